Context: an optimization exercise on an open-source flow, tuned for small area, a short achievable clock period and few clock cycles per item. The choices shown serve that exercise and are no tape-out recipe.
Where RTL was checked, it was by simulation tests only, not by an equivalence proof against the original.
The runs stand in the order in which they began. Some may have run side by side, so a run need not build on the results above it, and the first need not be the original design.
Some runs may be left out. An edit can pass the tests and still lose a function that they never use.
Only the layout flow was run in runs 2, 3, 5 to 8, 10, 11, 23 to 26, 28, 29, 31 and 32; the RTL was not checked for function there.
The clock cells of runs 34 to 36 come from the design's own scripts or RTL, not from TritonCTS.
No driver is modelled on the clock port, so clock power and skew are understated where the tree is cut down; a real chip needs a root buffer or a tree.

--- flow/run.sh ---
#!/bin/bash
# synth_recipe.tcl (not shown) runs the flow's synth.tcl, then flattens the netlist and writes it again
# the make line also repeats each setting of config.mk as NAME=value (left out here)
make -C /OpenROAD-flow-scripts/flow DESIGN_CONFIG=/design/flow/config.mk WORK_HOME=/design/flow/orfs CLKGATE_MAP_FILE= SYNTH_SCRIPT=/design/flow/synth_recipe.tcl finish
--- flow/config.mk ---
export PLATFORM = sky130hd
export DESIGN_NAME = ntt_bfly
export DESIGN_NICKNAME = ntt_bfly
export VERILOG_FILES = /design/flow/design.v
export SDC_FILE = /design/flow/constraint.sdc
export NUM_CORES = 4
export LEC_CHECK = 0
export CAP_MARGIN = 20
export CORE_MARGIN = 2
export CORE_UTILIZATION = 40
export SLEW_MARGIN = 20
--- flow/constraint.sdc ---
create_clock -name core_clock -period 42.0 [get_ports {clk}]
set_input_delay 8.4000 -clock core_clock [delete_from_list [all_inputs] [get_ports {clk}]]
set_output_delay 8.4000 -clock core_clock [all_outputs]
set_load 0.01 [all_outputs]
--- flow/design.v ---
`timescale 1ns / 1ps
module full_adder(
    input a,
    input b,
    input cin,
    output s,
    output cout
    );
    assign s = a ^ b ^ cin;
    assign cout = (a & b) | (a & cin) | (b & cin);
endmodule
`timescale 1ns / 1ps
module adder #(parameter N = 2) (
    input [N-1:0] a,
    input [N-1:0] b,
    input cin,
    output [N-1:0] s,
    output cout
    );
    wire cwire[N-2:0];
    genvar i;
    generate
    for (i = 0; i < N; i = i + 1) begin
        if (i == 0)
            full_adder fa(.a(a[i]), .b(b[i]), .cin(cin), .s(s[i]), .cout(cwire[i]));
        else if (i == N - 1)
            full_adder fa(.a(a[i]), .b(b[i]), .cin(cwire[i - 1]), .s(s[i]), .cout(cout));
        else
            full_adder fa(.a(a[i]), .b(b[i]), .cin(cwire[i - 1]), .s(s[i]), .cout(cwire[i]));
    end
    endgenerate
endmodule
`timescale 1ps/1ps
module multiplier_signed #(parameter N = 17) (
    input signed [N-1:0] a,
    input signed [N-1:0] b,
    output [2*N-1:0] p
    );
    genvar i;
    wire [2*N-1:0] adder_out [N-1:0];
    generate
    for (i = 0; i < N; i = i + 1) begin
        if (i == 0)
            adder #(.N(2*N)) add(
                .a({(2*N){1'B0}}), 
                .b({{N{1'B0}}, b} & {(2*N){a[i]}}), 
                .cin(1'B0), 
                .s(adder_out[i])
            );
        else if (i == N-1)
            adder #(.N(2*N)) add(
                .a(adder_out[i-1]), 
                .b(~{{{{N{1'B0}}, b} << i} & {(2*N){a[i]}}}), 
                .cin(1'B1), 
                .s(adder_out[i])
            );
        else
            adder #(.N(2*N)) add(
                .a(adder_out[i-1]), 
                .b({{{N{1'B0}}, b} << i} & {(2*N){a[i]}}), 
                .cin(1'B0), 
                .s(adder_out[i])
            );
    end
    endgenerate
    assign p = adder_out[N-1];
endmodule
`timescale 1ns / 1ps
module mux_2x1 #(parameter N = 1)(
    input [N-1:0] a,
    input [N-1:0] b,
    input sel,
    output reg [N-1:0] s
    );
    always @(sel or a or b) begin
        case (sel)
            1'B0: s <= a;
            1'B1: s <= b;
        endcase
    end
endmodule
`timescale 1ns / 1ps
module modred_v2 #(parameter LOGQ = 17) (
    input [2*LOGQ-1:0] a,
    output [LOGQ-1:0] s
    );
    parameter [2*LOGQ-1:0] Q = (1 << (LOGQ-1)) + 1;
    parameter K = LOGQ - 1;
    wire [LOGQ:0] t, s_temp, m0_out;
    wire gte;
    wire pos;
    assign pos = ~t[LOGQ];
    assign gte = t[LOGQ-1] & |t[LOGQ-2:0] & pos;
    adder #(.N(LOGQ+1)) a0(
        .a({2'B0, a[K-1:0]}), 
        .b(~a[2*LOGQ-1:K]), 
        .cin(1'B1), 
        .s(t)
    );
    adder #(.N(LOGQ+1)) a1(
        .a(t), 
        .b({(LOGQ+1){pos}}^(Q[LOGQ:0]&{(LOGQ+1){gte|(~gte&~pos)}})), 
        .cin(pos), 
        .s(s_temp)
    );
    assign s = s_temp;
endmodule
`timescale 1ps/1ps
module ntt_intt_pe_cell_v2 #(parameter N = 17, NINV = 61441) (
    input inv,
    input sub,
    input [N-1:0] tf,
    input [N-1:0] a,
    input [N-1:0] b,
    output [N-1:0] p
    );
    wire [N-1:0] m0_out, m2_out, m3_out, m5_out;
    wire [N-1:0] add0_out;
    wire [N:0] m1_out;
    wire [2*N-1:0] add1_out, m4_out;
    wire add0_cout;
    wire [2*N+1:0] mul0_out;
    mux_2x1 #(.N(N)) m0(.a(b), .b(a), .sel(sub), .s(m0_out));
    wire [N:0] add0_ext = (~sub & add0_cout) ? {(N+1){1'B1}} << 1 : {sub&~add0_cout, add0_out};
    mux_2x1 #(.N(N+1)) m1(.a({1'B0, m0_out}), .b(add0_ext), .sel(inv), .s(m1_out));
    mux_2x1 #(.N(N)) m2(.a(m5_out), .b(tf), .sel(~inv|(inv&sub)), .s(m2_out));
    mux_2x1 #(.N(N)) m3(.a(a), .b(b), .sel(sub), .s(m3_out));
    mux_2x1 #(.N(2*N)) m4(.a({{N{1'B0}}, m3_out}), .b({(2*N){1'B0}}), .sel(inv), .s(m4_out));
    mux_2x1 #(.N(N)) m5(.a(17'D1), .b(32769), .sel(~sub&inv), .s(m5_out));
    adder #(.N(N)) add0(.a(b), .b({N{sub}}^a), .cin(sub), .s(add0_out), .cout(add0_cout));
    adder #(.N(2*N)) add1(.a({(2*N){~inv}} & {{N{1'B0}}, m3_out}), .b({(2*N){(~inv&sub)}} ^ mul0_out[2*N-1:0]), .cin(~inv&sub), .s(add1_out), .cout());
    multiplier_signed #(.N(N+1)) mul0(.a(m1_out), .b({1'B0, m2_out}), .p(mul0_out));
    modred_v2 #(.LOGQ(N)) mr0(.a(add1_out), .s(p));
endmodule
`timescale 1ns / 1ps
module ntt_bfly (
    input clk,
    input rst,
    input in_valid,
    input inv,
    input sub,
    input [16:0] a,
    input [16:0] b,
    input [16:0] tf,
    output out_valid,
    output [16:0] p
    );
    reg v0, v1;
    reg inv_q, sub_q;
    reg [16:0] a_q, b_q, tf_q, p_q;
    wire [16:0] pe_p;
    always @(posedge clk) begin
        if (rst) begin
            v0 <= 1'B0;
            v1 <= 1'B0;
        end else begin
            v0 <= in_valid;
            v1 <= v0;
        end
        inv_q <= inv;
        sub_q <= sub;
        a_q <= a;
        b_q <= b;
        tf_q <= tf;
        p_q <= pe_p;
    end
    ntt_intt_pe_cell_v2 #(.N(17), .NINV(61441)) pe(
        .inv(inv_q),
        .sub(sub_q),
        .tf(tf_q),
        .a(a_q),
        .b(b_q),
        .p(pe_p)
    );
    assign out_valid = v1;
    assign p = p_q;
endmodule
==> results.toml, run 1 <==
[status]
status = "complete, no violations"

[place]
globalplace.congestion = 0.862
dp_hpwl_um = 21700
port_buffers = 73
place_inst = 1551

[timing]
fin_skew_ns = 0.00687
finalCritPeriodShare_pct = 92.0
grt_setup_unrepaired = "false"
tns_ns = 0
final_max_slew_viol_count = 0
worst_pin_slew_ns = 1.03
setup_viol = 0
relSlewSlack_pct = 31.6
fin_crit_ns = 38.65
hold_viol = 0
fmax_ghz = 0.0259

[worst_setup_path]
crit_family = "adder cells"
worstSetupPathType = "register to register"
crit_fanout = 36
worstPathArrival_ns = 38.89
cp-end-kind = "register"
cp_common_cell = "fa_1"
startpoint_type = "register"
crit_slowest_cell = "dfxtp_2"
critPathBufInv = 10
required_ns = 42.24
cp_slowest_stage_delay_ns = 0.84

[layout]
syn2layout_area_growth_pct = 10.8
drive_gt1_share_pct = 4.59
antenna_cells = 0
fin_cells = 1567
multi_input_area_um2 = 9710
n_fill_cell = 2868
finalNetCount = 1597
seqCellArea_um2 = 1440
final_common_cell = "fa_1"
final_cell_mix = "fa_1 (332), nor2_1 (266), inv_1 (129)"

[synth]
ys.flop_type = "dfxtp_1"
synth-simple-area-share_pct = 13.3
synth.area.mux_share_pct = 1.52
synth_top_family_by_area = "adder cells"
synth_warnings = 10
ys_ff_latch = 72
ys_seq_area_share_pct = 12.1
syn_avg_cell_area_um2 = 10.5
synth_edf_count = 0
synthXorXnorAreaFrac_pct = 4.24
yosysUniqueCellTypes = 38
syn_area_um2 = 11900
synthArstFlopShare_pct = 0
synth_compound_area_share_pct = 2.61
synthCells = 1139
synth_adder_area_share_pct = 59.6

[route]
vias = 7672
drt_iter0_drc = 297
drc = 0
post_drt_wl_per_cell_um = 16.0
ant_nets = 0
routed_wirelength_um = 25100
dr.pass1.iters = 5
vias_per_cell = 4.90

[global_routing]
antenna_found_initial = 0
grt_pass1_wl_um = 43200
grt_start_max_net_pins = 59
grt_pass1_vias = 8687
grtUsageTotal_pct = 17.8
overflow = 0

[clocking]
cts_tree = "yes"
cts_buffers = 9
clock_latency_ns = 0.34
cts-resized-gates = 0
cts.path.max_buffers = 2
cts_setup_buffers = 0
cts.sinks = 72
clock-root-buffer = "clkbuf_16"
path_clk_slew_ns = 0.06
cts_hold_buffers = 0
htreeDepth = 3

[floorplanning]
row_count = 63
die_x_um = 177
fp.dieH_um = 177
io_pins = 74
core-area_um2 = 29500
dieArea_um2 = 31200
start_util_pct = 40.4

[hold_path]
holdCritPathClass = "register to register"

[job]
drv_cap = 0
==> cells by family (layout without fill, tap and decap cells) <==
group	after synthesis	count (layout)
xor+xnor	56	56
simple gates	389	389
flops	72	72
mux	18	18
compound gates	44	44
fa+ha+maj	369	369
buf+inv	191	229
==> cell type report <==
class	instances	area share (%)
multi-input cells	876	73.5
repair buffers	83	6.10
inverters	130	3.70
clock inverters	6	0.341
clock buffers	10	1.73
flip-flops and latches	72	10.9
well taps	390	3.70
==> through the flow <==
stage	util, %	hold WS, ns	area, µm²	setup WS [ns]
3_5_place_dp	43.9	0.456	12900	3.15
3_3_place_gp	43.9	0.441	12900	3.78
4_1_cts	44.8	0.464	13200	3.14
5_1_grt	44.8	0.471	13200	1.74
6_report	44.8	0.457	13200	3.35
2_1_floorplan	-	0.414	11900	5.17
==> metal layers <==
layer | vias to the layer above | GRT usage, % | wire [µm]
met5 | - | 0 | 0
met4 | 0 | 4.48 | 522
met3 | 34 | 2.06 | 766
met2 | 138 | 32.8 | 13400
met1 | 4022 | 22.1 | 10500
li1 | 3478 | - | -
==> synthesized netlist by cell type, types with 7 or more instances <==
library cell	n	area, µm²
nor2_1	266	998
dfxtp_1	72	1440
inv_1	129	484
fa_1	332	6650
clkbuf_1	18	67.6
o21ai_2	9	78.8
xnor2_1	47	412
o21ai_0	17	85.1
ha_1	37	463
nand3_1	48	240
mux2i_1	17	170
nand2_1	50	188
xor2_1	7	61.3
buf_2	39	195
==> worst reg2reg max path, delay by kind of cell (launching register included) <==
kind | cells | cell delay, ns
fa+ha+maj | 82 | 34.53
simple gates | 3 | 0.49
compound gates | 3 | 1.16
flops | 1 | 0.84
buf+inv | 10 | 0.93
xor+xnor | 4 | 0.65
==> sequential cells by signal, summed over array words and instances, names as in the netlist <==
name and flops:
a_q 17, v0 1, inv_q 1, p_q 17, v1 1, sub_q 1, b_q 17, tf_q 17
==> path summary, 6_finish.rpt <==
kind                            start       to  slack, ns  cells past startpoint
worst max-delay path            sub_q  p_q[15]       3.35                    102
worst min-delay path               v0       v1       0.46                      1
worst max register to register  sub_q  p_q[15]       3.35                    102
worst min register to register     v0       v1       0.46                      1
Testbench counts, summed over its fixed seeds: cycles 24,008, items 24,000.
Power of run 1 is left out: the tool's default activity adds up to more than one toggle a clock period on the data nets, which glitch-free logic cannot reach.
==> run 2: changes to the inputs <==
==> flow/design.v (replaced) <==
`timescale 1ns / 1ps
module ntt_bfly (
    input clk,
    input rst,
    input in_valid,
    input inv,
    input sub,
    input [16:0] a,
    input [16:0] b,
    input [16:0] tf,
    output out_valid,
    output [16:0] p
    );
    reg v0, v1;
    reg inv_q, sub_q;
    reg [16:0] a_q, b_q, tf_q, p_q;
    always @(posedge clk) begin
        if (rst) begin
            v0 <= 1'b0;
            v1 <= 1'b0;
        end else begin
            v0 <= in_valid;
            v1 <= v0;
        end
        inv_q <= inv;
        sub_q <= sub;
        a_q <= a;
        b_q <= b;
        tf_q <= tf;
        p_q <= p_d;
    end
    wire use_b = inv_q | ~sub_q;
    wire use_a = inv_q | sub_q;
    wire [18:0] bx = use_b ? {2'b00, b_q} : 19'd0;
    wire [18:0] ax = use_a ? {2'b00, a_q} : 19'd0;
    wire signed [18:0] x = bx + (ax ^ {19{sub_q}}) + sub_q;
    wire [16:0] y = (inv_q & ~sub_q) ? 17'd32769 : tf_q;
    wire [16:0] c = inv_q ? 17'd0 : (sub_q ? b_q : a_q);
    wire signed [36:0] t = $signed({20'd0, c}) + x * $signed({1'b0, y});
    wire signed [18:0] r = $signed({3'b000, t[15:0]}) - $signed({3'b000, t[31:16]})
                         + $signed(t[34:32]);
    wire [18:0] rq = r + 19'd65537;
    wire [16:0] p_d = r[18] ? rq[16:0] : (r == 19'd65537 ? 17'd0 : r[16:0]);
    assign out_valid = v1;
    assign p = p_q;
endmodule
==> run 2 against run 1 <==
Still clean on timing, DRC and antenna. Final area grew 50%. Core utilization shrank 0.93 points. Final cell count grew 74%. Flip-flop and latch count is the same. Non-clock buffer count grew 8. Clock-buffer cell count shrank 1. Sequential share of layout area shrank 3.7 points. Critical path depth shrank 58. Global-route usage grew 4.7 points. Area after synthesis grew 53%. Critical path type unchanged. Largest cell class unchanged.
==> results.toml, run 2 <==
[worst_setup_path]
cp_slowest_stage_delay_ns = 0.95
r2r_slack_ns = 28.34
required_ns = 42.30
r2r-start = "sub_q"
critPathBufInv = 4
worstSetupPathType = "register to register"
crit_family = "compound AO/OA/AOI/OAI gates"
r2r-end = "p_q[15]"
cp-end-kind = "register"
worstPathArrival_ns = 13.96
cp_common_cell = "fa_1"
startpoint_type = "register"
ff2ff_path_depth = 44
crit_slowest_cell = "dfxtp_2"
crit_fanout = 43

[clocking]
cts_hold_buffers = 0
clock-root-buffer = "clkbuf_16"
clock_latency_ns = 0.39
cts.path.max_buffers = 2
cts-resized-gates = 0
path_clk_slew_ns = 0.07
cts_tree = "yes"
cts_buffers = 9
cts_setup_buffers = 0
htreeDepth = 3
cts.sinks = 72

[hold_path]
hold_path_end = "v1"
hold_start = "v0"
holdPathStages = 1
holdCritPathClass = "register to register"

[status]
status = "complete, no violations"

[synth]
synthCells = 2110
synth_top_area_share_pct = 36.4
ys.flop_type = "dfxtp_1"
synth_area_leaders = "fa_1 (36%), ha_1 (11%), inv_1 (9.1%)"
yosysUniqueCellTypes = 75
ys_seq_area_share_pct = 7.91
syn_avg_cell_area_um2 = 8.64
ys_ff_latch = 72
netlist_top_cells_count = "inv_1 (443), fa_1 (331), nor2_1 (182), ha_1 (158), nand2_1 (142)"
synthArstFlopShare_pct = 0
synth_edf_count = 0
yosysMostFrequentCell = "inv_1"
synth_warnings = 1
yosysTopAreaCell = "fa_1"
syn_area_um2 = 18200

[layout]
antenna_cells = 0
final_util_pct = 43.9
n_fill_cell = 4399
syn2layout_area_growth_pct = 8.78
finalNetCount = 2671
drive_gt1_share_pct = 5.07
final_cell_mix = "inv_1 (443), fa_1 (331), nor2_1 (182)"
final_common_cell = "inv_1"

[route]
ant_nets = 0
dr.pass1.iters = 8
vias = 14500
vias_per_cell = 5.31
drc = 0
routed_wirelength_um = 50100
post_drt_wl_per_cell_um = 18.3
drt_iter0_drc = 994

[job]
drv_cap = 0

[timing]
grt_setup_unrepaired = "false"
tns_ns = 0
fin_crit_ns = 13.66
fmax_ghz = 0.0732
fin_skew_ns = 0.0163
hold_viol = 0
final_max_slew_viol_count = 0
whs_ns = 0.454
setup_viol = 0
finalCritPeriodShare_pct = 32.5
relSlewSlack_pct = 20.9
worst_pin_slew_ns = 1.18

[floorplanning]
die_x_um = 217
start_util_pct = 40.3
fp.dieH_um = 217
core-area_um2 = 45200
row_count = 78
dieArea_um2 = 47300
io_pins = 74

[global_routing]
grtUsageTotal_pct = 22.5
grt_pass1_wl_um = 81700
antenna_found_initial = 0
grt_start_max_net_pins = 50
grt_pass1_vias = 15100
overflow = 0

[place]
dp_hpwl_um = 42000
globalplace.congestion = 0.950
port_buffers = 73
run 2: how the worst max path moves through the flow:
stage                    to  startpoint  cells after the start
floorplan           p_q[16]       sub_q                     51
global placement     p_q[8]       inv_q                     44
detailed placement   p_q[9]       inv_q                     44
CTS                 p_q[15]       inv_q                     44
global route        p_q[15]       sub_q                     44
finish              p_q[15]       sub_q                     44
run 2: final cells by class:
class	count	area [µm²]	area share, %
clock buffers	9	225	1.14
inverters	443	1660	8.39
flip-flops and latches	72	1440	7.28
repair buffers	91	866	4.37
well taps	600	751	3.79
multi-input cells	1509	14800	74.7
clock inverters	7	60.1	0.303
run 2: logic make-up (layout without fill, tap and decap cells):
kind of cell,after synthesis,after routing,share of synthesized area (%)
adder cells (fa/ha/maj),489,489,47.2
buffers and inverters,529,550,11.0
multiplexers,39,39,2.27
flip-flops,72,72,7.91
AND/OR/NAND/NOR,622,622,16.5
AO/OA/AOI/OAI,272,272,11.0
XOR/XNOR,87,87,4.18
run 2: through the flow:
step | cell area [µm²] | std cells | worst slack, ns
2_1_floorplan | 18200 | 2110 | 30.29
3_3_place_gp | 19500 | 2715 | 28.59
3_5_place_dp | 19500 | 2715 | 28.19
4_1_cts | 19800 | 2731 | 28.10
5_1_grt | 19800 | 2731 | 27.13
6_report | 19800 | 2731 | 28.34
run 2: worst register-to-register path, delay by kind of cell (launching register included):
family                     cells  cell delay, ns
xor gates and xnor gates       2            0.32
AOI/OAI and AO/OA             21            5.45
buffers and inverters          4            0.20
adders and majority gates     10            4.52
DFF                            1            0.95
and+or+nand+nor                7            2.17
run 2: layer usage:
layer,GRT usage (%),vias to the layer above,wire [µm]
li1,-,6732,-
met1,29.9,7287,21700
met2,37.2,418,23700
met3,3.44,74,3110
met4,7.76,0,1530
met5,0,-,0
Power of run 2 is left out for the same reason.
==> run 3: changes to the inputs <==
==> flow/design.v (replaced) <==
`timescale 1ns / 1ps
module ntt_bfly (
    input clk,
    input rst,
    input in_valid,
    input inv,
    input sub,
    input [16:0] a,
    input [16:0] b,
    input [16:0] tf,
    output out_valid,
    output [16:0] p
    );
    reg v0, v1;
    reg inv_q, sub_q;
    reg [16:0] a_q, b_q, tf_q, p_q;
    wire [16:0] p_d;
    always @(posedge clk) begin
        if (rst) begin
            v0 <= 1'b0;
            v1 <= 1'b0;
        end else begin
            v0 <= in_valid;
            v1 <= v0;
        end
        inv_q <= inv;
        sub_q <= sub;
        a_q <= a;
        b_q <= b;
        tf_q <= tf;
        p_q <= p_d;
    end
    wire m00 = ~inv_q & ~sub_q;
    wire m01 = ~inv_q & sub_q;
    wire m10 = inv_q & ~sub_q;
    wire m11 = inv_q & sub_q;
    wire [17:0] bt = b_q[16] ? 18'h3ffff : {2'b00, b_q[15:0]};
    wire [17:0] at = a_q[16] ? 18'h3ffff : {2'b00, a_q[15:0]};
    wire [17:0] bs = ~m01 ? bt : 18'd0;
    wire [17:0] as = ~m00 ? at : 18'd0;
    wire [17:0] y = bs + (as ^ {18{m11}}) + {17'd0, m11};
    wire tf16 = tf_q[16] & ~m10;
    wire [15:0] M = m10 ? 16'd32769 : (tf_q[15:0] | {15'd0, tf16});
    wire NG = m01 ^ tf16;
    wire [15:0] cl = ({16{m00}} & a_q[15:0]) | ({16{m01}} & b_q[15:0]);
    wire c16 = (m00 & a_q[16]) | (m01 & b_q[16]);
    wire [18:0] ye = {y, 1'b0};
    wire one0 = ye[1] ^ ye[0];
    wire two0 = (ye[2] & ~ye[1] & ~ye[0]) | (~ye[2] & ye[1] & ye[0]);
    wire neg0 = ye[2] ^ NG;
    wire one1 = ye[3] ^ ye[2];
    wire two1 = (ye[4] & ~ye[3] & ~ye[2]) | (~ye[4] & ye[3] & ye[2]);
    wire neg1 = ye[4] ^ NG;
    wire one2 = ye[5] ^ ye[4];
    wire two2 = (ye[6] & ~ye[5] & ~ye[4]) | (~ye[6] & ye[5] & ye[4]);
    wire neg2 = ye[6] ^ NG;
    wire one3 = ye[7] ^ ye[6];
    wire two3 = (ye[8] & ~ye[7] & ~ye[6]) | (~ye[8] & ye[7] & ye[6]);
    wire neg3 = ye[8] ^ NG;
    wire one4 = ye[9] ^ ye[8];
    wire two4 = (ye[10] & ~ye[9] & ~ye[8]) | (~ye[10] & ye[9] & ye[8]);
    wire neg4 = ye[10] ^ NG;
    wire one5 = ye[11] ^ ye[10];
    wire two5 = (ye[12] & ~ye[11] & ~ye[10]) | (~ye[12] & ye[11] & ye[10]);
    wire neg5 = ye[12] ^ NG;
    wire one6 = ye[13] ^ ye[12];
    wire two6 = (ye[14] & ~ye[13] & ~ye[12]) | (~ye[14] & ye[13] & ye[12]);
    wire neg6 = ye[14] ^ NG;
    wire one7 = ye[15] ^ ye[14];
    wire two7 = (ye[16] & ~ye[15] & ~ye[14]) | (~ye[16] & ye[15] & ye[14]);
    wire neg7 = ye[16] ^ NG;
    wire one8 = ye[17] ^ ye[16];
    wire two8 = (ye[18] & ~ye[17] & ~ye[16]) | (~ye[18] & ye[17] & ye[16]);
    wire neg8 = ye[18] ^ NG ^ 1'b1;
    wire pp1 = ((one0 & M[0]) | (two0 & ~M[15])) ^ neg0;
    wire pp2 = ((one0 & M[1]) | (two0 & M[0])) ^ neg0;
    wire pp3 = ((one0 & M[2]) | (two0 & M[1])) ^ neg0;
    wire pp4 = ((one0 & M[3]) | (two0 & M[2])) ^ neg0;
    wire pp5 = ((one0 & M[4]) | (two0 & M[3])) ^ neg0;
    wire pp6 = ((one0 & M[5]) | (two0 & M[4])) ^ neg0;
    wire pp7 = ((one0 & M[6]) | (two0 & M[5])) ^ neg0;
    wire pp8 = ((one0 & M[7]) | (two0 & M[6])) ^ neg0;
    wire pp9 = ((one0 & M[8]) | (two0 & M[7])) ^ neg0;
    wire pp10 = ((one0 & M[9]) | (two0 & M[8])) ^ neg0;
    wire pp11 = ((one0 & M[10]) | (two0 & M[9])) ^ neg0;
    wire pp12 = ((one0 & M[11]) | (two0 & M[10])) ^ neg0;
    wire pp13 = ((one0 & M[12]) | (two0 & M[11])) ^ neg0;
    wire pp14 = ((one0 & M[13]) | (two0 & M[12])) ^ neg0;
    wire pp15 = ((one0 & M[14]) | (two0 & M[13])) ^ neg0;
    wire pp16 = ((one0 & M[15]) | (two0 & M[14])) ^ neg0;
    wire pp17 = ~((one1 & M[14]) | (two1 & M[13])) ^ neg1;
    wire pp18 = ~((one1 & M[15]) | (two1 & M[14])) ^ neg1;
    wire pp19 = ((one1 & M[0]) | (two1 & ~M[15])) ^ neg1;
    wire pp20 = ((one1 & M[1]) | (two1 & M[0])) ^ neg1;
    wire pp21 = ((one1 & M[2]) | (two1 & M[1])) ^ neg1;
    wire pp22 = ((one1 & M[3]) | (two1 & M[2])) ^ neg1;
    wire pp23 = ((one1 & M[4]) | (two1 & M[3])) ^ neg1;
    wire pp24 = ((one1 & M[5]) | (two1 & M[4])) ^ neg1;
    wire pp25 = ((one1 & M[6]) | (two1 & M[5])) ^ neg1;
    wire pp26 = ((one1 & M[7]) | (two1 & M[6])) ^ neg1;
    wire pp27 = ((one1 & M[8]) | (two1 & M[7])) ^ neg1;
    wire pp28 = ((one1 & M[9]) | (two1 & M[8])) ^ neg1;
    wire pp29 = ((one1 & M[10]) | (two1 & M[9])) ^ neg1;
    wire pp30 = ((one1 & M[11]) | (two1 & M[10])) ^ neg1;
    wire pp31 = ((one1 & M[12]) | (two1 & M[11])) ^ neg1;
    wire pp32 = ((one1 & M[13]) | (two1 & M[12])) ^ neg1;
    wire pp33 = ~((one2 & M[12]) | (two2 & M[11])) ^ neg2;
    wire pp34 = ~((one2 & M[13]) | (two2 & M[12])) ^ neg2;
    wire pp35 = ~((one2 & M[14]) | (two2 & M[13])) ^ neg2;
    wire pp36 = ~((one2 & M[15]) | (two2 & M[14])) ^ neg2;
    wire pp37 = ((one2 & M[0]) | (two2 & ~M[15])) ^ neg2;
    wire pp38 = ((one2 & M[1]) | (two2 & M[0])) ^ neg2;
    wire pp39 = ((one2 & M[2]) | (two2 & M[1])) ^ neg2;
    wire pp40 = ((one2 & M[3]) | (two2 & M[2])) ^ neg2;
    wire pp41 = ((one2 & M[4]) | (two2 & M[3])) ^ neg2;
    wire pp42 = ((one2 & M[5]) | (two2 & M[4])) ^ neg2;
    wire pp43 = ((one2 & M[6]) | (two2 & M[5])) ^ neg2;
    wire pp44 = ((one2 & M[7]) | (two2 & M[6])) ^ neg2;
    wire pp45 = ((one2 & M[8]) | (two2 & M[7])) ^ neg2;
    wire pp46 = ((one2 & M[9]) | (two2 & M[8])) ^ neg2;
    wire pp47 = ((one2 & M[10]) | (two2 & M[9])) ^ neg2;
    wire pp48 = ((one2 & M[11]) | (two2 & M[10])) ^ neg2;
    wire pp49 = ~((one3 & M[10]) | (two3 & M[9])) ^ neg3;
    wire pp50 = ~((one3 & M[11]) | (two3 & M[10])) ^ neg3;
    wire pp51 = ~((one3 & M[12]) | (two3 & M[11])) ^ neg3;
    wire pp52 = ~((one3 & M[13]) | (two3 & M[12])) ^ neg3;
    wire pp53 = ~((one3 & M[14]) | (two3 & M[13])) ^ neg3;
    wire pp54 = ~((one3 & M[15]) | (two3 & M[14])) ^ neg3;
    wire pp55 = ((one3 & M[0]) | (two3 & ~M[15])) ^ neg3;
    wire pp56 = ((one3 & M[1]) | (two3 & M[0])) ^ neg3;
    wire pp57 = ((one3 & M[2]) | (two3 & M[1])) ^ neg3;
    wire pp58 = ((one3 & M[3]) | (two3 & M[2])) ^ neg3;
    wire pp59 = ((one3 & M[4]) | (two3 & M[3])) ^ neg3;
    wire pp60 = ((one3 & M[5]) | (two3 & M[4])) ^ neg3;
    wire pp61 = ((one3 & M[6]) | (two3 & M[5])) ^ neg3;
    wire pp62 = ((one3 & M[7]) | (two3 & M[6])) ^ neg3;
    wire pp63 = ((one3 & M[8]) | (two3 & M[7])) ^ neg3;
    wire pp64 = ((one3 & M[9]) | (two3 & M[8])) ^ neg3;
    wire pp65 = ~((one4 & M[8]) | (two4 & M[7])) ^ neg4;
    wire pp66 = ~((one4 & M[9]) | (two4 & M[8])) ^ neg4;
    wire pp67 = ~((one4 & M[10]) | (two4 & M[9])) ^ neg4;
    wire pp68 = ~((one4 & M[11]) | (two4 & M[10])) ^ neg4;
    wire pp69 = ~((one4 & M[12]) | (two4 & M[11])) ^ neg4;
    wire pp70 = ~((one4 & M[13]) | (two4 & M[12])) ^ neg4;
    wire pp71 = ~((one4 & M[14]) | (two4 & M[13])) ^ neg4;
    wire pp72 = ~((one4 & M[15]) | (two4 & M[14])) ^ neg4;
    wire pp73 = ((one4 & M[0]) | (two4 & ~M[15])) ^ neg4;
    wire pp74 = ((one4 & M[1]) | (two4 & M[0])) ^ neg4;
    wire pp75 = ((one4 & M[2]) | (two4 & M[1])) ^ neg4;
    wire pp76 = ((one4 & M[3]) | (two4 & M[2])) ^ neg4;
    wire pp77 = ((one4 & M[4]) | (two4 & M[3])) ^ neg4;
    wire pp78 = ((one4 & M[5]) | (two4 & M[4])) ^ neg4;
    wire pp79 = ((one4 & M[6]) | (two4 & M[5])) ^ neg4;
    wire pp80 = ((one4 & M[7]) | (two4 & M[6])) ^ neg4;
    wire pp81 = ~((one5 & M[6]) | (two5 & M[5])) ^ neg5;
    wire pp82 = ~((one5 & M[7]) | (two5 & M[6])) ^ neg5;
    wire pp83 = ~((one5 & M[8]) | (two5 & M[7])) ^ neg5;
    wire pp84 = ~((one5 & M[9]) | (two5 & M[8])) ^ neg5;
    wire pp85 = ~((one5 & M[10]) | (two5 & M[9])) ^ neg5;
    wire pp86 = ~((one5 & M[11]) | (two5 & M[10])) ^ neg5;
    wire pp87 = ~((one5 & M[12]) | (two5 & M[11])) ^ neg5;
    wire pp88 = ~((one5 & M[13]) | (two5 & M[12])) ^ neg5;
    wire pp89 = ~((one5 & M[14]) | (two5 & M[13])) ^ neg5;
    wire pp90 = ~((one5 & M[15]) | (two5 & M[14])) ^ neg5;
    wire pp91 = ((one5 & M[0]) | (two5 & ~M[15])) ^ neg5;
    wire pp92 = ((one5 & M[1]) | (two5 & M[0])) ^ neg5;
    wire pp93 = ((one5 & M[2]) | (two5 & M[1])) ^ neg5;
    wire pp94 = ((one5 & M[3]) | (two5 & M[2])) ^ neg5;
    wire pp95 = ((one5 & M[4]) | (two5 & M[3])) ^ neg5;
    wire pp96 = ((one5 & M[5]) | (two5 & M[4])) ^ neg5;
    wire pp97 = ~((one6 & M[4]) | (two6 & M[3])) ^ neg6;
    wire pp98 = ~((one6 & M[5]) | (two6 & M[4])) ^ neg6;
    wire pp99 = ~((one6 & M[6]) | (two6 & M[5])) ^ neg6;
    wire pp100 = ~((one6 & M[7]) | (two6 & M[6])) ^ neg6;
    wire pp101 = ~((one6 & M[8]) | (two6 & M[7])) ^ neg6;
    wire pp102 = ~((one6 & M[9]) | (two6 & M[8])) ^ neg6;
    wire pp103 = ~((one6 & M[10]) | (two6 & M[9])) ^ neg6;
    wire pp104 = ~((one6 & M[11]) | (two6 & M[10])) ^ neg6;
    wire pp105 = ~((one6 & M[12]) | (two6 & M[11])) ^ neg6;
    wire pp106 = ~((one6 & M[13]) | (two6 & M[12])) ^ neg6;
    wire pp107 = ~((one6 & M[14]) | (two6 & M[13])) ^ neg6;
    wire pp108 = ~((one6 & M[15]) | (two6 & M[14])) ^ neg6;
    wire pp109 = ((one6 & M[0]) | (two6 & ~M[15])) ^ neg6;
    wire pp110 = ((one6 & M[1]) | (two6 & M[0])) ^ neg6;
    wire pp111 = ((one6 & M[2]) | (two6 & M[1])) ^ neg6;
    wire pp112 = ((one6 & M[3]) | (two6 & M[2])) ^ neg6;
    wire pp113 = ~((one7 & M[2]) | (two7 & M[1])) ^ neg7;
    wire pp114 = ~((one7 & M[3]) | (two7 & M[2])) ^ neg7;
    wire pp115 = ~((one7 & M[4]) | (two7 & M[3])) ^ neg7;
    wire pp116 = ~((one7 & M[5]) | (two7 & M[4])) ^ neg7;
    wire pp117 = ~((one7 & M[6]) | (two7 & M[5])) ^ neg7;
    wire pp118 = ~((one7 & M[7]) | (two7 & M[6])) ^ neg7;
    wire pp119 = ~((one7 & M[8]) | (two7 & M[7])) ^ neg7;
    wire pp120 = ~((one7 & M[9]) | (two7 & M[8])) ^ neg7;
    wire pp121 = ~((one7 & M[10]) | (two7 & M[9])) ^ neg7;
    wire pp122 = ~((one7 & M[11]) | (two7 & M[10])) ^ neg7;
    wire pp123 = ~((one7 & M[12]) | (two7 & M[11])) ^ neg7;
    wire pp124 = ~((one7 & M[13]) | (two7 & M[12])) ^ neg7;
    wire pp125 = ~((one7 & M[14]) | (two7 & M[13])) ^ neg7;
    wire pp126 = ~((one7 & M[15]) | (two7 & M[14])) ^ neg7;
    wire pp127 = ((one7 & M[0]) | (two7 & ~M[15])) ^ neg7;
    wire pp128 = ((one7 & M[1]) | (two7 & M[0])) ^ neg7;
    wire pp129 = ((one8 & M[0]) | (two8 & ~M[15])) ^ neg8;
    wire pp130 = ((one8 & M[1]) | (two8 & M[0])) ^ neg8;
    wire pp131 = ((one8 & M[2]) | (two8 & M[1])) ^ neg8;
    wire pp132 = ((one8 & M[3]) | (two8 & M[2])) ^ neg8;
    wire pp133 = ((one8 & M[4]) | (two8 & M[3])) ^ neg8;
    wire pp134 = ((one8 & M[5]) | (two8 & M[4])) ^ neg8;
    wire pp135 = ((one8 & M[6]) | (two8 & M[5])) ^ neg8;
    wire pp136 = ((one8 & M[7]) | (two8 & M[6])) ^ neg8;
    wire pp137 = ((one8 & M[8]) | (two8 & M[7])) ^ neg8;
    wire pp138 = ((one8 & M[9]) | (two8 & M[8])) ^ neg8;
    wire pp139 = ((one8 & M[10]) | (two8 & M[9])) ^ neg8;
    wire pp140 = ((one8 & M[11]) | (two8 & M[10])) ^ neg8;
    wire pp141 = ((one8 & M[12]) | (two8 & M[11])) ^ neg8;
    wire pp142 = ((one8 & M[13]) | (two8 & M[12])) ^ neg8;
    wire pp143 = ((one8 & M[14]) | (two8 & M[13])) ^ neg8;
    wire pp144 = ((one8 & M[15]) | (two8 & M[14])) ^ neg8;
    wire s145 = (cl[0] | c16) ^ c16 ^ ~two0;
    wire c146 = ((cl[0] | c16) & c16) | ((cl[0] | c16) & ~two0) | (c16 & ~two0);
    wire s147 = 1'b1 ^ (cl[1] | c16) ^ (neg0 & ~two0);
    wire c148 = (1'b1 & (cl[1] | c16)) | (1'b1 & (neg0 & ~two0)) | ((cl[1] | c16) & (neg0 & ~two0));
    wire s149 = (cl[2] | c16) ^ (neg0 & two0) ^ ~two1;
    wire c150 = ((cl[2] | c16) & (neg0 & two0)) | ((cl[2] | c16) & ~two1) | ((neg0 & two0) & ~two1);
    wire s151 = 1'b1 ^ (cl[4] | c16) ^ (neg1 & two1);
    wire c152 = (1'b1 & (cl[4] | c16)) | (1'b1 & (neg1 & two1)) | ((cl[4] | c16) & (neg1 & two1));
    wire s153 = 1'b1 ^ (cl[6] | c16) ^ (neg2 & two2);
    wire c154 = (1'b1 & (cl[6] | c16)) | (1'b1 & (neg2 & two2)) | ((cl[6] | c16) & (neg2 & two2));
    wire s155 = 1'b1 ^ (cl[8] | c16) ^ (neg3 & two3);
    wire c156 = (1'b1 & (cl[8] | c16)) | (1'b1 & (neg3 & two3)) | ((cl[8] | c16) & (neg3 & two3));
    wire s157 = 1'b1 ^ (cl[10] | c16) ^ (neg4 & two4);
    wire c158 = (1'b1 & (cl[10] | c16)) | (1'b1 & (neg4 & two4)) | ((cl[10] | c16) & (neg4 & two4));
    wire s159 = 1'b1 ^ (cl[12] | c16) ^ (neg5 & two5);
    wire c160 = (1'b1 & (cl[12] | c16)) | (1'b1 & (neg5 & two5)) | ((cl[12] | c16) & (neg5 & two5));
    wire s161 = 1'b1 ^ (cl[14] | c16) ^ (neg6 & two6);
    wire c162 = (1'b1 & (cl[14] | c16)) | (1'b1 & (neg6 & two6)) | ((cl[14] | c16) & (neg6 & two6));
    wire s163 = (cl[3] | c16) ^ (neg1 & ~two1) ^ c150;
    wire c164 = ((cl[3] | c16) & (neg1 & ~two1)) | ((cl[3] | c16) & c150) | ((neg1 & ~two1) & c150);
    wire s165 = (cl[5] | c16) ^ (neg2 & ~two2) ^ c152;
    wire c166 = ((cl[5] | c16) & (neg2 & ~two2)) | ((cl[5] | c16) & c152) | ((neg2 & ~two2) & c152);
    wire s167 = (cl[7] | c16) ^ (neg3 & ~two3) ^ c154;
    wire c168 = ((cl[7] | c16) & (neg3 & ~two3)) | ((cl[7] | c16) & c154) | ((neg3 & ~two3) & c154);
    wire s169 = (cl[9] | c16) ^ (neg4 & ~two4) ^ c156;
    wire c170 = ((cl[9] | c16) & (neg4 & ~two4)) | ((cl[9] | c16) & c156) | ((neg4 & ~two4) & c156);
    wire s171 = (cl[11] | c16) ^ (neg5 & ~two5) ^ c158;
    wire c172 = ((cl[11] | c16) & (neg5 & ~two5)) | ((cl[11] | c16) & c158) | ((neg5 & ~two5) & c158);
    wire s173 = (cl[13] | c16) ^ (neg6 & ~two6) ^ c160;
    wire c174 = ((cl[13] | c16) & (neg6 & ~two6)) | ((cl[13] | c16) & c160) | ((neg6 & ~two6) & c160);
    wire s175 = (cl[15] | c16) ^ (neg7 & ~two7) ^ c162;
    wire c176 = ((cl[15] | c16) & (neg7 & ~two7)) | ((cl[15] | c16) & c162) | ((neg7 & ~two7) & c162);
    wire s177 = ~(neg7 & two7) ^ ~two8 ^ s145;
    wire c178 = (~(neg7 & two7) & ~two8) | (~(neg7 & two7) & s145) | (~two8 & s145);
    wire s179 = (neg8 & ~two8) ^ c146 ^ s147;
    wire c180 = ((neg8 & ~two8) & c146) | ((neg8 & ~two8) & s147) | (c146 & s147);
    wire s181 = (neg8 & two8) ^ c148 ^ s149;
    wire c182 = ((neg8 & two8) & c148) | ((neg8 & two8) & s149) | (c148 & s149);
    wire s183 = pp1 ^ pp17 ^ pp33;
    wire c184 = (pp1 & pp17) | (pp1 & pp33) | (pp17 & pp33);
    wire s185 = pp49 ^ pp65 ^ pp81;
    wire c186 = (pp49 & pp65) | (pp49 & pp81) | (pp65 & pp81);
    wire s187 = pp97 ^ pp113 ^ pp129;
    wire c188 = (pp97 & pp113) | (pp97 & pp129) | (pp113 & pp129);
    wire s189 = pp2 ^ pp18 ^ pp34;
    wire c190 = (pp2 & pp18) | (pp2 & pp34) | (pp18 & pp34);
    wire s191 = pp50 ^ pp66 ^ pp82;
    wire c192 = (pp50 & pp66) | (pp50 & pp82) | (pp66 & pp82);
    wire s193 = pp98 ^ pp114 ^ pp130;
    wire c194 = (pp98 & pp114) | (pp98 & pp130) | (pp114 & pp130);
    wire s195 = pp3 ^ pp19 ^ pp35;
    wire c196 = (pp3 & pp19) | (pp3 & pp35) | (pp19 & pp35);
    wire s197 = pp51 ^ pp67 ^ pp83;
    wire c198 = (pp51 & pp67) | (pp51 & pp83) | (pp67 & pp83);
    wire s199 = pp99 ^ pp115 ^ pp131;
    wire c200 = (pp99 & pp115) | (pp99 & pp131) | (pp115 & pp131);
    wire s201 = pp4 ^ pp20 ^ pp36;
    wire c202 = (pp4 & pp20) | (pp4 & pp36) | (pp20 & pp36);
    wire s203 = pp52 ^ pp68 ^ pp84;
    wire c204 = (pp52 & pp68) | (pp52 & pp84) | (pp68 & pp84);
    wire s205 = pp100 ^ pp116 ^ pp132;
    wire c206 = (pp100 & pp116) | (pp100 & pp132) | (pp116 & pp132);
    wire s207 = ~two2 ^ s151 ^ pp5;
    wire c208 = (~two2 & s151) | (~two2 & pp5) | (s151 & pp5);
    wire s209 = pp21 ^ pp37 ^ pp53;
    wire c210 = (pp21 & pp37) | (pp21 & pp53) | (pp37 & pp53);
    wire s211 = pp69 ^ pp85 ^ pp101;
    wire c212 = (pp69 & pp85) | (pp69 & pp101) | (pp85 & pp101);
    wire s213 = pp6 ^ pp22 ^ pp38;
    wire c214 = (pp6 & pp22) | (pp6 & pp38) | (pp22 & pp38);
    wire s215 = pp54 ^ pp70 ^ pp86;
    wire c216 = (pp54 & pp70) | (pp54 & pp86) | (pp70 & pp86);
    wire s217 = pp102 ^ pp118 ^ pp134;
    wire c218 = (pp102 & pp118) | (pp102 & pp134) | (pp118 & pp134);
    wire s219 = ~two3 ^ s153 ^ pp7;
    wire c220 = (~two3 & s153) | (~two3 & pp7) | (s153 & pp7);
    wire s221 = pp23 ^ pp39 ^ pp55;
    wire c222 = (pp23 & pp39) | (pp23 & pp55) | (pp39 & pp55);
    wire s223 = pp71 ^ pp87 ^ pp103;
    wire c224 = (pp71 & pp87) | (pp71 & pp103) | (pp87 & pp103);
    wire s225 = pp8 ^ pp24 ^ pp40;
    wire c226 = (pp8 & pp24) | (pp8 & pp40) | (pp24 & pp40);
    wire s227 = pp56 ^ pp72 ^ pp88;
    wire c228 = (pp56 & pp72) | (pp56 & pp88) | (pp72 & pp88);
    wire s229 = pp104 ^ pp120 ^ pp136;
    wire c230 = (pp104 & pp120) | (pp104 & pp136) | (pp120 & pp136);
    wire s231 = ~two4 ^ s155 ^ pp9;
    wire c232 = (~two4 & s155) | (~two4 & pp9) | (s155 & pp9);
    wire s233 = pp25 ^ pp41 ^ pp57;
    wire c234 = (pp25 & pp41) | (pp25 & pp57) | (pp41 & pp57);
    wire s235 = pp73 ^ pp89 ^ pp105;
    wire c236 = (pp73 & pp89) | (pp73 & pp105) | (pp89 & pp105);
    wire s237 = pp10 ^ pp26 ^ pp42;
    wire c238 = (pp10 & pp26) | (pp10 & pp42) | (pp26 & pp42);
    wire s239 = pp58 ^ pp74 ^ pp90;
    wire c240 = (pp58 & pp74) | (pp58 & pp90) | (pp74 & pp90);
    wire s241 = pp106 ^ pp122 ^ pp138;
    wire c242 = (pp106 & pp122) | (pp106 & pp138) | (pp122 & pp138);
    wire s243 = ~two5 ^ s157 ^ pp11;
    wire c244 = (~two5 & s157) | (~two5 & pp11) | (s157 & pp11);
    wire s245 = pp27 ^ pp43 ^ pp59;
    wire c246 = (pp27 & pp43) | (pp27 & pp59) | (pp43 & pp59);
    wire s247 = pp75 ^ pp91 ^ pp107;
    wire c248 = (pp75 & pp91) | (pp75 & pp107) | (pp91 & pp107);
    wire s249 = pp12 ^ pp28 ^ pp44;
    wire c250 = (pp12 & pp28) | (pp12 & pp44) | (pp28 & pp44);
    wire s251 = pp60 ^ pp76 ^ pp92;
    wire c252 = (pp60 & pp76) | (pp60 & pp92) | (pp76 & pp92);
    wire s253 = pp108 ^ pp124 ^ pp140;
    wire c254 = (pp108 & pp124) | (pp108 & pp140) | (pp124 & pp140);
    wire s255 = ~two6 ^ s159 ^ pp13;
    wire c256 = (~two6 & s159) | (~two6 & pp13) | (s159 & pp13);
    wire s257 = pp29 ^ pp45 ^ pp61;
    wire c258 = (pp29 & pp45) | (pp29 & pp61) | (pp45 & pp61);
    wire s259 = pp77 ^ pp93 ^ pp109;
    wire c260 = (pp77 & pp93) | (pp77 & pp109) | (pp93 & pp109);
    wire s261 = pp14 ^ pp30 ^ pp46;
    wire c262 = (pp14 & pp30) | (pp14 & pp46) | (pp30 & pp46);
    wire s263 = pp62 ^ pp78 ^ pp94;
    wire c264 = (pp62 & pp78) | (pp62 & pp94) | (pp78 & pp94);
    wire s265 = pp110 ^ pp126 ^ pp142;
    wire c266 = (pp110 & pp126) | (pp110 & pp142) | (pp126 & pp142);
    wire s267 = ~two7 ^ s161 ^ pp15;
    wire c268 = (~two7 & s161) | (~two7 & pp15) | (s161 & pp15);
    wire s269 = pp31 ^ pp47 ^ pp63;
    wire c270 = (pp31 & pp47) | (pp31 & pp63) | (pp47 & pp63);
    wire s271 = pp79 ^ pp95 ^ pp111;
    wire c272 = (pp79 & pp95) | (pp79 & pp111) | (pp95 & pp111);
    wire s273 = pp16 ^ pp32 ^ pp48;
    wire c274 = (pp16 & pp32) | (pp16 & pp48) | (pp32 & pp48);
    wire s275 = pp64 ^ pp80 ^ pp96;
    wire c276 = (pp64 & pp80) | (pp64 & pp96) | (pp80 & pp96);
    wire s277 = pp112 ^ pp128 ^ pp144;
    wire c278 = (pp112 & pp128) | (pp112 & pp144) | (pp128 & pp144);
    wire s279 = pp117 ^ pp133 ^ c164;
    wire c280 = (pp117 & pp133) | (pp117 & c164) | (pp133 & c164);
    wire s281 = pp119 ^ pp135 ^ c166;
    wire c282 = (pp119 & pp135) | (pp119 & c166) | (pp135 & c166);
    wire s283 = pp121 ^ pp137 ^ c168;
    wire c284 = (pp121 & pp137) | (pp121 & c168) | (pp137 & c168);
    wire s285 = pp123 ^ pp139 ^ c170;
    wire c286 = (pp123 & pp139) | (pp123 & c170) | (pp139 & c170);
    wire s287 = pp125 ^ pp141 ^ c172;
    wire c288 = (pp125 & pp141) | (pp125 & c172) | (pp141 & c172);
    wire s289 = pp127 ^ pp143 ^ c174;
    wire c290 = (pp127 & pp143) | (pp127 & c174) | (pp143 & c174);
    wire s291 = ~c176 ^ s177 ^ ~c274;
    wire c292 = (~c176 & s177) | (~c176 & ~c274) | (s177 & ~c274);
    wire s293 = c178 ^ s179 ^ c184;
    wire c294 = (c178 & s179) | (c178 & c184) | (s179 & c184);
    wire s295 = c180 ^ s181 ^ c190;
    wire c296 = (c180 & s181) | (c180 & c190) | (s181 & c190);
    wire s297 = s163 ^ c182 ^ c196;
    wire c298 = (s163 & c182) | (s163 & c196) | (c182 & c196);
    wire s299 = c202 ^ c204 ^ c206;
    wire c300 = (c202 & c204) | (c202 & c206) | (c204 & c206);
    wire s301 = s165 ^ c208 ^ c210;
    wire c302 = (s165 & c208) | (s165 & c210) | (c208 & c210);
    wire s303 = c214 ^ c216 ^ c218;
    wire c304 = (c214 & c216) | (c214 & c218) | (c216 & c218);
    wire s305 = s167 ^ c220 ^ c222;
    wire c306 = (s167 & c220) | (s167 & c222) | (c220 & c222);
    wire s307 = c226 ^ c228 ^ c230;
    wire c308 = (c226 & c228) | (c226 & c230) | (c228 & c230);
    wire s309 = s169 ^ c232 ^ c234;
    wire c310 = (s169 & c232) | (s169 & c234) | (c232 & c234);
    wire s311 = c238 ^ c240 ^ c242;
    wire c312 = (c238 & c240) | (c238 & c242) | (c240 & c242);
    wire s313 = s171 ^ c244 ^ c246;
    wire c314 = (s171 & c244) | (s171 & c246) | (c244 & c246);
    wire s315 = c250 ^ c252 ^ c254;
    wire c316 = (c250 & c252) | (c250 & c254) | (c252 & c254);
    wire s317 = s173 ^ c256 ^ c258;
    wire c318 = (s173 & c256) | (s173 & c258) | (c256 & c258);
    wire s319 = c262 ^ c264 ^ c266;
    wire c320 = (c262 & c264) | (c262 & c266) | (c264 & c266);
    wire s321 = s175 ^ c268 ^ c270;
    wire c322 = (s175 & c268) | (s175 & c270) | (c268 & c270);
    wire s323 = ~c276 ^ ~c278 ^ s183;
    wire c324 = (~c276 & ~c278) | (~c276 & s183) | (~c278 & s183);
    wire s325 = c186 ^ c188 ^ s189;
    wire c326 = (c186 & c188) | (c186 & s189) | (c188 & s189);
    wire s327 = c192 ^ c194 ^ s195;
    wire c328 = (c192 & c194) | (c192 & s195) | (c194 & s195);
    wire s329 = c198 ^ c200 ^ s201;
    wire c330 = (c198 & c200) | (c198 & s201) | (c200 & s201);
    wire s331 = s207 ^ s209 ^ s211;
    wire c332 = (s207 & s209) | (s207 & s211) | (s209 & s211);
    wire s333 = c212 ^ s213 ^ s215;
    wire c334 = (c212 & s213) | (c212 & s215) | (s213 & s215);
    wire s335 = s219 ^ s221 ^ s223;
    wire c336 = (s219 & s221) | (s219 & s223) | (s221 & s223);
    wire s337 = c224 ^ s225 ^ s227;
    wire c338 = (c224 & s225) | (c224 & s227) | (s225 & s227);
    wire s339 = s231 ^ s233 ^ s235;
    wire c340 = (s231 & s233) | (s231 & s235) | (s233 & s235);
    wire s341 = c236 ^ s237 ^ s239;
    wire c342 = (c236 & s237) | (c236 & s239) | (s237 & s239);
    wire s343 = s243 ^ s245 ^ s247;
    wire c344 = (s243 & s245) | (s243 & s247) | (s245 & s247);
    wire s345 = c248 ^ s249 ^ s251;
    wire c346 = (c248 & s249) | (c248 & s251) | (s249 & s251);
    wire s347 = s255 ^ s257 ^ s259;
    wire c348 = (s255 & s257) | (s255 & s259) | (s257 & s259);
    wire s349 = c260 ^ s261 ^ s263;
    wire c350 = (c260 & s261) | (c260 & s263) | (s261 & s263);
    wire s351 = s267 ^ s269 ^ s271;
    wire c352 = (s267 & s269) | (s267 & s271) | (s269 & s271);
    wire s353 = c272 ^ s273 ^ s275;
    wire c354 = (c272 & s273) | (c272 & s275) | (s273 & s275);
    wire s355 = s185 ^ s187 ^ ~c322;
    wire c356 = (s185 & s187) | (s185 & ~c322) | (s187 & ~c322);
    wire s357 = s191 ^ s193 ^ c292;
    wire c358 = (s191 & s193) | (s191 & c292) | (s193 & c292);
    wire s359 = s197 ^ s199 ^ c294;
    wire c360 = (s197 & s199) | (s197 & c294) | (s199 & c294);
    wire s361 = s203 ^ s205 ^ c296;
    wire c362 = (s203 & s205) | (s203 & c296) | (s205 & c296);
    wire s363 = s217 ^ c280 ^ c300;
    wire c364 = (s217 & c280) | (s217 & c300) | (c280 & c300);
    wire s365 = s229 ^ c282 ^ c304;
    wire c366 = (s229 & c282) | (s229 & c304) | (c282 & c304);
    wire s367 = s241 ^ c284 ^ c308;
    wire c368 = (s241 & c284) | (s241 & c308) | (c284 & c308);
    wire s369 = s253 ^ c286 ^ c312;
    wire c370 = (s253 & c286) | (s253 & c312) | (c286 & c312);
    wire s371 = s265 ^ c288 ^ c316;
    wire c372 = (s265 & c288) | (s265 & c316) | (c288 & c316);
    wire s373 = s277 ^ c290 ^ c320;
    wire c374 = (s277 & c290) | (s277 & c320) | (c290 & c320);
    wire s375 = s279 ^ c298 ^ s299;
    wire c376 = (s279 & c298) | (s279 & s299) | (c298 & s299);
    wire s377 = s281 ^ c302 ^ s303;
    wire c378 = (s281 & c302) | (s281 & s303) | (c302 & s303);
    wire s379 = s283 ^ c306 ^ s307;
    wire c380 = (s283 & c306) | (s283 & s307) | (c306 & s307);
    wire s381 = s285 ^ c310 ^ s311;
    wire c382 = (s285 & c310) | (s285 & s311) | (c310 & s311);
    wire s383 = s287 ^ c314 ^ s315;
    wire c384 = (s287 & c314) | (s287 & s315) | (c314 & s315);
    wire s385 = s289 ^ c318 ^ s319;
    wire c386 = (s289 & c318) | (s289 & s319) | (c318 & s319);
    wire s387 = s291 ^ ~c354 ^ s323;
    wire c388 = (s291 & ~c354) | (s291 & s323) | (~c354 & s323);
    wire s389 = s293 ^ c324 ^ s325;
    wire c390 = (s293 & c324) | (s293 & s325) | (c324 & s325);
    wire s391 = s295 ^ c326 ^ s327;
    wire c392 = (s295 & c326) | (s295 & s327) | (c326 & s327);
    wire s393 = s297 ^ c328 ^ s329;
    wire c394 = (s297 & c328) | (s297 & s329) | (c328 & s329);
    wire s395 = s301 ^ c332 ^ s333;
    wire c396 = (s301 & c332) | (s301 & s333) | (c332 & s333);
    wire s397 = s305 ^ c336 ^ s337;
    wire c398 = (s305 & c336) | (s305 & s337) | (c336 & s337);
    wire s399 = s309 ^ c340 ^ s341;
    wire c400 = (s309 & c340) | (s309 & s341) | (c340 & s341);
    wire s401 = s313 ^ c344 ^ s345;
    wire c402 = (s313 & c344) | (s313 & s345) | (c344 & s345);
    wire s403 = s317 ^ c348 ^ s349;
    wire c404 = (s317 & c348) | (s317 & s349) | (c348 & s349);
    wire s405 = s321 ^ c352 ^ s353;
    wire c406 = (s321 & c352) | (s321 & s353) | (c352 & s353);
    wire s407 = c330 ^ s331 ^ c362;
    wire c408 = (c330 & s331) | (c330 & c362) | (s331 & c362);
    wire s409 = c334 ^ s335 ^ c364;
    wire c410 = (c334 & s335) | (c334 & c364) | (s335 & c364);
    wire s411 = c338 ^ s339 ^ c366;
    wire c412 = (c338 & s339) | (c338 & c366) | (s339 & c366);
    wire s413 = c342 ^ s343 ^ c368;
    wire c414 = (c342 & s343) | (c342 & c368) | (s343 & c368);
    wire s415 = c346 ^ s347 ^ c370;
    wire c416 = (c346 & s347) | (c346 & c370) | (s347 & c370);
    wire s417 = c350 ^ s351 ^ c372;
    wire c418 = (c350 & s351) | (c350 & c372) | (s351 & c372);
    wire s419 = ~c374 ^ s355 ^ ~c406;
    wire c420 = (~c374 & s355) | (~c374 & ~c406) | (s355 & ~c406);
    wire s421 = c356 ^ s357 ^ c388;
    wire c422 = (c356 & s357) | (c356 & c388) | (s357 & c388);
    wire s423 = c358 ^ s359 ^ c390;
    wire c424 = (c358 & s359) | (c358 & c390) | (s359 & c390);
    wire s425 = c360 ^ s361 ^ c392;
    wire c426 = (c360 & s361) | (c360 & c392) | (s361 & c392);
    wire s427 = s363 ^ c376 ^ s395;
    wire c428 = (s363 & c376) | (s363 & s395) | (c376 & s395);
    wire s429 = s365 ^ c378 ^ s397;
    wire c430 = (s365 & c378) | (s365 & s397) | (c378 & s397);
    wire s431 = s367 ^ c380 ^ s399;
    wire c432 = (s367 & c380) | (s367 & s399) | (c380 & s399);
    wire s433 = s369 ^ c382 ^ s401;
    wire c434 = (s369 & c382) | (s369 & s401) | (c382 & s401);
    wire s435 = s371 ^ c384 ^ s403;
    wire c436 = (s371 & c384) | (s371 & s403) | (c384 & s403);
    wire s437 = s373 ^ c386 ^ s405;
    wire c438 = (s373 & c386) | (s373 & s405) | (c386 & s405);
    wire s439 = s375 ^ c394 ^ s407;
    wire c440 = (s375 & c394) | (s375 & s407) | (c394 & s407);
    wire s441 = s377 ^ c396 ^ s409;
    wire c442 = (s377 & c396) | (s377 & s409) | (c396 & s409);
    wire s443 = s379 ^ c398 ^ s411;
    wire c444 = (s379 & c398) | (s379 & s411) | (c398 & s411);
    wire s445 = s381 ^ c400 ^ s413;
    wire c446 = (s381 & c400) | (s381 & s413) | (c400 & s413);
    wire s447 = s383 ^ c402 ^ s415;
    wire c448 = (s383 & c402) | (s383 & s415) | (c402 & s415);
    wire s449 = s385 ^ c404 ^ s417;
    wire c450 = (s385 & c404) | (s385 & s417) | (c404 & s417);
    wire s451 = s387 ^ s419 ^ ~c438;
    wire c452 = (s387 & s419) | (s387 & ~c438) | (s419 & ~c438);
    wire s453 = s389 ^ c420 ^ s421;
    wire c454 = (s389 & c420) | (s389 & s421) | (c420 & s421);
    wire s455 = s391 ^ c422 ^ s423;
    wire c456 = (s391 & c422) | (s391 & s423) | (c422 & s423);
    wire s457 = s393 ^ c424 ^ s425;
    wire c458 = (s393 & c424) | (s393 & s425) | (c424 & s425);
    wire s459 = c408 ^ s427 ^ c440;
    wire c460 = (c408 & s427) | (c408 & c440) | (s427 & c440);
    wire s461 = c410 ^ s429 ^ c442;
    wire c462 = (c410 & s429) | (c410 & c442) | (s429 & c442);
    wire s463 = c412 ^ s431 ^ c444;
    wire c464 = (c412 & s431) | (c412 & c444) | (s431 & c444);
    wire s465 = c414 ^ s433 ^ c446;
    wire c466 = (c414 & s433) | (c414 & c446) | (s433 & c446);
    wire s467 = c416 ^ s435 ^ c448;
    wire c468 = (c416 & s435) | (c416 & c448) | (s435 & c448);
    wire s469 = c418 ^ s437 ^ c450;
    wire c470 = (c418 & s437) | (c418 & c450) | (s437 & c450);
    wire s471 = c426 ^ s439 ^ c458;
    wire c472 = (c426 & s439) | (c426 & c458) | (s439 & c458);
    wire s473 = c428 ^ s441 ^ c460;
    wire c474 = (c428 & s441) | (c428 & c460) | (s441 & c460);
    wire s475 = c430 ^ s443 ^ c462;
    wire c476 = (c430 & s443) | (c430 & c462) | (s443 & c462);
    wire s477 = c432 ^ s445 ^ c464;
    wire c478 = (c432 & s445) | (c432 & c464) | (s445 & c464);
    wire s479 = c434 ^ s447 ^ c466;
    wire c480 = (c434 & s447) | (c434 & c466) | (s447 & c466);
    wire s481 = c436 ^ s449 ^ c468;
    wire c482 = (c436 & s449) | (c436 & c468) | (s449 & c468);
    wire [15:0] S = {s469, s481, s467, s479, s465, s477, s463, s475, s461, s473, s459, s471, c456, c454, c452, s451};
    wire [15:0] C = {c482, 1'b0, c480, 1'b0, c478, 1'b0, c476, 1'b0, c474, 1'b0, c472, 1'b0, s457, s455, s453, ~c470};
    wire [16:0] u0 = {1'b0, S} + {1'b0, C};
    wire [16:0] u1 = {1'b0, S} + {1'b0, C} + 17'd1;
    assign p_d = u0[16] ? {1'b0, u0[15:0]} : u1;
    assign out_valid = v1;
    assign p = p_q;
endmodule
==> run 3 against run 2 <==
Critical path depth decreased by 10. Maximum frequency grew 23%. Worst hold slack gained 0.0029 ns. Register-to-register slack improved by 2.5 ns. Global-route usage increased by 4.6 points. Flip-flop and latch count unchanged. Sequential share of layout area increased by 2.7 points. Core utilization increased by 0.51 points. Worst setup slack improved by 2.5 ns. Critical endpoint unchanged. Via count is 17% lower.
==> results.toml, run 3 <==
[synth]
syn_area_um2 = 13200
synth_warnings = 1
syn_avg_cell_area_um2 = 8.22
netlist_top_cells_count = "inv_1 (164), fa_1 (162), xnor2_1 (143), nor2_1 (122), a21oi_1 (110)"
synthArstFlopShare_pct = 0
ys_seq_area_share_pct = 10.9
synth_top_area_share_pct = 24.6
synth_edf_count = 0
yosysMostFrequentCell = "inv_1"
yosysUniqueCellTypes = 83
synthCells = 1604
yosysTopAreaCell = "fa_1"
ys_ff_latch = 72
synth_area_leaders = "fa_1 (25%), dfxtp_1 (11%), xnor2_1 (9.5%)"
ys.flop_type = "dfxtp_1"

[clocking]
htreeDepth = 3
cts_hold_buffers = 0
cts_setup_buffers = 0
cts-resized-gates = 0
cts.path.max_buffers = 2
path_clk_slew_ns = 0.06
clock-root-buffer = "clkbuf_16"
cts_buffers = 9
cts.sinks = 72
cts_tree = "yes"
clock_latency_ns = 0.35

[layout]
final_common_cell = "inv_1"
finalNetCount = 1832
n_fill_cell = 3262
drive_gt1_share_pct = 6.13
antenna_cells = 0
final_cell_mix = "inv_1 (164), fa_1 (162), xnor2_1 (138)"
stdcell_area_um2 = 14400
syn2layout_area_growth_pct = 9.27

[timing]
fin_crit_ns = 11.14
grt_setup_unrepaired = "false"
tns_ns = 0
fin_skew_ns = 0.00976
hold_viol = 0
finalCritPeriodShare_pct = 26.5
relSlewSlack_pct = 22.6
final_max_slew_viol_count = 0
worst_pin_slew_ns = 1.16
setup_slack_ns = 30.86
setup_viol = 0
fmax_ghz = 0.0897

[floorplanning]
die_x_um = 186
io_pins = 74
core-area_um2 = 32500
row_count = 66
fp.dieH_um = 186
start_util_pct = 40.6
dieArea_um2 = 34400

[global_routing]
antenna_found_initial = 0
grt_pass1_wl_um = 70000
grtUsageTotal_pct = 27.1
overflow = 0
grt_start_max_net_pins = 50
grt_pass1_vias = 11800

[worst_setup_path]
r2r-start = "sub_q"
ff2ff_path_depth = 34
startpoint_type = "register"
cp_common_cell = "fa_1"
worstPathArrival_ns = 11.42
cp_slowest_stage_delay_ns = 0.73
r2r_slack_ns = 30.86
cp-end-kind = "register"
r2r-end = "p_q[15]"
worstSetupPathType = "register to register"
crit_fanout = 38
required_ns = 42.27
crit_slowest_cell = "nand2b_1"

[place]
place_ws_ns = 30.88
globalplace.congestion = 0.945
dp_hpwl_um = 34100
placed_area_um2 = 14100
port_buffers = 73

[hold_path]
hold_start = "v0"
holdPathStages = 1
hold_path_end = "v1"
holdCritPathClass = "register to register"

[route]
vias = 12000
ant_nets = 0
post_drt_wl_per_cell_um = 22.3
drt_iter0_drc = 1407
routed_wirelength_um = 45200
vias_per_cell = 5.92
drc = 0
dr.pass1.iters = 9

[job]
drv_cap = 0

[status]
status = "complete, no violations"
## run 3: cell count changes after synthesis, sizes merged, moves of 24 or more
cell    change
a21oi      +59
a221oi     +27
a22oi      +56
buf        +37
fa        -169
ha        -123
inv       -279
nand2      -64
nor2       -58
nor3       -24
o21ai      +41
o22ai      +49
xnor2      +93
## run 3: kinds of logic (layout without fill, tap and decap cells)
group	after synthesis	in the layout	share of synthesized area (%)
AOI/OAI and AO/OA	450	450	23.0
and+or+nand+nor	374	374	13.8
buffers and inverters	303	282	9.46
xor gates and xnor gates	201	201	14.3
adders and majority gates	199	199	28.1
DFF	72	72	10.9
muxes	5	5	0.389
## run 3: worst max-delay path by stage
stage,from,endpoint,slack (ns),cells past startpoint
3_3_place_gp,sub_q,p_q[15],31.15,31
3_5_place_dp,sub_q,p_q[15],30.88,31
5_1_grt,sub_q,p_q[15],30.11,34
2_1_floorplan,sub_q,p_q[9],32.72,39
6_report,sub_q,p_q[15],30.86,34
4_1_cts,sub_q,p_q[15],30.87,31
## run 3: worst max-delay path: cells and delay by family (launching register included)
kind / cells / cell delay [ns]
compound gates: 8 / 1.94
xor+xnor: 2 / 0.37
fa+ha+maj: 8 / 3.57
buf+inv: 5 / 0.78
flops: 1 / 0.30
simple gates: 11 / 4.09
## run 3: stage by stage
| stage | util [%] | instances | hold WS [ns] |
|---|---|---|---|
| floorplan | - | 1604 | 0.414 |
| global placement | 43.5 | 2010 | 0.447 |
| detailed placement | 43.5 | 2010 | 0.459 |
| CTS | 44.3 | 2025 | 0.467 |
| global route | 44.4 | 2025 | 0.479 |
| finish | 44.4 | 2025 | 0.457 |
## run 3: final cells by class
type	count	area (µm²)	share of cell area [%]
clock buffers	9	225	1.56
clock inverters	6	45.0	0.313
inverters	164	616	4.27
multi-input cells	1229	10600	73.4
flip-flops and latches	72	1440	10.0
well taps	442	553	3.84
repair buffers	103	956	6.64
## run 3: metal layers
layer,vias to the layer above,GRT usage [%],wire [µm]
li1,5425,-,-
met1,5789,37.1,18900
met2,651,40.9,19100
met3,127,5.77,4700
met4,0,12.3,2430
met5,-,0,0
Power of run 3 is left out for the same reason.
==> run 4: changes to the inputs <==
==> flow/design.v (replaced) <==
`timescale 1ns / 1ps
module full_adder(
    input a,
    input b,
    input cin,
    output s,
    output cout
    );
    assign s = a ^ b ^ cin;
    assign cout = (a & b) | (a & cin) | (b & cin);
endmodule
`timescale 1ns / 1ps
module ntt_bfly (
    input clk,
    input rst,
    input in_valid,
    input inv,
    input sub,
    input [16:0] a,
    input [16:0] b,
    input [16:0] tf,
    output out_valid,
    output [16:0] p
    );
    reg v0, v1;
    reg inv_q, sub_q;
    reg [16:0] a_q, b_q, tf_q, p_q;
    wire [16:0] p_d;
    always @(posedge clk) begin
        if (rst) begin
            v0 <= 1'b0;
            v1 <= 1'b0;
        end else begin
            v0 <= in_valid;
            v1 <= v0;
        end
        inv_q <= inv;
        sub_q <= sub;
        a_q <= a;
        b_q <= b;
        tf_q <= tf;
        p_q <= p_d;
    end
    wire m00 = ~inv_q & ~sub_q;
    wire m01 = ~inv_q & sub_q;
    wire m10 = inv_q & ~sub_q;
    wire m11 = inv_q & sub_q;
    wire [17:0] bt = b_q[16] ? 18'h3ffff : {2'b00, b_q[15:0]};
    wire [17:0] at = a_q[16] ? 18'h3ffff : {2'b00, a_q[15:0]};
    wire [17:0] bs = ~m01 ? bt : 18'd0;
    wire [17:0] ax = (~m00 ? at : 18'd0) ^ {18{m11}};
    wire [17:0] y;
    wire flip = ~m10 & (tf_q[16] | (tf_q[15:0] == 16'h8000));
    wire [15:0] M = m10 ? 16'h8001 : (tf_q[15:0] | {15'd0, flip});
    wire [14:0] Mdec = M[14:0] - 15'd1;
    wire [15:0] D = M[15] ? {Mdec, 1'b1} : {M[14:0], 1'b0};
    wire NG = m01 ^ flip;
    wire [15:0] cl = ({16{m00}} & a_q[15:0]) | ({16{m01}} & b_q[15:0]);
    wire c16 = (m00 & a_q[16]) | (m01 & b_q[16]);
    wire [15:0] cx = cl | {16{c16}};
    wire [18:0] ye = {y, 1'b0};
    assign y[0] = yp0_1 ^ m11;
    assign y[1] = yp0_2 ^ yag1;
    assign y[2] = yp0_3 ^ yag10;
    assign y[3] = yp0_4 ^ yag11;
    assign y[4] = yp0_5 ^ yag19;
    assign y[5] = yp0_6 ^ yag20;
    assign y[6] = yp0_7 ^ yag21;
    assign y[7] = yp0_8 ^ yag22;
    assign y[8] = yp0_9 ^ yag27;
    assign y[9] = yp0_10 ^ yag28;
    assign y[10] = yp0_11 ^ yag29;
    assign y[11] = yp0_12 ^ yag30;
    assign y[12] = yp0_13 ^ yag31;
    assign y[13] = yp0_14 ^ yag32;
    assign y[14] = yp0_15 ^ yag33;
    assign y[15] = yp0_16 ^ yag34;
    assign y[16] = yp0_17 ^ yag35;
    assign y[17] = yp0_18 ^ yag36;
    wire one0 = ye[1] ^ ye[0];
    wire two0 = ye[2] ? (~ye[1] & ~ye[0]) : (ye[1] & ye[0]);
    wire neg0 = ye[2] ^ NG;
    wire one1 = ye[3] ^ ye[2];
    wire two1 = ye[4] ? (~ye[3] & ~ye[2]) : (ye[3] & ye[2]);
    wire neg1 = ye[4] ^ NG;
    wire one2 = ye[5] ^ ye[4];
    wire two2 = ye[6] ? (~ye[5] & ~ye[4]) : (ye[5] & ye[4]);
    wire neg2 = ye[6] ^ NG;
    wire one3 = ye[7] ^ ye[6];
    wire two3 = ye[8] ? (~ye[7] & ~ye[6]) : (ye[7] & ye[6]);
    wire neg3 = ye[8] ^ NG;
    wire one4 = ye[9] ^ ye[8];
    wire two4 = ye[10] ? (~ye[9] & ~ye[8]) : (ye[9] & ye[8]);
    wire neg4 = ye[10] ^ NG;
    wire one5 = ye[11] ^ ye[10];
    wire two5 = ye[12] ? (~ye[11] & ~ye[10]) : (ye[11] & ye[10]);
    wire neg5 = ye[12] ^ NG;
    wire one6 = ye[13] ^ ye[12];
    wire two6 = ye[14] ? (~ye[13] & ~ye[12]) : (ye[13] & ye[12]);
    wire neg6 = ye[14] ^ NG;
    wire one7 = ye[15] ^ ye[14];
    wire two7 = ye[16] ? (~ye[15] & ~ye[14]) : (ye[15] & ye[14]);
    wire neg7 = ye[16] ^ NG;
    wire one8 = ye[17] ^ ye[16];
    wire two8 = ye[18] ? (~ye[17] & ~ye[16]) : (ye[17] & ye[16]);
    wire neg8 = ye[18] ^ NG ^ 1'b1;
    wire yg0_1 = bs[0] & ax[0];
    wire yg0_2 = bs[1] & ax[1];
    wire yg0_3 = bs[2] & ax[2];
    wire yg0_4 = bs[3] & ax[3];
    wire yg0_5 = bs[4] & ax[4];
    wire yg0_6 = bs[5] & ax[5];
    wire yg0_7 = bs[6] & ax[6];
    wire yg0_8 = bs[7] & ax[7];
    wire yg0_9 = bs[8] & ax[8];
    wire yg0_10 = bs[9] & ax[9];
    wire yg0_11 = bs[10] & ax[10];
    wire yg0_12 = bs[11] & ax[11];
    wire yg0_13 = bs[12] & ax[12];
    wire yg0_14 = bs[13] & ax[13];
    wire yg0_15 = bs[14] & ax[14];
    wire yg0_16 = bs[15] & ax[15];
    wire yg0_17 = bs[16] & ax[16];
    wire yg0_18 = bs[17] & ax[17];
    wire yp0_1 = bs[0] ^ ax[0];
    wire yp0_2 = bs[1] ^ ax[1];
    wire yp0_3 = bs[2] ^ ax[2];
    wire yp0_4 = bs[3] ^ ax[3];
    wire yp0_5 = bs[4] ^ ax[4];
    wire yp0_6 = bs[5] ^ ax[5];
    wire yp0_7 = bs[6] ^ ax[6];
    wire yp0_8 = bs[7] ^ ax[7];
    wire yp0_9 = bs[8] ^ ax[8];
    wire yp0_10 = bs[9] ^ ax[9];
    wire yp0_11 = bs[10] ^ ax[10];
    wire yp0_12 = bs[11] ^ ax[11];
    wire yp0_13 = bs[12] ^ ax[12];
    wire yp0_14 = bs[13] ^ ax[13];
    wire yp0_15 = bs[14] ^ ax[14];
    wire yp0_16 = bs[15] ^ ax[15];
    wire yp0_17 = bs[16] ^ ax[16];
    wire yp0_18 = bs[17] ^ ax[17];
    wire yag1 = yg0_1 | (yp0_1 & m11);
    wire yag2 = yg0_3 | (yp0_3 & yg0_2);
    wire yap1 = yp0_3 & yp0_2;
    wire yag3 = yg0_5 | (yp0_5 & yg0_4);
    wire yap2 = yp0_5 & yp0_4;
    wire yag4 = yg0_7 | (yp0_7 & yg0_6);
    wire yap3 = yp0_7 & yp0_6;
    wire yag5 = yg0_9 | (yp0_9 & yg0_8);
    wire yap4 = yp0_9 & yp0_8;
    wire yag6 = yg0_11 | (yp0_11 & yg0_10);
    wire yap5 = yp0_11 & yp0_10;
    wire yag7 = yg0_13 | (yp0_13 & yg0_12);
    wire yap6 = yp0_13 & yp0_12;
    wire yag8 = yg0_15 | (yp0_15 & yg0_14);
    wire yap7 = yp0_15 & yp0_14;
    wire yag9 = yg0_17 | (yp0_17 & yg0_16);
    wire yap8 = yp0_17 & yp0_16;
    wire yag10 = yg0_2 | (yp0_2 & yag1);
    wire yag11 = yag2 | (yap1 & yag1);
    wire yag12 = yg0_6 | (yp0_6 & yag3);
    wire yap9 = yp0_6 & yap2;
    wire yag13 = yag4 | (yap3 & yag3);
    wire yap10 = yap3 & yap2;
    wire yag14 = yg0_10 | (yp0_10 & yag5);
    wire yap11 = yp0_10 & yap4;
    wire yag15 = yag6 | (yap5 & yag5);
    wire yap12 = yap5 & yap4;
    wire yag16 = yg0_14 | (yp0_14 & yag7);
    wire yap13 = yp0_14 & yap6;
    wire yag17 = yag8 | (yap7 & yag7);
    wire yap14 = yap7 & yap6;
    wire yag18 = yg0_18 | (yp0_18 & yag9);
    wire yap15 = yp0_18 & yap8;
    wire yag19 = yg0_4 | (yp0_4 & yag11);
    wire yag20 = yag3 | (yap2 & yag11);
    wire yag21 = yag12 | (yap9 & yag11);
    wire yag22 = yag13 | (yap10 & yag11);
    wire yag23 = yg0_12 | (yp0_12 & yag15);
    wire yap16 = yp0_12 & yap12;
    wire yag24 = yag7 | (yap6 & yag15);
    wire yap17 = yap6 & yap12;
    wire yag25 = yag16 | (yap13 & yag15);
    wire yap18 = yap13 & yap12;
    wire yag26 = yag17 | (yap14 & yag15);
    wire yap19 = yap14 & yap12;
    wire yag27 = yg0_8 | (yp0_8 & yag22);
    wire yag28 = yag5 | (yap4 & yag22);
    wire yag29 = yag14 | (yap11 & yag22);
    wire yag30 = yag15 | (yap12 & yag22);
    wire yag31 = yag23 | (yap16 & yag22);
    wire yag32 = yag24 | (yap17 & yag22);
    wire yag33 = yag25 | (yap18 & yag22);
    wire yag34 = yag26 | (yap19 & yag22);
    wire yag35 = yg0_16 | (yp0_16 & yag34);
    wire yag36 = yag9 | (yap8 & yag34);
    wire yag37 = yag18 | (yap15 & yag34);
    wire pp1;
    bsel sel_pp1(.one(one0), .two(two0), .neg(neg0), .m(M[0]), .d(D[0]), .pp(pp1));
    wire pp2;
    bsel sel_pp2(.one(one0), .two(two0), .neg(neg0), .m(M[1]), .d(D[1]), .pp(pp2));
    wire pp3;
    bsel sel_pp3(.one(one0), .two(two0), .neg(neg0), .m(M[2]), .d(D[2]), .pp(pp3));
    wire pp4;
    bsel sel_pp4(.one(one0), .two(two0), .neg(neg0), .m(M[3]), .d(D[3]), .pp(pp4));
    wire pp5;
    bsel sel_pp5(.one(one0), .two(two0), .neg(neg0), .m(M[4]), .d(D[4]), .pp(pp5));
    wire pp6;
    bsel sel_pp6(.one(one0), .two(two0), .neg(neg0), .m(M[5]), .d(D[5]), .pp(pp6));
    wire pp7;
    bsel sel_pp7(.one(one0), .two(two0), .neg(neg0), .m(M[6]), .d(D[6]), .pp(pp7));
    wire pp8;
    bsel sel_pp8(.one(one0), .two(two0), .neg(neg0), .m(M[7]), .d(D[7]), .pp(pp8));
    wire pp9;
    bsel sel_pp9(.one(one0), .two(two0), .neg(neg0), .m(M[8]), .d(D[8]), .pp(pp9));
    wire pp10;
    bsel sel_pp10(.one(one0), .two(two0), .neg(neg0), .m(M[9]), .d(D[9]), .pp(pp10));
    wire pp11;
    bsel sel_pp11(.one(one0), .two(two0), .neg(neg0), .m(M[10]), .d(D[10]), .pp(pp11));
    wire pp12;
    bsel sel_pp12(.one(one0), .two(two0), .neg(neg0), .m(M[11]), .d(D[11]), .pp(pp12));
    wire pp13;
    bsel sel_pp13(.one(one0), .two(two0), .neg(neg0), .m(M[12]), .d(D[12]), .pp(pp13));
    wire pp14;
    bsel sel_pp14(.one(one0), .two(two0), .neg(neg0), .m(M[13]), .d(D[13]), .pp(pp14));
    wire pp15;
    bsel sel_pp15(.one(one0), .two(two0), .neg(neg0), .m(M[14]), .d(D[14]), .pp(pp15));
    wire pp16;
    bsel sel_pp16(.one(one0), .two(two0), .neg(neg0), .m(M[15]), .d(D[15]), .pp(pp16));
    wire pp17;
    bseln sel_pp17(.one(one1), .two(two1), .neg(neg1), .m(M[14]), .d(D[14]), .pp(pp17));
    wire pp18;
    bseln sel_pp18(.one(one1), .two(two1), .neg(neg1), .m(M[15]), .d(D[15]), .pp(pp18));
    wire pp19;
    bsel sel_pp19(.one(one1), .two(two1), .neg(neg1), .m(M[0]), .d(D[0]), .pp(pp19));
    wire pp20;
    bsel sel_pp20(.one(one1), .two(two1), .neg(neg1), .m(M[1]), .d(D[1]), .pp(pp20));
    wire pp21;
    bsel sel_pp21(.one(one1), .two(two1), .neg(neg1), .m(M[2]), .d(D[2]), .pp(pp21));
    wire pp22;
    bsel sel_pp22(.one(one1), .two(two1), .neg(neg1), .m(M[3]), .d(D[3]), .pp(pp22));
    wire pp23;
    bsel sel_pp23(.one(one1), .two(two1), .neg(neg1), .m(M[4]), .d(D[4]), .pp(pp23));
    wire pp24;
    bsel sel_pp24(.one(one1), .two(two1), .neg(neg1), .m(M[5]), .d(D[5]), .pp(pp24));
    wire pp25;
    bsel sel_pp25(.one(one1), .two(two1), .neg(neg1), .m(M[6]), .d(D[6]), .pp(pp25));
    wire pp26;
    bsel sel_pp26(.one(one1), .two(two1), .neg(neg1), .m(M[7]), .d(D[7]), .pp(pp26));
    wire pp27;
    bsel sel_pp27(.one(one1), .two(two1), .neg(neg1), .m(M[8]), .d(D[8]), .pp(pp27));
    wire pp28;
    bsel sel_pp28(.one(one1), .two(two1), .neg(neg1), .m(M[9]), .d(D[9]), .pp(pp28));
    wire pp29;
    bsel sel_pp29(.one(one1), .two(two1), .neg(neg1), .m(M[10]), .d(D[10]), .pp(pp29));
    wire pp30;
    bsel sel_pp30(.one(one1), .two(two1), .neg(neg1), .m(M[11]), .d(D[11]), .pp(pp30));
    wire pp31;
    bsel sel_pp31(.one(one1), .two(two1), .neg(neg1), .m(M[12]), .d(D[12]), .pp(pp31));
    wire pp32;
    bsel sel_pp32(.one(one1), .two(two1), .neg(neg1), .m(M[13]), .d(D[13]), .pp(pp32));
    wire pp33;
    bseln sel_pp33(.one(one2), .two(two2), .neg(neg2), .m(M[12]), .d(D[12]), .pp(pp33));
    wire pp34;
    bseln sel_pp34(.one(one2), .two(two2), .neg(neg2), .m(M[13]), .d(D[13]), .pp(pp34));
    wire pp35;
    bseln sel_pp35(.one(one2), .two(two2), .neg(neg2), .m(M[14]), .d(D[14]), .pp(pp35));
    wire pp36;
    bseln sel_pp36(.one(one2), .two(two2), .neg(neg2), .m(M[15]), .d(D[15]), .pp(pp36));
    wire pp37;
    bsel sel_pp37(.one(one2), .two(two2), .neg(neg2), .m(M[0]), .d(D[0]), .pp(pp37));
    wire pp38;
    bsel sel_pp38(.one(one2), .two(two2), .neg(neg2), .m(M[1]), .d(D[1]), .pp(pp38));
    wire pp39;
    bsel sel_pp39(.one(one2), .two(two2), .neg(neg2), .m(M[2]), .d(D[2]), .pp(pp39));
    wire pp40;
    bsel sel_pp40(.one(one2), .two(two2), .neg(neg2), .m(M[3]), .d(D[3]), .pp(pp40));
    wire pp41;
    bsel sel_pp41(.one(one2), .two(two2), .neg(neg2), .m(M[4]), .d(D[4]), .pp(pp41));
    wire pp42;
    bsel sel_pp42(.one(one2), .two(two2), .neg(neg2), .m(M[5]), .d(D[5]), .pp(pp42));
    wire pp43;
    bsel sel_pp43(.one(one2), .two(two2), .neg(neg2), .m(M[6]), .d(D[6]), .pp(pp43));
    wire pp44;
    bsel sel_pp44(.one(one2), .two(two2), .neg(neg2), .m(M[7]), .d(D[7]), .pp(pp44));
    wire pp45;
    bsel sel_pp45(.one(one2), .two(two2), .neg(neg2), .m(M[8]), .d(D[8]), .pp(pp45));
    wire pp46;
    bsel sel_pp46(.one(one2), .two(two2), .neg(neg2), .m(M[9]), .d(D[9]), .pp(pp46));
    wire pp47;
    bsel sel_pp47(.one(one2), .two(two2), .neg(neg2), .m(M[10]), .d(D[10]), .pp(pp47));
    wire pp48;
    bsel sel_pp48(.one(one2), .two(two2), .neg(neg2), .m(M[11]), .d(D[11]), .pp(pp48));
    wire pp49;
    bseln sel_pp49(.one(one3), .two(two3), .neg(neg3), .m(M[10]), .d(D[10]), .pp(pp49));
    wire pp50;
    bseln sel_pp50(.one(one3), .two(two3), .neg(neg3), .m(M[11]), .d(D[11]), .pp(pp50));
    wire pp51;
    bseln sel_pp51(.one(one3), .two(two3), .neg(neg3), .m(M[12]), .d(D[12]), .pp(pp51));
    wire pp52;
    bseln sel_pp52(.one(one3), .two(two3), .neg(neg3), .m(M[13]), .d(D[13]), .pp(pp52));
    wire pp53;
    bseln sel_pp53(.one(one3), .two(two3), .neg(neg3), .m(M[14]), .d(D[14]), .pp(pp53));
    wire pp54;
    bseln sel_pp54(.one(one3), .two(two3), .neg(neg3), .m(M[15]), .d(D[15]), .pp(pp54));
    wire pp55;
    bsel sel_pp55(.one(one3), .two(two3), .neg(neg3), .m(M[0]), .d(D[0]), .pp(pp55));
    wire pp56;
    bsel sel_pp56(.one(one3), .two(two3), .neg(neg3), .m(M[1]), .d(D[1]), .pp(pp56));
    wire pp57;
    bsel sel_pp57(.one(one3), .two(two3), .neg(neg3), .m(M[2]), .d(D[2]), .pp(pp57));
    wire pp58;
    bsel sel_pp58(.one(one3), .two(two3), .neg(neg3), .m(M[3]), .d(D[3]), .pp(pp58));
    wire pp59;
    bsel sel_pp59(.one(one3), .two(two3), .neg(neg3), .m(M[4]), .d(D[4]), .pp(pp59));
    wire pp60;
    bsel sel_pp60(.one(one3), .two(two3), .neg(neg3), .m(M[5]), .d(D[5]), .pp(pp60));
    wire pp61;
    bsel sel_pp61(.one(one3), .two(two3), .neg(neg3), .m(M[6]), .d(D[6]), .pp(pp61));
    wire pp62;
    bsel sel_pp62(.one(one3), .two(two3), .neg(neg3), .m(M[7]), .d(D[7]), .pp(pp62));
    wire pp63;
    bsel sel_pp63(.one(one3), .two(two3), .neg(neg3), .m(M[8]), .d(D[8]), .pp(pp63));
    wire pp64;
    bsel sel_pp64(.one(one3), .two(two3), .neg(neg3), .m(M[9]), .d(D[9]), .pp(pp64));
    wire pp65;
    bseln sel_pp65(.one(one4), .two(two4), .neg(neg4), .m(M[8]), .d(D[8]), .pp(pp65));
    wire pp66;
    bseln sel_pp66(.one(one4), .two(two4), .neg(neg4), .m(M[9]), .d(D[9]), .pp(pp66));
    wire pp67;
    bseln sel_pp67(.one(one4), .two(two4), .neg(neg4), .m(M[10]), .d(D[10]), .pp(pp67));
    wire pp68;
    bseln sel_pp68(.one(one4), .two(two4), .neg(neg4), .m(M[11]), .d(D[11]), .pp(pp68));
    wire pp69;
    bseln sel_pp69(.one(one4), .two(two4), .neg(neg4), .m(M[12]), .d(D[12]), .pp(pp69));
    wire pp70;
    bseln sel_pp70(.one(one4), .two(two4), .neg(neg4), .m(M[13]), .d(D[13]), .pp(pp70));
    wire pp71;
    bseln sel_pp71(.one(one4), .two(two4), .neg(neg4), .m(M[14]), .d(D[14]), .pp(pp71));
    wire pp72;
    bseln sel_pp72(.one(one4), .two(two4), .neg(neg4), .m(M[15]), .d(D[15]), .pp(pp72));
    wire pp73;
    bsel sel_pp73(.one(one4), .two(two4), .neg(neg4), .m(M[0]), .d(D[0]), .pp(pp73));
    wire pp74;
    bsel sel_pp74(.one(one4), .two(two4), .neg(neg4), .m(M[1]), .d(D[1]), .pp(pp74));
    wire pp75;
    bsel sel_pp75(.one(one4), .two(two4), .neg(neg4), .m(M[2]), .d(D[2]), .pp(pp75));
    wire pp76;
    bsel sel_pp76(.one(one4), .two(two4), .neg(neg4), .m(M[3]), .d(D[3]), .pp(pp76));
    wire pp77;
    bsel sel_pp77(.one(one4), .two(two4), .neg(neg4), .m(M[4]), .d(D[4]), .pp(pp77));
    wire pp78;
    bsel sel_pp78(.one(one4), .two(two4), .neg(neg4), .m(M[5]), .d(D[5]), .pp(pp78));
    wire pp79;
    bsel sel_pp79(.one(one4), .two(two4), .neg(neg4), .m(M[6]), .d(D[6]), .pp(pp79));
    wire pp80;
    bsel sel_pp80(.one(one4), .two(two4), .neg(neg4), .m(M[7]), .d(D[7]), .pp(pp80));
    wire pp81;
    bseln sel_pp81(.one(one5), .two(two5), .neg(neg5), .m(M[6]), .d(D[6]), .pp(pp81));
    wire pp82;
    bseln sel_pp82(.one(one5), .two(two5), .neg(neg5), .m(M[7]), .d(D[7]), .pp(pp82));
    wire pp83;
    bseln sel_pp83(.one(one5), .two(two5), .neg(neg5), .m(M[8]), .d(D[8]), .pp(pp83));
    wire pp84;
    bseln sel_pp84(.one(one5), .two(two5), .neg(neg5), .m(M[9]), .d(D[9]), .pp(pp84));
    wire pp85;
    bseln sel_pp85(.one(one5), .two(two5), .neg(neg5), .m(M[10]), .d(D[10]), .pp(pp85));
    wire pp86;
    bseln sel_pp86(.one(one5), .two(two5), .neg(neg5), .m(M[11]), .d(D[11]), .pp(pp86));
    wire pp87;
    bseln sel_pp87(.one(one5), .two(two5), .neg(neg5), .m(M[12]), .d(D[12]), .pp(pp87));
    wire pp88;
    bseln sel_pp88(.one(one5), .two(two5), .neg(neg5), .m(M[13]), .d(D[13]), .pp(pp88));
    wire pp89;
    bseln sel_pp89(.one(one5), .two(two5), .neg(neg5), .m(M[14]), .d(D[14]), .pp(pp89));
    wire pp90;
    bseln sel_pp90(.one(one5), .two(two5), .neg(neg5), .m(M[15]), .d(D[15]), .pp(pp90));
    wire pp91;
    bsel sel_pp91(.one(one5), .two(two5), .neg(neg5), .m(M[0]), .d(D[0]), .pp(pp91));
    wire pp92;
    bsel sel_pp92(.one(one5), .two(two5), .neg(neg5), .m(M[1]), .d(D[1]), .pp(pp92));
    wire pp93;
    bsel sel_pp93(.one(one5), .two(two5), .neg(neg5), .m(M[2]), .d(D[2]), .pp(pp93));
    wire pp94;
    bsel sel_pp94(.one(one5), .two(two5), .neg(neg5), .m(M[3]), .d(D[3]), .pp(pp94));
    wire pp95;
    bsel sel_pp95(.one(one5), .two(two5), .neg(neg5), .m(M[4]), .d(D[4]), .pp(pp95));
    wire pp96;
    bsel sel_pp96(.one(one5), .two(two5), .neg(neg5), .m(M[5]), .d(D[5]), .pp(pp96));
    wire pp97;
    bseln sel_pp97(.one(one6), .two(two6), .neg(neg6), .m(M[4]), .d(D[4]), .pp(pp97));
    wire pp98;
    bseln sel_pp98(.one(one6), .two(two6), .neg(neg6), .m(M[5]), .d(D[5]), .pp(pp98));
    wire pp99;
    bseln sel_pp99(.one(one6), .two(two6), .neg(neg6), .m(M[6]), .d(D[6]), .pp(pp99));
    wire pp100;
    bseln sel_pp100(.one(one6), .two(two6), .neg(neg6), .m(M[7]), .d(D[7]), .pp(pp100));
    wire pp101;
    bseln sel_pp101(.one(one6), .two(two6), .neg(neg6), .m(M[8]), .d(D[8]), .pp(pp101));
    wire pp102;
    bseln sel_pp102(.one(one6), .two(two6), .neg(neg6), .m(M[9]), .d(D[9]), .pp(pp102));
    wire pp103;
    bseln sel_pp103(.one(one6), .two(two6), .neg(neg6), .m(M[10]), .d(D[10]), .pp(pp103));
    wire pp104;
    bseln sel_pp104(.one(one6), .two(two6), .neg(neg6), .m(M[11]), .d(D[11]), .pp(pp104));
    wire pp105;
    bseln sel_pp105(.one(one6), .two(two6), .neg(neg6), .m(M[12]), .d(D[12]), .pp(pp105));
    wire pp106;
    bseln sel_pp106(.one(one6), .two(two6), .neg(neg6), .m(M[13]), .d(D[13]), .pp(pp106));
    wire pp107;
    bseln sel_pp107(.one(one6), .two(two6), .neg(neg6), .m(M[14]), .d(D[14]), .pp(pp107));
    wire pp108;
    bseln sel_pp108(.one(one6), .two(two6), .neg(neg6), .m(M[15]), .d(D[15]), .pp(pp108));
    wire pp109;
    bsel sel_pp109(.one(one6), .two(two6), .neg(neg6), .m(M[0]), .d(D[0]), .pp(pp109));
    wire pp110;
    bsel sel_pp110(.one(one6), .two(two6), .neg(neg6), .m(M[1]), .d(D[1]), .pp(pp110));
    wire pp111;
    bsel sel_pp111(.one(one6), .two(two6), .neg(neg6), .m(M[2]), .d(D[2]), .pp(pp111));
    wire pp112;
    bsel sel_pp112(.one(one6), .two(two6), .neg(neg6), .m(M[3]), .d(D[3]), .pp(pp112));
    wire pp113;
    bseln sel_pp113(.one(one7), .two(two7), .neg(neg7), .m(M[2]), .d(D[2]), .pp(pp113));
    wire pp114;
    bseln sel_pp114(.one(one7), .two(two7), .neg(neg7), .m(M[3]), .d(D[3]), .pp(pp114));
    wire pp115;
    bseln sel_pp115(.one(one7), .two(two7), .neg(neg7), .m(M[4]), .d(D[4]), .pp(pp115));
    wire pp116;
    bseln sel_pp116(.one(one7), .two(two7), .neg(neg7), .m(M[5]), .d(D[5]), .pp(pp116));
    wire pp117;
    bseln sel_pp117(.one(one7), .two(two7), .neg(neg7), .m(M[6]), .d(D[6]), .pp(pp117));
    wire pp118;
    bseln sel_pp118(.one(one7), .two(two7), .neg(neg7), .m(M[7]), .d(D[7]), .pp(pp118));
    wire pp119;
    bseln sel_pp119(.one(one7), .two(two7), .neg(neg7), .m(M[8]), .d(D[8]), .pp(pp119));
    wire pp120;
    bseln sel_pp120(.one(one7), .two(two7), .neg(neg7), .m(M[9]), .d(D[9]), .pp(pp120));
    wire pp121;
    bseln sel_pp121(.one(one7), .two(two7), .neg(neg7), .m(M[10]), .d(D[10]), .pp(pp121));
    wire pp122;
    bseln sel_pp122(.one(one7), .two(two7), .neg(neg7), .m(M[11]), .d(D[11]), .pp(pp122));
    wire pp123;
    bseln sel_pp123(.one(one7), .two(two7), .neg(neg7), .m(M[12]), .d(D[12]), .pp(pp123));
    wire pp124;
    bseln sel_pp124(.one(one7), .two(two7), .neg(neg7), .m(M[13]), .d(D[13]), .pp(pp124));
    wire pp125;
    bseln sel_pp125(.one(one7), .two(two7), .neg(neg7), .m(M[14]), .d(D[14]), .pp(pp125));
    wire pp126;
    bseln sel_pp126(.one(one7), .two(two7), .neg(neg7), .m(M[15]), .d(D[15]), .pp(pp126));
    wire pp127;
    bsel sel_pp127(.one(one7), .two(two7), .neg(neg7), .m(M[0]), .d(D[0]), .pp(pp127));
    wire pp128;
    bsel sel_pp128(.one(one7), .two(two7), .neg(neg7), .m(M[1]), .d(D[1]), .pp(pp128));
    wire pp129;
    bsel sel_pp129(.one(one8), .two(two8), .neg(neg8), .m(M[0]), .d(D[0]), .pp(pp129));
    wire pp130;
    bsel sel_pp130(.one(one8), .two(two8), .neg(neg8), .m(M[1]), .d(D[1]), .pp(pp130));
    wire pp131;
    bsel sel_pp131(.one(one8), .two(two8), .neg(neg8), .m(M[2]), .d(D[2]), .pp(pp131));
    wire pp132;
    bsel sel_pp132(.one(one8), .two(two8), .neg(neg8), .m(M[3]), .d(D[3]), .pp(pp132));
    wire pp133;
    bsel sel_pp133(.one(one8), .two(two8), .neg(neg8), .m(M[4]), .d(D[4]), .pp(pp133));
    wire pp134;
    bsel sel_pp134(.one(one8), .two(two8), .neg(neg8), .m(M[5]), .d(D[5]), .pp(pp134));
    wire pp135;
    bsel sel_pp135(.one(one8), .two(two8), .neg(neg8), .m(M[6]), .d(D[6]), .pp(pp135));
    wire pp136;
    bsel sel_pp136(.one(one8), .two(two8), .neg(neg8), .m(M[7]), .d(D[7]), .pp(pp136));
    wire pp137;
    bsel sel_pp137(.one(one8), .two(two8), .neg(neg8), .m(M[8]), .d(D[8]), .pp(pp137));
    wire pp138;
    bsel sel_pp138(.one(one8), .two(two8), .neg(neg8), .m(M[9]), .d(D[9]), .pp(pp138));
    wire pp139;
    bsel sel_pp139(.one(one8), .two(two8), .neg(neg8), .m(M[10]), .d(D[10]), .pp(pp139));
    wire pp140;
    bsel sel_pp140(.one(one8), .two(two8), .neg(neg8), .m(M[11]), .d(D[11]), .pp(pp140));
    wire pp141;
    bsel sel_pp141(.one(one8), .two(two8), .neg(neg8), .m(M[12]), .d(D[12]), .pp(pp141));
    wire pp142;
    bsel sel_pp142(.one(one8), .two(two8), .neg(neg8), .m(M[13]), .d(D[13]), .pp(pp142));
    wire pp143;
    bsel sel_pp143(.one(one8), .two(two8), .neg(neg8), .m(M[14]), .d(D[14]), .pp(pp143));
    wire pp144;
    bsel sel_pp144(.one(one8), .two(two8), .neg(neg8), .m(M[15]), .d(D[15]), .pp(pp144));
    wire ts1 = ~(cx[0] ^ c16);
    wire tc1 = cx[0] | c16;
    wire ts2, tc2;
    full_adder fa_ts2(.a(cx[1]), .b(tc1), .cin(neg0), .s(ts2), .cout(tc2));
    wire ts3 = ~(cx[3] ^ neg1);
    wire tc3 = cx[3] | neg1;
    wire ts4 = ~(cx[5] ^ neg2);
    wire tc4 = cx[5] | neg2;
    wire ts5 = ~(cx[7] ^ neg3);
    wire tc5 = cx[7] | neg3;
    wire ts6 = ~(cx[9] ^ neg4);
    wire tc6 = cx[9] | neg4;
    wire ts7 = ~(cx[11] ^ neg5);
    wire tc7 = cx[11] | neg5;
    wire ts8 = ~(cx[13] ^ neg6);
    wire tc8 = cx[13] | neg6;
    wire ts9 = ~(cx[15] ^ neg7);
    wire tc9 = cx[15] | neg7;
    wire ts10, tc10;
    full_adder fa_ts10(.a(ts1), .b(pp1), .cin(pp17), .s(ts10), .cout(tc10));
    wire ts11, tc11;
    full_adder fa_ts11(.a(pp33), .b(pp49), .cin(pp65), .s(ts11), .cout(tc11));
    wire ts12, tc12;
    full_adder fa_ts12(.a(pp81), .b(pp97), .cin(pp113), .s(ts12), .cout(tc12));
    wire ts13, tc13;
    full_adder fa_ts13(.a(neg8), .b(pp2), .cin(pp18), .s(ts13), .cout(tc13));
    wire ts14, tc14;
    full_adder fa_ts14(.a(pp34), .b(pp50), .cin(pp66), .s(ts14), .cout(tc14));
    wire ts15, tc15;
    full_adder fa_ts15(.a(pp82), .b(pp98), .cin(pp114), .s(ts15), .cout(tc15));
    wire ts16, tc16;
    full_adder fa_ts16(.a(cx[2]), .b(pp3), .cin(pp19), .s(ts16), .cout(tc16));
    wire ts17, tc17;
    full_adder fa_ts17(.a(pp35), .b(pp51), .cin(pp67), .s(ts17), .cout(tc17));
    wire ts18, tc18;
    full_adder fa_ts18(.a(pp83), .b(pp99), .cin(pp115), .s(ts18), .cout(tc18));
    wire ts19, tc19;
    full_adder fa_ts19(.a(pp4), .b(pp20), .cin(pp36), .s(ts19), .cout(tc19));
    wire ts20, tc20;
    full_adder fa_ts20(.a(pp52), .b(pp68), .cin(pp84), .s(ts20), .cout(tc20));
    wire ts21, tc21;
    full_adder fa_ts21(.a(pp100), .b(pp116), .cin(pp132), .s(ts21), .cout(tc21));
    wire ts22, tc22;
    full_adder fa_ts22(.a(cx[4]), .b(pp5), .cin(pp21), .s(ts22), .cout(tc22));
    wire ts23, tc23;
    full_adder fa_ts23(.a(pp37), .b(pp53), .cin(pp69), .s(ts23), .cout(tc23));
    wire ts24, tc24;
    full_adder fa_ts24(.a(pp85), .b(pp101), .cin(pp117), .s(ts24), .cout(tc24));
    wire ts25, tc25;
    full_adder fa_ts25(.a(pp6), .b(pp22), .cin(pp38), .s(ts25), .cout(tc25));
    wire ts26, tc26;
    full_adder fa_ts26(.a(pp54), .b(pp70), .cin(pp86), .s(ts26), .cout(tc26));
    wire ts27, tc27;
    full_adder fa_ts27(.a(pp102), .b(pp118), .cin(pp134), .s(ts27), .cout(tc27));
    wire ts28, tc28;
    full_adder fa_ts28(.a(cx[6]), .b(pp7), .cin(pp23), .s(ts28), .cout(tc28));
    wire ts29, tc29;
    full_adder fa_ts29(.a(pp39), .b(pp55), .cin(pp71), .s(ts29), .cout(tc29));
    wire ts30, tc30;
    full_adder fa_ts30(.a(pp87), .b(pp103), .cin(pp119), .s(ts30), .cout(tc30));
    wire ts31, tc31;
    full_adder fa_ts31(.a(pp8), .b(pp24), .cin(pp40), .s(ts31), .cout(tc31));
    wire ts32, tc32;
    full_adder fa_ts32(.a(pp56), .b(pp72), .cin(pp88), .s(ts32), .cout(tc32));
    wire ts33, tc33;
    full_adder fa_ts33(.a(pp104), .b(pp120), .cin(pp136), .s(ts33), .cout(tc33));
    wire ts34, tc34;
    full_adder fa_ts34(.a(cx[8]), .b(pp9), .cin(pp25), .s(ts34), .cout(tc34));
    wire ts35, tc35;
    full_adder fa_ts35(.a(pp41), .b(pp57), .cin(pp73), .s(ts35), .cout(tc35));
    wire ts36, tc36;
    full_adder fa_ts36(.a(pp89), .b(pp105), .cin(pp121), .s(ts36), .cout(tc36));
    wire ts37, tc37;
    full_adder fa_ts37(.a(pp10), .b(pp26), .cin(pp42), .s(ts37), .cout(tc37));
    wire ts38, tc38;
    full_adder fa_ts38(.a(pp58), .b(pp74), .cin(pp90), .s(ts38), .cout(tc38));
    wire ts39, tc39;
    full_adder fa_ts39(.a(pp106), .b(pp122), .cin(pp138), .s(ts39), .cout(tc39));
    wire ts40, tc40;
    full_adder fa_ts40(.a(cx[10]), .b(pp11), .cin(pp27), .s(ts40), .cout(tc40));
    wire ts41, tc41;
    full_adder fa_ts41(.a(pp43), .b(pp59), .cin(pp75), .s(ts41), .cout(tc41));
    wire ts42, tc42;
    full_adder fa_ts42(.a(pp91), .b(pp107), .cin(pp123), .s(ts42), .cout(tc42));
    wire ts43, tc43;
    full_adder fa_ts43(.a(pp12), .b(pp28), .cin(pp44), .s(ts43), .cout(tc43));
    wire ts44, tc44;
    full_adder fa_ts44(.a(pp60), .b(pp76), .cin(pp92), .s(ts44), .cout(tc44));
    wire ts45, tc45;
    full_adder fa_ts45(.a(pp108), .b(pp124), .cin(pp140), .s(ts45), .cout(tc45));
    wire ts46, tc46;
    full_adder fa_ts46(.a(cx[12]), .b(pp13), .cin(pp29), .s(ts46), .cout(tc46));
    wire ts47, tc47;
    full_adder fa_ts47(.a(pp45), .b(pp61), .cin(pp77), .s(ts47), .cout(tc47));
    wire ts48, tc48;
    full_adder fa_ts48(.a(pp93), .b(pp109), .cin(pp125), .s(ts48), .cout(tc48));
    wire ts49, tc49;
    full_adder fa_ts49(.a(pp14), .b(pp30), .cin(pp46), .s(ts49), .cout(tc49));
    wire ts50, tc50;
    full_adder fa_ts50(.a(pp62), .b(pp78), .cin(pp94), .s(ts50), .cout(tc50));
    wire ts51, tc51;
    full_adder fa_ts51(.a(pp110), .b(pp126), .cin(pp142), .s(ts51), .cout(tc51));
    wire ts52, tc52;
    full_adder fa_ts52(.a(cx[14]), .b(pp15), .cin(pp31), .s(ts52), .cout(tc52));
    wire ts53, tc53;
    full_adder fa_ts53(.a(pp47), .b(pp63), .cin(pp79), .s(ts53), .cout(tc53));
    wire ts54, tc54;
    full_adder fa_ts54(.a(pp95), .b(pp111), .cin(pp127), .s(ts54), .cout(tc54));
    wire ts55, tc55;
    full_adder fa_ts55(.a(pp16), .b(pp32), .cin(pp48), .s(ts55), .cout(tc55));
    wire ts56, tc56;
    full_adder fa_ts56(.a(pp64), .b(pp80), .cin(pp96), .s(ts56), .cout(tc56));
    wire ts57, tc57;
    full_adder fa_ts57(.a(pp112), .b(pp128), .cin(pp144), .s(ts57), .cout(tc57));
    wire ts58, tc58;
    full_adder fa_ts58(.a(pp129), .b(~tc9), .cin(~tc55), .s(ts58), .cout(tc58));
    wire ts59, tc59;
    full_adder fa_ts59(.a(pp130), .b(ts2), .cin(tc10), .s(ts59), .cout(tc59));
    wire ts60, tc60;
    full_adder fa_ts60(.a(pp131), .b(tc2), .cin(tc13), .s(ts60), .cout(tc60));
    wire ts61, tc61;
    full_adder fa_ts61(.a(ts3), .b(tc16), .cin(tc17), .s(ts61), .cout(tc61));
    wire ts62, tc62;
    full_adder fa_ts62(.a(pp133), .b(tc3), .cin(tc19), .s(ts62), .cout(tc62));
    wire ts63, tc63;
    full_adder fa_ts63(.a(ts4), .b(tc22), .cin(tc23), .s(ts63), .cout(tc63));
    wire ts64, tc64;
    full_adder fa_ts64(.a(pp135), .b(tc4), .cin(tc25), .s(ts64), .cout(tc64));
    wire ts65, tc65;
    full_adder fa_ts65(.a(ts5), .b(tc28), .cin(tc29), .s(ts65), .cout(tc65));
    wire ts66, tc66;
    full_adder fa_ts66(.a(pp137), .b(tc5), .cin(tc31), .s(ts66), .cout(tc66));
    wire ts67, tc67;
    full_adder fa_ts67(.a(ts6), .b(tc34), .cin(tc35), .s(ts67), .cout(tc67));
    wire ts68, tc68;
    full_adder fa_ts68(.a(pp139), .b(tc6), .cin(tc37), .s(ts68), .cout(tc68));
    wire ts69, tc69;
    full_adder fa_ts69(.a(ts7), .b(tc40), .cin(tc41), .s(ts69), .cout(tc69));
    wire ts70, tc70;
    full_adder fa_ts70(.a(pp141), .b(tc7), .cin(tc43), .s(ts70), .cout(tc70));
    wire ts71, tc71;
    full_adder fa_ts71(.a(ts8), .b(tc46), .cin(tc47), .s(ts71), .cout(tc71));
    wire ts72, tc72;
    full_adder fa_ts72(.a(pp143), .b(tc8), .cin(tc49), .s(ts72), .cout(tc72));
    wire ts73, tc73;
    full_adder fa_ts73(.a(ts9), .b(tc52), .cin(tc53), .s(ts73), .cout(tc73));
    wire ts74, tc74;
    full_adder fa_ts74(.a(~tc56), .b(~tc57), .cin(ts10), .s(ts74), .cout(tc74));
    wire ts75, tc75;
    full_adder fa_ts75(.a(tc11), .b(tc12), .cin(ts13), .s(ts75), .cout(tc75));
    wire ts76, tc76;
    full_adder fa_ts76(.a(tc14), .b(tc15), .cin(ts16), .s(ts76), .cout(tc76));
    wire ts77, tc77;
    full_adder fa_ts77(.a(tc18), .b(ts19), .cin(ts20), .s(ts77), .cout(tc77));
    wire ts78, tc78;
    full_adder fa_ts78(.a(tc20), .b(tc21), .cin(ts22), .s(ts78), .cout(tc78));
    wire ts79, tc79;
    full_adder fa_ts79(.a(tc24), .b(ts25), .cin(ts26), .s(ts79), .cout(tc79));
    wire ts80, tc80;
    full_adder fa_ts80(.a(tc26), .b(tc27), .cin(ts28), .s(ts80), .cout(tc80));
    wire ts81, tc81;
    full_adder fa_ts81(.a(tc30), .b(ts31), .cin(ts32), .s(ts81), .cout(tc81));
    wire ts82, tc82;
    full_adder fa_ts82(.a(tc32), .b(tc33), .cin(ts34), .s(ts82), .cout(tc82));
    wire ts83, tc83;
    full_adder fa_ts83(.a(tc36), .b(ts37), .cin(ts38), .s(ts83), .cout(tc83));
    wire ts84, tc84;
    full_adder fa_ts84(.a(tc38), .b(tc39), .cin(ts40), .s(ts84), .cout(tc84));
    wire ts85, tc85;
    full_adder fa_ts85(.a(tc42), .b(ts43), .cin(ts44), .s(ts85), .cout(tc85));
    wire ts86, tc86;
    full_adder fa_ts86(.a(tc44), .b(tc45), .cin(ts46), .s(ts86), .cout(tc86));
    wire ts87, tc87;
    full_adder fa_ts87(.a(tc48), .b(ts49), .cin(ts50), .s(ts87), .cout(tc87));
    wire ts88, tc88;
    full_adder fa_ts88(.a(tc50), .b(tc51), .cin(ts52), .s(ts88), .cout(tc88));
    wire ts89, tc89;
    full_adder fa_ts89(.a(tc54), .b(ts55), .cin(ts56), .s(ts89), .cout(tc89));
    wire ts90, tc90;
    full_adder fa_ts90(.a(ts11), .b(ts12), .cin(~tc73), .s(ts90), .cout(tc90));
    wire ts91, tc91;
    full_adder fa_ts91(.a(ts14), .b(ts15), .cin(tc58), .s(ts91), .cout(tc91));
    wire ts92, tc92;
    full_adder fa_ts92(.a(ts17), .b(ts18), .cin(tc59), .s(ts92), .cout(tc92));
    wire ts93, tc93;
    full_adder fa_ts93(.a(ts23), .b(ts24), .cin(tc61), .s(ts93), .cout(tc93));
    wire ts94, tc94;
    full_adder fa_ts94(.a(ts29), .b(ts30), .cin(tc63), .s(ts94), .cout(tc94));
    wire ts95, tc95;
    full_adder fa_ts95(.a(ts35), .b(ts36), .cin(tc65), .s(ts95), .cout(tc95));
    wire ts96, tc96;
    full_adder fa_ts96(.a(ts41), .b(ts42), .cin(tc67), .s(ts96), .cout(tc96));
    wire ts97, tc97;
    full_adder fa_ts97(.a(ts47), .b(ts48), .cin(tc69), .s(ts97), .cout(tc97));
    wire ts98, tc98;
    full_adder fa_ts98(.a(ts53), .b(ts54), .cin(tc71), .s(ts98), .cout(tc98));
    wire ts99, tc99;
    full_adder fa_ts99(.a(ts21), .b(tc60), .cin(ts61), .s(ts99), .cout(tc99));
    wire ts100, tc100;
    full_adder fa_ts100(.a(ts27), .b(tc62), .cin(ts63), .s(ts100), .cout(tc100));
    wire ts101, tc101;
    full_adder fa_ts101(.a(ts33), .b(tc64), .cin(ts65), .s(ts101), .cout(tc101));
    wire ts102, tc102;
    full_adder fa_ts102(.a(ts39), .b(tc66), .cin(ts67), .s(ts102), .cout(tc102));
    wire ts103, tc103;
    full_adder fa_ts103(.a(ts45), .b(tc68), .cin(ts69), .s(ts103), .cout(tc103));
    wire ts104, tc104;
    full_adder fa_ts104(.a(ts51), .b(tc70), .cin(ts71), .s(ts104), .cout(tc104));
    wire ts105, tc105;
    full_adder fa_ts105(.a(ts57), .b(tc72), .cin(ts73), .s(ts105), .cout(tc105));
    wire ts106, tc106;
    full_adder fa_ts106(.a(ts58), .b(~tc89), .cin(ts74), .s(ts106), .cout(tc106));
    wire ts107, tc107;
    full_adder fa_ts107(.a(ts59), .b(tc74), .cin(ts75), .s(ts107), .cout(tc107));
    wire ts108, tc108;
    full_adder fa_ts108(.a(ts60), .b(tc75), .cin(ts76), .s(ts108), .cout(tc108));
    wire ts109, tc109;
    full_adder fa_ts109(.a(ts62), .b(tc77), .cin(ts78), .s(ts109), .cout(tc109));
    wire ts110, tc110;
    full_adder fa_ts110(.a(ts64), .b(tc79), .cin(ts80), .s(ts110), .cout(tc110));
    wire ts111, tc111;
    full_adder fa_ts111(.a(ts66), .b(tc81), .cin(ts82), .s(ts111), .cout(tc111));
    wire ts112, tc112;
    full_adder fa_ts112(.a(ts68), .b(tc83), .cin(ts84), .s(ts112), .cout(tc112));
    wire ts113, tc113;
    full_adder fa_ts113(.a(ts70), .b(tc85), .cin(ts86), .s(ts113), .cout(tc113));
    wire ts114, tc114;
    full_adder fa_ts114(.a(ts72), .b(tc87), .cin(ts88), .s(ts114), .cout(tc114));
    wire ts115, tc115;
    full_adder fa_ts115(.a(tc76), .b(ts77), .cin(tc92), .s(ts115), .cout(tc115));
    wire ts116, tc116;
    full_adder fa_ts116(.a(tc78), .b(ts79), .cin(tc93), .s(ts116), .cout(tc116));
    wire ts117, tc117;
    full_adder fa_ts117(.a(tc80), .b(ts81), .cin(tc94), .s(ts117), .cout(tc117));
    wire ts118, tc118;
    full_adder fa_ts118(.a(tc82), .b(ts83), .cin(tc95), .s(ts118), .cout(tc118));
    wire ts119, tc119;
    full_adder fa_ts119(.a(tc84), .b(ts85), .cin(tc96), .s(ts119), .cout(tc119));
    wire ts120, tc120;
    full_adder fa_ts120(.a(tc86), .b(ts87), .cin(tc97), .s(ts120), .cout(tc120));
    wire ts121, tc121;
    full_adder fa_ts121(.a(tc88), .b(ts89), .cin(tc98), .s(ts121), .cout(tc121));
    wire ts122, tc122;
    full_adder fa_ts122(.a(tc90), .b(ts91), .cin(tc106), .s(ts122), .cout(tc122));
    wire ts123, tc123;
    full_adder fa_ts123(.a(tc91), .b(ts92), .cin(tc107), .s(ts123), .cout(tc123));
    wire ts124, tc124;
    full_adder fa_ts124(.a(ts90), .b(~tc105), .cin(ts106), .s(ts124), .cout(tc124));
    wire ts125, tc125;
    full_adder fa_ts125(.a(ts93), .b(tc99), .cin(ts109), .s(ts125), .cout(tc125));
    wire ts126, tc126;
    full_adder fa_ts126(.a(ts94), .b(tc100), .cin(ts110), .s(ts126), .cout(tc126));
    wire ts127, tc127;
    full_adder fa_ts127(.a(ts95), .b(tc101), .cin(ts111), .s(ts127), .cout(tc127));
    wire ts128, tc128;
    full_adder fa_ts128(.a(ts96), .b(tc102), .cin(ts112), .s(ts128), .cout(tc128));
    wire ts129, tc129;
    full_adder fa_ts129(.a(ts97), .b(tc103), .cin(ts113), .s(ts129), .cout(tc129));
    wire ts130, tc130;
    full_adder fa_ts130(.a(ts98), .b(tc104), .cin(ts114), .s(ts130), .cout(tc130));
    wire ts131, tc131;
    full_adder fa_ts131(.a(ts99), .b(tc108), .cin(ts115), .s(ts131), .cout(tc131));
    wire ts132, tc132;
    full_adder fa_ts132(.a(ts100), .b(tc109), .cin(ts116), .s(ts132), .cout(tc132));
    wire ts133, tc133;
    full_adder fa_ts133(.a(ts101), .b(tc110), .cin(ts117), .s(ts133), .cout(tc133));
    wire ts134, tc134;
    full_adder fa_ts134(.a(ts102), .b(tc111), .cin(ts118), .s(ts134), .cout(tc134));
    wire ts135, tc135;
    full_adder fa_ts135(.a(ts103), .b(tc112), .cin(ts119), .s(ts135), .cout(tc135));
    wire ts136, tc136;
    full_adder fa_ts136(.a(ts104), .b(tc113), .cin(ts120), .s(ts136), .cout(tc136));
    wire ts137, tc137;
    full_adder fa_ts137(.a(ts105), .b(tc114), .cin(ts121), .s(ts137), .cout(tc137));
    wire ts138, tc138;
    full_adder fa_ts138(.a(ts107), .b(ts122), .cin(tc124), .s(ts138), .cout(tc138));
    wire ts139, tc139;
    full_adder fa_ts139(.a(ts108), .b(tc122), .cin(ts123), .s(ts139), .cout(tc139));
    wire ts140, tc140;
    full_adder fa_ts140(.a(~tc121), .b(ts124), .cin(~tc137), .s(ts140), .cout(tc140));
    wire ts141, tc141;
    full_adder fa_ts141(.a(tc115), .b(ts125), .cin(tc131), .s(ts141), .cout(tc141));
    wire ts142, tc142;
    full_adder fa_ts142(.a(tc116), .b(ts126), .cin(tc132), .s(ts142), .cout(tc142));
    wire ts143, tc143;
    full_adder fa_ts143(.a(tc117), .b(ts127), .cin(tc133), .s(ts143), .cout(tc143));
    wire ts144, tc144;
    full_adder fa_ts144(.a(tc118), .b(ts128), .cin(tc134), .s(ts144), .cout(tc144));
    wire ts145, tc145;
    full_adder fa_ts145(.a(tc119), .b(ts129), .cin(tc135), .s(ts145), .cout(tc145));
    wire ts146, tc146;
    full_adder fa_ts146(.a(tc120), .b(ts130), .cin(tc136), .s(ts146), .cout(tc146));
    wire ts147, tc147;
    full_adder fa_ts147(.a(tc123), .b(ts131), .cin(tc139), .s(ts147), .cout(tc147));
    wire ts148, tc148;
    full_adder fa_ts148(.a(tc125), .b(ts132), .cin(tc141), .s(ts148), .cout(tc148));
    wire ts149, tc149;
    full_adder fa_ts149(.a(tc126), .b(ts133), .cin(tc142), .s(ts149), .cout(tc149));
    wire ts150, tc150;
    full_adder fa_ts150(.a(tc127), .b(ts134), .cin(tc143), .s(ts150), .cout(tc150));
    wire ts151, tc151;
    full_adder fa_ts151(.a(tc128), .b(ts135), .cin(tc144), .s(ts151), .cout(tc151));
    wire ts152, tc152;
    full_adder fa_ts152(.a(tc129), .b(ts136), .cin(tc145), .s(ts152), .cout(tc152));
    wire ts153, tc153;
    full_adder fa_ts153(.a(tc130), .b(ts137), .cin(tc146), .s(ts153), .cout(tc153));
    wire fg0_1 = ts140 & ~tc153;
    wire fg0_2 = ts138 & tc140;
    wire fg0_3 = tc138 & ts139;
    wire fg0_4 = ts147 & 1'b0;
    wire fg0_5 = ts141 & tc147;
    wire fg0_6 = ts148 & 1'b0;
    wire fg0_7 = ts142 & tc148;
    wire fg0_8 = ts149 & 1'b0;
    wire fg0_9 = ts143 & tc149;
    wire fg0_10 = ts150 & 1'b0;
    wire fg0_11 = ts144 & tc150;
    wire fg0_12 = ts151 & 1'b0;
    wire fg0_13 = ts145 & tc151;
    wire fg0_14 = ts152 & 1'b0;
    wire fg0_15 = ts146 & tc152;
    wire fg0_16 = ts153 & 1'b0;
    wire fp0_1 = ts140 ^ ~tc153;
    wire fp0_2 = ts138 ^ tc140;
    wire fp0_3 = tc138 ^ ts139;
    wire fp0_4 = ts147 ^ 1'b0;
    wire fp0_5 = ts141 ^ tc147;
    wire fp0_6 = ts148 ^ 1'b0;
    wire fp0_7 = ts142 ^ tc148;
    wire fp0_8 = ts149 ^ 1'b0;
    wire fp0_9 = ts143 ^ tc149;
    wire fp0_10 = ts150 ^ 1'b0;
    wire fp0_11 = ts144 ^ tc150;
    wire fp0_12 = ts151 ^ 1'b0;
    wire fp0_13 = ts145 ^ tc151;
    wire fp0_14 = ts152 ^ 1'b0;
    wire fp0_15 = ts146 ^ tc152;
    wire fp0_16 = ts153 ^ 1'b0;
    wire fag1 = fg0_2 | (fp0_2 & fg0_1);
    wire fap1 = fp0_2 & fp0_1;
    wire fag2 = fg0_4 | (fp0_4 & fg0_3);
    wire fap2 = fp0_4 & fp0_3;
    wire fag3 = fg0_6 | (fp0_6 & fg0_5);
    wire fap3 = fp0_6 & fp0_5;
    wire fag4 = fg0_8 | (fp0_8 & fg0_7);
    wire fap4 = fp0_8 & fp0_7;
    wire fag5 = fg0_10 | (fp0_10 & fg0_9);
    wire fap5 = fp0_10 & fp0_9;
    wire fag6 = fg0_12 | (fp0_12 & fg0_11);
    wire fap6 = fp0_12 & fp0_11;
    wire fag7 = fg0_14 | (fp0_14 & fg0_13);
    wire fap7 = fp0_14 & fp0_13;
    wire fag8 = fg0_16 | (fp0_16 & fg0_15);
    wire fap8 = fp0_16 & fp0_15;
    wire fag9 = fg0_3 | (fp0_3 & fag1);
    wire fap9 = fp0_3 & fap1;
    wire fag10 = fag2 | (fap2 & fag1);
    wire fap10 = fap2 & fap1;
    wire fag11 = fg0_7 | (fp0_7 & fag3);
    wire fap11 = fp0_7 & fap3;
    wire fag12 = fag4 | (fap4 & fag3);
    wire fap12 = fap4 & fap3;
    wire fag13 = fg0_11 | (fp0_11 & fag5);
    wire fap13 = fp0_11 & fap5;
    wire fag14 = fag6 | (fap6 & fag5);
    wire fap14 = fap6 & fap5;
    wire fag15 = fg0_15 | (fp0_15 & fag7);
    wire fap15 = fp0_15 & fap7;
    wire fag16 = fag8 | (fap8 & fag7);
    wire fap16 = fap8 & fap7;
    wire fag17 = fg0_5 | (fp0_5 & fag10);
    wire fap17 = fp0_5 & fap10;
    wire fag18 = fag3 | (fap3 & fag10);
    wire fap18 = fap3 & fap10;
    wire fag19 = fag11 | (fap11 & fag10);
    wire fap19 = fap11 & fap10;
    wire fag20 = fag12 | (fap12 & fag10);
    wire fap20 = fap12 & fap10;
    wire fag21 = fg0_13 | (fp0_13 & fag14);
    wire fap21 = fp0_13 & fap14;
    wire fag22 = fag7 | (fap7 & fag14);
    wire fap22 = fap7 & fap14;
    wire fag23 = fag15 | (fap15 & fag14);
    wire fap23 = fap15 & fap14;
    wire fag24 = fag16 | (fap16 & fag14);
    wire fap24 = fap16 & fap14;
    wire fag25 = fg0_9 | (fp0_9 & fag20);
    wire fap25 = fp0_9 & fap20;
    wire fag26 = fag5 | (fap5 & fag20);
    wire fap26 = fap5 & fap20;
    wire fag27 = fag13 | (fap13 & fag20);
    wire fap27 = fap13 & fap20;
    wire fag28 = fag14 | (fap14 & fag20);
    wire fap28 = fap14 & fap20;
    wire fag29 = fag21 | (fap21 & fag20);
    wire fap29 = fap21 & fap20;
    wire fag30 = fag22 | (fap22 & fag20);
    wire fap30 = fap22 & fap20;
    wire fag31 = fag23 | (fap23 & fag20);
    wire fap31 = fap23 & fap20;
    wire fag32 = fag24 | (fap24 & fag20);
    wire fap32 = fap24 & fap20;
    wire ncout = ~fag32;
    assign p_d[0] = fp0_1 ^ ncout;
    assign p_d[1] = fp0_2 ^ (fg0_1 | (fp0_1 & ncout));
    assign p_d[2] = fp0_3 ^ (fag1 | (fap1 & ncout));
    assign p_d[3] = fp0_4 ^ (fag9 | (fap9 & ncout));
    assign p_d[4] = fp0_5 ^ (fag10 | (fap10 & ncout));
    assign p_d[5] = fp0_6 ^ (fag17 | (fap17 & ncout));
    assign p_d[6] = fp0_7 ^ (fag18 | (fap18 & ncout));
    assign p_d[7] = fp0_8 ^ (fag19 | (fap19 & ncout));
    assign p_d[8] = fp0_9 ^ (fag20 | (fap20 & ncout));
    assign p_d[9] = fp0_10 ^ (fag25 | (fap25 & ncout));
    assign p_d[10] = fp0_11 ^ (fag26 | (fap26 & ncout));
    assign p_d[11] = fp0_12 ^ (fag27 | (fap27 & ncout));
    assign p_d[12] = fp0_13 ^ (fag28 | (fap28 & ncout));
    assign p_d[13] = fp0_14 ^ (fag29 | (fap29 & ncout));
    assign p_d[14] = fp0_15 ^ (fag30 | (fap30 & ncout));
    assign p_d[15] = fp0_16 ^ (fag31 | (fap31 & ncout));
    assign p_d[16] = ncout & fap32;
    wire [15:0] S = {ts153, ts146, ts152, ts145, ts151, ts144, ts150, ts143, ts149, ts142, ts148, ts141, ts147, tc138, ts138, ts140};
    wire [15:0] C = {1'b0, tc152, 1'b0, tc151, 1'b0, tc150, 1'b0, tc149, 1'b0, tc148, 1'b0, tc147, 1'b0, ts139, tc140, ~tc153};
    assign out_valid = v1;
    assign p = p_q;
endmodule
module bsel(input one, input two, input neg, input m, input d, output pp);
    assign pp = ((one & m) | (two & d)) ^ neg;
endmodule
module bseln(input one, input two, input neg, input m, input d, output pp);
    assign pp = ~((one & m) | (two & d)) ^ neg;
endmodule
--- a/flow/config.mk
+++ b/flow/config.mk
@@ -10,2 +10,3 @@
 export CORE_UTILIZATION = 40
 export SLEW_MARGIN = 20
+export SYNTH_HIERARCHICAL = 1
==> run 4 against run 3 <==
Core utilization up 1.8 points. Still clean. Via count down 31%. Flip-flop and latch count unchanged. Critical path type unchanged. Die area down 18%. Final cell count down 29%. Register-to-register slack better by 0.71 ns. Worst hold slack worse by 0.024 ns. Worst setup slack better by 0.71 ns. Critical endpoint is now p_q[14]. Clock skew up 0.0016 ns. Sequential share of layout area up 1.7 points. Clock-buffer cell count up 1.
==> results.toml, run 4 <==
[status]
status = "complete, no violations"

[synth]
ys_seq_area_share_pct = 13.4
synthArstFlopShare_pct = 0
synth_edf_count = 0
synth_top_area_share_pct = 27.9
synthCells = 1017
ys_ff_latch = 72
yosysTopAreaCell = "fa_1"
ys.flop_type = "dfxtp_1"
synth_warnings = 7
netlist_top_cells_count = "fa_1 (150), a22oi_2 (144), xnor2_1 (115), dfxtp_1 (72), nor2_1 (72)"
syn_area_um2 = 10800
synth_area_leaders = "fa_1 (28%), a22oi_2 (17%), dfxtp_1 (13%)"
yosysMostFrequentCell = "fa_1"
yosysUniqueCellTypes = 55
syn_avg_cell_area_um2 = 10.6

[clocking]
cts.path.max_buffers = 2
path_clk_slew_ns = 0.07
cts_tree = "yes"
htreeDepth = 3
clock-root-buffer = "clkbuf_16"
cts_hold_buffers = 0
cts_buffers = 9
cts_setup_buffers = 0
cts.sinks = 72
cts-resized-gates = 0
clock_latency_ns = 0.36

[layout]
antenna_cells = 0
drive_gt1_share_pct = 19.8
syn2layout_area_growth_pct = 14.5
final_cell_mix = "fa_1 (150), a22oi_2 (144), xnor2_1 (109)"
final_util_pct = 46.2
finalNetCount = 1355
n_fill_cell = 2545
final_common_cell = "fa_1"

[global_routing]
grtUsageTotal_pct = 23.3
antenna_found_initial = 0
grt_pass1_vias = 8215
grt_pass1_wl_um = 49900
grt_start_max_net_pins = 57
overflow = 0

[worst_setup_path]
required_ns = 42.23
worstSetupPathType = "register to register"
ff2ff_path_depth = 31
cp-end-kind = "register"
crit_fanout = 56
critPathBufInv = 2
crit_family = "adder cells"
r2r_slack_ns = 31.56
r2r-start = "sub_q"
cp_slowest_stage_delay_ns = 0.95
crit_slowest_cell = "dfxtp_2"
startpoint_type = "register"
worstPathArrival_ns = 10.67
r2r-end = "p_q[14]"
cp_common_cell = "fa_1"

[route]
routed_wirelength_um = 32500
drt_iter0_drc = 696
ant_nets = 0
vias = 8271
vias_per_cell = 5.72
dr.pass1.iters = 5
post_drt_wl_per_cell_um = 22.5
drc = 0

[floorplanning]
io_pins = 74
start_util_pct = 40.4
core-area_um2 = 26700
fp.dieH_um = 168
row_count = 60
dieArea_um2 = 28200
die_x_um = 168

[timing]
final_max_slew_viol_count = 0
tns_ns = 0
grt_setup_unrepaired = "false"
finalCritPeriodShare_pct = 24.8
hold_viol = 0
fin_skew_ns = 0.0114
fin_crit_ns = 10.44
worst_pin_slew_ns = 1.05
relSlewSlack_pct = 30.1
fmax_ghz = 0.0958
setup_viol = 0

[place]
port_buffers = 73
dp_hpwl_um = 24900
globalplace.congestion = 0.970

[job]
drv_cap = 0

[hold_path]
hold_path_end = "v1"
hold_start = "v0"
holdPathStages = 1
holdCritPathClass = "register to register"
-- run 4: changes by cell type after synthesis, moves of 23 or more --
cell / change
a221oi_1: -30
nor3_1: -38
buf_2: -33
nand2_1: -54
a21oi_1: -89
xnor2_1: -28
a22oi_2: +144
o21ai_0: -28
nor2_1: -50
o22ai_1: -48
inv_1: -103
a22oi_1: -57
clkbuf_1: -69
xor2_1: +23
-- run 4: final cells by class --
type | count | area, µm² | share of cell area [%]
sequential | 72 | 1440 | 11.7
tap | 341 | 427 | 3.47
inverter | 63 | 236 | 1.92
clock inverter | 6 | 50.0 | 0.407
multi-input combinational | 856 | 9020 | 73.2
timing repair buffer | 97 | 911 | 7.40
clock buffer | 10 | 229 | 1.86
-- run 4: worst max path at each step --
stage	cells after the start	slack [ns]	end	start
5_1_grt	31	30.97	p_q[14]	sub_q
6_report	31	31.56	p_q[14]	sub_q
3_5_place_dp	31	31.34	p_q[14]	sub_q
3_3_place_gp	31	31.67	p_q[14]	sub_q
4_1_cts	31	31.30	p_q[14]	sub_q
2_1_floorplan	33	32.56	p_q[14]	sub_q
-- run 4: per-stage QoR --
| stage | hold WS, ns | cell area (µm²) | std cells | setup slack (ns) |
|---|---|---|---|---|
| after floorplan | 0.414 | 10800 | 1017 | 32.56 |
| after global placement | 0.424 | 12000 | 1429 | 31.67 |
| after detailed placement | 0.442 | 12000 | 1429 | 31.34 |
| after CTS | 0.433 | 12300 | 1445 | 31.30 |
| after global routing | 0.448 | 12300 | 1445 | 30.97 |
| final | 0.433 | 12300 | 1445 | 31.56 |
-- run 4: cells by family (layout without fill, tap and decap cells) --
group / Yosys count / in the layout / synth area share, %
AO/OA/AOI/OAI: 257 / 257 / 23.2
XOR/XNOR: 189 / 189 / 15.7
adder cells (fa/ha/maj): 200 / 200 / 33.7
buffers and inverters: 89 / 176 / 3.26
flip-flops: 72 / 72 / 13.4
multiplexers: 18 / 18 / 1.78
AND/OR/NAND/NOR: 192 / 192 / 8.86
-- run 4: modules after synthesis (local to each module, per instance) --
module      cell area [µm²]  flip-flops and latches  cells inside  times used
bsel                   21.3                       0             2          88
bseln                  21.3                       0             2          56
full_adder             20.0                       0             1         145
ntt_bfly               4790                      72           584           1
-- run 4: per-layer routing --
metal  vias up  global-route usage, %  routed length (µm)  share of wire, %
met1      4120                   32.8               14500                45
met4         0                   6.62                 906               2.8
li1       3722                      -                   -                 -
met3        63                   4.07                2380               7.3
met5         -                      0                   0                 0
met2       366                   37.1               14700                45
Testbench counts for the RTL of run 4, summed over its fixed seeds: cycles 24,008, items 24,000.
Power of run 4 is left out for the same reason.
--- run 5: outline of the changes from run 4 ---
flow/design.v: 917 -> 981 lines; modules unchanged: 1
  ntt_bfly: edited, 899 -> 957 lines, shown in part
  c_inv: new, 1 line
  c_buf: new, 1 line
  c_nand2: new, 1 line
  c_nor2: new, 1 line
  c_and2: new, 1 line
  c_or2: new, 1 line
  c_xor2: new, 1 line
  c_xnor2: new, 1 line
  c_a21o: new, 1 line
  c_o22ai: new, 1 line
  c_a22o: new, 1 line
  c_ha: new, 1 line
  removed: bsel, bseln
==> module ntt_bfly as of run 5, first 31 of 957 lines <==
module ntt_bfly (
    input clk,
    input rst,
    input in_valid,
    input inv,
    input sub,
    input [16:0] a,
    input [16:0] b,
    input [16:0] tf,
    output out_valid,
    output [16:0] p
    );
    reg v0, v1;
    reg inv_q, sub_q;
    reg [16:0] a_q, b_q, tf_q, p_q;
    wire [16:0] p_d;
    always @(posedge clk) begin
        if (rst) begin
            v0 <= 1'b0;
            v1 <= 1'b0;
        end else begin
            v0 <= in_valid;
            v1 <= v0;
        end
        inv_q <= inv;
        sub_q <= sub;
        a_q <= a;
        b_q <= b;
        tf_q <= tf;
        p_q <= p_d;
    end
==> module c_inv as of run 5 <==
module c_inv(input a, output y); assign y = ~a; endmodule
==> module c_buf as of run 5 <==
module c_buf(input a, output y); assign y = a; endmodule
==> module c_nand2 as of run 5 <==
module c_nand2(input a, input b, output y); assign y = ~(a & b); endmodule
==> module c_nor2 as of run 5 <==
module c_nor2(input a, input b, output y); assign y = ~(a | b); endmodule
==> module c_and2 as of run 5 <==
module c_and2(input a, input b, output y); assign y = a & b; endmodule
==> module c_or2 as of run 5 <==
module c_or2(input a, input b, output y); assign y = a | b; endmodule
==> module c_xor2 as of run 5 <==
module c_xor2(input a, input b, output y); assign y = a ^ b; endmodule
==> module c_xnor2 as of run 5 <==
module c_xnor2(input a, input b, output y); assign y = ~(a ^ b); endmodule
==> module c_a21o as of run 5 <==
module c_a21o(input a1, input a2, input b1, output y); assign y = (a1 & a2) | b1; endmodule
==> module c_o22ai as of run 5 <==
module c_o22ai(input a1, input a2, input b1, input b2, output y); assign y = ~((a1 | a2) & (b1 | b2)); endmodule
==> module c_a22o as of run 5 <==
module c_a22o(input a1, input a2, input b1, input b2, output y); assign y = (a1 & a2) | (b1 & b2); endmodule
==> module c_ha as of run 5 <==
module c_ha(input a, input b, output s, output co); assign s = a ^ b; assign co = a & b; endmodule
==> run 5 against run 4 <==
Flip-flop and latch count did not move. Sequential share of layout area is 1.1 points higher. Final cell count shrank 4.6%. Worst hold slack better by 0.017 ns. Maximum frequency increased by 7.1%. Via count shrank 6.2%. Wire length decreased by 6.8%. Largest cell class unchanged. Still clean on timing, DRC and antenna. Global-route usage rose by 0.56 points. Clock-buffer cell count is 1 lower. Area after synthesis is 9.9% lower. Register-to-register slack better by 0.69 ns. Core utilization is 1.3 points higher.
==> results.toml, run 5 <==
[place]
globalplace.congestion = 0.981
port_buffers = 73
dp_hpwl_um = 22800
place_ws_ns = 32.06

[synth]
ys_ff_latch = 72
yosysUniqueCellTypes = 16
yosysTopAreaCell = "fa_1"
netlist_top_cells_count = "xor2_1 (172), o22ai_1 (160), fa_1 (145), nor2_1 (83), a21o_1 (82)"
ys_seq_area_share_pct = 14.9
synthCells = 977
synth_edf_count = 0
synthArstFlopShare_pct = 0
syn_area_um2 = 9700
ys.flop_type = "dfxtp_1"
syn_avg_cell_area_um2 = 9.92
synth_top_area_share_pct = 29.9
synth_warnings = 7
yosysMostFrequentCell = "xor2_1"
synth_area_leaders = "fa_1 (30%), xor2_1 (16%), dfxtp_1 (15%)"

[timing]
relSlewSlack_pct = 18.8
grt_setup_unrepaired = "false"
hold_viol = 0
fin_skew_ns = 0.0128
fin_crit_ns = 9.74
worst_pin_slew_ns = 1.21
tns_ns = 0
finalCritPeriodShare_pct = 23.2
setup_viol = 0
fmax_ghz = 0.103
setup_slack_ns = 32.26
final_max_slew_viol_count = 0

[worst_setup_path]
crit_fanout = 19
r2r_slack_ns = 32.26
required_ns = 42.23
r2r-end = "p_q[2]"
cp_slowest_stage_delay_ns = 0.91
cp-startpoint = "inv_q"
ff2ff_path_depth = 28
cp_common_cell = "a21o_1"
worstPathArrival_ns = 9.97
crit_end = "p_q[2]"
startpoint_type = "register"
crit_slowest_cell = "xnor2_2"
r2r-start = "inv_q"
worstSetupPathType = "register to register"
cp-end-kind = "register"

[clocking]
cts.path.max_buffers = 2
cts-resized-gates = 0
cts_tree = "yes"
cts_hold_buffers = 0
cts_buffers = 9
htreeDepth = 3
clock-root-buffer = "clkbuf_16"
clock_latency_ns = 0.35
cts_setup_buffers = 0
path_clk_slew_ns = 0.07
cts.sinks = 72

[floorplanning]
dieArea_um2 = 25500
start_util_pct = 41.1
io_pins = 74
die_x_um = 160
core-area_um2 = 23600
row_count = 56
fp.dieH_um = 160

[route]
vias_per_cell = 5.63
drc = 0
dr.pass1.iters = 6
post_drt_wl_per_cell_um = 22.0
ant_nets = 0
vias = 7758
drt_iter0_drc = 836
routed_wirelength_um = 30300

[hold_path]
holdCritPathClass = "register to register"

[global_routing]
use_met3_pct = 6.91
grt-busiest-layer = "met2"
grt_start_max_net_pins = 20
grtUsageTotal_pct = 23.9
grt_util_met2_pct = 37.9
use_met1_pct = 31.8
grt_pass1_vias = 7908
overflow = 0
grt_pass1_wl_um = 47000
antenna_found_initial = 0

[job]
drv_cap = 0

[layout]
final_common_cell = "xor2_1"
multi_input_area_um2 = 8100
drive_gt1_share_pct = 5.47
finalNetCount = 1283
final_cell_mix = "xor2_1 (162), o22ai_1 (160), fa_1 (145)"
n_fill_cell = 2270
seqCellArea_um2 = 1440
final_util_pct = 47.5
syn2layout_area_growth_pct = 15.7
antenna_cells = 0

[status]
status = "complete, no violations"
[run 5: cell count changes after synthesis, moves of 20 or more]
cell	before	now
clkbuf_1	20	0
xor2_1	69	172
a22oi_2	144	0
inv_1	61	19
buf_4	0	34
ha_1	50	27
and2_1	12	66
o22ai_1	1	160
nand3_1	20	0
a21o_1	5	82
o21ai_0	47	0
a21oi_1	21	0
xnor2_1	115	73
[run 5: worst min-delay path by stage]
stage / startpoint / end / slack [ns] / cells past startpoint
floorplan: v0 / v1 / 0.41 / 1
global placement: v0 / v1 / 0.42 / 1
detailed placement: v0 / v1 / 0.44 / 1
CTS: v0 / v1 / 0.46 / 1
global route: v0 / v1 / 0.48 / 1
finish: v0 / v1 / 0.45 / 1
[run 5: routing by layer]
metal  up-vias  part of all wire (%)
met5         -                     0
met2       443                    45
li1       3474                     -
met4         0                   3.1
met3        85                    11
met1      3756                    41
[run 5: Yosys stat by module (local to each module, per instance), a selection]
module	copies in the design	flip-flops and latches
c_nand2	30	0
c_xnor2	73	0
c_a22o	1	0
c_o22ai	160	0
c_xor2	172	0
c_buf	34	0
c_or2	10	0
ntt_bfly	1	72
c_inv	19	0
c_nor2	83	0
c_ha	27	0
full_adder	145	0
c_and2	66	0
[run 5: layout make-up]
| class | count | share of cell area [%] |
|---|---|---|
| Multi-Input combinational cell | 858 | 72.2 |
| Clock inverter | 7 | 0.736 |
| Tap cell | 319 | 3.56 |
| Sequential cell | 72 | 12.9 |
| Clock buffer | 9 | 2.01 |
| Inverter | 19 | 0.636 |
| Timing Repair Buffer | 95 | 8.02 |
[run 5: cells by family after synthesis]
logic type      share of synthesized area [%]
flops                                    14.9
xor+xnor                                 22.1
simple gates                             9.41
other cells                            0.0387
compound gates                           16.8
fa+ha+maj                                33.4
buf+inv                                  3.37
[run 5: through the flow]
| stage | hold slack, ns | std cells | area, µm² |
|---|---|---|---|
| after floorplan | 0.414 | 983 | 9720 |
| after global placement | 0.421 | 1362 | 10900 |
| after detailed placement | 0.437 | 1363 | 10900 |
| after CTS | 0.457 | 1379 | 11200 |
| after global routing | 0.483 | 1379 | 11200 |
| final | 0.450 | 1379 | 11200 |
[run 5: worst max-delay path, delay by kind of cell (launching register included)]
kind / cells / cell delay (ns)
and+or+nand+nor: 3 / 1.42
AOI/OAI and AO/OA: 10 / 2.49
adders and majority gates: 8 / 3.26
xor gates and xnor gates: 5 / 1.68
buffers and inverters: 2 / 0.34
DFF: 1 / 0.41
Power of run 5 is left out for the same reason.
==> run 6: too many edits to list; what changed since run 5 <==
flow/design.v: 981 -> 1013 lines; modules unchanged: 13
  ntt_bfly: edited, 957 -> 989 lines, shown in part
==> module ntt_bfly as of run 6, first 31 of 989 lines <==
module ntt_bfly (
    input clk,
    input rst,
    input in_valid,
    input inv,
    input sub,
    input [16:0] a,
    input [16:0] b,
    input [16:0] tf,
    output out_valid,
    output [16:0] p
    );
    reg v0, v1;
    reg inv_q, sub_q;
    reg [16:0] a_q, b_q, tf_q, p_q;
    wire [16:0] p_d;
    always @(posedge clk) begin
        if (rst) begin
            v0 <= 1'b0;
            v1 <= 1'b0;
        end else begin
            v0 <= in_valid;
            v1 <= v0;
        end
        inv_q <= inv;
        sub_q <= sub;
        a_q <= a;
        b_q <= b;
        tf_q <= tf;
        p_q <= p_d;
    end
==> run 6 against run 5 <==
Maximum frequency shrank 2.2%. Via count grew 1.3%. Highest routed layer unchanged. Flip-flop and latch count stayed put. Synthesized cell count up 3.3%. First-iteration DRC count up 4.2%. Die area increased by 1.7%. Final cell count rose by 2.4%. Critical path depth down 1. Critical endpoint is now p_q[12]. Area after synthesis rose by 1.7%. Register-to-register slack got worse by 0.22 ns. Critical path type unchanged. Worst hold slack got worse by 0.0078 ns.
==> results.toml, run 6 <==
[clocking]
cts-resized-gates = 0
cts_tree = "yes"
cts_setup_buffers = 0
path_clk_slew_ns = 0.07
cts_buffers = 9
clock_latency_ns = 0.35
clock-root-buffer = "clkbuf_16"
htreeDepth = 3
cts.sinks = 72
cts.path.max_buffers = 2
cts_hold_buffers = 0

[synth]
synth_edf_count = 0
synth_top_area_share_pct = 29.4
yosysTopAreaCell = "fa_1"
synthCells = 1009
netlist_top_cells_count = "xor2_1 (172), o22ai_1 (160), fa_1 (145), and2_1 (85), nor2_1 (83)"
syn_avg_cell_area_um2 = 9.78
ys_ff_latch = 72
synthArstFlopShare_pct = 0
yosysUniqueCellTypes = 16
synth_warnings = 7
syn_area_um2 = 9860
synth_area_leaders = "fa_1 (29%), xor2_1 (15%), dfxtp_1 (15%)"
yosysMostFrequentCell = "xor2_1"
ys_seq_area_share_pct = 14.6
ys.flop_type = "dfxtp_1"

[place]
dp_hpwl_um = 22900
globalplace.congestion = 0.974
port_buffers = 73

[timing]
fin_crit_ns = 9.96
fin_skew_ns = 0.0135
finalCritPeriodShare_pct = 23.7
final_max_slew_viol_count = 0
fmax_ghz = 0.100
setup_viol = 0
hold_viol = 0
tns_ns = 0
worst_pin_slew_ns = 1.19
relSlewSlack_pct = 20.4
grt_setup_unrepaired = "false"

[worst_setup_path]
cp-end-kind = "register"
cp_common_cell = "a21o_1"
crit_fanout = 19
worstPathArrival_ns = 10.24
r2r-start = "sub_q"
r2r_slack_ns = 32.04
required_ns = 42.27
crit_slowest_cell = "xnor2_2"
ff2ff_path_depth = 27
worstSetupPathType = "register to register"
r2r-end = "p_q[12]"
startpoint_type = "register"
cp_slowest_stage_delay_ns = 0.91

[layout]
seqCellArea_um2 = 1440
syn2layout_area_growth_pct = 15.0
final_cell_mix = "xor2_1 (163), o22ai_1 (160), fa_1 (145)"
drive_gt1_share_pct = 4.60
final_common_cell = "xor2_1"
n_fill_cell = 2337
finalNetCount = 1311
multi_input_area_um2 = 8200
antenna_cells = 0

[route]
vias = 7857
routed_wirelength_um = 30100
dr.pass1.iters = 6
vias_per_cell = 5.56
drc = 0
drt_iter0_drc = 871
post_drt_wl_per_cell_um = 21.3
ant_nets = 0

[status]
status = "complete, no violations"

[global_routing]
overflow = 0
grt_pass1_wl_um = 46600
antenna_found_initial = 0
grt_pass1_vias = 8052
grtUsageTotal_pct = 23.6
grt_start_max_net_pins = 20

[floorplanning]
start_util_pct = 40.7
dieArea_um2 = 25900
die_x_um = 161
core-area_um2 = 24200
io_pins = 74
row_count = 57
fp.dieH_um = 161

[hold_path]
holdCritPathClass = "register to register"
hold_path_end = "v1"
holdPathStages = 1
hold_start = "v0"

[job]
drv_cap = 0
-- run 6: critical path: cells and delay by family (launching register included) --
family,cells,cell delay [ns]
buffers and inverters,1,0.37
AOI/OAI and AO/OA,8,2.01
xor gates and xnor gates,5,1.62
and+or+nand+nor,5,1.99
adders and majority gates,8,3.47
DFF,1,0.41
-- run 6: per-stage QoR --
stage               hold WS [ns]  setup WS [ns]  instance area, µm²  instances  util (%)
global route               0.463          31.63               11300       1412      46.8
CTS                        0.448          32.20               11300       1412      46.8
finish                     0.442          32.04               11300       1412      46.8
floorplan                  0.414          33.27                9890       1015         -
global placement           0.421          32.23               11000       1396      45.5
detailed placement         0.430          32.24               11000       1396      45.5
-- run 6: final cells by class --
class | instances | area share [%]
Timing Repair Buffer | 91 | 7.63
Sequential cell | 72 | 12.7
Multi-Input combinational cell | 877 | 72.3
Clock buffer | 9 | 1.99
Inverter | 32 | 1.06
Tap cell | 324 | 3.57
Clock inverter | 7 | 0.750
-- run 6: logic make-up (layout without fill, tap and decap cells) --
family | after synthesis | in the layout | share of synthesized area, %
AO/OA/AOI/OAI | 243 | 243 | 16.5
XOR/XNOR | 245 | 245 | 21.8
adder cells (fa/ha/maj) | 172 | 172 | 32.9
buffers and inverters | 66 | 139 | 3.81
flip-flops | 72 | 72 | 14.6
other | 1 | 7 | 0.0380
AND/OR/NAND/NOR | 210 | 210 | 10.5
-- run 6: worst max-delay path by stage --
stage           endpoint  cells after the start  slack, ns  start
6_report         p_q[12]                     27      32.04  sub_q
5_1_grt          p_q[12]                     27      31.63  inv_q
4_1_cts          p_q[12]                     27      32.20  inv_q
3_5_place_dp     p_q[12]                     27      32.24  inv_q
3_3_place_gp     p_q[13]                     27      32.23  inv_q
2_1_floorplan  out_valid                      0      33.27     v1
-- run 6: routing by layer --
layer | vias to the layer above | wire (µm) | track usage [%]
li1 | 3546 | - | -
met1 | 3714 | 12300 | 30.7
met2 | 487 | 13400 | 37.6
met3 | 110 | 3190 | 6.39
met4 | 0 | 1230 | 9.46
met5 | - | 0 | 0
-- run 6: Yosys stat by module (local to each module, per instance), excerpt --
module	flops+latches	cell area (µm²)	cells inside	copies in the design
c_xnor2	0	8.76	1	73
c_xor2	0	8.76	1	172
c_buf	0	7.51	1	34
c_and2	0	6.26	1	85
full_adder	0	20.0	1	145
c_or2	0	6.26	1	10
ntt_bfly	72	1460	75	1
c_nor2	0	3.75	1	83
c_o22ai	0	6.26	1	160
c_inv	0	3.75	1	32
Power of run 6 is left out for the same reason.
==> run 7: too many edits to list; what changed since run 6 <==
flow/design.v: 1013 -> 975 lines; modules unchanged: 13
  ntt_bfly: edited, 989 -> 951 lines, shown in part
==> module ntt_bfly as of run 7, first 31 of 951 lines <==
module ntt_bfly (
    input clk,
    input rst,
    input in_valid,
    input inv,
    input sub,
    input [16:0] a,
    input [16:0] b,
    input [16:0] tf,
    output out_valid,
    output [16:0] p
    );
    reg v0, v1;
    reg inv_q, sub_q;
    reg [16:0] a_q, b_q, tf_q, p_q;
    wire [16:0] p_d;
    always @(posedge clk) begin
        if (rst) begin
            v0 <= 1'b0;
            v1 <= 1'b0;
        end else begin
            v0 <= in_valid;
            v1 <= v0;
        end
        inv_q <= inv;
        sub_q <= sub;
        a_q <= a;
        b_q <= b;
        tf_q <= tf;
        p_q <= p_d;
    end
--- a/flow/config.mk
+++ b/flow/config.mk
@@ -9,4 +9,6 @@
 export CORE_MARGIN = 2
 export CORE_UTILIZATION = 40
+export CTS_BUF_LIST = sky130_fd_sc_hd__clkbuf_4 sky130_fd_sc_hd__clkbuf_8
+export GPL_TIMING_DRIVEN = 0
 export SLEW_MARGIN = 20
 export SYNTH_HIERARCHICAL = 1
==> run 7 against run 6 <==
Critical endpoint is now p[1]. Clock-buffer cell count grew 1. Final area decreased by 2.4%. Final cell count shrank 1.7%. Maximum frequency is 3.4% higher. Synthesized cell count decreased by 3.6%. Area after synthesis decreased by 2.5%. Global-route usage fell by 1.2 points. Non-clock buffer count increased by 17. Clock skew up 0.012 ns. Core utilization grew 0.24 points.
==> results.toml, run 7 <==
[status]
status = "complete, no violations"

[timing]
finalCritPeriodShare_pct = 23.0
final_max_slew_viol_count = 0
grt_setup_unrepaired = "false"
worst_pin_slew_ns = 1.33
setup_viol = 0
whs_ns = 0.458
fin_crit_ns = 9.64
fin_skew_ns = 0.0254
relSlewSlack_pct = 11.1
tns_ns = 0
hold_viol = 0
fmax_ghz = 0.104

[synth]
synthCells = 973
syn_avg_cell_area_um2 = 9.89
yosysUniqueCellTypes = 16
syn_area_um2 = 9620
ys_seq_area_share_pct = 15.0
synth_edf_count = 0
netlist_top_cells_count = "xor2_1 (172), o22ai_1 (160), fa_1 (145), nor2_1 (96), xnor2_1 (73)"
synth_area_leaders = "fa_1 (30%), xor2_1 (16%), dfxtp_1 (15%)"
ys.flop_type = "dfxtp_1"
synth_top_area_share_pct = 30.2
synthArstFlopShare_pct = 0
yosysMostFrequentCell = "xor2_1"
yosysTopAreaCell = "fa_1"
ys_ff_latch = 72
synth_warnings = 7

[global_routing]
grt_pass1_wl_um = 44100
grt_start_max_net_pins = 20
grtUsageTotal_pct = 22.4
overflow = 0
antenna_found_initial = 0
grt_pass1_vias = 7558

[floorplanning]
fp.dieH_um = 159
die_x_um = 159
core-area_um2 = 23500
dieArea_um2 = 25300
io_pins = 74
row_count = 56
start_util_pct = 40.9

[clocking]
cts_buffers = 9
cts_hold_buffers = 0
htreeDepth = 3
cts_tree = "yes"
path_clk_slew_ns = 0.11
cts.path.max_buffers = 2
cts-resized-gates = 0
clock_latency_ns = 0.39
clock-root-buffer = "clkbuf_8"
cts_setup_buffers = 0
cts.sinks = 72

[route]
drc = 0
vias = 7710
dr.pass1.iters = 5
routed_wirelength_um = 28400
vias_per_cell = 5.55
ant_nets = 0
post_drt_wl_per_cell_um = 20.4
drt_iter0_drc = 802

[layout]
final_util_pct = 47.0
antenna_cells = 0
seqCellArea_um2 = 1440
final_cell_mix = "xor2_1 (167), o22ai_1 (160), fa_1 (145)"
fin_cells = 1388
multi_input_area_um2 = 7920
final_common_cell = "xor2_1"
drive_gt1_share_pct = 5.33
syn2layout_area_growth_pct = 15.1
finalNetCount = 1292
n_fill_cell = 2366

[worst_setup_path]
path_cells = "clkdlybuf4s50_1"
crit_fanout = 1
cp_slowest_stage_delay_ns = 0.52
worstPathArrival_ns = 1.24
ff2ff_path_depth = 30
r2r-start = "tf_q[13]"
worstSetupPathType = "register to output port"
r2r-end = "p_q[15]"
crit_slowest_cell = "clkdlybuf4s50_1"
cp-end-kind = "output port"
crit_family = "buffers and inverters"
r2r_slack_ns = 32.93
critPathBufInv = 1
startpoint_type = "register"
required_ns = 33.60

[place]
dp_hpwl_um = 20900
globalplace.congestion = 0.920
place_inst = 1372
port_buffers = 73

[job]
drv_cap = 0

[hold_path]
hold_path_end = "v1"
hold_start = "v0"
holdPathStages = 1
holdCritPathClass = "register to register"
-- run 7: cell types whose count changed in the layout (fill, tap and decap cells not counted), sizes merged, moves of 2 or more --
| cell | change |
|---|---|
| buf | +17 |
| or2 | +19 |
| a21o | -12 |
| bufinv | +2 |
| and2 | -44 |
| nor2 | +13 |
| inv | -15 |
-- run 7: layer usage --
metal	track usage [%]	vias to the layer above	wire length, µm
li1	-	3480	-
met1	31.0	3718	12400
met2	34.3	451	12400
met3	5.42	61	2770
met4	8.10	0	795
met5	0	-	0
-- run 7: how the worst max path moves through the flow --
stage                      start        end  slack [ns]  cells after the start
after global routing      p_q[3]       p[3]       32.30                      1
after detailed placement  p_q[4]       p[4]       32.77                      1
after CTS                 p_q[1]       p[1]       32.33                      1
after floorplan               v1  out_valid       33.27                      0
final                     p_q[1]       p[1]       32.36                      1
after global placement    p_q[6]       p[6]       32.78                      1
-- run 7: cell type report --
class	instances	share of cell area, %
inverters	19	0.644
well taps	319	3.61
plain buffers	34	2.31
clock inverters	6	1.04
clock buffers	10	1.19
repair buffers	74	6.70
multi-input cells	854	71.5
flip-flops and latches	72	13.0
-- run 7: per-stage QoR --
step	worst slack (ns)	instance area [µm²]
final	32.36	11100
after global routing	32.30	11100
after CTS	32.33	11000
after detailed placement	32.77	10800
after global placement	32.78	10800
after floorplan	33.27	9640
-- run 7: per-module statistics from Yosys, one instance, submodules excluded, excerpt --
module   area [µm²]  flops+latches  times used
c_inv          3.75              0          19
c_o22ai        6.26              0         160
c_nor2         3.75              0          96
c_or2          6.26              0          29
c_ha           12.5              0          27
c_a21o         7.51              0          70
c_xnor2        8.76              0          73
c_nand2        3.75              0          31
-- run 7: cells by family (layout without fill, tap and decap cells) --
logic type	count (synthesis)	count (layout)	synth area share (%)
adders and majority gates	172	172	33.7
xor gates and xnor gates	245	245	22.3
other	1	7	0.0390
buffers and inverters	53	143	3.39
DFF	72	72	15.0
and+or+nand+nor	199	199	9.64
AOI/OAI and AO/OA	231	231	16.0
Power of run 7 is left out for the same reason.
==> run 8: changes to the inputs <==
--- a/flow/config.mk
+++ b/flow/config.mk
@@ -9,5 +9,4 @@
 export CORE_MARGIN = 2
 export CORE_UTILIZATION = 40
-export CTS_BUF_LIST = sky130_fd_sc_hd__clkbuf_4 sky130_fd_sc_hd__clkbuf_8
 export GPL_TIMING_DRIVEN = 0
 export SLEW_MARGIN = 20
==> run 8 against run 7 <==
Still clean on timing, DRC and antenna. Non-clock buffer count up 1. Core utilization is 0.45 points higher. Clock-buffer cell count unchanged. Critical path depth unchanged. Global-route usage rose by 0.085 points. Synthesized cell count unchanged. Highest routed layer unchanged.
==> results.toml, run 8 <==
[status]
status = "complete, no violations"

[timing]
fin_crit_ns = 9.59
worst_pin_slew_ns = 1.26
relSlewSlack_pct = 15.6
grt_setup_unrepaired = "false"
fmax_ghz = 0.104
fin_skew_ns = 0.0158
setup_viol = 0
tns_ns = 0
hold_viol = 0
final_max_slew_viol_count = 0
finalCritPeriodShare_pct = 22.8

[floorplanning]
dieArea_um2 = 25300
fp.dieH_um = 159
core-area_um2 = 23500
io_pins = 74
die_x_um = 159
row_count = 56
start_util_pct = 40.9

[layout]
drive_gt1_share_pct = 5.33
final_common_cell = "xor2_1"
n_fill_cell = 2345
multi_input_area_um2 = 7920
finalNetCount = 1293
syn2layout_area_growth_pct = 16.2
antenna_cells = 0
final_cell_mix = "xor2_1 (167), o22ai_1 (160), fa_1 (145)"
seqCellArea_um2 = 1440

[synth]
yosysUniqueCellTypes = 16
syn_avg_cell_area_um2 = 9.89
ys_ff_latch = 72
synthCells = 973
synth_top_area_share_pct = 30.2
ys_seq_area_share_pct = 15.0
synthArstFlopShare_pct = 0
synth_warnings = 7
synth_area_leaders = "fa_1 (30%), xor2_1 (16%), dfxtp_1 (15%)"
yosysMostFrequentCell = "xor2_1"
syn_area_um2 = 9620
synth_edf_count = 0
yosysTopAreaCell = "fa_1"
ys.flop_type = "dfxtp_1"
netlist_top_cells_count = "xor2_1 (172), o22ai_1 (160), fa_1 (145), nor2_1 (96), xnor2_1 (73)"

[place]
globalplace.congestion = 0.920
dp_hpwl_um = 20900
port_buffers = 73

[clocking]
path_clk_slew_ns = 0.07
clock-root-buffer = "clkbuf_16"
cts_tree = "yes"
cts_hold_buffers = 0
clock_latency_ns = 0.35
cts-resized-gates = 0
htreeDepth = 3
cts_buffers = 9
cts.path.max_buffers = 2
cts.sinks = 72
cts_setup_buffers = 0

[global_routing]
antenna_found_initial = 0
grt_pass1_vias = 7606
grt_start_max_net_pins = 20
grtUsageTotal_pct = 22.5
overflow = 0
grt_pass1_wl_um = 44200

[worst_setup_path]
r2r_slack_ns = 32.97
required_ns = 33.60
cp-end-kind = "output port"
critPathBufInv = 1
crit_fanout = 1
startpoint_type = "register"
worstPathArrival_ns = 1.19
ff2ff_path_depth = 30
crit_slowest_cell = "clkdlybuf4s50_1"
cp_slowest_stage_delay_ns = 0.52
cp_num_cells = 1
worstSetupPathType = "register to output port"
path_cells = "clkdlybuf4s50_1"
crit_family = "buffers and inverters"

[route]
ant_nets = 0
drc = 0
vias = 7703
routed_wirelength_um = 28400
post_drt_wl_per_cell_um = 20.5
vias_per_cell = 5.55
dr.pass1.iters = 5
drt_iter0_drc = 819

[hold_path]
holdCritPathClass = "register to register"
holdPathStages = 1

[job]
drv_cap = 0
[run 8: cell types whose count changed in the layout (fill, tap and decap cells not counted)]
cell	change
clkbuf_4	-1
clkbuf_1	+1
clkbuf_8	-9
buf_4	+1
clkbuf_16	+9
[run 8: cell families (layout without fill, tap and decap cells)]
family                     count (synthesis)  count (layout)  synth area share, %
DFF                                       72              72                 15.0
adders and majority gates                172             172                 33.7
and+or+nand+nor                          199             199                 9.64
buffers and inverters                     53             144                 3.39
xor gates and xnor gates                 245             245                 22.3
AOI/OAI and AO/OA                        231             231                 16.0
other                                      1               7               0.0390
[run 8: layer usage]
metal / vias to the layer above / part of all wire [%] / track usage (%)
met5: - / 0 / 0
met3: 59 / 11 / 5.99
met1: 3720 / 42 / 30.7
li1: 3476 / - / -
met2: 448 / 44 / 34.4
met4: 0 / 2.8 / 8.31
[run 8: final cells by class]
class	count	area share, %
Buffer	34	2.28
Clock buffer	10	2.05
Clock inverter	6	1.03
Inverter	19	0.638
Multi-Input combinational cell	854	70.8
Sequential cell	72	12.9
Tap cell	319	3.57
Timing Repair Buffer	75	6.71
[run 8: worst paths after layout]
check | from | endpoint
min reg2reg | v0 | v1
max | p_q[1] | p[1]
max reg2reg | tf_q[11] | p_q[15]
min | v0 | v1
[run 8: Yosys stat by module, one instance, submodules excluded]
module,cells inside,flip-flops and latches
ntt_bfly,75,72
full_adder,1,0
c_ha,1,0
c_a22o,1,0
c_xnor2,1,0
c_xor2,1,0
c_a21o,1,0
c_buf,1,0
c_and2,1,0
c_o22ai,1,0
c_or2,1,0
c_inv,1,0
c_nand2,1,0
c_nor2,1,0
[run 8: metrics by stage]
stage / util, % / instance area, µm² / setup slack [ns] / hold slack [ns] / std cells
finish: 47.5 / 11200 / 32.41 / 0.450 / 1389
detailed placement: 45.8 / 10800 / 32.77 / 0.434 / 1372
global placement: 45.8 / 10800 / 32.78 / 0.419 / 1371
CTS: 47.3 / 11100 / 32.39 / 0.459 / 1388
global route: 47.5 / 11200 / 32.35 / 0.469 / 1389
floorplan: - / 9640 / 33.27 / 0.414 / 979
Power of run 8 is left out for the same reason.
## Run 9: large edit since run 8, in outline
flow/design.v: 975 -> 980 lines; modules unchanged: 13
  ntt_bfly: edited, 951 -> 956 lines, shown in part
==> module ntt_bfly as of run 9, first 31 of 956 lines <==
module ntt_bfly (
    input clk,
    input rst,
    input in_valid,
    input inv,
    input sub,
    input [16:0] a,
    input [16:0] b,
    input [16:0] tf,
    output out_valid,
    output [16:0] p
    );
    reg v0, v1;
    reg inv_q, sub_q;
    reg [16:0] a_q, b_q, tf_q, p_q;
    wire [16:0] p_d;
    always @(posedge clk) begin
        if (rst) begin
            v0 <= 1'b0;
            v1 <= 1'b0;
        end else begin
            v0 <= in_valid;
            v1 <= v0;
        end
        inv_q <= inv;
        sub_q <= sub;
        a_q <= a;
        b_q <= b;
        tf_q <= tf;
        p_q <= p_d;
    end
==> run 9 against run 8 <==
Final area about the same. Wire length fell by 1.8%. Register-to-register slack gained 0.93 ns. Flip-flop and latch count did not move. Core utilization about the same. Clock-buffer cell count unchanged. Critical endpoint is now p[4]. Largest cell class unchanged.
==> results.toml, run 9 <==
[global_routing]
grt_start_max_net_pins = 20
grt_pass1_vias = 7662
grt_pass1_wl_um = 43800
grtUsageTotal_pct = 22.3
overflow = 0
antenna_found_initial = 0

[timing]
worst_pin_slew_ns = 1.22
hold_viol = 0
finalCritPeriodShare_pct = 22.9
tns_ns = 0
fmax_ghz = 0.104
fin_crit_ns = 9.60
relSlewSlack_pct = 18.3
fin_skew_ns = 0.0125
final_max_slew_viol_count = 0
grt_setup_unrepaired = "false"
setup_viol = 0

[hold_path]
holdPathStages = 1
hold_start = "v0"
hold_path_end = "v1"
holdCritPathClass = "register to register"

[floorplanning]
start_util_pct = 40.9
dieArea_um2 = 25400
fp.dieH_um = 159
io_pins = 74
die_x_um = 159
row_count = 56
core-area_um2 = 23500

[worst_setup_path]
critPathBufInv = 1
r2r-end = "p_q[15]"
crit_fanout = 1
crit_slowest_cell = "clkdlybuf4s50_1"
worstPathArrival_ns = 1.20
startpoint_type = "register"
cp_slowest_stage_delay_ns = 0.53
worstSetupPathType = "register to output port"
ff2ff_path_depth = 28
r2r_slack_ns = 33.90
r2r-start = "a_q[16]"
crit_family = "buffers and inverters"
path_cells = "clkdlybuf4s50_1"
cp-end-kind = "output port"
required_ns = 33.60

[status]
status = "complete, no violations"

[route]
routed_wirelength_um = 27900
drt_iter0_drc = 731
post_drt_wl_per_cell_um = 20.0
vias_per_cell = 5.51
ant_nets = 0
drc = 0
dr.pass1.iters = 7
vias = 7678

[synth]
synth_warnings = 7
synthCells = 978
syn_area_um2 = 9640
synth_edf_count = 0
ys_ff_latch = 72
ys_seq_area_share_pct = 15.0
yosysUniqueCellTypes = 16
yosysMostFrequentCell = "xor2_1"
ys.flop_type = "dfxtp_1"
netlist_top_cells_count = "xor2_1 (172), o22ai_1 (160), fa_1 (145), nor2_1 (98), xnor2_1 (73)"
synth_area_leaders = "fa_1 (30%), xor2_1 (16%), dfxtp_1 (15%)"
synth_top_area_share_pct = 30.1
yosysTopAreaCell = "fa_1"
synthArstFlopShare_pct = 0
syn_avg_cell_area_um2 = 9.86

[clocking]
cts-resized-gates = 0
cts_setup_buffers = 0
cts_hold_buffers = 0
clock-root-buffer = "clkbuf_16"
cts.sinks = 72
htreeDepth = 3
cts.path.max_buffers = 2
cts_tree = "yes"
cts_buffers = 9
path_clk_slew_ns = 0.07
clock_latency_ns = 0.35

[place]
dp_hpwl_um = 20900
port_buffers = 73
globalplace.congestion = 0.922

[layout]
n_fill_cell = 2325
antenna_cells = 0
syn2layout_area_growth_pct = 15.9
final_common_cell = "xor2_1"
drive_gt1_share_pct = 5.40
final_cell_mix = "xor2_1 (166), o22ai_1 (160), fa_1 (145)"
finalNetCount = 1297

[job]
drv_cap = 0
run 9: worst max-delay path by stage:
stage | from | end | slack [ns] | cells past startpoint
2_1_floorplan | v1 | out_valid | 33.27 | 0
3_3_place_gp | p_q[15] | p[15] | 32.77 | 1
3_5_place_dp | p_q[4] | p[4] | 32.76 | 1
4_1_cts | v1 | out_valid | 32.38 | 1
5_1_grt | p_q[15] | p[15] | 32.36 | 1
6_report | p_q[4] | p[4] | 32.40 | 1
run 9: cell families after synthesis:
family	share of synthesized area [%]
xor+xnor	22.3
compound gates	15.9
other cells	0.0389
buf+inv	3.58
simple gates	9.63
flops	15.0
fa+ha+maj	33.6
run 9: cell type report:
cell class / count / area, µm² / area share [%]
multi-input combinational: 855 / 7920 / 70.9
sequential: 72 / 1440 / 12.9
timing repair buffer: 74 / 746 / 6.67
tap: 319 / 399 / 3.57
buffer: 35 / 263 / 2.35
clock buffer: 10 / 229 / 2.05
clock inverter: 6 / 92.6 / 0.828
inverter: 22 / 82.6 / 0.739
run 9: modules after synthesis, one instance, submodules excluded, a selection:
module | cells inside | cell area (µm²) | flip-flops and latches | copies in the design
c_a21o | 1 | 7.51 | 0 | 70
c_ha | 1 | 12.5 | 0 | 27
c_a22o | 1 | 8.76 | 0 | 1
c_buf | 1 | 7.51 | 0 | 35
full_adder | 1 | 20.0 | 0 | 145
c_xnor2 | 1 | 8.76 | 0 | 73
c_nand2 | 1 | 3.75 | 0 | 31
c_and2 | 1 | 6.26 | 0 | 40
ntt_bfly | 75 | 1460 | 72 | 1
c_nor2 | 1 | 3.75 | 0 | 98
c_o22ai | 1 | 6.26 | 0 | 160
c_inv | 1 | 3.75 | 0 | 22
c_or2 | 1 | 6.26 | 0 | 29
run 9: stage by stage:
stage               instance area [µm²]  instances  hold slack [ns]  setup slack (ns)  utilization (%)
global route                      11200       1393            0.481             32.36             47.5
floorplan                          9660        984            0.414             33.27                -
CTS                               11200       1393            0.467             32.38             47.4
detailed placement                10800       1377            0.454             32.76             46.0
global placement                  10800       1376            0.419             32.77             45.8
finish                            11200       1393            0.458             32.40             47.5
run 9: routing by layer:
metal  vias up  GRT usage, %  routed length [µm]
met1      3685          29.6               11800
li1       3484             -                   -
met2       413          35.1               12400
met3        96          5.21                2630
met4         0          9.01                1080
met5         -             0                   0
Testbench counts for the RTL of run 9, summed over its fixed seeds: cycles 24,008, items 24,000.
Power of run 9 is left out for the same reason.
--- run 10: outline of the changes from run 9 ---
flow/design.v: 980 -> 953 lines; modules unchanged: 13
  ntt_bfly: edited, 956 -> 929 lines, shown in part
==> module ntt_bfly as of run 10, first 31 of 929 lines <==
module ntt_bfly (
    input clk,
    input rst,
    input in_valid,
    input inv,
    input sub,
    input [16:0] a,
    input [16:0] b,
    input [16:0] tf,
    output out_valid,
    output [16:0] p
    );
    reg v0, v1;
    reg inv_q, sub_q;
    reg [16:0] a_q, b_q, tf_q, p_q;
    wire [16:0] p_d;
    always @(posedge clk) begin
        if (rst) begin
            v0 <= 1'b0;
            v1 <= 1'b0;
        end else begin
            v0 <= in_valid;
            v1 <= v0;
        end
        inv_q <= inv;
        sub_q <= sub;
        a_q <= a;
        b_q <= b;
        tf_q <= tf;
        p_q <= p_d;
    end
removed: flow/run.sh
==> flow/flow/run.sh (new file) <==
#!/bin/bash
# Own flow: the standard layout (standard.sh: the standard synthesis and
# steps), except the cells that buffer_ports puts on the ports: buf_2 on each
# output (hook before global placement), buf_1 on each input.  Every port
# still gets a buffer of its own.
set -euo pipefail
here=$(pwd)
printf 'buffer_ports -outputs -buffer_cell sky130_fd_sc_hd__buf_2\n' > "$here/buffer_outputs.tcl"
export PRE_GLOBAL_PLACE_TCL="$here/buffer_outputs.tcl"
export BUFFER_PORTS_ARGS="-inputs -buffer_cell sky130_fd_sc_hd__buf_1"
bash standard.sh finish > standard_make.log 2>&1
==> flow/standard.sh (new file) <==
#!/bin/bash
# synth_recipe.tcl (not shown) runs the flow's synth.tcl, then flattens the netlist and writes it again
# the make line also repeats each setting of config.mk as NAME=value (left out here)
make -C /OpenROAD-flow-scripts/flow DESIGN_CONFIG=/design/flow/config.mk WORK_HOME=/design/flow/orfs CLKGATE_MAP_FILE= SYNTH_SCRIPT=/design/flow/synth_recipe.tcl "${@:-finish}"
--- a/flow/config.mk
+++ b/flow/config.mk
@@ -8,5 +8,5 @@
 export CAP_MARGIN = 20
 export CORE_MARGIN = 2
-export CORE_UTILIZATION = 40
+export CORE_UTILIZATION = 60
 export GPL_TIMING_DRIVEN = 0
 export SLEW_MARGIN = 20
==> run 10 against run 9 <==
Still clean on timing, DRC and antenna. Global-route usage up 12 points. Synthesized cell count down 2.8%. Clock-buffer cell count down 1. Sequential share of layout area up 0.50 points. Final area down 3.7%. Die area down 34%. First-iteration DRC count up 17%. Via count up 1.9%.
==> results.toml, run 10 <==
[status]
status = "complete, no violations"

[global_routing]
grt_pass1_vias = 7955
grtUsageTotal_pct = 34.3
use_met1_pct = 44.9
grt-busiest-layer = "met2"
grt_start_max_net_pins = 20
overflow = 0
grt_pass1_wl_um = 43400
antenna_found_initial = 0
grt_util_met2_pct = 54.2
use_met3_pct = 7.64

[synth]
ys.flop_type = "dfxtp_1"
yosysMostFrequentCell = "xor2_1"
ys_seq_area_share_pct = 15.3
syn_avg_cell_area_um2 = 9.92
yosysTopAreaCell = "fa_1"
synthArstFlopShare_pct = 0
synth_top_area_share_pct = 30.8
synth_area_leaders = "fa_1 (31%), xor2_1 (16%), dfxtp_1 (15%)"
syn_area_um2 = 9440
synth_edf_count = 0
yosysUniqueCellTypes = 16
netlist_top_cells_count = "xor2_1 (172), o22ai_1 (160), fa_1 (145), nor2_1 (98), xnor2_1 (73)"
synthCells = 951
ys_ff_latch = 72
synth_warnings = 7

[worst_setup_path]
r2r-end = "p_q[15]"
cp-end-kind = "register"
cp_slowest_stage_delay_ns = 0.80
crit_fanout = 18
r2r-start = "a_q[16]"
crit_slowest_cell = "xnor2_2"
required_ns = 42.24
r2r_slack_ns = 32.76
worstPathArrival_ns = 9.47
ff2ff_path_depth = 30
startpoint_type = "register"
worstSetupPathType = "register to register"

[place]
port_buffers = 73
globalplace.congestion = 0.998
dp_hpwl_um = 20300

[timing]
finalCritPeriodShare_pct = 22.0
fin_skew_ns = 0.0107
relSlewSlack_pct = 18.6
hold_viol = 0
worst_pin_slew_ns = 1.22
fin_crit_ns = 9.24
whs_ns = 0.449
setup_viol = 0
final_max_slew_viol_count = 0
grt_setup_unrepaired = "false"
tns_ns = 0
fmax_ghz = 0.108

[clocking]
path_clk_slew_ns = 0.06
cts-resized-gates = 0
cts_setup_buffers = 0
cts_buffers = 9
clock-root-buffer = "clkbuf_16"
cts_hold_buffers = 0
cts.path.max_buffers = 2
htreeDepth = 3
cts.sinks = 72
clock_latency_ns = 0.35
cts_tree = "yes"

[floorplanning]
core-area_um2 = 15300
dieArea_um2 = 16700
start_util_pct = 61.9
io_pins = 74
die_x_um = 129
row_count = 45
fp.dieH_um = 129

[hold_path]
hold_start = "v0"
holdCritPathClass = "register to register"
holdPathStages = 1
hold_path_end = "v1"

[route]
ant_nets = 0
drc = 0
vias = 7821
vias_per_cell = 6.15
drt_iter0_drc = 852
post_drt_wl_per_cell_um = 21.3
routed_wirelength_um = 27100
dr.pass1.iters = 5

[layout]
final_cell_mix = "xor2_1 (160), o22ai_1 (160), fa_1 (145)"
seqCellArea_um2 = 1440
drive_gt1_share_pct = 7.36
antenna_cells = 0
syn2layout_area_growth_pct = 14.0
multi_input_area_um2 = 8120
n_fill_cell = 1241
finalNetCount = 1283

[job]
drv_cap = 0
-- run 10: cell count changes after synthesis, sizes merged --
| cell | change |
|---|---|
| buf | -27 |
-- run 10: kinds of logic (layout without fill, tap and decap cells) --
family	count (synthesis)	count (layout)	share of synthesized area, %
buf+inv	30	133	1.51
fa+ha+maj	172	172	34.3
compound gates	231	231	16.3
flops	72	72	15.3
other cells	1	7	0.0397
simple gates	200	200	9.84
xor+xnor	245	245	22.7
-- run 10: how the worst max path moves through the flow --
| stage | cells after the start | slack, ns | start | to |
|---|---|---|---|---|
| after floorplan | 0 | 33.27 | v1 | out_valid |
| after global placement | 29 | 32.04 | a_q[16] | p_q[15] |
| after detailed placement | 30 | 32.98 | a_q[16] | p_q[15] |
| after CTS | 1 | 32.82 | p_q[2] | p[2] |
| after global routing | 30 | 32.31 | a_q[16] | p_q[15] |
| final | 30 | 32.76 | a_q[16] | p_q[15] |
-- run 10: modules after synthesis, one instance, submodules excluded, a selection --
module	flops+latches	times used	area (µm²)	cells inside
c_inv	0	22	3.75	1
c_a22o	0	1	8.76	1
c_a21o	0	70	7.51	1
c_or2	0	29	6.26	1
c_ha	0	27	12.5	1
c_nor2	0	98	3.75	1
c_buf	0	8	7.51	1
-- run 10: stage by stage --
step / util (%) / area (µm²) / setup slack [ns] / std cells
detailed placement: 68.4 / 10400 / 32.98 / 1255
CTS: 70.4 / 10700 / 32.82 / 1271
global placement: 65.7 / 10000 / 32.04 / 1241
finish: 70.5 / 10800 / 32.76 / 1271
global route: 70.5 / 10800 / 32.31 / 1271
floorplan: - / 9460 / 33.27 / 957
-- run 10: critical path: cells and delay by family (launching register included) --
| family | cells | cell delay (ns) |
|---|---|---|
| and+or+nand+nor | 9 | 2.01 |
| adders and majority gates | 8 | 3.00 |
| DFF | 1 | 0.72 |
| AOI/OAI and AO/OA | 7 | 1.65 |
| buffers and inverters | 1 | 0.12 |
| xor gates and xnor gates | 5 | 1.59 |
-- run 10: area by class of cell --
type / count / share of cell area (%)
Buffer: 8 / 0.558
Clock buffer: 9 / 2.09
Clock inverter: 7 / 0.721
Inverter: 22 / 0.767
Multi-Input combinational cell: 855 / 75.4
Sequential cell: 72 / 13.4
Tap cell: 211 / 2.45
Timing Repair Buffer: 87 / 4.59
-- run 10: metal layers --
layer / wire length, µm / up-vias
li1: - / 3465
met1: 10500 / 3655
met2: 12200 / 554
met3: 2960 / 147
met4: 1460 / 0
met5: 0 / -
Power of run 10 is left out for the same reason.
==> run 11: changes to the inputs <==
--- a/flow/config.mk
+++ b/flow/config.mk
@@ -8,5 +8,5 @@
 export CAP_MARGIN = 20
 export CORE_MARGIN = 2
-export CORE_UTILIZATION = 60
+export CORE_UTILIZATION = 40
 export GPL_TIMING_DRIVEN = 0
 export SLEW_MARGIN = 20
==> run 11 against run 10 <==
Via count fell by 0.97%. Final area rose by 2.2%. Worst hold slack lost 0.0034 ns. Register-to-register slack better by 0.47 ns. Critical path depth shrank 29. Critical path type is now register to output port. Core utilization down 23 points. Area after synthesis unchanged. Wire length up 3.9%.
==> results.toml, run 11 <==
[status]
status = "complete, no violations"

[job]
drv_cap = 0

[clocking]
cts_hold_buffers = 0
clock-root-buffer = "clkbuf_16"
cts-resized-gates = 0
cts_buffers = 9
htreeDepth = 3
path_clk_slew_ns = 0.07
cts_tree = "yes"
cts_setup_buffers = 0
cts.sinks = 72
clock_latency_ns = 0.35
cts.path.max_buffers = 2

[synth]
ys_seq_area_share_pct = 15.3
syn_avg_cell_area_um2 = 9.92
yosysTopAreaCell = "fa_1"
yosysMostFrequentCell = "xor2_1"
ys.flop_type = "dfxtp_1"
ys_ff_latch = 72
synth_top_area_share_pct = 30.8
synth_area_leaders = "fa_1 (31%), xor2_1 (16%), dfxtp_1 (15%)"
netlist_top_cells_count = "xor2_1 (172), o22ai_1 (160), fa_1 (145), nor2_1 (98), xnor2_1 (73)"
synthArstFlopShare_pct = 0
yosysUniqueCellTypes = 16
synth_warnings = 7
synthCells = 951
synth_edf_count = 0
syn_area_um2 = 9440

[hold_path]
holdCritPathClass = "register to register"

[timing]
whs_ns = 0.445
relSlewSlack_pct = 14.3
hold_viol = 0
setup_slack_ns = 32.82
finalCritPeriodShare_pct = 21.9
fin_skew_ns = 0.0184
final_max_slew_viol_count = 0
tns_ns = 0
fmax_ghz = 0.109
worst_pin_slew_ns = 1.28
fin_crit_ns = 9.18
setup_viol = 0
grt_setup_unrepaired = "false"

[route]
drc = 0
dr.pass1.iters = 5
drt_iter0_drc = 727
post_drt_wl_per_cell_um = 20.4
ant_nets = 0
routed_wirelength_um = 28200
vias = 7745
vias_per_cell = 5.60

[place]
globalplace.congestion = 0.951
port_buffers = 73
dp_hpwl_um = 21800
place_ws_ns = 33.19

[global_routing]
grt_start_max_net_pins = 20
grt_pass1_vias = 7663
antenna_found_initial = 0
overflow = 0
grtUsageTotal_pct = 23.2
grt_pass1_wl_um = 43300

[worst_setup_path]
path_cells = "buf_2"
crit_fanout = 1
cp-end-kind = "output port"
required_ns = 33.60
worstPathArrival_ns = 0.78
crit_family = "flip-flops"
crit_slowest_cell = "dfxtp_1"
cp_slowest_stage_delay_ns = 0.31
critPathBufInv = 1
startpoint_type = "register"
worstSetupPathType = "register to output port"

[floorplanning]
core-area_um2 = 23300
die_x_um = 158
row_count = 56
start_util_pct = 40.4
io_pins = 74
fp.dieH_um = 158
dieArea_um2 = 24800

[layout]
final_cell_mix = "xor2_1 (161), o22ai_1 (160), fa_1 (145)"
multi_input_area_um2 = 8130
final_common_cell = "xor2_1"
n_fill_cell = 2242
antenna_cells = 0
syn2layout_area_growth_pct = 16.5
drive_gt1_share_pct = 7.71
seqCellArea_um2 = 1440
finalNetCount = 1287
run 11: cell types whose count changed in the layout (fill, tap and decap cells not counted), sizes merged:
| cell | change |
|---|---|
| buf | +4 |
| clkbuf | +1 |
| bufinv | -1 |
| inv | -1 |
| clkinvlp | +1 |
run 11: per-layer routing:
metal / share of wire, % / GRT usage [%]
met5: 0 / 0
met4: 3.9 / 9.83
met3: 10 / 5.72
met2: 45 / 36.6
met1: 40 / 30.5
run 11: final timing paths:
check / depth (start not counted) / startpoint / slack, ns / end
min reg2reg: 1 / v0 / 0.45 / v1
min: 1 / v0 / 0.45 / v1
max: 1 / v1 / 32.82 / out_valid
max reg2reg: 30 / a_q[16] / 33.23 / p_q[15]
run 11: per-module statistics from Yosys, one instance, submodules excluded:
module	area (µm²)	copies in the design
c_a22o	8.76	1
c_buf	7.51	8
c_inv	3.75	22
c_or2	6.26	29
c_xor2	8.76	172
ntt_bfly	1460	1
c_and2	6.26	40
c_o22ai	6.26	160
c_xnor2	8.76	73
full_adder	20.0	145
c_nor2	3.75	98
c_nand2	3.75	31
c_ha	12.5	27
c_a21o	7.51	70
run 11: final cells by class:
| cell class | count | share of cell area, % |
|---|---|---|
| Clock inverter | 6 | 0.455 |
| Tap cell | 319 | 3.63 |
| Multi-Input combinational cell | 855 | 74.0 |
| Buffer | 8 | 0.546 |
| Sequential cell | 72 | 13.1 |
| Inverter | 22 | 0.751 |
| Clock buffer | 10 | 2.17 |
| Timing Repair Buffer | 91 | 5.38 |
run 11: kinds of logic after synthesis:
logic type,count (synthesis),synth area share (%)
compound gates,231,16.3
xor+xnor,245,22.7
fa+ha+maj,172,34.3
buf+inv,30,1.51
flops,72,15.3
other cells,1,0.0397
simple gates,200,9.84
run 11: metrics by stage:
step	cell area, µm²	cells	utilization (%)
CTS	11000	1382	46.9
finish	11000	1383	47.1
global route	11000	1383	47.1
global placement	10200	1349	43.5
detailed placement	10700	1366	45.7
floorplan	9460	957	-
Power of run 11 is left out for the same reason.
==> run 12: changes to the inputs <==
==> flow/design.v: back to that of run 9 <==
==> flow/flow/run.sh (replaced) <==
#!/bin/bash
# Own flow: the standard layout (standard.sh, unchanged synthesis and
# steps), except that the ports get buf_2 buffers instead of the cell that
# buffer_ports picks by default.  Every port still gets its own buffer.
set -euo pipefail
export BUFFER_PORTS_ARGS="-buffer_cell sky130_fd_sc_hd__buf_2"
bash standard.sh finish > standard_make.log 2>&1
==> run 12 against run 11 <==
Clock-buffer cell count unchanged. Synthesized cell count grew 2.8%. Area after synthesis grew 2.1%. Final area is 1.8% lower. Critical path depth did not move. Core utilization decreased by 1.3 points. Flip-flop and latch count unchanged. Final cell count grew 0.72%. Global-route usage down 1.2 points. Worst hold slack better by 0.0055 ns. First-iteration DRC count is 16% higher. Wire length is 1.7% lower. Critical path type unchanged. Highest routed layer unchanged.
==> results.toml, run 12 <==
[layout]
finalNetCount = 1297
seqCellArea_um2 = 1440
n_fill_cell = 2308
antenna_cells = 0
syn2layout_area_growth_pct = 12.0
drive_gt1_share_pct = 11.8
multi_input_area_um2 = 7890
final_cell_mix = "xor2_1 (171), o22ai_1 (160), fa_1 (145)"
final_common_cell = "xor2_1"

[global_routing]
grtUsageTotal_pct = 22.0
grt_pass1_vias = 7695
grt_start_max_net_pins = 20
overflow = 0
antenna_found_initial = 0
grt_pass1_wl_um = 43600

[worst_setup_path]
crit_fanout = 1
critPathBufInv = 1
ff2ff_path_depth = 25
cp-end-kind = "output port"
path_cells = "buf_2"
crit_family = "flip-flops"
crit_slowest_cell = "dfxtp_1"
worstSetupPathType = "register to output port"
worstPathArrival_ns = 0.76
cp_slowest_stage_delay_ns = 0.31
r2r_slack_ns = 33.86
cp_num_cells = 1
r2r-start = "tf_q[1]"
required_ns = 33.60
r2r-end = "p_q[15]"
startpoint_type = "register"

[clocking]
clock-root-buffer = "clkbuf_16"
cts.sinks = 72
cts_setup_buffers = 0
cts-resized-gates = 0
cts_hold_buffers = 0
cts_buffers = 9
path_clk_slew_ns = 0.07
cts.path.max_buffers = 2
cts_tree = "yes"
htreeDepth = 3
clock_latency_ns = 0.35

[route]
routed_wirelength_um = 27700
dr.pass1.iters = 5
drc = 0
post_drt_wl_per_cell_um = 19.9
vias_per_cell = 5.56
drt_iter0_drc = 841
vias = 7747
ant_nets = 0

[floorplanning]
core-area_um2 = 23500
die_x_um = 159
fp.dieH_um = 159
row_count = 56
start_util_pct = 40.9
dieArea_um2 = 25400
io_pins = 74

[place]
globalplace.congestion = 0.946
dp_hpwl_um = 20500
port_buffers = 73

[synth]
synth_edf_count = 0
yosysMostFrequentCell = "xor2_1"
synth_area_leaders = "fa_1 (30%), xor2_1 (16%), dfxtp_1 (15%)"
ys_ff_latch = 72
synth_top_area_share_pct = 30.1
yosysUniqueCellTypes = 16
ys.flop_type = "dfxtp_1"
synthCells = 978
syn_avg_cell_area_um2 = 9.86
yosysTopAreaCell = "fa_1"
syn_area_um2 = 9640
netlist_top_cells_count = "xor2_1 (172), o22ai_1 (160), fa_1 (145), nor2_1 (98), xnor2_1 (73)"
synth_warnings = 7
ys_seq_area_share_pct = 15.0
synthArstFlopShare_pct = 0

[hold_path]
holdPathStages = 1
hold_path_end = "v1"
holdCritPathClass = "register to register"
hold_start = "v0"

[timing]
fmax_ghz = 0.109
tns_ns = 0
final_max_slew_viol_count = 0
finalCritPeriodShare_pct = 21.8
hold_viol = 0
worst_pin_slew_ns = 1.23
fin_crit_ns = 9.16
relSlewSlack_pct = 17.8
setup_viol = 0
fin_skew_ns = 0.0181
grt_setup_unrepaired = "false"

[status]
status = "complete, no violations"

[job]
drv_cap = 0
-- run 12: changes by cell type after synthesis, sizes merged --
| cell | before | now |
|---|---|---|
| buf | 8 | 35 |
-- run 12: kinds of logic after synthesis --
family                     synth area share [%]
xor gates and xnor gates                   22.3
AOI/OAI and AO/OA                          15.9
DFF                                        15.0
and+or+nand+nor                            9.63
buffers and inverters                      3.58
other                                    0.0389
adders and majority gates                  33.6
-- run 12: metrics by stage --
step	hold WS (ns)	cell area (µm²)	util (%)	cells	setup slack, ns
floorplan	0.414	9660	-	984	33.27
global placement	0.419	10400	44.3	1376	33.19
detailed placement	0.434	10400	44.4	1377	33.20
CTS	0.454	10800	45.8	1393	32.82
global route	0.463	10800	45.9	1393	32.77
finish	0.451	10800	45.9	1393	32.84
-- run 12: modules after synthesis, one instance, submodules excluded, a selection --
module,copies in the design,cells inside,flops+latches,area (µm²)
full_adder,145,1,0,20.0
c_and2,40,1,0,6.26
ntt_bfly,1,75,72,1460
c_nor2,98,1,0,3.75
c_inv,22,1,0,3.75
c_or2,29,1,0,6.26
c_a22o,1,1,0,8.76
c_ha,27,1,0,12.5
c_xnor2,73,1,0,8.76
-- run 12: worst max path at each step --
stage                     slack [ns]  startpoint   endpoint
after detailed placement       33.20     p_q[15]      p[15]
after floorplan                33.27          v1  out_valid
after CTS                      32.82     p_q[15]      p[15]
after global placement         33.19     p_q[15]      p[15]
after global routing           32.77     p_q[15]      p[15]
final                          32.84     p_q[13]      p[13]
-- run 12: routing by layer --
layer / share of wire, % / wire, µm / global-route usage [%]
met1: 41 / 11300 / 29.7
met2: 44 / 12100 / 34.1
met3: 12 / 3330 / 5.57
met4: 3.4 / 945 / 8.43
met5: 0 / 0 / 0
-- run 12: area by class of cell --
type | count | area share [%]
Multi-Input combinational cell | 855 | 73.1
Sequential cell | 72 | 13.3
Tap cell | 319 | 3.70
Timing Repair Buffer | 74 | 3.52
Buffer | 35 | 2.43
Clock buffer | 10 | 2.12
Clock inverter | 6 | 1.07
Inverter | 22 | 0.765
Testbench counts for the RTL of run 12, summed over its fixed seeds: cycles 24,008, items 24,000.
Power of run 12 is left out for the same reason.
==> run 13: changes to the inputs <==
==> flow/flow/run.sh (replaced) <==
#!/bin/bash
# Own flow: the standard layout (standard.sh: the standard synthesis and
# steps), except the cells that buffer_ports puts on the ports: buf_2 on each
# output (hook before global placement), buf_1 on each input.  Every port
# still gets a buffer of its own.
set -euo pipefail
here=$(pwd)
printf 'buffer_ports -outputs -buffer_cell sky130_fd_sc_hd__buf_2\n' > "$here/buffer_outputs.tcl"
export PRE_GLOBAL_PLACE_TCL="$here/buffer_outputs.tcl"
export BUFFER_PORTS_ARGS="-inputs -buffer_cell sky130_fd_sc_hd__buf_1"
bash standard.sh finish > standard_make.log 2>&1
==> run 13 against run 12 <==
Maximum frequency is essentially flat. Critical path depth stayed put. Non-clock buffer count did not move. Global-route usage grew 0.37 points. Worst setup slack got worse by 0.0080 ns. Highest routed layer unchanged.
==> results.toml, run 13 <==
[route]
drt_iter0_drc = 985
vias = 7665
drc = 0
vias_per_cell = 5.50
post_drt_wl_per_cell_um = 20.0
dr.pass1.iters = 8
ant_nets = 0
routed_wirelength_um = 27800

[synth]
synthCells = 978
netlist_top_cells_count = "xor2_1 (172), o22ai_1 (160), fa_1 (145), nor2_1 (98), xnor2_1 (73)"
synth_warnings = 7
yosysTopAreaCell = "fa_1"
syn_avg_cell_area_um2 = 9.86
ys.flop_type = "dfxtp_1"
synthArstFlopShare_pct = 0
ys_ff_latch = 72
syn_area_um2 = 9640
yosysMostFrequentCell = "xor2_1"
synth_top_area_share_pct = 30.1
ys_seq_area_share_pct = 15.0
yosysUniqueCellTypes = 16
synth_area_leaders = "fa_1 (30%), xor2_1 (16%), dfxtp_1 (15%)"
synth_edf_count = 0

[worst_setup_path]
cp_num_cells = 1
crit_family = "flip-flops"
cp_slowest_stage_delay_ns = 0.29
cp-startpoint = "p_q[5]"
startpoint_type = "register"
required_ns = 33.60
critPathBufInv = 1
r2r_slack_ns = 33.94
worstPathArrival_ns = 0.77
ff2ff_path_depth = 26
crit_fanout = 1
r2r-end = "p_q[15]"
crit_end = "p[5]"
worstSetupPathType = "register to output port"
crit_slowest_cell = "dfxtp_1"
r2r-start = "a_q[16]"
path_cells = "buf_2"
cp-end-kind = "output port"

[clocking]
cts_setup_buffers = 0
cts.path.max_buffers = 2
clock-root-buffer = "clkbuf_16"
cts_tree = "yes"
cts_hold_buffers = 0
clock_latency_ns = 0.36
path_clk_slew_ns = 0.06
htreeDepth = 3
cts_buffers = 9
cts.sinks = 72
cts-resized-gates = 0

[place]
dp_hpwl_um = 20500
port_buffers = 73
placed_area_um2 = 10400
globalplace.congestion = 0.946
place_ws_ns = 33.20

[layout]
drive_gt1_share_pct = 7.17
stdcell_area_um2 = 10700
multi_input_area_um2 = 7920
seqCellArea_um2 = 1440
antenna_cells = 0
finalNetCount = 1297
final_cell_mix = "xor2_1 (167), o22ai_1 (160), fa_1 (145)"
n_fill_cell = 2319
final_common_cell = "xor2_1"
syn2layout_area_growth_pct = 11.2

[timing]
finalCritPeriodShare_pct = 21.8
hold_viol = 0
setup_slack_ns = 32.83
fin_skew_ns = 0.0166
worst_pin_slew_ns = 1.20
final_max_slew_viol_count = 0
tns_ns = 0
fmax_ghz = 0.109
setup_viol = 0
fin_crit_ns = 9.17
grt_setup_unrepaired = "false"
relSlewSlack_pct = 19.5

[floorplanning]
row_count = 56
io_pins = 74
core-area_um2 = 23500
fp.dieH_um = 159
dieArea_um2 = 25400
start_util_pct = 40.9
die_x_um = 159

[job]
drv_cap = 0

[hold_path]
holdCritPathClass = "register to register"
holdPathStages = 1

[global_routing]
grt_start_max_net_pins = 20
grt_pass1_vias = 7905
grtUsageTotal_pct = 22.4
antenna_found_initial = 0
grt_pass1_wl_um = 44300
overflow = 0

[status]
status = "complete, no violations"
-- run 13: cell counts after synthesis --
No cell type changed its count.
-- run 13: per-layer routing --
metal	global-route usage [%]	share of wire (%)	wire [µm]	up-vias
li1	-	-	-	3494
met1	30.1	41	11400	3611
met2	34.5	44	12400	472
met3	4.95	11	3060	88
met4	10.2	3.6	998	0
met5	0	0	0	-
-- run 13: cell families after synthesis --
| logic type | after synthesis | synth area share, % |
|---|---|---|
| other | 1 | 0.0389 |
| xor gates and xnor gates | 245 | 22.3 |
| buffers and inverters | 57 | 3.58 |
| and+or+nand+nor | 200 | 9.63 |
| DFF | 72 | 15.0 |
| AOI/OAI and AO/OA | 231 | 15.9 |
| adders and majority gates | 172 | 33.6 |
-- run 13: cell type report --
class	instances	area share [%]
Clock buffer	10	2.23
Inverter	22	0.770
Buffer	35	2.45
Timing Repair Buffer	74	2.87
Tap cell	319	3.72
Clock inverter	6	0.619
Multi-Input combinational cell	855	73.9
Sequential cell	72	13.4
-- run 13: per-module statistics from Yosys, one instance, submodules excluded, excerpt --
module,area [µm²],flip-flops and latches
c_a22o,8.76,0
c_nor2,3.75,0
c_o22ai,6.26,0
ntt_bfly,1460,72
c_ha,12.5,0
c_buf,7.51,0
c_xnor2,8.76,0
c_inv,3.75,0
c_a21o,7.51,0
c_nand2,3.75,0
c_xor2,8.76,0
c_and2,6.26,0
-- run 13: how the worst min path moves through the flow --
stage,startpoint,endpoint
after floorplan,v0,v1
after global placement,v0,v1
after detailed placement,v0,v1
after CTS,v0,v1
after global routing,v0,v1
final,v0,v1
-- run 13: metrics by stage --
step           hold slack (ns)  utilization (%)  std cells
2_1_floorplan            0.414                -        984
3_3_place_gp             0.419             44.0       1376
3_5_place_dp             0.427             44.1       1377
4_1_cts                  0.448             45.4       1393
5_1_grt                  0.491             45.5       1393
6_report                 0.444             45.5       1393
Power of run 13 is left out for the same reason.
==> run 14: changes to the inputs <==
--- a/flow/config.mk
+++ b/flow/config.mk
@@ -9,4 +9,5 @@
 export CORE_MARGIN = 2
 export CORE_UTILIZATION = 40
+export CTS_BUF_LIST = sky130_fd_sc_hd__clkbuf_4 sky130_fd_sc_hd__clkbuf_8
 export GPL_TIMING_DRIVEN = 0
 export SLEW_MARGIN = 20
==> run 14 against run 13 <==
Critical path depth is the same. Via count grew 1.6%. Register-to-register slack lost 0.03 ns. Area after synthesis is the same. Core utilization shrank 0.46 points. Flip-flop and latch count is the same. Clock-buffer cell count is the same. Worst hold slack gained 0.0057 ns. First-iteration DRC count shrank 4.4%. Die area is the same. Clock skew grew 0.0087 ns. Final area shrank 1.0%.
==> results.toml, run 14 <==
[status]
status = "complete, no violations"

[timing]
final_max_slew_viol_count = 0
tns_ns = 0
relSlewSlack_pct = 18.5
setup_slack_ns = 32.80
hold_viol = 0
fmax_ghz = 0.109
grt_setup_unrepaired = "false"
whs_ns = 0.450
worst_pin_slew_ns = 1.22
fin_crit_ns = 9.20
fin_skew_ns = 0.0253
finalCritPeriodShare_pct = 21.9
setup_viol = 0

[floorplanning]
die_x_um = 159
row_count = 56
fp.dieH_um = 159
dieArea_um2 = 25400
core-area_um2 = 23500
start_util_pct = 40.9
io_pins = 74

[worst_setup_path]
cp-end-kind = "output port"
ff2ff_path_depth = 26
worstPathArrival_ns = 0.80
crit_family = "flip-flops"
startpoint_type = "register"
crit_fanout = 1
cp_num_cells = 1
crit_slowest_cell = "dfxtp_1"
critPathBufInv = 1
worstSetupPathType = "register to output port"
path_cells = "buf_2"
required_ns = 33.60
cp_slowest_stage_delay_ns = 0.30

[synth]
yosysMostFrequentCell = "xor2_1"
yosysUniqueCellTypes = 16
synth_warnings = 7
synthArstFlopShare_pct = 0
yosysTopAreaCell = "fa_1"
synth_area_leaders = "fa_1 (30%), xor2_1 (16%), dfxtp_1 (15%)"
syn_area_um2 = 9640
synth_top_area_share_pct = 30.1
synthCells = 978
syn_avg_cell_area_um2 = 9.86
synth_edf_count = 0
netlist_top_cells_count = "xor2_1 (172), o22ai_1 (160), fa_1 (145), nor2_1 (98), xnor2_1 (73)"
ys_seq_area_share_pct = 15.0
ys_ff_latch = 72
ys.flop_type = "dfxtp_1"

[route]
vias_per_cell = 5.59
vias = 7787
drt_iter0_drc = 942
wl_met2_um = 12500
wl_met3_um = 3140
highest-signal-layer = "met4"
drc = 0
routed_wirelength_um = 27900
dr.pass1.iters = 5
post_drt_wl_per_cell_um = 20.0
ant_nets = 0
wl_met1_um = 11300

[layout]
final_cell_mix = "xor2_1 (168), o22ai_1 (160), fa_1 (145)"
fin_cells = 1393
drive_gt1_share_pct = 7.08
finalNetCount = 1297
antenna_cells = 0
syn2layout_area_growth_pct = 10.0
final_common_cell = "xor2_1"

[clocking]
cts.path.max_buffers = 2
cts_buffers = 9
cts_tree = "yes"
clock_latency_ns = 0.39
cts_hold_buffers = 0
cts_setup_buffers = 0
clock-root-buffer = "clkbuf_8"
htreeDepth = 3
cts.sinks = 72
path_clk_slew_ns = 0.09
cts-resized-gates = 0

[place]
place_inst = 1377
dp_hpwl_um = 20500
port_buffers = 73
globalplace.congestion = 0.946
place_ws_ns = 33.20

[global_routing]
grt_pass1_wl_um = 44200
grt_start_max_net_pins = 20
overflow = 0
antenna_found_initial = 0
grt_pass1_vias = 7907
grtUsageTotal_pct = 22.3

[hold_path]
holdCritPathClass = "register to register"
holdPathStages = 1

[job]
drv_cap = 0
run 14: cells by family after synthesis:
logic type,share of synthesized area (%)
other,0.0389
and+or+nand+nor,9.63
AOI/OAI and AO/OA,15.9
DFF,15.0
xor gates and xnor gates,22.3
buffers and inverters,3.58
adders and majority gates,33.6
run 14: layout make-up:
cell class,instances,area (µm²)
Timing Repair Buffer,74,308
Fill cell,2329,12900
Inverter,22,82.6
Multi-Input combinational cell,855,7910
Tap cell,319,399
Buffer,35,263
Clock inverter,6,66.3
Sequential cell,72,1440
Clock buffer,10,138
run 14: routing by layer:
layer,track usage (%),vias up
li1,-,3484
met1,29.7,3700
met2,34.9,510
met3,4.95,93
met4,9.59,0
met5,0,-
run 14: worst paths after layout:
path	startpoint	to	slack, ns
max	p_q[5]	p[5]	32.80
min reg2reg	v0	v1	0.45
max reg2reg	a_q[16]	p_q[15]	33.91
min	v0	v1	0.45
run 14: modules after synthesis, one instance, submodules excluded, a selection:
module	flops+latches	cell area, µm²
c_and2	0	6.26
c_buf	0	7.51
c_nand2	0	3.75
c_nor2	0	3.75
c_o22ai	0	6.26
c_or2	0	6.26
c_xor2	0	8.76
run 14: metrics by stage:
stage | util (%) | cell area, µm²
after floorplan | - | 9660
after global placement | 44.0 | 10400
after detailed placement | 44.1 | 10400
after CTS | 45.0 | 10600
after global routing | 45.1 | 10600
final | 45.1 | 10600
Power of run 14 is left out for the same reason.
==> run 15: changes to the inputs <==
==> flow/flow/run.sh (replaced) <==
#!/bin/bash
# Own flow: the standard layout (standard.sh: the standard synthesis and
# steps), except:
#  - the cells that buffer_ports puts on the ports: buf_2 on each output
#    (hook before global placement), buf_1 on each input.  Every port still
#    gets a buffer of its own.
#  - clock tree synthesis without dummy load cells.
set -euo pipefail
here=$(pwd)
printf 'buffer_ports -outputs -buffer_cell sky130_fd_sc_hd__buf_2\n' > "$here/buffer_outputs.tcl"
export PRE_GLOBAL_PLACE_TCL="$here/buffer_outputs.tcl"
export BUFFER_PORTS_ARGS="-inputs -buffer_cell sky130_fd_sc_hd__buf_1"
export CTS_ARGS="-sink_clustering_enable -repair_clock_nets -dont_use_dummy_load"
bash standard.sh finish > standard_make.log 2>&1
--- a/flow/config.mk
+++ b/flow/config.mk
@@ -9,5 +9,4 @@
 export CORE_MARGIN = 2
 export CORE_UTILIZATION = 40
-export CTS_BUF_LIST = sky130_fd_sc_hd__clkbuf_4 sky130_fd_sc_hd__clkbuf_8
 export GPL_TIMING_DRIVEN = 0
 export SLEW_MARGIN = 20
==> run 15 against run 14 <==
Synthesized cell count unchanged. Via count is 2.2% lower. Wire length is 1.1% lower. Maximum frequency rose by 0.51%. First-iteration DRC count is 5.7% lower. Non-clock buffer count stayed put. Global-route usage is 0.075 points lower. Sequential share of layout area about the same. Die area is the same. Final cell count is 0.50% lower. Critical path type unchanged. Critical endpoint is now out_valid. Largest cell class unchanged.
==> results.toml, run 15 <==
[route]
drc = 0
drt_iter0_drc = 888
dr.pass1.iters = 5
vias = 7619
vias_per_cell = 5.50
routed_wirelength_um = 27600
post_drt_wl_per_cell_um = 19.9
ant_nets = 0

[floorplanning]
start_util_pct = 40.9
die_x_um = 159
core-area_um2 = 23500
io_pins = 74
fp.dieH_um = 159
row_count = 56
dieArea_um2 = 25400

[clocking]
clock_latency_ns = 0.35
cts.path.max_buffers = 2
cts_hold_buffers = 0
cts.sinks = 72
clock-root-buffer = "clkbuf_16"
cts_tree = "yes"
htreeDepth = 3
cts-resized-gates = 0
cts_buffers = 9
cts_setup_buffers = 0
path_clk_slew_ns = 0.06

[timing]
hold_viol = 0
tns_ns = 0
setup_viol = 0
finalCritPeriodShare_pct = 21.8
worst_pin_slew_ns = 1.22
fmax_ghz = 0.109
final_max_slew_viol_count = 0
fin_skew_ns = 0.0127
grt_setup_unrepaired = "false"
relSlewSlack_pct = 18.1
fin_crit_ns = 9.16

[layout]
final_common_cell = "xor2_1"
finalNetCount = 1297
syn2layout_area_growth_pct = 10.2
n_fill_cell = 2328
antenna_cells = 0
final_cell_mix = "xor2_1 (169), o22ai_1 (160), fa_1 (145)"
drive_gt1_share_pct = 6.37

[synth]
ys_seq_area_share_pct = 15.0
syn_avg_cell_area_um2 = 9.86
synthCells = 978
syn_area_um2 = 9640
ys_ff_latch = 72
netlist_top_cells_count = "xor2_1 (172), o22ai_1 (160), fa_1 (145), nor2_1 (98), xnor2_1 (73)"
ys.flop_type = "dfxtp_1"
synth_top_area_share_pct = 30.1
yosysUniqueCellTypes = 16
yosysMostFrequentCell = "xor2_1"
synthArstFlopShare_pct = 0
synth_warnings = 7
synth_area_leaders = "fa_1 (30%), xor2_1 (16%), dfxtp_1 (15%)"
yosysTopAreaCell = "fa_1"
synth_edf_count = 0

[worst_setup_path]
crit_fanout = 1
critPathBufInv = 1
crit_slowest_cell = "dfxtp_1"
required_ns = 33.60
startpoint_type = "register"
crit_family = "flip-flops"
cp-end-kind = "output port"
worstSetupPathType = "register to output port"
path_cells = "buf_2"
worstPathArrival_ns = 0.76
cp_slowest_stage_delay_ns = 0.29

[global_routing]
grtUsageTotal_pct = 22.2
grt_start_max_net_pins = 20
antenna_found_initial = 0
grt_pass1_vias = 7867
grt_pass1_wl_um = 43900
overflow = 0

[status]
status = "complete, no violations"

[place]
port_buffers = 73
dp_hpwl_um = 20500
globalplace.congestion = 0.946

[job]
drv_cap = 0

[hold_path]
holdCritPathClass = "register to register"
## run 15: cell types whose count changed in the layout (fill, tap and decap cells not counted)
cell	change
bufinv_16	-1
clkbuf_16	+9
clkbuf_8	-10
clkinv_2	-1
clkinvlp_4	-3
inv_6	-1
xor2_1	+1
xor2_2	-1
## run 15: per-module statistics from Yosys (local to each module, per instance), excerpt
module | cells | times used
ntt_bfly | 75 | 1
c_xor2 | 1 | 172
c_a22o | 1 | 1
c_and2 | 1 | 40
c_ha | 1 | 27
c_a21o | 1 | 70
c_or2 | 1 | 29
c_inv | 1 | 22
c_nor2 | 1 | 98
c_xnor2 | 1 | 73
c_o22ai | 1 | 160
c_nand2 | 1 | 31
c_buf | 1 | 35
## run 15: area by class of cell
cell class,instances,area (µm²),area share (%)
buffer,35,263,2.47
clock buffer,9,225,2.12
inverter,22,82.6,0.777
multi-input combinational,855,7900,74.4
sequential,72,1440,13.6
tap,319,399,3.76
timing repair buffer,74,308,2.90
## run 15: routing by layer
layer	share of wire [%]	global-route usage [%]
met3	10	4.69
met1	42	30.0
met4	3.9	10.3
met5	0	0
met2	44	34.1
## run 15: path summary, 6_finish.rpt
path                start         to  slack [ns]  cells after the start
setup / recovery       v1  out_valid       32.84                      1
hold / removal         v0         v1        0.45                      1
setup reg to reg  a_q[16]    p_q[15]       33.94                     25
hold reg to reg        v0         v1        0.45                      1
## run 15: kinds of logic (layout without fill, tap and decap cells)
logic type | count (synthesis) | after routing | synth area share (%)
buffers and inverters | 57 | 140 | 3.58
AOI/OAI and AO/OA | 231 | 231 | 15.9
xor gates and xnor gates | 245 | 245 | 22.3
and+or+nand+nor | 200 | 200 | 9.63
DFF | 72 | 72 | 15.0
adders and majority gates | 172 | 172 | 33.6
other | 1 | 7 | 0.0389
## run 15: stage by stage
step                      setup WS [ns]  hold slack (ns)  utilization, %  instances  cell area (µm²)
final                             32.84            0.449            45.1       1386            10600
after global placement            33.19            0.419            44.0       1376            10400
after detailed placement          33.20            0.427            44.1       1377            10400
after CTS                         32.83            0.449            45.0       1386            10600
after floorplan                   33.27            0.414               -        984             9660
after global routing              32.79            0.493            45.1       1386            10600
Power of run 15 is left out for the same reason.
==> run 16: changes to the inputs <==
--- a/flow/flow/run.sh
+++ b/flow/flow/run.sh
@@ -11,4 +11,4 @@
 export PRE_GLOBAL_PLACE_TCL="$here/buffer_outputs.tcl"
 export BUFFER_PORTS_ARGS="-inputs -buffer_cell sky130_fd_sc_hd__buf_1"
-export CTS_ARGS="-sink_clustering_enable -repair_clock_nets -dont_use_dummy_load"
+export CTS_ARGS="-sink_clustering_enable -repair_clock_nets -dont_use_dummy_load -buf_list sky130_fd_sc_hd__clkbuf_8 -sink_clustering_size 24 -sink_clustering_max_diameter 200"
 bash standard.sh finish > standard_make.log 2>&1
==> run 16 against run 15 <==
Wire length is 0.51% higher. Register-to-register slack about the same. Synthesized cell count stayed put. Via count up 0.97%. Die area stayed put.
==> results.toml, run 16 <==
[global_routing]
antenna_found_initial = 1
grt_start_max_net_pins = 20
overflow = 0
grt_pass1_vias = 7877
grtUsageTotal_pct = 22.2
grt_pass1_wl_um = 44000

[clocking]
cts_setup_buffers = 0
cts_hold_buffers = 0
cts_tree = "yes"
cts_buffers = 9
path_clk_slew_ns = 0.08
cts-resized-gates = 0
clock_latency_ns = 0.38
cts.sinks = 72
clock-root-buffer = "clkbuf_8"
htreeDepth = 3
cts.path.max_buffers = 2

[hold_path]
holdPathStages = 1
hold_start = "v0"
hold_path_end = "v1"
holdCritPathClass = "register to register"

[floorplanning]
row_count = 56
start_util_pct = 40.9
die_x_um = 159
fp.dieH_um = 159
dieArea_um2 = 25400
core-area_um2 = 23500
io_pins = 74

[timing]
final_max_slew_viol_count = 0
setup_slack_ns = 32.81
fin_crit_ns = 9.19
fin_skew_ns = 0.0237
relSlewSlack_pct = 16.1
setup_viol = 0
grt_setup_unrepaired = "false"
tns_ns = 0
worst_pin_slew_ns = 1.25
finalCritPeriodShare_pct = 21.9
hold_viol = 0
fmax_ghz = 0.109

[synth]
syn_area_um2 = 9640
ys_ff_latch = 72
yosysMostFrequentCell = "xor2_1"
synth_warnings = 7
ys_seq_area_share_pct = 15.0
yosysUniqueCellTypes = 16
synthCells = 978
synth_area_leaders = "fa_1 (30%), xor2_1 (16%), dfxtp_1 (15%)"
synthArstFlopShare_pct = 0
netlist_top_cells_count = "xor2_1 (172), o22ai_1 (160), fa_1 (145), nor2_1 (98), xnor2_1 (73)"
synth_edf_count = 0
syn_avg_cell_area_um2 = 9.86
yosysTopAreaCell = "fa_1"
synth_top_area_share_pct = 30.1
ys.flop_type = "dfxtp_1"

[place]
globalplace.congestion = 0.946
place_ws_ns = 33.20
dp_hpwl_um = 20500
port_buffers = 73
place_inst = 1377

[status]
status = "complete, no violations"

[route]
ant_nets = 0
drt_iter0_drc = 921
wl_met1_um = 11300
post_drt_wl_per_cell_um = 20.0
drc = 0
wl_met3_um = 3090
vias_per_cell = 5.55
routed_wirelength_um = 27700
highest-signal-layer = "met4"
vias = 7693
dr.pass1.iters = 8
wl_met2_um = 12300

[worst_setup_path]
ff2ff_path_depth = 25
cp-end-kind = "output port"
critPathBufInv = 1
startpoint_type = "register"
cp_slowest_stage_delay_ns = 0.30
crit_slowest_cell = "dfxtp_1"
r2r-end = "p_q[15]"
required_ns = 33.60
r2r_slack_ns = 33.93
crit_family = "flip-flops"
worstSetupPathType = "register to output port"
path_cells = "buf_2"
worstPathArrival_ns = 0.79
cp-startpoint = "v1"
r2r-start = "a_q[16]"
crit_fanout = 1

[layout]
n_fill_cell = 2333
finalNetCount = 1297
final_cell_mix = "xor2_1 (169), o22ai_1 (160), fa_1 (145)"
fin_cells = 1387
syn2layout_area_growth_pct = 9.16
final_common_cell = "xor2_1"
drive_gt1_share_pct = 6.37
final_util_pct = 44.7

[job]
drv_cap = 0
run 16: Yosys stat by module, one instance, submodules excluded, a selection:
module,flip-flops and latches,times used
c_xor2,0,172
c_or2,0,29
ntt_bfly,72,1
c_and2,0,40
c_nand2,0,31
c_inv,0,22
c_buf,0,35
c_o22ai,0,160
c_nor2,0,98
c_a22o,0,1
c_ha,0,27
full_adder,0,145
run 16: per-stage QoR:
step / area [µm²] / hold slack [ns]
after detailed placement: 10400 / 0.427
after floorplan: 9660 / 0.414
after CTS: 10500 / 0.459
after global placement: 10400 / 0.419
final: 10500 / 0.450
after global routing: 10500 / 0.506
run 16: cell type report:
class                      count  area, µm²  share of cell area (%)
antenna                        1       2.50                  0.0238
multi-input combinational    855       7900                    75.1
clock buffer                   9        124                    1.18
timing repair buffer          74        308                    2.92
tap                          319        399                    3.79
buffer                        35        263                    2.50
sequential                    72       1440                    13.7
inverter                      22       82.6                   0.785
run 16: cell families (layout without fill, tap and decap cells):
family / Yosys count / count (layout) / share of synthesized area [%]
compound gates: 231 / 231 / 15.9
xor+xnor: 245 / 245 / 22.3
fa+ha+maj: 172 / 172 / 33.6
buf+inv: 57 / 140 / 3.58
flops: 72 / 72 / 15.0
other cells: 1 / 8 / 0.0389
simple gates: 200 / 200 / 9.63
run 16: routing by layer:
layer	global-route usage (%)	up-vias
met1	29.7	3627
met5	0	-
met3	5.21	100
met4	9.88	0
li1	-	3479
met2	34.2	487
run 16: how the worst max path moves through the flow:
stage | cells past startpoint | end
final | 1 | out_valid
after global routing | 1 | p[15]
after CTS | 1 | out_valid
after detailed placement | 1 | p[15]
after global placement | 1 | p[15]
after floorplan | 0 | out_valid
run 16: worst register-to-register path: stages (launching register included):
cell and delay [ns]:
dfxtp_1 0.74, nor2_1 0.16, xor2_1 0.17, nor2_1 0.11
ha_1 0.26, a21o_1 0.23, xor2_1 0.33, xor2_1 0.11
buf_4 0.26, fa_1 0.44, fa_1 0.59, fa_1 0.46
fa_1 0.53, fa_1 0.55, fa_1 0.45, fa_1 0.44
fa_1 0.38, ha_1 0.33, and2_1 0.18, and2_1 0.15
a21o_1 0.24, a21o_1 0.21, a21o_1 0.17, a21o_1 0.15
a21o_1 0.15, xor2_1 0.15
Power of run 16 is left out for the same reason.
==> run 17: too many edits to list; what changed since run 16 <==
flow/design.v: 980 -> 954 lines; modules unchanged: 13
  ntt_bfly: edited, 956 -> 929 lines, shown in part
  c_nand2b: new, 1 line
==> module ntt_bfly as of run 17, first 31 of 929 lines <==
module ntt_bfly (
    input clk,
    input rst,
    input in_valid,
    input inv,
    input sub,
    input [16:0] a,
    input [16:0] b,
    input [16:0] tf,
    output out_valid,
    output [16:0] p
    );
    reg v0, v1;
    reg inv_q, sub_q;
    reg [16:0] a_q, b_q, tf_q, p_q;
    wire [16:0] p_d;
    always @(posedge clk) begin
        if (rst) begin
            v0 <= 1'b0;
            v1 <= 1'b0;
        end else begin
            v0 <= in_valid;
            v1 <= v0;
        end
        inv_q <= inv;
        sub_q <= sub;
        a_q <= a;
        b_q <= b;
        tf_q <= tf;
        p_q <= p_d;
    end
==> module c_nand2b as of run 17 <==
module c_nand2b(input a_n, input b, output y); assign y = ~(~a_n & b); endmodule
--- a/flow/flow/run.sh
+++ b/flow/flow/run.sh
@@ -11,4 +11,4 @@
 export PRE_GLOBAL_PLACE_TCL="$here/buffer_outputs.tcl"
 export BUFFER_PORTS_ARGS="-inputs -buffer_cell sky130_fd_sc_hd__buf_1"
-export CTS_ARGS="-sink_clustering_enable -repair_clock_nets -dont_use_dummy_load -buf_list sky130_fd_sc_hd__clkbuf_8 -sink_clustering_size 24 -sink_clustering_max_diameter 200"
+export CTS_ARGS="-sink_clustering_enable -repair_clock_nets -dont_use_dummy_load -buf_list sky130_fd_sc_hd__clkbuf_16 -sink_clustering_size 72 -sink_clustering_max_diameter 500"
 bash standard.sh finish > standard_make.log 2>&1
==> run 17 against run 16 <==
Global-route usage is 1.5 points higher. Register-to-register slack better by 0.32 ns. Maximum frequency is 0.22% higher. Worst hold slack worse by 0.014 ns. Final cell count is 2.5% lower. Still clean on timing, DRC and antenna. Critical path type unchanged. Clock skew is 0.0024 ns lower.
==> results.toml, run 17 <==
[place]
globalplace.congestion = 0.964
place_inst = 1344
dp_hpwl_um = 20500
port_buffers = 73

[synth]
synthArstFlopShare_pct = 0
synth_area_leaders = "fa_1 (31%), dfxtp_1 (15%), xor2_1 (14%)"
synth-simple-area-share_pct = 10.4
synth_compound_area_share_pct = 13.5
syn_area_um2 = 9430
ys.flop_type = "dfxtp_1"
synth.area.mux_share_pct = 0
ys_ff_latch = 72
synth_top_family_by_area = "adder cells"
syn_avg_cell_area_um2 = 9.92
netlist_top_cells_count = "o22ai_1 (160), xor2_1 (155), fa_1 (145), nor2_1 (106), xnor2_1 (81)"
synthXorXnorAreaFrac_pct = 21.9
synth_adder_area_share_pct = 35.3
synth_edf_count = 0
yosysTopAreaCell = "fa_1"
yosysMostFrequentCell = "o22ai_1"
synth_top_area_share_pct = 30.8
yosysUniqueCellTypes = 16
synth_warnings = 7
synthCells = 951
ys_seq_area_share_pct = 15.3

[timing]
tns_ns = 0
fmax_ghz = 0.109
worst_pin_slew_ns = 1.20
grt_setup_unrepaired = "false"
fin_crit_ns = 9.17
relSlewSlack_pct = 19.7
fin_skew_ns = 0.0213
hold_viol = 0
setup_viol = 0
final_max_slew_viol_count = 0
finalCritPeriodShare_pct = 21.8

[worst_setup_path]
path_cells = "buf_2"
startpoint_type = "register"
r2r-start = "tf_q[1]"
worstSetupPathType = "register to output port"
critPathBufInv = 1
crit_slowest_cell = "dfxtp_1"
required_ns = 33.60
crit_family = "flip-flops"
cp_slowest_stage_delay_ns = 0.30
cp-end-kind = "output port"
worstPathArrival_ns = 0.77
cp-startpoint = "v1"
crit_fanout = 1

[layout]
antenna_cells = 0
final_cell_mix = "o22ai_1 (160), xor2_1 (153), fa_1 (145)"
syn2layout_area_growth_pct = 10.1
fin_cells = 1353
drive_gt1_share_pct = 6.48
finalNetCount = 1271
final_common_cell = "o22ai_1"

[route]
drc = 0
ant_nets = 0
vias = 7454
post_drt_wl_per_cell_um = 20.7
drt_iter0_drc = 764
routed_wirelength_um = 28000
dr.pass1.iters = 5
vias_per_cell = 5.51

[status]
status = "complete, no violations"

[global_routing]
grtUsageTotal_pct = 23.6
grt_pass1_wl_um = 43700
overflow = 0
grt_start_max_net_pins = 20
antenna_found_initial = 0
grt_pass1_vias = 7663

[clocking]
cts_buffers = 9
cts_tree = "yes"
htreeDepth = 3
cts.sinks = 72
cts-resized-gates = 0
cts.path.max_buffers = 2
cts_hold_buffers = 0
clock_latency_ns = 0.35
clock-root-buffer = "clkbuf_16"
path_clk_slew_ns = 0.07
cts_setup_buffers = 0

[floorplanning]
die_x_um = 158
io_pins = 74
core-area_um2 = 23300
fp.dieH_um = 158
row_count = 56
dieArea_um2 = 24800
start_util_pct = 40.4

[hold_path]
hold_start = "v0"
holdCritPathClass = "register to register"

[job]
drv_cap = 0
-- run 17: cell count changes after synthesis, sizes merged --
cell,previous run,this run
xnor2,73,81
and2,40,35
xor2,172,155
a21o,70,35
nand2b,0,8
conb,1,0
nor2,98,106
ha,27,34
-- run 17: stage by stage --
stage | hold slack, ns | worst slack, ns | instance area, µm² | utilization (%)
5_1_grt | 0.471 | 32.79 | 10400 | 44.5
4_1_cts | 0.439 | 32.81 | 10400 | 44.5
3_3_place_gp | 0.429 | 33.18 | 10100 | 43.4
6_report | 0.435 | 32.83 | 10400 | 44.5
3_5_place_dp | 0.422 | 33.19 | 10200 | 43.5
2_1_floorplan | 0.414 | 33.27 | 9430 | -
-- run 17: cell type report --
cell class                 instances  area (µm²)
buffer                            35         263
sequential                        72        1440
clock buffer                       9         225
timing repair buffer              74         308
multi-input combinational        822        7660
inverter                          22        82.6
tap                              319         399
fill                            2345       12900
-- run 17: modules after synthesis, one instance, submodules excluded, excerpt --
module	times used	area, µm²
c_ha	34	12.5
c_o22ai	160	6.26
c_a22o	1	8.76
c_inv	22	3.75
c_nand2b	8	6.26
c_xor2	155	8.76
c_and2	35	6.26
c_nand2	31	3.75
c_buf	35	7.51
-- run 17: routing by layer --
| metal | global-route usage (%) | vias to the layer above | wire, µm |
|---|---|---|---|
| li1 | - | 3373 | - |
| met1 | 30.8 | 3506 | 11300 |
| met2 | 36.5 | 477 | 12200 |
| met3 | 6.83 | 98 | 3380 |
| met4 | 10.3 | 0 | 1100 |
| met5 | 0 | - | 0 |
-- run 17: path summary, 6_finish.rpt --
| check | endpoint | slack (ns) | cells past startpoint |
|---|---|---|---|
| worst max-delay path | out_valid | 32.83 | 1 |
| worst min-delay path | v1 | 0.44 | 1 |
| worst max register to register | p_q[15] | 34.25 | 24 |
| worst min register to register | v1 | 0.44 | 1 |
-- run 17: cells by family after synthesis --
family,after synthesis
buffers and inverters,57
adders and majority gates,179
and+or+nand+nor,211
DFF,72
AOI/OAI and AO/OA,196
xor gates and xnor gates,236
Testbench counts for the RTL of run 17, summed over its fixed seeds: cycles 24,008, items 24,000.
Power of run 17 is left out for the same reason.
==> run 18: changes to the inputs <==
--- a/flow/flow/run.sh
+++ b/flow/flow/run.sh
@@ -11,4 +11,4 @@
 export PRE_GLOBAL_PLACE_TCL="$here/buffer_outputs.tcl"
 export BUFFER_PORTS_ARGS="-inputs -buffer_cell sky130_fd_sc_hd__buf_1"
-export CTS_ARGS="-sink_clustering_enable -repair_clock_nets -dont_use_dummy_load -buf_list sky130_fd_sc_hd__clkbuf_16 -sink_clustering_size 72 -sink_clustering_max_diameter 500"
+export CTS_ARGS="-sink_clustering_enable -repair_clock_nets -dont_use_dummy_load -buf_list sky130_fd_sc_hd__clkbuf_8 -sink_clustering_size 24 -sink_clustering_max_diameter 200"
 bash standard.sh finish > standard_make.log 2>&1
==> run 18 against run 17 <==
Worst hold slack better by 0.0051 ns. Worst setup slack worse by 0.031 ns. Global-route usage about the same. Flip-flop and latch count unchanged. Critical path type unchanged.
==> results.toml, run 18 <==
[synth]
synth_area_leaders = "fa_1 (31%), dfxtp_1 (15%), xor2_1 (14%)"
ys_ff_latch = 72
yosysUniqueCellTypes = 16
synth_top_area_share_pct = 30.8
synth_edf_count = 0
ys_seq_area_share_pct = 15.3
synthCells = 951
synth_warnings = 7
syn_area_um2 = 9430
yosysMostFrequentCell = "o22ai_1"
ys.flop_type = "dfxtp_1"
netlist_top_cells_count = "o22ai_1 (160), xor2_1 (155), fa_1 (145), nor2_1 (106), xnor2_1 (81)"
yosysTopAreaCell = "fa_1"
synthArstFlopShare_pct = 0
syn_avg_cell_area_um2 = 9.92

[layout]
syn2layout_area_growth_pct = 9.02
final_common_cell = "o22ai_1"
drive_gt1_share_pct = 6.48
antenna_cells = 0
final_cell_mix = "o22ai_1 (160), xor2_1 (153), fa_1 (145)"
finalNetCount = 1271

[place]
globalplace.congestion = 0.964
port_buffers = 73
dp_hpwl_um = 20500

[timing]
fin_skew_ns = 0.0273
fin_crit_ns = 9.20
hold_viol = 0
relSlewSlack_pct = 18.1
grt_setup_unrepaired = "false"
final_max_slew_viol_count = 0
worst_pin_slew_ns = 1.22
setup_viol = 0
fmax_ghz = 0.109
tns_ns = 0
finalCritPeriodShare_pct = 21.9

[worst_setup_path]
path_cells = "buf_2"
startpoint_type = "register"
crit_slowest_cell = "dfxtp_1"
required_ns = 33.60
critPathBufInv = 1
cp-end-kind = "output port"
worstSetupPathType = "register to output port"
worstPathArrival_ns = 0.80
cp_num_cells = 1
cp_slowest_stage_delay_ns = 0.31
crit_family = "flip-flops"
ff2ff_path_depth = 24
crit_fanout = 1

[route]
vias = 7467
post_drt_wl_per_cell_um = 20.7
ant_nets = 0
routed_wirelength_um = 27900
drt_iter0_drc = 835
vias_per_cell = 5.52
drc = 0
dr.pass1.iters = 5

[clocking]
cts-resized-gates = 0
cts_buffers = 9
path_clk_slew_ns = 0.09
clock-root-buffer = "clkbuf_8"
clock_latency_ns = 0.37
cts.sinks = 72
htreeDepth = 3
cts_tree = "yes"
cts.path.max_buffers = 2
cts_hold_buffers = 0
cts_setup_buffers = 0

[floorplanning]
io_pins = 74
die_x_um = 158
row_count = 56
start_util_pct = 40.4
core-area_um2 = 23300
dieArea_um2 = 24800
fp.dieH_um = 158

[global_routing]
grtUsageTotal_pct = 23.6
overflow = 0
grt_pass1_vias = 7643
antenna_found_initial = 0
grt_start_max_net_pins = 20
grt_pass1_wl_um = 43700

[hold_path]
holdPathStages = 1
holdCritPathClass = "register to register"

[status]
status = "complete, no violations"

[job]
drv_cap = 0
## run 18: changes by cell type in the layout (fill, tap and decap cells not counted)
cell	before	now
clkbuf_16	9	0
clkbuf_8	0	9
## run 18: kinds of logic after synthesis
kind of cell / synth area share (%)
xor+xnor: 21.9
simple gates: 10.4
compound gates: 13.5
fa+ha+maj: 35.3
flops: 15.3
buf+inv: 3.66
## run 18: path summary, 6_finish.rpt
| path | start | endpoint | slack, ns |
|---|---|---|---|
| max | v1 | out_valid | 32.80 |
| max reg2reg | tf_q[1] | p_q[15] | 34.23 |
| min | v0 | v1 | 0.44 |
| min reg2reg | v0 | v1 | 0.44 |
## run 18: Yosys stat by module (local to each module, per instance), excerpt
| module | copies in the design | flip-flops and latches | area [µm²] |
|---|---|---|---|
| c_inv | 22 | 0 | 3.75 |
| c_a21o | 35 | 0 | 7.51 |
| c_ha | 34 | 0 | 12.5 |
| ntt_bfly | 1 | 72 | 1450 |
| c_buf | 35 | 0 | 7.51 |
| c_xor2 | 155 | 0 | 8.76 |
| c_nand2 | 31 | 0 | 3.75 |
| full_adder | 145 | 0 | 20.0 |
| c_nand2b | 8 | 0 | 6.26 |
| c_xnor2 | 81 | 0 | 8.76 |
| c_nor2 | 106 | 0 | 3.75 |
| c_o22ai | 160 | 0 | 6.26 |
| c_and2 | 35 | 0 | 6.26 |
## run 18: metrics by stage
stage	hold slack (ns)	cell area (µm²)	setup slack [ns]	util, %	instances
floorplan	0.414	9430	33.27	-	951
global placement	0.429	10100	33.18	43.4	1343
detailed placement	0.422	10200	33.19	43.5	1344
CTS	0.445	10300	32.76	44.0	1353
global route	0.475	10300	32.74	44.1	1353
finish	0.441	10300	32.80	44.1	1353
## run 18: layout make-up
class | count | area, µm²
Buffer | 35 | 263
Clock buffer | 9 | 124
Fill cell | 2351 | 13100
Inverter | 22 | 82.6
Multi-Input combinational cell | 822 | 7660
Sequential cell | 72 | 1440
Tap cell | 319 | 399
Timing Repair Buffer | 74 | 308
## run 18: routing by layer
metal	wire (µm)	track usage (%)	vias to the layer above
met5	0	0	-
met1	11300	31.0	3530
met4	1050	10.4	0
met3	3360	6.42	85
li1	-	-	3376
met2	12300	36.5	476
Power of run 18 is left out for the same reason.
==> run 19: changes to the inputs <==
--- a/flow/flow/run.sh
+++ b/flow/flow/run.sh
@@ -11,4 +11,4 @@
 export PRE_GLOBAL_PLACE_TCL="$here/buffer_outputs.tcl"
 export BUFFER_PORTS_ARGS="-inputs -buffer_cell sky130_fd_sc_hd__buf_1"
-export CTS_ARGS="-sink_clustering_enable -repair_clock_nets -dont_use_dummy_load -buf_list sky130_fd_sc_hd__clkbuf_8 -sink_clustering_size 24 -sink_clustering_max_diameter 200"
+export CTS_ARGS="-sink_clustering_enable -repair_clock_nets -dont_use_dummy_load -buf_list sky130_fd_sc_hd__clkbuf_4 -sink_clustering_size 24 -sink_clustering_max_diameter 200"
 bash standard.sh finish > standard_make.log 2>&1
--- a/flow/config.mk
+++ b/flow/config.mk
@@ -8,5 +8,5 @@
 export CAP_MARGIN = 20
 export CORE_MARGIN = 2
-export CORE_UTILIZATION = 40
+export CORE_UTILIZATION = 55
 export GPL_TIMING_DRIVEN = 0
 export SLEW_MARGIN = 20
==> run 19 against run 18 <==
Clock skew down 0.0017 ns. Wire length down 2.5%. Worst setup slack worse by 0.11 ns. Global-route usage up 7.3 points. Still clean on timing, DRC and antenna. Worst hold slack worse by 0.016 ns. Critical path type unchanged. Non-clock buffer count up 1.
==> results.toml, run 19 <==
[status]
status = "complete, no violations"

[timing]
grt_setup_unrepaired = "false"
fmax_ghz = 0.107
final_max_slew_viol_count = 0
setup_viol = 0
worst_pin_slew_ns = 1.25
finalCritPeriodShare_pct = 22.2
tns_ns = 0
relSlewSlack_pct = 16.5
whs_ns = 0.425
hold_viol = 0
fin_crit_ns = 9.30
fin_skew_ns = 0.0255

[worst_setup_path]
worstSetupPathType = "register to output port"
required_ns = 33.60
crit_fanout = 1
cp_slowest_stage_delay_ns = 0.34
crit_slowest_cell = "dfxtp_1"
r2r-start = "tf_q[1]"
path_cells = "buf_2"
cp-startpoint = "p_q[13]"
cp-end-kind = "output port"
worstPathArrival_ns = 0.90
startpoint_type = "register"
crit_family = "flip-flops"
critPathBufInv = 1

[synth]
synth_area_leaders = "fa_1 (31%), dfxtp_1 (15%), xor2_1 (14%)"
synth_top_area_share_pct = 30.8
netlist_top_cells_count = "o22ai_1 (160), xor2_1 (155), fa_1 (145), nor2_1 (106), xnor2_1 (81)"
ys.flop_type = "dfxtp_1"
yosysTopAreaCell = "fa_1"
synthArstFlopShare_pct = 0
syn_avg_cell_area_um2 = 9.92
synth_edf_count = 0
syn_area_um2 = 9430
synth_warnings = 7
yosysMostFrequentCell = "o22ai_1"
synthCells = 951
yosysUniqueCellTypes = 16
ys_seq_area_share_pct = 15.3
ys_ff_latch = 72

[floorplanning]
fp.dieH_um = 135
io_pins = 74
core-area_um2 = 16700
start_util_pct = 56.5
dieArea_um2 = 18200
die_x_um = 135
row_count = 47

[job]
drv_cap = 0

[layout]
syn2layout_area_growth_pct = 7.12
seqCellArea_um2 = 1440
final_cell_mix = "o22ai_1 (160), xor2_1 (155), fa_1 (145)"
n_fill_cell = 1536
multi_input_area_um2 = 7650
drive_gt1_share_pct = 6.38
finalNetCount = 1272
fin_cells = 1257
stdcell_area_um2 = 10100
final_common_cell = "o22ai_1"

[global_routing]
grt_pass1_vias = 7389
antenna_found_initial = 1
grt_pass1_wl_um = 42200
overflow = 0
grt_start_max_net_pins = 20
grtUsageTotal_pct = 30.9

[route]
vias = 7448
vias_per_cell = 5.93
routed_wirelength_um = 27300
post_drt_wl_per_cell_um = 21.7
drt_iter0_drc = 895
drc = 0
ant_nets = 0
dr.pass1.iters = 7

[clocking]
htreeDepth = 3
cts_hold_buffers = 0
path_clk_slew_ns = 0.12
cts.sinks = 72
cts_setup_buffers = 0
clock_latency_ns = 0.44
clock-root-buffer = "clkbuf_4"
cts-resized-gates = 0
cts_tree = "yes"
cts_buffers = 9
cts.path.max_buffers = 2

[hold_path]
hold_start = "v0"
holdCritPathClass = "register to register"

[place]
globalplace.congestion = 0.952
placed_area_um2 = 10000
port_buffers = 73
dp_hpwl_um = 20300
place_inst = 1245
-- run 19: changes by cell type in the layout (fill, tap and decap cells not counted), sizes merged --
cell,before,now
clkbuf,9,10
diode,0,2
-- run 19: per-layer routing --
metal / wire length [µm] / vias up / global-route usage (%)
met2: 12200 / 495 / 48.8
li1: - / 3368 / -
met4: 992 / 0 / 10.7
met5: 0 / - / 0
met3: 3420 / 88 / 7.39
met1: 10600 / 3497 / 41.7
-- run 19: worst paths after layout --
kind             end  slack, ns  cells past startpoint
max            p[13]      32.70                      1
min               v1       0.42                      1
max reg2reg  p_q[15]      34.16                     24
min reg2reg       v1       0.42                      1
-- run 19: cells by family after synthesis --
kind of cell	Yosys count	synth area share (%)
buffers and inverters	57	3.66
XOR/XNOR	236	21.9
adder cells (fa/ha/maj)	179	35.3
AO/OA/AOI/OAI	196	13.5
flip-flops	72	15.3
AND/OR/NAND/NOR	211	10.4
-- run 19: final cells by class --
class | instances | area share [%]
Timing Repair Buffer | 75 | 3.16
Clock buffer | 9 | 0.669
Inverter | 22 | 0.817
Tap cell | 220 | 2.72
Antenna cell | 2 | 0.0495
Buffer | 35 | 2.60
Sequential cell | 72 | 14.3
Multi-Input combinational cell | 822 | 75.7
-- run 19: metrics by stage --
stage / setup slack [ns] / util (%)
after global placement: 33.20 / 59.9
after CTS: 32.64 / 60.4
after detailed placement: 33.17 / 60.0
after global routing: 32.63 / 60.5
final: 32.70 / 60.5
after floorplan: 33.27 / -
-- run 19: modules after synthesis (local to each module, per instance), excerpt --
| module | area (µm²) | cells inside | flops+latches |
|---|---|---|---|
| c_nor2 | 3.75 | 1 | 0 |
| c_or2 | 6.26 | 1 | 0 |
| c_nand2b | 6.26 | 1 | 0 |
| c_ha | 12.5 | 1 | 0 |
| ntt_bfly | 1450 | 74 | 72 |
| c_a22o | 8.76 | 1 | 0 |
| c_xnor2 | 8.76 | 1 | 0 |
| c_xor2 | 8.76 | 1 | 0 |
| c_a21o | 7.51 | 1 | 0 |
| c_and2 | 6.26 | 1 | 0 |
| c_inv | 3.75 | 1 | 0 |
| c_buf | 7.51 | 1 | 0 |
Power of run 19 is left out for the same reason.
==> run 20: changes to the inputs <==
--- a/flow/flow/run.sh
+++ b/flow/flow/run.sh
@@ -11,4 +11,4 @@
 export PRE_GLOBAL_PLACE_TCL="$here/buffer_outputs.tcl"
 export BUFFER_PORTS_ARGS="-inputs -buffer_cell sky130_fd_sc_hd__buf_1"
-export CTS_ARGS="-sink_clustering_enable -repair_clock_nets -dont_use_dummy_load -buf_list sky130_fd_sc_hd__clkbuf_4 -sink_clustering_size 24 -sink_clustering_max_diameter 200"
+export CTS_ARGS="-sink_clustering_enable -repair_clock_nets -dont_use_dummy_load -buf_list sky130_fd_sc_hd__clkbuf_8 -sink_clustering_size 24 -sink_clustering_max_diameter 200"
 bash standard.sh finish > standard_make.log 2>&1
==> run 20 against run 19 <==
Area after synthesis did not move. Sequential share of layout area fell by 0.072 points. Final cell count fell by 0.16%. Worst setup slack improved by 0.093 ns. Flip-flop and latch count did not move. Final area rose by 0.51%. Wire length rose by 0.17%. First-iteration DRC count fell by 8.5%. Largest cell class unchanged.
==> results.toml, run 20 <==
[status]
status = "complete, no violations"

[timing]
finalCritPeriodShare_pct = 21.9
final_max_slew_viol_count = 0
relSlewSlack_pct = 18.8
hold_viol = 0
fin_skew_ns = 0.0233
whs_ns = 0.420
fin_crit_ns = 9.21
grt_setup_unrepaired = "false"
tns_ns = 0
worst_pin_slew_ns = 1.21
setup_viol = 0
fmax_ghz = 0.109

[synth]
synthArstFlopShare_pct = 0
synth_edf_count = 0
synth_warnings = 7
syn_avg_cell_area_um2 = 9.92
ys.flop_type = "dfxtp_1"
yosysTopAreaCell = "fa_1"
yosysMostFrequentCell = "o22ai_1"
syn_area_um2 = 9430
yosysUniqueCellTypes = 16
synth_top_area_share_pct = 30.8
synthCells = 951
ys_ff_latch = 72
ys_seq_area_share_pct = 15.3
synth_area_leaders = "fa_1 (31%), dfxtp_1 (15%), xor2_1 (14%)"
netlist_top_cells_count = "o22ai_1 (160), xor2_1 (155), fa_1 (145), nor2_1 (106), xnor2_1 (81)"

[global_routing]
grt_util_met2_pct = 49.0
use_met1_pct = 41.1
use_met3_pct = 8.30
grt_start_max_net_pins = 20
grt_pass1_wl_um = 42300
grt-busiest-layer = "met2"
grtUsageTotal_pct = 31.0
antenna_found_initial = 1
grt_pass1_vias = 7407
overflow = 0

[worst_setup_path]
critPathBufInv = 1
cp_slowest_stage_delay_ns = 0.33
crit_family = "flip-flops"
path_cells = "buf_2"
crit_slowest_cell = "dfxtp_1"
required_ns = 33.60
worstPathArrival_ns = 0.81
cp-end-kind = "output port"
crit_fanout = 1
worstSetupPathType = "register to output port"
startpoint_type = "register"

[route]
post_drt_wl_per_cell_um = 21.7
vias_per_cell = 5.92
drt_iter0_drc = 819
vias = 7425
drc = 0
ant_nets = 0
routed_wirelength_um = 27300
dr.pass1.iters = 8

[job]
drv_cap = 0

[clocking]
cts.path.max_buffers = 2
path_clk_slew_ns = 0.09
clock_latency_ns = 0.37
htreeDepth = 3
cts_tree = "yes"
cts_buffers = 9
cts.sinks = 72
clock-root-buffer = "clkbuf_8"
cts-resized-gates = 0
cts_setup_buffers = 0
cts_hold_buffers = 0

[floorplanning]
io_pins = 74
row_count = 47
start_util_pct = 56.5
die_x_um = 135
dieArea_um2 = 18200
core-area_um2 = 16700
fp.dieH_um = 135

[layout]
antenna_cells = 0
syn2layout_area_growth_pct = 7.67
finalNetCount = 1272
fin_cells = 1255
stdcell_area_um2 = 10200
n_fill_cell = 1525
final_common_cell = "o22ai_1"
drive_gt1_share_pct = 6.38
final_cell_mix = "o22ai_1 (160), xor2_1 (155), fa_1 (145)"

[hold_path]
holdCritPathClass = "register to register"

[place]
placed_area_um2 = 10000
globalplace.congestion = 0.952
dp_hpwl_um = 20300
place_inst = 1245
port_buffers = 73
run 20: modules after synthesis (local to each module, per instance), excerpt:
module,cells,flops+latches
ntt_bfly,74,72
c_nand2,1,0
c_nor2,1,0
c_or2,1,0
c_buf,1,0
c_xnor2,1,0
full_adder,1,0
c_o22ai,1,0
c_and2,1,0
run 20: per-layer routing:
metal	up-vias	share of wire (%)
li1	3369	-
met1	3481	40
met2	479	44
met3	94	12
met4	2	3.9
met5	-	0.026
run 20: worst register-to-register path, cell delays in order (launching register included):
cell	delay, ns
dfxtp_1	0.36
or2_1	0.26
or2_1	0.27
or2_1	0.28
or2_1	0.25
or2_1	0.22
nor2_1	0.13
xor2_1	0.91
o22ai_1	0.24
xnor2_1	0.21
fa_1	0.44
fa_1	0.63
fa_1	0.46
fa_1	0.47
fa_1	0.43
fa_1	0.39
ha_1	0.34
and2_1	0.17
and2_1	0.16
a21o_1	0.26
a21o_1	0.23
a21o_1	0.18
a21o_1	0.16
a21o_1	0.16
xor2_1	0.15
run 20: path summary, 6_finish.rpt:
check	startpoint	to	slack, ns	depth (start not counted)
worst min register to register	v0	v1	0.42	1
worst max-delay path	p_q[13]	p[13]	32.79	1
worst max register to register	tf_q[1]	p_q[15]	34.14	24
worst min-delay path	v0	v1	0.42	1
run 20: cell type report:
cell class                      count  area [µm²]  area share, %
Multi-Input combinational cell    822        7650           75.3
Sequential cell                    72        1440           14.2
Timing Repair Buffer               75         319           3.14
Tap cell                          220         275           2.71
Buffer                             35         263           2.59
Clock buffer                        9         124           1.22
Inverter                           22        82.6          0.813
run 20: cell families after synthesis:
family,synth area share [%]
AO/OA/AOI/OAI,13.5
XOR/XNOR,21.9
adder cells (fa/ha/maj),35.3
buffers and inverters,3.66
flip-flops,15.3
AND/OR/NAND/NOR,10.4
run 20: metrics by stage:
stage / setup slack [ns] / utilization [%]
floorplan: 33.27 / -
global placement: 33.20 / 59.9
detailed placement: 33.17 / 60.0
CTS: 32.75 / 60.7
global route: 32.74 / 60.8
finish: 32.79 / 60.8
Power of run 20 is left out for the same reason.
==> run 21: changes to the inputs <==
--- a/flow/design.v
+++ b/flow/design.v
@@ -42,5 +42,5 @@
         p_q <= p_d;
     end
-    wire n1, n2, n3, n4, n5, n6, n7, n8, n9, n10, n11, n12, n13, n14, n15, n16, n17, n18, n19, n20, n21, n22, n23, n24, n25, n26, n27, n28, n29, n30, n31, n32, n33, n34, n35, n36, n37, n38, n39, n40, n41, n42, n43, n44, n45, n46, n47, n48, n49, n50, n51, n52, n53, n54, n55, n56, n57, n58, n59, n60, n61, n62, n63, n64, n65, n66, n67, n68, n69, n70, n71, n72, n73, n74, n75, n76, n77, n78, n79, n80, n81, n82, n83, n84, n85, n86, n87, n88, n89, n90, n91, n92, n93, n94, n95, n96, n97, n98, n99, n100, n101, n102, n103, n104, n105, n106, n107, n108, n109, n110, n111, n112, n113, n114, n115, n116, n117, n118, n119, n120, n121, n122, n123, n124, n125, n126, n127, n128, n129, n130, n131, n132, n133, n134, n135, n136, n137, n138, n139, n140, n141, n142, n143, n144, n145, n146, n147, n148, n149, n150, n151, n152, n153, n154, n155, n156, n157, n158, n159, n160, n161, n162, n163, n164, n165, n166, n167, n168, n169, n170, n171, n172, n173, n174, n175, n176, n177, n178, n179, n180, n181, n182, n183, n184, n185, n186, n187, n188, n189, n190, n191, n192, n193, n194, n195, n196, n197, n198, n199, n200, n201, n202, n203, n204, n205, n206, n207, n208, n209, n210, n211, n212, n213, n214, n215, n216, n217, n218, n219, n220, n221, n222, n223, n224, n225, n226, n227, n228, n229, n230, n231, n232, n233, n234, n235, n236, n237, n238, n239, n240, n241, n242, n243, n244, n245, n246, n247, n248, n249, n250, n251, n252, n253, n254, n255, n256, n257, n258, n259, n260, n261, n262, n263, n264, n265, n266, n267, n268, n269, n270, n271, n272, n273, n274, n275, n276, n277, n278, n279, n280, n281, n282, n283, n284, n285, n286, n287, n288, n289, n290, n291, n292, n293, n294, n295, n296, n297, n298, n299, n300, n301, n302, n303, n304, n305, n306, n307, n308, n309, n310, n311, n312, n313, n314, n315, n316, n317, n318, n319, n320, n321, n322, n323, n324, n325, n326, n327, n328, n329, n330, n331, n332, n333, n334, n335, n336, n337, n338, n339, n340, n341, n342, n343, n344, n345, n346, n347, n348, n349, n350, n351, n352, n353, n354, n355, n356, n357, n358, n359, n360, n361, n362, n363, n364, n365, n366, n367, n368, n369, n370, n371, n372, n373, n374, n375, n376, n377, n378, n379, n380, n381, n382, n383, n384, n385, n386, n387, n388, n389, n390, n391, n392, n393, n394, n395, n396, n397, n398, n399, n400, n401, n402, n403, n404, n405, n406, n407, n408, n409, n410, n411, n412, n413, n414, n415, n416, n417, n418, n419, n420, n421, n422, n423, n424, n425, n426, n427, n428, n429, n430, n431, n432, n433, n434, n435, n436, n437, n438, n439, n440, n441, n442, n443, n444, n445, n446, n447, n448, n449, n450, n451, n452, n453, n454, n455, n456, n457, n458, n459, n460, n461, n462, n463, n464, n465, n466, n467, n468, n469, n470, n471, n472, n473, n474, n475, n476, n477, n478, n479, n480, n481, n482, n483, n484, n485, n486, n487, n488, n489, n490, n491, n492, n493, n494, n495, n496, n497, n498, n499, n500, n501, n502, n503, n504, n505, n506, n507, n508, n509, n510, n511, n512, n513, n514, n515, n516, n517, n518, n519, n520, n521, n522, n523, n524, n525, n526, n527, n528, n529, n530, n531, n532, n533, n534, n535, n536, n537, n538, n539, n540, n541, n542, n543, n544, n545, n546, n547, n548, n549, n550, n551, n552, n553, n554, n555, n556, n557, n558, n559, n560, n561, n562, n563, n564, n565, n566, n567, n568, n569, n570, n571, n572, n573, n574, n575, n576, n577, n578, n579, n580, n581, n582, n583, n584, n585, n586, n587, n588, n589, n590, n591, n592, n593, n594, n595, n596, n597, n598, n599, n600, n601, n602, n603, n604, n605, n606, n607, n608, n609, n610, n611, n612, n613, n614, n615, n616, n617, n618, n619, n620, n621, n622, n623, n624, n625, n626, n627, n628, n629, n630, n631, n632, n633, n634, n635, n636, n637, n638, n639, n640, n641, n642, n643, n644, n645, n646, n647, n648, n649, n650, n651, n652, n653, n654, n655, n656, n657, n658, n659, n660, n661, n662, n663, n664, n665, n666, n667, n668, n669, n670, n671, n672, n673, n674, n675, n676, n677, n678, n679, n680, n681, n682, n683, n684, n685, n686, n687, n688, n689, n690, n691, n692, n693, n694, n695, n696, n697, n698, n699, n700, n701, n702, n703, n704, n705, n706, n707, n708, n709, n710, n711, n712, n713, n714, n715, n716, n717, n718, n719, n720, n721, n722, n723, n724, n725, n726, n727, n728, n729, n730, n731, n732, n733, n734, n735, n736, n737, n738, n739, n740, n741, n742, n743, n744, n745, n746, n747, n748, n749, n750, n751, n752, n753, n754, n755, n756, n757, n758, n759, n760, n761, n762, n763, n764, n765, n766, n767, n768, n769, n770, n771, n772, n773, n774, n775, n776, n777, n778, n779, n780, n781, n782, n783, n784, n785, n786, n787, n788, n789, n790, n791, n792, n793, n794, n795, n796, n797, n798, n799, n800, n801, n802, n803, n804, n805, n806, n807, n808, n809, n810, n811, n812, n813, n814, n815, n816, n817, n818, n819, n820, n821, n822, n823, n824, n825, n826, n827, n828, n829, n830, n831, n832, n833, n834, n835, n836, n837, n838, n839, n840, n841, n842, n843, n844, n845, n846, n847, n848, n849, n850, n851, n852, n853, n854, n855, n856, n857, n858, n859, n860, n861, n862, n863, n864, n865, n866, n867, n868, n869, n870, n871, n872, n873, n874, n875, n876, n877, n878, n879, n880, n881, n882, n883, n884, n885, n886, n887, n888, n889, n890, n891, n892, n893, n894, n895, n896, n897, n898, n899, n900, n901, n902, n903, n904, n905, n906, n907, n908, n909, n910, n911, n912, n913, n914, n915, n916, n917, n918, n919, n920, n921, n922, n923, n924, n925, n926, n927, n928, n929, n930, n931, n932, n933, n934, n935, n936, n937, n938, n939, n940, n941, n942, n943, n944, n945, n946, n947, n948, n949, n950, n951, n952, n953, n954, n955, n956, n957, n958, n959, n960, n961, n962, n963, n964, n965, n966, n967, n968, n969, n970, n971, n972, n973, n974, n975, n976, n977, n978, n979, n980, n981, n982, n983, n984, n985, n986, n987, n988, n989, n990, n991, n992, n993, n994, n995, n996, n997, n998, n999, n1000, n1001, n1002, n1003, n1004, n1005, n1006, n1007, n1008, n1009, n1010, n1011, n1012, n1013, n1014, n1015, n1016, n1017, n1018, n1019, n1020, n1021, n1022, n1023, n1024, n1025, n1026, n1027, n1028, n1029, n1030, n1031, n1032, n1033, n1034, n1035, n1036, n1037, n1038, n1039, n1040, n1041, n1042, n1043, n1044, n1045, n1046, n1047, n1048, n1049, n1050, n1051, n1052, n1053, n1054, n1055, n1056;
+    wire n1, n2, n3, n4, n5, n6, n7, n8, n9, n10, n11, n12, n13, n14, n15, n16, n17, n18, n19, n20, n21, n22, n23, n24, n25, n26, n27, n28, n29, n30, n31, n32, n33, n34, n35, n36, n37, n38, n39, n40, n41, n42, n43, n44, n45, n46, n47, n48, n49, n50, n51, n52, n53, n54, n55, n56, n57, n58, n59, n60, n61, n62, n63, n64, n65, n66, n67, n68, n69, n70, n71, n72, n73, n74, n75, n76, n77, n78, n79, n80, n81, n82, n83, n84, n85, n86, n87, n88, n89, n90, n91, n92, n93, n94, n95, n96, n97, n98, n99, n100, n101, n102, n103, n104, n105, n106, n107, n108, n109, n110, n111, n112, n113, n114, n115, n116, n117, n118, n119, n120, n121, n122, n123, n124, n125, n126, n127, n128, n129, n130, n131, n132, n133, n134, n135, n136, n137, n138, n139, n140, n141, n142, n143, n144, n145, n146, n147, n148, n149, n150, n151, n152, n153, n154, n155, n156, n157, n158, n159, n160, n161, n162, n163, n164, n165, n166, n167, n168, n169, n170, n171, n172, n173, n174, n175, n176, n177, n178, n179, n180, n181, n182, n183, n184, n185, n186, n187, n188, n189, n190, n191, n192, n193, n194, n195, n196, n197, n198, n199, n200, n201, n202, n203, n204, n205, n206, n207, n208, n209, n210, n211, n212, n213, n214, n215, n216, n217, n218, n219, n220, n221, n222, n223, n224, n225, n226, n227, n228, n229, n230, n231, n232, n233, n234, n235, n236, n237, n238, n239, n240, n241, n242, n243, n244, n245, n246, n247, n248, n249, n250, n251, n252, n253, n254, n255, n256, n257, n258, n259, n260, n261, n262, n263, n264, n265, n266, n267, n268, n269, n270, n271, n272, n273, n274, n275, n276, n277, n278, n279, n280, n281, n282, n283, n284, n285, n286, n287, n288, n289, n290, n291, n292, n293, n294, n295, n296, n297, n298, n299, n300, n301, n302, n303, n304, n305, n306, n307, n308, n309, n310, n311, n312, n313, n314, n315, n316, n317, n318, n319, n320, n321, n322, n323, n324, n325, n326, n327, n328, n329, n330, n331, n332, n333, n334, n335, n336, n337, n338, n339, n340, n341, n342, n343, n344, n345, n346, n347, n348, n349, n350, n351, n352, n353, n354, n355, n356, n357, n358, n359, n360, n361, n362, n363, n364, n365, n366, n367, n368, n369, n370, n371, n372, n373, n374, n375, n376, n377, n378, n379, n380, n381, n382, n383, n384, n385, n386, n387, n388, n389, n390, n391, n392, n393, n394, n395, n396, n397, n398, n399, n400, n401, n402, n403, n404, n405, n406, n407, n408, n409, n410, n411, n412, n413, n414, n415, n416, n417, n418, n419, n420, n421, n422, n423, n424, n425, n426, n427, n428, n429, n430, n431, n432, n433, n434, n435, n436, n437, n438, n439, n440, n441, n442, n443, n444, n445, n446, n447, n448, n449, n450, n451, n452, n453, n454, n455, n456, n457, n458, n459, n460, n461, n462, n463, n464, n465, n466, n467, n468, n469, n470, n471, n472, n473, n474, n475, n476, n477, n478, n479, n480, n481, n482, n483, n484, n485, n486, n487, n488, n489, n490, n491, n492, n493, n494, n495, n496, n497, n498, n499, n500, n501, n502, n503, n504, n505, n506, n507, n508, n509, n510, n511, n512, n513, n514, n515, n516, n517, n518, n519, n520, n521, n522, n523, n524, n525, n526, n527, n528, n529, n530, n531, n532, n533, n534, n535, n536, n537, n538, n539, n540, n541, n542, n543, n544, n545, n546, n547, n548, n549, n550, n551, n552, n553, n554, n555, n556, n557, n558, n559, n560, n561, n562, n563, n564, n565, n566, n567, n568, n569, n570, n571, n572, n573, n574, n575, n576, n577, n578, n579, n580, n581, n582, n583, n584, n585, n586, n587, n588, n589, n590, n591, n592, n593, n594, n595, n596, n597, n598, n599, n600, n601, n602, n603, n604, n605, n606, n607, n608, n609, n610, n611, n612, n613, n614, n615, n616, n617, n618, n619, n620, n621, n622, n623, n624, n625, n626, n627, n628, n629, n630, n631, n632, n633, n634, n635, n636, n637, n638, n639, n640, n641, n642, n643, n644, n645, n646, n647, n648, n649, n650, n651, n652, n653, n654, n655, n656, n657, n658, n659, n660, n661, n662, n663, n664, n665, n666, n667, n668, n669, n670, n671, n672, n673, n674, n675, n676, n677, n678, n679, n680, n681, n682, n683, n684, n685, n686, n687, n688, n689, n690, n691, n692, n693, n694, n695, n696, n697, n698, n699, n700, n701, n702, n703, n704, n705, n706, n707, n708, n709, n710, n711, n712, n713, n714, n715, n716, n717, n718, n719, n720, n721, n722, n723, n724, n725, n726, n727, n728, n729, n730, n731, n732, n733, n734, n735, n736, n737, n738, n739, n740, n741, n742, n743, n744, n745, n746, n747, n748, n749, n750, n751, n752, n753, n754, n755, n756, n757, n758, n759, n760, n761, n762, n763, n764, n765, n766, n767, n768, n769, n770, n771, n772, n773, n774, n775, n776, n777, n778, n779, n780, n781, n782, n783, n784, n785, n786, n787, n788, n789, n790, n791, n792, n793, n794, n795, n796, n797, n798, n799, n800, n801, n802, n803, n804, n805, n806, n807, n808, n809, n810, n811, n812, n813, n814, n815, n816, n817, n818, n819, n820, n821, n822, n823, n824, n825, n826, n827, n828, n829, n830, n831, n832, n833, n834, n835, n836, n837, n838, n839, n840, n841, n842, n843, n844, n845, n846, n847, n848, n849, n850, n851, n852, n853, n854, n855, n856, n857, n858, n859, n860, n861, n862, n863, n864, n865, n866, n867, n868, n869, n870, n871, n872, n873, n874, n875, n876, n877, n878, n879, n880, n881, n882, n883, n884, n885, n886, n887, n888, n889, n890, n891, n892, n893, n894, n895, n896, n897, n898, n899, n900, n901, n902, n903, n904, n905, n906, n907, n908, n909, n910, n911, n912, n913, n914, n915, n916, n917, n918, n919, n920, n921, n922, n923, n924, n925, n926, n927, n928, n929, n930, n931, n932, n933, n934, n935, n936, n937, n938, n939, n940, n941, n942, n943, n944, n945, n946, n947, n948, n949, n950, n951, n952, n953, n954, n955, n956, n957, n958, n959, n960, n961, n962, n963, n964, n965, n966, n967, n968, n969, n970, n971, n972, n973, n974, n975, n976, n977, n978, n979, n980, n981, n982, n983, n984, n985, n986, n987, n988, n989, n990, n991, n992, n993, n994, n995, n996, n997, n998, n999, n1000, n1001, n1002, n1003, n1004, n1005, n1006, n1007, n1008, n1009, n1010, n1011, n1012, n1013, n1014, n1015, n1016, n1017, n1018, n1019, n1020, n1021, n1022, n1023, n1024, n1025, n1026, n1027, n1028, n1029, n1030, n1031, n1032, n1033, n1034;
     c_inv u1(.a(inv_q), .y(n1));
     c_inv u2(.a(sub_q), .y(n2));
@@ -836,105 +836,83 @@
     c_a21o u971(.a1(n955), .a2(n954), .b1(n956), .y(n971));
     c_and2 u972(.a(n955), .b(n953), .y(n972));
-    c_and2 u973(.a(n938), .b(n958), .y(n973));
-    c_and2 u974(.a(n938), .b(n957), .y(n974));
-    c_and2 u975(.a(n940), .b(n960), .y(n975));
-    c_and2 u976(.a(n940), .b(n959), .y(n976));
-    c_and2 u977(.a(n942), .b(n962), .y(n977));
-    c_and2 u978(.a(n942), .b(n961), .y(n978));
-    c_and2 u979(.a(n944), .b(n964), .y(n979));
-    c_and2 u980(.a(n944), .b(n963), .y(n980));
-    c_and2 u981(.a(n946), .b(n966), .y(n981));
-    c_and2 u982(.a(n946), .b(n965), .y(n982));
-    c_and2 u983(.a(n948), .b(n968), .y(n983));
-    c_and2 u984(.a(n948), .b(n967), .y(n984));
-    c_and2 u985(.a(n950), .b(n970), .y(n985));
-    c_and2 u986(.a(n950), .b(n969), .y(n986));
-    c_a21o u987(.a1(n974), .a2(n971), .b1(n973), .y(n987));
-    c_and2 u988(.a(n974), .b(n972), .y(n988));
-    c_a21o u989(.a1(n978), .a2(n975), .b1(n977), .y(n989));
-    c_and2 u990(.a(n978), .b(n976), .y(n990));
-    c_a21o u991(.a1(n982), .a2(n979), .b1(n981), .y(n991));
-    c_and2 u992(.a(n982), .b(n980), .y(n992));
-    c_a21o u993(.a1(n986), .a2(n983), .b1(n985), .y(n993));
-    c_and2 u994(.a(n986), .b(n984), .y(n994));
-    c_a21o u995(.a1(n990), .a2(n987), .b1(n989), .y(n995));
-    c_and2 u996(.a(n990), .b(n988), .y(n996));
-    c_a21o u997(.a1(n994), .a2(n991), .b1(n993), .y(n997));
-    c_and2 u998(.a(n994), .b(n992), .y(n998));
-    c_a21o u999(.a1(n998), .a2(n995), .b1(n997), .y(n999));
-    c_and2 u1000(.a(n998), .b(n996), .y(n1000));
-    c_a21o u1001(.a1(n992), .a2(n995), .b1(n991), .y(n1001));
-    c_and2 u1002(.a(n992), .b(n996), .y(n1002));
-    c_a21o u1003(.a1(n976), .a2(n987), .b1(n975), .y(n1003));
-    c_and2 u1004(.a(n976), .b(n988), .y(n1004));
-    c_a21o u1005(.a1(n980), .a2(n995), .b1(n979), .y(n1005));
-    c_and2 u1006(.a(n980), .b(n996), .y(n1006));
-    c_a21o u1007(.a1(n984), .a2(n1001), .b1(n983), .y(n1007));
-    c_and2 u1008(.a(n984), .b(n1002), .y(n1008));
-    c_a21o u1009(.a1(n957), .a2(n971), .b1(n958), .y(n1009));
-    c_and2 u1010(.a(n957), .b(n972), .y(n1010));
-    c_a21o u1011(.a1(n959), .a2(n987), .b1(n960), .y(n1011));
-    c_and2 u1012(.a(n959), .b(n988), .y(n1012));
-    c_a21o u1013(.a1(n961), .a2(n1003), .b1(n962), .y(n1013));
-    c_and2 u1014(.a(n961), .b(n1004), .y(n1014));
-    c_a21o u1015(.a1(n963), .a2(n995), .b1(n964), .y(n1015));
-    c_and2 u1016(.a(n963), .b(n996), .y(n1016));
-    c_a21o u1017(.a1(n965), .a2(n1005), .b1(n966), .y(n1017));
-    c_and2 u1018(.a(n965), .b(n1006), .y(n1018));
-    c_a21o u1019(.a1(n967), .a2(n1001), .b1(n968), .y(n1019));
-    c_and2 u1020(.a(n967), .b(n1002), .y(n1020));
-    c_a21o u1021(.a1(n969), .a2(n1007), .b1(n970), .y(n1021));
-    c_and2 u1022(.a(n969), .b(n1008), .y(n1022));
-    c_inv u1023(.a(n999), .y(n1023));
-    c_buf u1024(.a(n1023), .y(n1024));
-    c_xor2 u1025(.a(n953), .b(n1024), .y(n1025));
-    c_a21o u1026(.a1(n953), .a2(n1024), .b1(n954), .y(n1026));
-    c_xor2 u1027(.a(n955), .b(n1026), .y(n1027));
-    c_a21o u1028(.a1(n972), .a2(n1024), .b1(n971), .y(n1028));
-    c_xor2 u1029(.a(n957), .b(n1028), .y(n1029));
-    c_a21o u1030(.a1(n1010), .a2(n1024), .b1(n1009), .y(n1030));
-    c_xor2 u1031(.a(n938), .b(n1030), .y(n1031));
-    c_a21o u1032(.a1(n988), .a2(n1024), .b1(n987), .y(n1032));
-    c_xor2 u1033(.a(n959), .b(n1032), .y(n1033));
-    c_a21o u1034(.a1(n1012), .a2(n1024), .b1(n1011), .y(n1034));
-    c_xor2 u1035(.a(n940), .b(n1034), .y(n1035));
-    c_a21o u1036(.a1(n1004), .a2(n1024), .b1(n1003), .y(n1036));
-    c_xor2 u1037(.a(n961), .b(n1036), .y(n1037));
-    c_a21o u1038(.a1(n1014), .a2(n1024), .b1(n1013), .y(n1038));
-    c_xor2 u1039(.a(n942), .b(n1038), .y(n1039));
-    c_a21o u1040(.a1(n996), .a2(n1024), .b1(n995), .y(n1040));
-    c_xor2 u1041(.a(n963), .b(n1040), .y(n1041));
-    c_a21o u1042(.a1(n1016), .a2(n1024), .b1(n1015), .y(n1042));
-    c_xor2 u1043(.a(n944), .b(n1042), .y(n1043));
-    c_a21o u1044(.a1(n1006), .a2(n1024), .b1(n1005), .y(n1044));
-    c_xor2 u1045(.a(n965), .b(n1044), .y(n1045));
-    c_a21o u1046(.a1(n1018), .a2(n1024), .b1(n1017), .y(n1046));
-    c_xor2 u1047(.a(n946), .b(n1046), .y(n1047));
-    c_a21o u1048(.a1(n1002), .a2(n1024), .b1(n1001), .y(n1048));
-    c_xor2 u1049(.a(n967), .b(n1048), .y(n1049));
-    c_a21o u1050(.a1(n1020), .a2(n1024), .b1(n1019), .y(n1050));
-    c_xor2 u1051(.a(n948), .b(n1050), .y(n1051));
-    c_a21o u1052(.a1(n1008), .a2(n1024), .b1(n1007), .y(n1052));
-    c_xor2 u1053(.a(n969), .b(n1052), .y(n1053));
-    c_a21o u1054(.a1(n1022), .a2(n1024), .b1(n1021), .y(n1054));
-    c_xor2 u1055(.a(n950), .b(n1054), .y(n1055));
-    c_and2 u1056(.a(n1023), .b(n1000), .y(n1056));
-    assign p_d[0] = n1025;
-    assign p_d[1] = n1027;
-    assign p_d[2] = n1029;
-    assign p_d[3] = n1031;
-    assign p_d[4] = n1033;
-    assign p_d[5] = n1035;
-    assign p_d[6] = n1037;
-    assign p_d[7] = n1039;
-    assign p_d[8] = n1041;
-    assign p_d[9] = n1043;
-    assign p_d[10] = n1045;
-    assign p_d[11] = n1047;
-    assign p_d[12] = n1049;
-    assign p_d[13] = n1051;
-    assign p_d[14] = n1053;
-    assign p_d[15] = n1055;
-    assign p_d[16] = n1056;
+    c_a21o u973(.a1(n957), .a2(n971), .b1(n958), .y(n973));
+    c_and2 u974(.a(n957), .b(n972), .y(n974));
+    c_and2 u975(.a(n938), .b(n973), .y(n975));
+    c_and2 u976(.a(n938), .b(n974), .y(n976));
+    c_a21o u977(.a1(n959), .a2(n975), .b1(n960), .y(n977));
+    c_and2 u978(.a(n959), .b(n976), .y(n978));
+    c_and2 u979(.a(n940), .b(n977), .y(n979));
+    c_and2 u980(.a(n940), .b(n978), .y(n980));
+    c_a21o u981(.a1(n961), .a2(n979), .b1(n962), .y(n981));
+    c_and2 u982(.a(n961), .b(n980), .y(n982));
+    c_and2 u983(.a(n942), .b(n981), .y(n983));
+    c_and2 u984(.a(n942), .b(n982), .y(n984));
+    c_a21o u985(.a1(n963), .a2(n983), .b1(n964), .y(n985));
+    c_and2 u986(.a(n963), .b(n984), .y(n986));
+    c_and2 u987(.a(n944), .b(n985), .y(n987));
+    c_and2 u988(.a(n944), .b(n986), .y(n988));
+    c_a21o u989(.a1(n965), .a2(n987), .b1(n966), .y(n989));
+    c_and2 u990(.a(n965), .b(n988), .y(n990));
+    c_and2 u991(.a(n946), .b(n989), .y(n991));
+    c_and2 u992(.a(n946), .b(n990), .y(n992));
+    c_a21o u993(.a1(n967), .a2(n991), .b1(n968), .y(n993));
+    c_and2 u994(.a(n967), .b(n992), .y(n994));
+    c_and2 u995(.a(n948), .b(n993), .y(n995));
+    c_and2 u996(.a(n948), .b(n994), .y(n996));
+    c_a21o u997(.a1(n969), .a2(n995), .b1(n970), .y(n997));
+    c_and2 u998(.a(n969), .b(n996), .y(n998));
+    c_and2 u999(.a(n950), .b(n997), .y(n999));
+    c_and2 u1000(.a(n950), .b(n998), .y(n1000));
+    c_inv u1001(.a(n999), .y(n1001));
+    c_buf u1002(.a(n1001), .y(n1002));
+    c_xor2 u1003(.a(n953), .b(n1002), .y(n1003));
+    c_a21o u1004(.a1(n953), .a2(n1002), .b1(n954), .y(n1004));
+    c_xor2 u1005(.a(n955), .b(n1004), .y(n1005));
+    c_a21o u1006(.a1(n972), .a2(n1002), .b1(n971), .y(n1006));
+    c_xor2 u1007(.a(n957), .b(n1006), .y(n1007));
+    c_a21o u1008(.a1(n974), .a2(n1002), .b1(n973), .y(n1008));
+    c_xor2 u1009(.a(n938), .b(n1008), .y(n1009));
+    c_a21o u1010(.a1(n976), .a2(n1002), .b1(n975), .y(n1010));
+    c_xor2 u1011(.a(n959), .b(n1010), .y(n1011));
+    c_a21o u1012(.a1(n978), .a2(n1002), .b1(n977), .y(n1012));
+    c_xor2 u1013(.a(n940), .b(n1012), .y(n1013));
+    c_a21o u1014(.a1(n980), .a2(n1002), .b1(n979), .y(n1014));
+    c_xor2 u1015(.a(n961), .b(n1014), .y(n1015));
+    c_a21o u1016(.a1(n982), .a2(n1002), .b1(n981), .y(n1016));
+    c_xor2 u1017(.a(n942), .b(n1016), .y(n1017));
+    c_a21o u1018(.a1(n984), .a2(n1002), .b1(n983), .y(n1018));
+    c_xor2 u1019(.a(n963), .b(n1018), .y(n1019));
+    c_a21o u1020(.a1(n986), .a2(n1002), .b1(n985), .y(n1020));
+    c_xor2 u1021(.a(n944), .b(n1020), .y(n1021));
+    c_a21o u1022(.a1(n988), .a2(n1002), .b1(n987), .y(n1022));
+    c_xor2 u1023(.a(n965), .b(n1022), .y(n1023));
+    c_a21o u1024(.a1(n990), .a2(n1002), .b1(n989), .y(n1024));
+    c_xor2 u1025(.a(n946), .b(n1024), .y(n1025));
+    c_a21o u1026(.a1(n992), .a2(n1002), .b1(n991), .y(n1026));
+    c_xor2 u1027(.a(n967), .b(n1026), .y(n1027));
+    c_a21o u1028(.a1(n994), .a2(n1002), .b1(n993), .y(n1028));
+    c_xor2 u1029(.a(n948), .b(n1028), .y(n1029));
+    c_a21o u1030(.a1(n996), .a2(n1002), .b1(n995), .y(n1030));
+    c_xor2 u1031(.a(n969), .b(n1030), .y(n1031));
+    c_a21o u1032(.a1(n998), .a2(n1002), .b1(n997), .y(n1032));
+    c_xor2 u1033(.a(n950), .b(n1032), .y(n1033));
+    c_and2 u1034(.a(n1001), .b(n1000), .y(n1034));
+    assign p_d[0] = n1003;
+    assign p_d[1] = n1005;
+    assign p_d[2] = n1007;
+    assign p_d[3] = n1009;
+    assign p_d[4] = n1011;
+    assign p_d[5] = n1013;
+    assign p_d[6] = n1015;
+    assign p_d[7] = n1017;
+    assign p_d[8] = n1019;
+    assign p_d[9] = n1021;
+    assign p_d[10] = n1023;
+    assign p_d[11] = n1025;
+    assign p_d[12] = n1027;
+    assign p_d[13] = n1029;
+    assign p_d[14] = n1031;
+    assign p_d[15] = n1033;
+    assign p_d[16] = n1034;
     assign out_valid = v1;
     assign p = p_q;
--- a/flow/config.mk
+++ b/flow/config.mk
@@ -8,5 +8,5 @@
 export CAP_MARGIN = 20
 export CORE_MARGIN = 2
-export CORE_UTILIZATION = 55
+export CORE_UTILIZATION = 40
 export GPL_TIMING_DRIVEN = 0
 export SLEW_MARGIN = 20
==> run 21 against run 20 <==
Sequential share of layout area rose by 0.10 points. Synthesized cell count down 2.3%. Wire length rose by 0.62%. Flip-flop and latch count unchanged. Clock-buffer cell count did not move. Maximum frequency about the same. First-iteration DRC count increased by 3.7%. Via count decreased by 1.8%. Clock skew is 0.0043 ns higher. Highest routed layer is now met4. Core utilization decreased by 16 points. Critical path type unchanged. Die area rose by 34%.
==> results.toml, run 21 <==
[route]
drt_iter0_drc = 849
vias_per_cell = 5.62
vias = 7293
routed_wirelength_um = 27500
dr.pass1.iters = 8
ant_nets = 0
post_drt_wl_per_cell_um = 21.2
drc = 0

[global_routing]
grt_pass1_vias = 7337
grt_pass1_wl_um = 42600
overflow = 0
grt_util_met2_pct = 36.3
use_met3_pct = 5.23
use_met1_pct = 31.9
antenna_found_initial = 0
grtUsageTotal_pct = 23.2
grt_start_max_net_pins = 20
grt-busiest-layer = "met2"

[synth]
synth_top_area_share_pct = 31.3
yosysMostFrequentCell = "o22ai_1"
syn_avg_cell_area_um2 = 9.99
yosysTopAreaCell = "fa_1"
synthArstFlopShare_pct = 0
synthCells = 929
synth_area_leaders = "fa_1 (31%), dfxtp_1 (16%), xor2_1 (15%)"
synth_edf_count = 0
yosysUniqueCellTypes = 16
synth_warnings = 7
ys_ff_latch = 72
ys_seq_area_share_pct = 15.5
netlist_top_cells_count = "o22ai_1 (160), xor2_1 (155), fa_1 (145), nor2_1 (106), xnor2_1 (81)"
syn_area_um2 = 9280
ys.flop_type = "dfxtp_1"

[hold_path]
holdPathStages = 1
holdCritPathClass = "register to register"
hold_start = "v0"

[worst_setup_path]
crit_fanout = 1
crit_family = "flip-flops"
r2r-start = "tf_q[1]"
cp-startpoint = "v1"
ff2ff_path_depth = 36
worstSetupPathType = "register to output port"
path_cells = "buf_2"
worstPathArrival_ns = 0.81
cp_num_cells = 1
critPathBufInv = 1
cp-end-kind = "output port"
required_ns = 33.60
startpoint_type = "register"
crit_slowest_cell = "dfxtp_1"
cp_slowest_stage_delay_ns = 0.31

[place]
place_inst = 1288
dp_hpwl_um = 20500
place_ws_ns = 33.05
globalplace.congestion = 1.01
placed_area_um2 = 9950
port_buffers = 73

[floorplanning]
row_count = 55
fp.dieH_um = 156
core-area_um2 = 22700
die_x_um = 156
dieArea_um2 = 24400
io_pins = 74
start_util_pct = 40.9

[timing]
finalCritPeriodShare_pct = 21.9
worst_pin_slew_ns = 1.29
tns_ns = 0
grt_setup_unrepaired = "false"
relSlewSlack_pct = 13.7
setup_viol = 0
fmax_ghz = 0.109
fin_skew_ns = 0.0276
fin_crit_ns = 9.21
hold_viol = 0
final_max_slew_viol_count = 0
setup_slack_ns = 32.79

[clocking]
cts-resized-gates = 0
cts.path.max_buffers = 2
path_clk_slew_ns = 0.09
clock-root-buffer = "clkbuf_8"
cts_tree = "yes"
cts_hold_buffers = 0
clock_latency_ns = 0.37
cts_buffers = 9
htreeDepth = 3
cts_setup_buffers = 0
cts.sinks = 72

[layout]
n_fill_cell = 2240
drive_gt1_share_pct = 6.52
syn2layout_area_growth_pct = 8.63
final_cell_mix = "o22ai_1 (160), xor2_1 (154), fa_1 (145)"
fin_cells = 1297
finalNetCount = 1249
final_common_cell = "o22ai_1"
antenna_cells = 0
stdcell_area_um2 = 10100

[status]
status = "complete, no violations"

[job]
drv_cap = 0
-- run 21: cell count changes after synthesis, sizes merged --
| cell | before | now |
|---|---|---|
| a21o | 35 | 24 |
| and2 | 35 | 24 |
-- run 21: metal layers --
metal / wire length [µm] / up-vias / share of wire, %
met5: 0 / - / 0
met4: 831 / 0 / 3.0
met3: 3160 / 68 / 12
met2: 12000 / 465 / 44
met1: 11400 / 3465 / 42
li1: - / 3295 / -
-- run 21: logic make-up (layout without fill, tap and decap cells) --
family	count (synthesis)	after routing	synth area share, %
fa+ha+maj	179	179	35.9
buf+inv	57	140	3.72
compound gates	185	185	12.8
flops	72	72	15.5
simple gates	200	200	9.79
xor+xnor	236	236	22.3
-- run 21: path summary, 6_finish.rpt --
| check | endpoint | slack, ns |
|---|---|---|
| worst max-delay path | out_valid | 32.79 |
| worst min-delay path | v1 | 0.45 |
| worst max register to register | p_q[9] | 32.97 |
| worst min register to register | v1 | 0.45 |
-- run 21: stage by stage --
| stage | utilization, % | hold WS [ns] |
|---|---|---|
| CTS | 44.4 | 0.458 |
| floorplan | - | 0.414 |
| finish | 44.4 | 0.455 |
| global placement | 43.7 | 0.447 |
| global route | 44.4 | 0.475 |
| detailed placement | 43.8 | 0.442 |
-- run 21: layout make-up --
cell class | count | area (µm²) | area share, %
plain buffers | 35 | 263 | 2.61
clock buffers | 9 | 124 | 1.23
inverters | 22 | 82.6 | 0.819
multi-input cells | 800 | 7510 | 74.5
flip-flops and latches | 72 | 1440 | 14.3
well taps | 285 | 357 | 3.54
repair buffers | 74 | 308 | 3.05
-- run 21: modules after synthesis (local to each module, per instance), excerpt --
module      copies in the design  area (µm²)  cells inside
c_a21o                        24        7.51             1
c_a22o                         1        8.76             1
c_and2                        24        6.26             1
c_buf                         35        7.51             1
c_nand2b                       8        6.26             1
c_nor2                       106        3.75             1
c_o22ai                      160        6.26             1
c_or2                         29        6.26             1
c_xnor2                       81        8.76             1
c_xor2                       155        8.76             1
full_adder                   145        20.0             1
ntt_bfly                       1        1450            74
Testbench counts for the RTL of run 21, summed over its fixed seeds: cycles 24,008, items 24,000.
Power of run 21 is left out for the same reason.
==> run 22: changes to the inputs <==
--- a/flow/flow/run.sh
+++ b/flow/flow/run.sh
@@ -11,4 +11,4 @@
 export PRE_GLOBAL_PLACE_TCL="$here/buffer_outputs.tcl"
 export BUFFER_PORTS_ARGS="-inputs -buffer_cell sky130_fd_sc_hd__buf_1"
-export CTS_ARGS="-sink_clustering_enable -repair_clock_nets -dont_use_dummy_load -buf_list sky130_fd_sc_hd__clkbuf_8 -sink_clustering_size 24 -sink_clustering_max_diameter 200"
+export CTS_ARGS="-sink_clustering_enable -repair_clock_nets -dont_use_dummy_load -root_buf sky130_fd_sc_hd__clkbuf_16 -buf_list sky130_fd_sc_hd__clkbuf_8 -sink_clustering_size 24 -sink_clustering_max_diameter 200"
 bash standard.sh finish > standard_make.log 2>&1
==> run 22 against run 21 <==
Register-to-register slack gained 0.06 ns. Global-route usage is essentially flat. Core utilization grew 0.45 points. Largest cell class unchanged.
==> results.toml, run 22 <==
[status]
status = "complete, no violations"

[synth]
yosysMostFrequentCell = "o22ai_1"
ys_seq_area_share_pct = 15.5
yosysTopAreaCell = "fa_1"
synth_top_area_share_pct = 31.3
synth_area_leaders = "fa_1 (31%), dfxtp_1 (16%), xor2_1 (15%)"
synthCells = 929
syn_avg_cell_area_um2 = 9.99
synth_edf_count = 0
ys_ff_latch = 72
ys.flop_type = "dfxtp_1"
yosysUniqueCellTypes = 16
syn_area_um2 = 9280
synthArstFlopShare_pct = 0
netlist_top_cells_count = "o22ai_1 (160), xor2_1 (155), fa_1 (145), nor2_1 (106), xnor2_1 (81)"
synth_warnings = 7

[timing]
setup_viol = 0
grt_setup_unrepaired = "false"
final_max_slew_viol_count = 0
relSlewSlack_pct = 18.5
tns_ns = 0
finalCritPeriodShare_pct = 21.8
worst_pin_slew_ns = 1.22
fmax_ghz = 0.109
fin_crit_ns = 9.17
fin_skew_ns = 0.0193
hold_viol = 0

[floorplanning]
io_pins = 74
fp.dieH_um = 156
start_util_pct = 40.9
dieArea_um2 = 24400
core-area_um2 = 22700
die_x_um = 156
row_count = 55

[place]
port_buffers = 73
globalplace.congestion = 1.01
dp_hpwl_um = 20500

[route]
wl_met1_um = 11300
vias_per_cell = 5.58
highest-signal-layer = "met4"
dr.pass1.iters = 6
routed_wirelength_um = 27300
wl_met3_um = 3130
post_drt_wl_per_cell_um = 21.1
drc = 0
drt_iter0_drc = 762
wl_met2_um = 12200
ant_nets = 0
vias = 7243

[layout]
antenna_cells = 0
drive_gt1_share_pct = 6.52
syn2layout_area_growth_pct = 9.72
finalNetCount = 1249
final_common_cell = "o22ai_1"
final_cell_mix = "o22ai_1 (160), xor2_1 (154), fa_1 (145)"

[clocking]
cts.sinks = 72
cts_tree = "yes"
path_clk_slew_ns = 0.06
cts-resized-gates = 0
htreeDepth = 3
cts_hold_buffers = 0
clock-root-buffer = "clkbuf_16"
clock_latency_ns = 0.35
cts_buffers = 9
cts.path.max_buffers = 2
cts_setup_buffers = 0

[worst_setup_path]
startpoint_type = "register"
cp_slowest_stage_delay_ns = 0.30
critPathBufInv = 1
path_cells = "buf_2"
crit_slowest_cell = "dfxtp_1"
crit_fanout = 1
worstPathArrival_ns = 0.77
crit_family = "flip-flops"
worstSetupPathType = "register to output port"
cp-end-kind = "output port"
required_ns = 33.60

[global_routing]
overflow = 0
grt_pass1_wl_um = 42600
antenna_found_initial = 0
grt_pass1_vias = 7370
grt_start_max_net_pins = 20
grtUsageTotal_pct = 23.2

[hold_path]
holdCritPathClass = "register to register"

[job]
drv_cap = 0
-- run 22: cell types whose count changed in the layout (fill, tap and decap cells not counted) --
| cell | before | now |
|---|---|---|
| clkbuf_8 | 9 | 0 |
| clkbuf_16 | 0 | 9 |
-- run 22: final cells by class --
cell class,count,area (µm²)
Inverter,22,82.6
Tap cell,285,357
Sequential cell,72,1440
Timing Repair Buffer,74,308
Buffer,35,263
Multi-Input combinational cell,800,7510
Clock buffer,9,225
Fill cell,2235,12500
-- run 22: through the flow --
stage	hold WS, ns	area [µm²]	std cells	util [%]	setup slack, ns
2_1_floorplan	0.414	9280	929	-	33.27
3_3_place_gp	0.447	9930	1287	43.7	32.70
3_5_place_dp	0.442	9950	1288	43.8	33.05
4_1_cts	0.454	10200	1297	44.8	32.81
5_1_grt	0.471	10200	1297	44.8	32.53
6_report	0.449	10200	1297	44.8	32.83
-- run 22: cells by family (layout without fill, tap and decap cells) --
logic type / count (synthesis) / count (layout) / synth area share (%)
adders and majority gates: 179 / 179 / 35.9
buffers and inverters: 57 / 140 / 3.72
DFF: 72 / 72 / 15.5
AOI/OAI and AO/OA: 185 / 185 / 12.8
xor gates and xnor gates: 236 / 236 / 22.3
and+or+nand+nor: 200 / 200 / 9.79
-- run 22: layer usage --
layer | up-vias | global-route usage (%)
met5 | - | 0
met2 | 445 | 36.3
met1 | 3451 | 31.8
met4 | 0 | 7.25
li1 | 3289 | -
met3 | 58 | 5.46
-- run 22: worst paths after layout --
path	startpoint	endpoint	slack [ns]	depth (start not counted)
worst max-delay path	v1	out_valid	32.83	1
worst min-delay path	v0	v1	0.45	1
worst max register to register	tf_q[1]	p_q[9]	33.03	36
worst min register to register	v0	v1	0.45	1
-- run 22: modules after synthesis, one instance, submodules excluded --
module      flops+latches  cells  cell area, µm²  times used
full_adder              0      1            20.0         145
c_nand2b                0      1            6.26           8
c_a22o                  0      1            8.76           1
c_inv                   0      1            3.75          22
c_nand2                 0      1            3.75          31
c_a21o                  0      1            7.51          24
c_buf                   0      1            7.51          35
c_or2                   0      1            6.26          29
c_xor2                  0      1            8.76         155
ntt_bfly               72     74            1450           1
c_o22ai                 0      1            6.26         160
c_and2                  0      1            6.26          24
c_xnor2                 0      1            8.76          81
c_nor2                  0      1            3.75         106
c_ha                    0      1            12.5          34
Power of run 22 is left out for the same reason.
## Run 23: large edit since run 22, in outline
flow/design.v: 932 -> 919 lines; modules unchanged: 14
  ntt_bfly: edited, 907 -> 894 lines, shown in part
==> module ntt_bfly as of run 23, first 31 of 894 lines <==
module ntt_bfly (
    input clk,
    input rst,
    input in_valid,
    input inv,
    input sub,
    input [16:0] a,
    input [16:0] b,
    input [16:0] tf,
    output out_valid,
    output [16:0] p
    );
    reg v0, v1;
    reg inv_q, sub_q;
    reg [16:0] a_q, b_q, tf_q, p_q;
    wire [16:0] p_d;
    always @(posedge clk) begin
        if (rst) begin
            v0 <= 1'b0;
            v1 <= 1'b0;
        end else begin
            v0 <= in_valid;
            v1 <= v0;
        end
        inv_q <= inv;
        sub_q <= sub;
        a_q <= a;
        b_q <= b;
        tf_q <= tf;
        p_q <= p_d;
    end
--- a/flow/flow/run.sh
+++ b/flow/flow/run.sh
@@ -11,4 +11,4 @@
 export PRE_GLOBAL_PLACE_TCL="$here/buffer_outputs.tcl"
 export BUFFER_PORTS_ARGS="-inputs -buffer_cell sky130_fd_sc_hd__buf_1"
-export CTS_ARGS="-sink_clustering_enable -repair_clock_nets -dont_use_dummy_load -root_buf sky130_fd_sc_hd__clkbuf_16 -buf_list sky130_fd_sc_hd__clkbuf_8 -sink_clustering_size 24 -sink_clustering_max_diameter 200"
+export CTS_ARGS="-sink_clustering_enable -repair_clock_nets -dont_use_dummy_load -buf_list sky130_fd_sc_hd__clkbuf_8 -sink_clustering_size 24 -sink_clustering_max_diameter 200"
 bash standard.sh finish > standard_make.log 2>&1
==> run 23 against run 22 <==
Flip-flop and latch count is the same. Final cell count shrank 1.0%. Worst hold slack gained 0.0042 ns. Critical endpoint unchanged. Worst setup slack lost 0.036 ns. Die area shrank 1.0%. Clock skew grew 0.011 ns. Still clean. Area after synthesis shrank 1.1%. Via count grew 0.95%. Critical path depth is the same. Sequential share of layout area grew 0.28 points. Final area shrank 1.9%. Register-to-register slack lost 0.21 ns.
==> results.toml, run 23 <==
[worst_setup_path]
critPathBufInv = 1
ff2ff_path_depth = 36
r2r_slack_ns = 32.82
crit_slowest_cell = "dfxtp_1"
cp_slowest_stage_delay_ns = 0.32
required_ns = 33.60
worstPathArrival_ns = 0.81
cp-end-kind = "output port"
crit_family = "flip-flops"
worstSetupPathType = "register to output port"
crit_fanout = 1
r2r-end = "p_q[13]"
r2r-start = "tf_q[1]"
path_cells = "buf_2"
startpoint_type = "register"

[floorplanning]
fp.dieH_um = 156
start_util_pct = 40.7
core-area_um2 = 22600
dieArea_um2 = 24200
io_pins = 74
die_x_um = 156
row_count = 55

[place]
dp_hpwl_um = 20400
globalplace.congestion = 0.969
port_buffers = 73
place_ws_ns = 32.87

[route]
drc = 0
vias = 7312
routed_wirelength_um = 27900
vias_per_cell = 5.69
dr.pass1.iters = 5
drt_iter0_drc = 843
ant_nets = 0
post_drt_wl_per_cell_um = 21.8

[clocking]
path_clk_slew_ns = 0.10
cts.path.max_buffers = 2
cts.sinks = 72
cts_hold_buffers = 0
clock-root-buffer = "clkbuf_8"
cts_buffers = 9
htreeDepth = 3
clock_latency_ns = 0.37
cts_setup_buffers = 0
cts_tree = "yes"
cts-resized-gates = 0

[synth]
ys_seq_area_share_pct = 15.7
yosysMostFrequentCell = "o22ai_1"
synth_warnings = 7
synth_edf_count = 0
synthCells = 916
synth_adder_area_share_pct = 36.2
ys.flop_type = "dfxtp_1"
synth-simple-area-share_pct = 9.89
synth.area.mux_share_pct = 0
netlist_top_cells_count = "o22ai_1 (160), xor2_1 (155), fa_1 (145), nor2_1 (106), xnor2_1 (81)"
syn_area_um2 = 9180
yosysUniqueCellTypes = 16
syn_avg_cell_area_um2 = 10.0
yosysTopAreaCell = "fa_1"
synth_compound_area_share_pct = 13.0
synthXorXnorAreaFrac_pct = 22.5
synth_top_family_by_area = "adder cells"
synth_top_area_share_pct = 31.6
ys_ff_latch = 72
synthArstFlopShare_pct = 0
synth_area_leaders = "fa_1 (32%), dfxtp_1 (16%), xor2_1 (15%)"

[timing]
setup_slack_ns = 32.79
setup_viol = 0
hold_viol = 0
grt_setup_unrepaired = "false"
fin_crit_ns = 9.21
fin_skew_ns = 0.0303
relSlewSlack_pct = 17.5
fmax_ghz = 0.109
worst_pin_slew_ns = 1.23
finalCritPeriodShare_pct = 21.9
final_max_slew_viol_count = 0
tns_ns = 0

[job]
drv_cap = 0

[layout]
syn2layout_area_growth_pct = 8.73
drive_gt1_share_pct = 5.21
antenna_cells = 0
finalNetCount = 1236
final_common_cell = "o22ai_1"
final_cell_mix = "o22ai_1 (160), xor2_1 (154), fa_1 (145)"

[hold_path]
hold_start = "v0"
holdPathStages = 1
holdCritPathClass = "register to register"
hold_path_end = "v1"

[status]
status = "complete, no violations"

[global_routing]
grt_start_max_net_pins = 20
grt_pass1_wl_um = 43000
grtUsageTotal_pct = 23.5
overflow = 0
antenna_found_initial = 0
grt_pass1_vias = 7277
-- run 23: how the worst max path moves through the flow --
| stage | cells past startpoint | start | slack (ns) | end |
|---|---|---|---|---|
| 4_1_cts | 1 | v1 | 32.76 | out_valid |
| 6_report | 1 | v1 | 32.79 | out_valid |
| 3_3_place_gp | 32 | inv_q | 32.69 | p_q[13] |
| 3_5_place_dp | 36 | a_q[16] | 32.87 | p_q[13] |
| 5_1_grt | 39 | a_q[16] | 32.24 | p_q[2] |
| 2_1_floorplan | 0 | v1 | 33.27 | out_valid |
-- run 23: cells by family after synthesis --
logic type	count (synthesis)
xor+xnor	236
simple gates	200
compound gates	185
fa+ha+maj	179
flops	72
buf+inv	44
-- run 23: cell type report --
type | count | area (µm²)
Clock buffer | 9 | 124
Multi-Input combinational cell | 800 | 7500
Buffer | 22 | 165
Fill cell | 2221 | 12600
Sequential cell | 72 | 1440
Timing Repair Buffer | 74 | 312
Inverter | 22 | 82.6
Tap cell | 285 | 357
-- run 23: modules after synthesis, one instance, submodules excluded, excerpt --
module	cell area (µm²)	flops+latches
c_a21o	7.51	0
c_o22ai	6.26	0
c_buf	7.51	0
c_nand2	3.75	0
c_a22o	8.76	0
c_xnor2	8.76	0
ntt_bfly	1450	72
c_nand2b	6.26	0
c_ha	12.5	0
c_xor2	8.76	0
c_or2	6.26	0
full_adder	20.0	0
-- run 23: metrics by stage --
step | util, % | area, µm² | std cells | hold WS [ns]
6_report | 44.2 | 9980 | 1284 | 0.454
5_1_grt | 44.2 | 9980 | 1284 | 0.466
4_1_cts | 44.2 | 9980 | 1284 | 0.458
3_5_place_dp | 43.7 | 9860 | 1275 | 0.439
3_3_place_gp | 43.6 | 9840 | 1274 | 0.448
2_1_floorplan | - | 9180 | 916 | 0.414
-- run 23: metal layers --
metal	routed length [µm]	GRT usage, %
met5	0	0
met4	715	6.12
met3	3210	6.35
met2	12200	36.9
met1	11800	32.3
Power of run 23 is left out for the same reason.
==> run 24: too many edits to list; what changed since run 23 <==
flow/design.v: 919 -> 920 lines; modules unchanged: 14
  ntt_bfly: edited, 894 -> 895 lines, shown in part
==> module ntt_bfly as of run 24, first 31 of 895 lines <==
module ntt_bfly (
    input clk,
    input rst,
    input in_valid,
    input inv,
    input sub,
    input [16:0] a,
    input [16:0] b,
    input [16:0] tf,
    output out_valid,
    output [16:0] p
    );
    reg v0, v1;
    reg inv_q, sub_q;
    reg [16:0] a_q, b_q, tf_q, p_q;
    wire [16:0] p_d;
    always @(posedge clk) begin
        if (rst) begin
            v0 <= 1'b0;
            v1 <= 1'b0;
        end else begin
            v0 <= in_valid;
            v1 <= v0;
        end
        inv_q <= inv;
        sub_q <= sub;
        a_q <= a;
        b_q <= b;
        tf_q <= tf;
        p_q <= p_d;
    end
==> run 24 against run 23 <==
Synthesized cell count rose by 0.11%. Highest routed layer unchanged. Core utilization is essentially flat. Global-route usage is 0.80 points lower. Flip-flop and latch count unchanged. Clock-buffer cell count did not move. Largest cell class unchanged. Via count shrank 2.1%.
==> results.toml, run 24 <==
[timing]
fmax_ghz = 0.109
finalCritPeriodShare_pct = 21.9
fin_crit_ns = 9.21
worst_pin_slew_ns = 1.10
relSlewSlack_pct = 26.5
hold_viol = 0
setup_viol = 0
tns_ns = 0
grt_setup_unrepaired = "false"
fin_skew_ns = 0.0191
final_max_slew_viol_count = 0

[synth]
synthArstFlopShare_pct = 0
yosysMostFrequentCell = "o22ai_1"
ys_seq_area_share_pct = 15.7
ys_ff_latch = 72
yosysTopAreaCell = "fa_1"
netlist_top_cells_count = "o22ai_1 (160), xor2_1 (155), fa_1 (145), nor2_1 (106), xnor2_1 (81)"
synth_edf_count = 0
yosysUniqueCellTypes = 16
syn_area_um2 = 9190
synth_area_leaders = "fa_1 (32%), dfxtp_1 (16%), xor2_1 (15%)"
synthCells = 917
synth_warnings = 7
ys.flop_type = "dfxtp_1"
synth_top_area_share_pct = 31.6
syn_avg_cell_area_um2 = 10.0

[clocking]
path_clk_slew_ns = 0.08
cts_setup_buffers = 0
htreeDepth = 3
cts-resized-gates = 0
cts.path.max_buffers = 2
cts_buffers = 9
cts_hold_buffers = 0
clock-root-buffer = "clkbuf_8"
cts_tree = "yes"
cts.sinks = 72
clock_latency_ns = 0.37

[place]
globalplace.congestion = 0.997
dp_hpwl_um = 20200
port_buffers = 73

[worst_setup_path]
crit_fanout = 18
cp_slowest_stage_delay_ns = 0.73
r2r-end = "p_q[11]"
startpoint_type = "register"
r2r-start = "a_q[16]"
cp_common_cell = "a21o_1"
crit_slowest_cell = "dfxtp_1"
ff2ff_path_depth = 36
cp-end-kind = "register"
worstSetupPathType = "register to register"
worstPathArrival_ns = 9.50
required_ns = 42.29
r2r_slack_ns = 32.79

[floorplanning]
start_util_pct = 40.7
die_x_um = 156
row_count = 55
dieArea_um2 = 24200
io_pins = 74
fp.dieH_um = 156
core-area_um2 = 22600

[global_routing]
grtUsageTotal_pct = 22.7
grt_pass1_wl_um = 41700
antenna_found_initial = 0
grt_pass1_vias = 7222
grt_start_max_net_pins = 20
overflow = 0

[route]
routed_wirelength_um = 26900
drt_iter0_drc = 728
ant_nets = 0
dr.pass1.iters = 5
vias = 7162
drc = 0
vias_per_cell = 5.57
post_drt_wl_per_cell_um = 20.9

[layout]
antenna_cells = 0
final_common_cell = "o22ai_1"
finalNetCount = 1237
drive_gt1_share_pct = 5.40
syn2layout_area_growth_pct = 8.75
final_cell_mix = "o22ai_1 (160), xor2_1 (154), fa_1 (145)"

[hold_path]
holdCritPathClass = "register to register"
hold_start = "v0"
hold_path_end = "v1"
holdPathStages = 1

[job]
drv_cap = 0

[status]
status = "complete, no violations"
run 24: modules after synthesis, one instance, submodules excluded:
module	flip-flops and latches	times used	cell area, µm²	cells inside
c_a21o	0	24	7.51	1
c_a22o	0	1	8.76	1
c_and2	0	24	6.26	1
c_buf	0	23	7.51	1
c_ha	0	34	12.5	1
c_inv	0	22	3.75	1
c_nand2	0	31	3.75	1
c_nand2b	0	8	6.26	1
c_nor2	0	106	3.75	1
c_o22ai	0	160	6.26	1
c_or2	0	29	6.26	1
c_xnor2	0	81	8.76	1
c_xor2	0	155	8.76	1
full_adder	0	145	20.0	1
ntt_bfly	72	1	1450	74
run 24: logic make-up (layout without fill, tap and decap cells):
group | Yosys count | after routing | synth area share, %
AND/OR/NAND/NOR | 200 | 200 | 9.88
flip-flops | 72 | 72 | 15.7
XOR/XNOR | 236 | 236 | 22.5
adder cells (fa/ha/maj) | 179 | 179 | 36.2
AO/OA/AOI/OAI | 185 | 185 | 12.9
buffers and inverters | 45 | 128 | 2.78
run 24: layout make-up:
cell class	count	area [µm²]
inverters	22	82.6
multi-input cells	800	7510
fillers	2265	12600
flip-flops and latches	72	1440
clock buffers	9	124
plain buffers	23	173
well taps	285	357
repair buffers	74	312
run 24: worst max-delay path: cells and delay by family, from the launching register on:
| family | cells | cell delay, ns |
|---|---|---|
| buffers and inverters | 2 | 0.27 |
| and+or+nand+nor | 11 | 1.98 |
| adders and majority gates | 8 | 3.31 |
| AOI/OAI and AO/OA | 10 | 1.91 |
| xor gates and xnor gates | 5 | 0.91 |
| DFF | 1 | 0.73 |
run 24: how the worst max path moves through the flow:
stage,depth (start not counted),from,end
3_5_place_dp,36,a_q[16],p_q[11]
6_report,36,a_q[16],p_q[11]
3_3_place_gp,31,sub_q,p_q[11]
5_1_grt,39,a_q[16],p_q[11]
2_1_floorplan,0,v1,out_valid
4_1_cts,1,v1,out_valid
run 24: per-stage QoR:
step | area, µm² | hold slack [ns] | setup WS (ns) | std cells | util, %
after floorplan | 9190 | 0.414 | 33.27 | 917 | -
after global placement | 9840 | 0.423 | 32.79 | 1275 | 43.6
after detailed placement | 9860 | 0.425 | 32.87 | 1276 | 43.7
after CTS | 9980 | 0.448 | 32.78 | 1285 | 44.2
after global routing | 9990 | 0.475 | 32.12 | 1285 | 44.3
final | 9990 | 0.443 | 32.79 | 1285 | 44.3
run 24: per-layer routing:
layer  track usage [%]  routed length, µm
met1              28.7              10700
met2              35.8              12000
met3              9.69               3590
met4              6.12                542
met5                 0                  0
Power of run 24 is left out for the same reason.
==> run 25: too many edits to list; what changed since run 24 <==
flow/design.v: 920 -> 922 lines; modules unchanged: 14
  ntt_bfly: edited, 895 -> 897 lines, shown in part
==> module ntt_bfly as of run 25, first 31 of 897 lines <==
module ntt_bfly (
    input clk,
    input rst,
    input in_valid,
    input inv,
    input sub,
    input [16:0] a,
    input [16:0] b,
    input [16:0] tf,
    output out_valid,
    output [16:0] p
    );
    reg v0, v1;
    reg inv_q, sub_q;
    reg [16:0] a_q, b_q, tf_q, p_q;
    wire [16:0] p_d;
    always @(posedge clk) begin
        if (rst) begin
            v0 <= 1'b0;
            v1 <= 1'b0;
        end else begin
            v0 <= in_valid;
            v1 <= v0;
        end
        inv_q <= inv;
        sub_q <= sub;
        a_q <= a;
        b_q <= b;
        tf_q <= tf;
        p_q <= p_d;
    end
==> run 25 against run 24 <==
Critical path type is now register to output port. Area after synthesis increased by 0.16%. Via count is 1.9% higher. Sequential share of layout area is 0.059 points lower. Register-to-register slack improved by 0.08 ns.
==> results.toml, run 25 <==
[status]
status = "complete, no violations"

[clocking]
cts-resized-gates = 0
clock-root-buffer = "clkbuf_8"
cts_buffers = 9
cts.sinks = 72
cts.path.max_buffers = 2
path_clk_slew_ns = 0.08
cts_hold_buffers = 0
cts_setup_buffers = 0
htreeDepth = 3
clock_latency_ns = 0.38
cts_tree = "yes"

[timing]
worst_pin_slew_ns = 1.14
grt_setup_unrepaired = "false"
fin_skew_ns = 0.0405
setup_viol = 0
relSlewSlack_pct = 23.6
fin_crit_ns = 9.20
fmax_ghz = 0.109
hold_viol = 0
finalCritPeriodShare_pct = 21.9
tns_ns = 0
final_max_slew_viol_count = 0
whs_ns = 0.442

[worst_setup_path]
worstSetupPathType = "register to output port"
crit_fanout = 1
required_ns = 33.60
cp_slowest_stage_delay_ns = 0.31
crit_family = "flip-flops"
startpoint_type = "register"
path_cells = "buf_2"
critPathBufInv = 1
worstPathArrival_ns = 0.80
crit_slowest_cell = "dfxtp_1"
cp-end-kind = "output port"

[global_routing]
grtUsageTotal_pct = 24.2
overflow = 0
antenna_found_initial = 0
grt_pass1_vias = 7498
grt_start_max_net_pins = 20
grt_pass1_wl_um = 43800

[synth]
yosysUniqueCellTypes = 16
ys.flop_type = "dfxtp_1"
ys_seq_area_share_pct = 15.7
synthArstFlopShare_pct = 0
synth_top_area_share_pct = 31.5
yosysTopAreaCell = "fa_1"
synth_edf_count = 0
yosysMostFrequentCell = "o22ai_1"
synthCells = 919
ys_ff_latch = 72
synth_area_leaders = "fa_1 (32%), dfxtp_1 (16%), xor2_1 (15%)"
syn_area_um2 = 9210
syn_avg_cell_area_um2 = 10.0
synth_warnings = 7
netlist_top_cells_count = "o22ai_1 (160), xor2_1 (155), fa_1 (145), nor2_1 (106), xnor2_1 (81)"

[route]
dr.pass1.iters = 5
vias_per_cell = 5.67
post_drt_wl_per_cell_um = 21.9
drc = 0
ant_nets = 0
routed_wirelength_um = 28200
vias = 7300
drt_iter0_drc = 784

[layout]
finalNetCount = 1240
n_fill_cell = 2236
final_cell_mix = "o22ai_1 (160), xor2_1 (151), fa_1 (145)"
final_util_pct = 44.3
syn2layout_area_growth_pct = 9.03
drive_gt1_share_pct = 5.98
final_common_cell = "o22ai_1"
antenna_cells = 0

[job]
drv_cap = 0

[place]
port_buffers = 73
globalplace.congestion = 0.966
dp_hpwl_um = 20500

[floorplanning]
io_pins = 74
fp.dieH_um = 156
row_count = 55
core-area_um2 = 22600
start_util_pct = 40.7
die_x_um = 156
dieArea_um2 = 24200

[hold_path]
holdCritPathClass = "register to register"
[run 25: cell count changes after synthesis]
| cell | delta |
|---|---|
| buf_4 | +2 |
[run 25: cell type report]
type / instances / area, µm² / share of cell area [%]
clock buffers: 9 / 124 / 1.23
plain buffers: 25 / 188 / 1.87
flip-flops and latches: 72 / 1440 / 14.4
well taps: 285 / 357 / 3.55
multi-input cells: 800 / 7530 / 75.0
repair buffers: 75 / 315 / 3.14
inverters: 22 / 82.6 / 0.823
[run 25: path summary, 6_finish.rpt]
path	end	slack [ns]	cells past startpoint	startpoint
setup reg to reg	p_q[2]	32.87	37	inv_q
hold / removal	v1	0.44	1	v0
setup / recovery	out_valid	32.80	1	v1
hold reg to reg	v1	0.44	1	v0
[run 25: per-module statistics from Yosys (local to each module, per instance)]
module | cell area [µm²] | cells | flip-flops and latches | times used
c_and2 | 6.26 | 1 | 0 | 24
ntt_bfly | 1450 | 74 | 72 | 1
c_or2 | 6.26 | 1 | 0 | 29
c_ha | 12.5 | 1 | 0 | 34
c_nand2 | 3.75 | 1 | 0 | 31
full_adder | 20.0 | 1 | 0 | 145
c_nor2 | 3.75 | 1 | 0 | 106
c_xnor2 | 8.76 | 1 | 0 | 81
c_o22ai | 6.26 | 1 | 0 | 160
c_inv | 3.75 | 1 | 0 | 22
c_nand2b | 6.26 | 1 | 0 | 8
c_buf | 7.51 | 1 | 0 | 25
c_a22o | 8.76 | 1 | 0 | 1
c_a21o | 7.51 | 1 | 0 | 24
c_xor2 | 8.76 | 1 | 0 | 155
[run 25: through the flow]
stage | std cells | setup WS (ns) | area, µm²
2_1_floorplan | 919 | 33.27 | 9210
3_3_place_gp | 1277 | 32.66 | 9860
3_5_place_dp | 1279 | 32.92 | 9900
4_1_cts | 1288 | 32.76 | 10000
5_1_grt | 1288 | 32.29 | 10000
6_report | 1288 | 32.80 | 10000
[run 25: metal layers]
| metal | wire [µm] | GRT usage, % | vias up | share of wire, % |
|---|---|---|---|---|
| li1 | - | - | 3268 | - |
| met1 | 11600 | 32.1 | 3509 | 41 |
| met2 | 12300 | 37.3 | 446 | 44 |
| met3 | 3260 | 7.22 | 77 | 12 |
| met4 | 978 | 9.17 | 0 | 3.5 |
| met5 | 0 | 0 | - | 0 |
[run 25: logic make-up (layout without fill, tap and decap cells)]
| kind of cell | count (synthesis) | after routing | synth area share, % |
|---|---|---|---|
| xor+xnor | 236 | 236 | 22.5 |
| simple gates | 200 | 200 | 9.87 |
| compound gates | 185 | 185 | 12.9 |
| fa+ha+maj | 179 | 179 | 36.2 |
| flops | 72 | 72 | 15.7 |
| buf+inv | 47 | 131 | 2.94 |
Power of run 25 is left out for the same reason.
--- run 26: outline of the changes from run 25 ---
flow/design.v: 922 -> 925 lines; modules unchanged: 14
  ntt_bfly: edited, 897 -> 900 lines, shown in part
==> module ntt_bfly as of run 26, first 31 of 900 lines <==
module ntt_bfly (
    input clk,
    input rst,
    input in_valid,
    input inv,
    input sub,
    input [16:0] a,
    input [16:0] b,
    input [16:0] tf,
    output out_valid,
    output [16:0] p
    );
    reg v0, v1;
    reg inv_q, sub_q;
    reg [16:0] a_q, b_q, tf_q, p_q;
    wire [16:0] p_d;
    always @(posedge clk) begin
        if (rst) begin
            v0 <= 1'b0;
            v1 <= 1'b0;
        end else begin
            v0 <= in_valid;
            v1 <= v0;
        end
        inv_q <= inv;
        sub_q <= sub;
        a_q <= a;
        b_q <= b;
        tf_q <= tf;
        p_q <= p_d;
    end
==> run 26 against run 25 <==
Core utilization hardly changed. Highest routed layer unchanged. Still clean on timing, DRC and antenna. Critical path type unchanged. Flip-flop and latch count stayed put. Final cell count is 0.23% higher. Largest cell class unchanged.
==> results.toml, run 26 <==
[layout]
final_cell_mix = "o22ai_1 (160), xor2_1 (154), fa_1 (145)"
seqCellArea_um2 = 1440
antenna_cells = 0
finalNetCount = 1243
drive_gt1_share_pct = 5.96
multi_input_area_um2 = 7510
n_fill_cell = 2264
syn2layout_area_growth_pct = 8.80
final_common_cell = "o22ai_1"

[worst_setup_path]
cp_slowest_stage_delay_ns = 0.30
r2r_slack_ns = 32.88
startpoint_type = "register"
required_ns = 33.60
critPathBufInv = 1
crit_slowest_cell = "dfxtp_1"
path_cells = "buf_2"
worstPathArrival_ns = 0.80
cp-end-kind = "output port"
crit_fanout = 1
worstSetupPathType = "register to output port"
crit_family = "flip-flops"

[status]
status = "complete, no violations"

[synth]
synthArstFlopShare_pct = 0
synth_top_area_share_pct = 31.5
ys_seq_area_share_pct = 15.6
synth_edf_count = 0
synth_compound_area_share_pct = 12.9
synth_warnings = 7
synthXorXnorAreaFrac_pct = 22.4
yosysTopAreaCell = "fa_1"
yosysUniqueCellTypes = 16
synthCells = 922
synth_adder_area_share_pct = 36.1
synth_top_family_by_area = "adder cells"
ys_ff_latch = 72
syn_avg_cell_area_um2 = 10.0
netlist_top_cells_count = "o22ai_1 (160), xor2_1 (155), fa_1 (145), nor2_1 (106), xnor2_1 (81)"
ys.flop_type = "dfxtp_1"
synth_area_leaders = "fa_1 (31%), dfxtp_1 (16%), xor2_1 (15%)"
synth-simple-area-share_pct = 9.84
yosysMostFrequentCell = "o22ai_1"
syn_area_um2 = 9230
synth.area.mux_share_pct = 0

[route]
drc = 0
post_drt_wl_per_cell_um = 21.5
ant_nets = 0
drt_iter0_drc = 802
vias = 7265
vias_per_cell = 5.63
routed_wirelength_um = 27800
dr.pass1.iters = 5

[global_routing]
grt_pass1_vias = 7536
antenna_found_initial = 1
grt_pass1_wl_um = 43000
grtUsageTotal_pct = 23.6
overflow = 0
grt_start_max_net_pins = 20

[place]
port_buffers = 73
globalplace.congestion = 1.02
dp_hpwl_um = 20400

[clocking]
cts_hold_buffers = 0
cts_setup_buffers = 0
cts_tree = "yes"
htreeDepth = 3
cts-resized-gates = 0
clock_latency_ns = 0.38
clock-root-buffer = "clkbuf_8"
path_clk_slew_ns = 0.08
cts_buffers = 9
cts.path.max_buffers = 2
cts.sinks = 72

[timing]
finalCritPeriodShare_pct = 21.9
relSlewSlack_pct = 19.2
tns_ns = 0
setup_viol = 0
final_max_slew_viol_count = 0
worst_pin_slew_ns = 1.21
grt_setup_unrepaired = "false"
hold_viol = 0
fmax_ghz = 0.109
fin_crit_ns = 9.20
fin_skew_ns = 0.0278

[floorplanning]
core-area_um2 = 22600
start_util_pct = 40.8
dieArea_um2 = 24300
fp.dieH_um = 156
row_count = 55
die_x_um = 156
io_pins = 74

[hold_path]
holdCritPathClass = "register to register"

[job]
drv_cap = 0
run 26: cell types whose count changed in the layout (fill, tap and decap cells not counted):
cell    delta
buf_6      -1
xor2_1     +3
buf_4      +3
buf_8      +1
xor2_2     -3
run 26: Yosys stat by module, one instance, submodules excluded:
module / copies in the design / flip-flops and latches / cell area (µm²) / cells inside
c_nor2: 106 / 0 / 3.75 / 1
c_nand2b: 8 / 0 / 6.26 / 1
c_o22ai: 160 / 0 / 6.26 / 1
c_and2: 24 / 0 / 6.26 / 1
full_adder: 145 / 0 / 20.0 / 1
c_inv: 22 / 0 / 3.75 / 1
c_xnor2: 81 / 0 / 8.76 / 1
c_or2: 29 / 0 / 6.26 / 1
c_ha: 34 / 0 / 12.5 / 1
c_a21o: 24 / 0 / 7.51 / 1
c_buf: 28 / 0 / 7.51 / 1
ntt_bfly: 1 / 72 / 1450 / 74
c_nand2: 31 / 0 / 3.75 / 1
c_a22o: 1 / 0 / 8.76 / 1
c_xor2: 155 / 0 / 8.76 / 1
run 26: cells by family (layout without fill, tap and decap cells):
logic type	Yosys count	in the layout
flops	72	72
compound gates	185	185
simple gates	200	200
xor+xnor	236	236
buf+inv	50	134
fa+ha+maj	179	179
run 26: final timing paths:
path	cells past startpoint	end	startpoint
worst max-delay path	1	out_valid	v1
worst min-delay path	1	v1	v0
worst max register to register	37	p_q[4]	inv_q
worst min register to register	1	v1	v0
run 26: layout make-up:
type                            instances  area share [%]
Buffer                                 28            2.09
Clock buffer                            9            1.23
Inverter                               22           0.823
Multi-Input combinational cell        800            74.8
Sequential cell                        72            14.4
Tap cell                              285            3.55
Timing Repair Buffer                   75            3.18
run 26: per-stage QoR:
stage,std cells,cell area [µm²],worst slack (ns),util [%],hold WS [ns]
after floorplan,922,9230,33.27,-,0.414
after global placement,1280,9880,32.80,43.6,0.420
after detailed placement,1281,9900,32.95,43.7,0.431
after CTS,1290,10000,32.77,44.3,0.428
after global routing,1291,10000,32.37,44.3,0.451
final,1291,10000,32.80,44.3,0.421
run 26: layer usage:
metal,GRT usage [%],routed length (µm),up-vias
met1,30.3,11300,3460
met3,8.14,3310,88
met4,9.00,1030,0
met5,0,0,-
met2,37.0,12200,435
li1,-,-,3282
Power of run 26 is left out for the same reason.
==> run 27: changes to the inputs <==
==> flow/design.v: back to that of run 21 <==
--- a/flow/flow/run.sh
+++ b/flow/flow/run.sh
@@ -11,4 +11,4 @@
 export PRE_GLOBAL_PLACE_TCL="$here/buffer_outputs.tcl"
 export BUFFER_PORTS_ARGS="-inputs -buffer_cell sky130_fd_sc_hd__buf_1"
-export CTS_ARGS="-sink_clustering_enable -repair_clock_nets -dont_use_dummy_load -buf_list sky130_fd_sc_hd__clkbuf_8 -sink_clustering_size 24 -sink_clustering_max_diameter 200"
+export CTS_ARGS="-sink_clustering_enable -repair_clock_nets -dont_use_dummy_load -buf_list sky130_fd_sc_hd__clkbuf_8 -sink_clustering_size 36 -sink_clustering_max_diameter 400 -sink_clustering_levels 1"
 bash standard.sh finish > standard_make.log 2>&1
==> run 27 against run 26 <==
Wire length fell by 1.1%. Synthesized cell count rose by 0.76%. Area after synthesis up 0.57%. Still clean on timing, DRC and antenna. Via count grew 0.39%. Critical path type unchanged.
==> results.toml, run 27 <==
[status]
status = "complete, no violations"

[timing]
relSlewSlack_pct = 13.7
worst_pin_slew_ns = 1.29
tns_ns = 0
hold_viol = 0
fin_skew_ns = 0.0276
fmax_ghz = 0.109
finalCritPeriodShare_pct = 21.9
setup_slack_ns = 32.79
grt_setup_unrepaired = "false"
whs_ns = 0.455
final_max_slew_viol_count = 0
fin_crit_ns = 9.21
setup_viol = 0

[global_routing]
antenna_found_initial = 0
grtUsageTotal_pct = 23.2
grt_start_max_net_pins = 20
grt_pass1_wl_um = 42600
grt_util_met2_pct = 36.3
use_met1_pct = 31.9
overflow = 0
use_met3_pct = 5.23
grt-busiest-layer = "met2"
grt_pass1_vias = 7337

[synth]
yosysMostFrequentCell = "o22ai_1"
synth_edf_count = 0
yosysUniqueCellTypes = 16
synthArstFlopShare_pct = 0
syn_area_um2 = 9280
ys_ff_latch = 72
ys.flop_type = "dfxtp_1"
synth_warnings = 7
synth_area_leaders = "fa_1 (31%), dfxtp_1 (16%), xor2_1 (15%)"
netlist_top_cells_count = "o22ai_1 (160), xor2_1 (155), fa_1 (145), nor2_1 (106), xnor2_1 (81)"
synthCells = 929
ys_seq_area_share_pct = 15.5
synth_top_area_share_pct = 31.3
syn_avg_cell_area_um2 = 9.99
yosysTopAreaCell = "fa_1"

[layout]
final_cell_mix = "o22ai_1 (160), xor2_1 (154), fa_1 (145)"
finalNetCount = 1249
syn2layout_area_growth_pct = 8.63
drive_gt1_share_pct = 6.52
final_common_cell = "o22ai_1"
antenna_cells = 0

[worst_setup_path]
startpoint_type = "register"
required_ns = 33.60
worstSetupPathType = "register to output port"
crit_fanout = 1
worstPathArrival_ns = 0.81
crit_slowest_cell = "dfxtp_1"
critPathBufInv = 1
cp_slowest_stage_delay_ns = 0.31
crit_family = "flip-flops"
cp-end-kind = "output port"
path_cells = "buf_2"

[floorplanning]
core-area_um2 = 22700
start_util_pct = 40.9
row_count = 55
dieArea_um2 = 24400
io_pins = 74
fp.dieH_um = 156
die_x_um = 156

[clocking]
clock_latency_ns = 0.37
clock-root-buffer = "clkbuf_8"
cts_buffers = 9
cts.sinks = 72
cts-resized-gates = 0
cts_setup_buffers = 0
htreeDepth = 3
cts.path.max_buffers = 2
cts_hold_buffers = 0
path_clk_slew_ns = 0.09
cts_tree = "yes"

[route]
drc = 0
post_drt_wl_per_cell_um = 21.2
drt_iter0_drc = 849
dr.pass1.iters = 8
vias = 7293
routed_wirelength_um = 27500
ant_nets = 0
vias_per_cell = 5.62

[place]
dp_hpwl_um = 20500
port_buffers = 73
place_ws_ns = 33.05
globalplace.congestion = 1.01

[job]
drv_cap = 0

[hold_path]
holdCritPathClass = "register to register"
==> run 27: cells by family after synthesis <==
kind of cell             count (synthesis)  synth area share, %
AO/OA/AOI/OAI                          185                 12.8
buffers and inverters                   57                 3.72
AND/OR/NAND/NOR                        200                 9.79
XOR/XNOR                               236                 22.3
adder cells (fa/ha/maj)                179                 35.9
flip-flops                              72                 15.5
==> run 27: modules after synthesis, one instance, submodules excluded, excerpt <==
module	cells	copies in the design	area, µm²
c_a21o	1	24	7.51
c_inv	1	22	3.75
full_adder	1	145	20.0
c_nand2	1	31	3.75
c_buf	1	35	7.51
c_or2	1	29	6.26
c_nand2b	1	8	6.26
c_nor2	1	106	3.75
==> run 27: layout make-up <==
cell class	instances	area [µm²]
fill	2240	12600
multi-input combinational	800	7510
sequential	72	1440
tap	285	357
timing repair buffer	74	308
buffer	35	263
clock buffer	9	124
inverter	22	82.6
==> run 27: final timing paths <==
| path | startpoint | slack (ns) | depth (start not counted) | to |
|---|---|---|---|---|
| worst min-delay path | v0 | 0.45 | 1 | v1 |
| worst max-delay path | v1 | 32.79 | 1 | out_valid |
| worst max register to register | tf_q[1] | 32.97 | 36 | p_q[9] |
| worst min register to register | v0 | 0.45 | 1 | v1 |
==> run 27: routing by layer <==
| layer | wire, µm | up-vias | part of all wire [%] |
|---|---|---|---|
| li1 | - | 3295 | - |
| met1 | 11400 | 3465 | 42 |
| met2 | 12000 | 465 | 44 |
| met3 | 3160 | 68 | 12 |
| met4 | 831 | 0 | 3.0 |
| met5 | 0 | - | 0 |
==> run 27: per-stage QoR <==
step,instance area [µm²],std cells,utilization (%)
6_report,10100,1297,44.4
5_1_grt,10100,1297,44.4
4_1_cts,10100,1297,44.4
3_5_place_dp,9950,1288,43.8
3_3_place_gp,9930,1287,43.7
2_1_floorplan,9280,929,-
Testbench counts for the RTL of run 27, summed over its fixed seeds: cycles 24,008, items 24,000.
Power of run 27 is left out for the same reason.
==> run 28: changes to the inputs <==
==> flow/design.v: back to that of run 25 <==
--- a/flow/flow/run.sh
+++ b/flow/flow/run.sh
@@ -11,4 +11,4 @@
 export PRE_GLOBAL_PLACE_TCL="$here/buffer_outputs.tcl"
 export BUFFER_PORTS_ARGS="-inputs -buffer_cell sky130_fd_sc_hd__buf_1"
-export CTS_ARGS="-sink_clustering_enable -repair_clock_nets -dont_use_dummy_load -buf_list sky130_fd_sc_hd__clkbuf_8 -sink_clustering_size 36 -sink_clustering_max_diameter 400 -sink_clustering_levels 1"
+export CTS_ARGS="-sink_clustering_enable -repair_clock_nets -dont_use_dummy_load -buf_list sky130_fd_sc_hd__clkbuf_8 -sink_clustering_size 24 -sink_clustering_max_diameter 200"
 bash standard.sh finish > standard_make.log 2>&1
--- a/flow/config.mk
+++ b/flow/config.mk
@@ -10,4 +10,5 @@
 export CORE_UTILIZATION = 40
 export GPL_TIMING_DRIVEN = 0
+export PLACE_DENSITY = 0.8
 export SLEW_MARGIN = 20
 export SYNTH_HIERARCHICAL = 1
==> run 28 against run 27 <==
Final area decreased by 0.58%. Final cell count is 0.77% lower. Via count is 3.4% higher. Critical path depth unchanged. Area after synthesis down 0.81%. First-iteration DRC count up 6.6%. Highest routed layer unchanged.
==> results.toml, run 28 <==
[global_routing]
overflow = 0
grt_pass1_vias = 7728
grtUsageTotal_pct = 23.4
antenna_found_initial = 0
grt_start_max_net_pins = 20
grt_pass1_wl_um = 42900

[worst_setup_path]
crit_slowest_cell = "dfxtp_1"
crit_family = "flip-flops"
critPathBufInv = 1
r2r-end = "p_q[8]"
worstSetupPathType = "register to output port"
worstPathArrival_ns = 0.80
startpoint_type = "register"
crit_fanout = 1
required_ns = 33.60
ff2ff_path_depth = 40
cp_slowest_stage_delay_ns = 0.31
cp-end-kind = "output port"
path_cells = "buf_2"
r2r_slack_ns = 32.87
r2r-start = "sub_q"

[place]
globalplace.congestion = 1.04
dp_hpwl_um = 20000
port_buffers = 73

[clocking]
clock-root-buffer = "clkbuf_8"
cts_tree = "yes"
clock_latency_ns = 0.37
path_clk_slew_ns = 0.07
cts_hold_buffers = 0
cts.sinks = 72
cts.path.max_buffers = 2
cts-resized-gates = 0
htreeDepth = 3
cts_buffers = 9
cts_setup_buffers = 0

[synth]
yosysTopAreaCell = "fa_1"
synthCells = 919
syn_avg_cell_area_um2 = 10.0
syn_area_um2 = 9210
synth_edf_count = 0
yosysMostFrequentCell = "o22ai_1"
synthArstFlopShare_pct = 0
netlist_top_cells_count = "o22ai_1 (160), xor2_1 (155), fa_1 (145), nor2_1 (106), xnor2_1 (81)"
synth_warnings = 7
ys_ff_latch = 72
synth_area_leaders = "fa_1 (32%), dfxtp_1 (16%), xor2_1 (15%)"
ys.flop_type = "dfxtp_1"
ys_seq_area_share_pct = 15.7
yosysUniqueCellTypes = 16
synth_top_area_share_pct = 31.5

[timing]
fin_skew_ns = 0.0279
finalCritPeriodShare_pct = 21.9
fmax_ghz = 0.109
hold_viol = 0
grt_setup_unrepaired = "false"
fin_crit_ns = 9.20
tns_ns = 0
relSlewSlack_pct = 16.4
worst_pin_slew_ns = 1.25
final_max_slew_viol_count = 0
setup_viol = 0

[floorplanning]
core-area_um2 = 22600
start_util_pct = 40.7
dieArea_um2 = 24200
fp.dieH_um = 156
die_x_um = 156
io_pins = 74
row_count = 55

[layout]
syn2layout_area_growth_pct = 8.88
drive_gt1_share_pct = 5.69
finalNetCount = 1239
antenna_cells = 0
final_cell_mix = "o22ai_1 (160), xor2_1 (152), fa_1 (145)"
final_common_cell = "o22ai_1"

[route]
highest-signal-layer = "met4"
vias_per_cell = 5.86
drc = 0
dr.pass1.iters = 5
ant_nets = 0
post_drt_wl_per_cell_um = 21.8
vias = 7544
routed_wirelength_um = 28100
drt_iter0_drc = 905
wl_met1_um = 10800
wl_met3_um = 3690
wl_met2_um = 12400

[hold_path]
holdCritPathClass = "register to register"
hold_start = "v0"
hold_path_end = "v1"
holdPathStages = 1

[status]
status = "complete, no violations"

[job]
drv_cap = 0
## run 28: metal layers
layer | vias to the layer above | global-route usage (%)
met5 | - | 0
met4 | 0 | 9.48
met3 | 117 | 8.67
met2 | 494 | 36.9
met1 | 3666 | 29.1
li1 | 3267 | -
## run 28: how the worst max path moves through the flow
stage,from,end,slack (ns),depth (start not counted)
3_5_place_dp,sub_q,p_q[8],33.01,40
6_report,p_q[13],p[13],32.80,1
5_1_grt,sub_q,p_q[8],32.36,40
4_1_cts,p_q[15],p[15],32.78,1
2_1_floorplan,v1,out_valid,33.27,0
3_3_place_gp,sub_q,p_q[14],33.01,31
## run 28: kinds of logic (layout without fill, tap and decap cells)
family                     after synthesis  after routing  share of synthesized area [%]
AOI/OAI and AO/OA                      185            185                           12.9
DFF                                     72             72                           15.7
adders and majority gates              179            179                           36.2
and+or+nand+nor                        200            200                           9.87
buffers and inverters                   47            130                           2.94
xor gates and xnor gates               236            236                           22.5
## run 28: per-stage QoR
| step | utilization (%) | setup slack [ns] | hold slack, ns | std cells | cell area, µm² |
|---|---|---|---|---|---|
| 5_1_grt | 44.3 | 32.36 | 0.504 | 1287 | 10000 |
| 2_1_floorplan | - | 33.27 | 0.414 | 919 | 9210 |
| 4_1_cts | 44.2 | 32.78 | 0.461 | 1287 | 10000 |
| 3_5_place_dp | 43.6 | 33.01 | 0.439 | 1278 | 9880 |
| 6_report | 44.3 | 32.80 | 0.453 | 1287 | 10000 |
| 3_3_place_gp | 43.5 | 33.01 | 0.419 | 1277 | 9860 |
## run 28: layout make-up
| class | count | area (µm²) |
|---|---|---|
| repair buffers | 74 | 312 |
| fillers | 2183 | 12600 |
| multi-input cells | 800 | 7520 |
| flip-flops and latches | 72 | 1440 |
| clock buffers | 9 | 124 |
| plain buffers | 25 | 188 |
| inverters | 22 | 82.6 |
| well taps | 285 | 357 |
## run 28: modules after synthesis (local to each module, per instance), a selection
module | flip-flops and latches | times used | cells
c_inv | 0 | 22 | 1
ntt_bfly | 72 | 1 | 74
c_a22o | 0 | 1 | 1
c_o22ai | 0 | 160 | 1
c_nor2 | 0 | 106 | 1
full_adder | 0 | 145 | 1
Power of run 28 is left out for the same reason.
==> run 29: changes to the inputs <==
--- a/flow/config.mk
+++ b/flow/config.mk
@@ -8,7 +8,7 @@
 export CAP_MARGIN = 20
 export CORE_MARGIN = 2
-export CORE_UTILIZATION = 40
+export CORE_UTILIZATION = 65
 export GPL_TIMING_DRIVEN = 0
-export PLACE_DENSITY = 0.8
+export PLACE_DENSITY = 0.75
 export SLEW_MARGIN = 20
 export SYNTH_HIERARCHICAL = 1
==> run 29 against run 28 <==
Wire length is 8.8% lower. Register-to-register slack worse by 0.02 ns. Area after synthesis stayed put.
==> results.toml, run 29 <==
[hold_path]
holdCritPathClass = "register to register"
hold_path_end = "v1"
hold_start = "v0"
holdPathStages = 1

[clocking]
cts-resized-gates = 0
cts_tree = "yes"
htreeDepth = 3
cts_setup_buffers = 0
clock-root-buffer = "clkbuf_8"
cts.sinks = 72
cts_buffers = 9
cts.path.max_buffers = 2
clock_latency_ns = 0.37
path_clk_slew_ns = 0.08
cts_hold_buffers = 0

[worst_setup_path]
crit_fanout = 1
startpoint_type = "register"
r2r-end = "p_q[14]"
crit_family = "flip-flops"
ff2ff_path_depth = 39
path_cells = "buf_2"
cp-startpoint = "p_q[3]"
worstSetupPathType = "register to output port"
r2r-start = "sub_q"
cp_slowest_stage_delay_ns = 0.32
worstPathArrival_ns = 0.81
critPathBufInv = 1
cp-end-kind = "output port"
required_ns = 33.60
r2r_slack_ns = 32.85
crit_slowest_cell = "dfxtp_1"

[place]
dp_hpwl_um = 18800
port_buffers = 73
globalplace.congestion = 1.01

[route]
post_drt_wl_per_cell_um = 21.7
vias_per_cell = 6.33
drt_iter0_drc = 873
routed_wirelength_um = 25600
drc = 0
ant_nets = 0
dr.pass1.iters = 6
vias = 7481

[floorplanning]
die_x_um = 123
io_pins = 74
core-area_um2 = 13900
row_count = 43
start_util_pct = 66.3
fp.dieH_um = 123
dieArea_um2 = 15100

[global_routing]
grtUsageTotal_pct = 35.6
antenna_found_initial = 0
grt_pass1_wl_um = 39700
overflow = 0
grt_pass1_vias = 7332
grt_start_max_net_pins = 20

[synth]
yosysMostFrequentCell = "o22ai_1"
synth_area_leaders = "fa_1 (32%), dfxtp_1 (16%), xor2_1 (15%)"
yosysTopAreaCell = "fa_1"
syn_area_um2 = 9210
ys_ff_latch = 72
syn_avg_cell_area_um2 = 10.0
ys.flop_type = "dfxtp_1"
synth_top_area_share_pct = 31.5
ys_seq_area_share_pct = 15.7
synth_edf_count = 0
yosysUniqueCellTypes = 16
synth_warnings = 7
netlist_top_cells_count = "o22ai_1 (160), xor2_1 (155), fa_1 (145), nor2_1 (106), xnor2_1 (81)"
synthArstFlopShare_pct = 0
synthCells = 919

[timing]
whs_ns = 0.448
fin_crit_ns = 9.21
hold_viol = 0
tns_ns = 0
final_max_slew_viol_count = 0
fmax_ghz = 0.109
worst_pin_slew_ns = 1.16
setup_viol = 0
finalCritPeriodShare_pct = 21.9
fin_skew_ns = 0.0193
grt_setup_unrepaired = "false"
relSlewSlack_pct = 22.5

[layout]
finalNetCount = 1239
multi_input_area_um2 = 7500
final_common_cell = "o22ai_1"
seqCellArea_um2 = 1440
drive_gt1_share_pct = 5.49
syn2layout_area_growth_pct = 7.29
antenna_cells = 0
final_cell_mix = "o22ai_1 (160), xor2_1 (154), fa_1 (145)"
n_fill_cell = 1149

[job]
drv_cap = 0

[status]
status = "complete, no violations"
==> run 29: kinds of logic after synthesis <==
kind of cell    count (synthesis)  synth area share (%)
compound gates                185                  12.9
xor+xnor                      236                  22.5
buf+inv                        47                  2.94
flops                          72                  15.7
simple gates                  200                  9.87
fa+ha+maj                     179                  36.2
==> run 29: worst max path at each step <==
stage / slack [ns] / cells past startpoint / to
floorplan: 33.27 / 0 / out_valid
global placement: 32.95 / 31 / p_q[6]
detailed placement: 32.96 / 37 / p_q[3]
CTS: 32.77 / 1 / out_valid
global route: 32.34 / 37 / p_q[13]
finish: 32.79 / 1 / p[3]
==> run 29: worst reg2reg max path: cells and delay by family (launching register included) <==
kind | cells | cell delay, ns
adder cells (fa/ha/maj) | 9 | 3.35
buffers and inverters | 4 | 0.63
flip-flops | 1 | 0.40
XOR/XNOR | 5 | 0.82
AND/OR/NAND/NOR | 11 | 1.92
AO/OA/AOI/OAI | 10 | 1.93
==> run 29: per-layer routing <==
metal  vias up  part of all wire [%]  global-route usage, %
met4         0                   5.3                   16.2
li1       3277                     -                      -
met5         -                     0                      0
met2       575                    44                   55.8
met1      3482                    37                   44.1
met3       147                    14                   12.9
==> run 29: modules after synthesis, one instance, submodules excluded, excerpt <==
module	flip-flops and latches	area (µm²)
full_adder	0	20.0
c_buf	0	7.51
ntt_bfly	72	1450
c_inv	0	3.75
c_or2	0	6.26
c_a21o	0	7.51
c_and2	0	6.26
c_a22o	0	8.76
c_xnor2	0	8.76
c_o22ai	0	6.26
c_xor2	0	8.76
c_ha	0	12.5
==> run 29: final cells by class <==
| class | count | area share (%) |
|---|---|---|
| Clock buffer | 9 | 1.25 |
| Timing Repair Buffer | 74 | 3.15 |
| Sequential cell | 72 | 14.6 |
| Inverter | 22 | 0.836 |
| Tap cell | 180 | 2.28 |
| Buffer | 25 | 1.90 |
| Multi-Input combinational cell | 800 | 76.0 |
==> run 29: stage by stage <==
| stage | std cells | cell area (µm²) | setup WS [ns] | utilization, % |
|---|---|---|---|---|
| after floorplan | 919 | 9210 | 33.27 | - |
| after global placement | 1172 | 9730 | 32.95 | 70.1 |
| after detailed placement | 1173 | 9740 | 32.96 | 70.2 |
| after CTS | 1182 | 9870 | 32.77 | 71.1 |
| after global routing | 1182 | 9880 | 32.34 | 71.1 |
| final | 1182 | 9880 | 32.79 | 71.1 |
Power of run 29 is left out for the same reason.
==> run 30: too many edits to list; what changed since run 29 <==
flow/design.v: 922 -> 942 lines; modules unchanged: 14
  ntt_bfly: edited, 897 -> 917 lines, shown in part
==> module ntt_bfly as of run 30, first 31 of 917 lines <==
module ntt_bfly (
    input clk,
    input rst,
    input in_valid,
    input inv,
    input sub,
    input [16:0] a,
    input [16:0] b,
    input [16:0] tf,
    output out_valid,
    output [16:0] p
    );
    reg v0, v1;
    reg inv_q, sub_q;
    reg [16:0] a_q, b_q, tf_q, p_q;
    wire [16:0] p_d;
    always @(posedge clk) begin
        if (rst) begin
            v0 <= 1'b0;
            v1 <= 1'b0;
        end else begin
            v0 <= in_valid;
            v1 <= v0;
        end
        inv_q <= inv;
        sub_q <= sub;
        a_q <= a;
        b_q <= b;
        tf_q <= tf;
        p_q <= p_d;
    end
--- a/flow/config.mk
+++ b/flow/config.mk
@@ -8,7 +8,6 @@
 export CAP_MARGIN = 20
 export CORE_MARGIN = 2
-export CORE_UTILIZATION = 65
+export CORE_UTILIZATION = 40
 export GPL_TIMING_DRIVEN = 0
-export PLACE_DENSITY = 0.75
 export SLEW_MARGIN = 20
 export SYNTH_HIERARCHICAL = 1
==> run 30 against run 29 <==
Still clean on timing, DRC and antenna. Area after synthesis increased by 0.82%. Clock skew increased by 0.011 ns. Final cell count increased by 11%. Clock-buffer cell count unchanged. Sequential share of layout area decreased by 0.31 points. Non-clock buffer count increased by 10. Global-route usage decreased by 12 points. First-iteration DRC count decreased by 18%. Die area increased by 62%.
==> results.toml, run 30 <==
[timing]
whs_ns = 0.454
fin_crit_ns = 9.20
grt_setup_unrepaired = "false"
fin_skew_ns = 0.0306
worst_pin_slew_ns = 1.19
finalCritPeriodShare_pct = 21.9
final_max_slew_viol_count = 0
relSlewSlack_pct = 20.2
hold_viol = 0
fmax_ghz = 0.109
setup_viol = 0
tns_ns = 0

[status]
status = "complete, no violations"

[clocking]
cts.sinks = 72
path_clk_slew_ns = 0.08
clock_latency_ns = 0.37
cts_tree = "yes"
cts_setup_buffers = 0
clock-root-buffer = "clkbuf_8"
htreeDepth = 3
cts.path.max_buffers = 2
cts_hold_buffers = 0
cts-resized-gates = 0
cts_buffers = 9

[synth]
ys_ff_latch = 72
synthArstFlopShare_pct = 0
ys.flop_type = "dfxtp_1"
netlist_top_cells_count = "o22ai_1 (160), xor2_1 (155), fa_1 (145), nor2_1 (112), xnor2_1 (81)"
ys_seq_area_share_pct = 15.5
synth_top_area_share_pct = 31.3
synth_area_leaders = "fa_1 (31%), dfxtp_1 (16%), xor2_1 (15%)"
synth_warnings = 7
yosysTopAreaCell = "fa_1"
synthCells = 939
yosysUniqueCellTypes = 16
yosysMostFrequentCell = "o22ai_1"
syn_avg_cell_area_um2 = 9.88
synth_edf_count = 0
syn_area_um2 = 9280

[floorplanning]
fp.dieH_um = 156
die_x_um = 156
io_pins = 74
core-area_um2 = 22700
dieArea_um2 = 24400
row_count = 55
start_util_pct = 40.9

[layout]
syn2layout_area_growth_pct = 8.71
finalNetCount = 1259
fin_cells = 1307
antenna_cells = 0
n_fill_cell = 2240
final_common_cell = "o22ai_1"
final_cell_mix = "o22ai_1 (160), xor2_1 (153), fa_1 (145)"
drive_gt1_share_pct = 6.56

[route]
drc = 0
routed_wirelength_um = 27800
ant_nets = 0
drt_iter0_drc = 718
vias_per_cell = 5.57
dr.pass1.iters = 6
vias = 7285
post_drt_wl_per_cell_um = 21.3

[hold_path]
hold_path_end = "v1"
holdCritPathClass = "register to register"
hold_start = "v0"
holdPathStages = 1

[worst_setup_path]
cp-end-kind = "output port"
r2r-start = "inv_q"
crit_family = "flip-flops"
r2r-end = "p_q[2]"
ff2ff_path_depth = 35
worstPathArrival_ns = 0.80
crit_slowest_cell = "dfxtp_1"
critPathBufInv = 1
crit_fanout = 1
r2r_slack_ns = 33.19
startpoint_type = "register"
worstSetupPathType = "register to output port"
required_ns = 33.60
cp_slowest_stage_delay_ns = 0.31
path_cells = "buf_2"

[place]
port_buffers = 73
dp_hpwl_um = 20500
place_inst = 1298
globalplace.congestion = 0.965

[global_routing]
antenna_found_initial = 0
grt_pass1_wl_um = 43400
overflow = 0
grt_pass1_vias = 7393
grtUsageTotal_pct = 23.8
grt_start_max_net_pins = 20

[job]
drv_cap = 0
-- run 30: cell types whose count changed in the layout (fill, tap and decap cells not counted), moves of 4 or more --
cell	delta
nor2_1	+5
nand2_1	+12
inv_1	+7
or2_1	-19
buf_4	+10
and2_1	+4
-- run 30: layout make-up --
type                    instances  area, µm²  area share, %
well taps                     285        357           3.53
clock buffers                   9        124           1.23
repair buffers                 74        308           3.05
inverters                      29        109           1.08
flip-flops and latches         72       1440           14.3
plain buffers                  35        263           2.60
multi-input cells             803       7490           74.2
-- run 30: layer usage --
layer  vias to the layer above  global-route usage (%)  wire (µm)
met4                         0                    8.56        858
met3                        68                    6.26       3020
met5                         -                       0          0
met1                      3472                    32.4      11800
met2                       434                    36.5      12200
li1                       3311                       -          -
-- run 30: Yosys stat by module, one instance, submodules excluded, excerpt --
module      times used  cells inside  flops+latches  cell area [µm²]
c_xor2             155             1              0             8.76
full_adder         145             1              0             20.0
c_or2               10             1              0             6.26
c_ha                34             1              0             12.5
c_o22ai            160             1              0             6.26
c_a21o              24             1              0             7.51
c_buf               35             1              0             7.51
c_nor2             112             1              0             3.75
c_nand2b             8             1              0             6.26
c_inv               29             1              0             3.75
ntt_bfly             1            74             72             1450
-- run 30: stage by stage --
stage | util, % | setup WS [ns] | cell area, µm²
global route | 44.4 | 32.59 | 10100
floorplan | - | 33.27 | 9280
detailed placement | 43.8 | 33.12 | 9950
CTS | 44.4 | 32.77 | 10100
global placement | 43.7 | 33.00 | 9930
finish | 44.4 | 32.80 | 10100
-- run 30: how the worst max path moves through the flow --
stage	startpoint	to	slack [ns]	cells past startpoint
after floorplan	v1	out_valid	33.27	0
after global placement	sub_q	p_q[12]	33.00	31
after detailed placement	tf_q[13]	p_q[3]	33.12	36
after CTS	v1	out_valid	32.77	1
after global routing	a_q[16]	p_q[6]	32.59	40
final	v1	out_valid	32.80	1
-- run 30: cells by family (layout without fill, tap and decap cells) --
kind of cell / Yosys count / after routing / synth area share [%]
adder cells (fa/ha/maj): 179 / 179 / 35.9
buffers and inverters: 64 / 147 / 4.00
XOR/XNOR: 236 / 236 / 22.3
AND/OR/NAND/NOR: 203 / 203 / 9.51
flip-flops: 72 / 72 / 15.5
AO/OA/AOI/OAI: 185 / 185 / 12.8
Testbench counts for the RTL of run 30, summed over its fixed seeds: cycles 24,008, items 24,000.
Power of run 30 is left out for the same reason.
--- run 31: outline of the changes from run 30 ---
flow/design.v: 942 -> 930 lines; modules unchanged: 14
  ntt_bfly: edited, 917 -> 905 lines, shown in part
==> module ntt_bfly as of run 31, first 31 of 905 lines <==
module ntt_bfly (
    input clk,
    input rst,
    input in_valid,
    input inv,
    input sub,
    input [16:0] a,
    input [16:0] b,
    input [16:0] tf,
    output out_valid,
    output [16:0] p
    );
    reg v0, v1;
    reg inv_q, sub_q;
    reg [16:0] a_q, b_q, tf_q, p_q;
    wire [16:0] p_d;
    always @(posedge clk) begin
        if (rst) begin
            v0 <= 1'b0;
            v1 <= 1'b0;
        end else begin
            v0 <= in_valid;
            v1 <= v0;
        end
        inv_q <= inv;
        sub_q <= sub;
        a_q <= a;
        b_q <= b;
        tf_q <= tf;
        p_q <= p_d;
    end
==> run 31 against run 30 <==
Still clean on timing, DRC and antenna. Core utilization fell by 0.14 points. Area after synthesis fell by 0.97%. Global-route usage fell by 0.39 points. Final area fell by 0.92%.
==> results.toml, run 31 <==
[synth]
ys_seq_area_share_pct = 15.7
synthArstFlopShare_pct = 0
synth_edf_count = 0
yosysTopAreaCell = "fa_1"
ys.flop_type = "dfxtp_1"
synth_area_leaders = "fa_1 (32%), dfxtp_1 (16%), xor2_1 (15%)"
synth_warnings = 7
synth_top_area_share_pct = 31.6
netlist_top_cells_count = "o22ai_1 (160), xor2_1 (155), fa_1 (145), nor2_1 (112), xnor2_1 (81)"
yosysMostFrequentCell = "o22ai_1"
syn_avg_cell_area_um2 = 9.91
ys_ff_latch = 72
synthCells = 927
yosysUniqueCellTypes = 16
syn_area_um2 = 9190

[clocking]
cts.sinks = 72
clock_latency_ns = 0.37
cts_setup_buffers = 0
clock-root-buffer = "clkbuf_8"
cts-resized-gates = 0
cts_hold_buffers = 0
cts_buffers = 9
htreeDepth = 3
cts.path.max_buffers = 2
cts_tree = "yes"
path_clk_slew_ns = 0.08

[worst_setup_path]
crit_fanout = 1
worstPathArrival_ns = 0.80
crit_slowest_cell = "dfxtp_1"
required_ns = 33.60
startpoint_type = "register"
critPathBufInv = 1
cp-end-kind = "output port"
cp_slowest_stage_delay_ns = 0.32
path_cells = "buf_2"
worstSetupPathType = "register to output port"
crit_family = "flip-flops"

[route]
routed_wirelength_um = 27400
ant_nets = 0
drc = 0
dr.pass1.iters = 5
vias_per_cell = 5.63
post_drt_wl_per_cell_um = 21.1
drt_iter0_drc = 870
vias = 7285

[floorplanning]
row_count = 55
io_pins = 74
fp.dieH_um = 156
dieArea_um2 = 24200
start_util_pct = 40.7
die_x_um = 156
core-area_um2 = 22600

[timing]
tns_ns = 0
grt_setup_unrepaired = "false"
setup_viol = 0
hold_viol = 0
fmax_ghz = 0.109
finalCritPeriodShare_pct = 21.9
fin_crit_ns = 9.20
final_max_slew_viol_count = 0
relSlewSlack_pct = 18.8
worst_pin_slew_ns = 1.21
setup_slack_ns = 32.80
fin_skew_ns = 0.0265

[global_routing]
grt_pass1_wl_um = 42500
grt_pass1_vias = 7288
grtUsageTotal_pct = 23.4
overflow = 0
antenna_found_initial = 0
grt_start_max_net_pins = 20

[job]
drv_cap = 0

[layout]
final_cell_mix = "o22ai_1 (160), xor2_1 (153), fa_1 (145)"
final_common_cell = "o22ai_1"
final_util_pct = 44.3
antenna_cells = 0
drive_gt1_share_pct = 5.35
syn2layout_area_growth_pct = 8.77
finalNetCount = 1247

[place]
globalplace.congestion = 0.983
place_ws_ns = 33.03
dp_hpwl_um = 20300
port_buffers = 73

[status]
status = "complete, no violations"

[hold_path]
holdCritPathClass = "register to register"
==> run 31: changes by cell type after synthesis <==
cell and change:
buf_4 -12
==> run 31: per-layer routing <==
metal  vias up  GRT usage [%]  part of all wire, %  routed length [µm]
met3        56           6.33                   12                3310
met1      3523           32.6                   42               11400
met2       410           35.7                   44               12000
li1       3296              -                    -                   -
met4         0           7.08                  2.5                 697
met5         -              0                    0                   0
==> run 31: final timing paths <==
kind         startpoint  endpoint  slack [ns]  cells after the start
max             p_q[15]     p[15]       32.80                      1
min                  v0        v1        0.45                      1
max reg2reg     a_q[16]    p_q[5]       32.95                     39
min reg2reg          v0        v1        0.45                      1
==> run 31: Yosys stat by module, one instance, submodules excluded, excerpt <==
module	cells inside	copies in the design	area, µm²
c_or2	1	10	6.26
c_a22o	1	1	8.76
c_nand2b	1	8	6.26
c_ha	1	34	12.5
c_nor2	1	112	3.75
c_xor2	1	155	8.76
c_xnor2	1	81	8.76
ntt_bfly	74	1	1450
c_buf	1	23	7.51
c_and2	1	28	6.26
full_adder	1	145	20.0
==> run 31: final cells by class <==
| class | count | area [µm²] |
|---|---|---|
| sequential | 72 | 1440 |
| timing repair buffer | 74 | 308 |
| multi-input combinational | 803 | 7480 |
| fill | 2248 | 12600 |
| buffer | 23 | 173 |
| tap | 285 | 357 |
| inverter | 29 | 109 |
| clock buffer | 9 | 124 |
==> run 31: through the flow <==
| stage | std cells | hold WS (ns) | instance area [µm²] |
|---|---|---|---|
| final | 1295 | 0.448 | 10000 |
| after floorplan | 927 | 0.414 | 9190 |
| after CTS | 1295 | 0.452 | 9980 |
| after detailed placement | 1286 | 0.431 | 9860 |
| after global routing | 1295 | 0.484 | 10000 |
| after global placement | 1285 | 0.420 | 9840 |
==> run 31: kinds of logic after synthesis <==
family                   count (synthesis)  synth area share [%]
XOR/XNOR                               236                  22.5
flip-flops                              72                  15.7
adder cells (fa/ha/maj)                179                  36.2
AO/OA/AOI/OAI                          185                  12.9
AND/OR/NAND/NOR                        203                  9.60
buffers and inverters                   52                  3.06
Power of run 31 is left out for the same reason.
==> run 32: too many edits to list; what changed since run 31 <==
flow/design.v: 930 -> 931 lines; modules unchanged: 14
  ntt_bfly: edited, 905 -> 906 lines, shown in part
==> module ntt_bfly as of run 32, first 31 of 906 lines <==
module ntt_bfly (
    input clk,
    input rst,
    input in_valid,
    input inv,
    input sub,
    input [16:0] a,
    input [16:0] b,
    input [16:0] tf,
    output out_valid,
    output [16:0] p
    );
    reg v0, v1;
    reg inv_q, sub_q;
    reg [16:0] a_q, b_q, tf_q, p_q;
    wire [16:0] p_d;
    always @(posedge clk) begin
        if (rst) begin
            v0 <= 1'b0;
            v1 <= 1'b0;
        end else begin
            v0 <= in_valid;
            v1 <= v0;
        end
        inv_q <= inv;
        sub_q <= sub;
        a_q <= a;
        b_q <= b;
        tf_q <= tf;
        p_q <= p_d;
    end
==> run 32 against run 31 <==
Synthesized cell count increased by 0.11%. Clock skew increased by 0.0072 ns. Final area increased by 0.21%. Highest routed layer unchanged. Sequential share of layout area about the same.
==> results.toml, run 32 <==
[layout]
multi_input_area_um2 = 7490
drive_gt1_share_pct = 5.64
syn2layout_area_growth_pct = 8.91
final_common_cell = "o22ai_1"
finalNetCount = 1248
antenna_cells = 0
seqCellArea_um2 = 1440
n_fill_cell = 2270
final_cell_mix = "o22ai_1 (160), xor2_1 (152), fa_1 (145)"

[worst_setup_path]
worstSetupPathType = "register to output port"
startpoint_type = "register"
worstPathArrival_ns = 0.83
cp_slowest_stage_delay_ns = 0.33
crit_end = "p[0]"
required_ns = 33.60
crit_family = "flip-flops"
r2r-end = "p_q[2]"
crit_fanout = 1
r2r-start = "sub_q"
crit_slowest_cell = "dfxtp_1"
cp-startpoint = "p_q[0]"
critPathBufInv = 1
ff2ff_path_depth = 37
cp_num_cells = 1
path_cells = "buf_2"
r2r_slack_ns = 32.87
cp-end-kind = "output port"

[clocking]
cts.sinks = 72
cts.path.max_buffers = 2
path_clk_slew_ns = 0.10
clock_latency_ns = 0.39
cts_tree = "yes"
cts_setup_buffers = 0
cts_hold_buffers = 0
clock-root-buffer = "clkbuf_8"
cts-resized-gates = 0
htreeDepth = 3
cts_buffers = 9

[place]
globalplace.congestion = 0.959
dp_hpwl_um = 20700
port_buffers = 73
place_ws_ns = 32.97

[route]
vias = 7330
wl_met3_um = 3450
drc = 0
vias_per_cell = 5.66
wl_met2_um = 12100
drt_iter0_drc = 753
post_drt_wl_per_cell_um = 21.6
highest-signal-layer = "met4"
dr.pass1.iters = 6
ant_nets = 0
routed_wirelength_um = 28100
wl_met1_um = 11300

[timing]
worst_pin_slew_ns = 1.28
setup_slack_ns = 32.77
hold_viol = 0
relSlewSlack_pct = 14.3
final_max_slew_viol_count = 0
fin_crit_ns = 9.23
finalCritPeriodShare_pct = 22.0
tns_ns = 0
grt_setup_unrepaired = "false"
fin_skew_ns = 0.0337
fmax_ghz = 0.108
setup_viol = 0

[synth]
netlist_top_cells_count = "o22ai_1 (160), xor2_1 (155), fa_1 (145), nor2_1 (112), xnor2_1 (81)"
synth_area_leaders = "fa_1 (32%), dfxtp_1 (16%), xor2_1 (15%)"
yosysUniqueCellTypes = 16
ys.flop_type = "dfxtp_1"
synth_warnings = 7
yosysTopAreaCell = "fa_1"
ys_seq_area_share_pct = 15.7
synth_top_area_share_pct = 31.6
syn_avg_cell_area_um2 = 9.91
syn_area_um2 = 9200
yosysMostFrequentCell = "o22ai_1"
synth_edf_count = 0
synthCells = 928
ys_ff_latch = 72
synthArstFlopShare_pct = 0

[status]
status = "complete, no violations"

[global_routing]
grtUsageTotal_pct = 23.9
overflow = 0
antenna_found_initial = 0
grt_pass1_wl_um = 43000
grt_pass1_vias = 7368
grt_start_max_net_pins = 20

[hold_path]
holdCritPathClass = "register to register"
holdPathStages = 1

[floorplanning]
io_pins = 74
die_x_um = 156
fp.dieH_um = 156
core-area_um2 = 22600
dieArea_um2 = 24200
start_util_pct = 40.7
row_count = 55

[job]
drv_cap = 0
run 32: cell types whose count changed after synthesis:
cell and change:
buf_4 +1
run 32: final cells by class:
| class | instances | share of cell area [%] |
|---|---|---|
| plain buffers | 24 | 1.80 |
| clock buffers | 9 | 1.24 |
| inverters | 29 | 1.09 |
| multi-input cells | 803 | 74.8 |
| flip-flops and latches | 72 | 14.4 |
| well taps | 285 | 3.56 |
| repair buffers | 74 | 3.11 |
run 32: how the worst min path moves through the flow:
stage | from | end
after global placement | v0 | v1
after floorplan | v0 | v1
after CTS | v0 | v1
after detailed placement | v0 | v1
final | v0 | v1
after global routing | v0 | v1
run 32: logic make-up after synthesis:
logic type / share of synthesized area, %
XOR/XNOR: 22.5
AND/OR/NAND/NOR: 9.59
AO/OA/AOI/OAI: 12.9
adder cells (fa/ha/maj): 36.2
flip-flops: 15.7
buffers and inverters: 3.14
run 32: layer usage:
metal | global-route usage (%) | up-vias
met5 | 0 | -
met4 | 9.26 | 0
met3 | 7.42 | 101
met2 | 37.4 | 485
met1 | 31.1 | 3446
li1 | - | 3298
run 32: per-stage QoR:
stage                     utilization (%)  cells  hold WS (ns)  instance area, µm²
final                                44.4   1296         0.454               10000
after global routing                 44.4   1296         0.475               10000
after CTS                            44.3   1296         0.459               10000
after detailed placement             43.8   1287         0.445                9880
after global placement               43.6   1286         0.449                9850
after floorplan                         -    928         0.414                9200
run 32: Yosys stat by module, one instance, submodules excluded, a selection:
module	times used	flops+latches
ntt_bfly	1	72
c_o22ai	160	0
c_ha	34	0
c_xnor2	81	0
c_or2	10	0
c_a21o	24	0
Power of run 32 is left out for the same reason.
--- run 33: outline of the changes from run 32 ---
flow/design.v: 931 -> 932 lines; modules unchanged: 14
  ntt_bfly: edited, 906 -> 907 lines, shown in part
==> module ntt_bfly as of run 33, first 31 of 907 lines <==
module ntt_bfly (
    input clk,
    input rst,
    input in_valid,
    input inv,
    input sub,
    input [16:0] a,
    input [16:0] b,
    input [16:0] tf,
    output out_valid,
    output [16:0] p
    );
    reg v0, v1;
    reg inv_q, sub_q;
    reg [16:0] a_q, b_q, tf_q, p_q;
    wire [16:0] p_d;
    always @(posedge clk) begin
        if (rst) begin
            v0 <= 1'b0;
            v1 <= 1'b0;
        end else begin
            v0 <= in_valid;
            v1 <= v0;
        end
        inv_q <= inv;
        sub_q <= sub;
        a_q <= a;
        b_q <= b;
        tf_q <= tf;
        p_q <= p_d;
    end
==> run 33 against run 32 <==
Non-clock buffer count grew 2. Wire length shrank 0.38%. Synthesized cell count is 0.11% higher. Maximum frequency up 0.33%. Worst hold slack worse by 0.0042 ns. Die area about the same. Still clean on timing, DRC and antenna. Register-to-register slack gained 0.07 ns.
==> results.toml, run 33 <==
[status]
status = "complete, no violations"

[layout]
final_common_cell = "o22ai_1"
drive_gt1_share_pct = 5.53
finalNetCount = 1250
final_cell_mix = "o22ai_1 (160), xor2_1 (154), fa_1 (145)"
syn2layout_area_growth_pct = 8.75
antenna_cells = 0

[place]
globalplace.congestion = 0.972
dp_hpwl_um = 20300
port_buffers = 73

[clocking]
path_clk_slew_ns = 0.08
cts-resized-gates = 0
cts.sinks = 72
cts_tree = "yes"
htreeDepth = 3
cts.path.max_buffers = 2
cts_hold_buffers = 0
cts_buffers = 9
clock_latency_ns = 0.38
clock-root-buffer = "clkbuf_8"
cts_setup_buffers = 0

[timing]
relSlewSlack_pct = 20.1
grt_setup_unrepaired = "false"
setup_viol = 0
tns_ns = 0
final_max_slew_viol_count = 0
worst_pin_slew_ns = 1.19
fin_crit_ns = 9.20
finalCritPeriodShare_pct = 21.9
fmax_ghz = 0.109
fin_skew_ns = 0.0359
hold_viol = 0

[route]
post_drt_wl_per_cell_um = 21.5
vias = 7247
drc = 0
drt_iter0_drc = 768
dr.pass1.iters = 5
routed_wirelength_um = 27900
ant_nets = 0
vias_per_cell = 5.58

[worst_setup_path]
crit_slowest_cell = "dfxtp_1"
worstSetupPathType = "register to output port"
critPathBufInv = 1
cp_slowest_stage_delay_ns = 0.31
crit_fanout = 1
cp-end-kind = "output port"
path_cells = "buf_2"
startpoint_type = "register"
crit_family = "flip-flops"
worstPathArrival_ns = 0.80
required_ns = 33.60

[synth]
ys_ff_latch = 72
yosysTopAreaCell = "fa_1"
synthArstFlopShare_pct = 0
syn_avg_cell_area_um2 = 9.91
synth_warnings = 7
netlist_top_cells_count = "o22ai_1 (160), xor2_1 (155), fa_1 (145), nor2_1 (112), xnor2_1 (81)"
synth_edf_count = 0
synthCells = 929
yosysMostFrequentCell = "o22ai_1"
ys.flop_type = "dfxtp_1"
yosysUniqueCellTypes = 16
synth_top_area_share_pct = 31.5
ys_seq_area_share_pct = 15.7
syn_area_um2 = 9210
synth_area_leaders = "fa_1 (32%), dfxtp_1 (16%), xor2_1 (15%)"

[floorplanning]
fp.dieH_um = 156
core-area_um2 = 22600
row_count = 55
io_pins = 74
start_util_pct = 40.7
dieArea_um2 = 24200
die_x_um = 156

[global_routing]
grtUsageTotal_pct = 23.9
grt_start_max_net_pins = 20
overflow = 0
antenna_found_initial = 0
grt_pass1_wl_um = 43300
grt_pass1_vias = 7365

[hold_path]
holdCritPathClass = "register to register"

[job]
drv_cap = 0
[run 33: final timing paths]
check	startpoint	to	slack, ns	depth (start not counted)
max reg2reg	sub_q	p_q[7]	32.94	37
min	v0	v1	0.45	1
max	v1	out_valid	32.80	1
min reg2reg	v0	v1	0.45	1
[run 33: kinds of logic after synthesis]
kind of cell / Yosys count / share of synthesized area, %
AND/OR/NAND/NOR: 203 / 9.58
XOR/XNOR: 236 / 22.5
buffers and inverters: 54 / 3.22
flip-flops: 72 / 15.7
adder cells (fa/ha/maj): 179 / 36.2
AO/OA/AOI/OAI: 185 / 12.9
[run 33: stage by stage]
stage | worst slack (ns) | utilization, % | cell area [µm²] | std cells | hold slack, ns
4_1_cts | 32.76 | 44.2 | 10000 | 1297 | 0.456
5_1_grt | 32.33 | 44.2 | 10000 | 1298 | 0.492
3_3_place_gp | 32.82 | 43.5 | 9860 | 1287 | 0.419
6_report | 32.80 | 44.2 | 10000 | 1298 | 0.450
3_5_place_dp | 32.98 | 43.6 | 9870 | 1288 | 0.439
2_1_floorplan | 33.27 | - | 9210 | 929 | 0.414
[run 33: layout make-up]
cell class                      instances  area (µm²)
Tap cell                              285         357
Fill cell                            2226       12600
Timing Repair Buffer                   75         315
Inverter                               29         109
Clock buffer                            9         124
Multi-Input combinational cell        803        7480
Buffer                                 25         188
Sequential cell                        72        1440
[run 33: Yosys stat by module (local to each module, per instance), excerpt]
module      cells inside  flops+latches
ntt_bfly              74             72
full_adder             1              0
c_xor2                 1              0
c_xnor2                1              0
c_buf                  1              0
c_or2                  1              0
c_and2                 1              0
c_o22ai                1              0
c_nor2                 1              0
c_nand2                1              0
[run 33: per-layer routing]
layer / track usage [%] / share of wire, % / routed length (µm)
met1: 31.7 / 41 / 11600
met5: 0 / 0 / 0
met2: 36.2 / 44 / 12200
met4: 9.57 / 3.5 / 980
met3: 7.86 / 11 / 3210
Testbench counts for the RTL of run 33, summed over its fixed seeds: cycles 24,008, items 24,000.
Power of run 33 is left out for the same reason.
==> run 34: changes to the inputs <==
==> flow/design.v: back to that of run 30 <==
==> flow/flow/run.sh (replaced) <==
#!/bin/bash
# Own flow: the standard layout (standard.sh: the standard synthesis and
# steps), except:
#  - the cells that buffer_ports puts on the ports: buf_2 on each output
#    (hook before global placement), buf_1 on each input.  Every port still
#    gets a buffer of its own.
#  - the clock tree: in place of TritonCTS, ktree_cts.tcl has the clock port
#    feed four clock buffers, each driving a cluster of nearby flip-flops,
#    so every register sees the same single buffer level.
# Each tool's full output goes to a log file of its own here.
set -euo pipefail
here=$(pwd)
printf 'buffer_ports -outputs -buffer_cell sky130_fd_sc_hd__buf_2\n' > "$here/buffer_outputs.tcl"
export PRE_GLOBAL_PLACE_TCL="$here/buffer_outputs.tcl"
export BUFFER_PORTS_ARGS="-inputs -buffer_cell sky130_fd_sc_hd__buf_1"
bash standard.sh place > standard_place.log 2>&1
export ORFS_RESULTS="$here/orfs/results/sky130hd/ntt_bfly/base"
export KTREE_K=4
export KTREE_BUF=sky130_fd_sc_hd__clkbuf_16
openroad -no_init -exit "$here/flow/ktree_cts.tcl" > ktree_cts.log 2>&1
bash standard.sh finish > standard_finish.log 2>&1
==> flow/flow/ktree_cts.tcl (new file) <==
# Clock tree for this design in place of TritonCTS: the clock port feeds K
# clock buffers, each of which drives one cluster of flip-flops (k-means on
# their placed locations), so every register's clock passes exactly one
# buffer.  Reads the placed design and writes the CTS results that the
# standard flow's later steps read.
set results $::env(ORFS_RESULTS)
set K $::env(KTREE_K)
set master_name $::env(KTREE_BUF)

read_liberty $::env(FLOW_HOME)/platforms/sky130hd/lib/sky130_fd_sc_hd__tt_025C_1v80.lib
read_db $results/3_place.odb
read_sdc $results/3_place.sdc

set block [ord::get_db_block]
set db [ord::get_db]
set master [$db findMaster $master_name]
set clknet [$block findNet clk]
set its {}
set pts {}
foreach it [$clknet getITerms] {
  set bb [[$it getInst] getBBox]
  lappend its $it
  lappend pts [list [expr {([$bb xMin] + [$bb xMax]) / 2.0}] [expr {([$bb yMin] + [$bb yMax]) / 2.0}]]
}
set n [llength $pts]
puts "clock sinks: $n"

# k-means, seeded with sinks spread through the list
set cent {}
for {set k 0} {$k < $K} {incr k} { lappend cent [lindex $pts [expr {int(($k + 0.5) * $n / $K)}]] }
for {set iter 0} {$iter < 100} {incr iter} {
  set asg {}
  foreach p $pts {
    set best 0
    set bd 1e30
    for {set k 0} {$k < $K} {incr k} {
      set c [lindex $cent $k]
      set d [expr {pow([lindex $p 0] - [lindex $c 0], 2) + pow([lindex $p 1] - [lindex $c 1], 2)}]
      if {$d < $bd} { set bd $d; set best $k }
    }
    lappend asg $best
  }
  set ncent {}
  for {set k 0} {$k < $K} {incr k} {
    set sx 0.0; set sy 0.0; set m 0
    foreach p $pts a $asg {
      if {$a == $k} { set sx [expr {$sx + [lindex $p 0]}]; set sy [expr {$sy + [lindex $p 1]}]; incr m }
    }
    if {$m == 0} { lappend ncent [lindex $cent $k] } else { lappend ncent [list [expr {$sx / $m}] [expr {$sy / $m}]] }
  }
  set cent $ncent
}

for {set k 0} {$k < $K} {incr k} {
  set inst [odb::dbInst_create $block $master "clkbuf_leaf_$k"]
  set net [odb::dbNet_create $block "clknet_leaf_$k"]
  $net setSigType CLOCK
  [$inst findITerm A] connect $clknet
  [$inst findITerm X] connect $net
  set m 0
  foreach it $its a $asg {
    if {$a == $k} { $it disconnect; $it connect $net; incr m }
  }
  set c [lindex $cent $k]
  $inst setLocation [expr {int([lindex $c 0])}] [expr {int([lindex $c 1])}]
  $inst setPlacementStatus PLACED
  puts "clock buffer $k ($master_name): $m sinks"
}
$clknet setSigType CLOCK

detailed_placement
check_placement -verbose

source $::env(FLOW_HOME)/platforms/sky130hd/setRC.tcl
set_propagated_clock [all_clocks]
estimate_parasitics -placement
report_clock_latency
report_clock_skew
report_check_types -max_slew -max_capacitance -violators

write_db $results/4_1_cts.odb
file copy -force $results/4_1_cts.odb $results/4_cts.odb
file copy -force $results/3_place.sdc $results/4_cts.sdc
==> run 34 against run 33 <==
Sequential share of layout area down 0.077 points. Wire length down 2.1%. Worst hold slack worse by 0.0017 ns.
==> results.toml, run 34 <==
[layout]
drive_gt1_share_pct = 6.10
n_fill_cell = 2239
final_cell_mix = "o22ai_1 (160), xor2_1 (153), fa_1 (145)"
syn2layout_area_growth_pct = 8.45
finalNetCount = 1254
final_common_cell = "o22ai_1"
stdcell_area_um2 = 10100
antenna_cells = 0

[timing]
fin_skew_ns = 0.00854
tns_ns = 0
hold_viol = 0
worst_pin_slew_ns = 1.21
whs_ns = 0.448
grt_setup_unrepaired = "false"
fmax_ghz = 0.112
setup_slack_ns = 33.04
relSlewSlack_pct = 19.1
finalCritPeriodShare_pct = 21.3
setup_viol = 0
final_max_slew_viol_count = 0
fin_crit_ns = 8.96

[synth]
synth_warnings = 7
syn_area_um2 = 9280
ys_seq_area_share_pct = 15.5
synth_top_area_share_pct = 31.3
yosysUniqueCellTypes = 16
netlist_top_cells_count = "o22ai_1 (160), xor2_1 (155), fa_1 (145), nor2_1 (112), xnor2_1 (81)"
yosysMostFrequentCell = "o22ai_1"
syn_avg_cell_area_um2 = 9.88
synth_edf_count = 0
synthCells = 939
yosysTopAreaCell = "fa_1"
ys_ff_latch = 72
synth_area_leaders = "fa_1 (31%), dfxtp_1 (16%), xor2_1 (15%)"
ys.flop_type = "dfxtp_1"
synthArstFlopShare_pct = 0

[global_routing]
grtUsageTotal_pct = 22.7
antenna_found_initial = 0
overflow = 0
grt_pass1_vias = 7342
grt_pass1_wl_um = 42700
grt_start_max_net_pins = 22

[floorplanning]
fp.dieH_um = 156
start_util_pct = 40.9
row_count = 55
dieArea_um2 = 24400
io_pins = 74
core-area_um2 = 22700
die_x_um = 156

[route]
vias_per_cell = 5.60
ant_nets = 0
post_drt_wl_per_cell_um = 21.0
drc = 0
drt_iter0_drc = 637
dr.pass1.iters = 8
routed_wirelength_um = 27400
vias = 7286

[place]
dp_hpwl_um = 20500
globalplace.congestion = 0.965
place_ws_ns = 33.12
placed_area_um2 = 9950
port_buffers = 73

[worst_setup_path]
startpoint_type = "register"
crit_slowest_cell = "dfxtp_1"
cp-end-kind = "output port"
required_ns = 33.60
crit_family = "flip-flops"
critPathBufInv = 1
path_cells = "buf_2"
crit_fanout = 1
worstPathArrival_ns = 0.56
cp_slowest_stage_delay_ns = 0.31
worstSetupPathType = "register to output port"

[clocking]
path_clk_slew_ns = 0.07
clock_latency_ns = 0.14

[status]
status = "complete, no violations"

[hold_path]
holdCritPathClass = "register to register"

[job]
drv_cap = 0
==> run 34: cell types whose count changed after synthesis, sizes merged <==
| cell | delta |
|---|---|
| buf | +10 |
==> run 34: layout make-up <==
cell class	instances	area, µm²	share of cell area (%)
buffer	39	363	3.61
inverter	29	109	1.08
multi-input combinational	803	7490	74.4
sequential	72	1440	14.3
tap	285	357	3.54
timing repair buffer	74	308	3.06
==> run 34: final timing paths <==
kind            from     end  slack, ns  cells past startpoint
max          p_q[13]   p[13]      33.04                      1
min               v0      v1       0.45                      1
max reg2reg  a_q[16]  p_q[3]      33.25                     34
min reg2reg       v0      v1       0.45                      1
==> run 34: stage by stage <==
step,std cells,utilization [%]
6_report,1302,44.3
2_1_floorplan,939,-
3_5_place_dp,1298,43.8
5_1_grt,1302,44.3
3_3_place_gp,1297,43.7
==> run 34: modules after synthesis (local to each module, per instance), a selection <==
module	area, µm²	times used	cells inside
c_o22ai	6.26	160	1
c_a21o	7.51	24	1
c_nand2b	6.26	8	1
c_ha	12.5	34	1
c_buf	7.51	35	1
c_xnor2	8.76	81	1
c_nor2	3.75	112	1
c_and2	6.26	28	1
c_nand2	3.75	43	1
c_xor2	8.76	155	1
full_adder	20.0	145	1
c_or2	6.26	10	1
==> run 34: kinds of logic (layout without fill, tap and decap cells) <==
kind of cell / count (synthesis) / in the layout / share of synthesized area, %
buffers and inverters: 64 / 142 / 4.00
XOR/XNOR: 236 / 236 / 22.3
AND/OR/NAND/NOR: 203 / 203 / 9.51
adder cells (fa/ha/maj): 179 / 179 / 35.9
flip-flops: 72 / 72 / 15.5
AO/OA/AOI/OAI: 185 / 185 / 12.8
==> run 34: layer usage <==
layer	routed length, µm	share of wire (%)	vias to the layer above	track usage (%)
met5	0	0	-	0.207
met1	11400	42	3457	31.7
met2	11900	43	436	35.3
met4	1030	3.8	0	7.34
met3	3070	11	83	4.62
li1	-	-	3310	-
Testbench counts for the RTL of run 34, summed over its fixed seeds: cycles 24,008, items 24,000.
Power of run 34 is left out for the same reason.
==> run 35: changes to the inputs <==
--- a/flow/flow/run.sh
+++ b/flow/flow/run.sh
@@ -17,5 +17,5 @@
 export ORFS_RESULTS="$here/orfs/results/sky130hd/ntt_bfly/base"
 export KTREE_K=4
-export KTREE_BUF=sky130_fd_sc_hd__clkbuf_16
+export KTREE_BUF=sky130_fd_sc_hd__clkbuf_8
 openroad -no_init -exit "$here/flow/ktree_cts.tcl" > ktree_cts.log 2>&1
 bash standard.sh finish > standard_finish.log 2>&1
==> run 35 against run 34 <==
Final area shrank 0.45%. Final cell count did not move. Critical path depth unchanged. Maximum frequency is 0.33% lower. Still clean on timing, DRC and antenna. Worst hold slack better by 0.0052 ns. Global-route usage hardly changed. Register-to-register slack hardly changed.
==> results.toml, run 35 <==
[status]
status = "complete, no violations"

[floorplanning]
fp.dieH_um = 156
row_count = 55
die_x_um = 156
core-area_um2 = 22700
io_pins = 74
start_util_pct = 40.9
dieArea_um2 = 24400

[worst_setup_path]
startpoint_type = "register"
worstPathArrival_ns = 0.59
crit_fanout = 1
required_ns = 33.60
path_cells = "buf_2"
r2r_slack_ns = 33.24
cp-end-kind = "output port"
crit_slowest_cell = "dfxtp_1"
critPathBufInv = 1
worstSetupPathType = "register to output port"
cp_slowest_stage_delay_ns = 0.32
crit_family = "flip-flops"

[synth]
synth_edf_count = 0
ys_ff_latch = 72
synth_top_area_share_pct = 31.3
yosysTopAreaCell = "fa_1"
synth_warnings = 7
yosysUniqueCellTypes = 16
syn_area_um2 = 9280
synth_area_leaders = "fa_1 (31%), dfxtp_1 (16%), xor2_1 (15%)"
synthArstFlopShare_pct = 0
ys.flop_type = "dfxtp_1"
netlist_top_cells_count = "o22ai_1 (160), xor2_1 (155), fa_1 (145), nor2_1 (112), xnor2_1 (81)"
yosysMostFrequentCell = "o22ai_1"
ys_seq_area_share_pct = 15.5
syn_avg_cell_area_um2 = 9.88
synthCells = 939

[layout]
antenna_cells = 0
finalNetCount = 1254
final_cell_mix = "o22ai_1 (160), xor2_1 (153), fa_1 (145)"
syn2layout_area_growth_pct = 7.97
final_common_cell = "o22ai_1"
drive_gt1_share_pct = 6.10

[route]
drt_iter0_drc = 634
ant_nets = 0
post_drt_wl_per_cell_um = 20.9
dr.pass1.iters = 5
vias_per_cell = 5.56
drc = 0
routed_wirelength_um = 27300
vias = 7234

[timing]
fin_skew_ns = 0.0136
relSlewSlack_pct = 21.9
grt_setup_unrepaired = "false"
fin_crit_ns = 8.99
finalCritPeriodShare_pct = 21.4
setup_viol = 0
tns_ns = 0
hold_viol = 0
fmax_ghz = 0.111
final_max_slew_viol_count = 0
worst_pin_slew_ns = 1.17

[place]
globalplace.congestion = 0.965
dp_hpwl_um = 20500
port_buffers = 73

[global_routing]
grt_start_max_net_pins = 22
overflow = 0
antenna_found_initial = 0
grt_pass1_wl_um = 42700
grt_pass1_vias = 7348
grtUsageTotal_pct = 22.7

[job]
drv_cap = 0

[clocking]
path_clk_slew_ns = 0.10
clock_latency_ns = 0.16

[hold_path]
holdCritPathClass = "register to register"
-- run 35: worst register-to-register path, delay by kind of cell, from the launching register on --
kind | cells | cell delay (ns)
compound gates | 10 | 1.75
xor+xnor | 4 | 0.70
simple gates | 8 | 1.12
flops | 1 | 0.76
buf+inv | 4 | 0.72
fa+ha+maj | 8 | 3.65
-- run 35: path summary, 6_finish.rpt --
check / start / endpoint / cells past startpoint
worst max-delay path: p_q[13] / p[13] / 1
worst min register to register: v0 / v1 / 1
worst max register to register: a_q[16] / p_q[3] / 34
worst min-delay path: v0 / v1 / 1
-- run 35: final cells by class --
type | count | area [µm²]
buffer | 39 | 318
fill | 2244 | 12700
multi-input combinational | 803 | 7490
inverter | 29 | 109
tap | 285 | 357
timing repair buffer | 74 | 308
sequential | 72 | 1440
-- run 35: layer usage --
metal / share of wire (%) / track usage [%]
met1: 42 / 31.7
met2: 43 / 35.3
met3: 11 / 4.60
met4: 3.7 / 7.25
met5: 0 / 0.207
-- run 35: cell families after synthesis --
kind of cell             Yosys count  synth area share, %
AND/OR/NAND/NOR                  203                 9.51
buffers and inverters             64                 4.00
XOR/XNOR                         236                 22.3
flip-flops                        72                 15.5
AO/OA/AOI/OAI                    185                 12.8
adder cells (fa/ha/maj)          179                 35.9
-- run 35: per-module statistics from Yosys (local to each module, per instance), excerpt --
module    times used  flip-flops and latches  cells
c_a21o            24                       0      1
c_a22o             1                       0      1
c_and2            28                       0      1
c_buf             35                       0      1
c_ha              34                       0      1
c_inv             29                       0      1
c_nand2b           8                       0      1
c_nor2           112                       0      1
c_or2             10                       0      1
c_xnor2           81                       0      1
c_xor2           155                       0      1
ntt_bfly           1                      72     74
-- run 35: metrics by stage --
| stage | instance area (µm²) | worst slack (ns) | instances | utilization, % | hold slack, ns |
|---|---|---|---|---|---|
| 2_1_floorplan | 9280 | 33.27 | 939 | - | 0.414 |
| 3_3_place_gp | 9930 | 33.00 | 1297 | 43.7 | 0.423 |
| 3_5_place_dp | 9950 | 33.12 | 1298 | 43.8 | 0.440 |
| 5_1_grt | 10000 | 32.62 | 1302 | 44.1 | 0.480 |
| 6_report | 10000 | 33.01 | 1302 | 44.1 | 0.453 |
Power of run 35 is left out for the same reason.
## Run 36: large edit since run 35, in outline
flow/design.v: 942 -> 939 lines; modules unchanged: 14
  ntt_bfly: edited, 917 -> 914 lines, shown in part
==> module ntt_bfly as of run 36, first 31 of 914 lines <==
module ntt_bfly (
    input clk,
    input rst,
    input in_valid,
    input inv,
    input sub,
    input [16:0] a,
    input [16:0] b,
    input [16:0] tf,
    output out_valid,
    output [16:0] p
    );
    reg v0, v1;
    reg inv_q, sub_q;
    reg [16:0] a_q, b_q, tf_q, p_q;
    wire [16:0] p_d;
    always @(posedge clk) begin
        if (rst) begin
            v0 <= 1'b0;
            v1 <= 1'b0;
        end else begin
            v0 <= in_valid;
            v1 <= v0;
        end
        inv_q <= inv;
        sub_q <= sub;
        a_q <= a;
        b_q <= b;
        tf_q <= tf;
        p_q <= p_d;
    end
==> run 36 against run 35 <==
Worst hold slack about the same. Core utilization fell by 0.099 points. Flip-flop and latch count is the same. Die area is 0.24% lower. Critical path depth stayed put. Critical path type unchanged. Sequential share of layout area is essentially flat. Largest cell class unchanged. Clock skew is 0.0052 ns lower. Wire length is 1.4% lower. Worst setup slack got worse by 0.0014 ns. First-iteration DRC count is 0.95% higher. Still clean.
==> results.toml, run 36 <==
[status]
status = "complete, no violations"

[route]
drt_iter0_drc = 640
post_drt_wl_per_cell_um = 20.7
routed_wirelength_um = 26900
ant_nets = 0
drc = 0
vias = 7253
vias_per_cell = 5.58
highest-signal-layer = "met5"
wl_met1_um = 11100
dr.pass1.iters = 8
wl_met2_um = 11700
wl_met3_um = 3110

[timing]
final_max_slew_viol_count = 0
relSlewSlack_pct = 17.7
worst_pin_slew_ns = 1.23
fin_skew_ns = 0.00844
setup_viol = 0
finalCritPeriodShare_pct = 21.4
fin_crit_ns = 8.99
tns_ns = 0
grt_setup_unrepaired = "false"
fmax_ghz = 0.111
hold_viol = 0

[worst_setup_path]
cp_slowest_stage_delay_ns = 0.32
crit_slowest_cell = "dfxtp_1"
r2r_slack_ns = 33.10
cp-startpoint = "p_q[15]"
cp_num_cells = 1
worstSetupPathType = "register to output port"
worstPathArrival_ns = 0.59
startpoint_type = "register"
crit_family = "flip-flops"
crit_fanout = 1
path_cells = "buf_2"
critPathBufInv = 1
cp-end-kind = "output port"
ff2ff_path_depth = 36
r2r-start = "tf_q[13]"
required_ns = 33.60

[place]
port_buffers = 73
globalplace.congestion = 0.982
dp_hpwl_um = 20300

[synth]
yosysMostFrequentCell = "o22ai_1"
synth_area_leaders = "fa_1 (31%), dfxtp_1 (16%), xor2_1 (15%)"
ys_ff_latch = 72
yosysTopAreaCell = "fa_1"
syn_avg_cell_area_um2 = 9.89
syn_area_um2 = 9260
synthArstFlopShare_pct = 0
synth_edf_count = 0
ys_seq_area_share_pct = 15.6
yosysUniqueCellTypes = 16
ys.flop_type = "dfxtp_1"
netlist_top_cells_count = "o22ai_1 (160), xor2_1 (155), fa_1 (145), nor2_1 (112), xnor2_1 (81)"
synth_top_area_share_pct = 31.4
synthCells = 936
synth_warnings = 7

[hold_path]
holdCritPathClass = "register to register"
holdPathStages = 1
hold_start = "v0"

[layout]
final_common_cell = "o22ai_1"
n_fill_cell = 2268
finalNetCount = 1251
seqCellArea_um2 = 1440
drive_gt1_share_pct = 5.82
syn2layout_area_growth_pct = 7.99
antenna_cells = 0
multi_input_area_um2 = 7490
final_cell_mix = "o22ai_1 (160), xor2_1 (153), fa_1 (145)"

[global_routing]
grtUsageTotal_pct = 22.5
antenna_found_initial = 1
grt_start_max_net_pins = 21
overflow = 0
grt_pass1_vias = 7409
grt_pass1_wl_um = 42600

[job]
drv_cap = 0

[clocking]
path_clk_slew_ns = 0.10
clock_latency_ns = 0.16

[floorplanning]
start_util_pct = 40.8
die_x_um = 156
dieArea_um2 = 24400
io_pins = 74
row_count = 55
core-area_um2 = 22700
fp.dieH_um = 156
## run 36: changes by cell type after synthesis
cell / delta
buf_4: -3
## run 36: logic make-up after synthesis
family                     count (synthesis)  share of synthesized area (%)
xor gates and xnor gates                 236                           22.3
AOI/OAI and AO/OA                        185                           12.9
buffers and inverters                     61                           3.77
adders and majority gates                179                           36.0
DFF                                       72                           15.6
and+or+nand+nor                          203                           9.53
## run 36: per-module statistics from Yosys (local to each module, per instance), a selection
module	times used	cells inside	cell area, µm²
c_ha	34	1	12.5
c_buf	32	1	7.51
c_nand2	43	1	3.75
c_and2	28	1	6.26
c_or2	10	1	6.26
c_inv	29	1	3.75
c_a21o	24	1	7.51
ntt_bfly	1	74	1450
c_nand2b	8	1	6.26
c_xor2	155	1	8.76
full_adder	145	1	20.0
## run 36: cell type report
| cell class | count | area share, % |
|---|---|---|
| timing repair buffer | 74 | 3.08 |
| tap | 285 | 3.57 |
| sequential | 72 | 14.4 |
| inverter | 29 | 1.09 |
| multi-input combinational | 803 | 74.9 |
| buffer | 36 | 2.95 |
## run 36: per-stage QoR
| step | worst slack [ns] | instance area [µm²] | hold slack (ns) | cells | utilization, % |
|---|---|---|---|---|---|
| 2_1_floorplan | 33.27 | 9260 | 0.414 | 936 | - |
| 3_3_place_gp | 32.86 | 9910 | 0.444 | 1294 | 43.6 |
| 3_5_place_dp | 33.04 | 9930 | 0.444 | 1295 | 43.7 |
| 5_1_grt | 32.52 | 10000 | 0.471 | 1299 | 44.0 |
| 6_report | 33.01 | 10000 | 0.453 | 1299 | 44.0 |
## run 36: path summary, 6_finish.rpt
check,to
min,v1
max reg2reg,p_q[11]
max,p[15]
min reg2reg,v1
## run 36: routing by layer
metal | GRT usage, % | vias up
met3 | 6.03 | 86
met1 | 30.3 | 3428
met5 | 0 | -
li1 | - | 3303
met4 | 6.60 | 4
met2 | 35.5 | 432
Testbench counts for the RTL of run 36, summed over its fixed seeds: cycles 24,008, items 24,000.
Power of run 36 is left out for the same reason.

## what the ideal ports hide
In the flow no input, the clock included, has a driving cell. The finished layouts below were timed again as built, in two steps.
Step 1: set_driving_cell puts a clkbuf_16 on clk and a buf_2 on each other input, an assumption about the parent block.
Step 2 times the ports against the registers' clock, not the clock port: input delays grow and output delays shrink by t, the midpoint of the rising clock arrivals with the driver on.
a / b / c = ideal / step 1 / step 2; a / b = the first two.
| run | t (ns) | slack for setup (ns) | worst setup path after step 2 | latest minus earliest clock arrival (ns) |
|---|---|---|---|---|
| run 1 | 0.378 | 3.355 / 3.355 / 3.355 | register to register | 0.007 / 0.007 |
| run 2 | 0.433 | 28.340 / 28.340 / 28.340 | register to register | 0.017 / 0.017 |
| run 3 | 0.398 | 30.857 / 30.857 / 30.857 | register to register | 0.010 / 0.010 |
| run 4 | 0.399 | 31.563 / 31.563 / 31.563 | register to register | 0.012 / 0.012 |
| run 5 | 0.390 | 32.256 / 32.256 / 32.256 | register to register | 0.013 / 0.013 |
| run 6 | 0.398 | 32.036 / 32.036 / 32.036 | register to register | 0.016 / 0.015 |
| run 7 | 0.418 | 32.360 / 32.319 / 32.737 | register to output | 0.028 / 0.027 |
| run 8 | 0.393 | 32.407 / 32.361 / 32.754 | register to output | 0.017 / 0.016 |
| run 9 | 0.390 | 32.403 / 32.354 / 32.744 | register to output | 0.012 / 0.012 |
| run 10 | 0.393 | 32.765 / 32.765 / 32.765 | register to register | 0.012 / 0.013 |
| run 11 | 0.389 | 32.823 / 32.778 / 33.167 | register to output | 0.018 / 0.018 |
| run 12 | 0.387 | 32.837 / 32.791 / 33.178 | register to output | 0.018 / 0.018 |
| run 13 | 0.399 | 32.829 / 32.783 / 33.182 | register to output | 0.017 / 0.016 |
| run 14 | 0.416 | 32.797 / 32.755 / 33.172 | register to output | 0.025 / 0.025 |
| run 15 | 0.387 | 32.844 / 32.797 / 33.184 | register to output | 0.012 / 0.013 |
| run 16 | 0.405 | 32.811 / 32.770 / 33.175 | register to output | 0.024 / 0.024 |
| run 17 | 0.382 | 32.832 / 32.785 / 33.167 | register to output | 0.021 / 0.022 |
| run 18 | 0.400 | 32.801 / 32.757 / 33.157 | register to output | 0.027 / 0.028 |
| run 19 | 0.465 | 32.695 / 32.655 / 33.119 | register to output | 0.026 / 0.027 |
| run 20 | 0.395 | 32.789 / 32.748 / 33.143 | register to output | 0.023 / 0.024 |
| run 21 | 0.400 | 32.795 / 32.755 / 32.966 | register to register | 0.028 / 0.028 |
| run 22 | 0.387 | 32.827 / 32.782 / 33.026 | register to register | 0.019 / 0.020 |
| run 23 | 0.401 | 32.792 / 32.749 / 32.820 | register to register | 0.030 / 0.031 |
| run 24 | 0.399 | 32.789 / 32.763 / 32.789 | register to register | 0.021 / 0.021 |
| run 25 | 0.401 | 32.797 / 32.755 / 32.871 | register to register | 0.041 / 0.041 |
| run 26 | 0.407 | 32.801 / 32.759 / 32.883 | register to register | 0.033 / 0.033 |
| run 27 | 0.400 | 32.795 / 32.755 / 32.966 | register to register | 0.028 / 0.028 |
| run 28 | 0.399 | 32.803 / 32.764 / 32.869 | register to register | 0.028 / 0.028 |
| run 29 | 0.399 | 32.792 / 32.755 / 32.849 | register to register | 0.021 / 0.021 |
| run 30 | 0.398 | 32.800 / 32.756 / 33.154 | register to output | 0.030 / 0.031 |
| run 31 | 0.403 | 32.800 / 32.756 / 32.951 | register to register | 0.027 / 0.026 |
| run 32 | 0.411 | 32.766 / 32.723 / 32.872 | register to register | 0.034 / 0.033 |
| run 33 | 0.405 | 32.796 / 32.755 / 32.937 | register to register | 0.036 / 0.036 |
| run 34 | 0.231 | 33.036 / 32.939 / 33.170 | register to output | 0.010 / 0.010 |
| run 35 | 0.234 | 33.007 / 32.924 / 33.159 | register to output | 0.018 / 0.019 |
| run 36 | 0.235 | 33.005 / 32.923 / 33.099 | register to register | 0.013 / 0.013 |
After both steps every run listed still meets setup and hold.
